This design comes from an exercise in tuning for small area and a short achievable clock period on the open sky130 flow, not from production work. RTL that was checked went through simulation tests only; none was proved equivalent to the original. The runs stand in the order in which they began. Some may have run side by side, so a run need not build on the results above it, and the first need not be the original design. Some runs may be left out. An edit can pass the tests and still lose a function that they never use. No functional check of the RTL was part of runs 2 to 4, 6, 7, 11, 12, 22, 24, 25, 29 and 32. Power is estimated from default activity; no workload was simulated.

File: design/flow/config.mk
export PLATFORM = sky130hd
export DESIGN_NAME = residual_block
export DESIGN_NICKNAME = residual_block
export VERILOG_FILES = /design/flow/design.v
export SDC_FILE = /design/flow/constraint.sdc
export NUM_CORES = 4
export LEC_CHECK = 0
export CAP_MARGIN = 20
export CORE_MARGIN = 2
export CORE_UTILIZATION = 40
export SLEW_MARGIN = 20
File: design/flow/constraint.sdc
create_clock -name core_clock -period 10.0 [get_ports {clk}]
set_input_delay 2.0000 -clock core_clock [delete_from_list [all_inputs] [get_ports {clk}]]
set_output_delay 2.0000 -clock core_clock [all_outputs]
set_load 0.01 [all_outputs]
File: design/flow/design.v
`timescale 1ns / 1ps
module conv2d #(
    parameter BATCH_SIZE   = 1,
    parameter IN_CHANNELS  = 2,
    parameter OUT_CHANNELS = 1,
    parameter IN_HEIGHT    = 4,
    parameter IN_WIDTH     = 4,
    parameter KERNEL_SIZE  = 2,
    parameter STRIDE       = 2,  
    parameter PADDING      = 0,  
    parameter DATA_WIDTH   = 32
)(
    input clk,
    input rst,
    input start,
    output reg done,
    input  [BATCH_SIZE*IN_CHANNELS*IN_HEIGHT*IN_WIDTH*DATA_WIDTH-1:0] input_tensor_flat,
    input  [OUT_CHANNELS*IN_CHANNELS*KERNEL_SIZE*KERNEL_SIZE*DATA_WIDTH-1:0] weights_flat,
    input  [OUT_CHANNELS*DATA_WIDTH-1:0] bias_flat,
    output reg [BATCH_SIZE*OUT_CHANNELS*((IN_HEIGHT + (2 * PADDING) - KERNEL_SIZE) / STRIDE + 1)*
                ((IN_WIDTH  + (2 * PADDING) - KERNEL_SIZE) / STRIDE + 1)*DATA_WIDTH-1:0] output_tensor_flat
);
    localparam OUT_HEIGHT = (IN_HEIGHT + (2 * PADDING) - KERNEL_SIZE) / STRIDE + 1;
    localparam OUT_WIDTH  = (IN_WIDTH  + (2 * PADDING) - KERNEL_SIZE) / STRIDE + 1;
    reg signed [DATA_WIDTH-1:0] input_tensor  [0:BATCH_SIZE*IN_CHANNELS*IN_HEIGHT*IN_WIDTH-1];
    reg signed [DATA_WIDTH-1:0] weights       [0:OUT_CHANNELS*IN_CHANNELS*KERNEL_SIZE*KERNEL_SIZE-1];
    reg signed [DATA_WIDTH-1:0] bias          [0:OUT_CHANNELS-1];
    reg signed [DATA_WIDTH-1:0] output_tensor [0:BATCH_SIZE*OUT_CHANNELS*OUT_HEIGHT*OUT_WIDTH-1];
    localparam S_IDLE = 2'b00;
    localparam S_COMPUTE = 2'b01;
    localparam S_DONE = 2'b10;
    reg [1:0] current_state, next_state;
    integer b, out_ch, in_ch, out_h, out_w, k_h, k_w;
    integer input_h, input_w;
    integer in_index, w_index, out_index;
    reg signed [DATA_WIDTH*2-1:0] acc_full_precision;  
    reg signed [DATA_WIDTH-1:0] input_val_temp;  
    always @(posedge clk or posedge rst) begin
        if (rst)
            current_state <= S_IDLE;
        else
            current_state <= next_state;
    end
    always @(*) begin
        next_state = current_state;
        case (current_state)
            S_IDLE: begin
                if (start)
                    next_state = S_COMPUTE;
            end
            S_COMPUTE: begin
                next_state = S_DONE;
            end
            S_DONE: begin
                if (!start)  
                    next_state = S_IDLE;
            end
            default: next_state = S_IDLE;
        endcase
    end
    always @(posedge clk or posedge rst) begin
        if (rst) begin
            done <= 0;
        end else if (next_state == S_DONE && current_state == S_COMPUTE) begin
            done <= 1;
        end else begin
            done <= 0;
        end
    end
    always @(*) begin
        for (integer i = 0; i < BATCH_SIZE*IN_CHANNELS*IN_HEIGHT*IN_WIDTH; i = i + 1)
            input_tensor[i] = input_tensor_flat[i*DATA_WIDTH +: DATA_WIDTH];
        for (integer i = 0; i < OUT_CHANNELS*IN_CHANNELS*KERNEL_SIZE*KERNEL_SIZE; i = i + 1)
            weights[i] = weights_flat[i*DATA_WIDTH +: DATA_WIDTH];
        for (integer i = 0; i < OUT_CHANNELS; i = i + 1)
            bias[i] = bias_flat[i*DATA_WIDTH +: DATA_WIDTH];
    end
    always @(posedge clk or posedge rst) begin
        if (rst) begin
            for (integer i = 0; i < BATCH_SIZE*OUT_CHANNELS*OUT_HEIGHT*OUT_WIDTH; i = i + 1)
                output_tensor[i] <= 0;
        end else if (current_state == S_COMPUTE) begin
            for (b = 0; b < BATCH_SIZE; b = b + 1) begin
                for (out_ch = 0; out_ch < OUT_CHANNELS; out_ch = out_ch + 1) begin
                    for (out_h = 0; out_h < OUT_HEIGHT; out_h = out_h + 1) begin
                        for (out_w = 0; out_w < OUT_WIDTH; out_w = out_w + 1) begin
                            acc_full_precision = bias[out_ch];  
                            for (in_ch = 0; in_ch < IN_CHANNELS; in_ch = in_ch + 1) begin
                                for (k_h = 0; k_h < KERNEL_SIZE; k_h = k_h + 1) begin
                                    for (k_w = 0; k_w < KERNEL_SIZE; k_w = k_w + 1) begin
                                        input_h = out_h * STRIDE + k_h - PADDING;
                                        input_w = out_w * STRIDE + k_w - PADDING;
                                        if (input_h >= 0 && input_h < IN_HEIGHT &&
                                            input_w >= 0 && input_w < IN_WIDTH) begin
                                            in_index = b*IN_CHANNELS*IN_HEIGHT*IN_WIDTH +
                                                       in_ch*IN_HEIGHT*IN_WIDTH +
                                                       input_h*IN_WIDTH + input_w;
                                            input_val_temp = input_tensor[in_index];
                                        end else begin
                                            input_val_temp = 0;  
                                        end
                                        w_index = out_ch*IN_CHANNELS*KERNEL_SIZE*KERNEL_SIZE +
                                                  in_ch*KERNEL_SIZE*KERNEL_SIZE +
                                                  k_h*KERNEL_SIZE + k_w;
                                        acc_full_precision = acc_full_precision + (input_val_temp * weights[w_index]);
                                    end
                                end
                            end
                            out_index = b*OUT_CHANNELS*OUT_HEIGHT*OUT_WIDTH +
                                        out_ch*OUT_HEIGHT*OUT_WIDTH +
                                        out_h*OUT_WIDTH + out_w;
                            output_tensor[out_index] <= acc_full_precision[DATA_WIDTH-1:0];
                        end
                    end
                end
            end
        end
    end
    always @(*) begin
        for (integer i = 0; i < BATCH_SIZE*OUT_CHANNELS*OUT_HEIGHT*OUT_WIDTH; i = i + 1)
            output_tensor_flat[i*DATA_WIDTH +: DATA_WIDTH] = output_tensor[i];
    end
endmodule
`timescale 1ns / 1ps
module conv1x1 #(
    parameter BATCH_SIZE   = 1,
    parameter IN_CHANNELS  = 1,
    parameter OUT_CHANNELS = 1,
    parameter IN_HEIGHT    = 4,
    parameter IN_WIDTH     = 4,
    parameter STRIDE       = 1,  
    parameter DATA_WIDTH   = 32
)(
    input clk,
    input rst,
    input start,
    output wire done,
    input  [BATCH_SIZE*IN_CHANNELS*IN_HEIGHT*IN_WIDTH*DATA_WIDTH-1:0] input_tensor_flat,
    input  [OUT_CHANNELS*IN_CHANNELS*1*1*DATA_WIDTH-1:0] weights_flat,  
    input  [OUT_CHANNELS*DATA_WIDTH-1:0] bias_flat,
    output [BATCH_SIZE*OUT_CHANNELS*
            ((IN_HEIGHT - 1) / STRIDE + 1) *  
            ((IN_WIDTH  - 1) / STRIDE + 1) *  
            DATA_WIDTH-1:0] output_tensor_flat
);
    conv2d #(
        .BATCH_SIZE(BATCH_SIZE),
        .IN_CHANNELS(IN_CHANNELS),
        .OUT_CHANNELS(OUT_CHANNELS),
        .IN_HEIGHT(IN_HEIGHT),
        .IN_WIDTH(IN_WIDTH),
        .KERNEL_SIZE(1),  
        .STRIDE(STRIDE),  
        .PADDING(0),      
        .DATA_WIDTH(DATA_WIDTH)
    ) conv_inst (
        .clk(clk),
        .rst(rst),
        .start(start),
        .done(done),
        .input_tensor_flat(input_tensor_flat),
        .weights_flat(weights_flat),
        .bias_flat(bias_flat),
        .output_tensor_flat(output_tensor_flat)
    );
endmodule
`timescale 1ns / 1ps
module activation_wrapper #(
    parameter DATA_WIDTH   = 8,
    parameter NUM_ELEMENTS = 16,
    parameter USE_LEAKY_RELU = 1  
)(
    input clk,
    input rst,
    input start,
    output reg done,
    input  signed [DATA_WIDTH*NUM_ELEMENTS-1:0] input_tensor_flat,
    output reg signed [DATA_WIDTH*NUM_ELEMENTS-1:0] output_tensor_flat
);
    reg signed [DATA_WIDTH-1:0] input_elements [0:NUM_ELEMENTS-1];
    reg signed [DATA_WIDTH-1:0] output_elements [0:NUM_ELEMENTS-1];
    localparam S_IDLE    = 2'b00;
    localparam S_PROCESS = 2'b01;
    localparam S_DONE    = 2'b10;
    reg [1:0] current_state, next_state;
    always @(posedge clk or posedge rst) begin
        if (rst)
            current_state <= S_IDLE;
        else
            current_state <= next_state;
    end
    always @(*) begin
        next_state = current_state;
        case (current_state)
            S_IDLE:    if (start) next_state = S_PROCESS;
            S_PROCESS: next_state = S_DONE;
            S_DONE:    if (!start) next_state = S_IDLE;
        endcase
    end
    always @(posedge clk or posedge rst) begin
        if (rst)
            done <= 0;
        else if (next_state == S_DONE && current_state == S_PROCESS)
            done <= 1;
        else
            done <= 0;
    end
    integer i;
    always @(*) begin
        for (i = 0; i < NUM_ELEMENTS; i = i + 1)
            input_elements[i] = input_tensor_flat[i*DATA_WIDTH +: DATA_WIDTH];
    end
    always @(posedge clk or posedge rst) begin
        if (rst) begin
            for (i = 0; i < NUM_ELEMENTS; i = i + 1)
                output_elements[i] <= 0;
        end else if (current_state == S_PROCESS) begin
            for (i = 0; i < NUM_ELEMENTS; i = i + 1) begin
                if (USE_LEAKY_RELU) begin
                    if (input_elements[i][DATA_WIDTH-1] == 1'b1)
                        output_elements[i] <= input_elements[i] >>> 7;
                    else
                        output_elements[i] <= input_elements[i];
                end else begin
                    if (input_elements[i][DATA_WIDTH-1] == 1'b0)
                        output_elements[i] <= input_elements[i];
                    else
                        output_elements[i] <= {DATA_WIDTH{1'b0}};
                end
            end
        end
    end
    always @(*) begin
        for (i = 0; i < NUM_ELEMENTS; i = i + 1)
            output_tensor_flat[i*DATA_WIDTH +: DATA_WIDTH] = output_elements[i];
    end
endmodule
`timescale 1ns / 1ps
module residual_block #(
    parameter DATA_WIDTH      = 8,
    parameter IN_CHANNELS     = 1,
    parameter IN_HEIGHT       = 4,
    parameter IN_WIDTH        = 4,
    parameter KERNEL_SIZE     = 2,  
    parameter STRIDE          = 1,  
    parameter OUT_CHANNELS    = 1,  
    parameter USE_LEAKY_RELU  = 1,
    parameter USE_PROJECTION_SHORTCUT = 1  
)(
    input clk,
    input rst,
    input start,
    output reg done,
    input  signed [DATA_WIDTH*IN_CHANNELS*IN_HEIGHT*IN_WIDTH-1:0] input_tensor,
    input  [OUT_CHANNELS*IN_CHANNELS*1*1*DATA_WIDTH-1:0] conv1_weights_flat,
    input  [OUT_CHANNELS*DATA_WIDTH-1:0] conv1_bias_flat,
    input  [OUT_CHANNELS*IN_CHANNELS*KERNEL_SIZE*KERNEL_SIZE*DATA_WIDTH-1:0] conv2_weights_flat,
    input  [OUT_CHANNELS*DATA_WIDTH-1:0] conv2_bias_flat,
    input  [OUT_CHANNELS*OUT_CHANNELS*1*1*DATA_WIDTH-1:0] conv3_weights_flat,
    input  [OUT_CHANNELS*DATA_WIDTH-1:0] conv3_bias_flat,
    input  [OUT_CHANNELS*IN_CHANNELS*1*1*DATA_WIDTH-1:0] conv_shortcut_weights_flat,  
    input  [OUT_CHANNELS*DATA_WIDTH-1:0] conv_shortcut_bias_flat,
    output reg signed [DATA_WIDTH*OUT_CHANNELS*( (IN_HEIGHT-KERNEL_SIZE)/STRIDE + 1 )*( (IN_WIDTH-KERNEL_SIZE)/STRIDE + 1 )-1:0] output_tensor
);
    localparam CONV2_OUT_HEIGHT = (IN_HEIGHT - KERNEL_SIZE) / STRIDE + 1;
    localparam CONV2_OUT_WIDTH  = (IN_WIDTH  - KERNEL_SIZE) / STRIDE + 1;
    localparam NUM_OUTPUT_ELEMENTS = OUT_CHANNELS * CONV2_OUT_HEIGHT * CONV2_OUT_WIDTH;
    wire signed [DATA_WIDTH*OUT_CHANNELS*IN_HEIGHT*IN_WIDTH-1:0] conv1_out;  
    wire signed [DATA_WIDTH*OUT_CHANNELS*CONV2_OUT_HEIGHT*CONV2_OUT_WIDTH-1:0] conv2_out;
    wire signed [DATA_WIDTH*OUT_CHANNELS*CONV2_OUT_HEIGHT*CONV2_OUT_WIDTH-1:0] conv3_out;
    wire signed [DATA_WIDTH*NUM_OUTPUT_ELEMENTS-1:0] activated_out;  
    wire signed [DATA_WIDTH*NUM_OUTPUT_ELEMENTS-1:0] shortcut_out;  
    wire conv1_done, conv2_done, conv3_done, act_done, conv_shortcut_done;  
    localparam RB_IDLE = 4'd0;  
    localparam RB_CONV1 = 4'd1;
    localparam RB_CONV2 = 4'd2;
    localparam RB_CONV3 = 4'd3;
    localparam RB_ACT = 4'd4;
    localparam RB_SHORTCUT = 4'd5;  
    localparam RB_ADD = 4'd6;
    localparam RB_DONE = 4'd7;
    reg [3:0] current_rb_state, next_rb_state;  
    reg conv1_start_reg, conv2_start_reg, conv3_start_reg, act_start_reg, conv_shortcut_start_reg;
    always @(posedge clk or posedge rst) begin
        if (rst)
            current_rb_state <= RB_IDLE;
        else
            current_rb_state <= next_rb_state;
    end
    always @(*) begin
        next_rb_state = current_rb_state;
        conv1_start_reg = 0;
        conv2_start_reg = 0;
        conv3_start_reg = 0;
        act_start_reg = 0;
        conv_shortcut_start_reg = 0;
        done = 0;
        case (current_rb_state)
            RB_IDLE: begin
                if (start) begin
                    conv1_start_reg = 1;
                    next_rb_state = RB_CONV1;
                end
            end
            RB_CONV1: begin
                if (conv1_done) begin
                    conv2_start_reg = 1;
                    next_rb_state = RB_CONV2;
                end else begin
                    conv1_start_reg = 1;  
                end
            end
            RB_CONV2: begin
                if (conv2_done) begin
                    conv3_start_reg = 1;
                    next_rb_state = RB_CONV3;
                end else begin
                    conv2_start_reg = 1;  
                end
            end
            RB_CONV3: begin
                if (conv3_done) begin
                    act_start_reg = 1;
                    next_rb_state = RB_ACT;
                end else begin
                    conv3_start_reg = 1;  
                end
            end
            RB_ACT: begin
                if (act_done) begin
                    if (USE_PROJECTION_SHORTCUT || (IN_CHANNELS != OUT_CHANNELS) || (STRIDE != 1) || (KERNEL_SIZE != 1) ) begin
                        conv_shortcut_start_reg = 1;
                        next_rb_state = RB_SHORTCUT;
                    end else begin
                        next_rb_state = RB_ADD;
                    end
                end else begin
                    act_start_reg = 1;  
                end
            end
            RB_SHORTCUT: begin
                if (conv_shortcut_done) begin
                    next_rb_state = RB_ADD;
                end else begin
                    conv_shortcut_start_reg = 1;  
                end
            end
            RB_ADD: begin
                next_rb_state = RB_DONE;  
            end
            RB_DONE: begin
                done = 1;
                if (!start)  
                    next_rb_state = RB_IDLE;
            end
            default: next_rb_state = RB_IDLE;
        endcase
    end
    conv1x1 #(
        .DATA_WIDTH(DATA_WIDTH),
        .IN_CHANNELS(IN_CHANNELS),
        .OUT_CHANNELS(OUT_CHANNELS),  
        .IN_HEIGHT(IN_HEIGHT),
        .IN_WIDTH(IN_WIDTH)
    ) conv1 (
        .clk(clk),
        .rst(rst),
        .start(conv1_start_reg),
        .done(conv1_done),
        .input_tensor_flat(input_tensor),
        .weights_flat(conv1_weights_flat),
        .bias_flat(conv1_bias_flat),
        .output_tensor_flat(conv1_out)
    );
    conv2d #(
        .DATA_WIDTH(DATA_WIDTH),
        .IN_CHANNELS(OUT_CHANNELS),  
        .KERNEL_SIZE(KERNEL_SIZE),
        .STRIDE(STRIDE),  
        .PADDING(0),  
        .IN_HEIGHT(IN_HEIGHT),  
        .IN_WIDTH(IN_WIDTH),
        .OUT_CHANNELS(OUT_CHANNELS)  
    ) conv2 (
        .clk(clk),
        .rst(rst),
        .start(conv2_start_reg),
        .done(conv2_done),
        .input_tensor_flat(conv1_out),
        .weights_flat(conv2_weights_flat),
        .bias_flat(conv2_bias_flat),
        .output_tensor_flat(conv2_out)
    );
    conv1x1 #(
        .DATA_WIDTH(DATA_WIDTH),
        .IN_CHANNELS(OUT_CHANNELS),  
        .OUT_CHANNELS(OUT_CHANNELS),  
        .IN_HEIGHT(CONV2_OUT_HEIGHT),
        .IN_WIDTH(CONV2_OUT_WIDTH)
    ) conv3 (
        .clk(clk),
        .rst(rst),
        .start(conv3_start_reg),
        .done(conv3_done),
        .input_tensor_flat(conv2_out),
        .weights_flat(conv3_weights_flat),
        .bias_flat(conv3_bias_flat),
        .output_tensor_flat(conv3_out)
    );
    activation_wrapper #(
        .DATA_WIDTH(DATA_WIDTH),
        .NUM_ELEMENTS(NUM_OUTPUT_ELEMENTS),  
        .USE_LEAKY_RELU(USE_LEAKY_RELU)
    ) act (
        .clk(clk),
        .rst(rst),
        .start(act_start_reg),
        .done(act_done),  
        .input_tensor_flat(conv3_out),
        .output_tensor_flat(activated_out)
    );
    generate
        if (USE_PROJECTION_SHORTCUT || (IN_CHANNELS != OUT_CHANNELS) || (STRIDE != 1) || (KERNEL_SIZE != 1) ) begin : shortcut_projection_needed
            conv1x1 #(
                .DATA_WIDTH(DATA_WIDTH),
                .IN_CHANNELS(IN_CHANNELS),
                .OUT_CHANNELS(OUT_CHANNELS),
                .IN_HEIGHT(IN_HEIGHT),
                .IN_WIDTH(IN_WIDTH),
                .STRIDE(STRIDE)  
            ) conv_shortcut_inst (
                .clk(clk),
                .rst(rst),
                .start(conv_shortcut_start_reg),
                .done(conv_shortcut_done),
                .input_tensor_flat(input_tensor),
                .weights_flat(conv_shortcut_weights_flat),
                .bias_flat(conv_shortcut_bias_flat),
                .output_tensor_flat(shortcut_out)
            );
        end else begin : identity_shortcut_path
            assign shortcut_out = input_tensor;
            assign conv_shortcut_done = 1'b1;  
        end
    endgenerate
    wire signed [DATA_WIDTH*NUM_OUTPUT_ELEMENTS-1:0] combinatorial_sum_result;
    genvar g;
    generate
        for (g = 0; g < NUM_OUTPUT_ELEMENTS; g = g + 1) begin : elem_add
            assign combinatorial_sum_result[g*DATA_WIDTH +: DATA_WIDTH] =
                activated_out[g*DATA_WIDTH +: DATA_WIDTH] + shortcut_out[g*DATA_WIDTH +: DATA_WIDTH];
        end
    endgenerate
    always @(posedge clk or posedge rst) begin
        if (rst) begin
            for (integer i = 0; i < NUM_OUTPUT_ELEMENTS; i = i + 1) begin
                output_tensor[i*DATA_WIDTH +: DATA_WIDTH] <= {DATA_WIDTH{1'b0}};
            end
        end else if (current_rb_state == RB_ADD) begin
            output_tensor <= combinatorial_sum_result;
        end else if (current_rb_state == RB_DONE && !start) begin
            for (integer i = 0; i < NUM_OUTPUT_ELEMENTS; i = i + 1) begin
                output_tensor[i*DATA_WIDTH +: DATA_WIDTH] <= {DATA_WIDTH{1'b0}};
            end
        end
    end
    initial begin
        if (USE_PROJECTION_SHORTCUT == 0 && (IN_CHANNELS != OUT_CHANNELS || KERNEL_SIZE != 1 || STRIDE != 1) ) begin
            $display("WARNING: For identity shortcut (USE_PROJECTION_SHORTCUT=0), IN_CHANNELS must match OUT_CHANNELS, KERNEL_SIZE must be 1, and STRIDE must be 1. Current settings will result in a mismatch and likely incorrect residual addition.");
        end
    end
endmodule
File: design/flow/run.sh
#!/bin/bash
# synth_recipe.tcl (not shown) runs the flow's synth.tcl, then flattens the netlist and writes it again
# the make line also repeats each setting of config.mk as NAME=value (left out here)
make -C /OpenROAD-flow-scripts/flow DESIGN_CONFIG=/design/flow/config.mk WORK_HOME=/design/flow/orfs CLKGATE_MAP_FILE= SYNTH_SCRIPT=/design/flow/synth_recipe.tcl finish
==> impl_metrics.py, run 1 <==
metrics = {
    "synthesis": {
        "synthTopCellsByCount": "2367 x nand2_1, 2104 x inv_1, 1368 x ha_1, 1314 x fa_1, 1111 x and2_1",
        "synth-seq-cells": 506,
        "synth.distinct_cells": 38,
        "postSynth.asyncResetShare_pct": 100,
        "ys_warn_count": 20,
        "synth_ff_type": "dfrtp_1",
        "synth_cells": 11100,
        "yosysMostFrequentCell": "nand2_1",
        "synth_edf_count": 0,
        "yosysTopAreaCellShare_pct": 27.3,
        "yosysTopAreaCell": "fa_1",
        "synth_area_leaders": "fa_1 27%, ha_1 18%, dfrtp_1 13%",
        "ys_seq_area_share_pct": 13.1,
        "synth_area_um2": 96500,
        "syn_nets": 14000,
        "synth.avg_cell_area_um2": 8.66,
    },
    "floorplan": {
        "start_util_pct": 40.1,
        "ioPinCount": 292,
        "fp.dieW_um": 495,
        "num_rows": 180,
        "dieArea_um2": 245000,
        "fp.dieH_um": 495,
        "core_um2": 240000,
    },
    "route": {
        "viasPerCell": 5.08,
        "firstDrtPassIters": 6,
        "wirelength_um": 320000,
        "post_drt_wl_per_cell_um": 22.2,
        "drtIter0Drc": 5592,
        "vias": 73100,
        "ant_nets": 0,
        "drc_errors": 0,
    },
    "run": {
        "max_cap_violations": 0,
    },
    "setup_path": {
        "crit_cells": 22,
        "r2r-end": "conv2.output_tensor[1][7]",
        "worstPathArrival_ns": 9.43,
        "critPathSlowestCell": "clkdlybuf4s50_1",
        "critPathLaunchType": "input pin",
        "crit_path_end_kind": "flip-flop",
        "ff2ff_path_depth": 21,
        "worst_path_largest_cell_delay_ns": 1.03,
        "worstPathCellList": "clkdlybuf4s50_1 > nand2_1 > fa_1 > inv_1 > fa_1 > inv_1 > fa_1 > inv_1 > fa_1 > fa_1 > fa_1 > fa_1 > inv_1 > fa_1 > inv_1 > ha_1 > a21o_1 > a21oi_1 > xnor2_1 > xnor3_1 > xnor3_1 > o21ai_0",
        "crit_path_start": "conv2_weights_flat[20]",
        "reg2reg_from": "conv1.conv_inst.output_tensor[5][2]",
        "setup.worst_path.class": "in -> reg",
        "worst-path-buf-inv": 6,
        "reg2reg_slack_ns": 2.57,
        "critPathRequiredTime_ns": 10.61,
        "critical_path.most_common_cell": "fa_1",
        "endpoint": "conv2.output_tensor[5][7]",
        "crit_family": "adder cells",
        "path_max_fanout": 8,
    },
    "clock_network": {
        "clk_path_buf_depth": 3,
        "cts_hold_buf": 0,
        "clock-sinks": 506,
        "post_cts_resized": 0,
        "clock_latency_ns": 0.71,
        "cts_root_buf": "clkbuf_16",
        "cts_made_buffers": 61,
        "clkTransAtPathRegs_ns": 0.08,
        "post_cts_buffers": 0,
        "cts_tree": "yes",
        "htree_levels": 2,
    },
    "worst_hold_path": {
        "min_path_type": "reg -> reg",
    },
    "timing": {
        "setup_tns_ns": 0,
        "clock.fmax_mhz": 113,
        "finalHoldViolations": 0,
        "skew_ns": 0.0381,
        "fin_crit_ns": 8.83,
        "setup_viol": 0,
        "rsz0062_at_grt": "false",
        "worst_pin_slew_ns": 1.29,
        "slew_headroom_pct": 13.8,
        "maxSlewViolCount": 0,
        "post-route-period-util_pct": 88.3,
    },
    "global_routing": {
        "gr-usage-all-layers_pct": 26.5,
        "grt_pass1_wl_um": 490000,
        "grt_pass1_vias": 78600,
        "grt-ovfl-total": 0,
        "antenna_found_initial": 48,
        "grt_max_degree": 137,
    },
    "status": {
        "status": "finished clean",
    },
    "layout": {
        "drive_gt1_share_pct": 2.99,
        "fill_cells": 23500,
        "synthToLayoutAreaGrowth_pct": 8.99,
        "ff_latch_area_um2": 12700,
        "multi_input_comb_area_um2": 74000,
        "nNetsFinal": 14000,
    },
    "place": {
        "gp_congestion": 0.957,
        "port_buffers": 291,
        "post-dp-hpwl_um": 247000,
    },
}
## logic make-up (layout without fill, tap and decap cells)
logic type / count (synthesis) / in the layout / share of synthesized area, %
compound gates: 441 / 441 / 2.69
xor+xnor: 1248 / 1248 / 11.7
fa+ha+maj: 2682 / 2682 / 45.0
buf+inv: 2633 / 2689 / 10.2
flops: 506 / 506 / 13.1
mux: 2 / 2 / 0.0220
other cells: 0 / 23 / 0
simple gates: 3623 / 3623 / 17.2
## area by class of cell
| cell class | count | area share [%] |
|---|---|---|
| antenna | 23 | 0.0547 |
| clock buffer | 73 | 1.57 |
| clock inverter | 43 | 0.612 |
| inverter | 2109 | 7.53 |
| multi-input combinational | 7996 | 70.3 |
| sequential | 506 | 12.0 |
| tap | 3185 | 3.79 |
| timing repair buffer | 464 | 4.05 |
## routing by layer
| layer | global-route usage [%] | up-vias | part of all wire, % |
|---|---|---|---|
| met1 | 35.2 | 36900 | 42 |
| met2 | 42.4 | 2669 | 45 |
| met3 | 5.94 | 636 | 8.8 |
| met5 | 0 | - | 0.082 |
| met4 | 9.46 | 42 | 4.1 |
| li1 | - | 32900 | - |
## metrics by stage
| stage | worst slack [ns] | instance area, um2 | hold WS (ns) | util [%] | instances |
|---|---|---|---|---|---|
| after global routing | 0.975 | 105000 | 0.470 | 43.7 | 14400 |
| after detailed placement | 0.539 | 103000 | 0.439 | 42.8 | 14300 |
| after floorplan | 1.13 | 96500 | 0.416 | - | 11100 |
| after CTS | 1.28 | 105000 | 0.444 | 43.7 | 14400 |
| final | 1.17 | 105000 | 0.443 | 43.8 | 14400 |
| after global placement | 0.686 | 103000 | 0.427 | 42.8 | 14300 |
## how the worst min path moves through the flow
stage	start	end	slack (ns)	depth (start not counted)
2_1_floorplan	conv1.conv_inst.current_state[1]	conv1.conv_inst.current_state[0]	0.42	1
4_1_cts	conv1.conv_inst.current_state[1]	conv1.conv_inst.current_state[0]	0.44	1
3_3_place_gp	conv3.conv_inst.current_state[1]	conv3.conv_inst.current_state[0]	0.43	1
3_5_place_dp	conv3.conv_inst.current_state[1]	conv3.conv_inst.current_state[0]	0.44	1
6_report	conv3.conv_inst.current_state[1]	conv3.conv_inst.current_state[0]	0.44	1
5_1_grt	conv1.conv_inst.current_state[1]	conv1.conv_inst.current_state[0]	0.47	1
## worst register-to-register path: stages, from the launching register on
cell	delay [ns]
dfrtp_1	1.11
buf_4	0.36
nand2_1	0.10
fa_1	0.53
inv_1	0.05
fa_1	0.48
inv_1	0.06
fa_1	0.52
inv_1	0.05
fa_1	0.42
fa_1	0.49
inv_1	0.05
fa_1	0.56
fa_1	0.43
fa_1	0.39
xnor2_1	0.15
xnor2_1	0.19
xnor2_1	0.16
xnor3_1	0.34
xnor3_1	0.40
xnor3_1	0.39
o21ai_1	0.11
## cells in the final DEF, fill, tap and decap left out, drive strengths merged, types with 2 or more instances in the layout
cell type	Yosys	layout
a211oi	3	3
bufinv	0	12
xnor2	1026	1026
xor2	195	195
xnor3	27	27
inv	2107	2113
o211ai	9	9
fa	1314	1314
nand2b	30	30
a2111o	9	9
or2b	3	3
o21ai	216	216
a21o	71	71
a21oi	92	92
and2	1111	1111
clkinv	2	19
buf	37	205
clkdlybuf4s50	0	259
o21bai	19	19
dfrtp	506	506
nand2	2367	2367
nor2	72	72
diode	0	23
a22o	18	18
nor3	2	2
nor2b	36	36
ha	1368	1368
clkbuf	487	73
clkinvlp	0	8
Power of run 1 is left out: the tool's default activity adds up to more than one toggle a clock period on the data nets, which glitch-free logic cannot reach.
==> inputs of run 2 (changes only) <==
==> design/flow/design.v (replaced) <==
`timescale 1ns / 1ps
module residual_block (
    input clk,
    input rst,
    input start,
    output reg done,
    input  signed [127:0] input_tensor,
    input  [7:0]  conv1_weights_flat,
    input  [7:0]  conv1_bias_flat,
    input  [31:0] conv2_weights_flat,
    input  [7:0]  conv2_bias_flat,
    input  [7:0]  conv3_weights_flat,
    input  [7:0]  conv3_bias_flat,
    input  [7:0]  conv_shortcut_weights_flat,
    input  [7:0]  conv_shortcut_bias_flat,
    output reg signed [71:0] output_tensor
);
    wire [7:0] w1 = conv1_weights_flat,  b1 = conv1_bias_flat;
    wire [7:0] b2 = conv2_bias_flat;
    wire [7:0] w3 = conv3_weights_flat,  b3 = conv3_bias_flat;
    wire [7:0] ws = conv_shortcut_weights_flat, bs = conv_shortcut_bias_flat;
    function [7:0] xe(input integer i);
        xe = input_tensor[i*8 +: 8];
    endfunction
    function [7:0] w2e(input integer k);
        w2e = conv2_weights_flat[k*8 +: 8];
    endfunction
    reg [3:0] cnt;
    always @(posedge clk or posedge rst) begin
        if (rst) begin
            cnt  <= 4'd0;
            done <= 1'b0;
        end else if (!start) begin
            cnt  <= 4'd0;
            done <= 1'b0;
        end else begin
            if (cnt != 4'd11) cnt <= cnt + 4'd1;
            if (cnt == 4'd11) done <= 1'b1;
        end
    end
    reg [7:0] w1r, w3r, b1r, swr, wsr;    
    reg [7:0] W, t;                       
    reg [7:0] Cp;                         
    always @(posedge clk) begin
        w1r <= w1;
        w3r <= w3;
        b1r <= b1;
        wsr <= ws;
        swr <= w2e(0) + w2e(1) + w2e(2) + w2e(3);
        W   <= w1r * w3r;
        t   <= b2 + b1r * swr;
        Cp  <= b3 + w3r * t;
    end
    reg [1:0] oh, ow;
    always @(*) begin
        case (cnt)
            4'd0: begin oh = 2'd0; ow = 2'd0; end
            4'd1: begin oh = 2'd0; ow = 2'd1; end
            4'd2: begin oh = 2'd0; ow = 2'd2; end
            4'd3: begin oh = 2'd1; ow = 2'd0; end
            4'd4: begin oh = 2'd1; ow = 2'd1; end
            4'd5: begin oh = 2'd1; ow = 2'd2; end
            4'd6: begin oh = 2'd2; ow = 2'd0; end
            4'd7: begin oh = 2'd2; ow = 2'd1; end
            default: begin oh = 2'd2; ow = 2'd2; end
        endcase
    end
    reg [7:0] X [0:3];
    reg [7:0] WR [0:3];
    reg [7:0] XS;
    integer a, b;
    reg [1:0] r, c;
    always @(posedge clk) begin
        for (a = 0; a < 2; a = a + 1)
            for (b = 0; b < 2; b = b + 1) begin
                r = (oh[0] ^ a[0]) ? oh + 2'd1 : oh;
                c = (ow[0] ^ b[0]) ? ow + 2'd1 : ow;
                X[a*2+b]  <= xe(r*4 + c);
                WR[a*2+b] <= w2e((a[0] ^ oh[0])*2 + (b[0] ^ ow[0]));
            end
        XS <= xe(cnt);
    end
    reg [7:0] P01, P23, U;
    always @(posedge clk) begin
        P01 <= X[0]*WR[0] + X[1]*WR[1];
        P23 <= X[2]*WR[2] + X[3]*WR[3];
        U   <= bs + wsr * XS;
    end
    reg [7:0] T3, U3;
    always @(posedge clk) begin
        T3 <= W * (P01 + P23);
        U3 <= U;
    end
    wire [7:0] T  = T3 + Cp;
    wire [7:0] A  = T[7] ? 8'hFF : T;
    wire [7:0] O  = A + U3;
    wire [3:0] jw = cnt - 4'd3;
    integer j;
    always @(posedge clk) begin
        for (j = 0; j < 9; j = j + 1)
            if (start && !done && cnt >= 4'd3 && jw == j)
                output_tensor[j*8 +: 8] <= O;
    end
endmodule
==> run 2 against run 1 <==
Effect of this change: count of clock-buffer cells in the layout shrank 40; synthesized cell count is 85% lower; worst setup slack gained 3.5 ns; fmax is 64% higher; utilization grew 6.5 points; sequential share of layout area rose by 13 points; area after synthesis fell by 80%; final cell count decreased by 82%; first-iteration DRC count is 92% lower; non-clock buffer count is 165 lower; critical path depth is 2 lower; highest routed layer is now met4; routed wire length is 86% lower; still clean; critical path type is now reg -> reg.
==> impl_metrics.py, run 2 <==
metrics = {
    "synthesis": {
        "yosysTopAreaCell": "dfxtp_1",
        "synth_ff_type": "dfxtp_1",
        "syn_nets": 2268,
        "yosysMostFrequentCell": "inv_1",
        "synth_cells": 1700,
        "ys_warn_count": 3,
        "synth_area_leaders": "dfxtp_1 19%, fa_1 17%, ha_1 13%",
        "synth.distinct_cells": 41,
        "synthTopCellsByCount": "262 x inv_1, 192 x ha_1, 176 x dfxtp_1, 173 x nand2_1, 164 x and2_1",
        "synth_area_um2": 18900,
        "synth-seq-cells": 253,
        "ys_seq_area_share_pct": 30.8,
        "synth.avg_cell_area_um2": 11.1,
        "yosysTopAreaCellShare_pct": 18.7,
        "synth_edf_count": 72,
        "postSynth.asyncResetShare_pct": 1.98,
    },
    "route": {
        "drc_errors": 0,
        "ant_nets": 0,
        "viasPerCell": 4.83,
        "drtIter0Drc": 470,
        "vias": 12700,
        "wirelength_um": 46200,
        "firstDrtPassIters": 5,
        "post_drt_wl_per_cell_um": 17.6,
    },
    "global_routing": {
        "grt_pass1_wl_um": 75100,
        "antenna_found_initial": 0,
        "grt-ovfl-total": 0,
        "grt_pass1_vias": 14100,
        "grt_max_degree": 41,
        "gr-usage-all-layers_pct": 19.3,
    },
    "floorplan": {
        "num_rows": 79,
        "fp.dieW_um": 221,
        "dieArea_um2": 48900,
        "core_um2": 46600,
        "start_util_pct": 40.5,
        "fp.dieH_um": 221,
        "ioPinCount": 292,
    },
    "layout": {
        "largest_reg_flops": 72,
        "synthToLayoutAreaGrowth_pct": 24.1,
        "nNetsFinal": 2563,
        "layout_commonest_cell": "clkdlybuf4s50_1",
        "top_register": "output_tensor",
        "diodes": 0,
        "largestRegisters": "output_tensor (72), WR (32), X (32)",
        "final_cell_mix": "291 x clkdlybuf4s50_1, 262 x inv_1, 191 x ha_1",
        "final_util_pct": 50.3,
        "drive_gt1_share_pct": 6.64,
    },
    "setup_path": {
        "worstPathArrival_ns": 5.81,
        "r2r-end": "T3[7]",
        "crit_family": "adder cells",
        "critical_path.most_common_cell": "fa_1",
        "crit_path_end_kind": "flip-flop",
        "ff2ff_path_depth": 20,
        "critPathRequiredTime_ns": 10.45,
        "critPathSlowestCell": "fa_1",
        "reg2reg_slack_ns": 4.63,
        "path_max_fanout": 4,
        "setup.worst_path.class": "reg -> reg",
        "reg2reg_from": "P01[0]",
        "worst-path-buf-inv": 4,
        "worst_path_largest_cell_delay_ns": 0.55,
        "critPathLaunchType": "flip-flop",
        "crit_cells": 20,
        "worstPathCellList": "ha_1 > inv_1 > fa_1 > nand2b_1 > o2bb2ai_1 > xnor2_1 > nand2_1 > fa_1 > fa_1 > inv_1 > fa_1 > inv_1 > fa_1 > inv_1 > ha_1 > a21oi_1 > xnor2_1 > xnor2_1 > xnor3_1 > xnor3_1",
    },
    "clock_network": {
        "clock_latency_ns": 0.57,
        "cts_hold_buf": 0,
        "post_cts_resized": 0,
        "clock-sinks": 253,
        "clk_path_buf_depth": 3,
        "post_cts_buffers": 0,
        "cts_root_buf": "clkbuf_16",
        "htree_levels": 1,
        "cts_made_buffers": 29,
        "clkTransAtPathRegs_ns": 0.06,
        "cts_tree": "yes",
    },
    "worst_hold_path": {
        "min_path_type": "reg -> reg",
        "hp-start": "U[0]",
        "hold_end": "U3[0]",
        "hold_path_depth": 0,
    },
    "timing": {
        "worst_slack_ns": 4.63,
        "rsz0062_at_grt": "false",
        "clock.fmax_mhz": 186,
        "slew_headroom_pct": 30.6,
        "worst_pin_slew_ns": 1.04,
        "skew_ns": 0.0131,
        "maxSlewViolCount": 0,
        "post-route-period-util_pct": 53.7,
        "fin_crit_ns": 5.37,
        "setup_tns_ns": 0,
        "setup_viol": 0,
        "finalHoldViolations": 0,
    },
    "status": {
        "status": "finished clean",
    },
    "run": {
        "max_cap_violations": 0,
    },
    "place": {
        "dp_slack_ns": 4.46,
        "post-dp-hpwl_um": 37900,
        "gp_congestion": 0.888,
        "port_buffers": 291,
    },
}
## run 2: cell types whose count changed in the layout (fill, tap and decap cells not counted), moves of 64 or more
cell      previous run  this run
mux4_2               0        64
and2_1            1111       164
dfrtp_1            501         3
dfxtp_1              0       176
nand2_1           2366       173
buf_4              159         8
inv_1             2103       262
edfxtp_1             0        72
ha_1              1368       191
fa_1              1314       157
o21ai_0            212         3
xnor2_1           1025       148
mux2i_1              1        71
xor2_1             195        29
## run 2: routing by layer
metal	share of wire [%]	GRT usage, %
met1	41	23.3
met3	4.4	2.58
met5	0	0
met2	51	34.8
met4	3.6	7.08
## run 2: logic make-up (layout without fill, tap and decap cells)
kind of cell             Yosys count  in the layout  synth area share (%)
flip-flops                       253            253                  30.8
adder cells (fa/ha/maj)          349            349                  29.4
buffers and inverters            301            619                  6.13
AO/OA/AOI/OAI                     93             93                  3.12
multiplexers                     135            135                  11.4
AND/OR/NAND/NOR                  388            388                  10.5
XOR/XNOR                         181            181                  8.64
## run 2: layout make-up
cell class	instances	area (um2)
well taps	607	759
inverters	266	998
clock buffers	33	741
fillers	4210	23200
multi-input cells	1146	11900
repair buffers	299	2970
flip-flops and latches	253	5810
clock inverters	21	204
## run 2: worst max-delay path by stage
stage,slack [ns],startpoint,to
finish,4.63,P01[0],T3[7]
global placement,4.47,conv3_bias_flat[6],Cp[7]
CTS,4.61,P01[0],T3[7]
global route,4.34,P01[0],T3[7]
detailed placement,4.46,conv3_bias_flat[6],Cp[7]
floorplan,5.00,P01[0],T3[7]
## run 2: stage by stage
stage / std cells / hold WS [ns] / area [um2]
CTS: 2625 / 0.328 / 23400
floorplan: 1700 / 0.310 / 18900
global route: 2625 / 0.330 / 23400
detailed placement: 2571 / 0.314 / 22500
global placement: 2571 / 0.316 / 22500
finish: 2625 / 0.326 / 23400
## run 2: worst register-to-register path, delay by kind of cell, from the launching register on
| family | cells | cell delay [ns] |
|---|---|---|
| fa+ha+maj | 7 | 2.92 |
| xor+xnor | 5 | 1.20 |
| flops | 1 | 0.32 |
| compound gates | 2 | 0.32 |
| simple gates | 2 | 0.30 |
| buf+inv | 4 | 0.21 |
Power of run 2 is not shown: the default activity estimate is doubtful for this run.
==> inputs of run 3 (changes only) <==
==> design/flow/design.v (replaced) <==
`timescale 1ns / 1ps
module residual_block (
    input clk,
    input rst,
    input start,
    output reg done,
    input  signed [127:0] input_tensor,
    input  [7:0]  conv1_weights_flat,
    input  [7:0]  conv1_bias_flat,
    input  [31:0] conv2_weights_flat,
    input  [7:0]  conv2_bias_flat,
    input  [7:0]  conv3_weights_flat,
    input  [7:0]  conv3_bias_flat,
    input  [7:0]  conv_shortcut_weights_flat,
    input  [7:0]  conv_shortcut_bias_flat,
    output reg signed [71:0] output_tensor
);
    reg [3:0] cnt;
    always @(posedge clk or posedge rst) begin
        if (rst) begin
            cnt  <= 4'd0;
            done <= 1'b0;
        end else if (!start) begin
            cnt  <= 4'd0;
            done <= 1'b0;
        end else begin
            if (cnt != 4'd11) cnt <= cnt + 4'd1;
            if (cnt == 4'd11) done <= 1'b1;
        end
    end
    reg [1:0] oh, ow;
    always @(*) begin
        case (cnt)
            4'd0: begin oh = 2'd0; ow = 2'd0; end
            4'd1: begin oh = 2'd0; ow = 2'd1; end
            4'd2: begin oh = 2'd0; ow = 2'd2; end
            4'd3: begin oh = 2'd1; ow = 2'd0; end
            4'd4: begin oh = 2'd1; ow = 2'd1; end
            4'd5: begin oh = 2'd1; ow = 2'd2; end
            4'd6: begin oh = 2'd2; ow = 2'd0; end
            4'd7: begin oh = 2'd2; ow = 2'd1; end
            default: begin oh = 2'd2; ow = 2'd2; end
        endcase
    end
    reg [7:0] X0, X1, X2, X3, WR0, WR1, WR2, WR3, XS;
    reg [1:0] r0, r1, c0, c1;
    always @(*) begin
        r0 = oh[0] ? oh + 2'd1 : oh;     
        r1 = oh[0] ? oh : oh + 2'd1;     
        c0 = ow[0] ? ow + 2'd1 : ow;
        c1 = ow[0] ? ow : ow + 2'd1;
    end
    always @(posedge clk) begin
        X0  <= input_tensor[{r0, c0}*8 +: 8];
        X1  <= input_tensor[{r0, c1}*8 +: 8];
        X2  <= input_tensor[{r1, c0}*8 +: 8];
        X3  <= input_tensor[{r1, c1}*8 +: 8];
        WR0 <= conv2_weights_flat[{oh[0], ow[0]}*8 +: 8];
        WR1 <= conv2_weights_flat[{oh[0], ~ow[0]}*8 +: 8];
        WR2 <= conv2_weights_flat[{~oh[0], ow[0]}*8 +: 8];
        WR3 <= conv2_weights_flat[{~oh[0], ~ow[0]}*8 +: 8];
        XS  <= input_tensor[cnt*8 +: 8];
    end
    reg [7:0] w1r, w3r, b1r, b2r, b3r, wsr;
    always @(posedge clk) begin
        w1r <= conv1_weights_flat;
        w3r <= conv3_weights_flat;
        b1r <= conv1_bias_flat;
        b2r <= conv2_bias_flat;
        b3r <= conv3_bias_flat;
        wsr <= conv_shortcut_weights_flat;
    end
    reg [7:0] Wr, Zr, Yr, swr, Cp;
    wire p1 = w1r[0] & w3r[0];
    wire p2 = w1r[0] & w3r[1];
    wire p3 = w1r[0] & w3r[2];
    wire p4 = w1r[0] & w3r[3];
    wire p5 = w1r[0] & w3r[4];
    wire p6 = w1r[0] & w3r[5];
    wire p7 = w1r[0] & w3r[6];
    wire p8 = w1r[0] & w3r[7];
    wire p9 = w1r[1] & w3r[0];
    wire p10 = w1r[1] & w3r[1];
    wire p11 = w1r[1] & w3r[2];
    wire p12 = w1r[1] & w3r[3];
    wire p13 = w1r[1] & w3r[4];
    wire p14 = w1r[1] & w3r[5];
    wire p15 = w1r[1] & w3r[6];
    wire p16 = w1r[2] & w3r[0];
    wire p17 = w1r[2] & w3r[1];
    wire p18 = w1r[2] & w3r[2];
    wire p19 = w1r[2] & w3r[3];
    wire p20 = w1r[2] & w3r[4];
    wire p21 = w1r[2] & w3r[5];
    wire p22 = w1r[3] & w3r[0];
    wire p23 = w1r[3] & w3r[1];
    wire p24 = w1r[3] & w3r[2];
    wire p25 = w1r[3] & w3r[3];
    wire p26 = w1r[3] & w3r[4];
    wire p27 = w1r[4] & w3r[0];
    wire p28 = w1r[4] & w3r[1];
    wire p29 = w1r[4] & w3r[2];
    wire p30 = w1r[4] & w3r[3];
    wire p31 = w1r[5] & w3r[0];
    wire p32 = w1r[5] & w3r[1];
    wire p33 = w1r[5] & w3r[2];
    wire p34 = w1r[6] & w3r[0];
    wire p35 = w1r[6] & w3r[1];
    wire p36 = w1r[7] & w3r[0];
    wire n37 = p3 ^ p10 ^ p16;
    wire n38 = (p3 & p10) | (p3 & p16) | (p10 & p16);
    wire n39 = p4 ^ p11 ^ p17;
    wire n40 = (p4 & p11) | (p4 & p17) | (p11 & p17);
    wire n41 = p22 ^ n38 ^ n39;
    wire n42 = (p22 & n38) | (p22 & n39) | (n38 & n39);
    wire n43 = p5 ^ p12 ^ p18;
    wire n44 = (p5 & p12) | (p5 & p18) | (p12 & p18);
    wire n45 = p23 ^ p27 ^ n40;
    wire n46 = (p23 & p27) | (p23 & n40) | (p27 & n40);
    wire n47 = n43 ^ n45 ^ n42;
    wire n48 = (n43 & n45) | (n43 & n42) | (n45 & n42);
    wire n49 = p6 ^ p13 ^ p19;
    wire n50 = (p6 & p13) | (p6 & p19) | (p13 & p19);
    wire n51 = p24 ^ p28 ^ p31;
    wire n52 = (p24 & p28) | (p24 & p31) | (p28 & p31);
    wire n53 = n44 ^ n49 ^ n51;
    wire n54 = (n44 & n49) | (n44 & n51) | (n49 & n51);
    wire n55 = n46 ^ n53 ^ n48;
    wire n56 = (n46 & n53) | (n46 & n48) | (n53 & n48);
    wire n57 = p7 ^ p14 ^ p20;
    wire n58 = (p7 & p14) | (p7 & p20) | (p14 & p20);
    wire n59 = p25 ^ p29 ^ p32;
    wire n60 = (p25 & p29) | (p25 & p32) | (p29 & p32);
    wire n61 = p34 ^ n50 ^ n52;
    wire n62 = (p34 & n50) | (p34 & n52) | (n50 & n52);
    wire n63 = n57 ^ n59 ^ n61;
    wire n64 = (n57 & n59) | (n57 & n61) | (n59 & n61);
    wire n65 = n54 ^ n63 ^ n56;
    wire n66 = (n54 & n63) | (n54 & n56) | (n63 & n56);
    wire n67 = p8 ^ p15;
    wire n68 = p21 ^ p26;
    wire n69 = p30 ^ p33;
    wire n70 = p35 ^ p36;
    wire n71 = n67 ^ n68;
    wire n72 = n69 ^ n70;
    wire n73 = n58 ^ n60;
    wire n74 = n71 ^ n72;
    wire n75 = n73 ^ n74;
    wire n76 = n62 ^ n75;
    wire n77 = n76 ^ n64;
    wire [7:0] W_n_a = {n77, n65, n55, n47, n41, n37, p2, p1};
    wire [7:0] W_n_b = {n66, 1'b0, 1'b0, 1'b0, 1'b0, 1'b0, p9, 1'b0};
    wire [7:0] W_n = W_n_a + W_n_b;
    wire p78 = w3r[0] & b1r[0];
    wire p79 = w3r[0] & b1r[1];
    wire p80 = w3r[0] & b1r[2];
    wire p81 = w3r[0] & b1r[3];
    wire p82 = w3r[0] & b1r[4];
    wire p83 = w3r[0] & b1r[5];
    wire p84 = w3r[0] & b1r[6];
    wire p85 = w3r[0] & b1r[7];
    wire p86 = w3r[1] & b1r[0];
    wire p87 = w3r[1] & b1r[1];
    wire p88 = w3r[1] & b1r[2];
    wire p89 = w3r[1] & b1r[3];
    wire p90 = w3r[1] & b1r[4];
    wire p91 = w3r[1] & b1r[5];
    wire p92 = w3r[1] & b1r[6];
    wire p93 = w3r[2] & b1r[0];
    wire p94 = w3r[2] & b1r[1];
    wire p95 = w3r[2] & b1r[2];
    wire p96 = w3r[2] & b1r[3];
    wire p97 = w3r[2] & b1r[4];
    wire p98 = w3r[2] & b1r[5];
    wire p99 = w3r[3] & b1r[0];
    wire p100 = w3r[3] & b1r[1];
    wire p101 = w3r[3] & b1r[2];
    wire p102 = w3r[3] & b1r[3];
    wire p103 = w3r[3] & b1r[4];
    wire p104 = w3r[4] & b1r[0];
    wire p105 = w3r[4] & b1r[1];
    wire p106 = w3r[4] & b1r[2];
    wire p107 = w3r[4] & b1r[3];
    wire p108 = w3r[5] & b1r[0];
    wire p109 = w3r[5] & b1r[1];
    wire p110 = w3r[5] & b1r[2];
    wire p111 = w3r[6] & b1r[0];
    wire p112 = w3r[6] & b1r[1];
    wire p113 = w3r[7] & b1r[0];
    wire n114 = p80 ^ p87 ^ p93;
    wire n115 = (p80 & p87) | (p80 & p93) | (p87 & p93);
    wire n116 = p81 ^ p88 ^ p94;
    wire n117 = (p81 & p88) | (p81 & p94) | (p88 & p94);
    wire n118 = p99 ^ n115 ^ n116;
    wire n119 = (p99 & n115) | (p99 & n116) | (n115 & n116);
    wire n120 = p82 ^ p89 ^ p95;
    wire n121 = (p82 & p89) | (p82 & p95) | (p89 & p95);
    wire n122 = p100 ^ p104 ^ n117;
    wire n123 = (p100 & p104) | (p100 & n117) | (p104 & n117);
    wire n124 = n120 ^ n122 ^ n119;
    wire n125 = (n120 & n122) | (n120 & n119) | (n122 & n119);
    wire n126 = p83 ^ p90 ^ p96;
    wire n127 = (p83 & p90) | (p83 & p96) | (p90 & p96);
    wire n128 = p101 ^ p105 ^ p108;
    wire n129 = (p101 & p105) | (p101 & p108) | (p105 & p108);
    wire n130 = n121 ^ n126 ^ n128;
    wire n131 = (n121 & n126) | (n121 & n128) | (n126 & n128);
    wire n132 = n123 ^ n130 ^ n125;
    wire n133 = (n123 & n130) | (n123 & n125) | (n130 & n125);
    wire n134 = p84 ^ p91 ^ p97;
    wire n135 = (p84 & p91) | (p84 & p97) | (p91 & p97);
    wire n136 = p102 ^ p106 ^ p109;
    wire n137 = (p102 & p106) | (p102 & p109) | (p106 & p109);
    wire n138 = p111 ^ n127 ^ n129;
    wire n139 = (p111 & n127) | (p111 & n129) | (n127 & n129);
    wire n140 = n134 ^ n136 ^ n138;
    wire n141 = (n134 & n136) | (n134 & n138) | (n136 & n138);
    wire n142 = n131 ^ n140 ^ n133;
    wire n143 = (n131 & n140) | (n131 & n133) | (n140 & n133);
    wire n144 = p85 ^ p92;
    wire n145 = p98 ^ p103;
    wire n146 = p107 ^ p110;
    wire n147 = p112 ^ p113;
    wire n148 = n144 ^ n145;
    wire n149 = n146 ^ n147;
    wire n150 = n135 ^ n137;
    wire n151 = n148 ^ n149;
    wire n152 = n150 ^ n151;
    wire n153 = n139 ^ n152;
    wire n154 = n153 ^ n141;
    wire [7:0] Z_n_a = {n154, n142, n132, n124, n118, n114, p79, p78};
    wire [7:0] Z_n_b = {n143, 1'b0, 1'b0, 1'b0, 1'b0, 1'b0, p86, 1'b0};
    wire [7:0] Z_n = Z_n_a + Z_n_b;
    wire p155 = w3r[0] & b2r[0];
    wire p156 = w3r[0] & b2r[1];
    wire p157 = w3r[0] & b2r[2];
    wire p158 = w3r[0] & b2r[3];
    wire p159 = w3r[0] & b2r[4];
    wire p160 = w3r[0] & b2r[5];
    wire p161 = w3r[0] & b2r[6];
    wire p162 = w3r[0] & b2r[7];
    wire p163 = w3r[1] & b2r[0];
    wire p164 = w3r[1] & b2r[1];
    wire p165 = w3r[1] & b2r[2];
    wire p166 = w3r[1] & b2r[3];
    wire p167 = w3r[1] & b2r[4];
    wire p168 = w3r[1] & b2r[5];
    wire p169 = w3r[1] & b2r[6];
    wire p170 = w3r[2] & b2r[0];
    wire p171 = w3r[2] & b2r[1];
    wire p172 = w3r[2] & b2r[2];
    wire p173 = w3r[2] & b2r[3];
    wire p174 = w3r[2] & b2r[4];
    wire p175 = w3r[2] & b2r[5];
    wire p176 = w3r[3] & b2r[0];
    wire p177 = w3r[3] & b2r[1];
    wire p178 = w3r[3] & b2r[2];
    wire p179 = w3r[3] & b2r[3];
    wire p180 = w3r[3] & b2r[4];
    wire p181 = w3r[4] & b2r[0];
    wire p182 = w3r[4] & b2r[1];
    wire p183 = w3r[4] & b2r[2];
    wire p184 = w3r[4] & b2r[3];
    wire p185 = w3r[5] & b2r[0];
    wire p186 = w3r[5] & b2r[1];
    wire p187 = w3r[5] & b2r[2];
    wire p188 = w3r[6] & b2r[0];
    wire p189 = w3r[6] & b2r[1];
    wire p190 = w3r[7] & b2r[0];
    wire n191 = b3r[1] ^ p156 ^ p163;
    wire n192 = (b3r[1] & p156) | (b3r[1] & p163) | (p156 & p163);
    wire n193 = b3r[2] ^ p157 ^ p164;
    wire n194 = (b3r[2] & p157) | (b3r[2] & p164) | (p157 & p164);
    wire n195 = p170 ^ n192 ^ n193;
    wire n196 = (p170 & n192) | (p170 & n193) | (n192 & n193);
    wire n197 = b3r[3] ^ p158 ^ p165;
    wire n198 = (b3r[3] & p158) | (b3r[3] & p165) | (p158 & p165);
    wire n199 = p171 ^ p176 ^ n194;
    wire n200 = (p171 & p176) | (p171 & n194) | (p176 & n194);
    wire n201 = n197 ^ n199 ^ n196;
    wire n202 = (n197 & n199) | (n197 & n196) | (n199 & n196);
    wire n203 = b3r[4] ^ p159 ^ p166;
    wire n204 = (b3r[4] & p159) | (b3r[4] & p166) | (p159 & p166);
    wire n205 = p172 ^ p177 ^ p181;
    wire n206 = (p172 & p177) | (p172 & p181) | (p177 & p181);
    wire n207 = n198 ^ n203 ^ n205;
    wire n208 = (n198 & n203) | (n198 & n205) | (n203 & n205);
    wire n209 = n200 ^ n207 ^ n202;
    wire n210 = (n200 & n207) | (n200 & n202) | (n207 & n202);
    wire n211 = b3r[5] ^ p160 ^ p167;
    wire n212 = (b3r[5] & p160) | (b3r[5] & p167) | (p160 & p167);
    wire n213 = p173 ^ p178 ^ p182;
    wire n214 = (p173 & p178) | (p173 & p182) | (p178 & p182);
    wire n215 = p185 ^ n204 ^ n206;
    wire n216 = (p185 & n204) | (p185 & n206) | (n204 & n206);
    wire n217 = n211 ^ n213 ^ n215;
    wire n218 = (n211 & n213) | (n211 & n215) | (n213 & n215);
    wire n219 = n208 ^ n217 ^ n210;
    wire n220 = (n208 & n217) | (n208 & n210) | (n217 & n210);
    wire n221 = b3r[6] ^ p161 ^ p168;
    wire n222 = (b3r[6] & p161) | (b3r[6] & p168) | (p161 & p168);
    wire n223 = p174 ^ p179 ^ p183;
    wire n224 = (p174 & p179) | (p174 & p183) | (p179 & p183);
    wire n225 = p186 ^ p188 ^ n212;
    wire n226 = (p186 & p188) | (p186 & n212) | (p188 & n212);
    wire n227 = n214 ^ n221 ^ n223;
    wire n228 = (n214 & n221) | (n214 & n223) | (n221 & n223);
    wire n229 = n216 ^ n225 ^ n227;
    wire n230 = (n216 & n225) | (n216 & n227) | (n225 & n227);
    wire n231 = n218 ^ n229 ^ n220;
    wire n232 = (n218 & n229) | (n218 & n220) | (n229 & n220);
    wire n233 = b3r[7] ^ p162;
    wire n234 = p169 ^ p175;
    wire n235 = p180 ^ p184;
    wire n236 = p187 ^ p189;
    wire n237 = p190 ^ n233;
    wire n238 = n234 ^ n235;
    wire n239 = n236 ^ n222;
    wire n240 = n224 ^ n237;
    wire n241 = n238 ^ n239;
    wire n242 = n240 ^ n226;
    wire n243 = n241 ^ n228;
    wire n244 = n242 ^ n243;
    wire n245 = n244 ^ n230;
    wire [7:0] Y_n_a = {n245, n231, n219, n209, n201, n195, n191, b3r[0]};
    wire [7:0] Y_n_b = {n232, 1'b0, 1'b0, 1'b0, 1'b0, 1'b0, 1'b0, p155};
    wire [7:0] Y_n = Y_n_a + Y_n_b;
    wire [7:0] sw_n = WR0 + WR1 + WR2 + WR3;
    always @(posedge clk) begin Wr <= W_n; Zr <= Z_n; Yr <= Y_n; swr <= sw_n; end
    wire p246 = Zr[0] & swr[0];
    wire p247 = Zr[0] & swr[1];
    wire p248 = Zr[0] & swr[2];
    wire p249 = Zr[0] & swr[3];
    wire p250 = Zr[0] & swr[4];
    wire p251 = Zr[0] & swr[5];
    wire p252 = Zr[0] & swr[6];
    wire p253 = Zr[0] & swr[7];
    wire p254 = Zr[1] & swr[0];
    wire p255 = Zr[1] & swr[1];
    wire p256 = Zr[1] & swr[2];
    wire p257 = Zr[1] & swr[3];
    wire p258 = Zr[1] & swr[4];
    wire p259 = Zr[1] & swr[5];
    wire p260 = Zr[1] & swr[6];
    wire p261 = Zr[2] & swr[0];
    wire p262 = Zr[2] & swr[1];
    wire p263 = Zr[2] & swr[2];
    wire p264 = Zr[2] & swr[3];
    wire p265 = Zr[2] & swr[4];
    wire p266 = Zr[2] & swr[5];
    wire p267 = Zr[3] & swr[0];
    wire p268 = Zr[3] & swr[1];
    wire p269 = Zr[3] & swr[2];
    wire p270 = Zr[3] & swr[3];
    wire p271 = Zr[3] & swr[4];
    wire p272 = Zr[4] & swr[0];
    wire p273 = Zr[4] & swr[1];
    wire p274 = Zr[4] & swr[2];
    wire p275 = Zr[4] & swr[3];
    wire p276 = Zr[5] & swr[0];
    wire p277 = Zr[5] & swr[1];
    wire p278 = Zr[5] & swr[2];
    wire p279 = Zr[6] & swr[0];
    wire p280 = Zr[6] & swr[1];
    wire p281 = Zr[7] & swr[0];
    wire n282 = Yr[1] ^ p247 ^ p254;
    wire n283 = (Yr[1] & p247) | (Yr[1] & p254) | (p247 & p254);
    wire n284 = Yr[2] ^ p248 ^ p255;
    wire n285 = (Yr[2] & p248) | (Yr[2] & p255) | (p248 & p255);
    wire n286 = p261 ^ n283 ^ n284;
    wire n287 = (p261 & n283) | (p261 & n284) | (n283 & n284);
    wire n288 = Yr[3] ^ p249 ^ p256;
    wire n289 = (Yr[3] & p249) | (Yr[3] & p256) | (p249 & p256);
    wire n290 = p262 ^ p267 ^ n285;
    wire n291 = (p262 & p267) | (p262 & n285) | (p267 & n285);
    wire n292 = n288 ^ n290 ^ n287;
    wire n293 = (n288 & n290) | (n288 & n287) | (n290 & n287);
    wire n294 = Yr[4] ^ p250 ^ p257;
    wire n295 = (Yr[4] & p250) | (Yr[4] & p257) | (p250 & p257);
    wire n296 = p263 ^ p268 ^ p272;
    wire n297 = (p263 & p268) | (p263 & p272) | (p268 & p272);
    wire n298 = n289 ^ n294 ^ n296;
    wire n299 = (n289 & n294) | (n289 & n296) | (n294 & n296);
    wire n300 = n291 ^ n298 ^ n293;
    wire n301 = (n291 & n298) | (n291 & n293) | (n298 & n293);
    wire n302 = Yr[5] ^ p251 ^ p258;
    wire n303 = (Yr[5] & p251) | (Yr[5] & p258) | (p251 & p258);
    wire n304 = p264 ^ p269 ^ p273;
    wire n305 = (p264 & p269) | (p264 & p273) | (p269 & p273);
    wire n306 = p276 ^ n295 ^ n297;
    wire n307 = (p276 & n295) | (p276 & n297) | (n295 & n297);
    wire n308 = n302 ^ n304 ^ n306;
    wire n309 = (n302 & n304) | (n302 & n306) | (n304 & n306);
    wire n310 = n299 ^ n308 ^ n301;
    wire n311 = (n299 & n308) | (n299 & n301) | (n308 & n301);
    wire n312 = Yr[6] ^ p252 ^ p259;
    wire n313 = (Yr[6] & p252) | (Yr[6] & p259) | (p252 & p259);
    wire n314 = p265 ^ p270 ^ p274;
    wire n315 = (p265 & p270) | (p265 & p274) | (p270 & p274);
    wire n316 = p277 ^ p279 ^ n303;
    wire n317 = (p277 & p279) | (p277 & n303) | (p279 & n303);
    wire n318 = n305 ^ n312 ^ n314;
    wire n319 = (n305 & n312) | (n305 & n314) | (n312 & n314);
    wire n320 = n307 ^ n316 ^ n318;
    wire n321 = (n307 & n316) | (n307 & n318) | (n316 & n318);
    wire n322 = n309 ^ n320 ^ n311;
    wire n323 = (n309 & n320) | (n309 & n311) | (n320 & n311);
    wire n324 = Yr[7] ^ p253;
    wire n325 = p260 ^ p266;
    wire n326 = p271 ^ p275;
    wire n327 = p278 ^ p280;
    wire n328 = p281 ^ n324;
    wire n329 = n325 ^ n326;
    wire n330 = n327 ^ n313;
    wire n331 = n315 ^ n328;
    wire n332 = n329 ^ n330;
    wire n333 = n331 ^ n317;
    wire n334 = n332 ^ n319;
    wire n335 = n333 ^ n334;
    wire n336 = n335 ^ n321;
    wire [7:0] C_n_a = {n336, n322, n310, n300, n292, n286, n282, Yr[0]};
    wire [7:0] C_n_b = {n323, 1'b0, 1'b0, 1'b0, 1'b0, 1'b0, 1'b0, p246};
    wire [7:0] C_n = C_n_a + C_n_b;
    always @(posedge clk) Cp <= C_n;
    wire p337 = X0[0] & WR0[0];
    wire p338 = X0[0] & WR0[1];
    wire p339 = X0[0] & WR0[2];
    wire p340 = X0[0] & WR0[3];
    wire p341 = X0[0] & WR0[4];
    wire p342 = X0[0] & WR0[5];
    wire p343 = X0[0] & WR0[6];
    wire p344 = X0[0] & WR0[7];
    wire p345 = X0[1] & WR0[0];
    wire p346 = X0[1] & WR0[1];
    wire p347 = X0[1] & WR0[2];
    wire p348 = X0[1] & WR0[3];
    wire p349 = X0[1] & WR0[4];
    wire p350 = X0[1] & WR0[5];
    wire p351 = X0[1] & WR0[6];
    wire p352 = X0[2] & WR0[0];
    wire p353 = X0[2] & WR0[1];
    wire p354 = X0[2] & WR0[2];
    wire p355 = X0[2] & WR0[3];
    wire p356 = X0[2] & WR0[4];
    wire p357 = X0[2] & WR0[5];
    wire p358 = X0[3] & WR0[0];
    wire p359 = X0[3] & WR0[1];
    wire p360 = X0[3] & WR0[2];
    wire p361 = X0[3] & WR0[3];
    wire p362 = X0[3] & WR0[4];
    wire p363 = X0[4] & WR0[0];
    wire p364 = X0[4] & WR0[1];
    wire p365 = X0[4] & WR0[2];
    wire p366 = X0[4] & WR0[3];
    wire p367 = X0[5] & WR0[0];
    wire p368 = X0[5] & WR0[1];
    wire p369 = X0[5] & WR0[2];
    wire p370 = X0[6] & WR0[0];
    wire p371 = X0[6] & WR0[1];
    wire p372 = X0[7] & WR0[0];
    wire p373 = X1[0] & WR1[0];
    wire p374 = X1[0] & WR1[1];
    wire p375 = X1[0] & WR1[2];
    wire p376 = X1[0] & WR1[3];
    wire p377 = X1[0] & WR1[4];
    wire p378 = X1[0] & WR1[5];
    wire p379 = X1[0] & WR1[6];
    wire p380 = X1[0] & WR1[7];
    wire p381 = X1[1] & WR1[0];
    wire p382 = X1[1] & WR1[1];
    wire p383 = X1[1] & WR1[2];
    wire p384 = X1[1] & WR1[3];
    wire p385 = X1[1] & WR1[4];
    wire p386 = X1[1] & WR1[5];
    wire p387 = X1[1] & WR1[6];
    wire p388 = X1[2] & WR1[0];
    wire p389 = X1[2] & WR1[1];
    wire p390 = X1[2] & WR1[2];
    wire p391 = X1[2] & WR1[3];
    wire p392 = X1[2] & WR1[4];
    wire p393 = X1[2] & WR1[5];
    wire p394 = X1[3] & WR1[0];
    wire p395 = X1[3] & WR1[1];
    wire p396 = X1[3] & WR1[2];
    wire p397 = X1[3] & WR1[3];
    wire p398 = X1[3] & WR1[4];
    wire p399 = X1[4] & WR1[0];
    wire p400 = X1[4] & WR1[1];
    wire p401 = X1[4] & WR1[2];
    wire p402 = X1[4] & WR1[3];
    wire p403 = X1[5] & WR1[0];
    wire p404 = X1[5] & WR1[1];
    wire p405 = X1[5] & WR1[2];
    wire p406 = X1[6] & WR1[0];
    wire p407 = X1[6] & WR1[1];
    wire p408 = X1[7] & WR1[0];
    wire p409 = X2[0] & WR2[0];
    wire p410 = X2[0] & WR2[1];
    wire p411 = X2[0] & WR2[2];
    wire p412 = X2[0] & WR2[3];
    wire p413 = X2[0] & WR2[4];
    wire p414 = X2[0] & WR2[5];
    wire p415 = X2[0] & WR2[6];
    wire p416 = X2[0] & WR2[7];
    wire p417 = X2[1] & WR2[0];
    wire p418 = X2[1] & WR2[1];
    wire p419 = X2[1] & WR2[2];
    wire p420 = X2[1] & WR2[3];
    wire p421 = X2[1] & WR2[4];
    wire p422 = X2[1] & WR2[5];
    wire p423 = X2[1] & WR2[6];
    wire p424 = X2[2] & WR2[0];
    wire p425 = X2[2] & WR2[1];
    wire p426 = X2[2] & WR2[2];
    wire p427 = X2[2] & WR2[3];
    wire p428 = X2[2] & WR2[4];
    wire p429 = X2[2] & WR2[5];
    wire p430 = X2[3] & WR2[0];
    wire p431 = X2[3] & WR2[1];
    wire p432 = X2[3] & WR2[2];
    wire p433 = X2[3] & WR2[3];
    wire p434 = X2[3] & WR2[4];
    wire p435 = X2[4] & WR2[0];
    wire p436 = X2[4] & WR2[1];
    wire p437 = X2[4] & WR2[2];
    wire p438 = X2[4] & WR2[3];
    wire p439 = X2[5] & WR2[0];
    wire p440 = X2[5] & WR2[1];
    wire p441 = X2[5] & WR2[2];
    wire p442 = X2[6] & WR2[0];
    wire p443 = X2[6] & WR2[1];
    wire p444 = X2[7] & WR2[0];
    wire p445 = X3[0] & WR3[0];
    wire p446 = X3[0] & WR3[1];
    wire p447 = X3[0] & WR3[2];
    wire p448 = X3[0] & WR3[3];
    wire p449 = X3[0] & WR3[4];
    wire p450 = X3[0] & WR3[5];
    wire p451 = X3[0] & WR3[6];
    wire p452 = X3[0] & WR3[7];
    wire p453 = X3[1] & WR3[0];
    wire p454 = X3[1] & WR3[1];
    wire p455 = X3[1] & WR3[2];
    wire p456 = X3[1] & WR3[3];
    wire p457 = X3[1] & WR3[4];
    wire p458 = X3[1] & WR3[5];
    wire p459 = X3[1] & WR3[6];
    wire p460 = X3[2] & WR3[0];
    wire p461 = X3[2] & WR3[1];
    wire p462 = X3[2] & WR3[2];
    wire p463 = X3[2] & WR3[3];
    wire p464 = X3[2] & WR3[4];
    wire p465 = X3[2] & WR3[5];
    wire p466 = X3[3] & WR3[0];
    wire p467 = X3[3] & WR3[1];
    wire p468 = X3[3] & WR3[2];
    wire p469 = X3[3] & WR3[3];
    wire p470 = X3[3] & WR3[4];
    wire p471 = X3[4] & WR3[0];
    wire p472 = X3[4] & WR3[1];
    wire p473 = X3[4] & WR3[2];
    wire p474 = X3[4] & WR3[3];
    wire p475 = X3[5] & WR3[0];
    wire p476 = X3[5] & WR3[1];
    wire p477 = X3[5] & WR3[2];
    wire p478 = X3[6] & WR3[0];
    wire p479 = X3[6] & WR3[1];
    wire p480 = X3[7] & WR3[0];
    wire n481 = p337 ^ p373 ^ p409;
    wire n482 = (p337 & p373) | (p337 & p409) | (p373 & p409);
    wire n483 = p338 ^ p345 ^ p374;
    wire n484 = (p338 & p345) | (p338 & p374) | (p345 & p374);
    wire n485 = p381 ^ p410 ^ p417;
    wire n486 = (p381 & p410) | (p381 & p417) | (p410 & p417);
    wire n487 = p446 ^ p453 ^ n482;
    wire n488 = (p446 & p453) | (p446 & n482) | (p453 & n482);
    wire n489 = n483 ^ n485 ^ n487;
    wire n490 = (n483 & n485) | (n483 & n487) | (n485 & n487);
    wire n491 = p339 ^ p346 ^ p352;
    wire n492 = (p339 & p346) | (p339 & p352) | (p346 & p352);
    wire n493 = p375 ^ p382 ^ p388;
    wire n494 = (p375 & p382) | (p375 & p388) | (p382 & p388);
    wire n495 = p411 ^ p418 ^ p424;
    wire n496 = (p411 & p418) | (p411 & p424) | (p418 & p424);
    wire n497 = p447 ^ p454 ^ p460;
    wire n498 = (p447 & p454) | (p447 & p460) | (p454 & p460);
    wire n499 = n484 ^ n486 ^ n491;
    wire n500 = (n484 & n486) | (n484 & n491) | (n486 & n491);
    wire n501 = n493 ^ n495 ^ n497;
    wire n502 = (n493 & n495) | (n493 & n497) | (n495 & n497);
    wire n503 = n488 ^ n499 ^ n501;
    wire n504 = (n488 & n499) | (n488 & n501) | (n499 & n501);
    wire n505 = p340 ^ p347 ^ p353;
    wire n506 = (p340 & p347) | (p340 & p353) | (p347 & p353);
    wire n507 = p358 ^ p376 ^ p383;
    wire n508 = (p358 & p376) | (p358 & p383) | (p376 & p383);
    wire n509 = p389 ^ p394 ^ p412;
    wire n510 = (p389 & p394) | (p389 & p412) | (p394 & p412);
    wire n511 = p419 ^ p425 ^ p430;
    wire n512 = (p419 & p425) | (p419 & p430) | (p425 & p430);
    wire n513 = p448 ^ p455 ^ p461;
    wire n514 = (p448 & p455) | (p448 & p461) | (p455 & p461);
    wire n515 = p466 ^ n492 ^ n494;
    wire n516 = (p466 & n492) | (p466 & n494) | (n492 & n494);
    wire n517 = n496 ^ n498 ^ n505;
    wire n518 = (n496 & n498) | (n496 & n505) | (n498 & n505);
    wire n519 = n507 ^ n509 ^ n511;
    wire n520 = (n507 & n509) | (n507 & n511) | (n509 & n511);
    wire n521 = n513 ^ n500 ^ n502;
    wire n522 = (n513 & n500) | (n513 & n502) | (n500 & n502);
    wire n523 = n515 ^ n517 ^ n519;
    wire n524 = (n515 & n517) | (n515 & n519) | (n517 & n519);
    wire n525 = n504 ^ n521 ^ n523;
    wire n526 = (n504 & n521) | (n504 & n523) | (n521 & n523);
    wire n527 = p341 ^ p348 ^ p354;
    wire n528 = (p341 & p348) | (p341 & p354) | (p348 & p354);
    wire n529 = p359 ^ p363 ^ p377;
    wire n530 = (p359 & p363) | (p359 & p377) | (p363 & p377);
    wire n531 = p384 ^ p390 ^ p395;
    wire n532 = (p384 & p390) | (p384 & p395) | (p390 & p395);
    wire n533 = p399 ^ p413 ^ p420;
    wire n534 = (p399 & p413) | (p399 & p420) | (p413 & p420);
    wire n535 = p426 ^ p431 ^ p435;
    wire n536 = (p426 & p431) | (p426 & p435) | (p431 & p435);
    wire n537 = p449 ^ p456 ^ p462;
    wire n538 = (p449 & p456) | (p449 & p462) | (p456 & p462);
    wire n539 = p467 ^ p471 ^ n506;
    wire n540 = (p467 & p471) | (p467 & n506) | (p471 & n506);
    wire n541 = n508 ^ n510 ^ n512;
    wire n542 = (n508 & n510) | (n508 & n512) | (n510 & n512);
    wire n543 = n514 ^ n527 ^ n529;
    wire n544 = (n514 & n527) | (n514 & n529) | (n527 & n529);
    wire n545 = n531 ^ n533 ^ n535;
    wire n546 = (n531 & n533) | (n531 & n535) | (n533 & n535);
    wire n547 = n537 ^ n516 ^ n518;
    wire n548 = (n537 & n516) | (n537 & n518) | (n516 & n518);
    wire n549 = n520 ^ n539 ^ n541;
    wire n550 = (n520 & n539) | (n520 & n541) | (n539 & n541);
    wire n551 = n543 ^ n545 ^ n522;
    wire n552 = (n543 & n545) | (n543 & n522) | (n545 & n522);
    wire n553 = n524 ^ n547 ^ n549;
    wire n554 = (n524 & n547) | (n524 & n549) | (n547 & n549);
    wire n555 = n551 ^ n526 ^ n553;
    wire n556 = (n551 & n526) | (n551 & n553) | (n526 & n553);
    wire n557 = p342 ^ p349 ^ p355;
    wire n558 = (p342 & p349) | (p342 & p355) | (p349 & p355);
    wire n559 = p360 ^ p364 ^ p367;
    wire n560 = (p360 & p364) | (p360 & p367) | (p364 & p367);
    wire n561 = p378 ^ p385 ^ p391;
    wire n562 = (p378 & p385) | (p378 & p391) | (p385 & p391);
    wire n563 = p396 ^ p400 ^ p403;
    wire n564 = (p396 & p400) | (p396 & p403) | (p400 & p403);
    wire n565 = p414 ^ p421 ^ p427;
    wire n566 = (p414 & p421) | (p414 & p427) | (p421 & p427);
    wire n567 = p432 ^ p436 ^ p439;
    wire n568 = (p432 & p436) | (p432 & p439) | (p436 & p439);
    wire n569 = p450 ^ p457 ^ p463;
    wire n570 = (p450 & p457) | (p450 & p463) | (p457 & p463);
    wire n571 = p468 ^ p472 ^ p475;
    wire n572 = (p468 & p472) | (p468 & p475) | (p472 & p475);
    wire n573 = n528 ^ n530 ^ n532;
    wire n574 = (n528 & n530) | (n528 & n532) | (n530 & n532);
    wire n575 = n534 ^ n536 ^ n538;
    wire n576 = (n534 & n536) | (n534 & n538) | (n536 & n538);
    wire n577 = n557 ^ n559 ^ n561;
    wire n578 = (n557 & n559) | (n557 & n561) | (n559 & n561);
    wire n579 = n563 ^ n565 ^ n567;
    wire n580 = (n563 & n565) | (n563 & n567) | (n565 & n567);
    wire n581 = n569 ^ n571 ^ n540;
    wire n582 = (n569 & n571) | (n569 & n540) | (n571 & n540);
    wire n583 = n542 ^ n544 ^ n546;
    wire n584 = (n542 & n544) | (n542 & n546) | (n544 & n546);
    wire n585 = n573 ^ n575 ^ n577;
    wire n586 = (n573 & n575) | (n573 & n577) | (n575 & n577);
    wire n587 = n579 ^ n548 ^ n550;
    wire n588 = (n579 & n548) | (n579 & n550) | (n548 & n550);
    wire n589 = n581 ^ n583 ^ n585;
    wire n590 = (n581 & n583) | (n581 & n585) | (n583 & n585);
    wire n591 = n552 ^ n554 ^ n587;
    wire n592 = (n552 & n554) | (n552 & n587) | (n554 & n587);
    wire n593 = n589 ^ n556;
    wire n594 = n589 & n556;
    wire n595 = p343 ^ p350 ^ p356;
    wire n596 = (p343 & p350) | (p343 & p356) | (p350 & p356);
    wire n597 = p361 ^ p365 ^ p368;
    wire n598 = (p361 & p365) | (p361 & p368) | (p365 & p368);
    wire n599 = p370 ^ p379 ^ p386;
    wire n600 = (p370 & p379) | (p370 & p386) | (p379 & p386);
    wire n601 = p392 ^ p397 ^ p401;
    wire n602 = (p392 & p397) | (p392 & p401) | (p397 & p401);
    wire n603 = p404 ^ p406 ^ p415;
    wire n604 = (p404 & p406) | (p404 & p415) | (p406 & p415);
    wire n605 = p422 ^ p428 ^ p433;
    wire n606 = (p422 & p428) | (p422 & p433) | (p428 & p433);
    wire n607 = p437 ^ p440 ^ p442;
    wire n608 = (p437 & p440) | (p437 & p442) | (p440 & p442);
    wire n609 = p451 ^ p458 ^ p464;
    wire n610 = (p451 & p458) | (p451 & p464) | (p458 & p464);
    wire n611 = p469 ^ p473 ^ p476;
    wire n612 = (p469 & p473) | (p469 & p476) | (p473 & p476);
    wire n613 = p478 ^ n558 ^ n560;
    wire n614 = (p478 & n558) | (p478 & n560) | (n558 & n560);
    wire n615 = n562 ^ n564 ^ n566;
    wire n616 = (n562 & n564) | (n562 & n566) | (n564 & n566);
    wire n617 = n568 ^ n570 ^ n572;
    wire n618 = (n568 & n570) | (n568 & n572) | (n570 & n572);
    wire n619 = n595 ^ n597 ^ n599;
    wire n620 = (n595 & n597) | (n595 & n599) | (n597 & n599);
    wire n621 = n601 ^ n603 ^ n605;
    wire n622 = (n601 & n603) | (n601 & n605) | (n603 & n605);
    wire n623 = n607 ^ n609 ^ n611;
    wire n624 = (n607 & n609) | (n607 & n611) | (n609 & n611);
    wire n625 = n574 ^ n576 ^ n578;
    wire n626 = (n574 & n576) | (n574 & n578) | (n576 & n578);
    wire n627 = n580 ^ n613 ^ n615;
    wire n628 = (n580 & n613) | (n580 & n615) | (n613 & n615);
    wire n629 = n617 ^ n619 ^ n621;
    wire n630 = (n617 & n619) | (n617 & n621) | (n619 & n621);
    wire n631 = n623 ^ n582 ^ n584;
    wire n632 = (n623 & n582) | (n623 & n584) | (n582 & n584);
    wire n633 = n586 ^ n625 ^ n627;
    wire n634 = (n586 & n625) | (n586 & n627) | (n625 & n627);
    wire n635 = n629 ^ n588 ^ n631;
    wire n636 = (n629 & n588) | (n629 & n631) | (n588 & n631);
    wire n637 = n590 ^ n633 ^ n592;
    wire n638 = (n590 & n633) | (n590 & n592) | (n633 & n592);
    wire n639 = p344 ^ p351;
    wire n640 = p357 ^ p362;
    wire n641 = p366 ^ p369;
    wire n642 = p371 ^ p372;
    wire n643 = p380 ^ p387;
    wire n644 = p393 ^ p398;
    wire n645 = p402 ^ p405;
    wire n646 = p407 ^ p408;
    wire n647 = p416 ^ p423;
    wire n648 = p429 ^ p434;
    wire n649 = p438 ^ p441;
    wire n650 = p443 ^ p444;
    wire n651 = p452 ^ p459;
    wire n652 = p465 ^ p470;
    wire n653 = p474 ^ p477;
    wire n654 = p479 ^ p480;
    wire n655 = n639 ^ n640;
    wire n656 = n641 ^ n642;
    wire n657 = n643 ^ n644;
    wire n658 = n645 ^ n646;
    wire n659 = n647 ^ n648;
    wire n660 = n649 ^ n650;
    wire n661 = n651 ^ n652;
    wire n662 = n653 ^ n654;
    wire n663 = n596 ^ n598;
    wire n664 = n600 ^ n602;
    wire n665 = n604 ^ n606;
    wire n666 = n608 ^ n610;
    wire n667 = n612 ^ n655;
    wire n668 = n656 ^ n657;
    wire n669 = n658 ^ n659;
    wire n670 = n660 ^ n661;
    wire n671 = n662 ^ n663;
    wire n672 = n664 ^ n665;
    wire n673 = n666 ^ n667;
    wire n674 = n668 ^ n669;
    wire n675 = n670 ^ n614;
    wire n676 = n616 ^ n618;
    wire n677 = n671 ^ n672;
    wire n678 = n673 ^ n674;
    wire n679 = n620 ^ n622;
    wire n680 = n624 ^ n675;
    wire n681 = n676 ^ n677;
    wire n682 = n678 ^ n679;
    wire n683 = n680 ^ n681;
    wire n684 = n626 ^ n628;
    wire n685 = n682 ^ n630;
    wire n686 = n683 ^ n684;
    wire n687 = n685 ^ n632;
    wire n688 = n686 ^ n634;
    wire n689 = n687 ^ n688;
    wire n690 = n636 ^ n689;
    reg [13:0] S2;
    always @(posedge clk) S2 <= {n638, n690, n637, n594, n635, n593, n591, n555, n525, n503, n490, n489, n481, p445};
    reg [7:0] U2;
    wire p691 = wsr[0] & XS[0];
    wire p692 = wsr[0] & XS[1];
    wire p693 = wsr[0] & XS[2];
    wire p694 = wsr[0] & XS[3];
    wire p695 = wsr[0] & XS[4];
    wire p696 = wsr[0] & XS[5];
    wire p697 = wsr[0] & XS[6];
    wire p698 = wsr[0] & XS[7];
    wire p699 = wsr[1] & XS[0];
    wire p700 = wsr[1] & XS[1];
    wire p701 = wsr[1] & XS[2];
    wire p702 = wsr[1] & XS[3];
    wire p703 = wsr[1] & XS[4];
    wire p704 = wsr[1] & XS[5];
    wire p705 = wsr[1] & XS[6];
    wire p706 = wsr[2] & XS[0];
    wire p707 = wsr[2] & XS[1];
    wire p708 = wsr[2] & XS[2];
    wire p709 = wsr[2] & XS[3];
    wire p710 = wsr[2] & XS[4];
    wire p711 = wsr[2] & XS[5];
    wire p712 = wsr[3] & XS[0];
    wire p713 = wsr[3] & XS[1];
    wire p714 = wsr[3] & XS[2];
    wire p715 = wsr[3] & XS[3];
    wire p716 = wsr[3] & XS[4];
    wire p717 = wsr[4] & XS[0];
    wire p718 = wsr[4] & XS[1];
    wire p719 = wsr[4] & XS[2];
    wire p720 = wsr[4] & XS[3];
    wire p721 = wsr[5] & XS[0];
    wire p722 = wsr[5] & XS[1];
    wire p723 = wsr[5] & XS[2];
    wire p724 = wsr[6] & XS[0];
    wire p725 = wsr[6] & XS[1];
    wire p726 = wsr[7] & XS[0];
    wire n727 = p693 ^ p700 ^ p706;
    wire n728 = (p693 & p700) | (p693 & p706) | (p700 & p706);
    wire n729 = p694 ^ p701 ^ p707;
    wire n730 = (p694 & p701) | (p694 & p707) | (p701 & p707);
    wire n731 = p712 ^ n728 ^ n729;
    wire n732 = (p712 & n728) | (p712 & n729) | (n728 & n729);
    wire n733 = p695 ^ p702 ^ p708;
    wire n734 = (p695 & p702) | (p695 & p708) | (p702 & p708);
    wire n735 = p713 ^ p717 ^ n730;
    wire n736 = (p713 & p717) | (p713 & n730) | (p717 & n730);
    wire n737 = n733 ^ n732 ^ n735;
    wire n738 = (n733 & n732) | (n733 & n735) | (n732 & n735);
    wire n739 = p696 ^ p703 ^ p709;
    wire n740 = (p696 & p703) | (p696 & p709) | (p703 & p709);
    wire n741 = p714 ^ p718 ^ p721;
    wire n742 = (p714 & p718) | (p714 & p721) | (p718 & p721);
    wire n743 = n734 ^ n739 ^ n741;
    wire n744 = (n734 & n739) | (n734 & n741) | (n739 & n741);
    wire n745 = n736 ^ n743 ^ n738;
    wire n746 = (n736 & n743) | (n736 & n738) | (n743 & n738);
    wire n747 = p697 ^ p704 ^ p710;
    wire n748 = (p697 & p704) | (p697 & p710) | (p704 & p710);
    wire n749 = p715 ^ p719 ^ p722;
    wire n750 = (p715 & p719) | (p715 & p722) | (p719 & p722);
    wire n751 = p724 ^ n740 ^ n742;
    wire n752 = (p724 & n740) | (p724 & n742) | (n740 & n742);
    wire n753 = n747 ^ n749 ^ n744;
    wire n754 = (n747 & n749) | (n747 & n744) | (n749 & n744);
    wire n755 = n751 ^ n753 ^ n746;
    wire n756 = (n751 & n753) | (n751 & n746) | (n753 & n746);
    wire n757 = p698 ^ p705;
    wire n758 = p711 ^ p716;
    wire n759 = p720 ^ p723;
    wire n760 = p725 ^ p726;
    wire n761 = n757 ^ n758;
    wire n762 = n759 ^ n760;
    wire n763 = n748 ^ n750;
    wire n764 = n761 ^ n762;
    wire n765 = n763 ^ n764;
    wire n766 = n752 ^ n765;
    wire n767 = n766 ^ n754;
    wire [7:0] U_n_a = {n767, n755, n745, n737, n731, n727, p692, p691};
    wire [7:0] U_n_b = {n756, 1'b0, 1'b0, 1'b0, 1'b0, 1'b0, p699, 1'b0};
    wire [7:0] U_n = U_n_a + U_n_b;
    always @(posedge clk) U2 <= U_n;
    wire n768 = S2[9] ^ S2[10] ^ S2[11];
    wire n769 = (S2[9] & S2[10]) | (S2[9] & S2[11]) | (S2[10] & S2[11]);
    wire n770 = S2[12] ^ S2[13];
    wire [7:0] S3_a = {n770, n768, S2[7], S2[6], S2[5], S2[3], S2[2], S2[0]};
    wire [7:0] S3_b = {n769, 1'b0, S2[8], 1'b0, 1'b0, S2[4], 1'b0, S2[1]};
    wire [7:0] S = S3_a + S3_b;
    wire p771 = Wr[0] & S[0];
    wire p772 = Wr[0] & S[1];
    wire p773 = Wr[0] & S[2];
    wire p774 = Wr[0] & S[3];
    wire p775 = Wr[0] & S[4];
    wire p776 = Wr[0] & S[5];
    wire p777 = Wr[0] & S[6];
    wire p778 = Wr[0] & S[7];
    wire p779 = Wr[1] & S[0];
    wire p780 = Wr[1] & S[1];
    wire p781 = Wr[1] & S[2];
    wire p782 = Wr[1] & S[3];
    wire p783 = Wr[1] & S[4];
    wire p784 = Wr[1] & S[5];
    wire p785 = Wr[1] & S[6];
    wire p786 = Wr[2] & S[0];
    wire p787 = Wr[2] & S[1];
    wire p788 = Wr[2] & S[2];
    wire p789 = Wr[2] & S[3];
    wire p790 = Wr[2] & S[4];
    wire p791 = Wr[2] & S[5];
    wire p792 = Wr[3] & S[0];
    wire p793 = Wr[3] & S[1];
    wire p794 = Wr[3] & S[2];
    wire p795 = Wr[3] & S[3];
    wire p796 = Wr[3] & S[4];
    wire p797 = Wr[4] & S[0];
    wire p798 = Wr[4] & S[1];
    wire p799 = Wr[4] & S[2];
    wire p800 = Wr[4] & S[3];
    wire p801 = Wr[5] & S[0];
    wire p802 = Wr[5] & S[1];
    wire p803 = Wr[5] & S[2];
    wire p804 = Wr[6] & S[0];
    wire p805 = Wr[6] & S[1];
    wire p806 = Wr[7] & S[0];
    wire n807 = p773 ^ p780 ^ p786;
    wire n808 = (p773 & p780) | (p773 & p786) | (p780 & p786);
    wire n809 = p774 ^ p781 ^ p787;
    wire n810 = (p774 & p781) | (p774 & p787) | (p781 & p787);
    wire n811 = p792 ^ n808 ^ n809;
    wire n812 = (p792 & n808) | (p792 & n809) | (n808 & n809);
    wire n813 = p775 ^ p782 ^ p788;
    wire n814 = (p775 & p782) | (p775 & p788) | (p782 & p788);
    wire n815 = p793 ^ p797 ^ n810;
    wire n816 = (p793 & p797) | (p793 & n810) | (p797 & n810);
    wire n817 = n813 ^ n812;
    wire n818 = n813 & n812;
    wire n819 = p776 ^ p783 ^ p789;
    wire n820 = (p776 & p783) | (p776 & p789) | (p783 & p789);
    wire n821 = p794 ^ p798 ^ p801;
    wire n822 = (p794 & p798) | (p794 & p801) | (p798 & p801);
    wire n823 = n814 ^ n819 ^ n821;
    wire n824 = (n814 & n819) | (n814 & n821) | (n819 & n821);
    wire n825 = n816 ^ n823;
    wire n826 = n816 & n823;
    wire n827 = p777 ^ p784 ^ p790;
    wire n828 = (p777 & p784) | (p777 & p790) | (p784 & p790);
    wire n829 = p795 ^ p799 ^ p802;
    wire n830 = (p795 & p799) | (p795 & p802) | (p799 & p802);
    wire n831 = p804 ^ n820 ^ n822;
    wire n832 = (p804 & n820) | (p804 & n822) | (n820 & n822);
    wire n833 = p778 ^ p785;
    wire n834 = p791 ^ p796;
    wire n835 = p800 ^ p803;
    wire n836 = p805 ^ p806;
    wire n837 = n833 ^ n834;
    wire n838 = n835 ^ n836;
    wire n839 = n828 ^ n830;
    wire n840 = n837 ^ n838;
    wire n841 = n839 ^ n840;
    reg [15:0] T3;
    always @(posedge clk) T3 <= {n841, n832, n826, n831, n824, n829, n827, n825, n818, n817, n815, n811, n807, p779, p772, p771};
    reg [7:0] U3;
    always @(posedge clk) U3 <= U2 + conv_shortcut_bias_flat;
    wire n842 = T3[1] ^ T3[2] ^ Cp[1];
    wire n843 = (T3[1] & T3[2]) | (T3[1] & Cp[1]) | (T3[2] & Cp[1]);
    wire n844 = T3[3] ^ Cp[2] ^ n843;
    wire n845 = (T3[3] & Cp[2]) | (T3[3] & n843) | (Cp[2] & n843);
    wire n846 = T3[4] ^ Cp[3] ^ n845;
    wire n847 = (T3[4] & Cp[3]) | (T3[4] & n845) | (Cp[3] & n845);
    wire n848 = T3[5] ^ T3[6] ^ Cp[4];
    wire n849 = (T3[5] & T3[6]) | (T3[5] & Cp[4]) | (T3[6] & Cp[4]);
    wire n850 = T3[7] ^ T3[8] ^ Cp[5];
    wire n851 = (T3[7] & T3[8]) | (T3[7] & Cp[5]) | (T3[8] & Cp[5]);
    wire n852 = T3[9] ^ T3[10] ^ T3[11];
    wire n853 = (T3[9] & T3[10]) | (T3[9] & T3[11]) | (T3[10] & T3[11]);
    wire n854 = T3[12] ^ T3[13] ^ Cp[6];
    wire n855 = (T3[12] & T3[13]) | (T3[12] & Cp[6]) | (T3[13] & Cp[6]);
    wire n856 = n851 ^ n852 ^ n854;
    wire n857 = (n851 & n852) | (n851 & n854) | (n852 & n854);
    wire n858 = T3[14] ^ T3[15];
    wire n859 = Cp[7] ^ n858;
    wire n860 = n853 ^ n855;
    wire n861 = n859 ^ n860;
    wire [7:0] T4_a = {n861, n856, n849, n848, n846, n844, n842, T3[0]};
    wire [7:0] T4_b = {n857, 1'b0, n850, n847, 1'b0, 1'b0, 1'b0, Cp[0]};
    wire [7:0] T = T4_a + T4_b;
    wire [7:0] O = T[7] ? U3 - 8'd1 : T + U3;
    wire [3:0] jw = cnt - 4'd3;
    integer j;
    always @(posedge clk) begin
        for (j = 0; j < 9; j = j + 1)
            if (start && !done && cnt >= 4'd3 && jw == j)
                output_tensor[j*8 +: 8] <= O;
    end
endmodule
==> run 3 against run 2 <==
Effect of this change: critical path type unchanged; non-clock buffer count up 2; still clean; sequential share of layout area up 2.6 points; critical path depth down 3; flip-flop and latch count up 30; worst hold slack better by 0.13 ns; first-iteration DRC count up 30%; count of clock-buffer cells in the layout up 10; routed wire length up 2.7%; utilization up 0.22 points; cell area about the same; clock skew up 0.0038 ns; area after synthesis down 0.76%.
==> impl_metrics.py, run 3 <==
metrics = {
    "status": {
        "status": "finished clean",
    },
    "setup_path": {
        "critPathLaunchType": "flip-flop",
        "reg2reg_from": "Cp[1]",
        "critical_path.most_common_cell": "fa_1",
        "setup.worst_path.class": "reg -> reg",
        "crit_family": "adder cells",
        "worst-path-buf-inv": 1,
        "path_max_fanout": 9,
        "r2r-end": "output_tensor[15]",
        "worst_path_largest_cell_delay_ns": 0.51,
        "ff2ff_path_depth": 17,
        "crit_path_end_kind": "flip-flop",
        "worstPathArrival_ns": 4.85,
        "worstPathCellList": "fa_1 > inv_1 > fa_1 > fa_1 > nand2b_1 > o21bai_1 > a21oi_1 > or3_1 > nand2_1 > nand2_1 > ha_1 > nor2b_1 > o21ai_0 > a21boi_0 > o21a_1 > o21ai_0 > xor3_1",
        "critPathRequiredTime_ns": 10.27,
        "reg2reg_slack_ns": 5.43,
        "critPathSlowestCell": "xor3_1",
    },
    "floorplan": {
        "core_um2": 46400,
        "ioPinCount": 292,
        "start_util_pct": 40.4,
        "num_rows": 79,
        "dieArea_um2": 48500,
        "fp.dieW_um": 220,
        "fp.dieH_um": 220,
    },
    "global_routing": {
        "grt-busiest-layer": "met2",
        "grt_pass1_wl_um": 74400,
        "grt_pass1_vias": 13500,
        "use_met1_pct": 25.6,
        "grt-ovfl-total": 0,
        "use_met2_pct": 35.6,
        "use_met3_pct": 2.13,
        "gr-usage-all-layers_pct": 20.0,
        "grt_max_degree": 41,
        "antenna_found_initial": 2,
    },
    "layout": {
        "final_cell_area_um2": 23400,
        "final_util_pct": 50.5,
        "synthToLayoutAreaGrowth_pct": 25.1,
        "fill_cells": 4107,
        "drive_gt1_share_pct": 7.28,
        "nNetsFinal": 2371,
        "ff_latch_area_um2": 6410,
        "multi_input_comb_area_um2": 11500,
        "final_cell_mix": "291 x clkdlybuf4s50_1, 234 x and2_1, 206 x dfxtp_1",
        "largest_reg_flops": 72,
        "top_register": "output_tensor",
        "largestRegisters": "output_tensor (72), T3 (16), S2 (14)",
        "layout_commonest_cell": "clkdlybuf4s50_1",
    },
    "worst_hold_path": {
        "min_path_type": "reg -> reg",
        "hold_end": "U3[0]",
        "hold_path_depth": 1,
        "hp-start": "U2[0]",
    },
    "timing": {
        "worst_pin_slew_ns": 0.921,
        "clock.fmax_mhz": 219,
        "post-route-period-util_pct": 45.7,
        "setup_tns_ns": 0,
        "maxSlewViolCount": 0,
        "finalHoldViolations": 0,
        "skew_ns": 0.0169,
        "slew_headroom_pct": 38.1,
        "rsz0062_at_grt": "false",
        "setup_viol": 0,
        "fin_crit_ns": 4.57,
    },
    "run": {
        "max_cap_violations": 0,
    },
    "clock_network": {
        "clock-sinks": 283,
        "clk_path_buf_depth": 3,
        "clkTransAtPathRegs_ns": 0.06,
        "cts_tree": "yes",
        "post_cts_buffers": 0,
        "cts_hold_buf": 0,
        "clock_latency_ns": 0.59,
        "cts_made_buffers": 31,
        "cts_root_buf": "clkbuf_16",
        "post_cts_resized": 0,
        "htree_levels": 1,
    },
    "place": {
        "placed_cell_area_um2": 22300,
        "gp_congestion": 0.965,
        "post-dp-hpwl_um": 38400,
        "port_buffers": 291,
    },
    "synthesis": {
        "synth-seq-cells": 283,
        "syn_nets": 2070,
        "ys_warn_count": 1,
        "postSynth.asyncResetShare_pct": 1.77,
        "yosysMostFrequentCell": "and2_1",
        "synth_area_leaders": "dfxtp_1 22%, fa_1 22%, edfxtp_1 12%",
        "synth.distinct_cells": 48,
        "synth_edf_count": 72,
        "synth_ff_type": "dfxtp_1",
        "yosysTopAreaCellShare_pct": 22.0,
        "ys_seq_area_share_pct": 34.3,
        "synthTopCellsByCount": "234 x and2_1, 206 x dfxtp_1, 201 x fa_1, 166 x inv_1, 157 x nand2_1",
        "synth.avg_cell_area_um2": 11.7,
        "yosysTopAreaCell": "dfxtp_1",
        "synth_cells": 1596,
        "synth_area_um2": 18700,
    },
    "route": {
        "post_drt_wl_per_cell_um": 18.7,
        "drc_errors": 0,
        "ant_nets": 0,
        "viasPerCell": 4.82,
        "vias": 12200,
        "firstDrtPassIters": 4,
        "wirelength_um": 47400,
        "drtIter0Drc": 610,
    },
}
run 3: cell types whose count changed in the layout (fill, tap and decap cells not counted), moves of 18 or more:
cell and delta:
a21oi_1 -18, and2_1 +70, dfxtp_1 +30, fa_1 +44
ha_1 -137, inv_1 -96
run 3: cell type report:
class	instances	area share (%)
Clock buffer	43	3.77
Tap cell	607	3.24
Sequential cell	283	27.4
Inverter	168	2.69
Antenna cell	1	0.0107
Timing Repair Buffer	301	12.8
Multi-Input combinational cell	1112	49.3
Clock inverter	15	0.813
run 3: worst max-delay path by stage:
| stage | from | endpoint | slack [ns] | cells past startpoint |
|---|---|---|---|---|
| 2_1_floorplan | Cp[1] | output_tensor[15] | 5.85 | 17 |
| 3_3_place_gp | Cp[1] | output_tensor[39] | 5.54 | 19 |
| 3_5_place_dp | Cp[1] | output_tensor[47] | 5.42 | 17 |
| 4_1_cts | Cp[1] | output_tensor[15] | 5.40 | 17 |
| 5_1_grt | Cp[1] | output_tensor[15] | 5.02 | 19 |
| 6_report | Cp[1] | output_tensor[15] | 5.43 | 17 |
run 3: metrics by stage:
step	setup WS [ns]	hold slack, ns	std cells
2_1_floorplan	5.85	0.420	1596
3_3_place_gp	5.54	0.456	2470
3_5_place_dp	5.42	0.449	2471
4_1_cts	5.40	0.468	2529
5_1_grt	5.02	0.482	2530
6_report	5.43	0.460	2530
run 3: cell families (layout without fill, tap and decap cells):
family,after synthesis,after routing,share of synthesized area (%)
xor+xnor,196,196,9.48
flops,283,283,34.3
fa+ha+maj,255,255,25.1
simple gates,467,467,13.4
mux,134,134,11.4
compound gates,60,60,2.11
other cells,0,1,0
buf+inv,201,527,4.17
run 3: layer usage:
| layer | vias to the layer above | share of wire, % |
|---|---|---|
| li1 | 5753 | - |
| met3 | 75 | 4.2 |
| met5 | - | 0.030 |
| met1 | 6045 | 41 |
| met4 | 2 | 2.5 |
| met2 | 326 | 52 |
Power of run 3 is not shown: the default activity estimate is doubtful for this run.
==> inputs of run 4 (changes only) <==
--- a/design/flow/design.v
+++ b/design/flow/design.v
@@ -28,37 +28,40 @@
             if (cnt == 4'd11) done <= 1'b1;
         end
     end
-    reg [1:0] oh, ow;
+    wire [3:0] cnt_n = !start ? 4'd0 : (cnt != 4'd11) ? cnt + 4'd1 : cnt;
+    reg [1:0] ohn, own;
     always @(*) begin
-        case (cnt)
-            4'd0: begin oh = 2'd0; ow = 2'd0; end
-            4'd1: begin oh = 2'd0; ow = 2'd1; end
-            4'd2: begin oh = 2'd0; ow = 2'd2; end
-            4'd3: begin oh = 2'd1; ow = 2'd0; end
-            4'd4: begin oh = 2'd1; ow = 2'd1; end
-            4'd5: begin oh = 2'd1; ow = 2'd2; end
-            4'd6: begin oh = 2'd2; ow = 2'd0; end
-            4'd7: begin oh = 2'd2; ow = 2'd1; end
-            default: begin oh = 2'd2; ow = 2'd2; end
+        case (cnt_n)
+            4'd0: begin ohn = 2'd0; own = 2'd0; end
+            4'd1: begin ohn = 2'd0; own = 2'd1; end
+            4'd2: begin ohn = 2'd0; own = 2'd2; end
+            4'd3: begin ohn = 2'd1; own = 2'd0; end
+            4'd4: begin ohn = 2'd1; own = 2'd1; end
+            4'd5: begin ohn = 2'd1; own = 2'd2; end
+            4'd6: begin ohn = 2'd2; own = 2'd0; end
+            4'd7: begin ohn = 2'd2; own = 2'd1; end
+            default: begin ohn = 2'd2; own = 2'd2; end
         endcase
     end
-    reg [7:0] X0, X1, X2, X3, WR0, WR1, WR2, WR3, XS;
-    reg [1:0] r0, r1, c0, c1;
-    always @(*) begin
-        r0 = oh[0] ? oh + 2'd1 : oh;     
-        r1 = oh[0] ? oh : oh + 2'd1;     
-        c0 = ow[0] ? ow + 2'd1 : ow;
-        c1 = ow[0] ? ow : ow + 2'd1;
+    reg hr0, hr1, hc0, hc1, ohp, owp;
+    always @(posedge clk) begin
+        hr0 <= ohn != 2'd0;
+        hr1 <= ohn == 2'd2;
+        hc0 <= own != 2'd0;
+        hc1 <= own == 2'd2;
+        ohp <= ohn[0];
+        owp <= own[0];
     end
+    reg [7:0] X0, X1, X2, X3, WR0, WR1, WR2, WR3, XS;
     always @(posedge clk) begin
-        X0  <= input_tensor[{r0, c0}*8 +: 8];
-        X1  <= input_tensor[{r0, c1}*8 +: 8];
-        X2  <= input_tensor[{r1, c0}*8 +: 8];
-        X3  <= input_tensor[{r1, c1}*8 +: 8];
-        WR0 <= conv2_weights_flat[{oh[0], ow[0]}*8 +: 8];
-        WR1 <= conv2_weights_flat[{oh[0], ~ow[0]}*8 +: 8];
-        WR2 <= conv2_weights_flat[{~oh[0], ow[0]}*8 +: 8];
-        WR3 <= conv2_weights_flat[{~oh[0], ~ow[0]}*8 +: 8];
+        X0  <= input_tensor[{hr0, 1'b0, hc0, 1'b0}*8 +: 8];
+        X1  <= input_tensor[{hr0, 1'b0, hc1, 1'b1}*8 +: 8];
+        X2  <= input_tensor[{hr1, 1'b1, hc0, 1'b0}*8 +: 8];
+        X3  <= input_tensor[{hr1, 1'b1, hc1, 1'b1}*8 +: 8];
+        WR0 <= conv2_weights_flat[{ohp, owp}*8 +: 8];
+        WR1 <= conv2_weights_flat[{ohp, ~owp}*8 +: 8];
+        WR2 <= conv2_weights_flat[{~ohp, owp}*8 +: 8];
+        WR3 <= conv2_weights_flat[{~ohp, ~owp}*8 +: 8];
         XS  <= input_tensor[cnt*8 +: 8];
     end
     reg [7:0] w1r, w3r, b1r, b2r, b3r, wsr;
@@ -961,10 +964,29 @@
     wire n859 = Cp[7] ^ n858;
     wire n860 = n853 ^ n855;
     wire n861 = n859 ^ n860;
+    wire n862 = T3[0] ^ Cp[0] ^ U3[0];
+    wire n863 = (T3[0] & Cp[0]) | (T3[0] & U3[0]) | (Cp[0] & U3[0]);
+    wire n864 = U3[1] ^ n863 ^ n842;
+    wire n865 = (U3[1] & n863) | (U3[1] & n842) | (n863 & n842);
+    wire n866 = U3[2] ^ n844 ^ n865;
+    wire n867 = (U3[2] & n844) | (U3[2] & n865) | (n844 & n865);
+    wire n868 = U3[3] ^ n846 ^ n867;
+    wire n869 = (U3[3] & n846) | (U3[3] & n867) | (n846 & n867);
+    wire n870 = U3[4] ^ n848 ^ n847;
+    wire n871 = (U3[4] & n848) | (U3[4] & n847) | (n848 & n847);
+    wire n872 = U3[5] ^ n849 ^ n850;
+    wire n873 = (U3[5] & n849) | (U3[5] & n850) | (n849 & n850);
+    wire n874 = U3[6] ^ n873 ^ n856;
+    wire n875 = (U3[6] & n873) | (U3[6] & n856) | (n873 & n856);
+    wire n876 = U3[7] ^ n861;
+    wire n877 = n857 ^ n876;
     wire [7:0] T4_a = {n861, n856, n849, n848, n846, n844, n842, T3[0]};
     wire [7:0] T4_b = {n857, 1'b0, n850, n847, 1'b0, 1'b0, 1'b0, Cp[0]};
+    wire [7:0] TU4_a = {n877, n874, n872, n869, n868, n866, n864, n862};
+    wire [7:0] TU4_b = {n875, 1'b0, n871, n870, 1'b0, 1'b0, 1'b0, 1'b0};
     wire [7:0] T = T4_a + T4_b;
-    wire [7:0] O = T[7] ? U3 - 8'd1 : T + U3;
+    wire [7:0] TU = TU4_a + TU4_b;
+    wire [7:0] O = T[7] ? U3 - 8'd1 : TU;
     wire [3:0] jw = cnt - 4'd3;
     integer j;
     always @(posedge clk) begin
--- a/design/flow/config.mk
+++ b/design/flow/config.mk
@@ -5,7 +5,9 @@
 export SDC_FILE = /design/flow/constraint.sdc
 export NUM_CORES = 4
 export LEC_CHECK = 0
+export ABC_CLOCK_PERIOD_IN_PS = 3500
 export CAP_MARGIN = 20
 export CORE_MARGIN = 2
 export CORE_UTILIZATION = 40
+export CTS_BUF_LIST = sky130_fd_sc_hd__clkbuf_4 sky130_fd_sc_hd__clkbuf_8
 export SLEW_MARGIN = 20
==> run 4 against run 3 <==
Effect of this change: still clean on timing, DRC and antenna; sequential share of layout area is 0.18 points higher; global-route usage rose by 0.70 points; critical path depth down 4; register-to-register slack better by 0.14 ns; largest cell class unchanged; highest routed layer unchanged.
==> impl_metrics.py, run 4 <==
metrics = {
    "route": {
        "highest_layer": "met5",
        "met3RoutedLength_um": 3830,
        "vias": 12400,
        "viasPerCell": 4.91,
        "routed-wl-met2_um": 23300,
        "wl_met1_um": 20600,
        "wirelength_um": 49900,
        "ant_nets": 0,
        "drtIter0Drc": 621,
        "firstDrtPassIters": 25,
        "post_drt_wl_per_cell_um": 19.8,
        "drc_errors": 0,
    },
    "setup_path": {
        "path_max_fanout": 21,
        "reg2reg_from": "w3r[1]",
        "ff2ff_path_depth": 13,
        "worstPathArrival_ns": 4.94,
        "critPathLaunchType": "flip-flop",
        "worstPathCellList": "nand2_1 > fa_1 > inv_1 > fa_1 > fa_1 > fa_1 > fa_1 > fa_1 > xor2_1 > xnor2_1 > xnor2_1 > xnor2_1 > xnor2_1",
        "reg2reg_slack_ns": 5.57,
        "critPathSlowestCell": "dfxtp_1",
        "worst-path-buf-inv": 1,
        "endpoint": "Yr[7]",
        "crit_path_start": "w3r[1]",
        "r2r-end": "Yr[7]",
        "crit_cells": 13,
        "setup.worst_path.class": "reg -> reg",
        "crit_path_end_kind": "flip-flop",
        "worst_path_largest_cell_delay_ns": 0.77,
        "crit_family": "adder cells",
        "critPathRequiredTime_ns": 10.50,
        "critical_path.most_common_cell": "fa_1",
    },
    "floorplan": {
        "num_rows": 79,
        "fp.dieH_um": 222,
        "fp.dieW_um": 222,
        "core_um2": 46700,
        "start_util_pct": 40.6,
        "dieArea_um2": 49100,
        "ioPinCount": 292,
    },
    "pwr": {
        "ir_drop_uv": 333,
        "total_power_w": 0.00834,
        "p_leak_nw": 9.52,
        "power_density_nw_per_um2": 352,
    },
    "synthesis": {
        "synth_edf_count": 72,
        "yosysMostFrequentCell": "dfxtp_1",
        "syn_nets": 2035,
        "yosysTopAreaCell": "dfxtp_1",
        "ys_warn_count": 1,
        "synth.distinct_cells": 43,
        "ys_seq_area_share_pct": 34.5,
        "synth_area_um2": 18900,
        "synthTopCellsByCount": "212 x dfxtp_1, 208 x fa_1, 203 x and2_1, 200 x inv_1, 172 x nand2_1",
        "postSynth.asyncResetShare_pct": 1.73,
        "synth_cells": 1563,
        "yosysTopAreaCellShare_pct": 22.4,
        "synth_ff_type": "dfxtp_1",
        "synth-seq-cells": 289,
        "synth.avg_cell_area_um2": 12.1,
        "synth_area_leaders": "dfxtp_1 22%, fa_1 22%, edfxtp_1 11%",
    },
    "timing": {
        "finalHoldViolations": 0,
        "skew_ns": 0.0357,
        "worst_pin_slew_ns": 1.05,
        "fin_worst_hold_slack_ns": 0.492,
        "setup_tns_ns": 0,
        "setup_viol": 0,
        "maxSlewViolCount": 0,
        "post-route-period-util_pct": 44.3,
        "rsz0062_at_grt": "false",
        "slew_headroom_pct": 30.1,
        "clock.fmax_mhz": 226,
        "worst_slack_ns": 5.57,
        "fin_crit_ns": 4.43,
    },
    "clock_network": {
        "cts_made_buffers": 49,
        "cts_hold_buf": 0,
        "clock_latency_ns": 0.62,
        "post_cts_buffers": 0,
        "post_cts_resized": 0,
        "clkTransAtPathRegs_ns": 0.06,
        "cts_tree": "yes",
        "htree_levels": 2,
        "cts_root_buf": "clkbuf_8",
        "clock-sinks": 289,
        "clk_path_buf_depth": 3,
    },
    "layout": {
        "synthToLayoutAreaGrowth_pct": 25.1,
        "fill_cells": 4158,
        "final_cell_mix": "291 x clkdlybuf4s50_1, 211 x dfxtp_1, 208 x fa_1",
        "nNetsFinal": 2349,
        "top_register": "output_tensor",
        "largest_reg_flops": 72,
        "largestRegisters": "output_tensor (72), T3 (16), S2 (14)",
        "drive_gt1_share_pct": 9.66,
        "layout_commonest_cell": "clkdlybuf4s50_1",
    },
    "place": {
        "gp_congestion": 0.929,
        "port_buffers": 291,
        "post-dp-hpwl_um": 41000,
        "dp_slack_ns": 5.49,
    },
    "status": {
        "status": "finished clean",
    },
    "run": {
        "max_cap_violations": 0,
    },
    "global_routing": {
        "gr-usage-all-layers_pct": 20.7,
        "grt_pass1_wl_um": 76800,
        "grt_max_degree": 40,
        "grt-ovfl-total": 0,
        "grt_pass1_vias": 13400,
        "antenna_found_initial": 5,
    },
    "worst_hold_path": {
        "min_path_type": "reg -> reg",
    },
}
run 4: cell types whose count changed in the layout (fill, tap and decap cells not counted), sizes merged, moves of 8 or more:
cell,change
ha,-9
a211oi,-8
mux2i,-68
and2,-32
mux4,+40
clkbuf,+26
inv,+30
nand2,+16
run 4: how the worst min path moves through the flow:
stage	from	to	cells past startpoint
detailed placement	b3r[0]	Yr[0]	1
CTS	U2[0]	U3[0]	1
floorplan	U2[0]	U3[0]	1
global route	U2[0]	U3[0]	1
finish	U2[0]	U3[0]	1
global placement	b3r[0]	Yr[0]	1
run 4: final cells by class:
class | instances | area (um2) | area share [%]
Antenna cell | 3 | 7.51 | 0.0317
Clock buffer | 69 | 862 | 3.64
Clock inverter | 21 | 342 | 1.44
Inverter | 200 | 751 | 3.17
Multi-Input combinational cell | 1039 | 11500 | 48.4
Sequential cell | 289 | 6530 | 27.6
Tap cell | 607 | 759 | 3.21
Timing Repair Buffer | 298 | 2970 | 12.5
run 4: power by group:
group | internal, W | switching (W)
clock | 0.000792 | 0.000492
sequential | 0.00207 | 0.000245
combinational | 0.00209 | 0.00265
total | 0.00495 | 0.00339
run 4: stage by stage:
stage	utilization (%)	instances	cell area, um2
global route	50.8	2523	23700
global placement	48.2	2433	22500
detailed placement	48.2	2433	22500
CTS	50.8	2523	23700
floorplan	-	1563	18900
finish	50.8	2526	23700
run 4: metal layers:
metal,up-vias,track usage (%)
met5,-,0
met4,2,9.20
met3,111,4.84
met2,501,34.1
met1,6094,26.1
li1,5687,-
run 4: cell families after synthesis:
logic type / share of synthesized area (%)
and+or+nand+nor: 12.2
AOI/OAI and AO/OA: 1.41
xor gates and xnor gates: 9.05
DFF: 34.5
buffers and inverters: 4.94
adders and majority gates: 25.0
muxes: 13.0
run 4: worst reg2reg max path, delay by kind of cell (launching register included):
kind / cells / cell delay, ns
fa+ha+maj: 6 / 2.56
simple gates: 1 / 0.16
flops: 1 / 0.77
buf+inv: 1 / 0.09
xor+xnor: 5 / 0.74
--- run 5: outline of the changes from run 4 ---
design/flow/design.v: 997 -> 1031 lines; modules unchanged: 0
  residual_block: edited, 996 -> 1022 lines, shown in part
  fa3: new, 4 lines
  ha2: new, 4 lines
==> module residual_block, changes in run 5, first 51 of 1896 lines <==
@@ -51,7 +51,7 @@
         ohp <= ohn[0];
         owp <= own[0];
     end
-    reg [7:0] X0, X1, X2, X3, WR0, WR1, WR2, WR3, XS;
+    reg [7:0] X0, X1, X2, X3, WR0, WR1, WR2, WR3;
     always @(posedge clk) begin
         X0  <= input_tensor[{hr0, 1'b0, hc0, 1'b0}*8 +: 8];
         X1  <= input_tensor[{hr0, 1'b0, hc1, 1'b1}*8 +: 8];
@@ -61,936 +61,962 @@
         WR1 <= conv2_weights_flat[{ohp, ~owp}*8 +: 8];
         WR2 <= conv2_weights_flat[{~ohp, owp}*8 +: 8];
         WR3 <= conv2_weights_flat[{~ohp, ~owp}*8 +: 8];
-        XS  <= input_tensor[cnt*8 +: 8];
     end
-    reg [7:0] w1r, w3r, b1r, b2r, b3r, wsr;
+    reg [7:0] w1r, w3r, w3y, b2r, b3n, wsr;
     always @(posedge clk) begin
         w1r <= conv1_weights_flat;
         w3r <= conv3_weights_flat;
-        b1r <= conv1_bias_flat;
+        w3y <= conv3_weights_flat;    
         b2r <= conv2_bias_flat;
-        b3r <= conv3_bias_flat;
+        b3n <= ~conv3_bias_flat;    
         wsr <= conv_shortcut_weights_flat;
     end
-    reg [7:0] Wr, Zr, Yr, swr, Cp;
-    wire p1 = w1r[0] & w3r[0];
-    wire p2 = w1r[0] & w3r[1];
-    wire p3 = w1r[0] & w3r[2];
-    wire p4 = w1r[0] & w3r[3];
-    wire p5 = w1r[0] & w3r[4];
-    wire p6 = w1r[0] & w3r[5];
-    wire p7 = w1r[0] & w3r[6];
-    wire p8 = w1r[0] & w3r[7];
-    wire p9 = w1r[1] & w3r[0];
-    wire p10 = w1r[1] & w3r[1];
-    wire p11 = w1r[1] & w3r[2];
-    wire p12 = w1r[1] & w3r[3];
-    wire p13 = w1r[1] & w3r[4];
-    wire p14 = w1r[1] & w3r[5];
-    wire p15 = w1r[1] & w3r[6];
-    wire p16 = w1r[2] & w3r[0];
-    wire p17 = w1r[2] & w3r[1];
-    wire p18 = w1r[2] & w3r[2];
-    wire p19 = w1r[2] & w3r[3];
-    wire p20 = w1r[2] & w3r[4];
-    wire p21 = w1r[2] & w3r[5];
-    wire p22 = w1r[3] & w3r[0];
-    wire p23 = w1r[3] & w3r[1];
==> module fa3 as of run 5 <==
module fa3 (input a, input b, input c, output s, output co);
    assign s  = a ^ b ^ c;
    assign co = (a & b) | (a & c) | (b & c);
endmodule
==> module ha2 as of run 5 <==
module ha2 (input a, input b, output s, output co);
    assign s  = a ^ b;
    assign co = a & b;
endmodule
==> design/flow/config.mk (replaced) <==
export PLATFORM = sky130hd
export DESIGN_NAME = residual_block
export DESIGN_NICKNAME = residual_block
export VERILOG_FILES = /design/flow/design.v
export SDC_FILE = /design/flow/constraint.sdc
export NUM_CORES = 4
export LEC_CHECK = 0
export CAP_MARGIN = 20
export CORE_MARGIN = 2
export CORE_UTILIZATION = 40
export SLEW_MARGIN = 20
export SYNTH_HIERARCHICAL = 1
==> run 5 against run 4 <==
Effect of this change: utilization up 0.13 points; largest cell class unchanged; first-iteration DRC count up 12%; non-clock buffer count up 2; routed wire length down 2.3%; die area down 2.9%; combinational power up 22%; critical endpoint is now S2[11]; clock power about the same; clock skew down 0.021 ns; critical path type unchanged; register-to-register slack better by 0.37 ns; power up 8.6%; global-route usage up 0.26 points.
==> impl_metrics.py, run 5 <==
metrics = {
    "timing": {
        "post-route-period-util_pct": 40.6,
        "finalHoldViolations": 0,
        "setup_tns_ns": 0,
        "fin_crit_ns": 4.06,
        "clock.fmax_mhz": 246,
        "worst_pin_slew_ns": 0.939,
        "skew_ns": 0.0148,
        "setup_viol": 0,
        "rsz0062_at_grt": "false",
        "maxSlewViolCount": 0,
        "slew_headroom_pct": 37.4,
    },
    "pwr": {
        "power_density_nw_per_um2": 392,
        "seqPwrFrac_pct": 21.9,
        "ir_drop_uv": 425,
        "power.net_switching_w": 0.00364,
        "intPower_w": 0.00542,
        "switching_share_pct": 40.1,
        "clockPowerShare_pct": 14.4,
        "p_leak_nw": 8.74,
        "comb_power_share_pct": 63.7,
    },
    "setup_path": {
        "worstPathArrival_ns": 4.50,
        "reg2reg_slack_ns": 5.94,
        "crit_path_end_kind": "flip-flop",
        "critPathLaunchType": "flip-flop",
        "critPathRequiredTime_ns": 10.43,
        "path_max_fanout": 9,
        "setup.worst_path.class": "reg -> reg",
    },
    "synthesis": {
        "ys_warn_count": 7,
        "synth-seq-cells": 296,
        "ys_seq_area_share_pct": 36.3,
        "postSynth.asyncResetShare_pct": 1.69,
        "synthTopCellsByCount": "356 x nand2_1, 219 x dfxtp_1, 216 x fa_1, 133 x xnor2_1, 100 x inv_1",
        "synth.avg_cell_area_um2": 12.3,
        "synth_cells": 1500,
        "yosysTopAreaCell": "dfxtp_1",
        "synth_ff_type": "dfxtp_1",
        "synth_edf_count": 72,
        "synth_area_leaders": "dfxtp_1 24%, fa_1 24%, edfxtp_1 12%",
        "synth_area_um2": 18400,
        "yosysMostFrequentCell": "nand2_1",
        "synth.distinct_cells": 46,
        "yosysTopAreaCellShare_pct": 23.9,
        "syn_nets": 1989,
    },
    "layout": {
        "synthToLayoutAreaGrowth_pct": 25.7,
        "fill_cells": 3994,
        "layout_commonest_cell": "nand2_1",
        "nNetsFinal": 2272,
        "drive_gt1_share_pct": 10.0,
        "largest_reg_flops": 72,
        "top_register": "output_tensor",
        "largestRegisters": "output_tensor (72), Z1 (16)",
        "final_cell_mix": "356 x nand2_1, 291 x clkdlybuf4s50_1, 217 x dfxtp_1",
        "final_util_pct": 50.9,
        "final_cells": 2412,
    },
    "floorplan": {
        "core_um2": 45400,
        "fp.dieH_um": 218,
        "start_util_pct": 40.5,
        "dieArea_um2": 47700,
        "fp.dieW_um": 218,
        "ioPinCount": 292,
        "num_rows": 78,
    },
    "clock_network": {
        "clock-sinks": 296,
        "cts_hold_buf": 0,
        "cts_root_buf": "clkbuf_16",
        "clock_latency_ns": 0.55,
        "clk_path_buf_depth": 3,
        "cts_tree": "yes",
        "clkTransAtPathRegs_ns": 0.06,
        "cts_made_buffers": 37,
        "htree_levels": 2,
        "post_cts_resized": 0,
        "post_cts_buffers": 0,
    },
    "place": {
        "port_buffers": 291,
        "post-dp-hpwl_um": 40600,
        "dpl.cell_count": 2344,
        "gp_congestion": 0.966,
    },
    "route": {
        "drc_errors": 0,
        "firstDrtPassIters": 5,
        "wirelength_um": 48800,
        "ant_nets": 0,
        "post_drt_wl_per_cell_um": 20.2,
        "vias": 12200,
        "drtIter0Drc": 693,
        "viasPerCell": 5.06,
    },
    "status": {
        "status": "finished clean",
    },
    "global_routing": {
        "gr-usage-all-layers_pct": 21.0,
        "grt-ovfl-total": 0,
        "grt_max_degree": 73,
        "antenna_found_initial": 3,
        "grt_pass1_wl_um": 75100,
        "grt_pass1_vias": 13200,
    },
    "run": {
        "max_cap_violations": 0,
    },
    "worst_hold_path": {
        "min_path_type": "reg -> reg",
    },
}
==> run 5: modules after synthesis, one instance, submodules excluded <==
module / area (um2) / flip-flops and latches / cells inside
ha2: 12.5 / 0 / 1
fa3: 20.0 / 0 / 1
residual_block: 14400 / 296 / 1298
==> run 5: worst max-delay path, stage by stage (launching register included) <==
cell	delay (ns)
dfxtp_1	0.58
nand2_1	0.17
fa_1	0.53
fa_1	0.48
fa_1	0.47
fa_1	0.42
fa_1	0.42
xnor2_1	0.14
xnor2_1	0.18
xnor2_1	0.15
xnor2_1	0.15
xnor2_1	0.11
xnor2_1	0.14
==> run 5: power groups by stage <==
| stage | clock (W) | combinational, W | sequential, W |
|---|---|---|---|
| 6_report | 0.00130 | 0.00577 | 0.00198 |
| 3_3_place_gp | 0 | 0.00581 | 0.00201 |
| 3_5_place_dp | 0 | 0.00588 | 0.00202 |
| 5_1_grt | 0.00139 | 0.00654 | 0.00202 |
| 4_1_cts | 0.00134 | 0.00592 | 0.00199 |
| 2_1_floorplan | 0 | 0.00451 | 0.00189 |
==> run 5: path summary, 6_finish.rpt <==
path                        start     end  cells after the start
hold reg to reg            b3n[0]   Yr[0]                      0
max in group asynchronous     rst  cnt[0]                      2
hold / removal             b3n[0]   Yr[0]                      0
min in group asynchronous     rst    done                      2
setup reg to reg           WR0[0]  S2[11]                     12
setup / recovery           WR0[0]  S2[11]                     12
==> run 5: layout make-up <==
class,instances,area [um2],area share [%]
Timing Repair Buffer,300,2980,12.9
Tap cell,600,751,3.25
Clock inverter,18,179,0.775
Sequential cell,296,6680,28.9
Multi-Input combinational cell,1045,11100,48.1
Clock buffer,49,1020,4.42
Antenna cell,1,2.50,0.0108
Inverter,103,387,1.67
==> run 5: per-stage QoR <==
stage | hold slack (ns) | power [W] | area (um2) | setup slack, ns
global route | 0.329 | 0.00996 | 23100 | 5.73
global placement | 0.319 | 0.00782 | 21900 | 5.95
CTS | 0.328 | 0.00926 | 23100 | 5.93
finish | 0.325 | 0.00906 | 23100 | 5.94
floorplan | 0.310 | 0.00640 | 18400 | 6.17
detailed placement | 0.316 | 0.00790 | 21900 | 5.92
==> run 5: cells by family (layout without fill, tap and decap cells) <==
family / after synthesis / after routing / synth area share (%)
simple gates: 416 / 416 / 9.28
fa+ha+maj: 270 / 270 / 27.2
flops: 296 / 296 / 36.3
mux: 114 / 114 / 12.8
compound gates: 68 / 68 / 2.31
buf+inv: 159 / 470 / 3.34
other cells: 0 / 1 / 0
xor+xnor: 177 / 177 / 8.81
==> run 5: layer usage <==
metal,GRT usage (%),up-vias,wire [um]
met5,0,-,13
met4,6.71,2,1200
met3,4.09,78,3650
met2,34.7,524,23400
met1,27.7,6115,20500
li1,-,5494,-
==> run 6: too many edits to list; what changed since run 5 <==
design/flow/design.v: 1031 -> 946 lines; modules unchanged: 2
  residual_block: edited, 1022 -> 937 lines, shown in part
==> module residual_block as of run 6, first 54 of 937 lines <==
module residual_block (
    input clk,
    input rst,
    input start,
    output reg done,
    input  signed [127:0] input_tensor,
    input  [7:0]  conv1_weights_flat,
    input  [7:0]  conv1_bias_flat,
    input  [31:0] conv2_weights_flat,
    input  [7:0]  conv2_bias_flat,
    input  [7:0]  conv3_weights_flat,
    input  [7:0]  conv3_bias_flat,
    input  [7:0]  conv_shortcut_weights_flat,
    input  [7:0]  conv_shortcut_bias_flat,
    output reg signed [71:0] output_tensor
);
    reg [3:0] cnt;
    always @(posedge clk or posedge rst) begin
        if (rst) begin
            cnt  <= 4'd0;
            done <= 1'b0;
        end else if (!start) begin
            cnt  <= 4'd0;
            done <= 1'b0;
        end else begin
            if (cnt != 4'd11) cnt <= cnt + 4'd1;
            if (cnt == 4'd11) done <= 1'b1;
        end
    end
    wire [3:0] cnt_n = !start ? 4'd0 : (cnt != 4'd11) ? cnt + 4'd1 : cnt;
    reg [1:0] ohn, own;
    always @(*) begin
        case (cnt_n)
            4'd0: begin ohn = 2'd0; own = 2'd0; end
            4'd1: begin ohn = 2'd0; own = 2'd1; end
            4'd2: begin ohn = 2'd0; own = 2'd2; end
            4'd3: begin ohn = 2'd1; own = 2'd0; end
            4'd4: begin ohn = 2'd1; own = 2'd1; end
            4'd5: begin ohn = 2'd1; own = 2'd2; end
            4'd6: begin ohn = 2'd2; own = 2'd0; end
            4'd7: begin ohn = 2'd2; own = 2'd1; end
            default: begin ohn = 2'd2; own = 2'd2; end
        endcase
    end
    reg hr0, hr1, hc0, hc1, ohp, owp;
    always @(posedge clk) begin
        hr0 <= ohn != 2'd0;
        hr1 <= ohn == 2'd2;
        hc0 <= own != 2'd0;
        hc1 <= own == 2'd2;
        ohp <= ohn[0];
        owp <= own[0];
    end
    reg [7:0] X0, X1, X2, X3, WR0, WR1, WR2, WR3;
==> run 6 against run 5 <==
Effect of this change: still clean on timing, DRC and antenna; utilization fell by 0.52 points; worst hold slack improved by 0.043 ns; cell area fell by 3.8%; critical path depth up 2; sequential share of layout area fell by 0.64 points; routed wire length grew 0.26%; fmax down 0.59%; global-route usage grew 0.45 points; critical path type unchanged; largest cell class unchanged.
==> impl_metrics.py, run 6 <==
metrics = {
    "clock_network": {
        "cts_tree": "yes",
        "post_cts_buffers": 0,
        "clock_latency_ns": 0.57,
        "cts_hold_buf": 0,
        "clock-sinks": 274,
        "clkTransAtPathRegs_ns": 0.06,
        "htree_levels": 1,
        "cts_made_buffers": 29,
        "post_cts_resized": 0,
        "cts_root_buf": "clkbuf_16",
        "clk_path_buf_depth": 3,
    },
    "global_routing": {
        "grt-ovfl-total": 0,
        "gr-usage-all-layers_pct": 21.4,
        "grt_max_degree": 65,
        "antenna_found_initial": 2,
        "grt_pass1_wl_um": 76200,
        "grt_pass1_vias": 13300,
    },
    "layout": {
        "final_cells": 2369,
        "layout_commonest_cell": "nand2_1",
        "largestRegisters": "output_tensor (72), Z1 (16)",
        "nNetsFinal": 2233,
        "drive_gt1_share_pct": 9.18,
        "final_util_pct": 50.4,
        "top_register": "output_tensor",
        "ff_latch_area_um2": 6280,
        "fill_cells": 3996,
        "largest_reg_flops": 72,
        "final_cell_mix": "339 x nand2_1, 291 x clkdlybuf4s50_1, 198 x fa_1",
        "multi_input_comb_area_um2": 10900,
        "synthToLayoutAreaGrowth_pct": 24.7,
    },
    "setup_path": {
        "worstPathArrival_ns": 4.52,
        "critPathLaunchType": "flip-flop",
        "r2r-end": "T3[11]",
        "reg2reg_from": "Wr[2]",
        "path_max_fanout": 9,
        "crit_path_end_kind": "flip-flop",
        "reg2reg_slack_ns": 5.91,
        "ff2ff_path_depth": 14,
        "setup.worst_path.class": "reg -> reg",
        "critPathRequiredTime_ns": 10.44,
    },
    "place": {
        "gp_congestion": 0.943,
        "port_buffers": 291,
        "post-dp-hpwl_um": 40700,
        "dpl.cell_count": 2314,
        "dp_slack_ns": 5.90,
    },
    "synthesis": {
        "synth.distinct_cells": 53,
        "ys_warn_count": 7,
        "synth_area_um2": 17800,
        "synth-seq-cells": 274,
        "synth_edf_count": 77,
        "synth.avg_cell_area_um2": 12.0,
        "yosysMostFrequentCell": "nand2_1",
        "synth_ff_type": "dfxtp_1",
        "synthTopCellsByCount": "339 x nand2_1, 198 x fa_1, 192 x dfxtp_1, 121 x xnor2_1, 99 x inv_1",
        "postSynth.asyncResetShare_pct": 1.82,
        "yosysTopAreaCellShare_pct": 22.2,
        "yosysTopAreaCell": "fa_1",
        "synth_area_leaders": "fa_1 22%, dfxtp_1 22%, edfxtp_1 13%",
        "ys_seq_area_share_pct": 35.2,
        "synth_cells": 1480,
        "syn_nets": 1960,
    },
    "worst_hold_path": {
        "min_path_type": "reg -> reg",
        "hold_end": "Zr[0]",
        "hold_path_depth": 1,
        "hp-start": "Z1[0]",
    },
    "route": {
        "drtIter0Drc": 782,
        "drc_errors": 0,
        "firstDrtPassIters": 5,
        "post_drt_wl_per_cell_um": 20.6,
        "viasPerCell": 5.14,
        "vias": 12200,
        "wirelength_um": 48900,
        "ant_nets": 0,
    },
    "timing": {
        "maxSlewViolCount": 0,
        "post-route-period-util_pct": 40.9,
        "fin_crit_ns": 4.09,
        "slew_headroom_pct": 27.0,
        "setup_tns_ns": 0,
        "worst_slack_ns": 5.91,
        "clock.fmax_mhz": 245,
        "finalHoldViolations": 0,
        "worst_pin_slew_ns": 1.09,
        "skew_ns": 0.0192,
        "setup_viol": 0,
        "rsz0062_at_grt": "false",
    },
    "floorplan": {
        "start_util_pct": 40.4,
        "ioPinCount": 292,
        "fp.dieH_um": 215,
        "core_um2": 44100,
        "num_rows": 77,
        "dieArea_um2": 46300,
        "fp.dieW_um": 215,
    },
    "status": {
        "status": "finished clean",
    },
    "run": {
        "max_cap_violations": 0,
    },
}
run 6: stage by stage:
stage	cell area [um2]	hold slack (ns)
after global routing	22200	0.407
after floorplan	17800	0.338
final	22200	0.368
after CTS	22200	0.371
after global placement	21300	0.357
after detailed placement	21300	0.356
run 6: layout make-up:
| class | count | area share, % |
|---|---|---|
| clock buffers | 35 | 3.55 |
| well taps | 592 | 3.33 |
| clock inverters | 19 | 0.715 |
| multi-input cells | 1050 | 49.1 |
| repair buffers | 299 | 13.4 |
| flip-flops and latches | 274 | 28.3 |
| inverters | 99 | 1.67 |
| diodes | 1 | 0.0113 |
run 6: logic make-up (layout without fill, tap and decap cells):
family / after synthesis / count (layout) / share of synthesized area (%)
AOI/OAI and AO/OA: 92 / 92 / 3.17
xor gates and xnor gates: 161 / 161 / 8.26
adders and majority gates: 261 / 261 / 26.7
buffers and inverters: 156 / 452 / 3.56
DFF: 274 / 274 / 35.2
muxes: 137 / 137 / 13.9
other: 0 / 1 / 0
and+or+nand+nor: 399 / 399 / 9.18
run 6: per-layer routing:
layer	vias to the layer above	share of wire, %	track usage (%)
met4	0	2.3	5.45
met1	6086	42	27.8
li1	5458	-	-
met5	-	0	0
met3	71	7.0	4.12
met2	552	48	36.9
run 6: worst max-delay path by stage:
stage	from	end	slack (ns)	cells past startpoint
6_report	Wr[2]	T3[11]	5.91	14
5_1_grt	Wr[2]	T3[11]	5.72	14
4_1_cts	Wr[1]	T3[11]	5.89	14
3_5_place_dp	Wr[1]	T3[11]	5.90	14
3_3_place_gp	conv3_weights_flat[0]	Z1[15]	5.98	7
2_1_floorplan	WR0[0]	S2[11]	6.17	13
run 6: critical path: stages, from the launching register on:
cell and delay (ns):
dfxtp_1 0.30, ha_1 0.45, inv_1 0.10, fa_1 0.46, a21o_1 0.20, a21oi_1 0.19, xnor2_1 0.19, nand2_1 0.11
fa_1 0.39, fa_1 0.38, xnor2_1 0.17, xnor2_1 0.15, xnor2_1 0.16, xnor3_1 0.34, xnor3_1 0.37
run 6: Yosys stat by module (local to each module, per instance):
module          times used  flops+latches
ha2                      4              0
residual_block           1            274
fa3                    181              0
Power of run 6 is not shown: the default activity estimate is doubtful for this run.
==> inputs of run 7 (changes only) <==
==> design/flow/flow/run.sh (new file) <==
#!/bin/bash
set -euo pipefail
export BUFFER_PORTS_ARGS="-buffer_cell sky130_fd_sc_hd__buf_1"
bash standard.sh > standard_flow.log 2>&1
==> design/flow/standard.sh (new file) <==
#!/bin/bash
# synth_recipe.tcl (not shown) runs the flow's synth.tcl, then flattens the netlist and writes it again
# the make line also repeats each setting of config.mk as NAME=value (left out here)
make -C /OpenROAD-flow-scripts/flow DESIGN_CONFIG=/design/flow/config.mk WORK_HOME=/design/flow/orfs CLKGATE_MAP_FILE= SYNTH_SCRIPT=/design/flow/synth_recipe.tcl "${@:-finish}"
removed: design/flow/run.sh
==> run 7 against run 6 <==
Effect of this change: clock skew increased by 0.0052 ns; global-route usage down 0.75 points; area after synthesis stayed put; flip-flop and latch count unchanged; still clean on timing, DRC and antenna.
==> impl_metrics.py, run 7 <==
metrics = {
    "synthesis": {
        "yosysMostFrequentCell": "nand2_1",
        "ys_seq_area_share_pct": 35.2,
        "synth_area_leaders": "fa_1 22%, dfxtp_1 22%, edfxtp_1 13%",
        "synth_edf_count": 77,
        "synth.avg_cell_area_um2": 12.0,
        "synth_ff_type": "dfxtp_1",
        "yosysTopAreaCellShare_pct": 22.2,
        "synth_area_um2": 17800,
        "synth.distinct_cells": 53,
        "ys_warn_count": 7,
        "yosysTopAreaCell": "fa_1",
        "syn_nets": 1960,
        "synthTopCellsByCount": "339 x nand2_1, 198 x fa_1, 192 x dfxtp_1, 121 x xnor2_1, 99 x inv_1",
        "postSynth.asyncResetShare_pct": 1.82,
        "synth_cells": 1480,
        "synth-seq-cells": 274,
    },
    "global_routing": {
        "grt_pass1_vias": 13000,
        "grt-ovfl-total": 0,
        "grt_max_degree": 65,
        "grt_pass1_wl_um": 73500,
        "antenna_found_initial": 1,
        "gr-usage-all-layers_pct": 20.6,
    },
    "floorplan": {
        "core_um2": 44100,
        "ioPinCount": 292,
        "fp.dieW_um": 215,
        "num_rows": 77,
        "dieArea_um2": 46300,
        "fp.dieH_um": 215,
        "start_util_pct": 40.4,
    },
    "clock_network": {
        "cts_made_buffers": 31,
        "cts_root_buf": "clkbuf_16",
        "clock-sinks": 274,
        "clkTransAtPathRegs_ns": 0.06,
        "htree_levels": 1,
        "clk_path_buf_depth": 3,
        "post_cts_buffers": 0,
        "post_cts_resized": 0,
        "cts_tree": "yes",
        "cts_hold_buf": 0,
        "clock_latency_ns": 0.59,
    },
    "route": {
        "wirelength_um": 47000,
        "drc_errors": 0,
        "vias": 12100,
        "viasPerCell": 5.11,
        "drtIter0Drc": 704,
        "ant_nets": 0,
        "post_drt_wl_per_cell_um": 19.8,
        "firstDrtPassIters": 5,
    },
    "place": {
        "port_buffers": 291,
        "dp_slack_ns": 5.95,
        "dpl.cell_count": 2311,
        "post-dp-hpwl_um": 39500,
        "gp_congestion": 1.00,
    },
    "layout": {
        "diodes": 0,
        "ff_latch_area_um2": 6290,
        "nNetsFinal": 2232,
        "largest_reg_flops": 72,
        "final_cell_mix": "339 x nand2_1, 291 x buf_1, 198 x fa_1",
        "synthToLayoutAreaGrowth_pct": 15.2,
        "fill_cells": 4119,
        "layout_commonest_cell": "nand2_1",
        "multi_input_comb_area_um2": 10900,
        "largestRegisters": "output_tensor (72), Z1 (16)",
        "top_register": "output_tensor",
        "drive_gt1_share_pct": 9.40,
        "final_cells": 2369,
    },
    "timing": {
        "slew_headroom_pct": 28.5,
        "skew_ns": 0.0244,
        "fin_crit_ns": 4.06,
        "setup_viol": 0,
        "worst_slack_ns": 5.94,
        "maxSlewViolCount": 0,
        "clock.fmax_mhz": 246,
        "finalHoldViolations": 0,
        "rsz0062_at_grt": "false",
        "worst_pin_slew_ns": 1.07,
        "post-route-period-util_pct": 40.6,
        "setup_tns_ns": 0,
    },
    "setup_path": {
        "path_max_fanout": 9,
        "worstPathArrival_ns": 4.53,
        "setup.worst_path.class": "reg -> reg",
        "critPathRequiredTime_ns": 10.47,
        "crit_path_end_kind": "flip-flop",
        "critPathLaunchType": "flip-flop",
    },
    "status": {
        "status": "finished clean",
    },
    "run": {
        "max_cap_violations": 0,
    },
    "worst_hold_path": {
        "min_path_type": "reg -> reg",
    },
}
==> run 7: cell types whose count changed in the layout (fill, tap and decap cells not counted), sizes merged <==
cell / previous run / this run
clkdlybuf4s50: 291 / 0
buf: 8 / 296
inv: 106 / 105
clkbuf: 35 / 38
bufinv: 1 / 4
clkinvlp: 1 / 0
diode: 1 / 0
==> run 7: worst max-delay path, cell delays in order, from the launching register on <==
cell     delay, ns
dfxtp_1       0.31
ha_1          0.46
inv_1         0.10
fa_1          0.46
a21o_1        0.20
a21oi_1       0.16
xnor2_1       0.17
nand2_1       0.10
fa_1          0.39
fa_1          0.40
xnor2_1       0.19
xnor2_1       0.15
xnor2_1       0.16
xnor3_1       0.33
xnor3_1       0.35
==> run 7: cell type report <==
cell class	instances	share of cell area [%]
Inverter	99	1.81
Clock inverter	20	1.21
Sequential cell	274	30.6
Multi-Input combinational cell	1050	53.1
Tap cell	592	3.61
Clock buffer	38	4.15
Timing Repair Buffer	296	5.50
==> run 7: final timing paths <==
| check | from | depth (start not counted) | to | slack (ns) |
|---|---|---|---|---|
| setup / recovery | Wr[2] | 14 | T3[11] | 5.94 |
| hold / removal | Z1[0] | 1 | Zr[0] | 0.36 |
| setup reg to reg | Wr[2] | 14 | T3[11] | 5.94 |
| hold reg to reg | Z1[0] | 1 | Zr[0] | 0.36 |
| max in group asynchronous | rst | 2 | done | 8.53 |
| min in group asynchronous | rst | 2 | cnt[3] | 1.28 |
==> run 7: through the flow <==
stage               hold WS (ns)  area (um2)  util, %
global placement           0.345       19400     44.0
CTS                        0.357       20500     46.6
global route               0.380       20500     46.6
floorplan                  0.338       17800        -
finish                     0.355       20500     46.6
detailed placement         0.343       19400     44.1
==> run 7: Yosys stat by module, one instance, submodules excluded <==
module,flip-flops and latches,copies in the design,cell area [um2]
ha2,0,4,12.5
residual_block,274,1,14100
fa3,0,181,20.0
==> run 7: kinds of logic (layout without fill, tap and decap cells) <==
group	after synthesis	count (layout)	synth area share, %
compound gates	92	92	3.17
mux	137	137	13.9
xor+xnor	161	161	8.26
simple gates	399	399	9.18
fa+ha+maj	261	261	26.7
buf+inv	156	453	3.56
flops	274	274	35.2
==> run 7: per-layer routing <==
layer	GRT usage (%)	wire length [um]	vias to the layer above
met3	3.20	3190	100
met1	25.3	18400	5983
met2	36.3	23300	561
met5	0	13	-
met4	8.57	2100	2
li1	-	-	5456
Power of run 7 is not shown: the default activity estimate is doubtful for this run.
--- run 8: outline of the changes from run 7 ---
design/flow/design.v: 946 -> 1067 lines; modules unchanged: 2
  residual_block: edited, 937 -> 1055 lines, shown in part
  xor2: new, 3 lines
==> module residual_block, changes in run 8, first 52 of 882 lines <==
@@ -135,19 +135,30 @@
     fa3 u50 (.a(s47), .b(s48), .c(c45), .s(s50), .co(c50));
     wire s51, c51;
     fa3 u51 (.a(s49), .b(s50), .c(c46), .s(s51), .co(c51));
-    wire n52 = p8 ^ p15;
-    wire n53 = p21 ^ p26;
-    wire n54 = p30 ^ p33;
-    wire n55 = p35 ^ p36;
-    wire n56 = n52 ^ n53;
-    wire n57 = n54 ^ n55;
-    wire n58 = c47 ^ c48;
-    wire n59 = n56 ^ n57;
-    wire n60 = n58 ^ n59;
-    wire n61 = c49 ^ n60;
-    wire n62 = n61 ^ c50;
+    wire s52;
+    xor2 u52 (.a(p8), .b(p15), .y(s52));
+    wire s53;
+    xor2 u53 (.a(p21), .b(p26), .y(s53));
+    wire s54;
+    xor2 u54 (.a(p30), .b(p33), .y(s54));
+    wire s55;
+    xor2 u55 (.a(p35), .b(p36), .y(s55));
+    wire s56;
+    xor2 u56 (.a(s52), .b(s53), .y(s56));
+    wire s57;
+    xor2 u57 (.a(s54), .b(s55), .y(s57));
+    wire s58;
+    xor2 u58 (.a(c47), .b(c48), .y(s58));
+    wire s59;
+    xor2 u59 (.a(s56), .b(s57), .y(s59));
+    wire s60;
+    xor2 u60 (.a(s58), .b(s59), .y(s60));
+    wire s61;
+    xor2 u61 (.a(c49), .b(s60), .y(s61));
+    wire s62;
+    xor2 u62 (.a(s61), .b(c50), .y(s62));
     reg [9:0] Wr;
-    always @(posedge clk) Wr <= {c51, n62, s51, s46, s42, s39, s37, p9, p2, p1};
+    always @(posedge clk) Wr <= {c51, s62, s51, s46, s42, s39, s37, p9, p2, p1};
     wire p63 = ~(conv3_weights_flat[0] & conv1_bias_flat[0]);
     wire p64 = ~(conv3_weights_flat[0] & conv1_bias_flat[1]);
     wire p65 = ~(conv3_weights_flat[0] & conv1_bias_flat[2]);
@@ -206,17 +217,26 @@
     fa3 u108 (.a(p87), .b(p91), .c(p94), .s(s108), .co(c108));
     wire s109, c109;
     fa3 u109 (.a(p96), .b(c104), .c(c105), .s(s109), .co(c109));
-    wire n110 = p70 ^ p77;
-    wire n111 = p83 ^ p88;
-    wire n112 = p92 ^ p95;
-    wire n113 = p97 ^ p98;
-    wire n114 = n110 ^ n111;
==> module xor2 as of run 8 <==
module xor2 (input a, input b, output y);
    assign y = a ^ b;
endmodule
==> run 8 against run 7 <==
Effect of this change: via count is 5.6% higher; critical path depth decreased by 5; sequential share of layout area grew 0.29 points; die area grew 0.81%; worst setup slack improved by 0.34 ns; cell area grew 0.93%; critical path type unchanged.
==> impl_metrics.py, run 8 <==
metrics = {
    "status": {
        "status": "finished clean",
    },
    "setup_path": {
        "worst_path_largest_cell_delay_ns": 0.99,
        "critPathLaunchType": "flip-flop",
        "critPathRequiredTime_ns": 10.47,
        "r2r-end": "XS[2]",
        "crit_cells": 9,
        "crit_path_end_kind": "flip-flop",
        "critPathSlowestCell": "ha_1",
        "path_max_fanout": 34,
        "reg2reg_from": "cnt[0]",
        "reg2reg_slack_ns": 6.28,
        "critical_path.most_common_cell": "inv_1",
        "crit_family": "buffers and inverters",
        "worstPathArrival_ns": 4.20,
        "ff2ff_path_depth": 9,
        "worstPathCellList": "buf_4 > inv_1 > ha_1 > inv_1 > o21ai_2 > o22ai_1 > a221o_1 > a32oi_1 > nand2_1",
        "worst-path-buf-inv": 3,
        "setup.worst_path.class": "reg -> reg",
    },
    "layout": {
        "drive_gt1_share_pct": 8.36,
        "largest_reg_flops": 72,
        "final_cells": 2448,
        "synthToLayoutAreaGrowth_pct": 15.4,
        "ff_latch_area_um2": 6400,
        "nNetsFinal": 2309,
        "top_register": "output_tensor",
        "layout_commonest_cell": "nand2_1",
        "fill_cells": 4143,
        "final_cell_mix": "384 x nand2_1, 291 x buf_1, 197 x fa_1",
        "multi_input_comb_area_um2": 10900,
    },
    "timing": {
        "rsz0062_at_grt": "false",
        "setup_viol": 0,
        "clock.fmax_mhz": 269,
        "maxSlewViolCount": 0,
        "worst_pin_slew_ns": 1.02,
        "post-route-period-util_pct": 37.2,
        "skew_ns": 0.0133,
        "setup_tns_ns": 0,
        "finalHoldViolations": 0,
        "slew_headroom_pct": 31.7,
        "worst_slack_ns": 6.28,
        "fin_crit_ns": 3.72,
        "fin_worst_hold_slack_ns": 0.364,
    },
    "global_routing": {
        "grt-ovfl-total": 0,
        "grt_pass1_vias": 13600,
        "grt_pass1_wl_um": 79100,
        "gr-usage-all-layers_pct": 22.2,
        "grt_max_degree": 65,
        "antenna_found_initial": 1,
    },
    "synthesis": {
        "yosysTopAreaCellShare_pct": 22.1,
        "synth.avg_cell_area_um2": 11.5,
        "synth_area_um2": 18000,
        "ys_seq_area_share_pct": 35.6,
        "synth-seq-cells": 280,
        "synth_area_leaders": "dfxtp_1 22%, fa_1 22%, edfxtp_1 13%",
        "yosysTopAreaCell": "dfxtp_1",
        "synth_ff_type": "dfxtp_1",
        "postSynth.asyncResetShare_pct": 1.79,
        "syn_nets": 2035,
        "ys_warn_count": 7,
        "synthTopCellsByCount": "384 x nand2_1, 198 x dfxtp_1, 197 x fa_1, 133 x xor2_1, 104 x inv_1",
        "synth_cells": 1556,
        "yosysMostFrequentCell": "nand2_1",
        "synth.distinct_cells": 56,
        "synth_edf_count": 77,
    },
    "route": {
        "post_drt_wl_per_cell_um": 21.1,
        "viasPerCell": 5.22,
        "vias": 12800,
        "drtIter0Drc": 730,
        "drc_errors": 0,
        "ant_nets": 0,
        "firstDrtPassIters": 5,
        "wirelength_um": 51600,
    },
    "floorplan": {
        "start_util_pct": 40.5,
        "core_um2": 44300,
        "dieArea_um2": 46600,
        "ioPinCount": 292,
        "num_rows": 77,
        "fp.dieH_um": 216,
        "fp.dieW_um": 216,
    },
    "place": {
        "port_buffers": 291,
        "dpl.cell_count": 2389,
        "post-dp-hpwl_um": 42400,
        "dp_slack_ns": 6.37,
        "gp_congestion": 0.953,
    },
    "clock_network": {
        "clkTransAtPathRegs_ns": 0.07,
        "htree_levels": 1,
        "cts_root_buf": "clkbuf_16",
        "clock-sinks": 280,
        "clk_path_buf_depth": 3,
        "cts_tree": "yes",
        "cts_made_buffers": 31,
        "clock_latency_ns": 0.58,
        "post_cts_buffers": 0,
        "post_cts_resized": 0,
        "cts_hold_buf": 0,
    },
    "worst_hold_path": {
        "hold_end": "Zr[0]",
        "min_path_type": "reg -> reg",
        "hold_path_depth": 1,
        "hp-start": "Z1[0]",
    },
    "run": {
        "max_cap_violations": 0,
    },
}
-- run 8: changes by cell type in the layout (fill, tap and decap cells not counted), sizes merged, moves of 10 or more --
cell	change
xor2	+98
xnor2	-93
nand2	+45
mux4	-17
a32oi	+15
a21oi	-14
o211ai	+11
inv	+10
-- run 8: per-module statistics from Yosys, one instance, submodules excluded --
module	flip-flops and latches	cells	times used	area, um2
xor2	0	1	120	8.76
ha2	0	1	4	12.5
fa3	0	1	180	20.0
residual_block	280	1252	1	13300
-- run 8: final cells by class --
class	count	share of cell area (%)
multi-input cells	1114	52.7
flip-flops and latches	280	30.9
repair buffers	298	5.52
clock inverters	20	1.10
diodes	1	0.0121
well taps	592	3.57
inverters	105	1.90
clock buffers	38	4.27
-- run 8: worst reg2reg max path: cells and delay by family (launching register included) --
family                   cells  cell delay (ns)
AO/OA/AOI/OAI                4             1.07
adder cells (fa/ha/maj)      1             0.99
buffers and inverters        3             1.18
flip-flops                   1             0.32
AND/OR/NAND/NOR              1             0.07
-- run 8: cell families (layout without fill, tap and decap cells) --
logic type / Yosys count / count (layout) / synth area share, %
compound gates: 115 / 115 / 4.44
xor+xnor: 164 / 164 / 8.10
fa+ha+maj: 260 / 260 / 26.3
buf+inv: 162 / 461 / 3.58
flops: 280 / 280 / 35.6
mux: 115 / 115 / 11.4
other cells: 0 / 1 / 0
simple gates: 460 / 460 / 10.5
-- run 8: metrics by stage --
| stage | util, % | area (um2) |
|---|---|---|
| after floorplan | - | 18000 |
| after global placement | 44.3 | 19600 |
| after detailed placement | 44.3 | 19600 |
| after CTS | 46.8 | 20700 |
| after global routing | 46.8 | 20700 |
| final | 46.8 | 20700 |
-- run 8: metal layers --
metal | share of wire [%] | vias up | track usage (%)
met5 | 0 | - | 0
met4 | 3.8 | 0 | 8.45
met3 | 7.3 | 94 | 3.59
met2 | 47 | 663 | 36.6
met1 | 42 | 6305 | 29.6
li1 | - | 5717 | -
-- run 8: worst max path at each step --
stage,end,start
floorplan,output_tensor[71],Cp[3]
global placement,Z1[9],conv3_weights_flat[0]
detailed placement,XS[0],cnt[0]
CTS,XS[0],cnt[0]
global route,XS[4],cnt[0]
finish,XS[2],cnt[0]
Power of run 8 is not shown: the default activity estimate is doubtful for this run.
==> inputs of run 9 (changes only) <==
==> design/flow/flow/run.sh (replaced) <==
#!/bin/bash
set -euo pipefail
export BUFFER_PORTS_ARGS="-buffer_cell sky130_fd_sc_hd__buf_1"
export SETUP_SLACK_MARGIN=6.3
export TNS_END_PERCENT=0
bash standard.sh > standard_flow.log 2>&1
==> run 9 against run 8 <==
Effect of this change: still clean on timing, DRC and antenna; count of clock-buffer cells in the layout stayed put; worst setup slack better by 0.17 ns; area after synthesis stayed put; sequential share of layout area is 0.061 points lower; first-iteration DRC count is 7.4% higher; critical path depth is 4 higher; fmax is 4.7% higher; synthesized cell count stayed put; utilization is 0.093 points higher; worst hold slack hardly changed; non-clock buffer count is 4 higher.
==> impl_metrics.py, run 9 <==
metrics = {
    "synthesis": {
        "synth.avg_cell_area_um2": 11.5,
        "synth_ff_type": "dfxtp_1",
        "ys_warn_count": 7,
        "synth_area_leaders": "dfxtp_1 22%, fa_1 22%, edfxtp_1 13%",
        "synth_edf_count": 77,
        "synthTopCellsByCount": "384 x nand2_1, 198 x dfxtp_1, 197 x fa_1, 133 x xor2_1, 104 x inv_1",
        "synth_cells": 1556,
        "yosysMostFrequentCell": "nand2_1",
        "synth-seq-cells": 280,
        "postSynth.asyncResetShare_pct": 1.79,
        "yosysTopAreaCell": "dfxtp_1",
        "yosysTopAreaCellShare_pct": 22.1,
        "ys_seq_area_share_pct": 35.6,
        "synth.distinct_cells": 56,
        "syn_nets": 2035,
        "synth_area_um2": 18000,
    },
    "route": {
        "post_drt_wl_per_cell_um": 21.1,
        "drc_errors": 0,
        "vias": 12800,
        "viasPerCell": 5.20,
        "ant_nets": 0,
        "firstDrtPassIters": 4,
        "wirelength_um": 51600,
        "drtIter0Drc": 784,
    },
    "clock_network": {
        "clkTransAtPathRegs_ns": 0.06,
        "cts_tree": "yes",
        "clk_path_buf_depth": 3,
        "clock-sinks": 280,
        "cts_hold_buf": 0,
        "clock_latency_ns": 0.58,
        "cts_made_buffers": 31,
        "htree_levels": 1,
        "cts_root_buf": "clkbuf_16",
    },
    "layout": {
        "drive_gt1_share_pct": 8.77,
        "synthToLayoutAreaGrowth_pct": 15.6,
        "layout_commonest_cell": "nand2_1",
        "fill_cells": 4144,
        "top_register": "output_tensor",
        "largest_reg_flops": 72,
        "final_cells": 2452,
        "final_cell_mix": "384 x nand2_1, 291 x buf_1, 196 x dfxtp_1, 196 x fa_1, 133 x xor2_1",
        "nNetsFinal": 2313,
    },
    "timing": {
        "maxSlewViolCount": 0,
        "finalHoldViolations": 0,
        "setup_tns_ns": 0,
        "worst_pin_slew_ns": 1.02,
        "post-route-period-util_pct": 35.6,
        "setup_viol": 0,
        "clock.fmax_mhz": 281,
        "skew_ns": 0.0143,
        "slew_headroom_pct": 32.2,
        "fin_crit_ns": 3.56,
        "rsz0062_at_grt": "true",
    },
    "global_routing": {
        "gr-usage-all-layers_pct": 22.2,
        "grt-ovfl-total": 0,
        "antenna_found_initial": 1,
        "grt_max_degree": 65,
        "grt_pass1_vias": 13600,
        "grt_pass1_wl_um": 79100,
    },
    "floorplan": {
        "fp.dieW_um": 216,
        "num_rows": 77,
        "fp.dieH_um": 216,
        "ioPinCount": 292,
        "start_util_pct": 40.5,
        "dieArea_um2": 46600,
        "core_um2": 44300,
    },
    "worst_hold_path": {
        "min_path_type": "reg -> reg",
    },
    "setup_path": {
        "reg2reg_slack_ns": 6.44,
        "critPathRequiredTime_ns": 10.46,
        "path_max_fanout": 3,
        "setup.worst_path.class": "reg -> reg",
        "critPathLaunchType": "flip-flop",
        "worstPathArrival_ns": 4.01,
        "crit_path_end_kind": "flip-flop",
    },
    "place": {
        "post-dp-hpwl_um": 42400,
        "gp_congestion": 0.953,
        "port_buffers": 291,
        "dpl.cell_count": 2389,
    },
    "status": {
        "status": "finished clean",
    },
    "run": {
        "max_cap_violations": 0,
    },
}
==> run 9: critical path, cell delays in order, from the launching register on <==
cell,delay [ns]
edfxtp_1,0.39
fa_1,0.42
fa_1,0.40
fa_2,0.58
fa_1,0.41
inv_1,0.06
ha_1,0.22
ha_1,0.28
inv_1,0.06
nor2_1,0.13
nor2_2,0.06
o21ai_0,0.21
xnor2_1,0.14
mux2i_1,0.08
==> run 9: kinds of logic after synthesis <==
| group | share of synthesized area [%] |
|---|---|
| and+or+nand+nor | 10.5 |
| AOI/OAI and AO/OA | 4.44 |
| adders and majority gates | 26.3 |
| xor gates and xnor gates | 8.10 |
| muxes | 11.4 |
| buffers and inverters | 3.58 |
| DFF | 35.6 |
==> run 9: layout make-up <==
cell class	count	area (um2)	area share, %
Multi-Input combinational cell	1114	10900	52.7
Sequential cell	280	6400	30.8
Timing Repair Buffer	302	1170	5.66
Clock buffer	38	885	4.26
Tap cell	592	741	3.57
Inverter	105	398	1.92
Clock inverter	20	229	1.10
Antenna cell	1	2.50	0.0120
==> run 9: stage by stage <==
step	instance area, um2	setup WS (ns)	hold WS (ns)	util, %
6_report	20800	6.44	0.364	46.9
5_1_grt	20800	6.23	0.382	46.9
4_1_cts	20700	6.36	0.365	46.8
3_5_place_dp	19600	6.37	0.355	44.3
3_3_place_gp	19600	6.42	0.357	44.3
2_1_floorplan	18000	6.56	0.338	-
==> run 9: final timing paths <==
check                            from           endpoint  cells past startpoint
min in group asynchronous         rst             cnt[1]                      2
worst max-delay path            Cp[3]  output_tensor[71]                     13
worst min-delay path            Z1[0]              Zr[0]                      1
max in group asynchronous         rst               done                      2
worst min register to register  Z1[0]              Zr[0]                      1
worst max register to register  Cp[3]  output_tensor[71]                     13
==> run 9: per-layer routing <==
metal | share of wire (%) | vias up | global-route usage, %
li1 | - | 5727 | -
met1 | 42 | 6294 | 29.6
met2 | 47 | 641 | 36.6
met5 | 0 | - | 0
met3 | 7.3 | 94 | 3.59
met4 | 3.8 | 0 | 8.45
==> run 9: Yosys stat by module (local to each module, per instance) <==
module / area (um2) / copies in the design
ha2: 12.5 / 4
fa3: 20.0 / 180
residual_block: 13300 / 1
xor2: 8.76 / 120
==> run 9: repair_timing <==
item / 4_1_cts / 5_1_grt
setup buffers: 0 / 4
gates resized for setup: 0 / 4
endpoints found under the setup margin: 0 / 13
Power of run 9 is not shown: the default activity estimate is doubtful for this run.
==> inputs of run 10 (changes only) <==
==> design/flow/flow/run.sh (replaced) <==
#!/bin/bash
set -euo pipefail
export BUFFER_PORTS_ARGS="-buffer_cell sky130_fd_sc_hd__buf_1"
export SETUP_SLACK_MARGIN=6.3
bash standard.sh > standard_flow.log 2>&1
==> run 10 against run 9 <==
Effect of this change: utilization barely moved; area after synthesis did not move; critical path depth did not move; worst hold slack barely moved; via count barely moved; die area did not move.
==> impl_metrics.py, run 10 <==
metrics = {
    "layout": {
        "multi_input_comb_area_um2": 10900,
        "drive_gt1_share_pct": 8.82,
        "final_cell_mix": "384 x nand2_1, 291 x buf_1, 196 x dfxtp_1",
        "layout_commonest_cell": "nand2_1",
        "ff_latch_area_um2": 6400,
        "synthToLayoutAreaGrowth_pct": 15.6,
        "fill_cells": 4144,
        "largest_reg_flops": 72,
        "nNetsFinal": 2313,
        "top_register": "output_tensor",
    },
    "timing": {
        "slew_headroom_pct": 32.2,
        "setup_tns_ns": 0,
        "post-route-period-util_pct": 34.9,
        "rsz0062_at_grt": "false",
        "worst_slack_ns": 6.51,
        "clock.fmax_mhz": 287,
        "fin_crit_ns": 3.49,
        "skew_ns": 0.0143,
        "setup_viol": 0,
        "maxSlewViolCount": 0,
        "finalHoldViolations": 0,
        "worst_pin_slew_ns": 1.02,
    },
    "worst_hold_path": {
        "min_path_type": "reg -> reg",
        "hold_end": "Zr[0]",
        "hold_path_depth": 1,
        "hp-start": "Z1[0]",
    },
    "synthesis": {
        "synth.avg_cell_area_um2": 11.5,
        "synth-seq-cells": 280,
        "postSynth.asyncResetShare_pct": 1.79,
        "synth_cells": 1556,
        "synth_ff_type": "dfxtp_1",
        "synth_area_leaders": "dfxtp_1 22%, fa_1 22%, edfxtp_1 13%",
        "yosysTopAreaCell": "dfxtp_1",
        "yosysMostFrequentCell": "nand2_1",
        "yosysTopAreaCellShare_pct": 22.1,
        "ys_warn_count": 7,
        "synth_area_um2": 18000,
        "synth_edf_count": 77,
        "ys_seq_area_share_pct": 35.6,
        "synth.distinct_cells": 56,
        "synthTopCellsByCount": "384 x nand2_1, 198 x dfxtp_1, 197 x fa_1, 133 x xor2_1, 104 x inv_1",
        "syn_nets": 2035,
    },
    "global_routing": {
        "grt_pass1_wl_um": 79100,
        "use_met3_pct": 3.59,
        "use_met1_pct": 29.6,
        "grt_pass1_vias": 13600,
        "gr-usage-all-layers_pct": 22.2,
        "grt-busiest-layer": "met2",
        "antenna_found_initial": 1,
        "grt-ovfl-total": 0,
        "grt_max_degree": 65,
        "use_met2_pct": 36.6,
    },
    "setup_path": {
        "r2r-end": "output_tensor[71]",
        "ff2ff_path_depth": 13,
        "setup.worst_path.class": "reg -> reg",
        "worstPathArrival_ns": 3.94,
        "critPathRequiredTime_ns": 10.46,
        "reg2reg_slack_ns": 6.51,
        "reg2reg_from": "Cp[3]",
        "critPathLaunchType": "flip-flop",
        "crit_path_end_kind": "flip-flop",
        "path_max_fanout": 3,
    },
    "floorplan": {
        "start_util_pct": 40.5,
        "fp.dieH_um": 216,
        "ioPinCount": 292,
        "core_um2": 44300,
        "dieArea_um2": 46600,
        "fp.dieW_um": 216,
        "num_rows": 77,
    },
    "route": {
        "drc_errors": 0,
        "firstDrtPassIters": 5,
        "viasPerCell": 5.20,
        "drtIter0Drc": 782,
        "ant_nets": 0,
        "vias": 12800,
        "post_drt_wl_per_cell_um": 21.1,
        "wirelength_um": 51600,
    },
    "place": {
        "gp_congestion": 0.953,
        "post-dp-hpwl_um": 42400,
        "port_buffers": 291,
        "dp_slack_ns": 6.37,
    },
    "clock_network": {
        "clock_latency_ns": 0.58,
        "cts_made_buffers": 31,
        "cts_tree": "yes",
        "cts_hold_buf": 0,
        "clk_path_buf_depth": 3,
        "cts_root_buf": "clkbuf_16",
        "clock-sinks": 280,
        "htree_levels": 1,
        "clkTransAtPathRegs_ns": 0.06,
    },
    "run": {
        "max_cap_violations": 0,
    },
    "status": {
        "status": "finished clean",
    },
}
## run 10: critical path: stages, from the launching register on
cell and delay (ns):
edfxtp_1 0.39, fa_1 0.42, fa_2 0.36, fa_2 0.49, fa_1 0.49, inv_1 0.04, ha_1 0.27, ha_1 0.29
inv_1 0.10, nor2_1 0.07, nor2_2 0.14, o21ai_1 0.10, xnor2_1 0.13, mux2i_1 0.08
## run 10: what timing repair did
item,in CTS,in global routing
endpoints found under the setup margin,0,13
setup buffers,0,4
resized for setup,0,6
## run 10: modules after synthesis (local to each module, per instance)
| module | copies in the design | flip-flops and latches | area [um2] |
|---|---|---|---|
| fa3 | 180 | 0 | 20.0 |
| xor2 | 120 | 0 | 8.76 |
| residual_block | 1 | 280 | 13300 |
| ha2 | 4 | 0 | 12.5 |
## run 10: cell type report
| type | count | area share [%] |
|---|---|---|
| multi-input combinational | 1114 | 52.7 |
| inverter | 105 | 1.92 |
| timing repair buffer | 302 | 5.66 |
| tap | 592 | 3.57 |
| clock inverter | 20 | 1.10 |
| sequential | 280 | 30.8 |
| clock buffer | 38 | 4.26 |
| antenna | 1 | 0.0120 |
## run 10: through the flow
stage | cells | hold slack [ns] | utilization (%) | cell area [um2]
after floorplan | 1556 | 0.338 | - | 18000
after global placement | 2389 | 0.357 | 44.3 | 19600
after detailed placement | 2389 | 0.355 | 44.3 | 19600
after CTS | 2447 | 0.365 | 46.8 | 20700
after global routing | 2451 | 0.382 | 46.9 | 20800
final | 2452 | 0.364 | 46.9 | 20800
## run 10: cell families after synthesis
| kind of cell | Yosys count | synth area share (%) |
|---|---|---|
| compound gates | 115 | 4.44 |
| xor+xnor | 164 | 8.10 |
| fa+ha+maj | 260 | 26.3 |
| buf+inv | 162 | 3.58 |
| flops | 280 | 35.6 |
| mux | 115 | 11.4 |
| simple gates | 460 | 10.5 |
## run 10: worst max path at each step
stage	endpoint	startpoint	slack [ns]
2_1_floorplan	output_tensor[71]	Cp[3]	6.56
5_1_grt	output_tensor[71]	Cp[3]	6.30
3_3_place_gp	Z1[9]	conv3_weights_flat[0]	6.42
3_5_place_dp	XS[0]	cnt[0]	6.37
6_report	output_tensor[71]	Cp[3]	6.51
4_1_cts	XS[0]	cnt[0]	6.36
## run 10: metal layers
layer  vias to the layer above  part of all wire [%]
met4                         0                   3.8
li1                       5727                     -
met3                        94                   7.3
met1                      6292                    42
met2                       642                    47
met5                         -                     0
Power of run 10 is not shown: the default activity estimate is doubtful for this run.
==> inputs of run 11 (changes only) <==
--- a/design/flow/design.v
+++ b/design/flow/design.v
@@ -28,10 +28,10 @@
             if (cnt == 4'd11) done <= 1'b1;
         end
     end
-    wire [3:0] cnt_n = !start ? 4'd0 : (cnt != 4'd11) ? cnt + 4'd1 : cnt;
+    wire [3:0] cnt_inc = (cnt != 4'd11) ? cnt + 4'd1 : cnt;
     reg [1:0] ohn, own;
     always @(*) begin
-        case (cnt_n)
+        case (cnt_inc)
             4'd0: begin ohn = 2'd0; own = 2'd0; end
             4'd1: begin ohn = 2'd0; own = 2'd1; end
             4'd2: begin ohn = 2'd0; own = 2'd2; end
@@ -45,12 +45,12 @@
     end
     reg hr0, hr1, hc0, hc1, ohp, owp;
     always @(posedge clk) begin
-        hr0 <= ohn != 2'd0;
-        hr1 <= ohn == 2'd2;
-        hc0 <= own != 2'd0;
-        hc1 <= own == 2'd2;
-        ohp <= ohn[0];
-        owp <= own[0];
+        hr0 <= start & (ohn != 2'd0);
+        hr1 <= start & (ohn == 2'd2);
+        hc0 <= start & (own != 2'd0);
+        hc1 <= start & (own == 2'd2);
+        ohp <= start & ohn[0];
+        owp <= start & own[0];
     end
     reg [7:0] X0, X1, X2, X3, WR0, WR1, WR2, WR3;
     always @(posedge clk) begin
@@ -63,11 +63,17 @@
         WR2 <= conv2_weights_flat[{~ohp, owp}*8 +: 8];
         WR3 <= conv2_weights_flat[{~ohp, ~owp}*8 +: 8];
     end
+    reg first;
+    reg [3:0] xs_i;
+    always @(posedge clk) begin
+        first <= !start;
+        xs_i  <= (cnt_inc >= 4'd9) ? 4'd8 : cnt_inc - 4'd1;
+    end
     reg [7:0] w1r, w3r, wsr;
     always @(posedge clk) begin
         w1r <= conv1_weights_flat;
         w3r <= conv3_weights_flat;
-        wsr <= (cnt == 4'd0) ? conv3_weights_flat : conv_shortcut_weights_flat;
+        wsr <= first ? conv3_weights_flat : conv_shortcut_weights_flat;
     end
     reg [7:0] Zr, swr;
     wire p1 = ~(w1r[0] & w3r[0]);
@@ -658,8 +664,7 @@
     reg [15:0] S2;
     always @(posedge clk) S2 <= {s396, c345, s345, c324, s344, c323, s324, c306, s323, s306, s291, s280, c273, s273, s269, p233};
     reg [7:0] XS;
-    wire [3:0] js = (cnt >= 4'd9) ? 4'd8 : cnt - 4'd1;
-    always @(posedge clk) XS <= (cnt == 4'd0) ? conv2_bias_flat : input_tensor[js*8 +: 8];
+    always @(posedge clk) XS <= first ? conv2_bias_flat : input_tensor[xs_i*8 +: 8];
     wire s397, c397;
     fa3 u397 (.a(S2[7]), .b(S2[8]), .c(S2[9]), .s(s397), .co(c397));
     wire s398, c398;
@@ -723,7 +728,7 @@
     wire s442, c442;
     fa3 u442 (.a(p424), .b(p428), .c(c439), .s(s442), .co(c442));
     wire s443, c443;
-    ha2 u443 (.a(s441), .b(c440), .s(s443), .co(c443));
+    fa3 u443 (.a(s441), .b(c440), .c(s442), .s(s443), .co(c443));
     wire s444, c444;
     fa3 u444 (.a(p407), .b(p414), .c(p420), .s(s444), .co(c444));
     wire s445, c445;
@@ -731,325 +736,330 @@
     wire s446, c446;
     fa3 u446 (.a(c441), .b(s444), .c(s445), .s(s446), .co(c446));
     wire s447, c447;
-    fa3 u447 (.a(p408), .b(p415), .c(p421), .s(s447), .co(c447));
+    ha2 u447 (.a(c442), .b(s446), .s(s447), .co(c447));
     wire s448, c448;
-    fa3 u448 (.a(p426), .b(p430), .c(p433), .s(s448), .co(c448));
+    fa3 u448 (.a(p408), .b(p415), .c(p421), .s(s448), .co(c448));
     wire s449, c449;
-    fa3 u449 (.a(p435), .b(c444), .c(c445), .s(s449), .co(c449));
-    wire s450;
-    xor2 u450 (.a(p409), .b(p416), .y(s450));
-    wire s451;
-    xor2 u451 (.a(p422), .b(p427), .y(s451));
-    wire s452;
-    xor2 u452 (.a(p431), .b(p434), .y(s452));
+    fa3 u449 (.a(p426), .b(p430), .c(p433), .s(s449), .co(c449));
+    wire s450, c450;
+    fa3 u450 (.a(p435), .b(c444), .c(c445), .s(s450), .co(c450));
+    wire s451, c451;
+    fa3 u451 (.a(s448), .b(s449), .c(c446), .s(s451), .co(c451));
+    wire s452, c452;
+    ha2 u452 (.a(s450), .b(c447), .s(s452), .co(c452));
     wire s453;
-    xor2 u453 (.a(p436), .b(p437), .y(s453));
+    xor2 u453 (.a(p409), .b(p416), .y(s453));
     wire s454;
-    xor2 u454 (.a(s450), .b(s451), .y(s454));
+    xor2 u454 (.a(p422), .b(p427), .y(s454));
     wire s455;
-    xor2 u455 (.a(s452), .b(s453), .y(s455));
+    xor2 u455 (.a(p431), .b(p434), .y(s455));
     wire s456;
-    xor2 u456 (.a(c447), .b(c448), .y(s456));
+    xor2 u456 (.a(p436), .b(p437), .y(s456));
     wire s457;
-    xor2 u457 (.a(s454), .b(s455), .y(s457));
+    xor2 u457 (.a(s453), .b(s454), .y(s457));
     wire s458;
-    xor2 u458 (.a(s456), .b(s457), .y(s458));
-    reg [15:0] T3;
-    always @(posedge clk) T3 <= {s458, c449, s449, c446, s448, s447, c443, s446, c442, s443, s442, s440, s438, p410, p403, p402};
+    xor2 u458 (.a(s455), .b(s456), .y(s458));
+    wire s459;
+    xor2 u459 (.a(c448), .b(c449), .y(s459));
+    wire s460;
+    xor2 u460 (.a(s457), .b(s458), .y(s460));
+    wire s461;
+    xor2 u461 (.a(s459), .b(s460), .y(s461));
+    wire s462;
+    xor2 u462 (.a(c450), .b(s461), .y(s462));
+    reg [12:0] T3;
+    always @(posedge clk) T3 <= {c452, c451, s462, s452, s451, c443, s447, s443, s440, s438, p410, p403, p402};
     wire [7:0] uadd = (cnt == 4'd1) ? conv3_bias_flat : conv_shortcut_bias_flat;
-    wire p459 = ~(wsr[0] & XS[0]);
-    wire p460 = ~(wsr[0] & XS[1]);
-    wire p461 = ~(wsr[0] & XS[2]);
-    wire p462 = ~(wsr[0] & XS[3]);
-    wire p463 = ~(wsr[0] & XS[4]);
-    wire p464 = ~(wsr[0] & XS[5]);
-    wire p465 = ~(wsr[0] & XS[6]);
-    wire p466 = ~(wsr[0] & XS[7]);
-    wire p467 = ~(wsr[1] & XS[0]);
-    wire p468 = ~(wsr[1] & XS[1]);
-    wire p469 = ~(wsr[1] & XS[2]);
-    wire p470 = ~(wsr[1] & XS[3]);
-    wire p471 = ~(wsr[1] & XS[4]);
-    wire p472 = ~(wsr[1] & XS[5]);
-    wire p473 = ~(wsr[1] & XS[6]);
-    wire p474 = ~(wsr[2] & XS[0]);
-    wire p475 = ~(wsr[2] & XS[1]);
-    wire p476 = ~(wsr[2] & XS[2]);
-    wire p477 = ~(wsr[2] & XS[3]);
-    wire p478 = ~(wsr[2] & XS[4]);
-    wire p479 = ~(wsr[2] & XS[5]);
-    wire p480 = ~(wsr[3] & XS[0]);
-    wire p481 = ~(wsr[3] & XS[1]);
-    wire p482 = ~(wsr[3] & XS[2]);
-    wire p483 = ~(wsr[3] & XS[3]);
-    wire p484 = ~(wsr[3] & XS[4]);
-    wire p485 = ~(wsr[4] & XS[0]);
-    wire p486 = ~(wsr[4] & XS[1]);
-    wire p487 = ~(wsr[4] & XS[2]);
-    wire p488 = ~(wsr[4] & XS[3]);
-    wire p489 = ~(wsr[5] & XS[0]);
-    wire p490 = ~(wsr[5] & XS[1]);
-    wire p491 = ~(wsr[5] & XS[2]);
-    wire p492 = ~(wsr[6] & XS[0]);
-    wire p493 = ~(wsr[6] & XS[1]);
-    wire p494 = ~(wsr[7] & XS[0]);
-    wire n495 = ~uadd[0];
-    wire n496 = ~uadd[1];
-    wire n497 = ~uadd[2];
-    wire n498 = ~uadd[3];
-    wire n499 = ~uadd[4];
-    wire n500 = ~uadd[5];
-    wire n501 = ~uadd[6];
-    wire n502 = ~uadd[7];
-    wire s503, c503;
-    fa3 u503 (.a(p460), .b(p467), .c(n496), .s(s503), .co(c503));
-    wire s504, c504;
-    fa3 u504 (.a(p461), .b(p468), .c(p474), .s(s504), .co(c504));
-    wire s505, c505;
-    ha2 u505 (.a(s504), .b(n497), .s(s505), .co(c505));
-    wire s506, c506;
-    fa3 u506 (.a(p462), .b(p469), .c(p475), .s(s506), .co(c506));
+    wire p463 = ~(wsr[0] & XS[0]);
+    wire p464 = ~(wsr[0] & XS[1]);
+    wire p465 = ~(wsr[0] & XS[2]);
+    wire p466 = ~(wsr[0] & XS[3]);
+    wire p467 = ~(wsr[0] & XS[4]);
+    wire p468 = ~(wsr[0] & XS[5]);
+    wire p469 = ~(wsr[0] & XS[6]);
+    wire p470 = ~(wsr[0] & XS[7]);
+    wire p471 = ~(wsr[1] & XS[0]);
+    wire p472 = ~(wsr[1] & XS[1]);
+    wire p473 = ~(wsr[1] & XS[2]);
+    wire p474 = ~(wsr[1] & XS[3]);
+    wire p475 = ~(wsr[1] & XS[4]);
+    wire p476 = ~(wsr[1] & XS[5]);
+    wire p477 = ~(wsr[1] & XS[6]);
+    wire p478 = ~(wsr[2] & XS[0]);
+    wire p479 = ~(wsr[2] & XS[1]);
+    wire p480 = ~(wsr[2] & XS[2]);
+    wire p481 = ~(wsr[2] & XS[3]);
+    wire p482 = ~(wsr[2] & XS[4]);
+    wire p483 = ~(wsr[2] & XS[5]);
+    wire p484 = ~(wsr[3] & XS[0]);
+    wire p485 = ~(wsr[3] & XS[1]);
+    wire p486 = ~(wsr[3] & XS[2]);
+    wire p487 = ~(wsr[3] & XS[3]);
+    wire p488 = ~(wsr[3] & XS[4]);
+    wire p489 = ~(wsr[4] & XS[0]);
+    wire p490 = ~(wsr[4] & XS[1]);
+    wire p491 = ~(wsr[4] & XS[2]);
+    wire p492 = ~(wsr[4] & XS[3]);
+    wire p493 = ~(wsr[5] & XS[0]);
+    wire p494 = ~(wsr[5] & XS[1]);
+    wire p495 = ~(wsr[5] & XS[2]);
+    wire p496 = ~(wsr[6] & XS[0]);
+    wire p497 = ~(wsr[6] & XS[1]);
+    wire p498 = ~(wsr[7] & XS[0]);
+    wire n499 = ~uadd[0];
+    wire n500 = ~uadd[1];
+    wire n501 = ~uadd[2];
+    wire n502 = ~uadd[3];
+    wire n503 = ~uadd[4];
+    wire n504 = ~uadd[5];
+    wire n505 = ~uadd[6];
+    wire n506 = ~uadd[7];
     wire s507, c507;
-    fa3 u507 (.a(p480), .b(c504), .c(s506), .s(s507), .co(c507));
+    fa3 u507 (.a(p464), .b(p471), .c(n500), .s(s507), .co(c507));
     wire s508, c508;
-    fa3 u508 (.a(s507), .b(n498), .c(c505), .s(s508), .co(c508));
+    fa3 u508 (.a(p465), .b(p472), .c(p478), .s(s508), .co(c508));
     wire s509, c509;
-    fa3 u509 (.a(p463), .b(p470), .c(p476), .s(s509), .co(c509));
+    ha2 u509 (.a(s508), .b(n501), .s(s509), .co(c509));
     wire s510, c510;
-    fa3 u510 (.a(p481), .b(p485), .c(c506), .s(s510), .co(c510));
+    fa3 u510 (.a(p466), .b(p473), .c(p479), .s(s510), .co(c510));
     wire s511, c511;
-    fa3 u511 (.a(s509), .b(c507), .c(s510), .s(s511), .co(c511));
+    fa3 u511 (.a(p484), .b(c508), .c(s510), .s(s511), .co(c511));
     wire s512, c512;
-    ha2 u512 (.a(s511), .b(n499), .s(s512), .co(c512));
+    fa3 u512 (.a(s511), .b(n502), .c(c509), .s(s512), .co(c512));
     wire s513, c513;
-    fa3 u513 (.a(p464), .b(p471), .c(p477), .s(s513), .co(c513));
+    fa3 u513 (.a(p467), .b(p474), .c(p480), .s(s513), .co(c513));
     wire s514, c514;
-    fa3 u514 (.a(p482), .b(p486), .c(p489), .s(s514), .co(c514));
+    fa3 u514 (.a(p485), .b(p489), .c(c510), .s(s514), .co(c514));
     wire s515, c515;
-    fa3 u515 (.a(c509), .b(s513), .c(s514), .s(s515), .co(c515));
+    fa3 u515 (.a(s513), .b(c511), .c(s514), .s(s515), .co(c515));
     wire s516, c516;
-    fa3 u516 (.a(c510), .b(s515), .c(c511), .s(s516), .co(c516));
+    ha2 u516 (.a(s515), .b(n503), .s(s516), .co(c516));
     wire s517, c517;
-    fa3 u517 (.a(s516), .b(n500), .c(c512), .s(s517), .co(c517));
+    fa3 u517 (.a(p468), .b(p475), .c(p481), .s(s517), .co(c517));
     wire s518, c518;
-    fa3 u518 (.a(p465), .b(p472), .c(p478), .s(s518), .co(c518));
+    fa3 u518 (.a(p486), .b(p490), .c(p493), .s(s518), .co(c518));
     wire s519, c519;
-    fa3 u519 (.a(p483), .b(p487), .c(p490), .s(s519), .co(c519));
+    fa3 u519 (.a(c513), .b(s517), .c(s518), .s(s519), .co(c519));
     wire s520, c520;
-    fa3 u520 (.a(p492), .b(c513), .c(c514), .s(s520), .co(c520));
+    fa3 u520 (.a(c514), .b(s519), .c(c515), .s(s520), .co(c520));
     wire s521, c521;
-    fa3 u521 (.a(s518), .b(s519), .c(c515), .s(s521), .co(c521));
+    fa3 u521 (.a(s520), .b(n504), .c(c516), .s(s521), .co(c521));
     wire s522, c522;
-    fa3 u522 (.a(s520), .b(s521), .c(c516), .s(s522), .co(c522));
+    fa3 u522 (.a(p469), .b(p476), .c(p482), .s(s522), .co(c522));
     wire s523, c523;
-    ha2 u523 (.a(n501), .b(s522), .s(s523), .co(c523));
-    wire s524;
-    xor2 u524 (.a(p466), .b(p473), .y(s524));
-    wire s525;
-    xor2 u525 (.a(p479), .b(p484), .y(s525));
-    wire s526;
-    xor2 u526 (.a(p488), .b(p491), .y(s526));
-    wire s527;
-    xor2 u527 (.a(p493), .b(p494), .y(s527));
+    fa3 u523 (.a(p487), .b(p491), .c(p494), .s(s523), .co(c523));
+    wire s524, c524;
+    fa3 u524 (.a(p496), .b(c517), .c(c518), .s(s524), .co(c524));
+    wire s525, c525;
+    fa3 u525 (.a(s522), .b(s523), .c(c519), .s(s525), .co(c525));
+    wire s526, c526;
+    fa3 u526 (.a(s524), .b(s525), .c(c520), .s(s526), .co(c526));
+    wire s527, c527;
+    ha2 u527 (.a(n505), .b(s526), .s(s527), .co(c527));
     wire s528;
-    xor2 u528 (.a(s524), .b(s525), .y(s528));
+    xor2 u528 (.a(p470), .b(p477), .y(s528));
     wire s529;
-    xor2 u529 (.a(s526), .b(s527), .y(s529));
+    xor2 u529 (.a(p483), .b(p488), .y(s529));
     wire s530;
-    xor2 u530 (.a(c518), .b(c519), .y(s530));
+    xor2 u530 (.a(p492), .b(p495), .y(s530));
     wire s531;
-    xor2 u531 (.a(s528), .b(s529), .y(s531));
+    xor2 u531 (.a(p497), .b(p498), .y(s531));
     wire s532;
-    xor2 u532 (.a(s530), .b(s531), .y(s532));
+    xor2 u532 (.a(s528), .b(s529), .y(s532));
     wire s533;
-    xor2 u533 (.a(c520), .b(s532), .y(s533));
+    xor2 u533 (.a(s530), .b(s531), .y(s533));
     wire s534;
-    xor2 u534 (.a(s533), .b(c521), .y(s534));
+    xor2 u534 (.a(c522), .b(c523), .y(s534));
     wire s535;
-    xor2 u535 (.a(s534), .b(n502), .y(s535));
+    xor2 u535 (.a(s532), .b(s533), .y(s535));
     wire s536;
-    xor2 u536 (.a(c522), .b(s535), .y(s536));
+    xor2 u536 (.a(s534), .b(s535), .y(s536));
+    wire s537;
+    xor2 u537 (.a(c524), .b(s536), .y(s537));
+    wire s538;
+    xor2 u538 (.a(s537), .b(c525), .y(s538));
+    wire s539;
+    xor2 u539 (.a(s538), .b(n506), .y(s539));
+    wire s540;
+    xor2 u540 (.a(c526), .b(s539), .y(s540));
     reg [12:0] U3;
-    always @(posedge clk) U3 <= {s536, c523, c517, s523, s517, c508, s512, s508, c503, s505, s503, n495, p459};
-    wire p537 = ~(Zr[0] & swr[0]);
-    wire p538 = ~(Zr[0] & swr[1]);
-    wire p539 = ~(Zr[0] & swr[2]);
-    wire p540 = ~(Zr[0] & swr[3]);
-    wire p541 = ~(Zr[0] & swr[4]);
-    wire p542 = ~(Zr[0] & swr[5]);
-    wire p543 = ~(Zr[0] & swr[6]);
-    wire p544 = ~(Zr[0] & swr[7]);
-    wire p545 = ~(Zr[1] & swr[0]);
-    wire p546 = ~(Zr[1] & swr[1]);
-    wire p547 = ~(Zr[1] & swr[2]);
-    wire p548 = ~(Zr[1] & swr[3]);
-    wire p549 = ~(Zr[1] & swr[4]);
-    wire p550 = ~(Zr[1] & swr[5]);
-    wire p551 = ~(Zr[1] & swr[6]);
-    wire p552 = ~(Zr[2] & swr[0]);
-    wire p553 = ~(Zr[2] & swr[1]);
-    wire p554 = ~(Zr[2] & swr[2]);
-    wire p555 = ~(Zr[2] & swr[3]);
-    wire p556 = ~(Zr[2] & swr[4]);
-    wire p557 = ~(Zr[2] & swr[5]);
-    wire p558 = ~(Zr[3] & swr[0]);
-    wire p559 = ~(Zr[3] & swr[1]);
-    wire p560 = ~(Zr[3] & swr[2]);
-    wire p561 = ~(Zr[3] & swr[3]);
-    wire p562 = ~(Zr[3] & swr[4]);
-    wire p563 = ~(Zr[4] & swr[0]);
-    wire p564 = ~(Zr[4] & swr[1]);
-    wire p565 = ~(Zr[4] & swr[2]);
-    wire p566 = ~(Zr[4] & swr[3]);
-    wire p567 = ~(Zr[5] & swr[0]);
-    wire p568 = ~(Zr[5] & swr[1]);
-    wire p569 = ~(Zr[5] & swr[2]);
-    wire p570 = ~(Zr[6] & swr[0]);
-    wire p571 = ~(Zr[6] & swr[1]);
-    wire p572 = ~(Zr[7] & swr[0]);
-    wire s573, c573;
-    fa3 u573 (.a(U3[0]), .b(U3[1]), .c(p537), .s(s573), .co(c573));
-    wire s574, c574;
-    fa3 u574 (.a(U3[2]), .b(p538), .c(p545), .s(s574), .co(c574));
-    wire s575, c575;
-    fa3 u575 (.a(U3[3]), .b(U3[4]), .c(p539), .s(s575), .co(c575));
-    wire s576, c576;
-    fa3 u576 (.a(p546), .b(p552), .c(c574), .s(s576), .co(c576));
+    always @(posedge clk) U3 <= {s540, c527, c521, s527, s521, c512, s516, s512, c507, s509, s507, n499, p463};
+    wire p541 = ~(Zr[0] & swr[0]);
+    wire p542 = ~(Zr[0] & swr[1]);
+    wire p543 = ~(Zr[0] & swr[2]);
+    wire p544 = ~(Zr[0] & swr[3]);
+    wire p545 = ~(Zr[0] & swr[4]);
+    wire p546 = ~(Zr[0] & swr[5]);
+    wire p547 = ~(Zr[0] & swr[6]);
+    wire p548 = ~(Zr[0] & swr[7]);
+    wire p549 = ~(Zr[1] & swr[0]);
+    wire p550 = ~(Zr[1] & swr[1]);
+    wire p551 = ~(Zr[1] & swr[2]);
+    wire p552 = ~(Zr[1] & swr[3]);
+    wire p553 = ~(Zr[1] & swr[4]);
+    wire p554 = ~(Zr[1] & swr[5]);
+    wire p555 = ~(Zr[1] & swr[6]);
+    wire p556 = ~(Zr[2] & swr[0]);
+    wire p557 = ~(Zr[2] & swr[1]);
+    wire p558 = ~(Zr[2] & swr[2]);
+    wire p559 = ~(Zr[2] & swr[3]);
+    wire p560 = ~(Zr[2] & swr[4]);
+    wire p561 = ~(Zr[2] & swr[5]);
+    wire p562 = ~(Zr[3] & swr[0]);
+    wire p563 = ~(Zr[3] & swr[1]);
+    wire p564 = ~(Zr[3] & swr[2]);
+    wire p565 = ~(Zr[3] & swr[3]);
+    wire p566 = ~(Zr[3] & swr[4]);
+    wire p567 = ~(Zr[4] & swr[0]);
+    wire p568 = ~(Zr[4] & swr[1]);
+    wire p569 = ~(Zr[4] & swr[2]);
+    wire p570 = ~(Zr[4] & swr[3]);
+    wire p571 = ~(Zr[5] & swr[0]);
+    wire p572 = ~(Zr[5] & swr[1]);
+    wire p573 = ~(Zr[5] & swr[2]);
+    wire p574 = ~(Zr[6] & swr[0]);
+    wire p575 = ~(Zr[6] & swr[1]);
+    wire p576 = ~(Zr[7] & swr[0]);
     wire s577, c577;
-    fa3 u577 (.a(U3[5]), .b(p540), .c(p547), .s(s577), .co(c577));
+    fa3 u577 (.a(U3[0]), .b(U3[1]), .c(p541), .s(s577), .co(c577));
     wire s578, c578;
-    fa3 u578 (.a(p553), .b(p558), .c(c575), .s(s578), .co(c578));
+    fa3 u578 (.a(U3[2]), .b(p542), .c(p549), .s(s578), .co(c578));
     wire s579, c579;
-    fa3 u579 (.a(s577), .b(c576), .c(s578), .s(s579), .co(c579));
+    fa3 u579 (.a(U3[3]), .b(U3[4]), .c(p543), .s(s579), .co(c579));
     wire s580, c580;
-    fa3 u580 (.a(U3[6]), .b(U3[7]), .c(p541), .s(s580), .co(c580));
+    fa3 u580 (.a(p550), .b(p556), .c(c578), .s(s580), .co(c580));
     wire s581, c581;
-    fa3 u581 (.a(p548), .b(p554), .c(p559), .s(s581), .co(c581));
+    fa3 u581 (.a(U3[5]), .b(p544), .c(p551), .s(s581), .co(c581));
     wire s582, c582;
-    fa3 u582 (.a(p563), .b(c577), .c(s580), .s(s582), .co(c582));
+    fa3 u582 (.a(p557), .b(p562), .c(c579), .s(s582), .co(c582));
     wire s583, c583;
-    fa3 u583 (.a(s581), .b(c578), .c(s582), .s(s583), .co(c583));
+    fa3 u583 (.a(s581), .b(c580), .c(s582), .s(s583), .co(c583));
     wire s584, c584;
-    fa3 u584 (.a(U3[8]), .b(p542), .c(p549), .s(s584), .co(c584));
+    fa3 u584 (.a(U3[6]), .b(U3[7]), .c(p545), .s(s584), .co(c584));
     wire s585, c585;
-    fa3 u585 (.a(p555), .b(p560), .c(p564), .s(s585), .co(c585));
+    fa3 u585 (.a(p552), .b(p558), .c(p563), .s(s585), .co(c585));
     wire s586, c586;
-    fa3 u586 (.a(p567), .b(c580), .c(c581), .s(s586), .co(c586));
+    fa3 u586 (.a(p567), .b(c581), .c(s584), .s(s586), .co(c586));
     wire s587, c587;
-    fa3 u587 (.a(s584), .b(s585), .c(c582), .s(s587), .co(c587));
+    fa3 u587 (.a(s585), .b(c582), .c(s586), .s(s587), .co(c587));
     wire s588, c588;
-    fa3 u588 (.a(s586), .b(c583), .c(s587), .s(s588), .co(c588));
+    fa3 u588 (.a(U3[8]), .b(p546), .c(p553), .s(s588), .co(c588));
     wire s589, c589;
-    fa3 u589 (.a(U3[9]), .b(U3[10]), .c(p543), .s(s589), .co(c589));
+    fa3 u589 (.a(p559), .b(p564), .c(p568), .s(s589), .co(c589));
     wire s590, c590;
-    fa3 u590 (.a(p550), .b(p556), .c(p561), .s(s590), .co(c590));
+    fa3 u590 (.a(p571), .b(c584), .c(c585), .s(s590), .co(c590));
     wire s591, c591;
-    fa3 u591 (.a(p565), .b(p568), .c(p570), .s(s591), .co(c591));
+    fa3 u591 (.a(s588), .b(s589), .c(c586), .s(s591), .co(c591));
     wire s592, c592;
-    fa3 u592 (.a(c584), .b(c585), .c(s589), .s(s592), .co(c592));
+    fa3 u592 (.a(s590), .b(c587), .c(s591), .s(s592), .co(c592));
     wire s593, c593;
-    fa3 u593 (.a(s590), .b(s591), .c(c586), .s(s593), .co(c593));
+    fa3 u593 (.a(U3[9]), .b(U3[10]), .c(p547), .s(s593), .co(c593));
     wire s594, c594;
-    fa3 u594 (.a(s592), .b(c587), .c(s593), .s(s594), .co(c594));
-    wire s595;
-    xor2 u595 (.a(U3[11]), .b(U3[12]), .y(s595));
-    wire s596;
-    xor2 u596 (.a(p544), .b(p551), .y(s596));
-    wire s597;
-    xor2 u597 (.a(p557), .b(p562), .y(s597));
-    wire s598;
-    xor2 u598 (.a(p566), .b(p569), .y(s598));
+    fa3 u594 (.a(p554), .b(p560), .c(p565), .s(s594), .co(c594));
+    wire s595, c595;
+    fa3 u595 (.a(p569), .b(p572), .c(p574), .s(s595), .co(c595));
+    wire s596, c596;
+    fa3 u596 (.a(c588), .b(c589), .c(s593), .s(s596), .co(c596));
+    wire s597, c597;
+    fa3 u597 (.a(s594), .b(s595), .c(c590), .s(s597), .co(c597));
+    wire s598, c598;
+    fa3 u598 (.a(s596), .b(c591), .c(s597), .s(s598), .co(c598));
     wire s599;
-    xor2 u599 (.a(p571), .b(p572), .y(s599));
+    xor2 u599 (.a(U3[11]), .b(U3[12]), .y(s599));
     wire s600;
-    xor2 u600 (.a(s595), .b(s596), .y(s600));
+    xor2 u600 (.a(p548), .b(p555), .y(s600));
     wire s601;
-    xor2 u601 (.a(s597), .b(s598), .y(s601));
+    xor2 u601 (.a(p561), .b(p566), .y(s601));
     wire s602;
-    xor2 u602 (.a(s599), .b(c589), .y(s602));
+    xor2 u602 (.a(p570), .b(p573), .y(s602));
     wire s603;
-    xor2 u603 (.a(c590), .b(c591), .y(s603));
+    xor2 u603 (.a(p575), .b(p576), .y(s603));
     wire s604;
-    xor2 u604 (.a(s600), .b(s601), .y(s604));
+    xor2 u604 (.a(s599), .b(s600), .y(s604));
     wire s605;
-    xor2 u605 (.a(s602), .b(s603), .y(s605));
+    xor2 u605 (.a(s601), .b(s602), .y(s605));
     wire s606;
-    xor2 u606 (.a(s604), .b(s605), .y(s606));
+    xor2 u606 (.a(s603), .b(c593), .y(s606));
     wire s607;
-    xor2 u607 (.a(c592), .b(s606), .y(s607));
+    xor2 u607 (.a(c594), .b(c595), .y(s607));
     wire s608;
-    xor2 u608 (.a(c593), .b(s607), .y(s608));
+    xor2 u608 (.a(s604), .b(s605), .y(s608));
+    wire s609;
+    xor2 u609 (.a(s606), .b(s607), .y(s609));
+    wire s610;
+    xor2 u610 (.a(s608), .b(s609), .y(s610));
+    wire s611;
+    xor2 u611 (.a(c596), .b(s610), .y(s611));
+    wire s612;
+    xor2 u612 (.a(c597), .b(s611), .y(s612));
     reg [12:0] Cp;
-    always @(posedge clk) if (cnt == 4'd2) Cp <= {c594, s608, s594, c588, s588, s583, c579, s579, s576, s575, s574, c573, s573};
-    wire s609, c609;
-    fa3 u609 (.a(T3[1]), .b(T3[2]), .c(Cp[1]), .s(s609), .co(c609));
-    wire s610, c610;
-    fa3 u610 (.a(T3[3]), .b(Cp[3]), .c(Cp[4]), .s(s610), .co(c610));
-    wire s611, c611;
-    fa3 u611 (.a(T3[4]), .b(Cp[5]), .c(c610), .s(s611), .co(c611));
-    wire s612, c612;
-    fa3 u612 (.a(T3[5]), .b(T3[6]), .c(Cp[6]), .s(s612), .co(c612));
+    always @(posedge clk) if (cnt == 4'd2) Cp <= {c598, s612, s598, c592, s592, s587, c583, s583, s580, s579, s578, c577, s577};
     wire s613, c613;
-    fa3 u613 (.a(Cp[7]), .b(s612), .c(c611), .s(s613), .co(c613));
+    fa3 u613 (.a(T3[1]), .b(T3[2]), .c(Cp[1]), .s(s613), .co(c613));
     wire s614, c614;
-    fa3 u614 (.a(T3[7]), .b(T3[8]), .c(T3[9]), .s(s614), .co(c614));
+    fa3 u614 (.a(T3[3]), .b(Cp[3]), .c(Cp[4]), .s(s614), .co(c614));
     wire s615, c615;
-    fa3 u615 (.a(Cp[8]), .b(c612), .c(s614), .s(s615), .co(c615));
+    fa3 u615 (.a(T3[4]), .b(Cp[5]), .c(c614), .s(s615), .co(c615));
     wire s616, c616;
-    fa3 u616 (.a(T3[10]), .b(T3[11]), .c(T3[12]), .s(s616), .co(c616));
+    fa3 u616 (.a(T3[5]), .b(Cp[6]), .c(Cp[7]), .s(s616), .co(c616));
     wire s617, c617;
-    fa3 u617 (.a(T3[13]), .b(Cp[9]), .c(Cp[10]), .s(s617), .co(c617));
+    fa3 u617 (.a(T3[6]), .b(T3[7]), .c(Cp[8]), .s(s617), .co(c617));
     wire s618, c618;
-    fa3 u618 (.a(c614), .b(s616), .c(s617), .s(s618), .co(c618));
-    wire s619;
-    xor2 u619 (.a(T3[14]), .b(T3[15]), .y(s619));
+    fa3 u618 (.a(T3[8]), .b(T3[9]), .c(Cp[9]), .s(s618), .co(c618));
+    wire s619, c619;
+    fa3 u619 (.a(Cp[10]), .b(c617), .c(s618), .s(s619), .co(c619));
     wire s620;
-    xor2 u620 (.a(Cp[11]), .b(Cp[12]), .y(s620));
+    xor2 u620 (.a(T3[10]), .b(T3[11]), .y(s620));
     wire s621;
-    xor2 u621 (.a(s619), .b(s620), .y(s621));
+    xor2 u621 (.a(T3[12]), .b(Cp[11]), .y(s621));
     wire s622;
-    xor2 u622 (.a(c616), .b(c617), .y(s622));
+    xor2 u622 (.a(Cp[12]), .b(s620), .y(s622));
     wire s623;
-    xor2 u623 (.a(s621), .b(s622), .y(s623));
-    wire s624, c624;
-    fa3 u624 (.a(T3[0]), .b(Cp[0]), .c(U3[0]), .s(s624), .co(c624));
+    xor2 u623 (.a(s621), .b(c618), .y(s623));
+    wire s624;
+    xor2 u624 (.a(s622), .b(s623), .y(s624));
     wire s625, c625;
-    fa3 u625 (.a(Cp[2]), .b(U3[2]), .c(c624), .s(s625), .co(c625));
+    fa3 u625 (.a(T3[0]), .b(Cp[0]), .c(U3[0]), .s(s625), .co(c625));
     wire s626, c626;
-    fa3 u626 (.a(U3[3]), .b(U3[4]), .c(c609), .s(s626), .co(c626));
+    fa3 u626 (.a(Cp[2]), .b(U3[2]), .c(c625), .s(s626), .co(c626));
     wire s627, c627;
-    fa3 u627 (.a(s610), .b(c625), .c(s626), .s(s627), .co(c627));
+    fa3 u627 (.a(U3[3]), .b(U3[4]), .c(c613), .s(s627), .co(c627));
     wire s628, c628;
-    fa3 u628 (.a(U3[5]), .b(c626), .c(s611), .s(s628), .co(c628));
+    fa3 u628 (.a(s614), .b(c626), .c(s627), .s(s628), .co(c628));
     wire s629, c629;
-    fa3 u629 (.a(U3[6]), .b(U3[7]), .c(s613), .s(s629), .co(c629));
+    fa3 u629 (.a(U3[5]), .b(c627), .c(s615), .s(s629), .co(c629));
     wire s630, c630;
-    fa3 u630 (.a(U3[8]), .b(s615), .c(c613), .s(s630), .co(c630));
+    fa3 u630 (.a(U3[6]), .b(U3[7]), .c(s616), .s(s630), .co(c630));
     wire s631, c631;
-    fa3 u631 (.a(U3[9]), .b(U3[10]), .c(c615), .s(s631), .co(c631));
+    fa3 u631 (.a(c615), .b(s630), .c(c629), .s(s631), .co(c631));
     wire s632, c632;
-    fa3 u632 (.a(s618), .b(s631), .c(c630), .s(s632), .co(c632));
-    wire s633;
-    xor2 u633 (.a(U3[11]), .b(U3[12]), .y(s633));
-    wire s634;
-    xor2 u634 (.a(s633), .b(s623), .y(s634));
-    wire s635;
-    xor2 u635 (.a(c618), .b(s634), .y(s635));
+    fa3 u632 (.a(U3[8]), .b(c616), .c(s617), .s(s632), .co(c632));
+    wire s633, c633;
+    fa3 u633 (.a(c630), .b(s632), .c(c631), .s(s633), .co(c633));
+    wire s634, c634;
+    fa3 u634 (.a(U3[9]), .b(U3[10]), .c(c632), .s(s634), .co(c634));
+    wire s635, c635;
+    fa3 u635 (.a(s619), .b(s634), .c(c633), .s(s635), .co(c635));
     wire s636;
-    xor2 u636 (.a(s635), .b(c631), .y(s636));
-    wire [7:0] T_a = {s623, c615, s615, s613, s611, c609, Cp[2], T3[0]};
-    wire [7:0] T_b = {c618, s618, c613, 1'b0, 1'b0, s610, s609, Cp[0]};
+    xor2 u636 (.a(U3[11]), .b(U3[12]), .y(s636));
+    wire s637;
+    xor2 u637 (.a(s636), .b(s624), .y(s637));
+    wire s638;
+    xor2 u638 (.a(c619), .b(s637), .y(s638));
+    wire s639;
+    xor2 u639 (.a(s638), .b(c634), .y(s639));
+    wire [7:0] T_a = {s624, s619, c616, s616, s615, c613, Cp[2], T3[0]};
+    wire [7:0] T_b = {c619, 1'b0, s617, c615, 1'b0, s614, s613, Cp[0]};
     wire [7:0] T = 8'd2 - T_a - T_b;
-    wire [7:0] TU_a = {s636, s632, c629, c628, c627, s627, s609, U3[1]};
-    wire [7:0] TU_b = {c632, 1'b0, s630, s629, s628, 1'b0, s625, s624};
+    wire [7:0] TU_a = {s639, s635, s633, s631, c628, s628, s613, U3[1]};
+    wire [7:0] TU_b = {c635, 1'b0, 1'b0, 1'b0, s629, 1'b0, s626, s625};
     wire [7:0] TU = 8'd2 - TU_a - TU_b;
     wire [7:0] Um1_a = {U3[11], U3[9], U3[8], U3[6], U3[5], U3[3], U3[2], U3[0]};
     wire [7:0] Um1_b = {U3[12], U3[10], 1'b0, U3[7], 1'b0, U3[4], 1'b0, U3[1]};
     wire [7:0] Um1 = 8'd255 - Um1_a - Um1_b;
     wire [7:0] O = T[7] ? Um1 : TU;
-    wire done_n = start && (done || cnt == 4'd11);
     reg shift;
-    always @(posedge clk) shift <= !done_n && cnt_n >= 4'd4;
+    always @(posedge clk) shift <= start & !done & (cnt != 4'd11) & (cnt_inc >= 4'd4);
     always @(posedge clk) output_tensor[71:64] <= O;
     always @(posedge clk)
         if (shift) output_tensor[63:0] <= output_tensor[71:8];
==> design/flow/flow/run.sh (replaced) <==
#!/bin/bash
set -euo pipefail
export BUFFER_PORTS_ARGS="-buffer_cell sky130_fd_sc_hd__buf_1"
export SETUP_SLACK_MARGIN=7.0
bash standard.sh > standard_flow.log 2>&1
==> run 11 against run 10 <==
Effect of this change: highest routed layer unchanged; final cell count is 0.29% higher; clock skew is 0.0017 ns lower; first-iteration DRC count is 14% lower; critical path type unchanged; critical endpoint unchanged; largest cell class unchanged.
==> impl_metrics.py, run 11 <==
metrics = {
    "status": {
        "status": "finished clean",
    },
    "route": {
        "ant_nets": 0,
        "firstDrtPassIters": 5,
        "drc_errors": 0,
        "viasPerCell": 5.08,
        "vias": 12500,
        "post_drt_wl_per_cell_um": 18.6,
        "wirelength_um": 45700,
        "drtIter0Drc": 676,
    },
    "timing": {
        "rsz0062_at_grt": "true",
        "setup_tns_ns": 0,
        "fin_crit_ns": 3.68,
        "slew_headroom_pct": 30.5,
        "maxSlewViolCount": 0,
        "worst_pin_slew_ns": 1.01,
        "finalHoldViolations": 0,
        "skew_ns": 0.0125,
        "setup_viol": 0,
        "clock.fmax_mhz": 272,
        "post-route-period-util_pct": 36.8,
    },
    "floorplan": {
        "fp.dieW_um": 216,
        "dieArea_um2": 46700,
        "ioPinCount": 292,
        "fp.dieH_um": 216,
        "core_um2": 44300,
        "num_rows": 77,
        "start_util_pct": 40.6,
    },
    "synthesis": {
        "syn_nets": 1954,
        "synth.distinct_cells": 54,
        "ys_seq_area_share_pct": 35.8,
        "synth_edf_count": 77,
        "synth.avg_cell_area_um2": 12.2,
        "yosysTopAreaCell": "dfxtp_1",
        "synth_area_um2": 18000,
        "synth_area_leaders": "dfxtp_1 22%, fa_1 22%, edfxtp_1 13%",
        "synth_ff_type": "dfxtp_1",
        "ys_warn_count": 7,
        "yosysMostFrequentCell": "nand2_1",
        "postSynth.asyncResetShare_pct": 1.77,
        "synth_cells": 1477,
        "synth-seq-cells": 282,
        "synthTopCellsByCount": "317 x nand2_1, 200 x dfxtp_1, 198 x fa_1, 133 x xor2_1, 104 x inv_1",
        "yosysTopAreaCellShare_pct": 22.3,
    },
    "setup_path": {
        "reg2reg_slack_ns": 6.32,
        "worstPathArrival_ns": 4.11,
        "critPathLaunchType": "flip-flop",
        "critPathRequiredTime_ns": 10.44,
        "setup.worst_path.class": "reg -> reg",
        "path_max_fanout": 3,
        "crit_path_end_kind": "flip-flop",
    },
    "layout": {
        "nNetsFinal": 2320,
        "drive_gt1_share_pct": 25.3,
        "final_cell_mix": "311 x nand2_1, 217 x buf_1, 159 x fa_1",
        "largestRegisters": "output_tensor (72), S2 (16), Z1 (16)",
        "layout_commonest_cell": "nand2_1",
        "diodes": 0,
        "top_register": "output_tensor",
        "largest_reg_flops": 72,
        "synthToLayoutAreaGrowth_pct": 22.5,
    },
    "clock_network": {
        "clk_path_buf_depth": 3,
        "cts_made_buffers": 30,
        "clock-sinks": 282,
        "cts_tree": "yes",
        "htree_levels": 1,
        "clkTransAtPathRegs_ns": 0.06,
        "cts_hold_buf": 0,
        "clock_latency_ns": 0.57,
        "cts_root_buf": "clkbuf_16",
    },
    "global_routing": {
        "grt-ovfl-total": 0,
        "gr-usage-all-layers_pct": 19.5,
        "antenna_found_initial": 0,
        "grt_max_degree": 65,
        "grt_pass1_wl_um": 71200,
        "grt_pass1_vias": 13600,
    },
    "place": {
        "post-dp-hpwl_um": 36800,
        "port_buffers": 291,
        "gp_congestion": 0.923,
    },
    "worst_hold_path": {
        "min_path_type": "reg -> reg",
    },
    "run": {
        "max_cap_violations": 0,
    },
}
[run 11: changes by cell type after synthesis, moves of 6 or more]
cell      delta
clkbuf_1     -6
o22ai_1     -14
mux4_2      +25
a211oi_1     +9
o211ai_1    -10
a221oi_1     +8
a32oi_1     -15
nor2b_1      +8
mux2i_1     -12
nor2_1      +10
nand2_1     -67
[run 11: path summary, 6_finish.rpt]
path | depth (start not counted) | from | end
max reg2reg | 11 | Cp[3] | output_tensor[71]
min | 1 | Z1[0] | Zr[0]
max | 11 | Cp[3] | output_tensor[71]
min in group asynchronous | 2 | rst | cnt[0]
min reg2reg | 1 | Z1[0] | Zr[0]
max in group asynchronous | 2 | rst | cnt[3]
[run 11: metal layers]
metal	vias up	global-route usage (%)	wire length, um	part of all wire [%]
li1	5658	-	-	-
met2	522	34.5	23000	50
met4	0	8.36	1840	4.0
met1	6229	23.4	17800	39
met3	92	3.38	3100	6.8
met5	-	0	0	0
[run 11: cells by family (layout without fill, tap and decap cells)]
| group | Yosys count | after routing | synth area share (%) |
|---|---|---|---|
| and+or+nand+nor | 403 | 403 | 9.25 |
| DFF | 282 | 282 | 35.8 |
| adders and majority gates | 258 | 258 | 26.2 |
| xor gates and xnor gates | 163 | 163 | 8.08 |
| buffers and inverters | 158 | 548 | 3.46 |
| muxes | 134 | 134 | 14.2 |
| AOI/OAI and AO/OA | 79 | 79 | 2.93 |
[run 11: final cells by class]
class                           count  area [um2]
Timing Repair Buffer              388        2000
Clock buffer                       36         816
Multi-Input combinational cell   1037       11300
Inverter                          104         390
Clock inverter                     20         173
Tap cell                          592         741
Sequential cell                   282        6600
Fill cell                        3998       22300
[run 11: what timing repair did]
action                                  in CTS  in global routing
endpoints found under the setup margin     103                 97
hold endpoints to repair                     0                  0
gates resized for setup                    137                104
pin swaps                                   23                 34
buffers inserted                            67                 26
[run 11: modules after synthesis (local to each module, per instance)]
module	times used	cell area, um2	cells inside	flip-flops and latches
fa3	181	20.0	1	0
ha2	5	12.5	1	0
residual_block	1	13200	1170	282
xor2	121	8.76	1	0
[run 11: critical path, cell delays in order, from the launching register on]
cell      delay (ns)
edfxtp_1        0.39
fa_2            0.37
fa_2            0.45
fa_2            0.38
fa_2            0.36
fa_2            0.35
fa_2            0.57
ha_4            0.21
a21oi_2         0.11
o21ai_1         0.09
xnor2_1         0.18
mux2i_1         0.08
[run 11: metrics by stage]
step / utilization, % / hold slack (ns) / cells / instance area, um2 / worst slack (ns)
after floorplan: - / 0.338 / 1477 / 18200 / 6.39
after global routing: 49.7 / 0.381 / 2459 / 22000 / 6.15
after detailed placement: 44.5 / 0.363 / 2310 / 19700 / 6.22
after global placement: 44.5 / 0.353 / 2310 / 19700 / 6.24
after CTS: 48.7 / 0.377 / 2433 / 21600 / 6.34
final: 49.7 / 0.374 / 2459 / 22000 / 6.32
Power of run 11 is not shown: the default activity estimate is doubtful for this run.
==> inputs of run 12 (changes only) <==
==> design/flow/flow/run.sh (replaced) <==
#!/bin/bash
set -euo pipefail
export BUFFER_PORTS_ARGS="-buffer_cell sky130_fd_sc_hd__buf_1"
export SETUP_SLACK_MARGIN=6.7
export TNS_END_PERCENT=0
bash standard.sh > standard_flow.log 2>&1
==> run 12 against run 11 <==
Effect of this change: via count is 3.0% lower; worst setup slack improved by 0.038 ns; still clean; clock skew rose by 0.013 ns; critical path depth is the same; utilization down 2.8 points; routed wire length fell by 1.4%; register-to-register slack better by 0.04 ns; fmax increased by 1.0%; area after synthesis unchanged.
==> impl_metrics.py, run 12 <==
metrics = {
    "synthesis": {
        "synth_ff_type": "dfxtp_1",
        "synth_area_um2": 18000,
        "synth_mux_area_share_pct": 14.2,
        "synth_top_family_by_area": "adder cells",
        "synth_cells": 1477,
        "synth_area_leaders": "dfxtp_1 22%, fa_1 22%, edfxtp_1 13%",
        "synth_simple_gate_area_share_pct": 9.25,
        "synth_compound_area_share_pct": 2.93,
        "yosysTopAreaCellShare_pct": 22.3,
        "synthTopCellsByCount": "317 x nand2_1, 200 x dfxtp_1, 198 x fa_1, 133 x xor2_1, 104 x inv_1",
        "yosysMostFrequentCell": "nand2_1",
        "ys_warn_count": 7,
        "syn_nets": 1954,
        "synth_fa_ha_area_share_pct": 26.2,
        "ys_seq_area_share_pct": 35.8,
        "synth_edf_count": 77,
        "synth.distinct_cells": 54,
        "yosysTopAreaCell": "dfxtp_1",
        "synth.avg_cell_area_um2": 12.2,
        "synth_xor_area_share_pct": 8.08,
        "synth-seq-cells": 282,
        "postSynth.asyncResetShare_pct": 1.77,
    },
    "layout": {
        "synthToLayoutAreaGrowth_pct": 15.6,
        "top_register": "output_tensor",
        "final_cell_mix": "317 x nand2_1, 291 x buf_1, 195 x dfxtp_1",
        "drive_gt1_share_pct": 10.2,
        "largestRegisters": "output_tensor (72), S2 (16), Z1 (16)",
        "largest_reg_flops": 72,
        "layout_commonest_cell": "nand2_1",
        "diodes": 0,
        "final_cells": 2368,
        "nNetsFinal": 2228,
    },
    "route": {
        "firstDrtPassIters": 5,
        "post_drt_wl_per_cell_um": 19.1,
        "drtIter0Drc": 764,
        "ant_nets": 0,
        "drc_errors": 0,
        "viasPerCell": 5.12,
        "wirelength_um": 45100,
        "vias": 12100,
    },
    "floorplan": {
        "fp.dieW_um": 216,
        "start_util_pct": 40.6,
        "num_rows": 77,
        "ioPinCount": 292,
        "dieArea_um2": 46700,
        "core_um2": 44300,
        "fp.dieH_um": 216,
    },
    "place": {
        "dp_slack_ns": 6.21,
        "dpl.cell_count": 2309,
        "gp_congestion": 0.958,
        "post-dp-hpwl_um": 37200,
        "port_buffers": 291,
    },
    "timing": {
        "slew_headroom_pct": 33.7,
        "setup_tns_ns": 0,
        "fin_crit_ns": 3.64,
        "rsz0062_at_grt": "true",
        "post-route-period-util_pct": 36.4,
        "setup_viol": 0,
        "skew_ns": 0.0252,
        "maxSlewViolCount": 0,
        "worst_slack_ns": 6.36,
        "worst_pin_slew_ns": 0.966,
        "clock.fmax_mhz": 275,
        "finalHoldViolations": 0,
    },
    "setup_path": {
        "critPathRequiredTime_ns": 10.45,
        "critPathLaunchType": "flip-flop",
        "critPathSlowestCell": "fa_2",
        "path_max_fanout": 3,
        "crit_path_end_kind": "flip-flop",
        "worstPathArrival_ns": 4.08,
        "worst_path_largest_cell_delay_ns": 0.57,
        "setup.worst_path.class": "reg -> reg",
        "worstPathCellList": "fa_2 > fa_2 > fa_2 > fa_2 > fa_2 > fa_2 > ha_4 > a21oi_1 > o21ai_1 > xnor2_1 > mux2i_1",
        "critical_path.most_common_cell": "fa_2",
    },
    "clock_network": {
        "clkTransAtPathRegs_ns": 0.06,
        "cts_root_buf": "clkbuf_16",
        "clock_latency_ns": 0.57,
        "cts_tree": "yes",
        "cts_made_buffers": 31,
        "clk_path_buf_depth": 3,
        "clock-sinks": 282,
        "htree_levels": 1,
    },
    "run": {
        "max_cap_violations": 0,
    },
    "worst_hold_path": {
        "min_path_type": "reg -> reg",
    },
    "status": {
        "status": "finished clean",
    },
    "global_routing": {
        "antenna_found_initial": 0,
        "gr-usage-all-layers_pct": 19.5,
        "grt-ovfl-total": 0,
        "grt_pass1_wl_um": 70500,
        "grt_max_degree": 65,
        "grt_pass1_vias": 13000,
    },
}
run 12: per-module statistics from Yosys (local to each module, per instance):
| module | times used | cells inside | cell area (um2) |
|---|---|---|---|
| xor2 | 121 | 1 | 8.76 |
| ha2 | 5 | 1 | 12.5 |
| fa3 | 181 | 1 | 20.0 |
| residual_block | 1 | 1170 | 13200 |
run 12: per-layer routing:
| metal | vias up | share of wire (%) | track usage, % |
|---|---|---|---|
| li1 | 5473 | - | - |
| met4 | 0 | 4.2 | 8.42 |
| met3 | 96 | 7.1 | 3.44 |
| met2 | 512 | 49 | 34.0 |
| met5 | - | 0 | 0 |
| met1 | 6049 | 40 | 23.7 |
run 12: cell type report:
| type | count | area, um2 |
|---|---|---|
| clock inverter | 14 | 168 |
| tap | 592 | 741 |
| fill | 4132 | 23500 |
| sequential | 282 | 6450 |
| clock buffer | 44 | 971 |
| multi-input combinational | 1037 | 11000 |
| timing repair buffer | 295 | 1120 |
| inverter | 104 | 390 |
run 12: what timing repair did:
| item | in CTS | in global routing |
|---|---|---|
| pin swaps | 4 | 0 |
| hold buffers | 0 | 0 |
| gates resized for setup | 3 | 0 |
| buffers inserted | 1 | 0 |
| setup endpoints to repair | 11 | 17 |
run 12: logic make-up (layout without fill, tap and decap cells):
family,Yosys count,count (layout)
simple gates,403,403
flops,282,282
fa+ha+maj,258,258
xor+xnor,163,163
buf+inv,158,457
mux,134,134
compound gates,79,79
run 12: final timing paths:
path | start | endpoint | slack [ns] | depth (start not counted)
worst max-delay path | Cp[4] | output_tensor[71] | 6.36 | 11
worst min-delay path | Z1[0] | Zr[0] | 0.37 | 1
worst max register to register | Cp[4] | output_tensor[71] | 6.36 | 11
worst min register to register | Z1[0] | Zr[0] | 0.37 | 1
max in group asynchronous | rst | cnt[1] | 8.51 | 2
min in group asynchronous | rst | cnt[3] | 1.30 | 2
run 12: worst max-delay path, delay by kind of cell, from the launching register on:
family | cells | cell delay (ns)
compound gates | 2 | 0.19
xor+xnor | 1 | 0.15
fa+ha+maj | 7 | 2.69
flops | 1 | 0.40
mux | 1 | 0.07
run 12: metrics by stage:
stage          cell area [um2]  hold WS, ns  utilization [%]
6_report                 20800        0.365             46.9
5_1_grt                  20800        0.387             46.9
4_1_cts                  20800        0.366             46.9
3_5_place_dp             19600        0.351             44.3
3_3_place_gp             19600        0.354             44.3
2_1_floorplan            18000        0.338                -
Power of run 12 is not shown: the default activity estimate is doubtful for this run.
==> inputs of run 13 (changes only) <==
--- a/design/flow/design.v
+++ b/design/flow/design.v
@@ -666,17 +666,17 @@
     reg [7:0] XS;
     always @(posedge clk) XS <= first ? conv2_bias_flat : input_tensor[xs_i*8 +: 8];
     wire s397, c397;
-    fa3 u397 (.a(S2[7]), .b(S2[8]), .c(S2[9]), .s(s397), .co(c397));
+    ha2 u397 (.a(S2[10]), .b(S2[11]), .s(s397), .co(c397));
     wire s398, c398;
-    fa3 u398 (.a(S2[10]), .b(S2[11]), .c(S2[12]), .s(s398), .co(c398));
+    ha2 u398 (.a(S2[7]), .b(S2[8]), .s(s398), .co(c398));
     wire s399, c399;
-    fa3 u399 (.a(S2[13]), .b(c397), .c(s398), .s(s399), .co(c399));
+    fa3 u399 (.a(S2[12]), .b(S2[13]), .c(s397), .s(s399), .co(c399));
     wire s400;
     xor2 u400 (.a(S2[14]), .b(S2[15]), .y(s400));
     wire s401;
-    xor2 u401 (.a(s400), .b(c398), .y(s401));
-    wire [7:0] S_a = {s401, s399, s397, S2[6], S2[5], S2[3], S2[2], S2[0]};
-    wire [7:0] S_b = {c399, 1'b0, 1'b0, 1'b0, 1'b0, S2[4], 1'b0, S2[1]};
+    xor2 u401 (.a(c397), .b(s400), .y(s401));
+    wire [7:0] S_a = {s401, c398, S2[9], S2[6], S2[5], S2[3], S2[2], S2[0]};
+    wire [7:0] S_b = {c399, s399, s398, 1'b0, 1'b0, S2[4], 1'b0, S2[1]};
     wire [7:0] S = 8'd4 - S_a - S_b;
     wire [7:0] Wv_a = {Wr[8], Wr[7], Wr[6], Wr[5], Wr[4], Wr[3], Wr[1], Wr[0]};
     wire [7:0] Wv_b = {Wr[9], 1'b0, 1'b0, 1'b0, 1'b0, 1'b0, Wr[2], 1'b0};
@@ -767,292 +767,302 @@
     xor2 u461 (.a(s459), .b(s460), .y(s461));
     wire s462;
     xor2 u462 (.a(c450), .b(s461), .y(s462));
-    reg [12:0] T3;
-    always @(posedge clk) T3 <= {c452, c451, s462, s452, s451, c443, s447, s443, s440, s438, p410, p403, p402};
+    wire s463;
+    xor2 u463 (.a(s462), .b(c451), .y(s463));
+    reg [11:0] T3;
+    always @(posedge clk) T3 <= {s463, c452, s452, s451, c443, s447, s443, s440, s438, p410, p403, p402};
     wire [7:0] uadd = (cnt == 4'd1) ? conv3_bias_flat : conv_shortcut_bias_flat;
-    wire p463 = ~(wsr[0] & XS[0]);
-    wire p464 = ~(wsr[0] & XS[1]);
-    wire p465 = ~(wsr[0] & XS[2]);
-    wire p466 = ~(wsr[0] & XS[3]);
-    wire p467 = ~(wsr[0] & XS[4]);
-    wire p468 = ~(wsr[0] & XS[5]);
-    wire p469 = ~(wsr[0] & XS[6]);
-    wire p470 = ~(wsr[0] & XS[7]);
-    wire p471 = ~(wsr[1] & XS[0]);
-    wire p472 = ~(wsr[1] & XS[1]);
-    wire p473 = ~(wsr[1] & XS[2]);
-    wire p474 = ~(wsr[1] & XS[3]);
-    wire p475 = ~(wsr[1] & XS[4]);
-    wire p476 = ~(wsr[1] & XS[5]);
-    wire p477 = ~(wsr[1] & XS[6]);
-    wire p478 = ~(wsr[2] & XS[0]);
-    wire p479 = ~(wsr[2] & XS[1]);
-    wire p480 = ~(wsr[2] & XS[2]);
-    wire p481 = ~(wsr[2] & XS[3]);
-    wire p482 = ~(wsr[2] & XS[4]);
-    wire p483 = ~(wsr[2] & XS[5]);
-    wire p484 = ~(wsr[3] & XS[0]);
-    wire p485 = ~(wsr[3] & XS[1]);
-    wire p486 = ~(wsr[3] & XS[2]);
-    wire p487 = ~(wsr[3] & XS[3]);
-    wire p488 = ~(wsr[3] & XS[4]);
-    wire p489 = ~(wsr[4] & XS[0]);
-    wire p490 = ~(wsr[4] & XS[1]);
-    wire p491 = ~(wsr[4] & XS[2]);
-    wire p492 = ~(wsr[4] & XS[3]);
-    wire p493 = ~(wsr[5] & XS[0]);
-    wire p494 = ~(wsr[5] & XS[1]);
-    wire p495 = ~(wsr[5] & XS[2]);
-    wire p496 = ~(wsr[6] & XS[0]);
-    wire p497 = ~(wsr[6] & XS[1]);
-    wire p498 = ~(wsr[7] & XS[0]);
-    wire n499 = ~uadd[0];
-    wire n500 = ~uadd[1];
-    wire n501 = ~uadd[2];
-    wire n502 = ~uadd[3];
-    wire n503 = ~uadd[4];
-    wire n504 = ~uadd[5];
-    wire n505 = ~uadd[6];
-    wire n506 = ~uadd[7];
-    wire s507, c507;
-    fa3 u507 (.a(p464), .b(p471), .c(n500), .s(s507), .co(c507));
+    wire p464 = ~(wsr[0] & XS[0]);
+    wire p465 = ~(wsr[0] & XS[1]);
+    wire p466 = ~(wsr[0] & XS[2]);
+    wire p467 = ~(wsr[0] & XS[3]);
+    wire p468 = ~(wsr[0] & XS[4]);
+    wire p469 = ~(wsr[0] & XS[5]);
+    wire p470 = ~(wsr[0] & XS[6]);
+    wire p471 = ~(wsr[0] & XS[7]);
+    wire p472 = ~(wsr[1] & XS[0]);
+    wire p473 = ~(wsr[1] & XS[1]);
+    wire p474 = ~(wsr[1] & XS[2]);
+    wire p475 = ~(wsr[1] & XS[3]);
+    wire p476 = ~(wsr[1] & XS[4]);
+    wire p477 = ~(wsr[1] & XS[5]);
+    wire p478 = ~(wsr[1] & XS[6]);
+    wire p479 = ~(wsr[2] & XS[0]);
+    wire p480 = ~(wsr[2] & XS[1]);
+    wire p481 = ~(wsr[2] & XS[2]);
+    wire p482 = ~(wsr[2] & XS[3]);
+    wire p483 = ~(wsr[2] & XS[4]);
+    wire p484 = ~(wsr[2] & XS[5]);
+    wire p485 = ~(wsr[3] & XS[0]);
+    wire p486 = ~(wsr[3] & XS[1]);
+    wire p487 = ~(wsr[3] & XS[2]);
+    wire p488 = ~(wsr[3] & XS[3]);
+    wire p489 = ~(wsr[3] & XS[4]);
+    wire p490 = ~(wsr[4] & XS[0]);
+    wire p491 = ~(wsr[4] & XS[1]);
+    wire p492 = ~(wsr[4] & XS[2]);
+    wire p493 = ~(wsr[4] & XS[3]);
+    wire p494 = ~(wsr[5] & XS[0]);
+    wire p495 = ~(wsr[5] & XS[1]);
+    wire p496 = ~(wsr[5] & XS[2]);
+    wire p497 = ~(wsr[6] & XS[0]);
+    wire p498 = ~(wsr[6] & XS[1]);
+    wire p499 = ~(wsr[7] & XS[0]);
+    wire n500 = ~uadd[0];
+    wire n501 = ~uadd[1];
+    wire n502 = ~uadd[2];
+    wire n503 = ~uadd[3];
+    wire n504 = ~uadd[4];
+    wire n505 = ~uadd[5];
+    wire n506 = ~uadd[6];
+    wire n507 = ~uadd[7];
     wire s508, c508;
-    fa3 u508 (.a(p465), .b(p472), .c(p478), .s(s508), .co(c508));
+    fa3 u508 (.a(p465), .b(p472), .c(n501), .s(s508), .co(c508));
     wire s509, c509;
-    ha2 u509 (.a(s508), .b(n501), .s(s509), .co(c509));
+    fa3 u509 (.a(p466), .b(p473), .c(p479), .s(s509), .co(c509));
     wire s510, c510;
-    fa3 u510 (.a(p466), .b(p473), .c(p479), .s(s510), .co(c510));
+    ha2 u510 (.a(s509), .b(n502), .s(s510), .co(c510));
     wire s511, c511;
-    fa3 u511 (.a(p484), .b(c508), .c(s510), .s(s511), .co(c511));
+    fa3 u511 (.a(p467), .b(p474), .c(p480), .s(s511), .co(c511));
     wire s512, c512;
-    fa3 u512 (.a(s511), .b(n502), .c(c509), .s(s512), .co(c512));
+    fa3 u512 (.a(p485), .b(c509), .c(s511), .s(s512), .co(c512));
     wire s513, c513;
-    fa3 u513 (.a(p467), .b(p474), .c(p480), .s(s513), .co(c513));
+    fa3 u513 (.a(s512), .b(n503), .c(c510), .s(s513), .co(c513));
     wire s514, c514;
-    fa3 u514 (.a(p485), .b(p489), .c(c510), .s(s514), .co(c514));
+    fa3 u514 (.a(p468), .b(p475), .c(p481), .s(s514), .co(c514));
     wire s515, c515;
-    fa3 u515 (.a(s513), .b(c511), .c(s514), .s(s515), .co(c515));
+    fa3 u515 (.a(p486), .b(p490), .c(c511), .s(s515), .co(c515));
     wire s516, c516;
-    ha2 u516 (.a(s515), .b(n503), .s(s516), .co(c516));
+    fa3 u516 (.a(s514), .b(c512), .c(s515), .s(s516), .co(c516));
     wire s517, c517;
-    fa3 u517 (.a(p468), .b(p475), .c(p481), .s(s517), .co(c517));
+    ha2 u517 (.a(s516), .b(n504), .s(s517), .co(c517));
     wire s518, c518;
-    fa3 u518 (.a(p486), .b(p490), .c(p493), .s(s518), .co(c518));
+    fa3 u518 (.a(p469), .b(p476), .c(p482), .s(s518), .co(c518));
     wire s519, c519;
-    fa3 u519 (.a(c513), .b(s517), .c(s518), .s(s519), .co(c519));
+    fa3 u519 (.a(p487), .b(p491), .c(p494), .s(s519), .co(c519));
     wire s520, c520;
-    fa3 u520 (.a(c514), .b(s519), .c(c515), .s(s520), .co(c520));
+    fa3 u520 (.a(c514), .b(s518), .c(s519), .s(s520), .co(c520));
     wire s521, c521;
-    fa3 u521 (.a(s520), .b(n504), .c(c516), .s(s521), .co(c521));
+    fa3 u521 (.a(c515), .b(s520), .c(c516), .s(s521), .co(c521));
     wire s522, c522;
-    fa3 u522 (.a(p469), .b(p476), .c(p482), .s(s522), .co(c522));
+    fa3 u522 (.a(s521), .b(n505), .c(c517), .s(s522), .co(c522));
     wire s523, c523;
-    fa3 u523 (.a(p487), .b(p491), .c(p494), .s(s523), .co(c523));
+    fa3 u523 (.a(p470), .b(p477), .c(p483), .s(s523), .co(c523));
     wire s524, c524;
-    fa3 u524 (.a(p496), .b(c517), .c(c518), .s(s524), .co(c524));
+    fa3 u524 (.a(p488), .b(p492), .c(p495), .s(s524), .co(c524));
     wire s525, c525;
-    fa3 u525 (.a(s522), .b(s523), .c(c519), .s(s525), .co(c525));
+    fa3 u525 (.a(p497), .b(c518), .c(c519), .s(s525), .co(c525));
     wire s526, c526;
-    fa3 u526 (.a(s524), .b(s525), .c(c520), .s(s526), .co(c526));
+    fa3 u526 (.a(s523), .b(s524), .c(c520), .s(s526), .co(c526));
     wire s527, c527;
-    ha2 u527 (.a(n505), .b(s526), .s(s527), .co(c527));
-    wire s528;
-    xor2 u528 (.a(p470), .b(p477), .y(s528));
+    fa3 u527 (.a(s525), .b(s526), .c(c521), .s(s527), .co(c527));
+    wire s528, c528;
+    ha2 u528 (.a(n506), .b(s527), .s(s528), .co(c528));
     wire s529;
-    xor2 u529 (.a(p483), .b(p488), .y(s529));
+    xor2 u529 (.a(p471), .b(p478), .y(s529));
     wire s530;
-    xor2 u530 (.a(p492), .b(p495), .y(s530));
+    xor2 u530 (.a(p484), .b(p489), .y(s530));
     wire s531;
-    xor2 u531 (.a(p497), .b(p498), .y(s531));
+    xor2 u531 (.a(p493), .b(p496), .y(s531));
     wire s532;
-    xor2 u532 (.a(s528), .b(s529), .y(s532));
+    xor2 u532 (.a(p498), .b(p499), .y(s532));
     wire s533;
-    xor2 u533 (.a(s530), .b(s531), .y(s533));
+    xor2 u533 (.a(s529), .b(s530), .y(s533));
     wire s534;
-    xor2 u534 (.a(c522), .b(c523), .y(s534));
+    xor2 u534 (.a(s531), .b(s532), .y(s534));
     wire s535;
-    xor2 u535 (.a(s532), .b(s533), .y(s535));
+    xor2 u535 (.a(c523), .b(c524), .y(s535));
     wire s536;
-    xor2 u536 (.a(s534), .b(s535), .y(s536));
+    xor2 u536 (.a(s533), .b(s534), .y(s536));
     wire s537;
-    xor2 u537 (.a(c524), .b(s536), .y(s537));
+    xor2 u537 (.a(s535), .b(s536), .y(s537));
     wire s538;
-    xor2 u538 (.a(s537), .b(c525), .y(s538));
+    xor2 u538 (.a(c525), .b(s537), .y(s538));
     wire s539;
-    xor2 u539 (.a(s538), .b(n506), .y(s539));
+    xor2 u539 (.a(s538), .b(c526), .y(s539));
     wire s540;
-    xor2 u540 (.a(c526), .b(s539), .y(s540));
+    xor2 u540 (.a(s539), .b(n507), .y(s540));
+    wire s541;
+    xor2 u541 (.a(c527), .b(s540), .y(s541));
     reg [12:0] U3;
-    always @(posedge clk) U3 <= {s540, c527, c521, s527, s521, c512, s516, s512, c507, s509, s507, n499, p463};
-    wire p541 = ~(Zr[0] & swr[0]);
-    wire p542 = ~(Zr[0] & swr[1]);
-    wire p543 = ~(Zr[0] & swr[2]);
-    wire p544 = ~(Zr[0] & swr[3]);
-    wire p545 = ~(Zr[0] & swr[4]);
-    wire p546 = ~(Zr[0] & swr[5]);
-    wire p547 = ~(Zr[0] & swr[6]);
-    wire p548 = ~(Zr[0] & swr[7]);
-    wire p549 = ~(Zr[1] & swr[0]);
-    wire p550 = ~(Zr[1] & swr[1]);
-    wire p551 = ~(Zr[1] & swr[2]);
-    wire p552 = ~(Zr[1] & swr[3]);
-    wire p553 = ~(Zr[1] & swr[4]);
-    wire p554 = ~(Zr[1] & swr[5]);
-    wire p555 = ~(Zr[1] & swr[6]);
-    wire p556 = ~(Zr[2] & swr[0]);
-    wire p557 = ~(Zr[2] & swr[1]);
-    wire p558 = ~(Zr[2] & swr[2]);
-    wire p559 = ~(Zr[2] & swr[3]);
-    wire p560 = ~(Zr[2] & swr[4]);
-    wire p561 = ~(Zr[2] & swr[5]);
-    wire p562 = ~(Zr[3] & swr[0]);
-    wire p563 = ~(Zr[3] & swr[1]);
-    wire p564 = ~(Zr[3] & swr[2]);
-    wire p565 = ~(Zr[3] & swr[3]);
-    wire p566 = ~(Zr[3] & swr[4]);
-    wire p567 = ~(Zr[4] & swr[0]);
-    wire p568 = ~(Zr[4] & swr[1]);
-    wire p569 = ~(Zr[4] & swr[2]);
-    wire p570 = ~(Zr[4] & swr[3]);
-    wire p571 = ~(Zr[5] & swr[0]);
-    wire p572 = ~(Zr[5] & swr[1]);
-    wire p573 = ~(Zr[5] & swr[2]);
-    wire p574 = ~(Zr[6] & swr[0]);
-    wire p575 = ~(Zr[6] & swr[1]);
-    wire p576 = ~(Zr[7] & swr[0]);
-    wire s577, c577;
-    fa3 u577 (.a(U3[0]), .b(U3[1]), .c(p541), .s(s577), .co(c577));
+    always @(posedge clk) U3 <= {s541, c528, c522, s528, s522, c513, s517, s513, c508, s510, s508, n500, p464};
+    wire p542 = ~(Zr[0] & swr[0]);
+    wire p543 = ~(Zr[0] & swr[1]);
+    wire p544 = ~(Zr[0] & swr[2]);
+    wire p545 = ~(Zr[0] & swr[3]);
+    wire p546 = ~(Zr[0] & swr[4]);
+    wire p547 = ~(Zr[0] & swr[5]);
+    wire p548 = ~(Zr[0] & swr[6]);
+    wire p549 = ~(Zr[0] & swr[7]);
+    wire p550 = ~(Zr[1] & swr[0]);
+    wire p551 = ~(Zr[1] & swr[1]);
+    wire p552 = ~(Zr[1] & swr[2]);
+    wire p553 = ~(Zr[1] & swr[3]);
+    wire p554 = ~(Zr[1] & swr[4]);
+    wire p555 = ~(Zr[1] & swr[5]);
+    wire p556 = ~(Zr[1] & swr[6]);
+    wire p557 = ~(Zr[2] & swr[0]);
+    wire p558 = ~(Zr[2] & swr[1]);
+    wire p559 = ~(Zr[2] & swr[2]);
+    wire p560 = ~(Zr[2] & swr[3]);
+    wire p561 = ~(Zr[2] & swr[4]);
+    wire p562 = ~(Zr[2] & swr[5]);
+    wire p563 = ~(Zr[3] & swr[0]);
+    wire p564 = ~(Zr[3] & swr[1]);
+    wire p565 = ~(Zr[3] & swr[2]);
+    wire p566 = ~(Zr[3] & swr[3]);
+    wire p567 = ~(Zr[3] & swr[4]);
+    wire p568 = ~(Zr[4] & swr[0]);
+    wire p569 = ~(Zr[4] & swr[1]);
+    wire p570 = ~(Zr[4] & swr[2]);
+    wire p571 = ~(Zr[4] & swr[3]);
+    wire p572 = ~(Zr[5] & swr[0]);
+    wire p573 = ~(Zr[5] & swr[1]);
+    wire p574 = ~(Zr[5] & swr[2]);
+    wire p575 = ~(Zr[6] & swr[0]);
+    wire p576 = ~(Zr[6] & swr[1]);
+    wire p577 = ~(Zr[7] & swr[0]);
     wire s578, c578;
-    fa3 u578 (.a(U3[2]), .b(p542), .c(p549), .s(s578), .co(c578));
+    fa3 u578 (.a(U3[0]), .b(U3[1]), .c(p542), .s(s578), .co(c578));
     wire s579, c579;
-    fa3 u579 (.a(U3[3]), .b(U3[4]), .c(p543), .s(s579), .co(c579));
+    fa3 u579 (.a(U3[2]), .b(p543), .c(p550), .s(s579), .co(c579));
     wire s580, c580;
-    fa3 u580 (.a(p550), .b(p556), .c(c578), .s(s580), .co(c580));
+    fa3 u580 (.a(U3[3]), .b(U3[4]), .c(p544), .s(s580), .co(c580));
     wire s581, c581;
-    fa3 u581 (.a(U3[5]), .b(p544), .c(p551), .s(s581), .co(c581));
+    fa3 u581 (.a(p551), .b(p557), .c(c579), .s(s581), .co(c581));
     wire s582, c582;
-    fa3 u582 (.a(p557), .b(p562), .c(c579), .s(s582), .co(c582));
+    fa3 u582 (.a(U3[5]), .b(p545), .c(p552), .s(s582), .co(c582));
     wire s583, c583;
-    fa3 u583 (.a(s581), .b(c580), .c(s582), .s(s583), .co(c583));
+    fa3 u583 (.a(p558), .b(p563), .c(c580), .s(s583), .co(c583));
     wire s584, c584;
-    fa3 u584 (.a(U3[6]), .b(U3[7]), .c(p545), .s(s584), .co(c584));
+    fa3 u584 (.a(s582), .b(c581), .c(s583), .s(s584), .co(c584));
     wire s585, c585;
-    fa3 u585 (.a(p552), .b(p558), .c(p563), .s(s585), .co(c585));
+    fa3 u585 (.a(U3[6]), .b(U3[7]), .c(p546), .s(s585), .co(c585));
     wire s586, c586;
-    fa3 u586 (.a(p567), .b(c581), .c(s584), .s(s586), .co(c586));
+    fa3 u586 (.a(p553), .b(p559), .c(p564), .s(s586), .co(c586));
     wire s587, c587;
-    fa3 u587 (.a(s585), .b(c582), .c(s586), .s(s587), .co(c587));
+    fa3 u587 (.a(p568), .b(c582), .c(s585), .s(s587), .co(c587));
     wire s588, c588;
-    fa3 u588 (.a(U3[8]), .b(p546), .c(p553), .s(s588), .co(c588));
+    fa3 u588 (.a(s586), .b(c583), .c(s587), .s(s588), .co(c588));
     wire s589, c589;
-    fa3 u589 (.a(p559), .b(p564), .c(p568), .s(s589), .co(c589));
+    fa3 u589 (.a(U3[8]), .b(p547), .c(p554), .s(s589), .co(c589));
     wire s590, c590;
-    fa3 u590 (.a(p571), .b(c584), .c(c585), .s(s590), .co(c590));
+    fa3 u590 (.a(p560), .b(p565), .c(p569), .s(s590), .co(c590));
     wire s591, c591;
-    fa3 u591 (.a(s588), .b(s589), .c(c586), .s(s591), .co(c591));
+    fa3 u591 (.a(p572), .b(c585), .c(c586), .s(s591), .co(c591));
     wire s592, c592;
-    fa3 u592 (.a(s590), .b(c587), .c(s591), .s(s592), .co(c592));
+    fa3 u592 (.a(s589), .b(s590), .c(c587), .s(s592), .co(c592));
     wire s593, c593;
-    fa3 u593 (.a(U3[9]), .b(U3[10]), .c(p547), .s(s593), .co(c593));
+    fa3 u593 (.a(s591), .b(c588), .c(s592), .s(s593), .co(c593));
     wire s594, c594;
-    fa3 u594 (.a(p554), .b(p560), .c(p565), .s(s594), .co(c594));
+    fa3 u594 (.a(U3[9]), .b(U3[10]), .c(p548), .s(s594), .co(c594));
     wire s595, c595;
-    fa3 u595 (.a(p569), .b(p572), .c(p574), .s(s595), .co(c595));
+    fa3 u595 (.a(p555), .b(p561), .c(p566), .s(s595), .co(c595));
     wire s596, c596;
-    fa3 u596 (.a(c588), .b(c589), .c(s593), .s(s596), .co(c596));
+    fa3 u596 (.a(p570), .b(p573), .c(p575), .s(s596), .co(c596));
     wire s597, c597;
-    fa3 u597 (.a(s594), .b(s595), .c(c590), .s(s597), .co(c597));
+    fa3 u597 (.a(c589), .b(c590), .c(s594), .s(s597), .co(c597));
     wire s598, c598;
-    fa3 u598 (.a(s596), .b(c591), .c(s597), .s(s598), .co(c598));
-    wire s599;
-    xor2 u599 (.a(U3[11]), .b(U3[12]), .y(s599));
+    fa3 u598 (.a(s595), .b(s596), .c(c591), .s(s598), .co(c598));
+    wire s599, c599;
+    fa3 u599 (.a(s597), .b(c592), .c(s598), .s(s599), .co(c599));
     wire s600;
-    xor2 u600 (.a(p548), .b(p555), .y(s600));
+    xor2 u600 (.a(U3[11]), .b(U3[12]), .y(s600));
     wire s601;
-    xor2 u601 (.a(p561), .b(p566), .y(s601));
+    xor2 u601 (.a(p549), .b(p556), .y(s601));
     wire s602;
-    xor2 u602 (.a(p570), .b(p573), .y(s602));
+    xor2 u602 (.a(p562), .b(p567), .y(s602));
     wire s603;
-    xor2 u603 (.a(p575), .b(p576), .y(s603));
+    xor2 u603 (.a(p571), .b(p574), .y(s603));
     wire s604;
-    xor2 u604 (.a(s599), .b(s600), .y(s604));
+    xor2 u604 (.a(p576), .b(p577), .y(s604));
     wire s605;
-    xor2 u605 (.a(s601), .b(s602), .y(s605));
+    xor2 u605 (.a(s600), .b(s601), .y(s605));
     wire s606;
-    xor2 u606 (.a(s603), .b(c593), .y(s606));
+    xor2 u606 (.a(s602), .b(s603), .y(s606));
     wire s607;
-    xor2 u607 (.a(c594), .b(c595), .y(s607));
+    xor2 u607 (.a(s604), .b(c594), .y(s607));
     wire s608;
-    xor2 u608 (.a(s604), .b(s605), .y(s608));
+    xor2 u608 (.a(c595), .b(c596), .y(s608));
     wire s609;
-    xor2 u609 (.a(s606), .b(s607), .y(s609));
+    xor2 u609 (.a(s605), .b(s606), .y(s609));
     wire s610;
-    xor2 u610 (.a(s608), .b(s609), .y(s610));
+    xor2 u610 (.a(s607), .b(s608), .y(s610));
     wire s611;
-    xor2 u611 (.a(c596), .b(s610), .y(s611));
+    xor2 u611 (.a(s609), .b(s610), .y(s611));
     wire s612;
     xor2 u612 (.a(c597), .b(s611), .y(s612));
+    wire s613;
+    xor2 u613 (.a(c598), .b(s612), .y(s613));
     reg [12:0] Cp;
-    always @(posedge clk) if (cnt == 4'd2) Cp <= {c598, s612, s598, c592, s592, s587, c583, s583, s580, s579, s578, c577, s577};
-    wire s613, c613;
-    fa3 u613 (.a(T3[1]), .b(T3[2]), .c(Cp[1]), .s(s613), .co(c613));
+    always @(posedge clk) if (cnt == 4'd2) Cp <= {c599, s613, s599, c593, s593, s588, c584, s584, s581, s580, s579, c578, s578};
     wire s614, c614;
-    fa3 u614 (.a(T3[3]), .b(Cp[3]), .c(Cp[4]), .s(s614), .co(c614));
+    ha2 u614 (.a(T3[1]), .b(T3[2]), .s(s614), .co(c614));
     wire s615, c615;
-    fa3 u615 (.a(T3[4]), .b(Cp[5]), .c(c614), .s(s615), .co(c615));
+    ha2 u615 (.a(T3[3]), .b(Cp[3]), .s(s615), .co(c615));
     wire s616, c616;
-    fa3 u616 (.a(T3[5]), .b(Cp[6]), .c(Cp[7]), .s(s616), .co(c616));
-    wire s617, c617;
-    fa3 u617 (.a(T3[6]), .b(T3[7]), .c(Cp[8]), .s(s617), .co(c617));
-    wire s618, c618;
-    fa3 u618 (.a(T3[8]), .b(T3[9]), .c(Cp[9]), .s(s618), .co(c618));
+    ha2 u616 (.a(T3[8]), .b(T3[9]), .s(s616), .co(c616));
+    wire s617;
+    xor2 u617 (.a(T3[10]), .b(T3[11]), .y(s617));
+    wire s618;
+    xor2 u618 (.a(Cp[11]), .b(Cp[12]), .y(s618));
     wire s619, c619;
-    fa3 u619 (.a(Cp[10]), .b(c617), .c(s618), .s(s619), .co(c619));
-    wire s620;
-    xor2 u620 (.a(T3[10]), .b(T3[11]), .y(s620));
-    wire s621;
-    xor2 u621 (.a(T3[12]), .b(Cp[11]), .y(s621));
-    wire s622;
-    xor2 u622 (.a(Cp[12]), .b(s620), .y(s622));
-    wire s623;
-    xor2 u623 (.a(s621), .b(c618), .y(s623));
-    wire s624;
-    xor2 u624 (.a(s622), .b(s623), .y(s624));
-    wire s625, c625;
-    fa3 u625 (.a(T3[0]), .b(Cp[0]), .c(U3[0]), .s(s625), .co(c625));
-    wire s626, c626;
-    fa3 u626 (.a(Cp[2]), .b(U3[2]), .c(c625), .s(s626), .co(c626));
+    ha2 u619 (.a(Cp[1]), .b(Cp[2]), .s(s619), .co(c619));
+    wire s620, c620;
+    fa3 u620 (.a(Cp[4]), .b(c614), .c(s615), .s(s620), .co(c620));
+    wire s621, c621;
+    fa3 u621 (.a(T3[4]), .b(Cp[5]), .c(c615), .s(s621), .co(c621));
+    wire s622, c622;
+    fa3 u622 (.a(T3[5]), .b(Cp[6]), .c(Cp[7]), .s(s622), .co(c622));
+    wire s623, c623;
+    fa3 u623 (.a(T3[6]), .b(T3[7]), .c(Cp[8]), .s(s623), .co(c623));
+    wire s624, c624;
+    fa3 u624 (.a(Cp[9]), .b(Cp[10]), .c(s616), .s(s624), .co(c624));
+    wire s625;
+    xor2 u625 (.a(c616), .b(s617), .y(s625));
+    wire s626;
+    xor2 u626 (.a(s618), .b(s625), .y(s626));
     wire s627, c627;
-    fa3 u627 (.a(U3[3]), .b(U3[4]), .c(c613), .s(s627), .co(c627));
+    ha2 u627 (.a(T3[0]), .b(Cp[0]), .s(s627), .co(c627));
     wire s628, c628;
-    fa3 u628 (.a(s614), .b(c626), .c(s627), .s(s628), .co(c628));
+    ha2 u628 (.a(U3[2]), .b(s619), .s(s628), .co(c628));
     wire s629, c629;
-    fa3 u629 (.a(U3[5]), .b(c627), .c(s615), .s(s629), .co(c629));
+    fa3 u629 (.a(U3[3]), .b(U3[4]), .c(c619), .s(s629), .co(c629));
     wire s630, c630;
-    fa3 u630 (.a(U3[6]), .b(U3[7]), .c(s616), .s(s630), .co(c630));
+    ha2 u630 (.a(U3[5]), .b(s621), .s(s630), .co(c630));
     wire s631, c631;
-    fa3 u631 (.a(c615), .b(s630), .c(c629), .s(s631), .co(c631));
+    fa3 u631 (.a(U3[6]), .b(U3[7]), .c(s622), .s(s631), .co(c631));
     wire s632, c632;
-    fa3 u632 (.a(U3[8]), .b(c616), .c(s617), .s(s632), .co(c632));
+    ha2 u632 (.a(U3[8]), .b(c622), .s(s632), .co(c632));
     wire s633, c633;
-    fa3 u633 (.a(c630), .b(s632), .c(c631), .s(s633), .co(c633));
-    wire s634, c634;
-    fa3 u634 (.a(U3[9]), .b(U3[10]), .c(c632), .s(s634), .co(c634));
-    wire s635, c635;
-    fa3 u635 (.a(s619), .b(s634), .c(c633), .s(s635), .co(c635));
-    wire s636;
-    xor2 u636 (.a(U3[11]), .b(U3[12]), .y(s636));
-    wire s637;
-    xor2 u637 (.a(s636), .b(s624), .y(s637));
-    wire s638;
-    xor2 u638 (.a(c619), .b(s637), .y(s638));
-    wire s639;
-    xor2 u639 (.a(s638), .b(c634), .y(s639));
-    wire [7:0] T_a = {s624, s619, c616, s616, s615, c613, Cp[2], T3[0]};
-    wire [7:0] T_b = {c619, 1'b0, s617, c615, 1'b0, s614, s613, Cp[0]};
+    fa3 u633 (.a(U3[9]), .b(U3[10]), .c(c623), .s(s633), .co(c633));
+    wire s634;
+    xor2 u634 (.a(U3[11]), .b(U3[12]), .y(s634));
+    wire s635;
+    xor2 u635 (.a(s626), .b(c624), .y(s635));
+    wire s636, c636;
+    ha2 u636 (.a(U3[0]), .b(U3[1]), .s(s636), .co(c636));
+    wire s637, c637;
+    fa3 u637 (.a(c627), .b(s614), .c(s628), .s(s637), .co(c637));
+    wire s638, c638;
+    fa3 u638 (.a(c628), .b(s629), .c(s620), .s(s638), .co(c638));
+    wire s639, c639;
+    fa3 u639 (.a(c629), .b(c620), .c(s630), .s(s639), .co(c639));
+    wire s640, c640;
+    fa3 u640 (.a(c621), .b(c630), .c(s631), .s(s640), .co(c640));
+    wire s641, c641;
+    fa3 u641 (.a(s623), .b(s632), .c(c631), .s(s641), .co(c641));
+    wire s642, c642;
+    fa3 u642 (.a(c632), .b(s624), .c(s633), .s(s642), .co(c642));
+    wire s643;
+    xor2 u643 (.a(s634), .b(c633), .y(s643));
+    wire s644;
+    xor2 u644 (.a(s635), .b(s643), .y(s644));
+    wire [7:0] T_a = {s626, c623, c622, s622, s621, c619, s619, T3[0]};
+    wire [7:0] T_b = {c624, s624, s623, c621, c620, s620, s614, Cp[0]};
     wire [7:0] T = 8'd2 - T_a - T_b;
-    wire [7:0] TU_a = {s639, s635, s633, s631, c628, s628, s613, U3[1]};
-    wire [7:0] TU_b = {c635, 1'b0, 1'b0, 1'b0, s629, 1'b0, s626, s625};
+    wire [7:0] TU_a = {s644, c641, c640, c639, c638, c637, c636, s636};
+    wire [7:0] TU_b = {c642, s642, s641, s640, s639, s638, s637, s627};
     wire [7:0] TU = 8'd2 - TU_a - TU_b;
     wire [7:0] Um1_a = {U3[11], U3[9], U3[8], U3[6], U3[5], U3[3], U3[2], U3[0]};
     wire [7:0] Um1_b = {U3[12], U3[10], 1'b0, U3[7], 1'b0, U3[4], 1'b0, U3[1]};
==> design/flow/flow/run.sh (replaced) <==
#!/bin/bash
set -euo pipefail
export BUFFER_PORTS_ARGS="-buffer_cell sky130_fd_sc_hd__buf_1"
export SETUP_SLACK_MARGIN=6.7
bash standard.sh > standard_flow.log 2>&1
==> run 13 against run 12 <==
Effect of this change: final cell count up 2.0%; worst hold slack worse by 0.0025 ns; global-route usage up 0.10 points; area after synthesis up 0.74%; utilization up 0.49 points; worst setup slack better by 0.27 ns; largest cell class unchanged; die area up 0.72%.
==> impl_metrics.py, run 13 <==
metrics = {
    "clock_network": {
        "clkTransAtPathRegs_ns": 0.06,
        "clock_latency_ns": 0.57,
        "htree_levels": 1,
        "clock-sinks": 281,
        "cts_hold_buf": 0,
        "cts_made_buffers": 30,
        "clk_path_buf_depth": 3,
        "cts_root_buf": "clkbuf_16",
        "cts_tree": "yes",
    },
    "synthesis": {
        "yosysMostFrequentCell": "nand2_1",
        "synth_simple_gate_area_share_pct": 9.92,
        "synth.avg_cell_area_um2": 11.9,
        "synth_xor_area_share_pct": 7.93,
        "syn_nets": 2009,
        "ys_warn_count": 7,
        "synth_top_family_by_area": "adder cells",
        "postSynth.asyncResetShare_pct": 1.78,
        "synth.distinct_cells": 50,
        "synth-seq-cells": 281,
        "synth_edf_count": 77,
        "yosysTopAreaCellShare_pct": 22.0,
        "ys_seq_area_share_pct": 35.4,
        "synth_ff_type": "dfxtp_1",
        "synth_area_um2": 18100,
        "synth_mux_area_share_pct": 13.8,
        "yosysTopAreaCell": "dfxtp_1",
        "synth_area_leaders": "dfxtp_1 22%, fa_1 21%, edfxtp_1 13%",
        "synth_cells": 1518,
        "synth_fa_ha_area_share_pct": 26.7,
        "synthTopCellsByCount": "326 x nand2_1, 199 x dfxtp_1, 192 x fa_1, 133 x xor2_1, 106 x inv_1",
        "synth_compound_area_share_pct": 2.78,
    },
    "global_routing": {
        "gr-usage-all-layers_pct": 19.6,
        "grt_pass1_wl_um": 71700,
        "grt_max_degree": 65,
        "grt_pass1_vias": 13100,
        "antenna_found_initial": 1,
        "grt-ovfl-total": 0,
    },
    "layout": {
        "drive_gt1_share_pct": 12.2,
        "largestRegisters": "output_tensor (72), S2 (16), Z1 (16)",
        "final_cell_mix": "326 x nand2_1, 291 x buf_1, 191 x fa_1",
        "nNetsFinal": 2291,
        "top_register": "output_tensor",
        "synthToLayoutAreaGrowth_pct": 16.5,
        "diodes": 0,
        "largest_reg_flops": 72,
        "layout_commonest_cell": "nand2_1",
    },
    "place": {
        "post-dp-hpwl_um": 37700,
        "port_buffers": 291,
        "gp_congestion": 0.958,
    },
    "route": {
        "vias": 12300,
        "ant_nets": 0,
        "wl_met1_um": 18900,
        "drc_errors": 0,
        "viasPerCell": 5.10,
        "post_drt_wl_per_cell_um": 19.0,
        "highest_layer": "met5",
        "routed-wl-met2_um": 22900,
        "met3RoutedLength_um": 2980,
        "drtIter0Drc": 679,
        "firstDrtPassIters": 7,
        "wirelength_um": 45900,
    },
    "timing": {
        "fin_worst_hold_slack_ns": 0.363,
        "maxSlewViolCount": 0,
        "post-route-period-util_pct": 33.6,
        "worst_pin_slew_ns": 1.00,
        "rsz0062_at_grt": "true",
        "setup_tns_ns": 0,
        "slew_headroom_pct": 31.4,
        "clock.fmax_mhz": 297,
        "fin_crit_ns": 3.36,
        "setup_viol": 0,
        "skew_ns": 0.0126,
        "finalHoldViolations": 0,
    },
    "setup_path": {
        "worstPathArrival_ns": 3.87,
        "critPathRequiredTime_ns": 10.50,
        "setup.worst_path.class": "reg -> reg",
        "critPathLaunchType": "flip-flop",
        "crit_path_end_kind": "flip-flop",
        "path_max_fanout": 3,
    },
    "run": {
        "max_cap_violations": 0,
    },
    "worst_hold_path": {
        "min_path_type": "reg -> reg",
    },
    "floorplan": {
        "ioPinCount": 292,
        "core_um2": 44500,
        "fp.dieH_um": 217,
        "fp.dieW_um": 217,
        "dieArea_um2": 47000,
        "start_util_pct": 40.7,
        "num_rows": 77,
    },
    "status": {
        "status": "finished clean",
    },
}
## run 13: worst paths after layout
| kind | start | end | slack, ns | cells after the start |
|---|---|---|---|---|
| min in group asynchronous | rst | cnt[2] | 1.29 | 2 |
| setup reg to reg | S2[10] | T3[11] | 6.64 | 14 |
| hold reg to reg | Z1[0] | Zr[0] | 0.36 | 1 |
| max in group asynchronous | rst | cnt[0] | 8.54 | 2 |
| hold / removal | Z1[0] | Zr[0] | 0.36 | 1 |
| setup / recovery | S2[10] | T3[11] | 6.64 | 14 |
## run 13: kinds of logic after synthesis
family,after synthesis
AOI/OAI and AO/OA,78
adders and majority gates,272
xor gates and xnor gates,162
DFF,281
and+or+nand+nor,440
muxes,128
buffers and inverters,157
## run 13: Yosys stat by module, one instance, submodules excluded
module          flip-flops and latches  area, um2  cells
residual_block                     281      13400   1206
fa3                                  0       20.0      1
xor2                                 0       8.76      1
ha2                                  0       12.5      1
## run 13: final cells by class
type	instances	area [um2]
clock inverter	10	139
inverter	108	405
clock buffer	46	925
sequential	281	6460
tap	592	741
multi-input combinational	1080	11300
timing repair buffer	299	1160
fill	4085	23400
## run 13: worst max-delay path: stages (launching register included)
cell and delay (ns):
dfxtp_2 0.33, ha_4 0.24, fa_1 0.52, inv_2 0.05, ha_4 0.27, ha_4 0.20
a21o_1 0.16, o21a_1 0.16, or3_4 0.32, xor2_1 0.18, xor2_1 0.18, xor2_1 0.18
xor2_1 0.19, xor2_1 0.19, xor2_1 0.14
## run 13: timing repair
item,CTS,global route
gates resized for setup,10,36
gates cloned,0,0
setup endpoints to repair,13,13
buffers inserted,3,2
pin swaps,5,15
## run 13: through the flow
step                      cell area, um2  worst slack (ns)  instances  util (%)
final                              21100              6.64       2416      47.4
after global routing               21100              6.44       2416      47.4
after CTS                          20900              6.60       2414      47.0
after detailed placement           19800              6.32       2355      44.5
after global placement             19800              6.36       2355      44.5
after floorplan                    18200              6.70       1518         -
## run 13: per-layer routing
metal | GRT usage, % | vias up
li1 | - | 5631
met1 | 24.7 | 6138
met2 | 34.7 | 479
met3 | 3.27 | 67
met4 | 5.43 | 2
met5 | 0 | -
Power of run 13 is not shown: the default activity estimate is doubtful for this run.
==> inputs of run 14 (changes only) <==
==> design/flow/flow/run.sh (replaced) <==
#!/bin/bash
set -euo pipefail
export BUFFER_PORTS_ARGS="-buffer_cell sky130_fd_sc_hd__buf_1"
export SETUP_SLACK_MARGIN=6.7
export TNS_END_PERCENT=0
bash standard.sh > standard_flow.log 2>&1
==> run 14 against run 13 <==
Effect of this change: still clean; sequential share of layout area increased by 0.10 points; via count fell by 0.56%; synthesized cell count is the same; worst hold slack got worse by 0.00059 ns; critical endpoint unchanged.
==> impl_metrics.py, run 14 <==
metrics = {
    "floorplan": {
        "fp.dieH_um": 217,
        "num_rows": 77,
        "fp.dieW_um": 217,
        "dieArea_um2": 47000,
        "core_um2": 44500,
        "ioPinCount": 292,
        "start_util_pct": 40.7,
    },
    "route": {
        "wirelength_um": 45600,
        "wl_met1_um": 18800,
        "highest_layer": "met5",
        "viasPerCell": 5.08,
        "routed-wl-met2_um": 22800,
        "drc_errors": 0,
        "firstDrtPassIters": 5,
        "vias": 12200,
        "ant_nets": 0,
        "met3RoutedLength_um": 2930,
        "post_drt_wl_per_cell_um": 18.9,
        "drtIter0Drc": 664,
    },
    "timing": {
        "finalHoldViolations": 0,
        "skew_ns": 0.0128,
        "maxSlewViolCount": 0,
        "slew_headroom_pct": 31.9,
        "setup_viol": 0,
        "post-route-period-util_pct": 33.9,
        "setup_tns_ns": 0,
        "fin_crit_ns": 3.39,
        "rsz0062_at_grt": "true",
        "worst_pin_slew_ns": 0.994,
        "clock.fmax_mhz": 295,
    },
    "place": {
        "port_buffers": 291,
        "placed_cell_area_um2": 19800,
        "gp_congestion": 0.958,
        "post-dp-hpwl_um": 37700,
    },
    "synthesis": {
        "synth_ff_type": "dfxtp_1",
        "synth_area_um2": 18100,
        "synth.avg_cell_area_um2": 11.9,
        "synth-seq-cells": 281,
        "yosysMostFrequentCell": "nand2_1",
        "ys_seq_area_share_pct": 35.4,
        "postSynth.asyncResetShare_pct": 1.78,
        "synth_simple_gate_area_share_pct": 9.92,
        "synth_top_family_by_area": "adder cells",
        "synth_cells": 1518,
        "synth_area_leaders": "dfxtp_1 22%, fa_1 21%, edfxtp_1 13%",
        "synth_xor_area_share_pct": 7.93,
        "synth_compound_area_share_pct": 2.78,
        "synthTopCellsByCount": "326 x nand2_1, 199 x dfxtp_1, 192 x fa_1, 133 x xor2_1, 106 x inv_1",
        "syn_nets": 2009,
        "yosysTopAreaCell": "dfxtp_1",
        "synth_fa_ha_area_share_pct": 26.7,
        "synth_edf_count": 77,
        "yosysTopAreaCellShare_pct": 22.0,
        "synth_mux_area_share_pct": 13.8,
        "synth.distinct_cells": 50,
        "ys_warn_count": 7,
    },
    "setup_path": {
        "crit_family": "adder cells",
        "reg2reg_from": "S2[10]",
        "setup.worst_path.class": "reg -> reg",
        "ff2ff_path_depth": 15,
        "path_max_fanout": 3,
        "crit_path_end_kind": "flip-flop",
        "crit_path_start": "S2[10]",
        "r2r-end": "T3[11]",
        "worstPathCellList": "ha_4 > fa_1 > inv_2 > ha_4 > ha_4 > nand2_1 > a21oi_2 > nor3_2 > or3_4 > xor2_1 > xor2_1 > xor2_1 > xor2_1 > xor2_1 > xor2_1",
        "worst-path-buf-inv": 1,
        "critPathRequiredTime_ns": 10.50,
        "critical_path.most_common_cell": "xor2_1",
        "endpoint": "T3[11]",
        "critPathSlowestCell": "fa_1",
        "worstPathArrival_ns": 3.90,
        "critPathLaunchType": "flip-flop",
        "crit_cells": 15,
        "worst_path_largest_cell_delay_ns": 0.52,
        "reg2reg_slack_ns": 6.61,
    },
    "clock_network": {
        "cts_made_buffers": 30,
        "clk_path_buf_depth": 3,
        "cts_root_buf": "clkbuf_16",
        "clkTransAtPathRegs_ns": 0.06,
        "clock-sinks": 281,
        "htree_levels": 1,
        "clock_latency_ns": 0.57,
        "cts_tree": "yes",
    },
    "layout": {
        "largest_reg_flops": 72,
        "largestRegisters": "output_tensor (72), S2 (16), Z1 (16)",
        "nNetsFinal": 2287,
        "diodes": 0,
        "top_register": "output_tensor",
        "layout_commonest_cell": "nand2_1",
        "final_cell_mix": "326 x nand2_1, 291 x buf_1, 192 x dfxtp_1, 192 x fa_1, 133 x xor2_1",
        "synthToLayoutAreaGrowth_pct": 15.5,
        "drive_gt1_share_pct": 10.2,
        "final_cell_area_um2": 20900,
    },
    "global_routing": {
        "grt_pass1_vias": 13100,
        "antenna_found_initial": 1,
        "grt_pass1_wl_um": 71600,
        "grt-ovfl-total": 0,
        "gr-usage-all-layers_pct": 19.6,
        "grt_max_degree": 65,
    },
    "run": {
        "max_cap_violations": 0,
    },
    "worst_hold_path": {
        "min_path_type": "reg -> reg",
        "hp-start": "Z1[0]",
    },
    "status": {
        "status": "finished clean",
    },
}
run 14: cell counts after synthesis:
Identical to the previous run, type by type.
run 14: worst reg2reg max path: stages (launching register included):
cell	delay (ns)
dfxtp_2	0.33
ha_4	0.24
fa_1	0.52
inv_2	0.05
ha_4	0.21
ha_4	0.27
nand2_1	0.07
a21oi_2	0.15
nor3_2	0.07
or3_4	0.37
xor2_1	0.18
xor2_1	0.18
xor2_1	0.18
xor2_1	0.20
xor2_1	0.20
xor2_1	0.14
run 14: logic make-up after synthesis:
logic type      count (synthesis)
mux                           128
fa+ha+maj                     272
flops                         281
xor+xnor                      162
buf+inv                       157
simple gates                  440
compound gates                 78
run 14: how the worst min path moves through the flow:
stage	end	slack [ns]	depth (start not counted)
4_1_cts	Zr[0]	0.36	1
3_5_place_dp	Zr[0]	0.35	1
3_3_place_gp	Zr[0]	0.34	1
2_1_floorplan	Zr[0]	0.34	1
6_report	Zr[0]	0.36	1
5_1_grt	Zr[0]	0.38	1
run 14: what timing repair did:
item,CTS,global route
setup buffers,0,1
hold buffers,0,0
pin swaps,4,8
setup endpoints to repair,13,16
resized for setup,4,7
run 14: modules after synthesis, one instance, submodules excluded:
| module | cells | flip-flops and latches | area [um2] |
|---|---|---|---|
| xor2 | 1 | 0 | 8.76 |
| fa3 | 1 | 0 | 20.0 |
| residual_block | 1206 | 281 | 13400 |
| ha2 | 1 | 0 | 12.5 |
run 14: stage by stage:
stage	cells	hold slack [ns]	setup slack (ns)	utilization, %
floorplan	1518	0.338	6.70	-
global placement	2355	0.342	6.36	44.5
detailed placement	2355	0.348	6.32	44.5
CTS	2411	0.360	6.58	46.9
global route	2412	0.383	6.42	47.0
finish	2412	0.362	6.61	47.0
run 14: layer usage:
| layer | up-vias | GRT usage, % |
|---|---|---|
| met4 | 2 | 5.23 |
| met2 | 477 | 34.8 |
| met3 | 69 | 3.23 |
| met1 | 6080 | 24.7 |
| li1 | 5620 | - |
| met5 | - | 0 |
run 14: area by class of cell:
class                           instances  area [um2]
Clock inverter                         10         139
Sequential cell                       281        6430
Fill cell                            4114       23600
Clock buffer                           46         925
Tap cell                              592         741
Timing Repair Buffer                  295        1120
Inverter                              108         405
Multi-Input combinational cell       1080       11200
Power of run 14 is not shown: the default activity estimate is doubtful for this run.
==> inputs of run 15 (changes only) <==
==> design/flow/design.v: back to that of run 8 <==
==> run 15 against run 14 <==
Effect of this change: critical path type unchanged; synthesized cell count increased by 2.5%; worst setup slack improved by 0.036 ns; fmax increased by 1.1%; highest routed layer unchanged.
==> impl_metrics.py, run 15 <==
metrics = {
    "floorplan": {
        "ioPinCount": 292,
        "core_um2": 44300,
        "fp.dieW_um": 216,
        "dieArea_um2": 46600,
        "fp.dieH_um": 216,
        "start_util_pct": 40.5,
        "num_rows": 77,
    },
    "timing": {
        "post-route-period-util_pct": 33.6,
        "maxSlewViolCount": 0,
        "setup_tns_ns": 0,
        "skew_ns": 0.0352,
        "worst_pin_slew_ns": 1.00,
        "fin_crit_ns": 3.36,
        "clock.fmax_mhz": 298,
        "setup_viol": 0,
        "slew_headroom_pct": 33.2,
        "rsz0062_at_grt": "true",
        "finalHoldViolations": 0,
    },
    "setup_path": {
        "crit_path_end_kind": "flip-flop",
        "critPathLaunchType": "flip-flop",
        "path_max_fanout": 8,
        "critPathSlowestCell": "fa_2",
        "worst_path_largest_cell_delay_ns": 0.57,
        "worstPathCellList": "fa_2 > fa_2 > fa_2 > buf_4 > inv_1 > ha_1 > o211ai_1 > a21oi_1 > a211oi_2 > xnor2_4 > mux2_1",
        "worstPathArrival_ns": 3.83,
        "critPathRequiredTime_ns": 10.48,
        "setup.worst_path.class": "reg -> reg",
        "critical_path.most_common_cell": "fa_2",
    },
    "layout": {
        "layout_commonest_cell": "nand2_1",
        "top_register": "output_tensor",
        "synthToLayoutAreaGrowth_pct": 15.5,
        "largest_reg_flops": 72,
        "final_cell_mix": "384 x nand2_1, 291 x buf_1, 196 x dfxtp_1",
        "nNetsFinal": 2314,
        "drive_gt1_share_pct": 8.99,
        "diodes": 0,
    },
    "clock_network": {
        "clock_latency_ns": 0.60,
        "clkTransAtPathRegs_ns": 0.06,
        "htree_levels": 1,
        "cts_root_buf": "clkbuf_16",
        "clk_path_buf_depth": 3,
        "cts_made_buffers": 30,
        "cts_tree": "yes",
        "clock-sinks": 280,
    },
    "synthesis": {
        "syn_nets": 2035,
        "synth_area_um2": 18000,
        "synth_area_leaders": "dfxtp_1 22%, fa_1 22%, edfxtp_1 13%",
        "yosysTopAreaCellShare_pct": 22.1,
        "yosysTopAreaCell": "dfxtp_1",
        "postSynth.asyncResetShare_pct": 1.79,
        "synth_edf_count": 77,
        "synth-seq-cells": 280,
        "synth.distinct_cells": 56,
        "synth.avg_cell_area_um2": 11.5,
        "synthTopCellsByCount": "384 x nand2_1, 198 x dfxtp_1, 197 x fa_1, 133 x xor2_1, 104 x inv_1",
        "synth_cells": 1556,
        "yosysMostFrequentCell": "nand2_1",
        "synth_ff_type": "dfxtp_1",
        "ys_seq_area_share_pct": 35.6,
        "ys_warn_count": 7,
    },
    "route": {
        "viasPerCell": 5.17,
        "firstDrtPassIters": 5,
        "post_drt_wl_per_cell_um": 21.2,
        "wirelength_um": 52000,
        "ant_nets": 0,
        "drc_errors": 0,
        "vias": 12700,
        "drtIter0Drc": 738,
    },
    "global_routing": {
        "grt_pass1_wl_um": 79400,
        "gr-usage-all-layers_pct": 22.5,
        "grt_pass1_vias": 13500,
        "antenna_found_initial": 1,
        "grt-ovfl-total": 0,
        "grt_max_degree": 65,
    },
    "place": {
        "gp_congestion": 0.963,
        "post-dp-hpwl_um": 42400,
        "port_buffers": 291,
    },
    "status": {
        "status": "finished clean",
    },
    "worst_hold_path": {
        "min_path_type": "reg -> reg",
    },
    "run": {
        "max_cap_violations": 0,
    },
}
run 15: changes by cell type after synthesis, moves of 8 or more:
| cell | change |
|---|---|
| nand2_1 | +58 |
| ha_1 | -17 |
| nor2_1 | -41 |
| o211ai_1 | +9 |
| mux4_2 | -25 |
| mux2i_1 | +18 |
| a32oi_1 | +15 |
| clkbuf_1 | +9 |
| o22ai_1 | +8 |
run 15: logic make-up after synthesis:
group	Yosys count	synth area share (%)
simple gates	460	10.5
xor+xnor	164	8.10
flops	280	35.6
mux	115	11.4
buf+inv	162	3.58
fa+ha+maj	260	26.3
compound gates	115	4.44
run 15: worst max-delay path, delay by kind of cell (launching register included):
family,cells,cell delay (ns)
multiplexers,1,0.36
adder cells (fa/ha/maj),4,1.60
XOR/XNOR,1,0.25
buffers and inverters,2,0.15
flip-flops,1,0.39
AO/OA/AOI/OAI,3,0.48
run 15: path summary, 6_finish.rpt:
| kind | start | cells past startpoint | slack (ns) | end |
|---|---|---|---|---|
| setup / recovery | Cp[4] | 11 | 6.64 | output_tensor[66] |
| hold / removal | Z1[0] | 1 | 0.38 | Zr[0] |
| setup reg to reg | Cp[4] | 11 | 6.64 | output_tensor[66] |
| hold reg to reg | Z1[0] | 1 | 0.38 | Zr[0] |
| max in group asynchronous | rst | 2 | 8.46 | cnt[3] |
| min in group asynchronous | rst | 2 | 1.34 | done |
run 15: what timing repair did:
action | 4_1_cts | 5_1_grt
gates resized for setup | 3 | 11
hold buffers | 0 | 0
setup endpoints to repair | 19 | 27
setup buffers | 2 | 4
pin swaps | 6 | 7
run 15: through the flow:
step                util [%]  cell area [um2]  worst slack, ns  cells  hold WS, ns
global route            46.8            20700             6.49   2450        0.386
finish                  46.8            20700             6.64   2450        0.380
floorplan                  -            18000             6.65   1556        0.338
global placement        44.3            19600             6.41   2389        0.364
CTS                     46.6            20600             6.58   2446        0.383
detailed placement      44.3            19600             6.34   2389        0.367
run 15: final cells by class:
cell class / count / area [um2]
Clock buffer: 41 / 858
Inverter: 105 / 398
Fill cell: 4137 / 23600
Tap cell: 592 / 741
Timing Repair Buffer: 304 / 1190
Sequential cell: 280 / 6400
Multi-Input combinational cell: 1114 / 11000
Clock inverter: 14 / 141
run 15: routing by layer:
layer / part of all wire (%) / track usage (%) / vias up
li1: - / - / 5707
met3: 7.5 / 3.96 / 82
met4: 2.8 / 6.69 / 2
met1: 42 / 29.8 / 6277
met2: 47 / 37.7 / 595
met5: 0.025 / 0 / -
run 15: modules after synthesis, one instance, submodules excluded:
module,area (um2),cells inside,times used,flops+latches
residual_block,13300,1252,1,280
fa3,20.0,1,180,0
ha2,12.5,1,4,0
xor2,8.76,1,120,0
Power of run 15 is not shown: the default activity estimate is doubtful for this run.
==> inputs of run 16 (changes only) <==
==> design/flow/design.v: back to that of run 13 <==
--- a/design/flow/config.mk
+++ b/design/flow/config.mk
@@ -8,5 +8,7 @@
 export CAP_MARGIN = 20
 export CORE_MARGIN = 2
 export CORE_UTILIZATION = 40
+export CTS_CLUSTER_DIAMETER = 200
+export CTS_CLUSTER_SIZE = 30
 export SLEW_MARGIN = 20
 export SYNTH_HIERARCHICAL = 1
==> run 16 against run 15 <==
Effect of this change: still clean; synthesized cell count is 2.4% lower; die area is 0.81% higher; fmax is 1.6% lower; area after synthesis is 0.83% higher; routed wire length is 13% lower; register-to-register slack worse by 0.05 ns; clock skew is 0.0085 ns lower; sequential share of layout area is 0.95 points higher; utilization is 1.4 points lower; first-iteration DRC count is 4.9% lower; worst setup slack worse by 0.054 ns; worst hold slack better by 0.012 ns.
==> impl_metrics.py, run 16 <==
metrics = {
    "status": {
        "status": "finished clean",
    },
    "layout": {
        "layout_commonest_cell": "nand2_1",
        "largestRegisters": "output_tensor (72), S2 (16), Z1 (16)",
        "drive_gt1_share_pct": 8.24,
        "top_register": "output_tensor",
        "diodes": 0,
        "largest_reg_flops": 72,
        "final_cell_mix": "326 x nand2_1, 291 x buf_1, 193 x dfxtp_1",
        "nNetsFinal": 2269,
        "synthToLayoutAreaGrowth_pct": 11.5,
    },
    "place": {
        "port_buffers": 291,
        "dp_slack_ns": 6.32,
        "post-dp-hpwl_um": 37700,
        "gp_congestion": 0.958,
    },
    "synthesis": {
        "yosysMostFrequentCell": "nand2_1",
        "synth_ff_type": "dfxtp_1",
        "synth_edf_count": 77,
        "ys_seq_area_share_pct": 35.4,
        "postSynth.asyncResetShare_pct": 1.78,
        "yosysTopAreaCell": "dfxtp_1",
        "yosysTopAreaCellShare_pct": 22.0,
        "synth_area_um2": 18100,
        "synth-seq-cells": 281,
        "synth_fa_ha_area_share_pct": 26.7,
        "synth_cells": 1518,
        "synth_xor_area_share_pct": 7.93,
        "synthTopCellsByCount": "326 x nand2_1, 199 x dfxtp_1, 192 x fa_1, 133 x xor2_1, 106 x inv_1",
        "synth_compound_area_share_pct": 2.78,
        "synth.distinct_cells": 50,
        "synth_simple_gate_area_share_pct": 9.92,
        "synth_mux_area_share_pct": 13.8,
        "synth_top_family_by_area": "adder cells",
        "synth_area_leaders": "dfxtp_1 22%, fa_1 21%, edfxtp_1 13%",
        "syn_nets": 2009,
        "ys_warn_count": 7,
        "synth.avg_cell_area_um2": 11.9,
    },
    "floorplan": {
        "dieArea_um2": 47000,
        "fp.dieW_um": 217,
        "num_rows": 77,
        "ioPinCount": 292,
        "core_um2": 44500,
        "fp.dieH_um": 217,
        "start_util_pct": 40.7,
    },
    "route": {
        "routed-wl-met2_um": 22500,
        "viasPerCell": 5.11,
        "drtIter0Drc": 702,
        "highest_layer": "met5",
        "wirelength_um": 45000,
        "met3RoutedLength_um": 2910,
        "vias": 12100,
        "wl_met1_um": 18600,
        "post_drt_wl_per_cell_um": 18.9,
        "ant_nets": 0,
        "firstDrtPassIters": 5,
        "drc_errors": 0,
    },
    "timing": {
        "fin_worst_hold_slack_ns": 0.392,
        "setup_viol": 0,
        "skew_ns": 0.0267,
        "clock.fmax_mhz": 293,
        "post-route-period-util_pct": 34.1,
        "maxSlewViolCount": 0,
        "fin_crit_ns": 3.41,
        "slew_headroom_pct": 32.8,
        "finalHoldViolations": 0,
        "worst_pin_slew_ns": 0.981,
        "rsz0062_at_grt": "true",
        "setup_tns_ns": 0,
        "worst_slack_ns": 6.59,
    },
    "worst_hold_path": {
        "min_path_type": "reg -> reg",
        "hold_path_depth": 1,
    },
    "global_routing": {
        "gr-usage-all-layers_pct": 19.3,
        "grt_max_degree": 65,
        "grt-ovfl-total": 0,
        "antenna_found_initial": 1,
        "grt_pass1_vias": 12900,
        "grt_pass1_wl_um": 70500,
    },
    "setup_path": {
        "path_max_fanout": 6,
        "critPathRequiredTime_ns": 10.44,
        "crit_path_end_kind": "flip-flop",
        "critPathLaunchType": "flip-flop",
        "worstPathArrival_ns": 3.85,
        "setup.worst_path.class": "reg -> reg",
        "ff2ff_path_depth": 14,
    },
    "clock_network": {
        "clock_latency_ns": 0.51,
        "clock-sinks": 281,
        "cts_tree": "yes",
        "cts_root_buf": "clkbuf_16",
        "cts_made_buffers": 13,
        "clkTransAtPathRegs_ns": 0.11,
        "htree_levels": 1,
        "clk_path_buf_depth": 3,
        "post_cts_buffers": 0,
    },
    "run": {
        "max_cap_violations": 0,
    },
}
[run 16: cell families after synthesis]
logic type | count (synthesis)
AOI/OAI and AO/OA | 78
xor gates and xnor gates | 162
adders and majority gates | 272
buffers and inverters | 157
DFF | 281
muxes | 128
and+or+nand+nor | 440
[run 16: layout make-up]
| cell class | instances | area (um2) |
|---|---|---|
| clock buffer | 18 | 344 |
| clock inverter | 2 | 28.8 |
| fill | 4175 | 24300 |
| inverter | 108 | 405 |
| multi-input combinational | 1080 | 11100 |
| sequential | 281 | 6430 |
| tap | 592 | 741 |
| timing repair buffer | 294 | 1110 |
[run 16: final timing paths]
path	slack, ns	endpoint	start
min	0.39	Zr[0]	Z1[0]
max	6.59	T3[11]	S2[10]
max in group asynchronous	8.50	done	rst
min in group asynchronous	1.33	cnt[0]	rst
max reg2reg	6.59	T3[11]	S2[10]
min reg2reg	0.39	Zr[0]	Z1[0]
[run 16: metrics by stage]
step           cell area, um2  std cells  utilization, %
5_1_grt                 20200       2375            45.4
3_3_place_gp            19800       2355            44.5
2_1_floorplan           18200       1518               -
3_5_place_dp            19800       2355            44.5
4_1_cts                 20200       2375            45.4
6_report                20200       2375            45.4
[run 16: what timing repair did]
action	4_1_cts	5_1_grt
hold buffers	0	0
pin swaps	3	1
gates resized for setup	6	0
setup endpoints to repair	10	17
[run 16: worst max-delay path: stages (launching register included)]
cell and delay [ns]:
dfxtp_2 0.35, ha_4 0.23, fa_1 0.48, inv_1 0.06, ha_4 0.27, ha_4 0.21, a21o_1 0.19, o21a_1 0.16
or3_1 0.31, xor2_1 0.17, xor2_1 0.19, xor2_1 0.18, xor2_1 0.20, xor2_1 0.19, xor2_1 0.15
[run 16: routing by layer]
metal | vias to the layer above | track usage [%]
li1 | 5560 | -
met1 | 6034 | 24.7
met2 | 481 | 34.5
met3 | 53 | 2.87
met4 | 2 | 4.36
met5 | - | 0
[run 16: per-module statistics from Yosys, one instance, submodules excluded]
| module | flops+latches | cell area, um2 | cells inside | copies in the design |
|---|---|---|---|---|
| residual_block | 281 | 13400 | 1206 | 1 |
| xor2 | 0 | 8.76 | 1 | 121 |
| ha2 | 0 | 12.5 | 1 | 16 |
| fa3 | 0 | 20.0 | 1 | 175 |
Power of run 16 is not shown: the default activity estimate is doubtful for this run.
==> inputs of run 17 (changes only) <==
--- a/design/flow/config.mk
+++ b/design/flow/config.mk
@@ -8,7 +8,7 @@
 export CAP_MARGIN = 20
 export CORE_MARGIN = 2
 export CORE_UTILIZATION = 40
-export CTS_CLUSTER_DIAMETER = 200
-export CTS_CLUSTER_SIZE = 30
+export CTS_CLUSTER_DIAMETER = 150
+export CTS_CLUSTER_SIZE = 24
 export SLEW_MARGIN = 20
 export SYNTH_HIERARCHICAL = 1
==> run 17 against run 16 <==
Effect of this change: sequential share of layout area down 0.067 points; routed wire length about the same; critical path type unchanged; still clean on timing, DRC and antenna; critical path depth unchanged; synthesized cell count unchanged; flip-flop and latch count unchanged; non-clock buffer count unchanged; count of clock-buffer cells in the layout up 3; fmax down 0.24%; highest routed layer unchanged; die area unchanged; largest cell class unchanged.
==> impl_metrics.py, run 17 <==
metrics = {
    "status": {
        "status": "finished clean",
    },
    "timing": {
        "rsz0062_at_grt": "true",
        "post-route-period-util_pct": 34.2,
        "slew_headroom_pct": 33.0,
        "maxSlewViolCount": 0,
        "finalHoldViolations": 0,
        "worst_pin_slew_ns": 0.977,
        "skew_ns": 0.0323,
        "setup_tns_ns": 0,
        "fin_worst_hold_slack_ns": 0.400,
        "setup_viol": 0,
        "fin_crit_ns": 3.42,
        "clock.fmax_mhz": 292,
    },
    "synthesis": {
        "postSynth.asyncResetShare_pct": 1.78,
        "yosysTopAreaCellShare_pct": 22.0,
        "synth-seq-cells": 281,
        "yosysTopAreaCell": "dfxtp_1",
        "synthTopCellsByCount": "326 x nand2_1, 199 x dfxtp_1, 192 x fa_1, 133 x xor2_1, 106 x inv_1",
        "synth_edf_count": 77,
        "syn_nets": 2009,
        "yosysMostFrequentCell": "nand2_1",
        "synth_cells": 1518,
        "synth.distinct_cells": 50,
        "synth_ff_type": "dfxtp_1",
        "ys_warn_count": 7,
        "synth_area_leaders": "dfxtp_1 22%, fa_1 21%, edfxtp_1 13%",
        "synth_area_um2": 18100,
        "synth.avg_cell_area_um2": 11.9,
        "ys_seq_area_share_pct": 35.4,
    },
    "clock_network": {
        "clkTransAtPathRegs_ns": 0.10,
        "clock_latency_ns": 0.52,
        "cts_hold_buf": 0,
        "htree_levels": 1,
        "cts_made_buffers": 15,
        "clk_path_buf_depth": 3,
        "cts_tree": "yes",
        "clock-sinks": 281,
        "cts_root_buf": "clkbuf_16",
    },
    "floorplan": {
        "fp.dieW_um": 217,
        "dieArea_um2": 47000,
        "ioPinCount": 292,
        "core_um2": 44500,
        "num_rows": 77,
        "fp.dieH_um": 217,
        "start_util_pct": 40.7,
    },
    "route": {
        "wirelength_um": 45000,
        "viasPerCell": 5.11,
        "post_drt_wl_per_cell_um": 18.9,
        "drc_errors": 0,
        "drtIter0Drc": 774,
        "firstDrtPassIters": 5,
        "ant_nets": 0,
        "vias": 12200,
    },
    "global_routing": {
        "gr-usage-all-layers_pct": 19.3,
        "grt_max_degree": 65,
        "grt-ovfl-total": 0,
        "grt_pass1_vias": 12900,
        "grt_pass1_wl_um": 70800,
        "antenna_found_initial": 1,
    },
    "setup_path": {
        "crit_path_end_kind": "flip-flop",
        "reg2reg_slack_ns": 6.58,
        "ff2ff_path_depth": 14,
        "critPathRequiredTime_ns": 10.43,
        "worstPathArrival_ns": 3.85,
        "crit_path_start": "S2[10]",
        "reg2reg_from": "S2[10]",
        "r2r-end": "T3[11]",
        "path_max_fanout": 6,
        "critPathLaunchType": "flip-flop",
        "setup.worst_path.class": "reg -> reg",
    },
    "place": {
        "placed_cell_area_um2": 19800,
        "gp_congestion": 0.958,
        "post-dp-hpwl_um": 37700,
        "port_buffers": 291,
    },
    "layout": {
        "largestRegisters": "output_tensor (72), S2 (16), Z1 (16)",
        "final_cell_mix": "326 x nand2_1, 291 x buf_1, 193 x dfxtp_1",
        "diodes": 0,
        "nNetsFinal": 2271,
        "layout_commonest_cell": "nand2_1",
        "final_cell_area_um2": 20300,
        "synthToLayoutAreaGrowth_pct": 11.8,
        "top_register": "output_tensor",
        "fill_cells": 4173,
        "drive_gt1_share_pct": 8.34,
        "largest_reg_flops": 72,
    },
    "worst_hold_path": {
        "hold_path_depth": 1,
        "hp-start": "Z1[0]",
        "min_path_type": "reg -> reg",
        "hold_end": "Zr[0]",
    },
    "run": {
        "max_cap_violations": 0,
    },
}
[run 17: timing repair]
action                                 in CTS  in global routing
endpoints found under the hold margin       0                  0
resized for setup                           5                  1
pin swaps                                   3                  1
setup buffers                               0                  0
setup endpoints to repair                  10                 17
[run 17: cell families (layout without fill, tap and decap cells)]
| logic type | after synthesis | count (layout) | synth area share (%) |
|---|---|---|---|
| simple gates | 440 | 440 | 9.92 |
| flops | 281 | 281 | 35.4 |
| fa+ha+maj | 272 | 272 | 26.7 |
| xor+xnor | 162 | 162 | 7.93 |
| buf+inv | 157 | 425 | 3.39 |
| mux | 128 | 128 | 13.8 |
| compound gates | 78 | 78 | 2.78 |
[run 17: worst max-delay path by stage]
stage / to / slack (ns) / depth (start not counted)
after floorplan: T3[11] / 6.70 / 14
after global placement: Z1[9] / 6.36 / 4
after detailed placement: Z1[9] / 6.32 / 4
after CTS: T3[11] / 6.57 / 14
after global routing: T3[11] / 6.40 / 14
final: T3[11] / 6.58 / 14
[run 17: per-layer routing]
layer / GRT usage, % / wire [um]
met1: 24.7 / 18800
met2: 34.6 / 22500
met3: 3.07 / 2730
met4: 4.18 / 988
met5: 0 / 13
[run 17: cell type report]
cell class | count | area (um2) | share of cell area [%]
Clock buffer | 21 | 398 | 1.96
Clock inverter | 2 | 17.5 | 0.0865
Inverter | 108 | 405 | 2.00
Multi-Input combinational cell | 1080 | 11100 | 55.0
Sequential cell | 281 | 6430 | 31.8
Tap cell | 592 | 741 | 3.66
Timing Repair Buffer | 294 | 1110 | 5.50
[run 17: stage by stage]
step	worst slack (ns)	util, %	std cells
after floorplan	6.70	-	1518
after global placement	6.36	44.5	2355
after detailed placement	6.32	44.5	2355
after CTS	6.57	45.5	2378
after global routing	6.40	45.5	2378
final	6.58	45.5	2378
[run 17: critical path: stages, from the launching register on]
cell	delay (ns)
dfxtp_2	0.35
ha_4	0.23
fa_1	0.48
inv_1	0.06
ha_4	0.27
ha_4	0.21
a21o_1	0.19
o21a_1	0.16
or3_1	0.31
xor2_1	0.17
xor2_1	0.19
xor2_1	0.18
xor2_1	0.20
xor2_1	0.19
xor2_1	0.15
[run 17: per-module statistics from Yosys (local to each module, per instance)]
module          times used  flip-flops and latches  area (um2)
ha2                     16                       0        12.5
xor2                   121                       0        8.76
residual_block           1                     281       13400
fa3                    175                       0        20.0
Power of run 17 is not shown: the default activity estimate is doubtful for this run.
==> inputs of run 18 (changes only) <==
--- a/design/flow/config.mk
+++ b/design/flow/config.mk
@@ -7,7 +7,7 @@
 export LEC_CHECK = 0
 export CAP_MARGIN = 20
 export CORE_MARGIN = 2
-export CORE_UTILIZATION = 40
+export CORE_UTILIZATION = 65
 export CTS_CLUSTER_DIAMETER = 150
 export CTS_CLUSTER_SIZE = 24
 export SLEW_MARGIN = 20
==> run 18 against run 17 <==
Effect of this change: non-clock buffer count increased by 3; final cell count decreased by 8.8%; global-route usage increased by 11 points; die area decreased by 38%; critical endpoint unchanged; largest cell class unchanged.
==> impl_metrics.py, run 18 <==
metrics = {
    "status": {
        "status": "finished clean",
    },
    "floorplan": {
        "num_rows": 61,
        "fp.dieW_um": 171,
        "core_um2": 27600,
        "fp.dieH_um": 171,
        "start_util_pct": 65.6,
        "dieArea_um2": 29200,
        "ioPinCount": 292,
    },
    "layout": {
        "final_cell_mix": "325 x nand2_1, 291 x buf_1, 194 x dfxtp_1",
        "nNetsFinal": 2274,
        "synthToLayoutAreaGrowth_pct": 10.5,
        "diodes": 0,
        "top_register": "output_tensor",
        "largest_reg_flops": 72,
        "layout_commonest_cell": "nand2_1",
        "final_util_pct": 72.5,
        "final_cell_area_um2": 20000,
        "fill_cells": 2054,
        "drive_gt1_share_pct": 8.55,
        "largestRegisters": "output_tensor (72), S2 (16), Z1 (16)",
    },
    "synthesis": {
        "yosysTopAreaCellShare_pct": 22.0,
        "synth_area_um2": 18100,
        "yosysMostFrequentCell": "nand2_1",
        "ys_warn_count": 7,
        "synth.avg_cell_area_um2": 11.9,
        "synth.distinct_cells": 50,
        "postSynth.asyncResetShare_pct": 1.78,
        "synth_ff_type": "dfxtp_1",
        "synth_area_leaders": "dfxtp_1 22%, fa_1 21%, edfxtp_1 13%",
        "synth_edf_count": 77,
        "yosysTopAreaCell": "dfxtp_1",
        "syn_nets": 2009,
        "synth_cells": 1518,
        "ys_seq_area_share_pct": 35.4,
        "synth-seq-cells": 281,
        "synthTopCellsByCount": "326 x nand2_1, 199 x dfxtp_1, 192 x fa_1, 133 x xor2_1, 106 x inv_1",
    },
    "place": {
        "gp_congestion": 0.949,
        "placed_cell_area_um2": 19500,
        "post-dp-hpwl_um": 36200,
        "port_buffers": 291,
    },
    "route": {
        "firstDrtPassIters": 5,
        "post_drt_wl_per_cell_um": 20.1,
        "viasPerCell": 5.71,
        "drc_errors": 0,
        "vias": 12400,
        "ant_nets": 0,
        "wirelength_um": 43700,
        "drtIter0Drc": 848,
    },
    "clock_network": {
        "clock-sinks": 281,
        "clk_path_buf_depth": 3,
        "cts_tree": "yes",
        "clkTransAtPathRegs_ns": 0.10,
        "htree_levels": 1,
        "clock_latency_ns": 0.50,
        "cts_root_buf": "clkbuf_16",
        "cts_made_buffers": 15,
    },
    "setup_path": {
        "critPathSlowestCell": "fa_1",
        "worst_path_largest_cell_delay_ns": 0.49,
        "crit_family": "adder cells",
        "critPathLaunchType": "flip-flop",
        "setup.worst_path.class": "reg -> reg",
        "critical_path.most_common_cell": "xor2_1",
        "critPathRequiredTime_ns": 10.43,
        "crit_path_end_kind": "flip-flop",
        "worst-path-buf-inv": 1,
        "worstPathCellList": "ha_4 > fa_1 > inv_2 > ha_4 > ha_4 > a21o_1 > o21a_1 > or3_1 > xor2_1 > xor2_1 > xor2_1 > xor2_1 > xor2_1 > xor2_1",
        "worstPathArrival_ns": 3.82,
        "path_max_fanout": 3,
    },
    "timing": {
        "finalHoldViolations": 0,
        "slew_headroom_pct": 31.4,
        "fin_crit_ns": 3.39,
        "post-route-period-util_pct": 33.9,
        "setup_viol": 0,
        "setup_tns_ns": 0,
        "maxSlewViolCount": 0,
        "rsz0062_at_grt": "true",
        "worst_pin_slew_ns": 1.00,
        "clock.fmax_mhz": 295,
        "skew_ns": 0.0205,
        "fin_worst_hold_slack_ns": 0.364,
    },
    "global_routing": {
        "grt_pass1_vias": 12700,
        "gr-usage-all-layers_pct": 30.5,
        "grt_max_degree": 65,
        "grt-ovfl-total": 0,
        "grt_pass1_wl_um": 67500,
        "antenna_found_initial": 0,
    },
    "worst_hold_path": {
        "min_path_type": "reg -> reg",
    },
    "run": {
        "max_cap_violations": 0,
    },
}
run 18: cell counts after synthesis:
No cell type changed its count.
run 18: final cells by class:
type | instances | area (um2) | area share (%)
multi-input combinational | 1080 | 11200 | 55.7
clock buffer | 23 | 405 | 2.02
inverter | 108 | 405 | 2.02
sequential | 281 | 6430 | 32.1
timing repair buffer | 297 | 1140 | 5.68
tap | 378 | 473 | 2.36
clock inverter | 1 | 8.76 | 0.0437
run 18: worst register-to-register path, delay by kind of cell, from the launching register on:
family | cells | cell delay, ns
and+or+nand+nor | 1 | 0.31
buffers and inverters | 1 | 0.04
AOI/OAI and AO/OA | 2 | 0.33
adders and majority gates | 4 | 1.21
xor gates and xnor gates | 6 | 1.08
DFF | 1 | 0.34
run 18: metal layers:
metal  global-route usage (%)  share of wire, %  up-vias
met4                     11.4               4.3        0
li1                         -                 -     5570
met2                     54.0                50      647
met3                     3.68               7.0      106
met1                     38.8                38     6052
met5                        0                 0        -
run 18: path summary, 6_finish.rpt:
path / start / endpoint / slack, ns / depth (start not counted)
max: S2[11] / T3[11] / 6.61 / 14
min: Z1[0] / Zr[0] / 0.36 / 1
max reg2reg: S2[11] / T3[11] / 6.61 / 14
min reg2reg: Z1[0] / Zr[0] / 0.36 / 1
max in group asynchronous: rst / cnt[2] / 8.38 / 2
min in group asynchronous: rst / cnt[0] / 1.44 / 2
run 18: logic make-up after synthesis:
group | after synthesis | share of synthesized area (%)
buf+inv | 157 | 3.39
simple gates | 440 | 9.92
xor+xnor | 162 | 7.93
flops | 281 | 35.4
compound gates | 78 | 2.78
mux | 128 | 13.8
fa+ha+maj | 272 | 26.7
run 18: timing repair:
item | in CTS | in global routing
endpoints found under the setup margin | 8 | 16
pin swaps | 9 | 6
hold buffers | 0 | 0
resized for setup | 9 | 2
setup buffers | 1 | 0
run 18: Yosys stat by module (local to each module, per instance):
module	copies in the design	cells	cell area, um2	flip-flops and latches
residual_block	1	1206	13400	281
ha2	16	1	12.5	0
xor2	121	1	8.76	0
fa3	175	1	20.0	0
run 18: per-stage QoR:
stage | setup slack (ns) | cells
final | 6.61 | 2168
after detailed placement | 6.37 | 2143
after global placement | 6.38 | 2143
after floorplan | 6.70 | 1518
after global routing | 6.48 | 2168
after CTS | 6.59 | 2168
Power of run 18 is not shown: the default activity estimate is doubtful for this run.
==> inputs of run 19 (changes only) <==
--- a/design/flow/config.mk
+++ b/design/flow/config.mk
@@ -8,7 +8,5 @@
 export CAP_MARGIN = 20
 export CORE_MARGIN = 2
 export CORE_UTILIZATION = 65
-export CTS_CLUSTER_DIAMETER = 150
-export CTS_CLUSTER_SIZE = 24
 export SLEW_MARGIN = 20
 export SYNTH_HIERARCHICAL = 1
==> run 19 against run 18 <==
Effect of this change: still clean; area after synthesis stayed put; final cell count increased by 1.4%; fmax down 0.99%; worst hold slack lost 0.0092 ns; global-route usage increased by 0.75 points; routed wire length increased by 2.6%; critical endpoint unchanged; largest cell class unchanged; highest routed layer unchanged.
==> impl_metrics.py, run 19 <==
metrics = {
    "timing": {
        "worst_slack_ns": 6.58,
        "rsz0062_at_grt": "true",
        "skew_ns": 0.0218,
        "maxSlewViolCount": 0,
        "clock.fmax_mhz": 292,
        "setup_viol": 0,
        "post-route-period-util_pct": 34.2,
        "setup_tns_ns": 0,
        "fin_crit_ns": 3.42,
        "finalHoldViolations": 0,
        "worst_pin_slew_ns": 1.04,
        "slew_headroom_pct": 28.4,
    },
    "synthesis": {
        "yosysMostFrequentCell": "nand2_1",
        "synth_ff_type": "dfxtp_1",
        "synthTopCellsByCount": "326 x nand2_1, 199 x dfxtp_1, 192 x fa_1, 133 x xor2_1, 106 x inv_1",
        "synth_area_leaders": "dfxtp_1 22%, fa_1 21%, edfxtp_1 13%",
        "synth_cells": 1518,
        "ys_warn_count": 7,
        "synth.distinct_cells": 50,
        "synth-seq-cells": 281,
        "yosysTopAreaCellShare_pct": 22.0,
        "synth.avg_cell_area_um2": 11.9,
        "ys_seq_area_share_pct": 35.4,
        "yosysTopAreaCell": "dfxtp_1",
        "synth_area_um2": 18100,
        "synth_edf_count": 77,
        "syn_nets": 2009,
        "postSynth.asyncResetShare_pct": 1.78,
    },
    "setup_path": {
        "worst_path_largest_cell_delay_ns": 0.49,
        "ff2ff_path_depth": 14,
        "path_max_fanout": 3,
        "critical_path.most_common_cell": "xor2_1",
        "critPathSlowestCell": "fa_1",
        "crit_cells": 14,
        "critPathLaunchType": "flip-flop",
        "worstPathArrival_ns": 3.90,
        "reg2reg_from": "S2[11]",
        "critPathRequiredTime_ns": 10.48,
        "crit_family": "adder cells",
        "worstPathCellList": "ha_4 > fa_1 > inv_2 > ha_4 > ha_4 > a21o_1 > o21a_1 > or3_1 > xor2_1 > xor2_1 > xor2_1 > xor2_1 > xor2_1 > xor2_1",
        "setup.worst_path.class": "reg -> reg",
        "crit_path_end_kind": "flip-flop",
        "crit_path_start": "S2[11]",
        "worst-path-buf-inv": 1,
    },
    "place": {
        "dpl.cell_count": 2143,
        "port_buffers": 291,
        "post-dp-hpwl_um": 36200,
        "gp_congestion": 0.949,
        "dp_slack_ns": 6.37,
    },
    "clock_network": {
        "clock-sinks": 281,
        "clkTransAtPathRegs_ns": 0.06,
        "cts_hold_buf": 0,
        "clock_latency_ns": 0.56,
        "clk_path_buf_depth": 3,
        "cts_root_buf": "clkbuf_16",
        "cts_tree": "yes",
        "htree_levels": 1,
        "cts_made_buffers": 29,
    },
    "worst_hold_path": {
        "min_path_type": "reg -> reg",
        "hold_path_depth": 1,
        "hp-start": "Z1[0]",
    },
    "global_routing": {
        "grt_pass1_wl_um": 69000,
        "antenna_found_initial": 0,
        "grt_max_degree": 65,
        "grt_pass1_vias": 13100,
        "gr-usage-all-layers_pct": 31.3,
        "grt-ovfl-total": 0,
    },
    "floorplan": {
        "dieArea_um2": 29200,
        "start_util_pct": 65.6,
        "fp.dieW_um": 171,
        "num_rows": 61,
        "ioPinCount": 292,
        "fp.dieH_um": 171,
        "core_um2": 27600,
    },
    "route": {
        "drc_errors": 0,
        "ant_nets": 0,
        "drtIter0Drc": 850,
        "wirelength_um": 44800,
        "viasPerCell": 5.72,
        "post_drt_wl_per_cell_um": 20.4,
        "vias": 12600,
        "firstDrtPassIters": 5,
    },
    "layout": {
        "fill_cells": 1974,
        "final_cell_mix": "325 x nand2_1, 291 x buf_1, 195 x dfxtp_1",
        "drive_gt1_share_pct": 10.2,
        "final_util_pct": 74.8,
        "largest_reg_flops": 72,
        "final_cells": 2198,
        "diodes": 0,
        "layout_commonest_cell": "nand2_1",
        "nNetsFinal": 2288,
        "top_register": "output_tensor",
        "synthToLayoutAreaGrowth_pct": 14.0,
        "largestRegisters": "output_tensor (72), S2 (16), Z1 (16)",
    },
    "status": {
        "status": "finished clean",
    },
    "run": {
        "max_cap_violations": 0,
    },
}
run 19: cell counts after synthesis:
Identical to the previous run, type by type.
run 19: per-stage QoR:
| stage | hold WS (ns) | cell area (um2) |
|---|---|---|
| floorplan | 0.338 | 18200 |
| global placement | 0.345 | 19500 |
| detailed placement | 0.341 | 19500 |
| CTS | 0.356 | 20600 |
| global route | 0.379 | 20700 |
| finish | 0.355 | 20700 |
run 19: path summary, 6_finish.rpt:
check | end | slack [ns]
setup / recovery | T3[11] | 6.58
hold / removal | Zr[0] | 0.35
setup reg to reg | T3[11] | 6.58
hold reg to reg | Zr[0] | 0.35
max in group asynchronous | cnt[3] | 8.43
min in group asynchronous | cnt[0] | 1.39
run 19: layout make-up:
type,instances,area [um2],area share [%]
multi-input combinational,1080,11200,54.1
sequential,281,6430,31.1
timing repair buffer,297,1140,5.51
clock buffer,36,805,3.89
tap,378,473,2.29
inverter,108,405,1.96
clock inverter,18,231,1.12
run 19: modules after synthesis (local to each module, per instance):
module          times used  area, um2  cells inside
ha2                     16       12.5             1
residual_block           1      13400          1206
xor2                   121       8.76             1
fa3                    175       20.0             1
run 19: cell families (layout without fill, tap and decap cells):
| logic type | after synthesis | count (layout) | share of synthesized area (%) |
|---|---|---|---|
| compound gates | 78 | 78 | 2.78 |
| xor+xnor | 162 | 162 | 7.93 |
| fa+ha+maj | 272 | 272 | 26.7 |
| buf+inv | 157 | 459 | 3.39 |
| flops | 281 | 281 | 35.4 |
| mux | 128 | 128 | 13.8 |
| simple gates | 440 | 440 | 9.92 |
run 19: timing repair:
action | CTS | global route
pin swaps | 10 | 9
setup endpoints to repair | 10 | 17
gates resized for setup | 6 | 7
setup buffers | 1 | 0
run 19: layer usage:
metal / wire (um) / part of all wire, % / vias to the layer above / global-route usage, %
met2: 22100 / 49 / 667 / 53.7
met1: 16700 / 37 / 6165 / 38.4
met4: 2470 / 5.5 / 0 / 15.7
li1: - / - / 5617 / -
met3: 3580 / 8.0 / 130 / 5.32
met5: 0 / 0 / - / 0
Power of run 19 is not shown: the default activity estimate is doubtful for this run.
==> inputs of run 20 (changes only) <==
==> design/flow/flow/run.sh (replaced) <==
#!/bin/bash
set -euo pipefail
export BUFFER_PORTS_ARGS="-buffer_cell sky130_fd_sc_hd__buf_1"
export SETUP_SLACK_MARGIN=6.85
export TNS_END_PERCENT=0
bash standard.sh > standard_flow.log 2>&1
--- a/design/flow/config.mk
+++ b/design/flow/config.mk
@@ -8,5 +8,7 @@
 export CAP_MARGIN = 20
 export CORE_MARGIN = 2
 export CORE_UTILIZATION = 65
+export CTS_CLUSTER_DIAMETER = 150
+export CTS_CLUSTER_SIZE = 24
 export SLEW_MARGIN = 20
 export SYNTH_HIERARCHICAL = 1
==> run 20 against run 19 <==
Effect of this change: still clean; flip-flop and latch count is the same; critical path depth shrank 2; via count is 2.2% lower; worst hold slack improved by 0.019 ns; routed wire length down 1.9%; register-to-register slack worse by 0.03 ns; largest cell class unchanged; highest routed layer is now met5.
==> impl_metrics.py, run 20 <==
metrics = {
    "synthesis": {
        "synth.distinct_cells": 50,
        "postSynth.asyncResetShare_pct": 1.78,
        "syn_nets": 2009,
        "yosysTopAreaCellShare_pct": 22.0,
        "ys_seq_area_share_pct": 35.4,
        "synth_cells": 1518,
        "ys_warn_count": 7,
        "synth.avg_cell_area_um2": 11.9,
        "synth_area_um2": 18100,
        "synth-seq-cells": 281,
        "yosysMostFrequentCell": "nand2_1",
        "synth_ff_type": "dfxtp_1",
        "yosysTopAreaCell": "dfxtp_1",
        "synth_area_leaders": "dfxtp_1 22%, fa_1 21%, edfxtp_1 13%",
        "synthTopCellsByCount": "326 x nand2_1, 199 x dfxtp_1, 192 x fa_1, 133 x xor2_1, 106 x inv_1",
        "synth_edf_count": 77,
    },
    "floorplan": {
        "core_um2": 27600,
        "num_rows": 61,
        "start_util_pct": 65.6,
        "fp.dieW_um": 171,
        "fp.dieH_um": 171,
        "ioPinCount": 292,
        "dieArea_um2": 29200,
    },
    "status": {
        "status": "finished clean",
    },
    "clock_network": {
        "cts_tree": "yes",
        "htree_levels": 1,
        "clock_latency_ns": 0.50,
        "post_cts_resized": 0,
        "clk_path_buf_depth": 3,
        "post_cts_buffers": 0,
        "clkTransAtPathRegs_ns": 0.10,
        "clock-sinks": 281,
        "cts_root_buf": "clkbuf_16",
        "cts_made_buffers": 15,
    },
    "layout": {
        "final_util_pct": 72.3,
        "multi_input_comb_area_um2": 11100,
        "fill_cells": 2037,
        "synthToLayoutAreaGrowth_pct": 10.2,
        "top_register": "output_tensor",
        "final_cell_mix": "326 x nand2_1, 291 x buf_1, 196 x dfxtp_1",
        "largest_reg_flops": 72,
        "layout_commonest_cell": "nand2_1",
        "final_cell_area_um2": 20000,
        "largestRegisters": "output_tensor (72), S2 (16), Z1 (16)",
        "drive_gt1_share_pct": 8.05,
        "ff_latch_area_um2": 6430,
        "nNetsFinal": 2273,
    },
    "global_routing": {
        "grt-ovfl-total": 0,
        "grt_pass1_vias": 12500,
        "grt_max_degree": 65,
        "grt_pass1_wl_um": 66800,
        "gr-usage-all-layers_pct": 30.5,
        "antenna_found_initial": 2,
    },
    "timing": {
        "maxSlewViolCount": 0,
        "rsz0062_at_grt": "true",
        "worst_pin_slew_ns": 0.966,
        "fin_crit_ns": 3.45,
        "finalHoldViolations": 0,
        "setup_tns_ns": 0,
        "clock.fmax_mhz": 289,
        "slew_headroom_pct": 33.8,
        "post-route-period-util_pct": 34.5,
        "skew_ns": 0.0177,
        "setup_viol": 0,
    },
    "setup_path": {
        "critPathRequiredTime_ns": 10.37,
        "critPathLaunchType": "flip-flop",
        "setup.worst_path.class": "reg -> reg",
        "reg2reg_from": "Cp[3]",
        "critical_path.most_common_cell": "ha_1",
        "worst_path_largest_cell_delay_ns": 0.48,
        "worstPathCellList": "ha_1 > fa_1 > ha_1 > fa_1 > inv_1 > ha_1 > ha_1 > nor2b_1 > o31a_1 > o22ai_1 > xnor2_1 > mux2i_1",
        "crit_path_end_kind": "flip-flop",
        "worstPathArrival_ns": 3.82,
        "crit_family": "adder cells",
        "crit_path_start": "Cp[3]",
        "path_max_fanout": 4,
        "worst-path-buf-inv": 1,
        "critPathSlowestCell": "fa_1",
    },
    "place": {
        "placed_cell_area_um2": 19500,
        "post-dp-hpwl_um": 36500,
        "port_buffers": 291,
        "gp_congestion": 0.948,
    },
    "route": {
        "vias": 12300,
        "drtIter0Drc": 844,
        "firstDrtPassIters": 5,
        "wirelength_um": 44000,
        "ant_nets": 0,
        "viasPerCell": 5.68,
        "drc_errors": 0,
        "post_drt_wl_per_cell_um": 20.3,
    },
    "run": {
        "max_cap_violations": 0,
    },
    "worst_hold_path": {
        "hp-start": "Z1[0]",
        "min_path_type": "reg -> reg",
    },
}
[run 20: final timing paths]
| check | endpoint | slack, ns | cells past startpoint |
|---|---|---|---|
| worst max register to register | output_tensor[71] | 6.55 | 12 |
| worst min-delay path | Zr[0] | 0.37 | 1 |
| worst max-delay path | output_tensor[71] | 6.55 | 12 |
| worst min register to register | Zr[0] | 0.37 | 1 |
| min in group asynchronous | cnt[1] | 1.43 | 2 |
| max in group asynchronous | cnt[3] | 8.40 | 2 |
[run 20: Yosys stat by module (local to each module, per instance)]
module          copies in the design  cell area [um2]  flops+latches
ha2                               16             12.5              0
fa3                              175             20.0              0
xor2                             121             8.76              0
residual_block                     1            13400            281
[run 20: area by class of cell]
class | instances | share of cell area [%]
well taps | 378 | 2.37
inverters | 108 | 2.03
multi-input cells | 1080 | 55.7
clock inverters | 1 | 0.0439
diodes | 2 | 0.0251
flip-flops and latches | 281 | 32.2
clock buffers | 22 | 2.01
repair buffers | 296 | 5.66
[run 20: per-stage QoR]
| step | hold slack (ns) | cells | setup WS, ns |
|---|---|---|---|
| finish | 0.374 | 2168 | 6.55 |
| CTS | 0.379 | 2166 | 6.52 |
| detailed placement | 0.357 | 2143 | 6.33 |
| global placement | 0.348 | 2143 | 6.39 |
| floorplan | 0.338 | 1518 | 6.72 |
| global route | 0.394 | 2166 | 6.33 |
[run 20: what timing repair did]
action | CTS | global route
pin swaps | 3 | 2
endpoints found under the setup margin | 19 | 30
hold buffers | 0 | 0
[run 20: kinds of logic (layout without fill, tap and decap cells)]
group | Yosys count | in the layout | synth area share [%]
other | 0 | 2 | 0
and+or+nand+nor | 440 | 440 | 9.92
AOI/OAI and AO/OA | 78 | 78 | 2.78
adders and majority gates | 272 | 272 | 26.7
muxes | 128 | 128 | 13.8
buffers and inverters | 157 | 427 | 3.39
DFF | 281 | 281 | 35.4
xor gates and xnor gates | 162 | 162 | 7.93
[run 20: layer usage]
metal  vias up  track usage, %  share of wire (%)
met4         4            12.8                4.2
met2       607            52.9                 49
li1       5575               -                  -
met5         -               0              0.057
met3       111            5.00                7.5
met1      6008            38.1                 39
Power of run 20 is not shown: the default activity estimate is doubtful for this run.
==> inputs of run 21 (changes only) <==
==> design/flow/flow/run.sh (replaced) <==
#!/bin/bash
set -euo pipefail
export BUFFER_PORTS_ARGS="-buffer_cell sky130_fd_sc_hd__buf_1"
export SETUP_SLACK_MARGIN=6.55
export TNS_END_PERCENT=0
bash standard.sh > standard_flow.log 2>&1
==> run 21 against run 20 <==
Effect of this change: non-clock buffer count stayed put; sequential share of layout area hardly changed; register-to-register slack better by 0.04 ns; cell area is 0.16% higher; first-iteration DRC count is 12% lower; count of clock-buffer cells in the layout stayed put; routed wire length is 0.14% lower; via count is 0.93% higher; still clean.
==> impl_metrics.py, run 21 <==
metrics = {
    "status": {
        "status": "finished clean",
    },
    "place": {
        "dp_slack_ns": 6.35,
        "post-dp-hpwl_um": 36600,
        "dpl.cell_count": 2143,
        "port_buffers": 291,
        "gp_congestion": 0.966,
    },
    "floorplan": {
        "ioPinCount": 292,
        "num_rows": 61,
        "fp.dieW_um": 171,
        "start_util_pct": 65.6,
        "fp.dieH_um": 171,
        "dieArea_um2": 29200,
        "core_um2": 27600,
    },
    "timing": {
        "skew_ns": 0.0159,
        "fin_worst_hold_slack_ns": 0.384,
        "worst_slack_ns": 6.58,
        "fin_crit_ns": 3.42,
        "setup_viol": 0,
        "worst_pin_slew_ns": 0.999,
        "finalHoldViolations": 0,
        "rsz0062_at_grt": "true",
        "post-route-period-util_pct": 34.2,
        "maxSlewViolCount": 0,
        "setup_tns_ns": 0,
        "clock.fmax_mhz": 293,
        "slew_headroom_pct": 31.5,
    },
    "route": {
        "viasPerCell": 5.73,
        "firstDrtPassIters": 7,
        "drtIter0Drc": 746,
        "wirelength_um": 43900,
        "vias": 12400,
        "post_drt_wl_per_cell_um": 20.3,
        "ant_nets": 0,
        "drc_errors": 0,
    },
    "layout": {
        "top_register": "output_tensor",
        "synthToLayoutAreaGrowth_pct": 10.4,
        "largest_reg_flops": 72,
        "final_cells": 2167,
        "layout_commonest_cell": "nand2_1",
        "nNetsFinal": 2273,
        "final_cell_mix": "326 x nand2_1, 291 x buf_1, 195 x dfxtp_1",
        "largestRegisters": "output_tensor (72), S2 (16), Z1 (16)",
        "drive_gt1_share_pct": 8.33,
    },
    "synthesis": {
        "yosysTopAreaCell": "dfxtp_1",
        "synthTopCellsByCount": "326 x nand2_1, 199 x dfxtp_1, 192 x fa_1, 133 x xor2_1, 106 x inv_1",
        "syn_nets": 2009,
        "synth_edf_count": 77,
        "yosysTopAreaCellShare_pct": 22.0,
        "synth_cells": 1518,
        "synth.avg_cell_area_um2": 11.9,
        "postSynth.asyncResetShare_pct": 1.78,
        "synth_area_um2": 18100,
        "synth.distinct_cells": 50,
        "ys_seq_area_share_pct": 35.4,
        "yosysMostFrequentCell": "nand2_1",
        "ys_warn_count": 7,
        "synth_ff_type": "dfxtp_1",
        "synth_area_leaders": "dfxtp_1 22%, fa_1 21%, edfxtp_1 13%",
        "synth-seq-cells": 281,
    },
    "clock_network": {
        "clk_path_buf_depth": 3,
        "htree_levels": 1,
        "clkTransAtPathRegs_ns": 0.10,
        "clock_latency_ns": 0.49,
        "post_cts_buffers": 0,
        "cts_root_buf": "clkbuf_16",
        "cts_hold_buf": 0,
        "clock-sinks": 281,
        "cts_tree": "yes",
        "cts_made_buffers": 15,
    },
    "global_routing": {
        "gr-usage-all-layers_pct": 30.6,
        "antenna_found_initial": 0,
        "grt_pass1_vias": 12500,
        "grt_pass1_wl_um": 67400,
        "grt-ovfl-total": 0,
        "grt_max_degree": 65,
    },
    "setup_path": {
        "setup.worst_path.class": "reg -> reg",
        "critical_path.most_common_cell": "fa_1",
        "critPathSlowestCell": "fa_1",
        "worst_path_largest_cell_delay_ns": 0.56,
        "critPathRequiredTime_ns": 10.38,
        "critPathLaunchType": "flip-flop",
        "path_max_fanout": 5,
        "worstPathCellList": "fa_1 > fa_1 > fa_1 > inv_1 > ha_1 > ha_1 > o21a_1 > o31a_1 > o22ai_2 > xnor2_1 > mux2i_1",
        "ff2ff_path_depth": 11,
        "crit_path_end_kind": "flip-flop",
        "worstPathArrival_ns": 3.80,
    },
    "worst_hold_path": {
        "min_path_type": "reg -> reg",
        "hold_path_depth": 1,
    },
    "run": {
        "max_cap_violations": 0,
    },
}
-- run 21: worst max-delay path, delay by kind of cell, from the launching register on --
kind,cells,cell delay [ns]
DFF,1,0.40
adders and majority gates,5,2.17
AOI/OAI and AO/OA,3,0.48
xor gates and xnor gates,1,0.13
buffers and inverters,1,0.05
muxes,1,0.08
-- run 21: worst paths after layout --
check | start | endpoint | slack (ns)
worst max-delay path | Cp[6] | output_tensor[71] | 6.58
worst min-delay path | Z1[0] | Zr[0] | 0.38
worst max register to register | Cp[6] | output_tensor[71] | 6.58
worst min register to register | Z1[0] | Zr[0] | 0.38
max in group asynchronous | rst | cnt[0] | 8.42
min in group asynchronous | rst | done | 1.40
-- run 21: modules after synthesis (local to each module, per instance) --
module          flops+latches  area [um2]
xor2                        0        8.76
residual_block            281       13400
ha2                         0        12.5
fa3                         0        20.0
-- run 21: per-layer routing --
| layer | track usage, % | share of wire [%] | up-vias |
|---|---|---|---|
| met3 | 4.19 | 7.3 | 102 |
| met2 | 53.2 | 50 | 630 |
| met4 | 11.8 | 4.3 | 0 |
| met5 | 0 | 0 | - |
| li1 | - | - | 5568 |
| met1 | 39.1 | 38 | 6120 |
-- run 21: through the flow --
step	util (%)	cell area, um2
2_1_floorplan	-	18100
4_1_cts	72.3	20000
6_report	72.4	20000
5_1_grt	72.4	20000
3_3_place_gp	70.6	19500
3_5_place_dp	70.6	19500
-- run 21: what timing repair did --
action / 4_1_cts / 5_1_grt
gates cloned: 0 / 0
endpoints found under the setup margin: 2 / 7
pin swaps: 7 / 8
gates resized for setup: 6 / 4
-- run 21: logic make-up (layout without fill, tap and decap cells) --
| logic type | after synthesis | count (layout) | synth area share (%) |
|---|---|---|---|
| multiplexers | 128 | 128 | 13.8 |
| flip-flops | 281 | 281 | 35.4 |
| AND/OR/NAND/NOR | 440 | 440 | 9.92 |
| AO/OA/AOI/OAI | 78 | 78 | 2.78 |
| XOR/XNOR | 162 | 162 | 7.93 |
| adder cells (fa/ha/maj) | 272 | 272 | 26.7 |
| buffers and inverters | 157 | 427 | 3.39 |
| other | 0 | 1 | 0 |
-- run 21: final cells by class --
type	instances	area, um2
Timing Repair Buffer	296	1130
Sequential cell	281	6430
Antenna cell	1	2.50
Clock buffer	22	402
Tap cell	378	473
Fill cell	2033	7630
Inverter	108	405
Clock inverter	1	8.76
Multi-Input combinational cell	1080	11100
Power of run 21 is not shown: the default activity estimate is doubtful for this run.
==> run 22: too many edits to list; what changed since run 21 <==
design/flow/design.v: 1087 -> 1056 lines; modules unchanged: 3
  residual_block: edited, 1075 -> 1044 lines, shown in part
==> module residual_block, changes in run 22, first 43 of 749 lines <==
@@ -51,6 +51,20 @@
         ohp <= start & ohn[0];
         owp <= start & own[0];
     end
+    function [11:0] booth(input [7:0] v);
+        integer r;
+        reg hi, mid, lo;
+        begin
+            for (r = 0; r < 4; r = r + 1) begin
+                hi  = v[2*r+1];
+                mid = v[2*r];
+                lo  = (r == 0) ? 1'b0 : v[2*r-1];
+                booth[r]     = mid ^ lo;
+                booth[4 + r] = (hi & ~mid & ~lo) | (~hi & mid & lo);
+                booth[8 + r] = ~hi;
+            end
+        end
+    endfunction
     reg [7:0] X0, X1, X2, X3, WR0, WR1, WR2, WR3;
     always @(posedge clk) begin
         X0  <= input_tensor[{hr0, 1'b0, hc0, 1'b0}*8 +: 8];
@@ -163,8 +177,11 @@
     xor2 u61 (.a(c49), .b(s60), .y(s61));
     wire s62;
     xor2 u62 (.a(s61), .b(c50), .y(s62));
-    reg [9:0] Wr;
-    always @(posedge clk) Wr <= {c51, s62, s51, s46, s42, s39, s37, p9, p2, p1};
+    wire [7:0] W_n_a = {s62, s51, s46, s42, s39, s37, p2, p1};
+    wire [7:0] W_n_b = {c51, 1'b0, 1'b0, 1'b0, 1'b0, 1'b0, p9, 1'b0};
+    wire [7:0] W_n = 8'd1 - W_n_a - W_n_b;
+    reg [7:0] Wv;
+    always @(posedge clk) Wv <= W_n;
     wire p63 = ~(conv3_weights_flat[0] & conv1_bias_flat[0]);
     wire p64 = ~(conv3_weights_flat[0] & conv1_bias_flat[1]);
     wire p65 = ~(conv3_weights_flat[0] & conv1_bias_flat[2]);
@@ -677,392 +694,344 @@
     wire [7:0] S_a = {s401, c398, S2[9], S2[6], S2[5], S2[3], S2[2], S2[0]};
     wire [7:0] S_b = {c399, s399, s398, 1'b0, 1'b0, S2[4], 1'b0, S2[1]};
     wire [7:0] S = 8'd4 - S_a - S_b;
-    wire [7:0] Wv_a = {Wr[8], Wr[7], Wr[6], Wr[5], Wr[4], Wr[3], Wr[1], Wr[0]};
-    wire [7:0] Wv_b = {Wr[9], 1'b0, 1'b0, 1'b0, 1'b0, 1'b0, Wr[2], 1'b0};
-    wire [7:0] Wv = 8'd1 - Wv_a - Wv_b;
-    wire p402 = ~(Wv[0] & S[0]);
==> design/flow/flow/run.sh (replaced) <==
#!/bin/bash
set -euo pipefail
export BUFFER_PORTS_ARGS="-buffer_cell sky130_fd_sc_hd__buf_1"
export SETUP_SLACK_MARGIN=6.7
export TNS_END_PERCENT=0
bash standard.sh > standard_flow.log 2>&1
==> run 22 against run 21 <==
Effect of this change: still clean; routed wire length rose by 1.4%; worst hold slack got worse by 0.019 ns; utilization rose by 0.19 points; sequential share of layout area fell by 0.35 points; cell area rose by 0.54%; first-iteration DRC count rose by 21%; count of clock-buffer cells in the layout fell by 1; global-route usage rose by 0.37 points.
==> impl_metrics.py, run 22 <==
metrics = {
    "layout": {
        "layout_commonest_cell": "nand2_1",
        "synthToLayoutAreaGrowth_pct": 10.4,
        "top_register": "output_tensor",
        "final_cell_mix": "321 x nand2_1, 291 x buf_1, 183 x fa_1",
        "drive_gt1_share_pct": 9.22,
        "nNetsFinal": 2300,
        "diodes": 0,
        "multi_input_comb_area_um2": 11300,
        "largest_reg_flops": 72,
        "fill_cells": 2047,
        "largestRegisters": "output_tensor (72), S2 (16), Z1 (16)",
        "ff_latch_area_um2": 6390,
    },
    "worst_hold_path": {
        "hold_end": "Zr[0]",
        "min_path_type": "reg -> reg",
        "hold_path_depth": 1,
        "hp-start": "Z1[0]",
    },
    "route": {
        "drc_errors": 0,
        "post_drt_wl_per_cell_um": 20.2,
        "ant_nets": 0,
        "wirelength_um": 44500,
        "firstDrtPassIters": 5,
        "vias": 12700,
        "drtIter0Drc": 901,
        "viasPerCell": 5.79,
    },
    "timing": {
        "slew_headroom_pct": 31.3,
        "worst_pin_slew_ns": 1.00,
        "setup_viol": 0,
        "maxSlewViolCount": 0,
        "setup_tns_ns": 0,
        "clock.fmax_mhz": 297,
        "rsz0062_at_grt": "true",
        "skew_ns": 0.0273,
        "fin_crit_ns": 3.37,
        "finalHoldViolations": 0,
        "worst_slack_ns": 6.63,
        "post-route-period-util_pct": 33.7,
    },
    "synthesis": {
        "synth-seq-cells": 278,
        "synth_area_leaders": "dfxtp_1 22%, fa_1 21%, edfxtp_1 13%",
        "synth_edf_count": 77,
        "syn_nets": 2048,
        "yosysTopAreaCellShare_pct": 21.6,
        "ys_seq_area_share_pct": 34.9,
        "synth_ff_type": "dfxtp_1",
        "synth.avg_cell_area_um2": 11.6,
        "synth.distinct_cells": 52,
        "ys_warn_count": 7,
        "yosysTopAreaCell": "dfxtp_1",
        "postSynth.asyncResetShare_pct": 1.80,
        "yosysMostFrequentCell": "nand2_1",
        "synth_area_um2": 18200,
        "synthTopCellsByCount": "321 x nand2_1, 196 x dfxtp_1, 187 x fa_1, 135 x xor2_1, 111 x inv_1",
        "synth_cells": 1565,
    },
    "floorplan": {
        "core_um2": 27700,
        "fp.dieW_um": 171,
        "fp.dieH_um": 171,
        "num_rows": 61,
        "start_util_pct": 65.7,
        "ioPinCount": 292,
        "dieArea_um2": 29400,
    },
    "setup_path": {
        "r2r-end": "output_tensor[71]",
        "reg2reg_slack_ns": 6.63,
        "critPathLaunchType": "flip-flop",
        "ff2ff_path_depth": 12,
        "crit_path_end_kind": "flip-flop",
        "setup.worst_path.class": "reg -> reg",
        "reg2reg_from": "Cp[2]",
        "critPathRequiredTime_ns": 10.38,
        "crit_path_start": "Cp[2]",
        "path_max_fanout": 3,
        "worstPathArrival_ns": 3.75,
    },
    "clock_network": {
        "clock-sinks": 278,
        "cts_made_buffers": 15,
        "clkTransAtPathRegs_ns": 0.10,
        "htree_levels": 1,
        "clk_path_buf_depth": 3,
        "cts_tree": "yes",
        "clock_latency_ns": 0.50,
        "cts_root_buf": "clkbuf_16",
    },
    "run": {
        "max_cap_violations": 0,
    },
    "global_routing": {
        "antenna_found_initial": 0,
        "grt_pass1_wl_um": 68100,
        "grt_pass1_vias": 13000,
        "grt-ovfl-total": 0,
        "grt_max_degree": 65,
        "gr-usage-all-layers_pct": 30.9,
    },
    "place": {
        "gp_congestion": 0.940,
        "port_buffers": 291,
        "dp_slack_ns": 6.37,
        "post-dp-hpwl_um": 36700,
    },
    "status": {
        "status": "finished clean",
    },
}
[run 22: cell count changes in the layout (fill, tap and decap cells not counted), sizes merged, moves of 6 or more]
cell    change
a31oi       +6
a21oi      +13
nor2       +10
nand2b     -15
o21ai      +19
[run 22: worst max-delay path by stage]
stage,to,cells past startpoint,slack [ns]
finish,output_tensor[71],12,6.63
global route,output_tensor[71],12,6.48
CTS,Wv[7],9,6.69
detailed placement,Z1[4],4,6.37
global placement,Z1[9],4,6.41
floorplan,Wv[7],10,6.69
[run 22: logic make-up (layout without fill, tap and decap cells)]
group / after synthesis / count (layout) / synth area share, %
xor+xnor: 169 / 169 / 8.13
fa+ha+maj: 266 / 266 / 26.0
flops: 278 / 278 / 34.9
buf+inv: 176 / 433 / 3.86
simple gates: 427 / 427 / 9.31
compound gates: 124 / 124 / 4.27
mux: 125 / 125 / 13.5
[run 22: modules after synthesis (local to each module, per instance)]
module | cells | area, um2 | copies in the design
ha2 | 1 | 12.5 | 13
fa3 | 1 | 20.0 | 170
residual_block | 1268 | 13600 | 1
xor2 | 1 | 8.76 | 114
[run 22: metal layers]
layer	track usage, %	wire length [um]	up-vias
li1	-	-	5714
met1	38.3	16900	6253
met2	53.6	22200	660
met3	3.89	3070	120
met4	15.9	2420	0
met5	0	0	-
[run 22: per-stage QoR]
step           cells  utilization, %  hold WS [ns]  instance area (um2)
6_report        2200            72.6         0.365                20100
2_1_floorplan   1565               -         0.338                18200
3_5_place_dp    2174            70.5         0.345                19500
3_3_place_gp    2174            70.5         0.341                19500
5_1_grt         2200            72.6         0.375                20100
4_1_cts         2199            72.4         0.365                20100
[run 22: final cells by class]
type                            instances  area share, %
Multi-Input combinational cell       1111           56.0
Inverter                              112           2.09
Tap cell                              378           2.35
Timing Repair Buffer                  299           5.73
Clock buffer                           21           1.98
Clock inverter                          1         0.0560
Sequential cell                       278           31.8
[run 22: what timing repair did]
item / in CTS / in global routing
buffers inserted: 3 / 1
endpoints found under the setup margin: 7 / 15
hold buffers: 0 / 0
gates resized for setup: 24 / 11
pin swaps: 6 / 1
[run 22: worst max-delay path: stages, from the launching register on]
cell and delay, ns:
edfxtp_1 0.42, fa_2 0.39, fa_1 0.39, fa_1 0.49, inv_1 0.04, ha_1 0.31, ha_4 0.27, nor2b_2 0.15
nor3_1 0.28, o21bai_1 0.11, a21oi_1 0.18, xnor2_1 0.14, mux2i_1 0.08
Power of run 22 is not shown: the default activity estimate is doubtful for this run.
==> inputs of run 23 (changes only) <==
==> design/flow/design.v: back to that of run 13 <==
==> run 23 against run 22 <==
Effect of this change: largest cell class unchanged; routed wire length decreased by 1.9%; still clean; final cell count decreased by 1.5%; sequential share of layout area increased by 0.32 points; worst hold slack got worse by 0.00078 ns; area after synthesis decreased by 0.48%; first-iteration DRC count decreased by 5.9%; non-clock buffer count decreased by 2.
==> impl_metrics.py, run 23 <==
metrics = {
    "global_routing": {
        "grt_pass1_wl_um": 67500,
        "grt-ovfl-total": 0,
        "gr-usage-all-layers_pct": 30.5,
        "antenna_found_initial": 0,
        "grt_max_degree": 65,
        "grt_pass1_vias": 12700,
    },
    "route": {
        "wirelength_um": 43700,
        "post_drt_wl_per_cell_um": 20.1,
        "firstDrtPassIters": 5,
        "drtIter0Drc": 848,
        "viasPerCell": 5.71,
        "drc_errors": 0,
        "vias": 12400,
        "ant_nets": 0,
    },
    "synthesis": {
        "synth.distinct_cells": 50,
        "ys_warn_count": 7,
        "synth.avg_cell_area_um2": 11.9,
        "synth_area_um2": 18100,
        "yosysTopAreaCell": "dfxtp_1",
        "ys_seq_area_share_pct": 35.4,
        "yosysTopAreaCellShare_pct": 22.0,
        "yosysMostFrequentCell": "nand2_1",
        "synth_ff_type": "dfxtp_1",
        "postSynth.asyncResetShare_pct": 1.78,
        "syn_nets": 2009,
        "synth_cells": 1518,
        "synthTopCellsByCount": "326 x nand2_1, 199 x dfxtp_1, 192 x fa_1, 133 x xor2_1, 106 x inv_1",
        "synth_edf_count": 77,
        "synth_area_leaders": "dfxtp_1 22%, fa_1 21%, edfxtp_1 13%",
        "synth-seq-cells": 281,
    },
    "setup_path": {
        "crit_path_end_kind": "flip-flop",
        "worstPathArrival_ns": 3.82,
        "critPathSlowestCell": "fa_1",
        "worstPathCellList": "ha_4 > fa_1 > inv_2 > ha_4 > ha_4 > a21o_1 > o21a_1 > or3_1 > xor2_1 > xor2_1 > xor2_1 > xor2_1 > xor2_1 > xor2_1",
        "crit_family": "adder cells",
        "worst_path_largest_cell_delay_ns": 0.49,
        "critical_path.most_common_cell": "xor2_1",
        "critPathLaunchType": "flip-flop",
        "setup.worst_path.class": "reg -> reg",
        "critPathRequiredTime_ns": 10.43,
        "worst-path-buf-inv": 1,
        "path_max_fanout": 3,
    },
    "layout": {
        "drive_gt1_share_pct": 8.55,
        "nNetsFinal": 2274,
        "largest_reg_flops": 72,
        "multi_input_comb_area_um2": 11200,
        "ff_latch_area_um2": 6430,
        "final_util_pct": 72.5,
        "synthToLayoutAreaGrowth_pct": 10.5,
        "top_register": "output_tensor",
        "largestRegisters": "output_tensor (72), S2 (16), Z1 (16)",
        "diodes": 0,
        "layout_commonest_cell": "nand2_1",
        "final_cell_mix": "325 x nand2_1, 291 x buf_1, 194 x dfxtp_1",
        "fill_cells": 2054,
    },
    "timing": {
        "rsz0062_at_grt": "true",
        "fin_crit_ns": 3.39,
        "maxSlewViolCount": 0,
        "worst_slack_ns": 6.61,
        "clock.fmax_mhz": 295,
        "finalHoldViolations": 0,
        "worst_pin_slew_ns": 1.00,
        "skew_ns": 0.0205,
        "setup_tns_ns": 0,
        "slew_headroom_pct": 31.4,
        "setup_viol": 0,
        "post-route-period-util_pct": 33.9,
    },
    "floorplan": {
        "core_um2": 27600,
        "start_util_pct": 65.6,
        "num_rows": 61,
        "dieArea_um2": 29200,
        "ioPinCount": 292,
        "fp.dieH_um": 171,
        "fp.dieW_um": 171,
    },
    "place": {
        "port_buffers": 291,
        "post-dp-hpwl_um": 36200,
        "gp_congestion": 0.949,
        "dp_slack_ns": 6.37,
    },
    "clock_network": {
        "htree_levels": 1,
        "cts_root_buf": "clkbuf_16",
        "clkTransAtPathRegs_ns": 0.10,
        "cts_tree": "yes",
        "clk_path_buf_depth": 3,
        "clock-sinks": 281,
        "clock_latency_ns": 0.50,
        "cts_made_buffers": 15,
    },
    "worst_hold_path": {
        "min_path_type": "reg -> reg",
    },
    "status": {
        "status": "finished clean",
    },
    "run": {
        "max_cap_violations": 0,
    },
}
[run 23: layout make-up]
type	instances	share of cell area, %
Multi-Input combinational cell	1080	55.7
Sequential cell	281	32.1
Timing Repair Buffer	297	5.68
Tap cell	378	2.36
Clock buffer	23	2.02
Inverter	108	2.02
Clock inverter	1	0.0437
[run 23: cells by family (layout without fill, tap and decap cells)]
group | after synthesis | count (layout) | synth area share [%]
AOI/OAI and AO/OA | 78 | 78 | 2.78
adders and majority gates | 272 | 272 | 26.7
buffers and inverters | 157 | 429 | 3.39
DFF | 281 | 281 | 35.4
xor gates and xnor gates | 162 | 162 | 7.93
and+or+nand+nor | 440 | 440 | 9.92
muxes | 128 | 128 | 13.8
[run 23: worst paths after layout]
check	from	end	slack [ns]	depth (start not counted)
setup / recovery	S2[11]	T3[11]	6.61	14
hold / removal	Z1[0]	Zr[0]	0.36	1
setup reg to reg	S2[11]	T3[11]	6.61	14
hold reg to reg	Z1[0]	Zr[0]	0.36	1
max in group asynchronous	rst	cnt[2]	8.38	2
min in group asynchronous	rst	cnt[0]	1.44	2
[run 23: stage by stage]
step           area (um2)  hold slack, ns  instances
6_report            20000           0.364       2168
4_1_cts             20000           0.365       2168
5_1_grt             20000           0.389       2168
3_3_place_gp        19500           0.345       2143
3_5_place_dp        19500           0.341       2143
2_1_floorplan       18200           0.338       1518
[run 23: timing repair]
item | CTS | global route
resized for setup | 9 | 2
setup endpoints to repair | 8 | 16
pin swaps | 9 | 6
gates cloned | 0 | 0
hold buffers | 0 | 0
setup buffers | 1 | 0
[run 23: layer usage]
metal  vias up  wire length (um)  part of all wire [%]  track usage (%)
li1       5570                 -                     -                -
met1      6052             16700                    38             38.8
met2       647             22000                    50             54.0
met3       106              3070                   7.0             3.68
met4         0              1880                   4.3             11.4
met5         -                 0                     0                0
[run 23: modules after synthesis, one instance, submodules excluded]
| module | cells inside | cell area (um2) | flip-flops and latches | times used |
|---|---|---|---|---|
| ha2 | 1 | 12.5 | 0 | 16 |
| xor2 | 1 | 8.76 | 0 | 121 |
| residual_block | 1206 | 13400 | 281 | 1 |
| fa3 | 1 | 20.0 | 0 | 175 |
Power of run 23 is not shown: the default activity estimate is doubtful for this run.
==> run 24: too many edits to list; what changed since run 23 <==
design/flow/design.v: 1087 -> 1056 lines; modules unchanged: 3
  residual_block: edited, 1075 -> 1044 lines, shown in part
==> module residual_block, changes in run 24, first 53 of 1008 lines <==
@@ -51,6 +51,20 @@
         ohp <= start & ohn[0];
         owp <= start & own[0];
     end
+    function [11:0] booth(input [7:0] v);
+        integer r;
+        reg hi, mid, lo;
+        begin
+            for (r = 0; r < 4; r = r + 1) begin
+                hi  = v[2*r+1];
+                mid = v[2*r];
+                lo  = (r == 0) ? 1'b0 : v[2*r-1];
+                booth[r]     = mid ^ lo;
+                booth[4 + r] = (hi & ~mid & ~lo) | (~hi & mid & lo);
+                booth[8 + r] = ~hi;
+            end
+        end
+    endfunction
     reg [7:0] X0, X1, X2, X3, WR0, WR1, WR2, WR3;
     always @(posedge clk) begin
         X0  <= input_tensor[{hr0, 1'b0, hc0, 1'b0}*8 +: 8];
@@ -68,103 +82,106 @@
         first <= !start;
         xs_i  <= (cnt_inc >= 4'd9) ? 4'd8 : cnt_inc - 4'd1;
     end
-    reg [7:0] w1r, w3r, wsr;
+    reg [7:0] wsr;
     always @(posedge clk) begin
-        w1r <= conv1_weights_flat;
-        w3r <= conv3_weights_flat;
         wsr <= first ? conv3_weights_flat : conv_shortcut_weights_flat;
     end
     reg [7:0] Zr, swr;
-    wire p1 = ~(w1r[0] & w3r[0]);
-    wire p2 = ~(w1r[0] & w3r[1]);
-    wire p3 = ~(w1r[0] & w3r[2]);
-    wire p4 = ~(w1r[0] & w3r[3]);
-    wire p5 = ~(w1r[0] & w3r[4]);
-    wire p6 = ~(w1r[0] & w3r[5]);
-    wire p7 = ~(w1r[0] & w3r[6]);
-    wire p8 = ~(w1r[0] & w3r[7]);
-    wire p9 = ~(w1r[1] & w3r[0]);
-    wire p10 = ~(w1r[1] & w3r[1]);
-    wire p11 = ~(w1r[1] & w3r[2]);
-    wire p12 = ~(w1r[1] & w3r[3]);
-    wire p13 = ~(w1r[1] & w3r[4]);
-    wire p14 = ~(w1r[1] & w3r[5]);
-    wire p15 = ~(w1r[1] & w3r[6]);
-    wire p16 = ~(w1r[2] & w3r[0]);
-    wire p17 = ~(w1r[2] & w3r[1]);
-    wire p18 = ~(w1r[2] & w3r[2]);
-    wire p19 = ~(w1r[2] & w3r[3]);
-    wire p20 = ~(w1r[2] & w3r[4]);
==> run 24 against run 23 <==
Effect of this change: fmax up 1.2%; die area up 1.8%; critical path depth down 8; worst hold slack worse by 0.0024 ns; area after synthesis up 1.8%; via count up 4.0%; flip-flop and latch count up 7; still clean; routed wire length up 8.2%; critical path type unchanged; synthesized cell count up 3.0%.
==> impl_metrics.py, run 24 <==
metrics = {
    "global_routing": {
        "grt_max_degree": 65,
        "grt_pass1_vias": 12800,
        "grt_pass1_wl_um": 71000,
        "gr-usage-all-layers_pct": 32.2,
        "antenna_found_initial": 2,
        "grt-ovfl-total": 0,
    },
    "layout": {
        "synthToLayoutAreaGrowth_pct": 9.93,
        "drive_gt1_share_pct": 8.26,
        "top_register": "output_tensor",
        "largestRegisters": "output_tensor (72), W1 (21), Z1 (21)",
        "layout_commonest_cell": "nand2_1",
        "final_util_pct": 72.8,
        "fill_cells": 2094,
        "nNetsFinal": 2300,
        "final_cell_mix": "311 x nand2_1, 291 x buf_1, 199 x dfxtp_1",
        "largest_reg_flops": 72,
    },
    "timing": {
        "setup_tns_ns": 0,
        "skew_ns": 0.0252,
        "worst_pin_slew_ns": 1.05,
        "clock.fmax_mhz": 299,
        "rsz0062_at_grt": "true",
        "setup_viol": 0,
        "maxSlewViolCount": 0,
        "fin_crit_ns": 3.35,
        "finalHoldViolations": 0,
        "slew_headroom_pct": 29.8,
        "post-route-period-util_pct": 33.5,
    },
    "synthesis": {
        "synth_ff_type": "dfxtp_1",
        "yosysTopAreaCellShare_pct": 22.4,
        "synth_cells": 1563,
        "synth_area_um2": 18500,
        "synthTopCellsByCount": "311 x nand2_1, 206 x dfxtp_1, 183 x fa_1, 134 x xor2_1, 123 x inv_1",
        "yosysMostFrequentCell": "nand2_1",
        "postSynth.asyncResetShare_pct": 1.74,
        "yosysTopAreaCell": "dfxtp_1",
        "synth_edf_count": 77,
        "ys_warn_count": 7,
        "synth.distinct_cells": 52,
        "synth_area_leaders": "dfxtp_1 22%, fa_1 20%, edfxtp_1 13%",
        "synth-seq-cells": 288,
        "ys_seq_area_share_pct": 35.6,
        "synth.avg_cell_area_um2": 11.8,
        "syn_nets": 2050,
    },
    "route": {
        "wirelength_um": 47300,
        "viasPerCell": 5.86,
        "firstDrtPassIters": 5,
        "drc_errors": 0,
        "vias": 12900,
        "post_drt_wl_per_cell_um": 21.5,
        "ant_nets": 0,
        "drtIter0Drc": 948,
    },
    "setup_path": {
        "critPathRequiredTime_ns": 10.38,
        "worst_path_largest_cell_delay_ns": 0.63,
        "worstPathCellList": "nand2_1 > fa_1 > fa_1 > fa_1 > fa_1 > fa_1",
        "setup.worst_path.class": "reg -> reg",
        "critPathLaunchType": "flip-flop",
        "crit_path_end_kind": "flip-flop",
        "critical_path.most_common_cell": "fa_1",
        "worstPathArrival_ns": 3.72,
        "path_max_fanout": 8,
        "critPathSlowestCell": "dfxtp_1",
    },
    "clock_network": {
        "clock_latency_ns": 0.50,
        "cts_root_buf": "clkbuf_16",
        "clkTransAtPathRegs_ns": 0.10,
        "cts_made_buffers": 15,
        "clock-sinks": 288,
        "cts_tree": "yes",
        "htree_levels": 1,
        "clk_path_buf_depth": 3,
    },
    "floorplan": {
        "dieArea_um2": 29700,
        "ioPinCount": 292,
        "start_util_pct": 66.2,
        "fp.dieW_um": 172,
        "fp.dieH_um": 172,
        "core_um2": 27900,
        "num_rows": 61,
    },
    "run": {
        "max_cap_violations": 0,
    },
    "worst_hold_path": {
        "min_path_type": "reg -> reg",
    },
    "place": {
        "gp_congestion": 0.998,
        "port_buffers": 291,
        "post-dp-hpwl_um": 38500,
    },
    "status": {
        "status": "finished clean",
    },
}
## run 24: worst max-delay path: cells and delay by family, from the launching register on
family        cells  cell delay, ns
simple gates      1            0.15
fa+ha+maj         5            2.46
flops             1            0.63
## run 24: routing by layer
layer / global-route usage, % / routed length [um] / vias to the layer above
met1: 42.9 / 18600 / 6354
li1: - / - / 5713
met4: 10.9 / 1730 / 0
met5: 0 / 0 / -
met2: 54.0 / 23000 / 705
met3: 5.52 / 3980 / 99
## run 24: cell type report
type | count | area [um2] | area share, %
multi-input cells | 1085 | 11200 | 55.3
flip-flops and latches | 288 | 6570 | 32.4
clock buffers | 21 | 398 | 1.96
well taps | 378 | 473 | 2.33
inverters | 124 | 465 | 2.29
diodes | 2 | 5.00 | 0.0247
repair buffers | 299 | 1150 | 5.68
## run 24: path summary, 6_finish.rpt
kind / start / endpoint / slack, ns / cells past startpoint
worst min register to register: Z1[0] / Zr[0] / 0.36 / 1
worst max-delay path: X0[0] / S2[6] / 6.65 / 6
worst min-delay path: Z1[0] / Zr[0] / 0.36 / 1
max in group asynchronous: rst / cnt[2] / 8.40 / 2
worst max register to register: X0[0] / S2[6] / 6.65 / 6
min in group asynchronous: rst / cnt[1] / 1.43 / 2
## run 24: Yosys stat by module, one instance, submodules excluded
module | cell area, um2 | cells | copies in the design | flops+latches
residual_block | 13900 | 1266 | 1 | 288
ha2 | 12.5 | 1 | 17 | 0
xor2 | 8.76 | 1 | 114 | 0
fa3 | 20.0 | 1 | 166 | 0
## run 24: cell families (layout without fill, tap and decap cells)
group / count (synthesis) / in the layout / synth area share [%]
adder cells (fa/ha/maj): 271 / 271 / 25.8
multiplexers: 134 / 134 / 13.8
AO/OA/AOI/OAI: 117 / 117 / 4.05
XOR/XNOR: 166 / 166 / 7.88
buffers and inverters: 190 / 444 / 4.14
flip-flops: 288 / 288 / 35.6
AND/OR/NAND/NOR: 397 / 397 / 8.75
other: 0 / 2 / 0
## run 24: timing repair
| item | in CTS | in global routing |
|---|---|---|
| pin swaps | 5 | 0 |
| gates resized for setup | 14 | 6 |
| hold buffers | 0 | 0 |
| endpoints found under the setup margin | 10 | 12 |
| cloned | 0 | 0 |
| buffers inserted | 2 | 0 |
## run 24: metrics by stage
stage | area (um2) | setup WS [ns] | hold slack [ns] | cells
after floorplan | 18500 | 6.71 | 0.338 | 1563
after global placement | 19800 | 6.43 | 0.343 | 2172
after detailed placement | 19800 | 6.38 | 0.345 | 2172
after CTS | 20300 | 6.67 | 0.366 | 2195
after global routing | 20300 | 6.55 | 0.376 | 2197
final | 20300 | 6.65 | 0.362 | 2197
Power of run 24 is not shown: the default activity estimate is doubtful for this run.
==> run 25: too many edits to list; what changed since run 24 <==
design/flow/design.v: 1056 -> 1159 lines; modules unchanged: 3
  residual_block: edited, 1044 -> 1147 lines, shown in part
==> module residual_block as of run 25, first 53 of 1147 lines <==
module residual_block (
    input clk,
    input rst,
    input start,
    output reg done,
    input  signed [127:0] input_tensor,
    input  [7:0]  conv1_weights_flat,
    input  [7:0]  conv1_bias_flat,
    input  [31:0] conv2_weights_flat,
    input  [7:0]  conv2_bias_flat,
    input  [7:0]  conv3_weights_flat,
    input  [7:0]  conv3_bias_flat,
    input  [7:0]  conv_shortcut_weights_flat,
    input  [7:0]  conv_shortcut_bias_flat,
    output reg signed [71:0] output_tensor
);
    reg [3:0] cnt;
    always @(posedge clk or posedge rst) begin
        if (rst) begin
            cnt  <= 4'd0;
            done <= 1'b0;
        end else if (!start) begin
            cnt  <= 4'd0;
            done <= 1'b0;
        end else begin
            if (cnt != 4'd11) cnt <= cnt + 4'd1;
            if (cnt == 4'd11) done <= 1'b1;
        end
    end
    wire [3:0] cnt_inc = (cnt != 4'd11) ? cnt + 4'd1 : cnt;
    reg [1:0] ohn, own;
    always @(*) begin
        case (cnt_inc)
            4'd0: begin ohn = 2'd0; own = 2'd0; end
            4'd1: begin ohn = 2'd0; own = 2'd1; end
            4'd2: begin ohn = 2'd0; own = 2'd2; end
            4'd3: begin ohn = 2'd1; own = 2'd0; end
            4'd4: begin ohn = 2'd1; own = 2'd1; end
            4'd5: begin ohn = 2'd1; own = 2'd2; end
            4'd6: begin ohn = 2'd2; own = 2'd0; end
            4'd7: begin ohn = 2'd2; own = 2'd1; end
            default: begin ohn = 2'd2; own = 2'd2; end
        endcase
    end
    reg hr0, hr1, hc0, hc1, ohp, owp;
    always @(posedge clk) begin
        hr0 <= start & (ohn != 2'd0);
        hr1 <= start & (ohn == 2'd2);
        hc0 <= start & (own != 2'd0);
        hc1 <= start & (own == 2'd2);
        ohp <= start & ohn[0];
        owp <= start & own[0];
    end
==> run 25 against run 24 <==
Effect of this change: worst setup slack worse by 0.12 ns; final cell count is 2.5% lower; count of clock-buffer cells in the layout is 2 higher; synthesized cell count is 4.3% lower; global-route usage is 2.9 points lower; fmax is 3.5% lower; cell area is 1.1% lower; largest cell class unchanged; sequential share of layout area is 0.34 points lower; critical endpoint is now T3[11]; register-to-register slack worse by 0.12 ns; first-iteration DRC count is 14% lower; utilization is 0.40 points lower; highest routed layer unchanged; non-clock buffer count is 4 lower.
==> impl_metrics.py, run 25 <==
metrics = {
    "timing": {
        "fin_crit_ns": 3.47,
        "slew_headroom_pct": 23.9,
        "finalHoldViolations": 0,
        "fin_worst_hold_slack_ns": 0.379,
        "maxSlewViolCount": 0,
        "rsz0062_at_grt": "true",
        "skew_ns": 0.0187,
        "setup_tns_ns": 0,
        "post-route-period-util_pct": 34.7,
        "setup_viol": 0,
        "clock.fmax_mhz": 288,
        "worst_pin_slew_ns": 1.11,
    },
    "clock_network": {
        "clock_latency_ns": 0.50,
        "cts_tree": "yes",
        "clk_path_buf_depth": 3,
        "clkTransAtPathRegs_ns": 0.10,
        "cts_hold_buf": 0,
        "clock-sinks": 281,
        "htree_levels": 1,
        "cts_made_buffers": 15,
        "cts_root_buf": "clkbuf_16",
    },
    "floorplan": {
        "fp.dieW_um": 172,
        "ioPinCount": 292,
        "core_um2": 27700,
        "num_rows": 61,
        "start_util_pct": 65.9,
        "fp.dieH_um": 172,
        "dieArea_um2": 29400,
    },
    "layout": {
        "largest_reg_flops": 72,
        "final_cell_mix": "305 x nand2_1, 291 x buf_1, 203 x fa_1",
        "top_register": "output_tensor",
        "nNetsFinal": 2243,
        "synthToLayoutAreaGrowth_pct": 9.93,
        "largestRegisters": "output_tensor (72), S2 (16), Z1 (16)",
        "layout_commonest_cell": "nand2_1",
        "final_cell_area_um2": 20100,
        "drive_gt1_share_pct": 8.23,
    },
    "synthesis": {
        "yosysTopAreaCellShare_pct": 22.3,
        "synth.avg_cell_area_um2": 12.2,
        "synth_compound_area_share_pct": 2.99,
        "synth.distinct_cells": 45,
        "synth_area_leaders": "fa_1 22%, dfxtp_1 22%, edfxtp_1 13%",
        "postSynth.asyncResetShare_pct": 1.78,
        "syn_nets": 1984,
        "yosysMostFrequentCell": "nand2_1",
        "synth_simple_gate_area_share_pct": 9.15,
        "synth_edf_count": 77,
        "synth_fa_ha_area_share_pct": 26.8,
        "synth_ff_type": "dfxtp_1",
        "synth_top_family_by_area": "adder cells",
        "synthTopCellsByCount": "305 x nand2_1, 203 x fa_1, 199 x dfxtp_1, 141 x xor2_1, 102 x inv_1",
        "synth_mux_area_share_pct": 14.3,
        "synth_cells": 1496,
        "synth_area_um2": 18200,
        "ys_seq_area_share_pct": 35.2,
        "synth_xor_area_share_pct": 8.25,
        "yosysTopAreaCell": "fa_1",
        "synth-seq-cells": 281,
        "ys_warn_count": 7,
    },
    "route": {
        "vias": 12200,
        "firstDrtPassIters": 5,
        "wirelength_um": 42100,
        "drc_errors": 0,
        "drtIter0Drc": 811,
        "viasPerCell": 5.70,
        "ant_nets": 0,
        "post_drt_wl_per_cell_um": 19.6,
    },
    "setup_path": {
        "worstPathArrival_ns": 3.85,
        "setup.worst_path.class": "reg -> reg",
        "critPathRequiredTime_ns": 10.38,
        "worstPathCellList": "fa_1 > fa_1 > ha_4 > or4_1 > o21ai_0 > a211oi_1 > fa_1 > fa_1 > xor2_1",
        "critPathLaunchType": "flip-flop",
        "path_max_fanout": 7,
        "worst_path_largest_cell_delay_ns": 0.57,
        "critPathSlowestCell": "fa_1",
        "crit_path_end_kind": "flip-flop",
        "critical_path.most_common_cell": "fa_1",
    },
    "global_routing": {
        "gr-usage-all-layers_pct": 29.3,
        "antenna_found_initial": 4,
        "grt-ovfl-total": 0,
        "grt_pass1_vias": 12400,
        "grt_max_degree": 65,
        "grt_pass1_wl_um": 65100,
    },
    "place": {
        "port_buffers": 291,
        "placed_cell_area_um2": 19600,
        "gp_congestion": 0.964,
        "post-dp-hpwl_um": 34500,
    },
    "status": {
        "status": "finished clean",
    },
    "run": {
        "max_cap_violations": 0,
    },
    "worst_hold_path": {
        "min_path_type": "reg -> reg",
    },
}
## run 25: area by class of cell
type,count,area [um2]
clock inverters,1,8.76
fillers,2066,7640
flip-flops and latches,281,6430
diodes,3,7.51
repair buffers,295,1120
multi-input cells,1060,11200
inverters,102,383
clock buffers,23,405
well taps,378,473
## run 25: cells by family (layout without fill, tap and decap cells)
kind of cell,Yosys count,after routing
AOI/OAI and AO/OA,83,83
xor gates and xnor gates,171,171
adders and majority gates,269,269
buffers and inverters,155,421
DFF,281,281
muxes,137,137
other,0,3
and+or+nand+nor,400,400
## run 25: path summary, 6_finish.rpt
check	startpoint	endpoint	slack, ns	cells past startpoint
worst min register to register	Z1[0]	Zr[0]	0.38	1
worst max register to register	S2[11]	T3[11]	6.53	9
max in group asynchronous	rst	cnt[3]	8.43	2
worst min-delay path	Z1[0]	Zr[0]	0.38	1
min in group asynchronous	rst	cnt[0]	1.38	2
worst max-delay path	S2[11]	T3[11]	6.53	9
## run 25: routing by layer
metal,wire (um),global-route usage (%)
met1,16000,35.8
met5,0,0
met2,22300,53.6
met4,1340,10.5
met3,2490,3.38
## run 25: metrics by stage
stage / std cells / setup slack (ns) / utilization (%)
floorplan: 1496 / 6.69 / -
global placement: 2116 / 6.42 / 70.9
detailed placement: 2116 / 6.38 / 70.9
CTS: 2140 / 6.51 / 72.4
global route: 2143 / 6.36 / 72.4
finish: 2143 / 6.53 / 72.4
## run 25: critical path: cells and delay by family, from the launching register on
kind | cells | cell delay (ns)
compound gates | 2 | 0.19
simple gates | 1 | 0.46
flops | 1 | 0.33
fa+ha+maj | 5 | 2.22
xor+xnor | 1 | 0.16
## run 25: modules after synthesis (local to each module, per instance)
module	cells inside	copies in the design
residual_block	1169	1
fa3	1	185
ha2	1	12
xor2	1	130
## run 25: repair_timing
action / CTS / global route
setup buffers: 0 / 0
setup endpoints to repair: 7 / 15
resized for setup: 1 / 1
Power of run 25 is not shown: the default activity estimate is doubtful for this run.
==> inputs of run 26 (changes only) <==
==> design/flow/design.v: back to that of run 13 <==
--- a/design/flow/config.mk
+++ b/design/flow/config.mk
@@ -10,5 +10,6 @@
 export CORE_UTILIZATION = 65
 export CTS_CLUSTER_DIAMETER = 150
 export CTS_CLUSTER_SIZE = 24
+export GPL_TIMING_DRIVEN = 1
 export SLEW_MARGIN = 20
 export SYNTH_HIERARCHICAL = 1
==> run 26 against run 25 <==
Effect of this change: still clean; count of clock-buffer cells in the layout did not move; area after synthesis is 0.71% lower; non-clock buffer count rose by 2; largest cell class unchanged; highest routed layer unchanged.
==> impl_metrics.py, run 26 <==
metrics = {
    "timing": {
        "setup_tns_ns": 0,
        "clock.fmax_mhz": 295,
        "fin_crit_ns": 3.39,
        "slew_headroom_pct": 31.4,
        "finalHoldViolations": 0,
        "maxSlewViolCount": 0,
        "rsz0062_at_grt": "true",
        "worst_pin_slew_ns": 1.00,
        "post-route-period-util_pct": 33.9,
        "setup_viol": 0,
        "skew_ns": 0.0205,
    },
    "layout": {
        "largestRegisters": "output_tensor (72), S2 (16), Z1 (16)",
        "nNetsFinal": 2274,
        "fill_cells": 2054,
        "layout_commonest_cell": "nand2_1",
        "largest_reg_flops": 72,
        "top_register": "output_tensor",
        "synthToLayoutAreaGrowth_pct": 10.5,
        "final_cell_mix": "325 x nand2_1, 291 x buf_1, 194 x dfxtp_1",
        "drive_gt1_share_pct": 8.55,
        "diodes": 0,
    },
    "status": {
        "status": "finished clean",
    },
    "clock_network": {
        "clock_latency_ns": 0.50,
        "cts_hold_buf": 0,
        "clkTransAtPathRegs_ns": 0.10,
        "clock-sinks": 281,
        "clk_path_buf_depth": 3,
        "cts_made_buffers": 15,
        "htree_levels": 1,
        "cts_root_buf": "clkbuf_16",
        "cts_tree": "yes",
    },
    "floorplan": {
        "fp.dieW_um": 171,
        "ioPinCount": 292,
        "start_util_pct": 65.6,
        "core_um2": 27600,
        "num_rows": 61,
        "fp.dieH_um": 171,
        "dieArea_um2": 29200,
    },
    "synthesis": {
        "ys_seq_area_share_pct": 35.4,
        "yosysTopAreaCell": "dfxtp_1",
        "syn_nets": 2009,
        "postSynth.asyncResetShare_pct": 1.78,
        "synth_ff_type": "dfxtp_1",
        "synthTopCellsByCount": "326 x nand2_1, 199 x dfxtp_1, 192 x fa_1, 133 x xor2_1, 106 x inv_1",
        "synth.distinct_cells": 50,
        "synth_edf_count": 77,
        "synth_area_um2": 18100,
        "synth-seq-cells": 281,
        "yosysTopAreaCellShare_pct": 22.0,
        "synth_cells": 1518,
        "synth.avg_cell_area_um2": 11.9,
        "synth_area_leaders": "dfxtp_1 22%, fa_1 21%, edfxtp_1 13%",
        "ys_warn_count": 7,
        "yosysMostFrequentCell": "nand2_1",
    },
    "place": {
        "port_buffers": 291,
        "post-dp-hpwl_um": 36200,
        "gp_congestion": 0.949,
    },
    "route": {
        "wirelength_um": 43700,
        "post_drt_wl_per_cell_um": 20.1,
        "ant_nets": 0,
        "firstDrtPassIters": 5,
        "viasPerCell": 5.71,
        "drc_errors": 0,
        "vias": 12400,
        "drtIter0Drc": 848,
    },
    "setup_path": {
        "worstPathCellList": "ha_4 > fa_1 > inv_2 > ha_4 > ha_4 > a21o_1 > o21a_1 > or3_1 > xor2_1 > xor2_1 > xor2_1 > xor2_1 > xor2_1 > xor2_1",
        "critical_path.most_common_cell": "xor2_1",
        "worstPathArrival_ns": 3.82,
        "crit_path_end_kind": "flip-flop",
        "critPathLaunchType": "flip-flop",
        "critPathSlowestCell": "fa_1",
        "path_max_fanout": 3,
        "critPathRequiredTime_ns": 10.43,
        "worst-path-buf-inv": 1,
        "crit_family": "adder cells",
        "setup.worst_path.class": "reg -> reg",
        "worst_path_largest_cell_delay_ns": 0.49,
    },
    "global_routing": {
        "grt_max_degree": 65,
        "grt-ovfl-total": 0,
        "grt_pass1_wl_um": 67500,
        "gr-usage-all-layers_pct": 30.5,
        "grt_pass1_vias": 12700,
        "antenna_found_initial": 0,
    },
    "worst_hold_path": {
        "min_path_type": "reg -> reg",
    },
    "run": {
        "max_cap_violations": 0,
    },
}
-- run 26: changes by cell type in the layout (fill, tap and decap cells not counted), sizes merged, moves of 8 or more --
cell    change
nor2       +26
nand2      +21
ha         +14
a211oi     -11
fa         -11
mux2i       -9
or2         -8
xor2        -8
-- run 26: stage by stage --
stage / util (%) / area [um2] / hold slack (ns) / cells / worst slack, ns
detailed placement: 70.7 / 19500 / 0.341 / 2143 / 6.37
CTS: 72.4 / 20000 / 0.365 / 2168 / 6.59
floorplan: - / 18200 / 0.338 / 1518 / 6.70
global placement: 70.7 / 19500 / 0.345 / 2143 / 6.38
global route: 72.5 / 20000 / 0.389 / 2168 / 6.48
finish: 72.5 / 20000 / 0.364 / 2168 / 6.61
-- run 26: layout make-up --
cell class | count | area [um2] | area share [%]
Clock buffer | 23 | 405 | 2.02
Clock inverter | 1 | 8.76 | 0.0437
Inverter | 108 | 405 | 2.02
Multi-Input combinational cell | 1080 | 11200 | 55.7
Sequential cell | 281 | 6430 | 32.1
Tap cell | 378 | 473 | 2.36
Timing Repair Buffer | 297 | 1140 | 5.68
-- run 26: path summary, 6_finish.rpt --
check	from	endpoint	slack, ns	cells past startpoint
hold reg to reg	Z1[0]	Zr[0]	0.36	1
setup / recovery	S2[11]	T3[11]	6.61	14
min in group asynchronous	rst	cnt[0]	1.44	2
hold / removal	Z1[0]	Zr[0]	0.36	1
max in group asynchronous	rst	cnt[2]	8.38	2
setup reg to reg	S2[11]	T3[11]	6.61	14
-- run 26: layer usage --
metal	vias up	global-route usage [%]	part of all wire, %
met5	-	0	0
met4	0	11.4	4.3
met3	106	3.68	7.0
met2	647	54.0	50
met1	6052	38.8	38
li1	5570	-	-
-- run 26: timing repair --
| item | CTS | global route |
|---|---|---|
| pin swaps | 9 | 6 |
| setup buffers | 1 | 0 |
| setup endpoints to repair | 8 | 16 |
| resized for setup | 9 | 2 |
-- run 26: cells by family after synthesis --
logic type      Yosys count  share of synthesized area (%)
fa+ha+maj               272                           26.7
buf+inv                 157                           3.39
mux                     128                           13.8
xor+xnor                162                           7.93
compound gates           78                           2.78
simple gates            440                           9.92
flops                   281                           35.4
-- run 26: per-module statistics from Yosys, one instance, submodules excluded --
| module | cells | cell area (um2) |
|---|---|---|
| residual_block | 1206 | 13400 |
| fa3 | 1 | 20.0 |
| ha2 | 1 | 12.5 |
| xor2 | 1 | 8.76 |
Power of run 26 is not shown: the default activity estimate is doubtful for this run.
==> inputs of run 27 (changes only) <==
--- a/design/flow/config.mk
+++ b/design/flow/config.mk
@@ -8,8 +8,7 @@
 export CAP_MARGIN = 20
 export CORE_MARGIN = 2
 export CORE_UTILIZATION = 65
-export CTS_CLUSTER_DIAMETER = 150
-export CTS_CLUSTER_SIZE = 24
-export GPL_TIMING_DRIVEN = 1
+export CTS_CLUSTER_DIAMETER = 200
+export CTS_CLUSTER_SIZE = 30
 export SLEW_MARGIN = 20
 export SYNTH_HIERARCHICAL = 1
==> run 27 against run 26 <==
Effect of this change: non-clock buffer count did not move; global-route usage decreased by 0.073 points; first-iteration DRC count is 0.24% higher; die area did not move; critical path depth is the same; area after synthesis unchanged; final cell count about the same; synthesized cell count is the same; utilization shrank 0.054 points; clock skew up 0.0030 ns; flip-flop and latch count stayed put; count of clock-buffer cells in the layout down 3.
==> impl_metrics.py, run 27 <==
metrics = {
    "clock_network": {
        "clkTransAtPathRegs_ns": 0.12,
        "clk_path_buf_depth": 3,
        "clock-sinks": 281,
        "cts_root_buf": "clkbuf_16",
        "htree_levels": 1,
        "cts_hold_buf": 0,
        "clock_latency_ns": 0.50,
        "cts_made_buffers": 13,
        "cts_tree": "yes",
    },
    "synthesis": {
        "yosysTopAreaCellShare_pct": 22.0,
        "ys_seq_area_share_pct": 35.4,
        "synth.avg_cell_area_um2": 11.9,
        "ys_warn_count": 7,
        "yosysTopAreaCell": "dfxtp_1",
        "synth_edf_count": 77,
        "synth_area_leaders": "dfxtp_1 22%, fa_1 21%, edfxtp_1 13%",
        "synth_area_um2": 18100,
        "synth_cells": 1518,
        "postSynth.asyncResetShare_pct": 1.78,
        "synth.distinct_cells": 50,
        "synth-seq-cells": 281,
        "synthTopCellsByCount": "326 x nand2_1, 199 x dfxtp_1, 192 x fa_1, 133 x xor2_1, 106 x inv_1",
        "synth_ff_type": "dfxtp_1",
        "syn_nets": 2009,
        "yosysMostFrequentCell": "nand2_1",
    },
    "timing": {
        "clock.fmax_mhz": 295,
        "fin_crit_ns": 3.39,
        "worst_pin_slew_ns": 0.995,
        "maxSlewViolCount": 0,
        "setup_viol": 0,
        "worst_slack_ns": 6.61,
        "setup_tns_ns": 0,
        "slew_headroom_pct": 31.8,
        "skew_ns": 0.0235,
        "fin_worst_hold_slack_ns": 0.368,
        "post-route-period-util_pct": 33.9,
        "rsz0062_at_grt": "true",
        "finalHoldViolations": 0,
    },
    "layout": {
        "nNetsFinal": 2272,
        "top_register": "output_tensor",
        "final_cell_mix": "325 x nand2_1, 291 x buf_1, 194 x dfxtp_1",
        "synthToLayoutAreaGrowth_pct": 10.4,
        "largest_reg_flops": 72,
        "multi_input_comb_area_um2": 11200,
        "layout_commonest_cell": "nand2_1",
        "ff_latch_area_um2": 6430,
        "drive_gt1_share_pct": 8.67,
        "fill_cells": 2060,
        "largestRegisters": "output_tensor (72), S2 (16), Z1 (16)",
        "diodes": 0,
    },
    "global_routing": {
        "grt-ovfl-total": 0,
        "grt_pass1_vias": 12700,
        "gr-usage-all-layers_pct": 30.4,
        "grt_pass1_wl_um": 67400,
        "grt_max_degree": 65,
        "antenna_found_initial": 0,
    },
    "route": {
        "firstDrtPassIters": 5,
        "vias": 12400,
        "wirelength_um": 43800,
        "drtIter0Drc": 850,
        "post_drt_wl_per_cell_um": 20.2,
        "viasPerCell": 5.71,
        "drc_errors": 0,
        "ant_nets": 0,
    },
    "place": {
        "dp_slack_ns": 6.37,
        "gp_congestion": 0.949,
        "port_buffers": 291,
        "post-dp-hpwl_um": 36200,
    },
    "setup_path": {
        "critPathLaunchType": "flip-flop",
        "crit_path_end_kind": "flip-flop",
        "critPathSlowestCell": "fa_1",
        "worstPathCellList": "ha_4 > fa_1 > inv_2 > ha_4 > ha_4 > a21o_1 > o21a_1 > or3_1 > xor2_1 > xor2_1 > xor2_1 > xor2_1 > xor2_1 > xor2_1",
        "ff2ff_path_depth": 14,
        "path_max_fanout": 3,
        "worst_path_largest_cell_delay_ns": 0.49,
        "worstPathArrival_ns": 3.85,
        "critical_path.most_common_cell": "xor2_1",
        "critPathRequiredTime_ns": 10.46,
        "reg2reg_from": "S2[11]",
        "setup.worst_path.class": "reg -> reg",
        "r2r-end": "T3[11]",
        "reg2reg_slack_ns": 6.61,
    },
    "floorplan": {
        "fp.dieH_um": 171,
        "core_um2": 27600,
        "fp.dieW_um": 171,
        "ioPinCount": 292,
        "dieArea_um2": 29200,
        "num_rows": 61,
        "start_util_pct": 65.6,
    },
    "worst_hold_path": {
        "min_path_type": "reg -> reg",
        "hp-start": "Z1[0]",
        "hold_path_depth": 1,
        "hold_end": "Zr[0]",
    },
    "status": {
        "status": "finished clean",
    },
    "run": {
        "max_cap_violations": 0,
    },
}
==> run 27: Yosys stat by module (local to each module, per instance) <==
module	cells	cell area, um2	flip-flops and latches
ha2	1	12.5	0
xor2	1	8.76	0
fa3	1	20.0	0
residual_block	1206	13400	281
==> run 27: area by class of cell <==
type                            count  area share, %
Multi-Input combinational cell   1080           55.9
Sequential cell                   281           32.1
Timing Repair Buffer              297           5.69
Tap cell                          378           2.36
Inverter                          108           2.03
Clock buffer                       20           1.76
Clock inverter                      2          0.144
==> run 27: kinds of logic after synthesis <==
| group | count (synthesis) | synth area share (%) |
|---|---|---|
| AND/OR/NAND/NOR | 440 | 9.92 |
| flip-flops | 281 | 35.4 |
| adder cells (fa/ha/maj) | 272 | 26.7 |
| XOR/XNOR | 162 | 7.93 |
| buffers and inverters | 157 | 3.39 |
| multiplexers | 128 | 13.8 |
| AO/OA/AOI/OAI | 78 | 2.78 |
==> run 27: metrics by stage <==
stage / area, um2 / instances / util (%)
after global placement: 19500 / 2143 / 70.7
final: 20000 / 2166 / 72.4
after detailed placement: 19500 / 2143 / 70.7
after global routing: 20000 / 2166 / 72.4
after floorplan: 18200 / 1518 / -
after CTS: 20000 / 2166 / 72.3
==> run 27: worst max-delay path by stage <==
| stage | depth (start not counted) | end | from |
|---|---|---|---|
| after floorplan | 14 | T3[11] | S2[10] |
| after global routing | 14 | T3[11] | S2[11] |
| final | 14 | T3[11] | S2[11] |
| after detailed placement | 4 | Z1[9] | conv3_weights_flat[0] |
| after global placement | 4 | Z1[9] | conv3_weights_flat[0] |
| after CTS | 14 | T3[11] | S2[11] |
==> run 27: worst max-delay path: cells and delay by family, from the launching register on <==
| kind | cells | cell delay, ns |
|---|---|---|
| flops | 1 | 0.35 |
| simple gates | 1 | 0.32 |
| compound gates | 2 | 0.33 |
| buf+inv | 1 | 0.04 |
| fa+ha+maj | 4 | 1.22 |
| xor+xnor | 6 | 1.07 |
==> run 27: layer usage <==
metal,wire length [um],global-route usage (%),vias up
li1,-,-,5565
met3,3030,3.77,94
met1,16800,38.6,6104
met2,22200,54.0,601
met4,1740,11.3,0
met5,0,0,-
==> run 27: repair_timing <==
item / in CTS / in global routing
buffers inserted: 1 / 0
endpoints found under the setup margin: 9 / 18
cloned: 0 / 0
gates resized for setup: 9 / 5
pin swaps: 9 / 8
Power of run 27 is not shown: the default activity estimate is doubtful for this run.
## Run 28: large edit since run 27, in outline
design/flow/design.v: 1087 -> 1171 lines; modules unchanged: 3
  residual_block: edited, 1075 -> 1159 lines, shown in part
==> module residual_block, changes in run 28, first 40 of 1602 lines <==
@@ -243,829 +243,913 @@
     xor2 u118 (.a(s116), .b(s117), .y(s118));
     reg [15:0] Z1;
     always @(posedge clk) Z1 <= {s118, c109, s109, c106, s108, s107, s106, c103, s103, c101, s102, s101, s99, p71, p64, p63};
-    wire s119, c119;
-    fa3 u119 (.a(Z1[5]), .b(Z1[6]), .c(Z1[7]), .s(s119), .co(c119));
-    wire s120, c120;
-    fa3 u120 (.a(Z1[8]), .b(Z1[9]), .c(c119), .s(s120), .co(c120));
-    wire s121, c121;
-    fa3 u121 (.a(Z1[10]), .b(Z1[11]), .c(Z1[12]), .s(s121), .co(c121));
+    wire n119 = ~Z1[10];
+    wire n120 = ~Z1[5];
+    wire n121 = ~Z1[8];
     wire s122, c122;
-    fa3 u122 (.a(Z1[13]), .b(s121), .c(c120), .s(s122), .co(c122));
-    wire s123;
-    xor2 u123 (.a(Z1[14]), .b(Z1[15]), .y(s123));
+    fa3 u122 (.a(Z1[11]), .b(Z1[12]), .c(Z1[13]), .s(s122), .co(c122));
+    wire n123 = ~Z1[10];
     wire s124;
-    xor2 u124 (.a(s123), .b(c121), .y(s124));
-    wire [7:0] Z_n_a = {s124, s122, s120, s119, Z1[4], Z1[3], Z1[1], Z1[0]};
-    wire [7:0] Z_n_b = {c122, 1'b0, 1'b0, 1'b0, 1'b0, 1'b0, Z1[2], 1'b0};
-    wire [7:0] Z_n = 8'd1 - Z_n_a - Z_n_b;
+    xor2 u124 (.a(Z1[14]), .b(Z1[15]), .y(s124));
+    wire n125 = ~Z1[1];
+    wire n126 = ~Z1[3];
+    wire n127 = ~Z1[4];
+    wire s128, c128;
+    fa3 u128 (.a(Z1[6]), .b(Z1[7]), .c(n120), .s(s128), .co(c128));
+    wire s129, c129;
+    fa3 u129 (.a(Z1[5]), .b(Z1[9]), .c(n121), .s(s129), .co(c129));
+    wire s130, c130;
+    fa3 u130 (.a(Z1[8]), .b(n119), .c(s122), .s(s130), .co(c130));
+    wire s131;
+    xor2 u131 (.a(n123), .b(s124), .y(s131));
+    wire s132;
+    xor2 u132 (.a(c122), .b(s131), .y(s132));
+    wire [7:0] Z_n_a = {s132, c129, c128, Z1[4], Z1[3], Z1[1], Z1[2], Z1[0]};
+    wire [7:0] Z_n_b = {c130, s130, s129, s128, n127, n126, n125, 1'b0};
--- a/design/flow/config.mk
+++ b/design/flow/config.mk
@@ -8,7 +8,7 @@
 export CAP_MARGIN = 20
 export CORE_MARGIN = 2
 export CORE_UTILIZATION = 65
-export CTS_CLUSTER_DIAMETER = 200
-export CTS_CLUSTER_SIZE = 30
+export CTS_CLUSTER_DIAMETER = 150
+export CTS_CLUSTER_SIZE = 24
 export SLEW_MARGIN = 20
 export SYNTH_HIERARCHICAL = 1
==> run 28 against run 27 <==
Effect of this change: area after synthesis rose by 1.8%; flip-flop and latch count up 4; worst setup slack gained 0.11 ns; synthesized cell count increased by 0.59%; utilization is 0.72 points higher; die area rose by 1.7%; routed wire length up 3.1%; worst hold slack better by 0.035 ns; count of clock-buffer cells in the layout is 2 higher; non-clock buffer count up 1; critical path type unchanged; highest routed layer is now met5.
==> impl_metrics.py, run 28 <==
metrics = {
    "synthesis": {
        "synth-seq-cells": 285,
        "synth_edf_count": 77,
        "synth_area_leaders": "fa_1 22%, dfxtp_1 22%, edfxtp_1 13%",
        "synth.distinct_cells": 47,
        "synth_cells": 1527,
        "synth.avg_cell_area_um2": 12.1,
        "ys_warn_count": 7,
        "synthTopCellsByCount": "313 x nand2_1, 207 x fa_1, 203 x dfxtp_1, 143 x xor2_1, 96 x mux4_2",
        "yosysMostFrequentCell": "nand2_1",
        "synth_area_um2": 18400,
        "yosysTopAreaCell": "fa_1",
        "yosysTopAreaCellShare_pct": 22.5,
        "ys_seq_area_share_pct": 35.3,
        "syn_nets": 2020,
        "synth_ff_type": "dfxtp_1",
        "postSynth.asyncResetShare_pct": 1.75,
    },
    "setup_path": {
        "reg2reg_slack_ns": 6.72,
        "critical_path.most_common_cell": "fa_1",
        "endpoint": "S2[6]",
        "worstPathArrival_ns": 3.66,
        "crit_cells": 6,
        "reg2reg_from": "WR1[3]",
        "crit_path_end_kind": "flip-flop",
        "worstPathCellList": "nand2_1 > fa_1 > fa_1 > fa_1 > fa_1 > fa_1",
        "crit_path_start": "WR1[3]",
        "path_max_fanout": 6,
        "r2r-end": "S2[6]",
        "critPathLaunchType": "flip-flop",
        "critPathSlowestCell": "fa_1",
        "ff2ff_path_depth": 6,
        "worst-path-buf-inv": 0,
        "critPathRequiredTime_ns": 10.38,
        "crit_family": "adder cells",
        "setup.worst_path.class": "reg -> reg",
        "worst_path_largest_cell_delay_ns": 0.61,
    },
    "layout": {
        "top_register": "output_tensor",
        "final_cell_area_um2": 20400,
        "nNetsFinal": 2281,
        "final_cell_mix": "312 x nand2_1, 291 x buf_1, 207 x fa_1",
        "ff_latch_area_um2": 6530,
        "synthToLayoutAreaGrowth_pct": 10.5,
        "largest_reg_flops": 72,
        "fill_cells": 1986,
        "layout_commonest_cell": "nand2_1",
        "drive_gt1_share_pct": 9.75,
        "multi_input_comb_area_um2": 11400,
    },
    "timing": {
        "worst_slack_ns": 6.72,
        "post-route-period-util_pct": 32.8,
        "worst_pin_slew_ns": 1.05,
        "clock.fmax_mhz": 305,
        "skew_ns": 0.0179,
        "setup_tns_ns": 0,
        "slew_headroom_pct": 28.2,
        "maxSlewViolCount": 0,
        "rsz0062_at_grt": "true",
        "finalHoldViolations": 0,
        "fin_crit_ns": 3.28,
        "fin_worst_hold_slack_ns": 0.403,
        "setup_viol": 0,
    },
    "floorplan": {
        "ioPinCount": 292,
        "start_util_pct": 66.2,
        "num_rows": 61,
        "fp.dieW_um": 172,
        "core_um2": 27900,
        "fp.dieH_um": 172,
        "dieArea_um2": 29700,
    },
    "global_routing": {
        "grt-ovfl-total": 0,
        "grt_max_degree": 65,
        "antenna_found_initial": 5,
        "gr-usage-all-layers_pct": 30.5,
        "grt_pass1_vias": 12700,
        "grt_pass1_wl_um": 67400,
    },
    "clock_network": {
        "clock_latency_ns": 0.50,
        "cts_hold_buf": 0,
        "cts_made_buffers": 15,
        "htree_levels": 1,
        "clkTransAtPathRegs_ns": 0.10,
        "cts_root_buf": "clkbuf_16",
        "clock-sinks": 285,
        "cts_tree": "yes",
        "clk_path_buf_depth": 3,
    },
    "route": {
        "post_drt_wl_per_cell_um": 20.7,
        "drc_errors": 0,
        "drtIter0Drc": 876,
        "vias": 12600,
        "viasPerCell": 5.77,
        "ant_nets": 0,
        "wirelength_um": 45100,
        "firstDrtPassIters": 6,
    },
    "place": {
        "dp_slack_ns": 6.37,
        "placed_cell_area_um2": 19800,
        "port_buffers": 291,
        "gp_congestion": 0.965,
        "post-dp-hpwl_um": 36400,
    },
    "status": {
        "status": "finished clean",
    },
    "run": {
        "max_cap_violations": 0,
    },
    "worst_hold_path": {
        "min_path_type": "reg -> reg",
    },
}
==> run 28: worst min path at each step <==
| stage | start | to | depth (start not counted) |
|---|---|---|---|
| floorplan | Z1[0] | Zr[0] | 1 |
| global placement | Z1[0] | Zr[0] | 1 |
| detailed placement | Z1[0] | Zr[0] | 1 |
| CTS | Z1[0] | Zr[0] | 1 |
| global route | Z1[0] | Zr[0] | 1 |
| finish | Z1[0] | Zr[0] | 1 |
==> run 28: cells by family (layout without fill, tap and decap cells) <==
kind of cell / after synthesis / after routing / share of synthesized area (%)
other cells: 0 / 4 / 0
buf+inv: 149 / 416 / 3.18
xor+xnor: 174 / 174 / 8.31
simple gates: 432 / 432 / 9.58
mux: 128 / 128 / 13.5
compound gates: 85 / 85 / 3.11
flops: 285 / 285 / 35.3
fa+ha+maj: 274 / 274 / 27.0
==> run 28: routing by layer <==
layer | vias to the layer above | global-route usage (%) | routed length [um]
li1 | 5603 | - | -
met2 | 637 | 54.4 | 23200
met4 | 2 | 12.6 | 1800
met1 | 6211 | 37.6 | 17000
met3 | 103 | 3.98 | 3170
met5 | - | 0 | 13
==> run 28: metrics by stage <==
stage               cells  util (%)
finish               2176      73.1
global route         2176      73.1
floorplan            1527         -
global placement     2146      71.1
CTS                  2171      72.7
detailed placement   2146      71.1
==> run 28: worst reg2reg max path: stages (launching register included) <==
cell and delay (ns):
dfxtp_1 0.57, nand2_1 0.13, fa_1 0.50, fa_1 0.47, fa_1 0.61, fa_1 0.45, fa_1 0.43
==> run 28: final cells by class <==
cell class                      instances  share of cell area [%]
Tap cell                              378                    2.32
Clock inverter                          1                  0.0246
Timing Repair Buffer                  298                    5.70
Clock buffer                           22                    1.97
Sequential cell                       285                    32.0
Antenna cell                            4                  0.0491
Inverter                               95                    1.75
Multi-Input combinational cell       1093                    56.2
==> run 28: Yosys stat by module, one instance, submodules excluded <==
module | flip-flops and latches | area, um2 | cells | copies in the design
ha2 | 0 | 12.5 | 1 | 13
residual_block | 285 | 13300 | 1193 | 1
fa3 | 0 | 20.0 | 1 | 189
xor2 | 0 | 8.76 | 1 | 132
==> run 28: what timing repair did <==
item,CTS,global route
buffers inserted,2,1
setup endpoints to repair,9,15
pin swaps,1,9
gates resized for setup,2,26
Power of run 28 is not shown: the default activity estimate is doubtful for this run.
## Run 29: large edit since run 28, in outline
design/flow/design.v: 1171 -> 1160 lines; modules unchanged: 3
  residual_block: edited, 1159 -> 1148 lines, shown in part
==> module residual_block, changes in run 29, first 37 of 1083 lines <==
@@ -488,7 +488,7 @@
     wire s313, c313;
     fa3 u313 (.a(c298), .b(s310), .c(s311), .s(s313), .co(c313));
     wire s314, c314;
-    fa3 u314 (.a(s312), .b(c299), .c(s313), .s(s314), .co(c314));
+    ha2 u314 (.a(s312), .b(c299), .s(s314), .co(c314));
     wire s315, c315;
     fa3 u315 (.a(p138), .b(p145), .c(p151), .s(s315), .co(c315));
     wire s316, c316;
@@ -524,628 +524,617 @@
     wire s331, c331;
     fa3 u331 (.a(s327), .b(s328), .c(s329), .s(s331), .co(c331));
     wire s332, c332;
-    fa3 u332 (.a(c312), .b(c313), .c(s330), .s(s332), .co(c332));
+    fa3 u332 (.a(p139), .b(p146), .c(p152), .s(s332), .co(c332));
     wire s333, c333;
-    fa3 u333 (.a(p139), .b(p146), .c(p152), .s(s333), .co(c333));
+    fa3 u333 (.a(p157), .b(p161), .c(p164), .s(s333), .co(c333));
     wire s334, c334;
-    fa3 u334 (.a(p157), .b(p161), .c(p164), .s(s334), .co(c334));
+    fa3 u334 (.a(p166), .b(p175), .c(p182), .s(s334), .co(c334));
     wire s335, c335;
-    fa3 u335 (.a(p166), .b(p175), .c(p182), .s(s335), .co(c335));
+    fa3 u335 (.a(p188), .b(p193), .c(p197), .s(s335), .co(c335));
     wire s336, c336;
-    fa3 u336 (.a(p188), .b(p193), .c(p197), .s(s336), .co(c336));
+    fa3 u336 (.a(p200), .b(p202), .c(p211), .s(s336), .co(c336));
     wire s337, c337;
-    fa3 u337 (.a(p200), .b(p202), .c(p211), .s(s337), .co(c337));
+    fa3 u337 (.a(p218), .b(p224), .c(p229), .s(s337), .co(c337));
     wire s338, c338;
-    fa3 u338 (.a(p218), .b(p224), .c(p229), .s(s338), .co(c338));
+    fa3 u338 (.a(p233), .b(p236), .c(p238), .s(s338), .co(c338));
     wire s339, c339;
-    fa3 u339 (.a(p233), .b(p236), .c(p238), .s(s339), .co(c339));
+    fa3 u339 (.a(p247), .b(p254), .c(p260), .s(s339), .co(c339));
     wire s340, c340;
==> run 29 against run 28 <==
Effect of this change: still clean; flip-flop and latch count up 1; register-to-register slack worse by 0.32 ns; clock skew increased by 0.0030 ns; critical endpoint is now T3[11].
==> impl_metrics.py, run 29 <==
metrics = {
    "synthesis": {
        "synth.avg_cell_area_um2": 12.1,
        "syn_nets": 2014,
        "synthTopCellsByCount": "307 x nand2_1, 204 x dfxtp_1, 200 x fa_1, 140 x xor2_1, 118 x inv_1",
        "yosysTopAreaCellShare_pct": 22.1,
        "synth_edf_count": 77,
        "postSynth.asyncResetShare_pct": 1.75,
        "synth.distinct_cells": 48,
        "ys_warn_count": 7,
        "synth_cells": 1523,
        "synth-seq-cells": 286,
        "yosysMostFrequentCell": "nand2_1",
        "synth_area_leaders": "dfxtp_1 22%, fa_1 22%, edfxtp_1 13%",
        "yosysTopAreaCell": "dfxtp_1",
        "ys_seq_area_share_pct": 35.4,
        "synth_ff_type": "dfxtp_1",
        "synth_area_um2": 18400,
    },
    "route": {
        "drc_errors": 0,
        "viasPerCell": 5.70,
        "drtIter0Drc": 702,
        "ant_nets": 0,
        "post_drt_wl_per_cell_um": 20.3,
        "wirelength_um": 44000,
        "vias": 12400,
        "firstDrtPassIters": 5,
    },
    "setup_path": {
        "crit_path_end_kind": "flip-flop",
        "critPathSlowestCell": "fa_1",
        "worst_path_largest_cell_delay_ns": 0.59,
        "critical_path.most_common_cell": "xor2_1",
        "worstPathArrival_ns": 4.04,
        "critPathRequiredTime_ns": 10.43,
        "worstPathCellList": "inv_1 > ha_1 > inv_2 > fa_1 > fa_1 > ha_4 > buf_4 > a21oi_1 > o31ai_2 > mux2i_1 > xor2_1 > xor2_1 > xor2_1 > xor2_1 > xor2_1",
        "path_max_fanout": 6,
        "critPathLaunchType": "flip-flop",
        "setup.worst_path.class": "reg -> reg",
    },
    "timing": {
        "slew_headroom_pct": 33.0,
        "clock.fmax_mhz": 277,
        "finalHoldViolations": 0,
        "fin_crit_ns": 3.60,
        "worst_slack_ns": 6.40,
        "skew_ns": 0.0208,
        "setup_tns_ns": 0,
        "post-route-period-util_pct": 36.0,
        "maxSlewViolCount": 0,
        "worst_pin_slew_ns": 1.00,
        "setup_viol": 0,
        "rsz0062_at_grt": "true",
    },
    "run": {
        "max_cap_violations": 0,
    },
    "clock_network": {
        "cts_made_buffers": 15,
        "cts_tree": "yes",
        "clock_latency_ns": 0.50,
        "clk_path_buf_depth": 3,
        "clock-sinks": 286,
        "clkTransAtPathRegs_ns": 0.10,
        "cts_root_buf": "clkbuf_16",
        "htree_levels": 1,
    },
    "place": {
        "post-dp-hpwl_um": 36100,
        "dp_slack_ns": 6.36,
        "port_buffers": 291,
        "gp_congestion": 0.965,
    },
    "floorplan": {
        "core_um2": 27900,
        "fp.dieH_um": 172,
        "dieArea_um2": 29700,
        "start_util_pct": 66.2,
        "ioPinCount": 292,
        "num_rows": 61,
        "fp.dieW_um": 172,
    },
    "worst_hold_path": {
        "min_path_type": "reg -> reg",
    },
    "layout": {
        "final_cell_mix": "307 x nand2_1, 291 x buf_1, 200 x fa_1",
        "largest_reg_flops": 72,
        "synthToLayoutAreaGrowth_pct": 9.88,
        "drive_gt1_share_pct": 8.52,
        "layout_commonest_cell": "nand2_1",
        "nNetsFinal": 2269,
        "top_register": "output_tensor",
        "largestRegisters": "output_tensor (72), S2 (20), Z1 (16)",
    },
    "global_routing": {
        "antenna_found_initial": 5,
        "grt_max_degree": 65,
        "grt_pass1_wl_um": 67500,
        "gr-usage-all-layers_pct": 30.4,
        "grt-ovfl-total": 0,
        "grt_pass1_vias": 12600,
    },
    "status": {
        "status": "finished clean",
    },
}
run 29: cell count changes after synthesis, sizes merged, moves of 8 or more:
cell	before	now
inv	94	118
a221oi	0	8
nor2	65	29
mux2i	23	32
run 29: per-layer routing:
metal | wire (um) | vias to the layer above | part of all wire [%] | track usage (%)
met1 | 17000 | 6165 | 39 | 38.1
met2 | 22500 | 526 | 51 | 53.7
li1 | - | 5581 | - | -
met5 | 0 | - | 0 | 0
met4 | 1760 | 0 | 4.0 | 11.5
met3 | 2840 | 86 | 6.4 | 4.44
run 29: metrics by stage:
step / instances / utilization (%) / hold slack, ns / cell area [um2]
after floorplan: 1523 / - / 0.338 / 18500
after global placement: 2138 / 71.1 / 0.415 / 19800
after detailed placement: 2138 / 71.1 / 0.415 / 19800
after CTS: 2162 / 72.6 / 0.424 / 20200
after global routing: 2168 / 72.7 / 0.430 / 20300
final: 2168 / 72.7 / 0.409 / 20300
run 29: modules after synthesis, one instance, submodules excluded:
module | flops+latches | cell area, um2 | times used
fa3 | 0 | 20.0 | 182
ha2 | 0 | 12.5 | 14
residual_block | 286 | 13500 | 1
xor2 | 0 | 8.76 | 129
run 29: cell families (layout without fill, tap and decap cells):
logic type	after synthesis	in the layout	synth area share, %
xor+xnor	170	170	8.12
fa+ha+maj	272	272	26.6
other cells	0	5	0
flops	286	286	35.4
buf+inv	175	437	3.75
compound gates	83	83	3.09
simple gates	400	400	9.05
mux	137	137	14.0
run 29: final cells by class:
class	instances	area [um2]
tap	378	473
clock buffer	24	419
sequential	286	6530
inverter	118	443
multi-input combinational	1062	11300
fill	2011	7600
timing repair buffer	295	1120
antenna	5	12.5
run 29: path summary, 6_finish.rpt:
check | start | cells after the start | to | slack [ns]
setup / recovery | S2[13] | 15 | T3[11] | 6.40
hold / removal | Z1[0] | 1 | Zr[0] | 0.41
setup reg to reg | S2[13] | 15 | T3[11] | 6.40
hold reg to reg | Z1[0] | 1 | Zr[0] | 0.41
max in group asynchronous | rst | 2 | cnt[3] | 8.47
min in group asynchronous | rst | 2 | cnt[0] | 1.37
run 29: what timing repair did:
action	in CTS	in global routing
pin swaps	3	7
gates cloned	0	0
resized for setup	1	5
hold endpoints to repair	0	0
hold buffers	0	0
buffers inserted	0	1
endpoints found under the setup margin	4	12
run 29: worst max-delay path, delay by kind of cell, from the launching register on:
kind | cells | cell delay [ns]
adder cells (fa/ha/maj) | 4 | 1.56
AO/OA/AOI/OAI | 2 | 0.33
buffers and inverters | 3 | 0.22
multiplexers | 1 | 0.18
XOR/XNOR | 5 | 0.95
flip-flops | 1 | 0.32
Power of run 29 is not shown: the default activity estimate is doubtful for this run.
==> inputs of run 30 (changes only) <==
==> design/flow/design.v: back to that of run 28 <==
==> design/flow/flow/run.sh (replaced) <==
#!/bin/bash
set -euo pipefail
export BUFFER_PORTS_ARGS="-buffer_cell sky130_fd_sc_hd__buf_1"
export SETUP_SLACK_MARGIN=6.7
export TNS_END_PERCENT=100
bash standard.sh > standard_flow.log 2>&1
==> run 30 against run 29 <==
Effect of this change: worst setup slack improved by 0.34 ns; still clean on timing, DRC and antenna; final cell count rose by 0.32%; count of clock-buffer cells in the layout fell by 2; global-route usage rose by 0.090 points; critical path type unchanged; first-iteration DRC count rose by 22%; register-to-register slack improved by 0.34 ns; cell area rose by 0.44%; die area barely moved; worst hold slack got worse by 0.0032 ns.
==> impl_metrics.py, run 30 <==
metrics = {
    "setup_path": {
        "critPathLaunchType": "flip-flop",
        "setup.worst_path.class": "reg -> reg",
        "crit_path_end_kind": "flip-flop",
        "critPathRequiredTime_ns": 10.38,
        "path_max_fanout": 9,
        "worstPathArrival_ns": 3.65,
    },
    "floorplan": {
        "ioPinCount": 292,
        "fp.dieW_um": 172,
        "fp.dieH_um": 172,
        "start_util_pct": 66.2,
        "dieArea_um2": 29700,
        "core_um2": 27900,
        "num_rows": 61,
    },
    "clock_network": {
        "clkTransAtPathRegs_ns": 0.10,
        "htree_levels": 1,
        "cts_root_buf": "clkbuf_16",
        "clock_latency_ns": 0.50,
        "cts_made_buffers": 15,
        "cts_tree": "yes",
        "clock-sinks": 285,
        "clk_path_buf_depth": 3,
    },
    "route": {
        "firstDrtPassIters": 6,
        "drtIter0Drc": 856,
        "vias": 12500,
        "viasPerCell": 5.74,
        "wirelength_um": 45100,
        "post_drt_wl_per_cell_um": 20.7,
        "drc_errors": 0,
        "ant_nets": 0,
    },
    "layout": {
        "final_cell_mix": "313 x nand2_1, 291 x buf_1, 207 x fa_1",
        "synthToLayoutAreaGrowth_pct": 10.4,
        "nNetsFinal": 2280,
        "layout_commonest_cell": "nand2_1",
        "top_register": "output_tensor",
        "final_cells": 2175,
        "largest_reg_flops": 72,
        "final_util_pct": 73.1,
        "drive_gt1_share_pct": 9.87,
    },
    "synthesis": {
        "yosysTopAreaCell": "fa_1",
        "ys_warn_count": 7,
        "syn_nets": 2020,
        "synthTopCellsByCount": "313 x nand2_1, 207 x fa_1, 203 x dfxtp_1, 143 x xor2_1, 96 x mux4_2",
        "synth_cells": 1527,
        "synth-seq-cells": 285,
        "yosysMostFrequentCell": "nand2_1",
        "synth_area_um2": 18400,
        "synth_edf_count": 77,
        "ys_seq_area_share_pct": 35.3,
        "synth_ff_type": "dfxtp_1",
        "synth_area_leaders": "fa_1 22%, dfxtp_1 22%, edfxtp_1 13%",
        "yosysTopAreaCellShare_pct": 22.5,
        "postSynth.asyncResetShare_pct": 1.75,
        "synth.avg_cell_area_um2": 12.1,
        "synth.distinct_cells": 47,
    },
    "global_routing": {
        "grt_pass1_vias": 12700,
        "grt-ovfl-total": 0,
        "antenna_found_initial": 5,
        "grt_pass1_wl_um": 67400,
        "grt_max_degree": 65,
        "gr-usage-all-layers_pct": 30.5,
    },
    "worst_hold_path": {
        "min_path_type": "reg -> reg",
    },
    "timing": {
        "skew_ns": 0.0192,
        "worst_pin_slew_ns": 1.08,
        "worst_slack_ns": 6.73,
        "rsz0062_at_grt": "true",
        "slew_headroom_pct": 25.7,
        "maxSlewViolCount": 0,
        "setup_tns_ns": 0,
        "fin_crit_ns": 3.27,
        "finalHoldViolations": 0,
        "setup_viol": 0,
        "clock.fmax_mhz": 306,
        "post-route-period-util_pct": 32.7,
    },
    "place": {
        "dp_slack_ns": 6.37,
        "dpl.cell_count": 2146,
        "post-dp-hpwl_um": 36400,
        "gp_congestion": 0.965,
        "port_buffers": 291,
    },
    "status": {
        "status": "finished clean",
    },
    "run": {
        "max_cap_violations": 0,
    },
}
## run 30: layout make-up
| class | count | area, um2 |
|---|---|---|
| Clock buffer | 22 | 402 |
| Timing Repair Buffer | 297 | 1150 |
| Sequential cell | 285 | 6530 |
| Tap cell | 378 | 473 |
| Inverter | 95 | 357 |
| Clock inverter | 1 | 5.00 |
| Multi-Input combinational cell | 1093 | 11400 |
| Antenna cell | 4 | 10.0 |
| Fill cell | 1993 | 7510 |
## run 30: final timing paths
path	depth (start not counted)	startpoint	to	slack, ns
min reg2reg	1	Z1[0]	Zr[0]	0.41
min	1	Z1[0]	Zr[0]	0.41
max	6	WR2[0]	S2[6]	6.73
max in group asynchronous	2	rst	done	8.45
max reg2reg	6	WR2[0]	S2[6]	6.73
min in group asynchronous	2	rst	cnt[3]	1.38
## run 30: kinds of logic after synthesis
group / count (synthesis) / synth area share, %
simple gates: 432 / 9.58
flops: 285 / 35.3
fa+ha+maj: 274 / 27.0
xor+xnor: 174 / 8.31
buf+inv: 149 / 3.18
mux: 128 / 13.5
compound gates: 85 / 3.11
## run 30: repair_timing
item                                    4_1_cts  5_1_grt
buffers inserted                              2        0
endpoints found under the setup margin        9       15
resized for setup                             2       27
hold buffers                                  0        0
pin swaps                                     2        2
## run 30: layer usage
layer	track usage, %	part of all wire (%)
met5	0	0.029
met4	12.6	4.1
met3	3.98	7.0
met2	54.4	51
met1	37.6	38
## run 30: worst max-delay path, cell delays in order, from the launching register on
cell and delay (ns):
dfxtp_1 0.63, nand2_1 0.14, fa_1 0.53, fa_1 0.45
fa_1 0.43, fa_1 0.58, fa_1 0.41
## run 30: Yosys stat by module, one instance, submodules excluded
module	area [um2]	flops+latches
fa3	20.0	0
ha2	12.5	0
residual_block	13300	285
xor2	8.76	0
## run 30: through the flow
stage / area, um2 / hold slack, ns
2_1_floorplan: 18400 / 0.338
3_3_place_gp: 19800 / 0.371
3_5_place_dp: 19800 / 0.364
4_1_cts: 20300 / 0.417
5_1_grt: 20400 / 0.420
6_report: 20400 / 0.406
Power of run 30 is not shown: the default activity estimate is doubtful for this run.
==> inputs of run 31 (changes only) <==
==> design/flow/flow/run.sh (replaced) <==
#!/bin/bash
set -euo pipefail
export BUFFER_PORTS_ARGS="-buffer_cell sky130_fd_sc_hd__buf_1"
export SETUP_SLACK_MARGIN=6.9
export TNS_END_PERCENT=0
bash standard.sh > standard_flow.log 2>&1
==> run 31 against run 30 <==
Effect of this change: still clean; fmax increased by 0.21%; register-to-register slack is essentially flat; area after synthesis is the same; synthesized cell count did not move; final cell count is 0.23% lower; worst setup slack better by 0.0068 ns; critical path type unchanged; critical endpoint is now U3[9].
==> impl_metrics.py, run 31 <==
metrics = {
    "setup_path": {
        "worst_path_largest_cell_delay_ns": 0.54,
        "worst-path-buf-inv": 0,
        "critPathLaunchType": "flip-flop",
        "ff2ff_path_depth": 7,
        "setup.worst_path.class": "reg -> reg",
        "path_max_fanout": 8,
        "worstPathArrival_ns": 3.64,
        "critPathRequiredTime_ns": 10.38,
        "worstPathCellList": "nand2_1 > fa_1 > fa_1 > fa_1 > fa_1 > fa_1 > ha_1",
        "crit_cells": 7,
        "crit_family": "adder cells",
        "critPathSlowestCell": "fa_1",
        "critical_path.most_common_cell": "fa_1",
        "crit_path_end_kind": "flip-flop",
    },
    "route": {
        "wirelength_um": 45100,
        "post_drt_wl_per_cell_um": 20.8,
        "firstDrtPassIters": 7,
        "drtIter0Drc": 796,
        "ant_nets": 0,
        "viasPerCell": 5.77,
        "drc_errors": 0,
        "vias": 12500,
    },
    "global_routing": {
        "grt_pass1_vias": 12900,
        "grt_max_degree": 65,
        "antenna_found_initial": 1,
        "grt_pass1_wl_um": 68300,
        "grt-ovfl-total": 0,
        "gr-usage-all-layers_pct": 30.7,
    },
    "place": {
        "placed_cell_area_um2": 19800,
        "port_buffers": 291,
        "gp_congestion": 1.00,
        "post-dp-hpwl_um": 36800,
        "dp_slack_ns": 6.44,
    },
    "synthesis": {
        "synth.distinct_cells": 47,
        "yosysTopAreaCell": "fa_1",
        "synth_edf_count": 77,
        "syn_nets": 2020,
        "postSynth.asyncResetShare_pct": 1.75,
        "synth_ff_type": "dfxtp_1",
        "yosysTopAreaCellShare_pct": 22.5,
        "ys_warn_count": 7,
        "yosysMostFrequentCell": "nand2_1",
        "synth-seq-cells": 285,
        "synth_area_leaders": "fa_1 22%, dfxtp_1 22%, edfxtp_1 13%",
        "synth.avg_cell_area_um2": 12.1,
        "synth_area_um2": 18400,
        "synth_cells": 1527,
        "ys_seq_area_share_pct": 35.3,
        "synthTopCellsByCount": "313 x nand2_1, 207 x fa_1, 203 x dfxtp_1, 143 x xor2_1, 96 x mux4_2",
    },
    "timing": {
        "fin_crit_ns": 3.26,
        "skew_ns": 0.0265,
        "rsz0062_at_grt": "true",
        "setup_viol": 0,
        "setup_tns_ns": 0,
        "maxSlewViolCount": 0,
        "worst_slack_ns": 6.74,
        "finalHoldViolations": 0,
        "clock.fmax_mhz": 307,
        "post-route-period-util_pct": 32.6,
        "slew_headroom_pct": 32.4,
        "worst_pin_slew_ns": 1.01,
    },
    "clock_network": {
        "clock-sinks": 285,
        "clkTransAtPathRegs_ns": 0.09,
        "cts_made_buffers": 15,
        "cts_tree": "yes",
        "htree_levels": 1,
        "clock_latency_ns": 0.50,
        "cts_root_buf": "clkbuf_16",
        "clk_path_buf_depth": 3,
        "cts_hold_buf": 0,
    },
    "floorplan": {
        "dieArea_um2": 29700,
        "fp.dieW_um": 172,
        "fp.dieH_um": 172,
        "start_util_pct": 66.2,
        "num_rows": 61,
        "core_um2": 27900,
        "ioPinCount": 292,
    },
    "layout": {
        "final_cell_mix": "311 x nand2_1, 291 x buf_1, 206 x fa_1",
        "layout_commonest_cell": "nand2_1",
        "multi_input_comb_area_um2": 11400,
        "ff_latch_area_um2": 6520,
        "nNetsFinal": 2279,
        "fill_cells": 2008,
        "final_cell_area_um2": 20300,
        "largest_reg_flops": 72,
        "top_register": "output_tensor",
        "synthToLayoutAreaGrowth_pct": 10.1,
        "drive_gt1_share_pct": 9.21,
    },
    "worst_hold_path": {
        "hold_path_depth": 1,
        "min_path_type": "reg -> reg",
    },
    "status": {
        "status": "finished clean",
    },
    "run": {
        "max_cap_violations": 0,
    },
}
-- run 31: cell counts after synthesis --
Identical to the previous run, type by type.
-- run 31: kinds of logic after synthesis --
logic type | after synthesis | synth area share [%]
and+or+nand+nor | 432 | 9.58
DFF | 285 | 35.3
adders and majority gates | 274 | 27.0
xor gates and xnor gates | 174 | 8.31
buffers and inverters | 149 | 3.18
muxes | 128 | 13.5
AOI/OAI and AO/OA | 85 | 3.11
-- run 31: per-layer routing --
metal / track usage, % / share of wire [%] / routed length [um]
met1: 37.4 / 38 / 17000
met4: 12.8 / 4.6 / 2060
met2: 55.3 / 51 / 23100
met5: 0 / 0 / 0
met3: 4.07 / 6.3 / 2840
-- run 31: what timing repair did --
action                                 4_1_cts  5_1_grt
setup endpoints to repair                   22       43
gates resized for setup                     10        3
pin swaps                                    2        0
endpoints found under the hold margin        0        0
buffers inserted                             1        0
-- run 31: worst paths after layout --
check | start | to | slack, ns
max reg2reg | wsr[0] | U3[9] | 6.74
max | wsr[0] | U3[9] | 6.74
min reg2reg | Z1[0] | Zr[0] | 0.43
min | Z1[0] | Zr[0] | 0.43
max in group asynchronous | rst | done | 8.45
min in group asynchronous | rst | cnt[3] | 1.38
-- run 31: metrics by stage --
| stage | hold slack [ns] | cells | utilization (%) |
|---|---|---|---|
| final | 0.425 | 2170 | 72.9 |
| after global routing | 0.450 | 2170 | 72.9 |
| after CTS | 0.416 | 2169 | 72.8 |
| after detailed placement | 0.395 | 2146 | 71.2 |
| after global placement | 0.377 | 2145 | 71.1 |
| after floorplan | 0.338 | 1527 | - |
-- run 31: worst register-to-register path, cell delays in order (launching register included) --
cell and delay [ns]:
dfxtp_1 0.49, nand2_1 0.15, fa_1 0.54, fa_1 0.42
fa_1 0.43, fa_1 0.40, fa_1 0.44, ha_1 0.29
-- run 31: layout make-up --
cell class / count / area share, %
Multi-Input combinational cell: 1093 / 56.2
Antenna cell: 1 / 0.0123
Inverter: 95 / 1.76
Clock inverter: 1 / 0.0247
Clock buffer: 21 / 1.96
Timing Repair Buffer: 296 / 5.60
Tap cell: 378 / 2.33
Sequential cell: 285 / 32.1
-- run 31: per-module statistics from Yosys, one instance, submodules excluded --
module	flip-flops and latches	cell area (um2)
fa3	0	20.0
ha2	0	12.5
residual_block	285	13300
xor2	0	8.76
Power of run 31 is not shown: the default activity estimate is doubtful for this run.
## Run 32: large edit since run 31, in outline
design/flow/design.v: 1171 -> 1172 lines; modules unchanged: 3
  residual_block: edited, 1159 -> 1160 lines, shown in part
==> module residual_block as of run 32, first 53 of 1160 lines <==
module residual_block (
    input clk,
    input rst,
    input start,
    output reg done,
    input  signed [127:0] input_tensor,
    input  [7:0]  conv1_weights_flat,
    input  [7:0]  conv1_bias_flat,
    input  [31:0] conv2_weights_flat,
    input  [7:0]  conv2_bias_flat,
    input  [7:0]  conv3_weights_flat,
    input  [7:0]  conv3_bias_flat,
    input  [7:0]  conv_shortcut_weights_flat,
    input  [7:0]  conv_shortcut_bias_flat,
    output reg signed [71:0] output_tensor
);
    reg [3:0] cnt;
    always @(posedge clk or posedge rst) begin
        if (rst) begin
            cnt  <= 4'd0;
            done <= 1'b0;
        end else if (!start) begin
            cnt  <= 4'd0;
            done <= 1'b0;
        end else begin
            if (cnt != 4'd11) cnt <= cnt + 4'd1;
            if (cnt == 4'd11) done <= 1'b1;
        end
    end
    wire [3:0] cnt_inc = (cnt != 4'd11) ? cnt + 4'd1 : cnt;
    reg [1:0] ohn, own;
    always @(*) begin
        case (cnt_inc)
            4'd0: begin ohn = 2'd0; own = 2'd0; end
            4'd1: begin ohn = 2'd0; own = 2'd1; end
            4'd2: begin ohn = 2'd0; own = 2'd2; end
            4'd3: begin ohn = 2'd1; own = 2'd0; end
            4'd4: begin ohn = 2'd1; own = 2'd1; end
            4'd5: begin ohn = 2'd1; own = 2'd2; end
            4'd6: begin ohn = 2'd2; own = 2'd0; end
            4'd7: begin ohn = 2'd2; own = 2'd1; end
            default: begin ohn = 2'd2; own = 2'd2; end
        endcase
    end
    reg hr0, hr1, hc0, hc1, ohp, owp;
    always @(posedge clk) begin
        hr0 <= start & (ohn != 2'd0);
        hr1 <= start & (ohn == 2'd2);
        hc0 <= start & (own != 2'd0);
        hc1 <= start & (own == 2'd2);
        ohp <= start & ohn[0];
        owp <= start & own[0];
    end
==> run 32 against run 31 <==
Effect of this change: sequential share of layout area shrank 0.60 points; routed wire length shrank 1.4%; count of clock-buffer cells in the layout is the same; largest cell class unchanged; cell area shrank 0.44%; critical endpoint is now S2[6]; non-clock buffer count grew 2; flip-flop and latch count shrank 8; highest routed layer unchanged; worst hold slack gained 0.015 ns.
==> impl_metrics.py, run 32 <==
metrics = {
    "status": {
        "status": "finished clean",
    },
    "route": {
        "firstDrtPassIters": 5,
        "viasPerCell": 5.67,
        "ant_nets": 0,
        "wirelength_um": 44400,
        "drtIter0Drc": 677,
        "post_drt_wl_per_cell_um": 20.5,
        "drc_errors": 0,
        "vias": 12300,
    },
    "layout": {
        "final_util_pct": 72.7,
        "largestRegisters": "output_tensor (72), S2 (16), T3 (16)",
        "drive_gt1_share_pct": 9.71,
        "synthToLayoutAreaGrowth_pct": 10.3,
        "nNetsFinal": 2281,
        "largest_reg_flops": 72,
        "layout_commonest_cell": "nand2_1",
        "fill_cells": 2054,
        "final_cell_mix": "304 x nand2_1, 291 x buf_1, 205 x fa_1",
        "top_register": "output_tensor",
    },
    "global_routing": {
        "grt_pass1_vias": 12900,
        "grt_max_degree": 65,
        "grt-ovfl-total": 0,
        "gr-usage-all-layers_pct": 31.1,
        "grt_pass1_wl_um": 68500,
        "antenna_found_initial": 3,
    },
    "clock_network": {
        "htree_levels": 1,
        "clk_path_buf_depth": 3,
        "cts_root_buf": "clkbuf_16",
        "clock-sinks": 277,
        "cts_made_buffers": 15,
        "cts_tree": "yes",
        "clock_latency_ns": 0.51,
        "clkTransAtPathRegs_ns": 0.10,
    },
    "synthesis": {
        "yosysTopAreaCell": "fa_1",
        "synth_mux_area_share_pct": 13.5,
        "synth_xor_area_share_pct": 8.35,
        "yosysTopAreaCellShare_pct": 22.4,
        "synth_area_um2": 18300,
        "synth_top_family_by_area": "adder cells",
        "ys_seq_area_share_pct": 34.6,
        "synth_simple_gate_area_share_pct": 9.82,
        "synthTopCellsByCount": "304 x nand2_1, 205 x fa_1, 195 x dfxtp_1, 144 x xor2_1, 99 x inv_1",
        "synth_ff_type": "dfxtp_1",
        "synth_area_leaders": "fa_1 22%, dfxtp_1 21%, edfxtp_1 13%",
        "yosysMostFrequentCell": "nand2_1",
        "synth_compound_area_share_pct": 3.15,
        "syn_nets": 2022,
        "synth_edf_count": 77,
        "synth.avg_cell_area_um2": 12.0,
        "ys_warn_count": 7,
        "postSynth.asyncResetShare_pct": 1.81,
        "synth_fa_ha_area_share_pct": 27.2,
        "synth-seq-cells": 277,
        "synth_cells": 1527,
        "synth.distinct_cells": 46,
    },
    "floorplan": {
        "dieArea_um2": 29600,
        "num_rows": 61,
        "fp.dieH_um": 172,
        "start_util_pct": 66.0,
        "fp.dieW_um": 172,
        "core_um2": 27800,
        "ioPinCount": 292,
    },
    "place": {
        "post-dp-hpwl_um": 37100,
        "gp_congestion": 0.988,
        "port_buffers": 291,
    },
    "timing": {
        "skew_ns": 0.0207,
        "clock.fmax_mhz": 306,
        "finalHoldViolations": 0,
        "rsz0062_at_grt": "true",
        "post-route-period-util_pct": 32.7,
        "setup_viol": 0,
        "slew_headroom_pct": 34.6,
        "fin_crit_ns": 3.27,
        "setup_tns_ns": 0,
        "maxSlewViolCount": 0,
        "worst_pin_slew_ns": 0.982,
        "fin_worst_hold_slack_ns": 0.441,
    },
    "setup_path": {
        "crit_cells": 6,
        "worst-path-buf-inv": 0,
        "r2r-end": "S2[6]",
        "worstPathArrival_ns": 3.66,
        "path_max_fanout": 7,
        "crit_path_end_kind": "flip-flop",
        "worstPathCellList": "nand2_1 > fa_1 > fa_1 > fa_1 > fa_1 > fa_1",
        "critPathLaunchType": "flip-flop",
        "setup.worst_path.class": "reg -> reg",
        "critical_path.most_common_cell": "fa_1",
        "crit_family": "adder cells",
        "critPathSlowestCell": "fa_1",
        "ff2ff_path_depth": 6,
        "critPathRequiredTime_ns": 10.39,
        "reg2reg_slack_ns": 6.73,
        "reg2reg_from": "X0[1]",
        "worst_path_largest_cell_delay_ns": 0.58,
    },
    "worst_hold_path": {
        "min_path_type": "reg -> reg",
        "hp-start": "output_tensor[66]",
        "hold_path_depth": 0,
        "hold_end": "output_tensor[58]",
    },
    "run": {
        "max_cap_violations": 0,
    },
}
==> run 32: cell count changes in the layout (fill, tap and decap cells not counted), moves of 3 or more <==
cell      before  now
nand3b_1       2    6
buf_4          4    7
dfxtp_1      192  176
inv_1         94   99
ha_1          65   69
nor2_1        65   62
dfxtp_2       10   18
nand2_1      311  304
o21ai_0       15   12
and2_1         2    8
==> run 32: worst register-to-register path: stages, from the launching register on <==
cell and delay (ns):
dfxtp_1 0.54, nand2_1 0.14, fa_1 0.56, fa_1 0.46
fa_1 0.46, fa_1 0.58, fa_1 0.42
==> run 32: metrics by stage <==
step | instances | worst slack, ns | area (um2)
finish | 2173 | 6.73 | 20200
global route | 2173 | 6.59 | 20200
CTS | 2170 | 6.78 | 20200
detailed placement | 2144 | 6.66 | 19700
global placement | 2144 | 6.74 | 19700
floorplan | 1527 | 6.86 | 18300
==> run 32: cell families (layout without fill, tap and decap cells) <==
logic type | Yosys count | count (layout)
XOR/XNOR | 174 | 174
adder cells (fa/ha/maj) | 276 | 276
multiplexers | 126 | 126
buffers and inverters | 156 | 421
AND/OR/NAND/NOR | 433 | 433
flip-flops | 277 | 277
other | 0 | 3
AO/OA/AOI/OAI | 85 | 85
==> run 32: per-module statistics from Yosys, one instance, submodules excluded <==
module          area (um2)  cells inside  copies in the design  flops+latches
fa3                   20.0             1                   187              0
ha2                   12.5             1                    15              0
residual_block       13200          1193                     1            277
xor2                  8.76             1                   132              0
==> run 32: worst max path at each step <==
stage	slack [ns]	from	to
4_1_cts	6.78	T3[9]	output_tensor[68]
3_5_place_dp	6.66	X0[0]	S2[6]
6_report	6.73	X0[1]	S2[6]
3_3_place_gp	6.74	T3[10]	output_tensor[68]
2_1_floorplan	6.86	w3r[1]	Zr[7]
5_1_grt	6.59	T3[9]	output_tensor[65]
==> run 32: cell type report <==
class,instances,area [um2],area share [%]
antenna,3,7.51,0.0371
clock buffer,21,398,1.97
clock inverter,2,25.0,0.124
inverter,100,375,1.86
multi-input combinational,1094,11400,56.5
sequential,277,6370,31.5
tap,378,473,2.34
timing repair buffer,298,1140,5.66
==> run 32: per-layer routing <==
| metal | vias to the layer above | track usage [%] | routed length, um |
|---|---|---|---|
| li1 | 5592 | - | - |
| met1 | 6095 | 37.7 | 16800 |
| met2 | 549 | 55.8 | 22900 |
| met3 | 94 | 4.23 | 2800 |
| met4 | 0 | 13.2 | 1980 |
| met5 | - | 0 | 0 |
==> run 32: timing repair <==
| item | CTS | global route |
|---|---|---|
| gates resized for setup | 17 | 3 |
| pin swaps | 2 | 0 |
| cloned | 0 | 0 |
| buffers inserted | 3 | 0 |
| setup endpoints to repair | 22 | 47 |
| hold buffers | 0 | 0 |
Power of run 32 is not shown: the default activity estimate is doubtful for this run.
--- run 33: outline of the changes from run 32 ---
design/flow/design.v: 1172 -> 1174 lines; modules unchanged: 3
  residual_block: edited, 1160 -> 1162 lines, shown in part
==> module residual_block, changes in run 33, first 48 of 1835 lines <==
@@ -112,1041 +112,1043 @@
     wire p34 = ~(w1r[6] & w3r[0]);
     wire p35 = ~(w1r[6] & w3r[1]);
     wire p36 = ~(w1r[7] & w3r[0]);
-    wire s37, c37;
-    fa3 u37 (.a(p3), .b(p10), .c(p16), .s(s37), .co(c37));
-    wire s38, c38;
-    fa3 u38 (.a(p4), .b(p11), .c(p17), .s(s38), .co(c38));
-    wire s39, c39;
-    fa3 u39 (.a(p22), .b(c37), .c(s38), .s(s39), .co(c39));
+    wire n37 = ~p6;
+    wire n38 = ~(p7 ^ p14);
+    wire n39 = p7 | p14;
     wire s40, c40;
-    fa3 u40 (.a(p5), .b(p12), .c(p18), .s(s40), .co(c40));
-    wire s41, c41;
-    fa3 u41 (.a(p23), .b(p27), .c(c38), .s(s41), .co(c41));
-    wire s42, c42;
-    fa3 u42 (.a(s40), .b(c39), .c(s41), .s(s42), .co(c42));
-    wire s43, c43;
-    fa3 u43 (.a(p6), .b(p13), .c(p19), .s(s43), .co(c43));
-    wire s44, c44;
-    fa3 u44 (.a(p24), .b(p28), .c(p31), .s(s44), .co(c44));
-    wire s45, c45;
-    fa3 u45 (.a(c40), .b(s43), .c(s44), .s(s45), .co(c45));
-    wire s46, c46;
-    fa3 u46 (.a(c41), .b(s45), .c(c42), .s(s46), .co(c46));
-    wire s47, c47;
-    fa3 u47 (.a(p7), .b(p14), .c(p20), .s(s47), .co(c47));
+    ha2 u40 (.a(p20), .b(p25), .s(s40), .co(c40));
+    wire n41 = ~p8;
+    wire s42;
+    xor2 u42 (.a(p15), .b(p21), .y(s42));
+    wire s43;
+    xor2 u43 (.a(p26), .b(p30), .y(s43));
+    wire s44;
+    xor2 u44 (.a(p33), .b(p35), .y(s44));
+    wire n45 = ~p4;
+    wire n46 = ~(p5 ^ p12);
+    wire n47 = p5 | p12;
     wire s48, c48;
-    fa3 u48 (.a(p25), .b(p29), .c(p32), .s(s48), .co(c48));
+    ha2 u48 (.a(p18), .b(p23), .s(s48), .co(c48));
     wire s49, c49;
-    fa3 u49 (.a(p34), .b(c43), .c(c44), .s(s49), .co(c49));
+    fa3 u49 (.a(p13), .b(p19), .c(p24), .s(s49), .co(c49));
     wire s50, c50;
-    fa3 u50 (.a(s47), .b(s48), .c(c45), .s(s50), .co(c50));
==> run 33 against run 32 <==
Effect of this change: global-route usage up 1.1 points; area after synthesis down 0.55%; non-clock buffer count unchanged; sequential share of layout area about the same; critical path depth up 4; via count up 1.2%.
==> impl_metrics.py, run 33 <==
metrics = {
    "timing": {
        "maxSlewViolCount": 0,
        "rsz0062_at_grt": "true",
        "setup_tns_ns": 0,
        "worst_pin_slew_ns": 1.09,
        "slew_headroom_pct": 26.9,
        "finalHoldViolations": 0,
        "fin_crit_ns": 3.19,
        "skew_ns": 0.0259,
        "clock.fmax_mhz": 313,
        "setup_viol": 0,
        "post-route-period-util_pct": 31.9,
        "worst_slack_ns": 6.81,
    },
    "layout": {
        "fill_cells": 2071,
        "final_util_pct": 72.6,
        "layout_commonest_cell": "nand2_1",
        "drive_gt1_share_pct": 9.29,
        "top_register": "output_tensor",
        "nNetsFinal": 2256,
        "largest_reg_flops": 72,
        "synthToLayoutAreaGrowth_pct": 10.4,
        "final_cells": 2148,
        "largestRegisters": "output_tensor (72), S2 (16), T3 (16)",
        "final_cell_mix": "303 x nand2_1, 291 x buf_1, 203 x fa_1",
    },
    "floorplan": {
        "start_util_pct": 65.8,
        "dieArea_um2": 29400,
        "num_rows": 61,
        "fp.dieH_um": 171,
        "ioPinCount": 292,
        "fp.dieW_um": 171,
        "core_um2": 27700,
    },
    "worst_hold_path": {
        "hold_end": "output_tensor[45]",
        "hp-start": "output_tensor[53]",
        "hold_path_depth": 0,
        "min_path_type": "reg -> reg",
    },
    "synthesis": {
        "synth.avg_cell_area_um2": 12.2,
        "synth.distinct_cells": 46,
        "synth_ff_type": "dfxtp_1",
        "ys_seq_area_share_pct": 34.6,
        "yosysTopAreaCell": "fa_1",
        "synthTopCellsByCount": "303 x nand2_1, 203 x fa_1, 193 x dfxtp_1, 147 x xor2_1, 110 x inv_1",
        "yosysMostFrequentCell": "nand2_1",
        "yosysTopAreaCellShare_pct": 22.3,
        "ys_warn_count": 7,
        "postSynth.asyncResetShare_pct": 1.82,
        "synth_edf_count": 77,
        "synth-seq-cells": 275,
        "synth_cells": 1498,
        "synth_area_leaders": "fa_1 22%, dfxtp_1 21%, edfxtp_1 13%",
        "synth_area_um2": 18200,
        "syn_nets": 1995,
    },
    "clock_network": {
        "clock-sinks": 275,
        "clkTransAtPathRegs_ns": 0.11,
        "htree_levels": 1,
        "cts_root_buf": "clkbuf_16",
        "cts_tree": "yes",
        "clock_latency_ns": 0.51,
        "cts_made_buffers": 15,
        "clk_path_buf_depth": 3,
    },
    "place": {
        "post-dp-hpwl_um": 38600,
        "port_buffers": 291,
        "dpl.cell_count": 2118,
        "gp_congestion": 0.985,
        "dp_slack_ns": 6.67,
    },
    "setup_path": {
        "r2r-end": "T3[15]",
        "crit_family": "adder cells",
        "critPathLaunchType": "flip-flop",
        "crit_path_end_kind": "flip-flop",
        "path_max_fanout": 7,
        "worst-path-buf-inv": 0,
        "critPathRequiredTime_ns": 10.44,
        "reg2reg_slack_ns": 6.81,
        "crit_cells": 10,
        "critPathSlowestCell": "fa_1",
        "critical_path.most_common_cell": "xor2_1",
        "setup.worst_path.class": "reg -> reg",
        "reg2reg_from": "S2[11]",
        "worstPathCellList": "fa_1 > fa_1 > ha_2 > a21o_1 > a21oi_1 > mux2_2 > xor2_1 > xor2_1 > xor2_1 > xor2_1",
        "worstPathArrival_ns": 3.63,
        "worst_path_largest_cell_delay_ns": 0.51,
        "ff2ff_path_depth": 10,
    },
    "route": {
        "firstDrtPassIters": 6,
        "ant_nets": 0,
        "viasPerCell": 5.81,
        "wirelength_um": 46200,
        "post_drt_wl_per_cell_um": 21.5,
        "drtIter0Drc": 972,
        "drc_errors": 0,
        "vias": 12500,
    },
    "global_routing": {
        "gr-usage-all-layers_pct": 32.2,
        "grt_pass1_wl_um": 70200,
        "grt-ovfl-total": 0,
        "antenna_found_initial": 4,
        "grt_pass1_vias": 12900,
        "grt-busiest-layer": "met2",
        "use_met3_pct": 5.66,
        "use_met2_pct": 54.2,
        "grt_max_degree": 65,
        "use_met1_pct": 42.1,
    },
    "status": {
        "status": "finished clean",
    },
    "run": {
        "max_cap_violations": 0,
    },
}
-- run 33: worst max path at each step --
stage | from | to
after global placement | input_tensor[94] | XS[6]
final | S2[11] | T3[15]
after global routing | T3[9] | output_tensor[66]
after CTS | T3[10] | output_tensor[70]
after detailed placement | input_tensor[94] | XS[6]
after floorplan | w3r[1] | Zr[7]
-- run 33: worst reg2reg max path, stage by stage (launching register included) --
cell and delay, ns:
dfxtp_1 0.34, fa_1 0.49, fa_1 0.51, ha_2 0.31, a21o_1 0.20, a21oi_1 0.15
mux2_2 0.36, xor2_1 0.17, xor2_1 0.24, xor2_1 0.20, xor2_1 0.15
-- run 33: cell families (layout without fill, tap and decap cells) --
logic type	Yosys count	in the layout	share of synthesized area (%)
adders and majority gates	278	278	27.4
AOI/OAI and AO/OA	81	81	3.03
xor gates and xnor gates	176	176	8.54
muxes	132	132	13.9
DFF	275	275	34.6
and+or+nand+nor	392	392	8.98
other	0	4	0
buffers and inverters	164	432	3.51
-- run 33: repair_timing --
action                     4_1_cts  5_1_grt
buffers inserted                 2        0
gates cloned                     0        0
pin swaps                        3        0
hold buffers                     0        0
gates resized for setup         25        0
setup endpoints to repair       27       43
hold endpoints to repair         0        0
-- run 33: per-stage QoR --
| stage | area, um2 | hold WS, ns |
|---|---|---|
| floorplan | 18200 | 0.453 |
| global placement | 19600 | 0.429 |
| detailed placement | 19600 | 0.434 |
| CTS | 20100 | 0.455 |
| global route | 20100 | 0.471 |
| finish | 20100 | 0.450 |
-- run 33: metal layers --
| metal | vias to the layer above | routed length (um) |
|---|---|---|
| met5 | - | 0 |
| met4 | 0 | 1730 |
| li1 | 5519 | - |
| met2 | 698 | 22700 |
| met3 | 98 | 4030 |
| met1 | 6167 | 17700 |
-- run 33: per-module statistics from Yosys, one instance, submodules excluded --
module,copies in the design,flip-flops and latches,cell area [um2]
xor2,132,0,8.76
ha2,17,0,12.5
fa3,185,0,20.0
residual_block,1,275,13200
-- run 33: layout make-up --
class	instances	area (um2)	area share, %
clock buffers	23	405	2.02
clock inverters	1	16.3	0.0809
flip-flops and latches	275	6330	31.5
well taps	378	473	2.35
multi-input cells	1059	11300	56.3
diodes	4	10.0	0.0498
inverters	110	413	2.05
repair buffers	298	1140	5.69
Power of run 33 is not shown: the default activity estimate is doubtful for this run.
==> inputs of run 34 (changes only) <==
--- a/design/flow/config.mk
+++ b/design/flow/config.mk
@@ -7,7 +7,7 @@
 export LEC_CHECK = 0
 export CAP_MARGIN = 20
 export CORE_MARGIN = 2
-export CORE_UTILIZATION = 65
+export CORE_UTILIZATION = 75
 export CTS_CLUSTER_DIAMETER = 150
 export CTS_CLUSTER_SIZE = 24
 export SLEW_MARGIN = 20
==> run 34 against run 33 <==
Effect of this change: still clean; via count rose by 5.4%; worst hold slack better by 0.0040 ns; final cell count down 2.2%; flip-flop and latch count unchanged; global-route usage increased by 7.7 points; register-to-register slack got worse by 0.05 ns; routed wire length is 7.6% higher; fmax down 1.4%; critical path depth down 4; cell area fell by 0.17%; largest cell class unchanged.
==> impl_metrics.py, run 34 <==
metrics = {
    "status": {
        "status": "finished clean",
    },
    "route": {
        "post_drt_wl_per_cell_um": 23.7,
        "ant_nets": 0,
        "firstDrtPassIters": 12,
        "vias": 13200,
        "wirelength_um": 49800,
        "drc_errors": 0,
        "viasPerCell": 6.26,
        "drtIter0Drc": 1499,
    },
    "synthesis": {
        "synth_edf_count": 77,
        "synthTopCellsByCount": "303 x nand2_1, 203 x fa_1, 193 x dfxtp_1, 147 x xor2_1, 110 x inv_1",
        "synth_ff_type": "dfxtp_1",
        "ys_seq_area_share_pct": 34.6,
        "yosysMostFrequentCell": "nand2_1",
        "synth-seq-cells": 275,
        "yosysTopAreaCellShare_pct": 22.3,
        "ys_warn_count": 7,
        "postSynth.asyncResetShare_pct": 1.82,
        "synth.avg_cell_area_um2": 12.2,
        "yosysTopAreaCell": "fa_1",
        "syn_nets": 1995,
        "synth_area_leaders": "fa_1 22%, dfxtp_1 21%, edfxtp_1 13%",
        "synth_cells": 1498,
        "synth.distinct_cells": 46,
        "synth_area_um2": 18200,
    },
    "timing": {
        "finalHoldViolations": 0,
        "worst_pin_slew_ns": 1.13,
        "skew_ns": 0.0235,
        "post-route-period-util_pct": 32.4,
        "fin_crit_ns": 3.24,
        "setup_tns_ns": 0,
        "rsz0062_at_grt": "true",
        "setup_viol": 0,
        "maxSlewViolCount": 0,
        "slew_headroom_pct": 24.4,
        "clock.fmax_mhz": 309,
    },
    "worst_hold_path": {
        "hp-start": "output_tensor[52]",
        "hold_path_depth": 0,
        "hold_end": "output_tensor[44]",
        "min_path_type": "reg -> reg",
    },
    "layout": {
        "nNetsFinal": 2258,
        "largest_reg_flops": 72,
        "drive_gt1_share_pct": 9.28,
        "layout_commonest_cell": "nand2_1",
        "final_cell_mix": "302 x nand2_1, 291 x buf_1, 203 x fa_1",
        "fill_cells": 1395,
        "top_register": "output_tensor",
        "synthToLayoutAreaGrowth_pct": 10.2,
        "largestRegisters": "output_tensor (72), S2 (16), T3 (16)",
    },
    "clock_network": {
        "htree_levels": 1,
        "clk_path_buf_depth": 3,
        "cts_root_buf": "clkbuf_16",
        "cts_hold_buf": 0,
        "clock_latency_ns": 0.51,
        "clock-sinks": 275,
        "cts_made_buffers": 15,
        "cts_tree": "yes",
        "clkTransAtPathRegs_ns": 0.10,
    },
    "setup_path": {
        "path_max_fanout": 7,
        "ff2ff_path_depth": 6,
        "critPathLaunchType": "flip-flop",
        "crit_path_end_kind": "flip-flop",
        "critPathRequiredTime_ns": 10.37,
        "worstPathArrival_ns": 3.60,
        "setup.worst_path.class": "reg -> reg",
        "reg2reg_from": "X0[1]",
        "r2r-end": "S2[9]",
        "reg2reg_slack_ns": 6.76,
    },
    "run": {
        "max_cap_violations": 0,
    },
    "global_routing": {
        "gr-usage-all-layers_pct": 39.9,
        "grt_pass1_wl_um": 76500,
        "grt-ovfl-total": 0,
        "antenna_found_initial": 9,
        "grt_pass1_vias": 13600,
        "grt_max_degree": 65,
    },
    "place": {
        "port_buffers": 291,
        "gp_congestion": 1.05,
        "post-dp-hpwl_um": 39800,
    },
    "floorplan": {
        "dieArea_um2": 25600,
        "ioPinCount": 292,
        "start_util_pct": 75.6,
        "num_rows": 57,
        "fp.dieW_um": 160,
        "fp.dieH_um": 160,
        "core_um2": 24100,
    },
}
run 34: worst max-delay path by stage:
stage	start	endpoint	slack (ns)	cells after the start
2_1_floorplan	w3r[1]	Zr[7]	6.86	10
3_3_place_gp	input_tensor[93]	XS[5]	6.75	5
3_5_place_dp	w3r[1]	Zr[7]	6.70	9
4_1_cts	T3[9]	output_tensor[68]	6.79	11
5_1_grt	T3[9]	output_tensor[70]	6.65	12
6_report	X0[1]	S2[9]	6.76	6
run 34: timing repair:
item,in CTS,in global routing
resized for setup,21,3
setup buffers,3,0
pin swaps,3,0
setup endpoints to repair,34,51
run 34: cells by family (layout without fill, tap and decap cells):
logic type | count (synthesis) | in the layout | share of synthesized area [%]
mux | 132 | 132 | 13.9
flops | 275 | 275 | 34.6
other cells | 0 | 8 | 0
simple gates | 392 | 392 | 8.98
xor+xnor | 176 | 176 | 8.54
fa+ha+maj | 278 | 278 | 27.4
buf+inv | 164 | 434 | 3.51
compound gates | 81 | 81 | 3.03
run 34: layout make-up:
class                      count  area (um2)  share of cell area (%)
antenna                        8        20.0                  0.0997
clock buffer                  23         405                    2.02
clock inverter                 1        16.3                  0.0810
inverter                     110         413                    2.06
multi-input combinational   1059       11300                    56.4
sequential                   275        6330                    31.5
tap                          324         405                    2.02
timing repair buffer         300        1170                    5.84
run 34: per-module statistics from Yosys (local to each module, per instance):
module / times used / flops+latches
residual_block: 1 / 275
fa3: 185 / 0
ha2: 17 / 0
xor2: 132 / 0
run 34: stage by stage:
stage                     area, um2  utilization (%)  std cells  hold WS [ns]  worst slack (ns)
after floorplan               18200                -       1498         0.453              6.86
after detailed placement      19600             81.1       2065         0.428              6.70
after CTS                     20100             83.2       2092         0.458              6.79
after global routing          20100             83.3       2100         0.470              6.65
after global placement        19600             81.1       2065         0.421              6.75
final                         20100             83.3       2100         0.454              6.76
run 34: routing by layer:
layer  part of all wire, %  vias up  GRT usage [%]
li1                      -     5522              -
met1                    35     6423           50.6
met2                    49     1017           67.3
met3                    11      190           7.71
met4                   5.8        2           18.6
met5                 0.026        -              0
run 34: critical path, stage by stage (launching register included):
cell     delay, ns
dfxtp_1       0.56
nand2_1       0.15
fa_1          0.45
fa_1          0.51
fa_1          0.46
fa_1          0.46
fa_1          0.50
Power of run 34 is not shown: the default activity estimate is doubtful for this run.
==> inputs of run 35 (changes only) <==
==> design/flow/flow/run.sh (replaced) <==
#!/bin/bash
set -euo pipefail
export BUFFER_PORTS_ARGS="-buffer_cell sky130_fd_sc_hd__buf_1"
export SETUP_SLACK_MARGIN=7.05
export TNS_END_PERCENT=0
bash standard.sh > standard_flow.log 2>&1
--- a/design/flow/config.mk
+++ b/design/flow/config.mk
@@ -7,7 +7,7 @@
 export LEC_CHECK = 0
 export CAP_MARGIN = 20
 export CORE_MARGIN = 2
-export CORE_UTILIZATION = 75
+export CORE_UTILIZATION = 65
 export CTS_CLUSTER_DIAMETER = 150
 export CTS_CLUSTER_SIZE = 24
 export SLEW_MARGIN = 20
==> run 35 against run 34 <==
Effect of this change: flip-flop and latch count stayed put; critical path type unchanged; die area increased by 15%; critical path depth unchanged; largest cell class unchanged; still clean on timing, DRC and antenna; worst hold slack got worse by 0.0017 ns; via count fell by 6.0%; count of clock-buffer cells in the layout decreased by 2; area after synthesis is the same.
==> impl_metrics.py, run 35 <==
metrics = {
    "status": {
        "status": "finished clean",
    },
    "synthesis": {
        "syn_nets": 1995,
        "synth_edf_count": 77,
        "synth_cells": 1498,
        "synth-seq-cells": 275,
        "synth.distinct_cells": 46,
        "synth_ff_type": "dfxtp_1",
        "ys_seq_area_share_pct": 34.6,
        "synthTopCellsByCount": "303 x nand2_1, 203 x fa_1, 193 x dfxtp_1, 147 x xor2_1, 110 x inv_1",
        "yosysTopAreaCell": "fa_1",
        "synth.avg_cell_area_um2": 12.2,
        "yosysMostFrequentCell": "nand2_1",
        "synth_area_um2": 18200,
        "synth_area_leaders": "fa_1 22%, dfxtp_1 21%, edfxtp_1 13%",
        "postSynth.asyncResetShare_pct": 1.82,
        "ys_warn_count": 7,
        "yosysTopAreaCellShare_pct": 22.3,
    },
    "setup_path": {
        "worst_path_largest_cell_delay_ns": 0.57,
        "path_max_fanout": 6,
        "setup.worst_path.class": "reg -> reg",
        "crit_cells": 6,
        "crit_family": "adder cells",
        "critPathLaunchType": "flip-flop",
        "worstPathCellList": "nand2_1 > fa_1 > fa_1 > fa_1 > fa_1 > fa_1",
        "critPathRequiredTime_ns": 10.37,
        "critPathSlowestCell": "fa_1",
        "worst-path-buf-inv": 0,
        "crit_path_end_kind": "flip-flop",
        "worstPathArrival_ns": 3.57,
        "ff2ff_path_depth": 6,
        "critical_path.most_common_cell": "fa_1",
    },
    "clock_network": {
        "htree_levels": 1,
        "cts_tree": "yes",
        "clock_latency_ns": 0.50,
        "cts_root_buf": "clkbuf_16",
        "cts_hold_buf": 0,
        "clk_path_buf_depth": 3,
        "clkTransAtPathRegs_ns": 0.09,
        "clock-sinks": 275,
        "cts_made_buffers": 15,
    },
    "layout": {
        "multi_input_comb_area_um2": 11400,
        "largest_reg_flops": 72,
        "ff_latch_area_um2": 6350,
        "synthToLayoutAreaGrowth_pct": 10.6,
        "fill_cells": 2017,
        "top_register": "output_tensor",
        "nNetsFinal": 2257,
        "layout_commonest_cell": "nand2_1",
        "largestRegisters": "output_tensor (72), S2 (16), T3 (16)",
        "drive_gt1_share_pct": 10.2,
        "final_cell_mix": "302 x nand2_1, 291 x buf_1, 201 x fa_1",
    },
    "route": {
        "wirelength_um": 46500,
        "ant_nets": 0,
        "drc_errors": 0,
        "viasPerCell": 5.76,
        "post_drt_wl_per_cell_um": 21.6,
        "vias": 12400,
        "firstDrtPassIters": 5,
        "drtIter0Drc": 934,
    },
    "global_routing": {
        "gr-usage-all-layers_pct": 32.2,
        "grt_pass1_wl_um": 69700,
        "grt-ovfl-total": 0,
        "grt_max_degree": 65,
        "grt_pass1_vias": 12500,
        "antenna_found_initial": 5,
    },
    "worst_hold_path": {
        "hold_path_depth": 0,
        "min_path_type": "reg -> reg",
    },
    "timing": {
        "clock.fmax_mhz": 312,
        "finalHoldViolations": 0,
        "worst_pin_slew_ns": 0.954,
        "slew_headroom_pct": 34.6,
        "maxSlewViolCount": 0,
        "setup_viol": 0,
        "post-route-period-util_pct": 32.0,
        "skew_ns": 0.0227,
        "setup_tns_ns": 0,
        "rsz0062_at_grt": "true",
        "fin_crit_ns": 3.20,
    },
    "floorplan": {
        "start_util_pct": 65.8,
        "dieArea_um2": 29400,
        "num_rows": 61,
        "core_um2": 27700,
        "fp.dieW_um": 171,
        "ioPinCount": 292,
        "fp.dieH_um": 171,
    },
    "run": {
        "max_cap_violations": 0,
    },
    "place": {
        "port_buffers": 291,
        "gp_congestion": 0.981,
        "post-dp-hpwl_um": 38300,
    },
}
==> run 35: cell count changes in the layout (fill, tap and decap cells not counted), sizes merged <==
| cell | delta |
|---|---|
| buf | -1 |
| inv | +1 |
| clkbuf | -2 |
| diode | -3 |
| clkinv | -1 |
==> run 35: cells by family (layout without fill, tap and decap cells) <==
group	after synthesis	after routing	synth area share [%]
fa+ha+maj	278	278	27.4
other cells	0	5	0
buf+inv	164	431	3.51
flops	275	275	34.6
mux	132	132	13.9
xor+xnor	176	176	8.54
compound gates	81	81	3.03
simple gates	392	392	8.98
==> run 35: per-layer routing <==
| layer | global-route usage [%] | vias to the layer above | share of wire [%] |
|---|---|---|---|
| met5 | 0 | - | 0 |
| met4 | 13.6 | 0 | 4.3 |
| met3 | 6.60 | 107 | 9.3 |
| met2 | 52.3 | 699 | 48 |
| met1 | 42.6 | 6062 | 38 |
| li1 | - | 5503 | - |
==> run 35: metrics by stage <==
step	utilization (%)	worst slack (ns)	hold slack (ns)	std cells	cell area (um2)
CTS	72.6	6.82	0.455	2141	20100
finish	72.8	6.80	0.452	2148	20200
floorplan	-	6.96	0.453	1498	18300
detailed placement	70.9	6.66	0.433	2119	19600
global route	72.8	6.70	0.465	2148	20200
global placement	70.9	6.68	0.417	2119	19600
==> run 35: final timing paths <==
kind | from | endpoint | slack [ns]
hold reg to reg | output_tensor[34] | output_tensor[26] | 0.45
max in group asynchronous | rst | cnt[2] | 8.44
min in group asynchronous | rst | done | 1.37
hold / removal | output_tensor[34] | output_tensor[26] | 0.45
setup / recovery | WR1[3] | S2[6] | 6.80
setup reg to reg | WR1[3] | S2[6] | 6.80
==> run 35: repair_timing <==
action                                  4_1_cts  5_1_grt
endpoints found under the hold margin         0        0
pin swaps                                     3        9
setup buffers                                 0        2
endpoints found under the setup margin      104      106
resized for setup                            26       17
==> run 35: final cells by class <==
type	count	area share, %
multi-input combinational	1059	56.3
sequential	275	31.5
timing repair buffer	299	5.71
tap	378	2.35
inverter	110	2.05
clock buffer	21	1.97
clock inverter	1	0.0807
antenna	5	0.0620
==> run 35: worst register-to-register path: stages (launching register included) <==
cell and delay [ns]:
dfxtp_1 0.54, nand2_1 0.14, fa_1 0.51, fa_1 0.46, fa_1 0.57, fa_1 0.43, fa_1 0.43
==> run 35: per-module statistics from Yosys, one instance, submodules excluded <==
module	times used	area, um2
fa3	185	20.0
ha2	17	12.5
residual_block	1	13200
xor2	132	8.76
Power of run 35 is not shown: the default activity estimate is doubtful for this run.
==> inputs of run 36 (changes only) <==
==> design/flow/flow/run.sh (replaced) <==
#!/bin/bash
set -euo pipefail
export BUFFER_PORTS_ARGS="-buffer_cell sky130_fd_sc_hd__buf_1"
export SETUP_SLACK_MARGIN=6.9
export TNS_END_PERCENT=0
bash standard.sh > standard_flow.log 2>&1
--- a/design/flow/config.mk
+++ b/design/flow/config.mk
@@ -7,7 +7,7 @@
 export LEC_CHECK = 0
 export CAP_MARGIN = 20
 export CORE_MARGIN = 2
-export CORE_UTILIZATION = 65
+export CORE_UTILIZATION = 55
 export CTS_CLUSTER_DIAMETER = 150
 export CTS_CLUSTER_SIZE = 24
 export SLEW_MARGIN = 20
==> run 36 against run 35 <==
Effect of this change: first-iteration DRC count down 16%; flip-flop and latch count unchanged; critical path depth unchanged; register-to-register slack got worse by 0.02 ns; fmax is 0.74% lower; critical endpoint unchanged; largest cell class unchanged; highest routed layer unchanged.
==> impl_metrics.py, run 36 <==
metrics = {
    "synthesis": {
        "synth_cells": 1498,
        "synth_ff_type": "dfxtp_1",
        "yosysMostFrequentCell": "nand2_1",
        "synth_area_um2": 18200,
        "synth.distinct_cells": 46,
        "synth_area_leaders": "fa_1 22%, dfxtp_1 21%, edfxtp_1 13%",
        "synth.avg_cell_area_um2": 12.2,
        "ys_warn_count": 7,
        "synth-seq-cells": 275,
        "synth_edf_count": 77,
        "syn_nets": 1995,
        "yosysTopAreaCell": "fa_1",
        "ys_seq_area_share_pct": 34.6,
        "synthTopCellsByCount": "303 x nand2_1, 203 x fa_1, 193 x dfxtp_1, 147 x xor2_1, 110 x inv_1",
        "postSynth.asyncResetShare_pct": 1.82,
        "yosysTopAreaCellShare_pct": 22.3,
    },
    "timing": {
        "setup_viol": 0,
        "maxSlewViolCount": 0,
        "finalHoldViolations": 0,
        "worst_pin_slew_ns": 1.00,
        "slew_headroom_pct": 31.3,
        "clock.fmax_mhz": 310,
        "post-route-period-util_pct": 32.3,
        "setup_tns_ns": 0,
        "rsz0062_at_grt": "true",
        "fin_worst_hold_slack_ns": 0.455,
        "fin_crit_ns": 3.23,
        "skew_ns": 0.0159,
    },
    "clock_network": {
        "htree_levels": 1,
        "cts_hold_buf": 0,
        "cts_made_buffers": 15,
        "clkTransAtPathRegs_ns": 0.10,
        "clk_path_buf_depth": 3,
        "cts_root_buf": "clkbuf_16",
        "clock_latency_ns": 0.50,
        "clock-sinks": 275,
        "cts_tree": "yes",
    },
    "layout": {
        "largestRegisters": "output_tensor (72), S2 (16), T3 (16)",
        "fill_cells": 2744,
        "largest_reg_flops": 72,
        "synthToLayoutAreaGrowth_pct": 10.7,
        "top_register": "output_tensor",
        "layout_commonest_cell": "nand2_1",
        "multi_input_comb_area_um2": 11300,
        "final_cell_mix": "303 x nand2_1, 291 x buf_1, 203 x fa_1",
        "ff_latch_area_um2": 6330,
        "diodes": 0,
        "drive_gt1_share_pct": 9.35,
        "nNetsFinal": 2257,
    },
    "route": {
        "viasPerCell": 5.50,
        "drc_errors": 0,
        "wirelength_um": 47100,
        "vias": 12100,
        "post_drt_wl_per_cell_um": 21.3,
        "drtIter0Drc": 780,
        "ant_nets": 0,
        "firstDrtPassIters": 6,
    },
    "setup_path": {
        "critPathRequiredTime_ns": 10.38,
        "worstPathCellList": "nand2_1 > fa_1 > fa_1 > fa_1 > fa_1 > fa_1",
        "worst-path-buf-inv": 0,
        "reg2reg_slack_ns": 6.77,
        "crit_path_end_kind": "flip-flop",
        "path_max_fanout": 7,
        "worst_path_largest_cell_delay_ns": 0.58,
        "crit_family": "adder cells",
        "critPathLaunchType": "flip-flop",
        "setup.worst_path.class": "reg -> reg",
        "critical_path.most_common_cell": "fa_1",
        "critPathSlowestCell": "fa_1",
        "worstPathArrival_ns": 3.60,
    },
    "run": {
        "max_cap_violations": 0,
    },
    "floorplan": {
        "fp.dieH_um": 186,
        "fp.dieW_um": 186,
        "core_um2": 32600,
        "num_rows": 66,
        "start_util_pct": 55.9,
        "dieArea_um2": 34600,
        "ioPinCount": 292,
    },
    "worst_hold_path": {
        "min_path_type": "reg -> reg",
    },
    "global_routing": {
        "grt_pass1_wl_um": 71500,
        "grt_max_degree": 65,
        "grt_pass1_vias": 12600,
        "grt-ovfl-total": 0,
        "gr-usage-all-layers_pct": 27.8,
        "antenna_found_initial": 0,
    },
    "status": {
        "status": "finished clean",
    },
    "place": {
        "port_buffers": 291,
        "gp_congestion": 0.970,
        "post-dp-hpwl_um": 39200,
    },
}
-- run 36: Yosys stat by module, one instance, submodules excluded --
module,cell area (um2),flops+latches
xor2,8.76,0
fa3,20.0,0
residual_block,13200,275
ha2,12.5,0
-- run 36: routing by layer --
metal	vias up	GRT usage [%]	part of all wire, %
met2	506	47.9	50
li1	5506	-	-
met3	66	4.23	6.6
met4	0	6.55	2.2
met5	-	0	0
met1	6070	37.2	41
-- run 36: kinds of logic after synthesis --
group | after synthesis | share of synthesized area, %
XOR/XNOR | 176 | 8.54
AO/OA/AOI/OAI | 81 | 3.03
flip-flops | 275 | 34.6
AND/OR/NAND/NOR | 392 | 8.98
buffers and inverters | 164 | 3.51
multiplexers | 132 | 13.9
adder cells (fa/ha/maj) | 278 | 27.4
-- run 36: repair_timing --
item,CTS,global route
endpoints found under the setup margin,30,42
pin swaps,2,0
buffers inserted,2,0
gates resized for setup,25,0
-- run 36: worst paths after layout --
kind,start,endpoint,cells past startpoint
worst max-delay path,X1[1],S2[6],6
worst min-delay path,output_tensor[28],output_tensor[20],0
worst max register to register,X1[1],S2[6],6
worst min register to register,output_tensor[28],output_tensor[20],0
max in group asynchronous,rst,done,2
min in group asynchronous,rst,cnt[0],2
-- run 36: per-stage QoR --
stage	cells	utilization (%)	setup WS (ns)	cell area, um2
floorplan	1498	-	6.86	18200
global placement	2183	60.4	6.57	19700
detailed placement	2183	60.4	6.59	19700
CTS	2207	61.9	6.80	20200
global route	2207	61.9	6.64	20200
finish	2207	61.9	6.77	20200
-- run 36: final cells by class --
type,count,area share (%)
multi-input cells,1059,56.1
flip-flops and latches,275,31.4
repair buffers,299,5.71
inverters,110,2.05
well taps,442,2.74
clock buffers,21,1.97
clock inverters,1,0.0806
Power of run 36 is not shown: the default activity estimate is doubtful for this run.

==> afterwards: timing with drivers on the ports <==
The results above use ideal ports. As a check the final layouts listed here were re-extracted and re-timed, cells and wires unchanged.
Step 1, drivers: a clkbuf_16 drives clk and a buf_2 each remaining input, both assumed.
Step 2, shift: input delay + t, output delay - t, t = (earliest + latest rising clock arrival at the registers) / 2. This alone moves slack from input paths to output paths.
Slacks: ideal ports / drivers / drivers and shift; pairs: ideal ports / drivers.
| run | t, ns | slack for setup (ns) | worst setup path at the end |
|---|---|---|---|
| run 1 | 0.770 | 1.174 / 1.162 / 0.392 | input to register |
| run 2 | 0.615 | 4.635 / 4.635 / 4.441 | input to register |
| run 3 | 0.632 | 5.428 / 5.428 / 5.428 | register to register |
| run 4 | 0.652 | 5.566 / 5.566 / 5.340 | input to register |
| run 5 | 0.604 | 5.938 / 5.938 / 5.938 | register to register |
| run 6 | 0.614 | 5.914 / 5.914 / 5.914 | register to register |
| run 7 | 0.641 | 5.941 / 5.941 / 5.941 | register to register |
| run 8 | 0.631 | 6.277 / 6.277 / 6.277 | register to register |
| run 9 | 0.630 | 6.444 / 6.444 / 6.386 | input to register |
| run 10 | 0.630 | 6.513 / 6.513 / 6.383 | input to register |
| run 11 | 0.622 | 6.325 / 6.325 / 6.325 | register to register |
| run 12 | 0.619 | 6.363 / 6.363 / 6.344 | input to register |
| run 13 | 0.611 | 6.635 / 6.635 / 6.321 | input to register |
| run 14 | 0.611 | 6.607 / 6.607 / 6.321 | input to register |
| run 15 | 0.639 | 6.643 / 6.643 / 6.373 | input to register |
| run 16 | 0.550 | 6.589 / 6.589 / 6.347 | input to register |
| run 17 | 0.553 | 6.581 / 6.581 / 6.333 | input to register |
| run 18 | 0.540 | 6.613 / 6.613 / 6.321 | input to register |
| run 19 | 0.599 | 6.579 / 6.579 / 6.315 | input to register |
| run 20 | 0.541 | 6.545 / 6.545 / 6.324 | input to register |
| run 21 | 0.540 | 6.581 / 6.581 / 6.312 | input to register |
| run 22 | 0.545 | 6.634 / 6.634 / 6.312 | input to register |
| run 23 | 0.540 | 6.613 / 6.613 / 6.321 | input to register |
| run 24 | 0.541 | 6.653 / 6.653 / 6.370 | input to register |
| run 25 | 0.535 | 6.530 / 6.530 / 6.368 | input to register |
| run 26 | 0.540 | 6.613 / 6.613 / 6.321 | input to register |
| run 27 | 0.549 | 6.608 / 6.608 / 6.337 | input to register |
| run 28 | 0.535 | 6.720 / 6.720 / 6.339 | input to register |
| run 29 | 0.539 | 6.395 / 6.395 / 6.368 | input to register |
| run 30 | 0.536 | 6.734 / 6.734 / 6.329 | input to register |
| run 31 | 0.539 | 6.740 / 6.740 / 6.427 | input to register |
| run 32 | 0.548 | 6.730 / 6.730 / 6.730 | register to register |
| run 33 | 0.544 | 6.810 / 6.810 / 6.628 | input to register |
| run 34 | 0.542 | 6.764 / 6.764 / 6.713 | input to register |
| run 35 | 0.536 | 6.797 / 6.797 / 6.665 | input to register |
| run 36 | 0.537 | 6.773 / 6.773 / 6.611 | input to register |
After both steps setup and hold are still met in every run listed. The setup slack of run 1, which loses most, moves by -0.012 ns with the drivers and by -0.782 ns with both steps.
